Context: an optimization exercise on an open-source flow, tuned for small area. The choices shown serve that exercise and are no tape-out recipe.
At most, simulation tests tie the RTL to the original design; equivalence was not proved.
The runs stand in the order in which they began. Some may have run side by side, so a run need not build on the results above it, and the first need not be the original design.
Some runs may be left out. An edit can pass the tests and still lose a function that they never use.
No functional check of the RTL was part of runs 2, 4, 9 to 13, 16, 23, 30, 31, 40 and 41.
No driver is modelled on the clock port, so clocking that relies on it looks cheaper here than on a real chip.
Power is estimated from default activity; no workload was simulated.

[constraint.sdc]
create_clock -name core_clock -period 36.0 [get_ports {clk}]
set_input_delay 7.2000 -clock core_clock [delete_from_list [all_inputs] [get_ports {clk}]]
set_output_delay 7.2000 -clock core_clock [all_outputs]
set_load 0.01 [all_outputs]
[config.mk]
export PLATFORM = sky130hd
export DESIGN_NAME = TOP_VIEW
export DESIGN_NICKNAME = TOP_VIEW
export VERILOG_FILES = /design/flow/design.v
export SDC_FILE = /design/flow/constraint.sdc
export NUM_CORES = 4
export LEC_CHECK = 0
export CAP_MARGIN = 20
export CORE_MARGIN = 2
export CORE_UTILIZATION = 40
export SLEW_MARGIN = 20
[design.v]
module DECODER_UNIT
(input wire [1:0]            alu_fun,
output reg arith_enable,logic_enable,comp_enable,shift_enable);
  always@(*)
  begin
    arith_enable = 1'b0;
    logic_enable = 1'b0;
    comp_enable = 1'b0;
    shift_enable = 1'b0;
    case(alu_fun)
      4'b00:arith_enable = 1'b1;
      4'b01:logic_enable = 1'b1;
      4'b10:comp_enable = 1'b1;
      4'b11:shift_enable = 1'b1;
      default: begin
            arith_enable = 1'b0;
            logic_enable = 1'b0;
            comp_enable =1'b 0;
            shift_enable = 1'b0;
        end
      endcase
  end
endmodule
module ARITHMATIC_UNIT#(parameter alu_width =16)
(
  input wire [alu_width-1:0]  A,B,
  input wire                  clk,rst,
  input wire arith_enable,
  input wire [1:0]            alu_fun,
  output reg                  arith_flag,carry_out,
  output reg [alu_width-1:0]  arith_out);
reg [alu_width:0] arith_out_reg;
wire carry_out_reg;
reg arith_flag_reg;  
always@(posedge clk or negedge rst)
begin
  if(!rst)
    begin
    arith_out <= 16'b0;
    carry_out <= 16'b0;
    arith_flag <= 16'b0;
    end
  else
   begin
    arith_out <= arith_out_reg[alu_width-1:0];
    carry_out <= carry_out_reg;
    arith_flag <= arith_flag_reg;
   end 
end
always@(*)
  begin
    arith_out_reg   = 1'b0  ;
    arith_flag_reg  = 1'b0 ;
      if(arith_enable)
        begin
    case(alu_fun)  
    4'b00:begin
    arith_out_reg   = A+B  ;
    arith_flag_reg  = 1'b1 ;
            end
    4'b01:begin
    arith_out_reg   = A-B  ;
    arith_flag_reg  = 1'b1 ;
           end
    4'b10:begin
    arith_out_reg   = A*B  ;
    arith_flag_reg  = 1'b1 ;
            end
    4'b11:begin
    arith_out_reg   = (B == 0) ? {1'b0, {alu_width{1'b1}}} : A/B  ;
    arith_flag_reg  = 1'b1 ;
           end
          endcase
          end    
end
assign carry_out_reg = arith_out_reg[alu_width] ;
endmodule
module LOGIC_UNIT#(parameter alu_width =16)
(
  input wire [alu_width-1:0]  A,B,
  input wire                  clk,rst,
  input wire logic_enable,
  input wire [1:0]            alu_fun,
  output reg                  logic_flag,
  output reg [alu_width-1:0]  logic_out);
reg [alu_width-1:0] logic_out_reg;
reg logic_flag_reg;
always @ (posedge clk or negedge rst)
 begin 
   if (!rst)
     begin
      logic_out  <= 'b0 ;
      logic_flag <= 'b0 ;	
	 end
   else
     begin   
      logic_out  <= logic_out_reg ;
      logic_flag <= logic_flag_reg ;
	 end
 end	
always@(*)
begin
    logic_out_reg  = 1'b0  ;
    logic_flag_reg = 1'b0 ;
    if(logic_enable)
        begin
    case(alu_fun)  
    4'b00:begin
    logic_out_reg   = A&B  ;
    logic_flag_reg  = 1'b1 ;
            end
    4'b01:begin
    logic_out_reg   = A|B  ;
    logic_flag_reg  = 1'b1 ;
           end
    4'b10:begin
    logic_out_reg   = ~(A&B) ;
    logic_flag_reg  = 1'b1 ;
            end
    4'b11:begin
    logic_out_reg   = ~(A|B) ;
    logic_flag_reg  = 1'b1 ;
           end
          endcase
          end            
end 
endmodule
module comparsion_unit#(parameter alu_width =16)
(
  input wire [alu_width-1:0]  A,B,
  input wire                  clk,rst,
  input wire comp_enable,
  input wire [1:0]            alu_fun,
  output reg                  comp_flag,
  output reg [alu_width-1:0]  comp_out);
reg comp_out_reg ;
reg  comp_flag_reg ;
always @ (posedge clk or negedge rst)
 begin 
   if (!rst)
     begin
      comp_out  <= 'b0 ;
      comp_flag <= 'b0 ;	
	 end
   else
     begin   
      comp_out  <= comp_out_reg ;
      comp_flag <= comp_flag_reg ;
	 end
 end
always@(*)
    begin
      comp_out_reg = 1'b0;
      comp_flag_reg = 1'b0;
      if(comp_enable)
        begin
  case(alu_fun)
      4'b00:begin
      comp_out_reg = 1'b0;
      comp_flag_reg = 1'b1;
      end 
      4'b01:begin
        comp_flag_reg  = 1'b1;
        if(A==B)
           begin
    comp_out_reg = 1'b1;
          end
       else
          begin
    comp_out_reg   = 1'b0;
          end
        end
    4'b10:begin
      comp_flag_reg  = 1'b1 ;
      if(A > B)
        begin
    comp_out_reg   = 1'b1;
        end
    else
        begin
    comp_out_reg   = 1'b0;
        end
        end
    4'b11:begin
      comp_flag_reg  = 1'b1;
      if(A < B)
          begin
    comp_out_reg   = 16'b1;
          end
    else
          begin
    comp_out_reg   = 1'b0;
          end
      end
   endcase
          end
   end
  endmodule
module shift_unit#(parameter alu_width =16)
(
  input wire [alu_width-1:0]  A,B,
  input wire                  clk,rst,
  input wire                shift_enable,
  input wire [1:0]            alu_fun,
  output reg                  shift_flag,
  output reg [alu_width-1:0]  shift_out);
reg [alu_width-1:0]  shift_out_reg ;
reg shift_flag_reg ;
always @ (posedge clk or negedge rst)
 begin 
   if (!rst)
     begin
      shift_out  <= 'b0 ;
      shift_flag <= 'b0 ;	
	 end
   else
     begin   
      shift_out  <= shift_out_reg ;
      shift_flag <= shift_flag_reg ;
	 end
 end
   always@(*)
begin
        shift_out_reg = 1'b0;
        shift_flag_reg = 1'b0;
      if(shift_enable)
        begin
      case(alu_fun)  
        4'b00:begin
        shift_flag_reg = 1'b1;
        shift_out_reg = A >> 1;
        end
        4'b01:begin
        shift_out_reg = A << 1;
        shift_flag_reg = 1'b1;
        end
        4'b10:begin
        shift_flag_reg = 1'b1;
        shift_out_reg = B >> 1;
         end
        4'b11:begin
        shift_flag_reg = 1'b1;
        shift_out_reg = B << 1;
        end
      endcase
end
end 
endmodule
module TOP_VIEW#(parameter alu_width =16)
(
  input wire [alu_width-1:0]    A,B,
  input wire                    clk,rst,
  input wire [3:0]              alu_fun,
  output wire                   arith_flag,carry_out,logic_flag,comp_flag,shift_flag,
  output wire [alu_width-1:0]   arith_out,logic_out,comp_out,shift_out
  );
wire                  comp_enable ;
wire                  shift_enable ;
wire                  logic_enable ;
wire                  arith_enable ;
  DECODER_UNIT U_decoder(
  .alu_fun(alu_fun[3:2]),
  .arith_enable(arith_enable),
  .logic_enable(logic_enable),
  .shift_enable(shift_enable),
  .comp_enable(comp_enable)
  );
  ARITHMATIC_UNIT U_arithmatic(
  .A(A),
  .arith_enable(arith_enable),
  .B(B),
  .clk(clk),
  .rst(rst),
  .alu_fun(alu_fun[1:0]),
  .arith_out(arith_out),
  .arith_flag(arith_flag),
  .carry_out(carry_out)
  );
   LOGIC_UNIT U_logic(
  .A(A),
  .logic_enable(logic_enable),
  .B(B),
  .clk(clk),
  .rst(rst),
  .alu_fun(alu_fun[1:0]),
  .logic_out(logic_out),
  .logic_flag(logic_flag)
   );
   comparsion_unit U_comp (
  .A(A),
  .comp_enable(comp_enable),
  .B(B),
  .clk(clk),
  .rst(rst),
  .alu_fun(alu_fun[1:0]),
  .comp_out(comp_out),
  .comp_flag(comp_flag)
  );
  shift_unit U_shift(
  .A(A),
  .shift_enable(shift_enable),
  .B(B),
  .clk(clk),
  .rst(rst),
  .alu_fun(alu_fun[1:0]),
  .shift_out(shift_out),
  .shift_flag(shift_flag)
  );
endmodule
[run.sh]
#!/bin/bash
# synth_recipe.tcl (not shown) runs the flow's synth.tcl, then flattens the netlist and writes it again
# the make line also repeats each setting of config.mk as NAME=value (left out here)
make -C /OpenROAD-flow-scripts/flow DESIGN_CONFIG=/design/flow/config.mk WORK_HOME=/design/flow/orfs CLKGATE_MAP_FILE= SYNTH_SCRIPT=/design/flow/synth_recipe.tcl finish
==> metrics.md, run 1 <==
| Metric | Value |
|---|---|
| Post-Route WL | 57670 µm |
| Setup-violating endpoint count in the final report | 0 |
| Layout cell share with drive strength beyond 1 | 13.77% |
| Max-slew violations | 0 |
| Critical Path Max Stage Delay | 570 ps |
| Startpoint types | input port |
| Mapped Cells | 2054 |
| Overall die height | 205.3 µm |
| Hold Violations, Final | 0 |
| Die width | 205.3 µm |
| Core ar. | 0.03991 mm² |
| Post-synth EDFFs | 0 |
| Post-synthesis sequential element count | 54 |
| Placed Area | 0.01814 mm² |
| P_leak | 8.869 nW |
| Ys Warns | 5 |
| CTS clk-pin slew, worst paths | 90 ps |
| Setup CP Type | in2reg |
| Synthesized area per cell | 7.895 µm² |
| Top_reg_cell synth | dfrtp_1 |
| Final cell count without fillers | 2718 |
| Max rail drop VDD | 0.06217 mV |
| Post-CTS Hold Buffers | 0 |
| WL/cell | 21.22 µm |
| Crit-path slowest cell | clkdlybuf4s50_1 |
| Max cap viols | 0 |
| Max Freq | 28.95 MHz |
| Async S/R FF share, synth | 100.0% |
| Area of the multi-input gates | 0.01405 mm² |
| I/O pin cnt | 107 |
| Crit-path max FO | 16 |
| Mapped cell area | 0.01622 mm² |
| Filler instances | 3952 |
| Clock Path Buffers | 2 |
| Final instance area | 0.01884 mm² |
| Commonest cells after routing, fill and taps aside | ha_1 (245), nor2_1 (235), inv_1 (199), nand2_1 (180), buf_4 (122) |
| Clock Sink Count | 54 |
| Slew headroom | 34.63% |
| CP arrival | 34760 ps |
| Period Utilization, post-route | 95.96% |
| Vias per cell | 5.799 |
| N_diodes | 0 |
| Die area | 0.04216 mm² |
| Hold Crit Class | in2async |
| Routability Congestion | 0.9549 |
| Worst path most repeated cell | ha_1 |
| Distinct cells, synth | 103 |
| Synthesis-to-finish area growth | 16.19% |
| Gr usage total | 27.28% |
| DRT Pass-1 Iters | 6 |
| CP endpoint kind | register |
| Hpwl dp | 44290 µm |
| Gr ovfl total | 0 |
| Largest net degree at the start of global routing | 77 |
| Most common cell after layout, fill and taps aside | ha_1 |
| Post-route ant nets | 0 |
| CTS root buf | clkbuf_16 |
| Total number of vias | 15.76k |
| Actual transition at the worst max-transition pin | 955.8 ps |
| # H-tree levels | 2 |
| Num CTS Buffers | 5 |
| Register area | 0.001351 mm² |
| Status | no timing/DRC/antenna violations |
| Num rows | 73 |
| CTS tree | built |
| Initial DRC count | 1228 |
| Vias in the first global route | 15.31k |
| Initial Util | 40.63% |
| Initial antenna violation count | 0 |
| Post-route DRC violation count | 0 |
| Sequential fraction of the synthesis area | 8.333% |
| Worst endpoint required time | 36210 ps |
| Power density cells | 38.80 mW/mm² |
| Placed Instances | 2686 |
| First-pass GRT wire length | 88620 µm |
| Tmin final | 34550 ps |
| Port Buffer Count | 91 |
| Fin nets | 2577 |
kinds of logic after synthesis:
family | synth area share, %
mux | 5.872
buf+inv | 7.562
xor+xnor | 7.940
compound gates | 19.29
fa+ha+maj | 31.22
simple gates | 19.76
flops | 8.333
other cells | 0.02313
critical path: cells and delay by family:
| family | cells | cell delay, ps |
|---|---|---|
| fa+ha+maj | 15 | 4670 |
| mux | 4 | 1270 |
| buf+inv | 17 | 3030 |
| simple gates | 36 | 6070 |
| compound gates | 57 | 12460 |
area by class of cell:
cell class / instances / share of cell area [%]
clock buffer: 5 / 0.6641
timing repair buffer: 217 / 9.915
clock inverter: 3 / 0.1328
sequential: 54 / 7.172
inverter: 204 / 4.064
multi-input combinational: 1710 / 74.57
tap: 525 / 3.487
routing by layer:
layer	global-route usage, %	share of wire, %	vias to the layer above
li1	-	-	7394
met1	36.97	44	7629
met2	45.62	46	628
met3	3.453	7.1	111
met4	7.477	2.8	0
met5	0	0	-
metrics by stage:
| step | hold WS (ps) | power [mW] | TNS, ps | util, % | worst slack [ps] |
|---|---|---|---|---|---|
| floorplan | 6904 | 0.5184 | 0 | - | 234.2 |
| global placement | 7374 | 0.6584 | -356.6 | 45.44 | -356.6 |
| detailed placement | 7376 | 0.6629 | -1052 | 45.44 | -1052 |
| CTS | 7054 | 0.7184 | 0 | 45.98 | 27.44 |
| global route | 7093 | 0.8035 | -211.2 | 47.20 | -211.2 |
| finish | 7032 | 0.7309 | 0 | 47.20 | 1453 |
power by group:
part           internal (mW)  switching [mW]  total, mW
combinational          0.273           0.340      0.613
sequential            0.0656         0.00173     0.0674
clock                 0.0263          0.0245     0.0508
cell usage after synthesis, types with 5 or more instances:
cell type,instances,area [µm²]
xor2_1,42,367.9
nand4_1,14,87.58
a31oi_1,17,106.4
nor3b_1,7,52.55
a21o_1,36,270.3
o21bai_1,12,90.09
buf_2,8,40.04
or2_2,17,106.4
xnor2_1,105,919.6
mux4_2,15,337.8
o21ai_1,9,45.04
buf_4,15,112.6
and3_1,9,56.30
a21boi_0,6,45.04
and2_1,10,62.56
a21oi_1,113,565.5
fa_1,96,1922
buf_1,7,26.28
o211ai_1,16,120.1
dfrtp_1,54,1351
o31ai_1,11,82.58
o31a_1,5,43.79
nor2_1,242,908.4
a211o_1,8,70.07
nand2b_1,17,106.4
o21a_1,37,277.8
clkbuf_1,69,259.0
inv_1,199,747.0
a2111oi_0,5,43.79
nand2_1,180,675.7
nor2b_1,35,219.0
o22ai_1,13,81.33
nand3_1,28,140.1
mux2_2,27,304.0
nor4_1,11,68.82
o21ai_0,68,340.3
mux2i_1,28,280.3
a211oi_1,16,120.1
or3_1,14,87.58
a31o_2,6,52.55
and4_1,5,43.79
nor3_1,64,320.3
ha_1,251,3141
worst max path at each step:
stage,end,depth (start not counted),start,slack [ps]
after floorplan,U_arithmatic.arith_out[0]$_DFF_PN0_,136,B[0],230
after global placement,U_arithmatic.arith_out[0]$_DFF_PN0_,133,B[0],-360
after detailed placement,U_arithmatic.arith_out[0]$_DFF_PN0_,132,B[0],-1050
after CTS,U_arithmatic.arith_out[0]$_DFF_PN0_,134,B[0],30
after global routing,U_arithmatic.arith_out[0]$_DFF_PN0_,137,B[10],-210
final,U_arithmatic.arith_out[0]$_DFF_PN0_,129,B[15],1450
repair_timing:
item | in CTS | in global routing
buffers inserted | 1 | 23
endpoints found under the setup margin | 1 | 2
hold endpoints to repair | 0 | 0
pin swaps | 1 | 25
gates resized for setup | 12 | 80
gates cloned | 0 | 0
==> run 2: changes to the inputs <==
==> design.v (replaced) <==
module DECODER_UNIT
(input wire [1:0]            alu_fun,
output wire arith_enable,logic_enable,comp_enable,shift_enable);
assign arith_enable = alu_fun == 2'b00;
assign logic_enable = alu_fun == 2'b01;
assign comp_enable  = alu_fun == 2'b10;
assign shift_enable = alu_fun == 2'b11;
endmodule
module ARITHMATIC_UNIT
(
  input wire [15:0]  A,B,
  input wire         mul, div, add,
  output wire [16:0] sum,
  output wire [15:0] quo);
wire [16:0] a = {1'b0, A};
wire [16:0] bx = {1'b0, B} ^ {17{~add}};   
wire cin = ~mul & ~add;
wire [16:0] hz;
assign hz[16] = 1'b1;
genvar k, i;
generate
  for (i = 15; i >= 0; i = i - 1) begin : g_hz
    assign hz[i] = hz[i+1] & ~B[i];
  end
endgenerate
wire [16:0] R [0:16];
assign R[16] = 17'b0;
generate
  for (k = 15; k >= 0; k = k - 1) begin : g_stage
    localparam W = 17 - k;
    wire [W-1:0] x, y, s;
    wire [W:0] c;
    assign x = {R[k+1][W-2:0], A[k] & ~mul};
    assign y = mul ? (a[W-1:0] & {W{B[k]}}) : bx[W-1:0];
    assign c[0] = cin;
    for (i = 0; i < W; i = i + 1) begin : g_bit
      assign s[i] = x[i] ^ y[i] ^ c[i];
      assign c[i+1] = (x[i] & y[i]) | (c[i] & (x[i] ^ y[i]));
    end
    assign quo[k] = hz[16-k] & c[W-1];
    if (k > 0) begin : g_sel
      wire sel = mul | (div & quo[k]);
      assign R[k] = {{k{1'b0}}, sel ? s : x};
    end else begin : g_last
      assign R[k] = s;
    end
  end
endgenerate
assign sum = R[0];
endmodule
module LOGIC_UNIT
(
  input wire [15:0]  A,B,
  input wire         logic_enable,
  input wire [1:0]   alu_fun,
  output wire [15:0] logic_out);
wire [15:0] r = alu_fun[0] ? (A | B) : (A & B);
assign logic_out = logic_enable ? (r ^ {16{alu_fun[1]}}) : 16'b0;
endmodule
module comparsion_unit
(
  input wire [16:0]  diff,
  input wire         comp_enable,
  input wire [1:0]   alu_fun,
  output wire [15:0] comp_out);
wire lt = diff[16];
wire eq = ~|diff[15:0];
wire gt = ~lt & ~eq;
assign comp_out = {15'b0, comp_enable & (alu_fun == 2'b01 ? eq :
                                         alu_fun == 2'b10 ? gt :
                                         alu_fun == 2'b11 ? lt : 1'b0)};
endmodule
module shift_unit
(
  input wire [15:0]  A,B,
  input wire         shift_enable,
  input wire [1:0]   alu_fun,
  output wire [15:0] shift_out);
wire [15:0] s = alu_fun[1] ? B : A;
assign shift_out = shift_enable ? (alu_fun[0] ? {s[14:0], 1'b0} : {1'b0, s[15:1]}) : 16'b0;
endmodule
module TOP_VIEW#(parameter alu_width =16)
(
  input wire [alu_width-1:0]    A,B,
  input wire                    clk,rst,
  input wire [3:0]              alu_fun,
  output wire                   arith_flag,carry_out,logic_flag,comp_flag,shift_flag,
  output wire [alu_width-1:0]   arith_out,logic_out,comp_out,shift_out
  );
reg [15:0] a_r, b_r;
reg [1:0]  fun_r;
reg        arith_en, logic_en, comp_en, shift_en;
wire arith_enable, logic_enable, comp_enable, shift_enable;
DECODER_UNIT U_decoder(
  .alu_fun(alu_fun[3:2]),
  .arith_enable(arith_enable),
  .logic_enable(logic_enable),
  .shift_enable(shift_enable),
  .comp_enable(comp_enable)
  );
always @(posedge clk) begin
  a_r   <= A;
  b_r   <= B;
  fun_r <= alu_fun[1:0];
end
always @(posedge clk or negedge rst) begin
  if (!rst) begin
    arith_en <= 1'b0;
    logic_en <= 1'b0;
    comp_en  <= 1'b0;
    shift_en <= 1'b0;
  end else begin
    arith_en <= arith_enable;
    logic_en <= logic_enable;
    comp_en  <= comp_enable;
    shift_en <= shift_enable;
  end
end
assign arith_flag = arith_en;
assign logic_flag = logic_en;
assign comp_flag  = comp_en;
assign shift_flag = shift_en;
wire [16:0] sum;
wire [15:0] quo;
ARITHMATIC_UNIT U_arithmatic(
  .A(a_r),
  .B(b_r),
  .mul(arith_en & fun_r == 2'b10),
  .div(arith_en & fun_r == 2'b11),
  .add(arith_en & fun_r == 2'b00),
  .sum(sum),
  .quo(quo)
  );
wire div_sel = fun_r == 2'b11;
assign arith_out = arith_en ? (div_sel ? quo : sum[15:0]) : 16'b0;
assign carry_out = arith_en & ~div_sel & sum[16];
LOGIC_UNIT U_logic(
  .A(a_r),
  .B(b_r),
  .logic_enable(logic_en),
  .alu_fun(fun_r),
  .logic_out(logic_out)
  );
comparsion_unit U_comp(
  .diff(sum),
  .comp_enable(comp_en),
  .alu_fun(fun_r),
  .comp_out(comp_out)
  );
shift_unit U_shift(
  .A(a_r),
  .B(b_r),
  .shift_enable(shift_en),
  .alu_fun(fun_r),
  .shift_out(shift_out)
  );
endmodule
==> metrics.md, run 2 <==
| Metric | Value |
|---|---|
| Status | finished with violations |
| Layout check failures | negative setup slack |
| Slew headroom | 48.03% (+13 points) |
| Core ar. | 0.02418 mm² (-39%) |
| Largest net degree at the start of global routing | 62 (-19%) |
| Initial antenna violation count | 1 (+1) |
| Num CTS Buffers | 5 (unchanged) |
| Mapped cell area | 0.009813 mm² (-39%) |
| Top_reg_cell synth | dfxtp_1 |
| Max Freq | 17.79 MHz (-39%) |
| Initial Util | 40.59% (about the same) |
| Layout cell share with drive strength beyond 1 | 37.30% (+24 points) |
| Total number of vias | 10.89k (-31%) |
| WL/cell | 22.05 µm (+3.9%) |
| Actual transition at the worst max-transition pin | 779.5 ps (-176.3 ps) |
| Overall die height | 160.6 µm (-22%) |
| Sequential fraction of the synthesis area | 7.956% (-0.38 points) |
| N_diodes | 0 (unchanged) |
| Post-synthesis sequential element count | 38 (-30%) |
| Vias in the first global route | 10.95k (-28%) |
| Post-synth EDFFs | 0 (unchanged) |
| First-pass GRT wire length | 63960 µm (-28%) |
| Final core occ | 56.77% (+9.6 points) |
| Setup-violating endpoint count in the final report | 18 (+18) |
| P_leak | 6.105 nW (-31%) |
| Max cap viols | 0 (unchanged) |
| Crit-path slowest cell | or4_4 |
| Gr ovfl total | 0 (unchanged) |
| Post-route DRC violation count | 0 (unchanged) |
| Hold Violations, Final | 0 (unchanged) |
| Ys Warns | 2 (-3) |
| Num rows | 57 (-22%) |
| Synthesis-to-finish area growth | 39.87% |
| Worst path top cell family by delay | adder cells |
| Post-route ant nets | 0 (unchanged) |
| Tmin final | 56200 ps (+21650 ps) |
| Startpoint types | register |
| Worst endpoint required time | 28800 ps (-7410 ps) |
| Crit-path max FO | 5 (-11) |
| Port Buffer Count | 91 (unchanged) |
| Max-slew violations | 0 (unchanged) |
| Hpwl dp | 31770 µm (-28%) |
| Most common cell in the netlist | nand2_1 |
| Worst path most repeated cell | fa_2 |
| Gr usage total | 32.82% (+5.5 points) |
| Most common cell after layout, fill and taps aside | buf_4 |
| Initial DRC count | 1097 (-11%) |
| Mapped Cells | 1306 (-36%) |
| Clock Sink Count | 38 (-30%) |
| CTS tree | built |
| Die area | 0.02580 mm² (-39%) |
| Period Utilization, post-route | 156.1% (+60 points) |
| Final cell count without fillers | 1919 (-29%) |
| I/O pin cnt | 107 (unchanged) |
| Commonest cells after routing, fill and taps aside | buf_4 (292), nand2_1 (291), fa_2 (120), nor2_1 (119), a21oi_1 (108) |
| # H-tree levels | 2 (unchanged) |
| Routability Congestion | 0.9757 (+2.2%) |
| Power density cells | 29.82 mW/mm² (-23%) |
| Commonest cells post-synth | nand2_1 (305), fa_1 (135), nor2_1 (123) |
| Post-Route WL | 42310 µm (-27%) |
| Setup CP Type | reg2out |
| Fin nets | 1768 (-31%) |
| Critical Path Max Stage Delay | 490 ps (-80 ps) |
| Final worst slack | -20200 ps (-21650 ps) |
| Clock Path Buffers | 2 (unchanged) |
| Placed Instances | 1891 (-30%) |
| Async S/R FF share, synth | 10.53% (-89 points) |
| Synth area leader | fa_1 |
| CTS root buf | clkbuf_16 |
| Vias per cell | 5.673 (-2.2%) |
| CP arrival | 49000 ps (+14240 ps) |
| Critical Path Sink | carry_out |
| Max rail drop VDD | 0.02189 mV (-65%) |
| Biggest regs | a_r: 16 flops, b_r: 16 flops, fun_r: 2 flops |
| DRT Pass-1 Iters | 5 (-1) |
| Synthesized area per cell | 7.514 µm² (-4.8%) |
| CP endpoint kind | output pin |
| Die width | 160.6 µm (-22%) |
| CTS clk-pin slew, worst paths | 60 ps (-30 ps) |
| Synth top area share | 27.54% (+8.2 points) |
| Critical Path Start | arith_en$_DFF_PN0_ |
| Crit path depth | 199 (+54%) |
| Hold Crit Class | in2async |
| Top post-synthesis cells by area | fa_1 (28%), nand2_1 (12%), dfxtp_1 (6.9%), a21oi_1 (5.8%), nor2_1 (4.7%) |
| Unrepaired setup endpoints after global routing | yes |
| WP buf/inv | 19 (+2) |
| Distinct cells, synth | 84 (-18%) |
==> run 2: worst min-delay path by stage <==
stage | start | to
finish | rst | logic_en$_DFF_PN0_
global route | rst | logic_en$_DFF_PN0_
CTS | rst | logic_en$_DFF_PN0_
detailed placement | rst | arith_en$_DFF_PN0_
global placement | rst | arith_en$_DFF_PN0_
floorplan | rst | arith_en$_DFF_PN0_
==> run 2: kinds of logic (layout without fill, tap and decap cells) <==
logic type,count (synthesis),in the layout,synth area share [%]
AO/OA/AOI/OAI,279,279,17.81
other,1,15,0.03821
XOR/XNOR,38,38,3.532
AND/OR/NAND/NOR,573,573,26.30
flip-flops,38,38,7.956
adder cells (fa/ha/maj),150,150,29.10
multiplexers,60,60,7.867
buffers and inverters,167,442,7.395
==> run 2: per-layer routing <==
metal  track usage (%)  wire (µm)
met4             16.95       2521
met2             52.49      18910
met1             42.06      16610
met3             6.818       4262
met5                 0          0
==> run 2: per-stage QoR <==
step	area (µm²)	hold WS [ps]	power [mW]	worst slack, ps	setup TNS (ps)
after global placement	13260	7422	0.3272	-19840	-315750
final	13730	7107	0.4093	-20200	-322780
after floorplan	10550	6904	0.2187	-20010	-320770
after detailed placement	13260	7415	0.3327	-20430	-325650
after CTS	13590	7109	0.4009	-20150	-322020
after global routing	13730	7117	0.4402	-21670	-347410
==> run 2: report_power, final <==
part	internal, mW	total, mW	switching, mW
clock	0.0371	0.0575	0.0204
combinational	0.151	0.305	0.153
sequential	0.0444	0.0472	0.00276
total	0.233	0.409	0.177
==> run 2: final cells by class <==
cell class	count	area (µm²)
fill	2225	10450
multi-input combinational	1115	9016
timing repair buffer	394	3181
sequential	38	784.5
tap	324	405.4
clock buffer	6	150.1
inverter	40	150.1
clock inverter	2	38.79
==> run 2: what timing repair did <==
item	4_1_cts	5_1_grt
setup endpoints to repair	18	18
hold buffers	0	0
cloned	0	0
pin swaps	20	21
setup buffers	12	8
resized for setup	96	27
==> run 3: changes to the inputs <==
--- a/design.v
+++ b/design.v
@@ -8,3 +8,3 @@
 endmodule
-module ARITHMATIC_UNIT
+module ARITHMATIC_UNIT #(parameter KH = 15, parameter KL = 0, parameter P_TOP = 0)
 (
@@ -12,4 +12,5 @@
   input wire         mul, div, add,
-  output wire [16:0] sum,
-  output wire [15:0] quo);
+  input wire [16:0]  r_in,     
+  output wire [16:0] r_out,    
+  output wire [15:0] quo);     
 wire [16:0] a = {1'b0, A};
@@ -17,2 +18,3 @@
 wire cin = ~mul & ~add;
+wire [15:0] mb = B & {16{mul}};
 wire [16:0] hz;
@@ -25,12 +27,18 @@
 endgenerate
-wire [16:0] R [0:16];
-assign R[16] = 17'b0;
+wire [16:0] R [KL:KH+1];
+assign R[KH+1] = r_in;
 generate
-  for (k = 15; k >= 0; k = k - 1) begin : g_stage
+  for (k = KH; k >= KL; k = k - 1) begin : g_stage
     localparam W = 17 - k;
+    localparam P = (P_TOP + KH - k) % 2;
     wire [W-1:0] x, y, s;
     wire [W:0] c;
-    assign x = {R[k+1][W-2:0], A[k] & ~mul};
-    assign y = mul ? (a[W-1:0] & {W{B[k]}}) : bx[W-1:0];
-    assign c[0] = cin;
+    wire lsb = (A[k] & ~mul) ^ P;
+    if (W > 1) begin : g_x
+      assign x = {R[k+1][W-2:0], lsb};
+    end else begin : g_x1
+      assign x = lsb;
+    end
+    assign y = ((a[W-1:0] & {W{mb[k]}}) | (bx[W-1:0] & {W{~mul}})) ^ {W{P[0]}};
+    assign c[0] = cin ^ P;
     for (i = 0; i < W; i = i + 1) begin : g_bit
@@ -39,6 +47,6 @@
     end
-    assign quo[k] = hz[16-k] & c[W-1];
+    assign quo[k] = hz[16-k] & (c[W-1] ^ P);
     if (k > 0) begin : g_sel
       wire sel = mul | (div & quo[k]);
-      assign R[k] = {{k{1'b0}}, sel ? s : x};
+      assign R[k] = {{k{1'b0}}, ~(sel ? s : x)};
     end else begin : g_last
@@ -48,3 +56,9 @@
 endgenerate
-assign sum = R[0];
+assign r_out = R[KL];
+if (KL > 0) begin : g_qlo
+  assign quo[KL-1:0] = {KL{1'b0}};
+end
+if (KH < 15) begin : g_qhi
+  assign quo[15:KH+1] = {(15-KH){1'b0}};
+end
 endmodule
@@ -89,5 +103,3 @@
   );
-reg [15:0] a_r, b_r;
-reg [1:0]  fun_r;
-reg        arith_en, logic_en, comp_en, shift_en;
+localparam KS = 5;
 wire arith_enable, logic_enable, comp_enable, shift_enable;
@@ -100,5 +112,26 @@
   );
+wire mul_i = arith_enable & alu_fun[1:0] == 2'b10;
+wire div_i = arith_enable & alu_fun[1:0] == 2'b11;
+wire add_i = arith_enable & alu_fun[1:0] == 2'b00;
+wire [16:0] r_mid;
+wire [15:0] quo_hi;
+localparam P0 = KS % 2;
+ARITHMATIC_UNIT #(.KH(15), .KL(KS), .P_TOP((15-KS)%2)) U_arith_hi(
+  .A(A), .B(B),
+  .mul(mul_i), .div(div_i), .add(add_i),
+  .r_in({17{(15-KS)%2 == 1}}),
+  .r_out(r_mid),
+  .quo(quo_hi)
+  );
+reg [KS-1:0]   a_lo;
+reg [15-KS:0]  h_r;        
+reg [15:0]     b_r;
+reg [16-KS:0]  r_r;
+reg [1:0]      fun_r;
+reg            arith_en, logic_en, comp_en, shift_en;
 always @(posedge clk) begin
-  a_r   <= A;
+  a_lo  <= A[KS-1:0];
+  h_r   <= div_i ? quo_hi[15:KS] : A[15:KS];
   b_r   <= B;
+  r_r   <= r_mid[16-KS:0];    
   fun_r <= alu_fun[1:0];
@@ -122,15 +155,17 @@
 assign shift_flag = shift_en;
-wire [16:0] sum;
-wire [15:0] quo;
-ARITHMATIC_UNIT U_arithmatic(
-  .A(a_r),
-  .B(b_r),
+wire [15:0] a_r = {h_r, a_lo};
+wire div_sel = fun_r == 2'b11;
+wire [16:0] sum_p;
+wire [16:0] sum = sum_p ^ {17{P0 == 1}};
+wire [15:0] quo_lo;
+ARITHMATIC_UNIT #(.KH(KS-1), .KL(0), .P_TOP(1)) U_arith_lo(
+  .A(a_r), .B(b_r),
   .mul(arith_en & fun_r == 2'b10),
-  .div(arith_en & fun_r == 2'b11),
+  .div(arith_en & div_sel),
   .add(arith_en & fun_r == 2'b00),
-  .sum(sum),
-  .quo(quo)
+  .r_in({{KS{1'b0}}, r_r}),
+  .r_out(sum_p),
+  .quo(quo_lo)
   );
-wire div_sel = fun_r == 2'b11;
-assign arith_out = arith_en ? (div_sel ? quo : sum[15:0]) : 16'b0;
+assign arith_out = arith_en ? (div_sel ? {h_r, quo_lo[KS-1:0]} : sum[15:0]) : 16'b0;
 assign carry_out = arith_en & ~div_sel & sum[16];
--- a/config.mk
+++ b/config.mk
@@ -7,2 +7,3 @@
 export LEC_CHECK = 0
+export ABC_AREA = 1
 export CAP_MARGIN = 20
==> metrics.md, run 3 <==
| Metric | Value |
|---|---|
| Status | no timing/DRC/antenna violations |
| Post-Route WL | 33500 µm (-21%) |
| Tmin final | 34990 ps (-21220 ps) |
| Port Buffer Count | 91 (unchanged) |
| Routability Congestion | 0.9746 (-0.11%) |
| I/O pin cnt | 107 (unchanged) |
| Placed Instances | 1636 (-13%) |
| CP arrival | 27790 ps (-21210 ps) |
| Worst endpoint required time | 28800 ps (about the same) |
| Power density cells | 30.53 mW/mm² (+2.4%) |
| Worst slack at placement | -52.36 ps (+20380 ps) |
| First-pass GRT wire length | 51850 µm (-19%) |
| Final core occ | 48.74% (-8.0 points) |
| Num CTS Buffers | 5 (unchanged) |
| Core ar. | 0.02182 mm² (-9.7%) |
| Num rows | 54 (-5.3%) |
| Startpoint types | register |
| Filler instances | 2257 (+1.4%) |
| Critical Path Max Stage Delay | 430 ps (-60 ps) |
| Mapped cell area | 0.008880 mm² (-9.5%) |
| Die area | 0.02341 mm² (-9.3%) |
| CTS tree | built |
| Setup-violating endpoint count in the final report | 0 (-18) |
| Setup CP Type | reg2out |
| Most common cell after layout, fill and taps aside | nand2_1 |
| Biggest regs | b_r: 16 flops, r_r: 12 flops, h_r: 11 flops |
| Final instance area | 0.01064 mm² (-23%) |
| Distinct cells, synth | 47 (-44%) |
| Top_reg_cell synth | dfxtp_1 |
| Synthesized area per cell | 7.053 µm² (-6.1%) |
| Die width | 153.0 µm (-4.8%) |
| Vias per cell | 5.488 (-3.3%) |
| Gr ovfl total | 0 (unchanged) |
| Worst path most repeated cell | fa_1 |
| Clock Sink Count | 50 (+32%) |
| N_diodes | 0 (unchanged) |
| CP endpoint kind | output pin |
| Hpwl dp | 27340 µm (-14%) |
| WL/cell | 20.29 µm (-8.0%) |
| Mapped Cells | 1259 (-3.6%) |
| Actual transition at the worst max-transition pin | 1112 ps (+332.1 ps) |
| Post-route ant nets | 0 (unchanged) |
| Clock Path Buffers | 2 (unchanged) |
| Commonest cells post-synth | nand2_1 (244), o21ai_0 (195), inv_1 (190) |
| DRT Pass-1 Iters | 5 (unchanged) |
| Layout cell share with drive strength beyond 1 | 11.74% (-26 points) |
| Hold Violations, Final | 0 (unchanged) |
| Largest net degree at the start of global routing | 43 (-31%) |
| Initial Util | 40.69% (+0.10 points) |
| Initial antenna violation count | 0 (-1) |
| Synth top area share | 30.66% (+3.1 points) |
| Synthesis-to-finish area growth | 19.78% |
| Max reg flops | 16 |
| Async S/R FF share, synth | 8.000% (-2.5 points) |
| Commonest cells after routing, fill and taps aside | nand2_1 (243), inv_1 (188), o21ai_0 (186), fa_1 (108), clkdlybuf4s50_1 (86) |
| CTS root buf | clkbuf_16 |
| Post-synthesis sequential element count | 50 (+32%) |
| Fin nets | 1544 (-13%) |
| Vias in the first global route | 9027 (-18%) |
| Post-synth EDFFs | 0 (unchanged) |
| Ys Warns | 3 (+1) |
| Max Freq | 28.58 MHz (+61%) |
| Synth area leader | fa_1 |
| Post-route DRC violation count | 0 (unchanged) |
| Final worst slack | 1014 ps (+21220 ps) |
| Overall die height | 153.0 µm (-4.8%) |
| Total number of vias | 9060 (-17%) |
| Hold Crit Class | in2async |
| Crit-path max FO | 4 (-1) |
| Most common cell in the netlist | nand2_1 |
| Crit-path slowest cell | fa_1 |
| Placed Area | 0.01028 mm² (-22%) |
| Gr usage total | 28.61% (-4.2 points) |
| CTS clk-pin slew, worst paths | 70 ps (about the same) |
| Max-slew violations | 0 (unchanged) |
| Sequential fraction of the synthesis area | 11.50% (+3.5 points) |
| # H-tree levels | 2 (unchanged) |
| Biggest register | b_r |
| Period Utilization, post-route | 97.18% (-59 points) |
| Post-CTS Hold Buffers | 0 (unchanged) |
| Initial DRC count | 777 (-29%) |
| Top post-synthesis cells by area | fa_1 (31%), o21ai_0 (11%), dfxtp_1 (10%), nand2_1 (10%), inv_1 (8.0%) |
| Max rail drop VDD | 0.01798 mV (-18%) |
| Max cap viols | 0 (unchanged) |
| P_leak | 4.921 nW (-19%) |
| Slew headroom | 25.11% (-23 points) |
| Final cell count without fillers | 1651 (-14%) |
==> run 3: worst max-delay path, delay by kind of cell, from the launching register on <==
kind                       cells  cell delay, ps
DFF                            1             420
xor gates and xnor gates       4             780
AOI/OAI and AO/OA              5             530
and+or+nand+nor               16            1480
adders and majority gates     66           22830
buffers and inverters         18            1460
==> run 3: final timing paths <==
kind / startpoint / to / slack [ps]
max: arith_en$_DFF_PN0_ / comp_out[0] / 1010
min: rst / comp_en$_DFF_PN0_ / 7130
max in group asynchronous: rst / arith_en$_DFF_PN0_ / 28670
min in group core_clock: alu_fun[0] / fun_r[0]$_DFF_P_ / 7150
==> run 3: final cells by class <==
type                    count  area (µm²)  area share (%)
inverters                 203       762.0           7.164
clock buffers               6       128.9           1.212
multi-input cells         959        6958           65.42
flip-flops and latches     50        1026           9.646
well taps                 280       350.3           3.294
repair buffers            151        1374           12.92
clock inverters             2       37.54          0.3529
==> run 3: power breakdown <==
part | switching (mW) | internal (mW)
Sequential | 0.00580 | 0.0605
Clock | 0.0205 | 0.0328
Combinational | 0.121 | 0.0841
==> run 3: per-layer routing <==
layer | up-vias | global-route usage, % | part of all wire, %
met3 | 94 | 1.730 | 6.4
li1 | 4242 | - | -
met5 | - | 0 | 0
met1 | 4298 | 37.10 | 40
met4 | 0 | 14.51 | 5.7
met2 | 426 | 48.58 | 48
==> run 3: timing repair <==
action	in CTS	in global routing
buffers inserted	3	4
pin swaps	2	9
endpoints found under the setup margin	2	18
gates resized for setup	7	50
hold endpoints to repair	0	0
==> run 3: logic make-up (layout without fill, tap and decap cells) <==
family / count (synthesis) / count (layout) / share of synthesized area (%)
and+or+nand+nor: 423 / 423 / 21.07
DFF: 50 / 50 / 11.50
xor gates and xnor gates: 24 / 24 / 2.367
muxes: 16 / 16 / 1.804
adders and majority gates: 136 / 136 / 30.66
other: 1 / 15 / 0.04223
buffers and inverters: 264 / 362 / 12.10
AOI/OAI and AO/OA: 345 / 345 / 20.46
==> run 3: metrics by stage <==
| stage | power, mW | hold slack [ps] | TNS [ps] |
|---|---|---|---|
| after floorplan | 0.1977 | 6904 | 0 |
| after global placement | 0.2578 | 7449 | 0 |
| after detailed placement | 0.2605 | 7451 | -52.36 |
| after CTS | 0.3176 | 7137 | 0 |
| after global routing | 0.3579 | 7136 | -67.66 |
| final | 0.3248 | 7132 | 0 |
==> run 4: changes to the inputs <==
--- a/design.v
+++ b/design.v
@@ -12,9 +12,8 @@
   input wire         mul, div, add,
-  input wire [16:0]  r_in,     
-  output wire [16:0] r_out,    
-  output wire [15:0] quo);     
-wire [16:0] a = {1'b0, A};
-wire [16:0] bx = {1'b0, B} ^ {17{~add}};   
-wire cin = ~mul & ~add;
-wire [15:0] mb = B & {16{mul}};
+  input wire [15-KH:0] r_in,    
+  output wire [16-KL:0] r_out,  
+  output wire [KH:KL] sel);     
+wire sub = ~mul & ~add;                  
+wire [15:0] mb = B & {16{mul}};          
+wire [15:0] nbx = (B ^ {16{sub}}) & {16{~mul}};   
 wire [16:0] hz;
@@ -27,4 +26,2 @@
 endgenerate
-wire [16:0] R [KL:KH+1];
-assign R[KH+1] = r_in;
 generate
@@ -33,22 +30,39 @@
     localparam P = (P_TOP + KH - k) % 2;
-    wire [W-1:0] x, y, s;
-    wire [W:0] c;
+    wire [W-1:0] x;        
+    wire [W-1:0] r;        
+    wire [W-1:0] c;        
     wire lsb = (A[k] & ~mul) ^ P;
-    if (W > 1) begin : g_x
-      assign x = {R[k+1][W-2:0], lsb};
-    end else begin : g_x1
-      assign x = lsb;
+    if (k == KH) begin : g_x0
+      if (W > 1) begin : g_w
+        assign x = {r_in[W-2:0], lsb};
+      end else begin : g_w1
+        assign x = lsb;
+      end
+    end else begin : g_x
+      assign x = {g_stage[k+1].r[W-2:0], lsb};
     end
-    assign y = ((a[W-1:0] & {W{mb[k]}}) | (bx[W-1:0] & {W{~mul}})) ^ {W{P[0]}};
-    assign c[0] = cin ^ P;
-    for (i = 0; i < W; i = i + 1) begin : g_bit
-      assign s[i] = x[i] ^ y[i] ^ c[i];
-      assign c[i+1] = (x[i] & y[i]) | (c[i] & (x[i] ^ y[i]));
+    for (i = 0; i < W-1; i = i + 1) begin : g_bit
+      if (k > 0) begin : g_c
+        ALU_CELL #(.P(P)) U_cell(
+          .x(x[i]), .c(i == 0 ? sub ^ P[0] : c[i-1]),
+          .a(A[i]), .mb(mb[k]), .nbx(nbx[i]), .sel(sel[k]),
+          .co(c[i]), .r(r[i]));
+      end else begin : g_c0
+        ALU_CELL0 #(.P(P)) U_cell(
+          .x(x[i]), .c(i == 0 ? sub ^ P[0] : c[i-1]),
+          .a(A[i]), .mb(mb[k]), .nbx(nbx[i]),
+          .co(c[i]), .s(r[i]));
+      end
     end
-    assign quo[k] = hz[16-k] & (c[W-1] ^ P);
-    if (k > 0) begin : g_sel
-      wire sel = mul | (div & quo[k]);
-      assign R[k] = {{k{1'b0}}, ~(sel ? s : x)};
-    end else begin : g_last
-      assign R[k] = s;
+    if (k > 0) begin : g_top
+      wire st = x[W-1] ^ ((A[W-1] & mb[k]) ^ P[0]) ^ c[W-2];
+      if (P == 0) begin : g_p0
+        assign r[W-1] = ~(sel[k] & st);
+      end else begin : g_p1
+        assign r[W-1] = sel[k] & ~st;
+      end
+      assign sel[k] = mul | (div & hz[16-k] & (c[W-2] ^ P[0]));
+    end else begin : g_top0
+      assign r[W-1] = x[W-1] ^ (sub ^ P[0]) ^ c[W-2];
+      assign sel[0] = c[W-2] ^ P[0];    
     end
@@ -56,9 +70,20 @@
 endgenerate
-assign r_out = R[KL];
-if (KL > 0) begin : g_qlo
-  assign quo[KL-1:0] = {KL{1'b0}};
-end
-if (KH < 15) begin : g_qhi
-  assign quo[15:KH+1] = {(15-KH){1'b0}};
-end
+assign r_out = g_stage[KL].r;
+endmodule
+module ALU_CELL #(parameter P = 0)
+(
+  input wire x, c, a, mb, nbx, sel,
+  output wire co, r);
+wire y = ((a & mb) | nbx) ^ P[0];
+wire s = x ^ y ^ c;
+assign co = (x & y) | (c & (x ^ y));
+assign r = ~(sel ? s : x);
+endmodule
+module ALU_CELL0 #(parameter P = 0)
+(
+  input wire x, c, a, mb, nbx,
+  output wire co, s);
+wire y = ((a & mb) | nbx) ^ P[0];
+assign s = x ^ y ^ c;
+assign co = (x & y) | (c & (x ^ y));
 endmodule
@@ -104,2 +129,3 @@
 localparam KS = 5;
+localparam P0 = KS % 2;
 wire arith_enable, logic_enable, comp_enable, shift_enable;
@@ -115,5 +141,4 @@
 wire add_i = arith_enable & alu_fun[1:0] == 2'b00;
-wire [16:0] r_mid;
-wire [15:0] quo_hi;
-localparam P0 = KS % 2;
+wire [16-KS:0] r_mid;
+wire [15:KS]   sel_hi;
 ARITHMATIC_UNIT #(.KH(15), .KL(KS), .P_TOP((15-KS)%2)) U_arith_hi(
@@ -121,5 +146,5 @@
   .mul(mul_i), .div(div_i), .add(add_i),
-  .r_in({17{(15-KS)%2 == 1}}),
+  .r_in((15-KS)%2 == 1),
   .r_out(r_mid),
-  .quo(quo_hi)
+  .sel(sel_hi)
   );
@@ -128,3 +153,3 @@
 reg [15:0]     b_r;
-reg [16-KS:0]  r_r;
+reg [16-KS:0]  r_r;        
 reg [1:0]      fun_r;
@@ -133,5 +158,5 @@
   a_lo  <= A[KS-1:0];
-  h_r   <= div_i ? quo_hi[15:KS] : A[15:KS];
+  h_r   <= div_i ? sel_hi : A[15:KS];
   b_r   <= B;
-  r_r   <= r_mid[16-KS:0];    
+  r_r   <= r_mid;
   fun_r <= alu_fun[1:0];
@@ -159,3 +184,3 @@
 wire [16:0] sum = sum_p ^ {17{P0 == 1}};
-wire [15:0] quo_lo;
+wire [KS-1:0] sel_lo;
 ARITHMATIC_UNIT #(.KH(KS-1), .KL(0), .P_TOP(1)) U_arith_lo(
@@ -165,7 +190,7 @@
   .add(arith_en & fun_r == 2'b00),
-  .r_in({{KS{1'b0}}, r_r}),
+  .r_in(r_r),
   .r_out(sum_p),
-  .quo(quo_lo)
-  );
-assign arith_out = arith_en ? (div_sel ? {h_r, quo_lo[KS-1:0]} : sum[15:0]) : 16'b0;
+  .sel(sel_lo)
+  );
+assign arith_out = arith_en ? (div_sel ? {h_r, sel_lo} : sum[15:0]) : 16'b0;
 assign carry_out = arith_en & ~div_sel & sum[16];
==> flow/run.sh (new file) <==
#!/bin/bash
# Layout flow: the standard flow (standard.sh), with two changes.
#  - Synthesis is the standard flow's synthesis script, except that ABC maps the logic
#    with the area-oriented script in flow/abc_area.script instead of
#    ORFS's default.  Registers are untouched by ABC, so they are the same
#    as in the standard synthesis.
#  - Port buffers are sky130_fd_sc_hd__buf_1; the resizer still sizes them
#    up where timing or slew needs it.
# Each tool's output goes to a log file in this folder.
set -euo pipefail
HERE=$(pwd)
FLOWDIR=$HERE/flow

# ORFS's synth.tcl with the abc call replaced
sed 's#^\(\s*\)log_cmd abc {\*}$abc_args$#\1log_cmd abc -script '"$FLOWDIR"'/abc_area.script {*}$lib_args {*}$lib_dont_use_args#' \
  "$FLOW_HOME/scripts/synth.tcl" > "$HERE/synth_area.tcl"
grep -q "abc_area.script {\*}\$lib_args" "$HERE/synth_area.tcl"

# The standard flow's synthesis script, sourcing that copy
sed 's#^source \$::env(SCRIPTS_DIR)/synth.tcl$#source '"$HERE"'/synth_area.tcl#' \
  "$HERE/synth_recipe.tcl" > "$HERE/synth_recipe_area.tcl"
grep -q "synth_area.tcl" "$HERE/synth_recipe_area.tcl"

# standard.sh, using that synthesis script
sed 's#SYNTH_SCRIPT=[^ ]*synth_recipe.tcl#SYNTH_SCRIPT='"$HERE"'/synth_recipe_area.tcl#' \
  "$HERE/standard.sh" > "$HERE/standard_area.sh"
grep -q "synth_recipe_area.tcl" "$HERE/standard_area.sh"

export BUFFER_PORTS_ARGS="-buffer_cell sky130_fd_sc_hd__buf_1"
bash "$HERE/standard_area.sh" > "$HERE/flow.log" 2>&1
==> flow/abc_area.script (new file) <==
strash
dch
map -a
topo
==> standard.sh (new file) <==
#!/bin/bash
# synth_recipe.tcl (not shown) runs the flow's synth.tcl, then flattens the netlist and writes it again
# the make line also repeats each setting of config.mk as NAME=value (left out here)
make -C /OpenROAD-flow-scripts/flow DESIGN_CONFIG=/design/flow/config.mk WORK_HOME=/design/flow/orfs CLKGATE_MAP_FILE= SYNTH_SCRIPT=/design/flow/synth_recipe.tcl "${@:-finish}"
--- a/config.mk
+++ b/config.mk
@@ -7,3 +7,2 @@
 export LEC_CHECK = 0
-export ABC_AREA = 1
 export CAP_MARGIN = 20
removed: run.sh
==> metrics.md, run 4 <==
| Metric | Value |
|---|---|
| Status | no timing/DRC/antenna violations |
| Top post-synthesis cells by area | fa_1 (33%), o21ai_0 (11%), dfxtp_1 (11%), nand2_1 (8.9%), clkinv_1 (7.2%) |
| Gr ovfl total | 0 (unchanged) |
| Most common cell in the netlist | nand2_1 |
| Die area | 0.02171 mm² (-7.2%) |
| Max rail drop VDD | 0.01983 mV (+10%) |
| Startpoint types | register |
| Synthesis-to-finish area growth | 18.11% |
| WL/cell | 18.57 µm (-8.5%) |
| Total number of vias | 8308 (-8.3%) |
| Switching pwr | 0.1417 mW (-3.8%) |
| P_leak | 3.595 nW (-27%) |
| Most common cell after layout, fill and taps aside | nand2_1 |
| Max-slew violations | 0 (unchanged) |
| Largest net degree at the start of global routing | 36 (-16%) |
| Ys Warns | 1 (-2) |
| Synth top area share | 33.12% (+2.5 points) |
| Worst endpoint required time | 28800 ps (about the same) |
| Clock power frac | 17.2% (+0.8 points) |
| Crit-path max FO | 11 (+7) |
| DRT Pass-1 Iters | 5 (unchanged) |
| CP arrival | 27750 ps (-40 ps) |
| Minimum hold slack | 6720 ps (-412.0 ps) |
| Final core occ | 48.14% (-0.60 points) |
| Worst path most repeated cell | fa_1 |
| Hpwl dp | 23380 µm (-14%) |
| Biggest regs | b_r: 16 flops, r_r: 12 flops, h_r: 11 flops |
| Largest family of logic cells by synthesized area | adder cells |
| Vias per cell | 5.427 (-1.1%) |
| CTS root buf | clkbuf_16 |
| Post-Synth Adder-Cell Area | 33.12% (+2.5 points) |
| Post-route DRC violation count | 0 (unchanged) |
| Async S/R FF share, synth | 8.000% (unchanged) |
| Reg power frac | 21.1% (+0.7 points) |
| Mux contribution to synthesized area | 4.444% (+2.6 points) |
| Post-Synth Simple-Gate Area | 16.21% (-4.9 points) |
| Logic pwr share | 61.7% (-1.5 points) |
| Biggest register | b_r |
| N_diodes | 0 (unchanged) |
| Fin nets | 1434 (-7.1%) |
| Max reg flops | 16 (unchanged) |
| Post-CTS Hold Buffers | 0 (unchanged) |
| Sw frac | 45.72% (+0.33 points) |
| # H-tree levels | 2 (unchanged) |
| Synthesized area per cell | 7.419 µm² (+5.2%) |
| Critical Path Max Stage Delay | 450 ps (+20 ps) |
| Routability Congestion | 0.9233 (-5.3%) |
| Post-synthesis sequential element count | 50 (unchanged) |
| CTS tree | built |
| CTS clk-pin slew, worst paths | 70 ps (about the same) |
| Tmin final | 34950 ps (-35.20 ps) |
| Clock Sink Count | 50 (unchanged) |
| Initial DRC count | 571 (-27%) |
| Core ar. | 0.02017 mm² (-7.6%) |
| Setup-violating endpoint count in the final report | 0 (unchanged) |
| Initial Util | 40.76% (+0.068 points) |
| Mapped cell area | 0.008220 mm² (-7.4%) |
| Period Utilization, post-route | 97.09% (-0.098 points) |
| Slew headroom | 39.53% (+14 points) |
| Xor/xnor share of the synthesized area | 2.983% (+0.62 points) |
| Post-route ant nets | 0 (unchanged) |
| Synth Area in Compound Gates | 22.19% (+1.7 points) |
| Commonest cells after routing, fill and taps aside | nand2_1 (192), o21ai_0 (176), clkinv_1 (149), fa_1 (112), a21oi_1 (110) |
| CP endpoint kind | output pin |
| Port Buffer Count | 91 (unchanged) |
| Post-Route WL | 28430 µm (-15%) |
| Setup CP Type | reg2out |
| Post-synth EDFFs | 0 (unchanged) |
| Die width | 147.4 µm (-3.7%) |
| Synth area leader | fa_1 |
| Max Freq | 28.61 MHz (+0.10%) |
| Num CTS Buffers | 5 (unchanged) |
| Sequential fraction of the synthesis area | 12.42% (+0.92 points) |
| First-pass GRT wire length | 44870 µm (-13%) |
| Layout cell share with drive strength beyond 1 | 10.71% (-1.0 points) |
| Actual transition at the worst max-transition pin | 897.6 ps (-214.0 ps) |
| Hold Crit Class | in2async |
| Vias in the first global route | 8047 (-11%) |
| Crit-path slowest cell | fa_1 |
| Power, Total | 0.3100 mW (-4.5%) |
| Commonest cells post-synth | nand2_1 (196), o21ai_0 (188), clkinv_1 (158) |
| Gr usage total | 26.32% (-2.3 points) |
| Int Power | 0.1682 mW (-5.1%) |
| Power density cells | 31.93 mW/mm² (+4.6%) |
| Filler instances | 2139 (-5.2%) |
| Distinct cells, synth | 28 (-40%) |
| Overall die height | 147.4 µm (-3.7%) |
| Num rows | 52 (-3.7%) |
| I/O pin cnt | 107 (unchanged) |
| Hold Violations, Final | 0 (unchanged) |
| Max cap viols | 0 (unchanged) |
| Top_reg_cell synth | dfxtp_1 |
| Mapped Cells | 1108 (-12%) |
| Initial antenna violation count | 0 (unchanged) |
| Clock Path Buffers | 2 (unchanged) |
run 4: cell types whose count changed in the layout (fill, tap and decap cells not counted), moves of 12 or more:
| cell | change |
|---|---|
| mux2i_1 | +12 |
| inv_2 | -12 |
| o21ai_1 | -19 |
| clkinv_1 | +147 |
| clkdlybuf4s50_1 | -86 |
| or2_2 | -17 |
| nor2_1 | +29 |
| buf_1 | +90 |
| a21oi_1 | +30 |
| nand3_1 | -27 |
| inv_1 | -188 |
| nand2_1 | -51 |
run 4: area by class of cell:
| class | instances | area, µm² | area share, % |
|---|---|---|---|
| flip-flops and latches | 50 | 1027 | 10.58 |
| multi-input cells | 899 | 6764 | 69.66 |
| well taps | 270 | 337.8 | 3.479 |
| inverters | 158 | 619.3 | 6.379 |
| clock inverters | 3 | 47.55 | 0.4897 |
| repair buffers | 146 | 788.3 | 8.119 |
| clock buffers | 5 | 125.1 | 1.289 |
run 4: cells by family (layout without fill, tap and decap cells):
logic type | count (synthesis) | after routing
AOI/OAI and AO/OA | 348 | 348
xor gates and xnor gates | 28 | 28
adders and majority gates | 136 | 136
buffers and inverters | 173 | 312
DFF | 50 | 50
muxes | 36 | 36
other | 1 | 15
and+or+nand+nor | 336 | 336
run 4: power by group through the flow:
stage	clock network (mW)	logic, mW	registers, mW
finish	0.0533	0.191	0.0654
global route	0.0565	0.221	0.0659
CTS	0.0545	0.185	0.0653
detailed placement	0	0.183	0.0665
global placement	0	0.181	0.0664
floorplan	0	0.133	0.0651
run 4: path summary, 6_finish.rpt:
path                                  start                  to  slack [ps]  cells after the start
setup / recovery           fun_r[0]$_DFF_P_         comp_out[0]        1050                    109
hold / removal                          rst   comp_en$_DFF_PN0_        6720                      1
max in group asynchronous               rst  arith_en$_DFF_PN0_       29090                      1
min in group core_clock               B[11]     b_r[11]$_DFF_P_        7030                      1
run 4: repair_timing:
item                       4_1_cts  5_1_grt
pin swaps                        2        9
hold endpoints to repair         0        0
setup endpoints to repair        4       18
gates resized for setup         25       65
setup buffers                    3       11
run 4: worst max-delay path, delay by kind of cell (launching register included):
kind,cells,cell delay (ps)
adders and majority gates,66,22840
and+or+nand+nor,19,1930
buffers and inverters,18,1570
AOI/OAI and AO/OA,6,730
DFF,1,410
run 4: per-layer routing:
layer  global-route usage [%]  part of all wire (%)  up-vias
li1                         -                     -     3963
met1                    36.80                    43     4013
met2                    44.30                    49      291
met3                    2.329                   5.9       41
met4                    6.635                   2.1        0
met5                        0                     0        -
run 4: per-stage QoR:
step                setup TNS [ps]  setup WS (ps)  cells  instance area, µm²
floorplan                        0          52.64   1122                8280
global placement            -530.0         -479.3   1509                9155
detailed placement          -673.7         -565.8   1509                9155
CTS                              0          33.73   1520                9422
global route                -13.59         -10.90   1531                9709
finish                           0           1049   1531                9709
==> run 5: changes to the inputs <==
--- a/design.v
+++ b/design.v
@@ -11,3 +11,3 @@
   input wire [15:0]  A,B,
-  input wire         mul, div, add,
+  input wire         mul, div, add,    
   input wire [15-KH:0] r_in,    
@@ -15,5 +15,4 @@
   output wire [KH:KL] sel);     
-wire sub = ~mul & ~add;                  
 wire [15:0] mb = B & {16{mul}};          
-wire [15:0] nbx = (B ^ {16{sub}}) & {16{~mul}};   
+wire [15:0] nbd = ~B & {16{~mul}};       
 wire [16:0] hz;
@@ -43,16 +42,9 @@
     end
-    for (i = 0; i < W-1; i = i + 1) begin : g_bit
-      if (k > 0) begin : g_c
+    if (k > 0) begin : g_mid
+      for (i = 0; i < W-1; i = i + 1) begin : g_bit
         ALU_CELL #(.P(P)) U_cell(
-          .x(x[i]), .c(i == 0 ? sub ^ P[0] : c[i-1]),
-          .a(A[i]), .mb(mb[k]), .nbx(nbx[i]), .sel(sel[k]),
+          .x(x[i]), .c(i == 0 ? ~mul ^ P[0] : c[i-1]),
+          .a(A[i]), .mb(mb[k]), .nb(nbd[i]), .sel(sel[k]),
           .co(c[i]), .r(r[i]));
-      end else begin : g_c0
-        ALU_CELL0 #(.P(P)) U_cell(
-          .x(x[i]), .c(i == 0 ? sub ^ P[0] : c[i-1]),
-          .a(A[i]), .mb(mb[k]), .nbx(nbx[i]),
-          .co(c[i]), .s(r[i]));
-      end
-    end
-    if (k > 0) begin : g_top
+      end
       wire st = x[W-1] ^ ((A[W-1] & mb[k]) ^ P[0]) ^ c[W-2];
@@ -64,3 +56,11 @@
       assign sel[k] = mul | (div & hz[16-k] & (c[W-2] ^ P[0]));
-    end else begin : g_top0
+    end else begin : g_last
+      wire sub = ~mul & ~add;
+      wire [15:0] nb0 = (B ^ {16{sub}}) & {16{~mul}};
+      for (i = 0; i < W-1; i = i + 1) begin : g_bit
+        ALU_CELL0 #(.P(P)) U_cell(
+          .x(x[i]), .c(i == 0 ? sub ^ P[0] : c[i-1]),
+          .a(A[i]), .mb(mb[k]), .nb(nb0[i]),
+          .co(c[i]), .s(r[i]));
+      end
       assign r[W-1] = x[W-1] ^ (sub ^ P[0]) ^ c[W-2];
@@ -74,5 +74,5 @@
 (
-  input wire x, c, a, mb, nbx, sel,
+  input wire x, c, a, mb, nb, sel,
   output wire co, r);
-wire y = ((a & mb) | nbx) ^ P[0];
+wire y = ((a & mb) | nb) ^ P[0];
 wire s = x ^ y ^ c;
@@ -83,5 +83,5 @@
 (
-  input wire x, c, a, mb, nbx,
+  input wire x, c, a, mb, nb,
   output wire co, s);
-wire y = ((a & mb) | nbx) ^ P[0];
+wire y = ((a & mb) | nb) ^ P[0];
 assign s = x ^ y ^ c;
@@ -98,3 +98,3 @@
 endmodule
-module comparsion_unit
+module comparsion_unit #(parameter P = 0)
 (
@@ -104,4 +104,4 @@
   output wire [15:0] comp_out);
-wire lt = diff[16];
-wire eq = ~|diff[15:0];
+wire lt = diff[16] ^ P[0];
+wire eq = P ? &diff[15:0] : ~|diff[15:0];
 wire gt = ~lt & ~eq;
@@ -203,4 +203,4 @@
   );
-comparsion_unit U_comp(
-  .diff(sum),
+comparsion_unit #(.P(P0)) U_comp(
+  .diff(sum_p),
   .comp_enable(comp_en),
--- a/config.mk
+++ b/config.mk
@@ -7,5 +7,7 @@
 export LEC_CHECK = 0
-export CAP_MARGIN = 20
+export CAP_MARGIN = 5
 export CORE_MARGIN = 2
 export CORE_UTILIZATION = 40
-export SLEW_MARGIN = 20
+export CTS_BUF_LIST = sky130_fd_sc_hd__clkbuf_8
+export SLEW_MARGIN = 5
+export SYNTH_HIERARCHICAL = 1
==> metrics.md, run 5 <==
| Metric | Value |
|---|---|
| Worst endpoint required time | 28800 ps (about the same) |
| Most common cell after layout, fill and taps aside | mux2i_1 |
| Die width | 145.9 µm (-0.97%) |
| Clock Path Buffers | 2 (unchanged) |
| Clock power frac | 11.5% (-5.7 points) |
| Fin nets | 1190 (-17%) |
| DRT Pass-1 Iters | 4 (-1) |
| Critical Path Sink | comp_out[0] |
| Placed Area | 0.009539 mm² (+4.2%) |
| Routability Congestion | 0.8726 (-5.5%) |
| Mapped cell area | 0.008058 mm² (-2.0%) |
| I/O pin cnt | 107 (unchanged) |
| Crit-path slowest cell | fa_1 |
| Initial Util | 41.13% (+0.37 points) |
| Hpwl dp | 20070 µm (-14%) |
| Post-Route WL | 25790 µm (-9.3%) |
| Minimum hold slack | 6680 ps (-39.81 ps) |
| P_leak | 3.533 nW (-1.7%) |
| Sw frac | 46.54% (+0.82 points) |
| CTS root buf | clkbuf_8 |
| Num rows | 51 (-1.9%) |
| Period Utilization, post-route | 98.43% (+1.3 points) |
| Startpoint types | register |
| Clock Sink Count | 50 (unchanged) |
| Post-route ant nets | 0 (unchanged) |
| Commonest cells after routing, fill and taps aside | mux2i_1 (121), fa_2 (119), a21oi_1 (104), nand2_1 (93), buf_1 (90) |
| Vias in the first global route | 7081 (-12%) |
| Num CTS Buffers | 5 (unchanged) |
| Max cap viols | 0 (unchanged) |
| Setup CP Type | reg2out |
| Biggest regs | b_r: 16 flops, r_r: 12 flops, h_r: 11 flops |
| Synthesis-to-finish area growth | 23.34% |
| Max Freq | 28.22 MHz (-1.4%) |
| Filler instances | 1885 (-12%) |
| CTS tree | built |
| Die area | 0.02130 mm² (-1.9%) |
| Max rail drop VDD | 0.01435 mV (-28%) |
| Critical Path Max Stage Delay | 530 ps (+80 ps) |
| Worst path most repeated cell | fa_2 |
| Hold Crit Class | in2async |
| Largest net degree at the start of global routing | 54 (+50%) |
| CTS clk-pin slew, worst paths | 100 ps (+30 ps) |
| Total number of vias | 7068 (-15%) |
| Max reg flops | 16 (unchanged) |
| Biggest register | b_r |
| WL/cell | 20.11 µm (+8.3%) |
| Overall die height | 145.9 µm (-0.97%) |
| Tmin final | 35430 ps (+482.6 ps) |
| # H-tree levels | 2 (unchanged) |
| Gr ovfl total | 0 (unchanged) |
| Gr usage total | 23.78% (-2.5 points) |
| Initial antenna violation count | 0 (unchanged) |
| Int Power | 0.1652 mW (-1.8%) |
| N_diodes | 0 (unchanged) |
| Post-route DRC violation count | 0 (unchanged) |
| Slew headroom | 30.09% (-9.4 points) |
| Core ar. | 0.01959 mm² (-2.9%) |
| Ys Warns | 7 (+6) |
| First-pass GRT wire length | 40080 µm (-11%) |
| Vias per cell | 5.513 (+1.6%) |
| Logic pwr share | 66.1% (+4.4 points) |
| Switching pwr | 0.1438 mW (+1.5%) |
| Initial DRC count | 402 (-30%) |
| Actual transition at the worst max-transition pin | 1045 ps (+147.2 ps) |
| Crit-path max FO | 5 (-6) |
| CP endpoint kind | output pin |
| Mapped Cells | 862 (-22%) |
| Max-slew violations | 0 (unchanged) |
| Reg power frac | 22.4% (+1.3 points) |
| Final instance area | 0.009938 mm² (+2.4%) |
| Power density cells | 31.09 mW/mm² (-2.6%) |
| CP arrival | 28230 ps (+480 ps) |
| Critical Path Start | arith_en$_DFF_PN0_ |
| Layout cell share with drive strength beyond 1 | 29.89% (+19 points) |
| Setup-violating endpoint count in the final report | 0 (unchanged) |
| Hold Violations, Final | 0 (unchanged) |
| Port Buffer Count | 91 (unchanged) |
| Synthesized area per cell | 9.348 µm² (+26%) |
| Status | no timing/DRC/antenna violations |
## run 5: timing repair
| item | CTS | global route |
|---|---|---|
| hold buffers | 0 | 0 |
| endpoints found under the setup margin | 0 | 15 |
| buffers inserted | 0 | 26 |
| resized for setup | 0 | 20 |
## run 5: routing by layer
metal  vias to the layer above  wire length [µm]  track usage [%]
li1                       3309                 -                -
met1                      3511             11530            33.82
met2                       212             12490            38.70
met3                        36              1257            2.696
met4                         0               513            6.176
met5                         -                 0                0
## run 5: cell type report
cell class	count	area [µm²]	share of cell area [%]
sequential	50	1025	10.31
clock inverter	3	28.78	0.2896
timing repair buffer	147	812.0	8.171
clock buffer	5	68.82	0.6924
inverter	44	186.4	1.876
multi-input combinational	768	7486	75.32
tap	265	331.6	3.336
## run 5: worst max-delay path: cells and delay by family, from the launching register on
kind / cells / cell delay [ps]
AOI/OAI and AO/OA: 4 / 930
DFF: 1 / 390
adders and majority gates: 66 / 24190
buffers and inverters: 4 / 510
muxes: 4 / 640
and+or+nand+nor: 8 / 1230
## run 5: metrics by stage
stage | power (mW) | TNS, ps | setup slack [ps] | util [%] | std cells
6_report | 0.3090 | 0 | 566.3 | 50.73 | 1282
5_1_grt | 0.3417 | -14.13 | -14.13 | 50.73 | 1282
4_1_cts | 0.3075 | 0 | 68.87 | 49.19 | 1254
3_5_place_dp | 0.2724 | -1429 | -128.3 | 48.69 | 1246
3_3_place_gp | 0.2682 | 0 | 225.7 | 48.69 | 1246
2_1_floorplan | 0.2208 | -9.754 | -9.754 | - | 876
## run 5: power groups by stage
stage	logic, mW	registers [mW]	clock network, mW
after floorplan	0.153	0.0682	0
after global placement	0.198	0.0705	0
after detailed placement	0.202	0.0705	0
after CTS	0.202	0.0692	0.0363
after global routing	0.233	0.0702	0.0382
final	0.204	0.0692	0.0356
## run 5: worst min-delay path by stage
stage,from,endpoint,slack [ps]
detailed placement,rst,comp_en$_DFF_PN0_,7040
floorplan,rst,arith_en$_DFF_PN0_,6900
finish,rst,comp_en$_DFF_PN0_,6680
global route,rst,comp_en$_DFF_PN0_,6690
global placement,rst,arith_en$_DFF_PN0_,7030
CTS,rst,comp_en$_DFF_PN0_,6680
==> run 6: changes to the inputs <==
--- a/config.mk
+++ b/config.mk
@@ -12,2 +12,2 @@
 export SLEW_MARGIN = 5
-export SYNTH_HIERARCHICAL = 1
+export SYNTH_HIERARCHICAL = 0
==> metrics.md, run 6 <==
| Metric | Value |
|---|---|
| Most common cell in the netlist | nand2_1 |
| Reg power frac | 23.5% (+1.1 points) |
| Power density cells | 29.98 mW/mm² (-3.6%) |
| Most common cell after layout, fill and taps aside | nand2_1 |
| Top_reg_cell synth | dfxtp_1 |
| N_diodes | 0 (unchanged) |
| Placed Instances | 1477 (+19%) |
| DRT Pass-1 Iters | 5 (+1) |
| CP endpoint kind | output pin |
| Slew headroom | 51.66% (+22 points) |
| Initial antenna violation count | 0 (unchanged) |
| CP arrival | 27780 ps (-450 ps) |
| Final worst slack | 1016 ps (+449.3 ps) |
| Switching pwr | 0.1304 mW (-9.3%) |
| Core ar. | 0.02010 mm² (+2.6%) |
| Period Utilization, post-route | 97.18% (-1.2 points) |
| Mapped Cells | 1088 (+26%) |
| Synth top area share | 33.53% |
| Clock Sink Count | 50 (unchanged) |
| Synthesized area per cell | 7.464 µm² (-20%) |
| Layout cell share with drive strength beyond 1 | 9.150% (-21 points) |
| Initial Util | 40.39% (-0.74 points) |
| Setup-violating endpoint count in the final report | 0 (unchanged) |
| I/O pin cnt | 107 (unchanged) |
| Initial DRC count | 685 (+70%) |
| Commonest cells after routing, fill and taps aside | nand2_1 (196), o21ai_0 (148), clkinv_1 (132), nor2_1 (117), fa_1 (107) |
| Die area | 0.02146 mm² (+0.76%) |
| Hold Violations, Final | 0 (unchanged) |
| Commonest cells post-synth | nand2_1 (199), o21ai_0 (157), clkinv_1 (140) |
| Max-slew violations | 0 (unchanged) |
| Worst slack at placement | -319.5 ps (-191.2 ps) |
| Top post-synthesis cells by area | fa_1 (34%), dfxtp_1 (11%), o21ai_0 (9.7%), nand2_1 (9.2%), clkinv_1 (6.5%) |
| Num CTS Buffers | 5 (unchanged) |
| Post-synthesis sequential element count | 50 |
| Post-CTS Hold Buffers | 0 (unchanged) |
| First-pass GRT wire length | 43220 µm (+7.9%) |
| Minimum hold slack | 6706 ps (+25.42 ps) |
| Placed Area | 0.008977 mm² (-5.9%) |
| Die width | 146.5 µm (+0.38%) |
| Max rail drop VDD | 0.01337 mV (-6.8%) |
| Total Neg Setup Slack | 0 ps (unchanged) |
| Final instance area | 0.009356 mm² (-5.9%) |
| Crit-path max FO | 20 (+15) |
| Crit-path slowest cell | fa_1 |
| Status | no timing/DRC/antenna violations |
| Final cell count without fillers | 1494 (+17%) |
| Actual transition at the worst max-transition pin | 722.5 ps (-322.3 ps) |
| Distinct cells, synth | 27 |
| Routability Congestion | 0.9469 (+8.5%) |
| Hold Crit Class | in2async |
| Gr usage total | 25.31% (+1.5 points) |
| Hpwl dp | 22680 µm (+13%) |
| Biggest register | b_r |
| CTS clk-pin slew, worst paths | 100 ps (about the same) |
| Num rows | 52 (+2.0%) |
| Tmin final | 34980 ps (-449.3 ps) |
| Post-Route WL | 27140 µm (+5.3%) |
| CTS root buf | clkbuf_8 |
| Gr ovfl total | 0 (unchanged) |
| Post-synth EDFFs | 0 |
| Sw frac | 46.50% (about the same) |
| Post-route ant nets | 0 (unchanged) |
| Vias in the first global route | 7934 (+12%) |
| Logic pwr share | 62.6% (-3.5 points) |
| Synth area leader | fa_1 |
| WL/cell | 18.17 µm (-9.7%) |
| Final core occ | 46.54% (-4.2 points) |
| Fin nets | 1397 (+17%) |
| Vias per cell | 5.439 (-1.3%) |
| Max cap viols | 0 (unchanged) |
| Clock power frac | 13.9% (+2.4 points) |
| Biggest regs | b_r: 16 flops, r_r: 12 flops, h_r: 11 flops |
| CTS tree | built |
| Power, Total | 0.2805 mW (-9.2%) |
| Critical Path Max Stage Delay | 480 ps (-50 ps) |
| Total number of vias | 8126 (+15%) |
| Overall die height | 146.5 µm (+0.38%) |
| Int Power | 0.1500 mW (-9.2%) |
| Filler instances | 2102 (+12%) |
| Worst path most repeated cell | fa_1 |
| Ys Warns | 1 (-6) |
| P_leak | 3.477 nW (-1.6%) |
| Clock Path Buffers | 2 (unchanged) |
| Max reg flops | 16 (unchanged) |
| Synthesis-to-finish area growth | 15.22% |
| Post-route DRC violation count | 0 (unchanged) |
| Largest net degree at the start of global routing | 37 (-31%) |
| Port Buffer Count | 91 (unchanged) |
| Setup CP Type | reg2out |
| Startpoint types | register |
| Worst endpoint required time | 28800 ps (about the same) |
| Sequential fraction of the synthesis area | 12.57% |
| # H-tree levels | 2 (unchanged) |
| Mapped cell area | 0.008120 mm² (+0.78%) |
| Max Freq | 28.58 MHz (+1.3%) |
| Async S/R FF share, synth | 8.000% |
run 6: kinds of logic (layout without fill, tap and decap cells):
group                    count (synthesis)  in the layout  synth area share, %
buffers and inverters                  155            277                7.858
flip-flops                              50             50                12.57
AO/OA/AOI/OAI                          317            317                21.02
XOR/XNOR                                29             29                3.128
AND/OR/NAND/NOR                        366            366                17.64
other                                    1             15              0.04618
multiplexers                            34             34                4.207
adder cells (fa/ha/maj)                136            136                33.53
run 6: metal layers:
metal  routed length, µm  global-route usage [%]
met3                1896                   2.125
met1               11920                   36.55
met4                 695                   6.796
met5                   0                       0
met2               12630                   41.13
run 6: layout make-up:
type	count	area, µm²	area share, %
Clock buffer	5	68.82	0.7355
Inverter	140	541.8	5.790
Timing Repair Buffer	129	658.1	7.034
Multi-Input combinational cell	897	6684	71.44
Clock inverter	3	43.79	0.4680
Sequential cell	50	1022	10.93
Tap cell	270	337.8	3.611
run 6: repair_timing:
action	CTS	global route
pin swaps	0	8
setup endpoints to repair	3	19
gates resized for setup	16	61
buffers inserted	0	9
run 6: worst paths after layout:
path	startpoint	slack (ps)	cells after the start	to
max in group asynchronous	rst	29100	1	shift_en$_DFF_PN0_
min in group core_clock	B[7]	7030	1	b_r[7]$_DFF_P_
min	rst	6710	1	logic_en$_DFF_PN0_
max	fun_r[1]$_DFF_P_	1020	107	comp_out[0]
run 6: worst max-delay path, delay by kind of cell, from the launching register on:
kind | cells | cell delay, ps
flip-flops | 1 | 350
AND/OR/NAND/NOR | 19 | 1930
AO/OA/AOI/OAI | 5 | 680
buffers and inverters | 17 | 1630
adder cells (fa/ha/maj) | 66 | 22840
run 6: power by group through the flow:
stage,combinational (mW),sequential [mW],clock [mW]
6_report,0.176,0.0659,0.0390
3_3_place_gp,0.167,0.0670,0
5_1_grt,0.203,0.0664,0.0414
4_1_cts,0.171,0.0657,0.0401
2_1_floorplan,0.124,0.0653,0
3_5_place_dp,0.169,0.0670,0
==> run 7: changes to the inputs <==
==> flow/abc_area.script (replaced) <==
strash
dch
amap
topo
--- a/config.mk
+++ b/config.mk
@@ -12,2 +12 @@
 export SLEW_MARGIN = 5
-export SYNTH_HIERARCHICAL = 0
==> metrics.md, run 7 <==
| Metric | Value |
|---|---|
| N_diodes | 0 (unchanged) |
| Critical Path Start | fun_r[0]$_DFF_P_ |
| Core ar. | 0.01940 mm² (-3.5%) |
| Actual transition at the worst max-transition pin | 800.0 ps (+77.51 ps) |
| Max rail drop VDD | 0.01529 mV (+14%) |
| Gr usage total | 25.62% (+0.31 points) |
| CTS clk-pin slew, worst paths | 100 ps (about the same) |
| Num rows | 51 (-1.9%) |
| Crit-path max FO | 16 (-20%) |
| Mapped cell area | 0.007886 mm² (-2.9%) |
| Clock Sink Count | 50 (unchanged) |
| Vias per cell | 5.727 (+5.3%) |
| Filler instances | 1984 (-5.6%) |
| Most common cell in the netlist | fa_1 |
| Die area | 0.02085 mm² (-2.8%) |
| CP arrival | 27690 ps (-90 ps) |
| Ys Warns | 1 (unchanged) |
| Clock power frac | 14.0% (about the same) |
| Critical Path Sink | comp_out[0] |
| Critical Path Max Stage Delay | 460 ps (-20 ps) |
| Synthesized area per cell | 8.080 µm² (+8.3%) |
| Sequential fraction of the synthesis area | 12.95% (+0.37 points) |
| P_leak | 3.202 nW (-7.9%) |
| Largest net degree at the start of global routing | 44 (+19%) |
| Slew headroom | 46.67% (-5.0 points) |
| Startpoint types | register |
| Commonest cells after routing, fill and taps aside | o22ai_1 (128), clkinv_1 (123), nor2_1 (121), o21ai_0 (119), fa_1 (110) |
| Top post-synthesis cells by area | fa_1 (35%), dfxtp_1 (12%), o22ai_1 (11%), o21ai_0 (7.9%), clkinv_1 (6.4%) |
| CP endpoint kind | output pin |
| Vias in the first global route | 7513 (-5.3%) |
| Tmin final | 34890 ps (-90.30 ps) |
| Top_reg_cell synth | dfxtp_1 |
| CTS root buf | clkbuf_8 |
| Die width | 144.4 µm (-1.4%) |
| CTS tree | built |
| Port Buffer Count | 91 (unchanged) |
| Routability Congestion | 0.9485 (+0.17%) |
| Crit path depth | 100 (-6.5%) |
| Crit-path slowest cell | fa_1 |
| Mapped Cells | 976 (-10%) |
| Initial Util | 40.65% (+0.26 points) |
| Power density cells | 30.15 mW/mm² (+0.56%) |
| Worst path top cell family by delay | adder cells |
| Synthesis-to-finish area growth | 17.61% |
| Hpwl dp | 21700 µm (-4.3%) |
| Commonest cells post-synth | fa_1 (136), clkinv_1 (134), o22ai_1 (133) |
| Logic pwr share | 62.9% (+0.3 points) |
| Synth area leader | fa_1 |
| Layout cell share with drive strength beyond 1 | 10.98% (+1.8 points) |
| Worst path most repeated cell | fa_1 |
| Max-slew violations | 0 (unchanged) |
| Post-CTS Hold Buffers | 0 (unchanged) |
| Initial antenna violation count | 0 (unchanged) |
| Gr ovfl total | 0 (unchanged) |
| Biggest regs | b_r: 16 flops, r_r: 12 flops, h_r: 11 flops |
| I/O pin cnt | 107 (unchanged) |
| Biggest register | b_r |
| Setup CP Type | reg2out |
| Worst endpoint required time | 28800 ps (about the same) |
| First-pass GRT wire length | 41540 µm (-3.9%) |
| Switching pwr | 0.1279 mW (-2.0%) |
| Total number of vias | 7932 (-2.4%) |
| Distinct cells, synth | 35 (+30%) |
| Status | no timing/DRC/antenna violations |
| # H-tree levels | 2 (unchanged) |
| Hold Violations, Final | 0 (unchanged) |
| Post-route DRC violation count | 0 (unchanged) |
| Post-Route WL | 26630 µm (-1.9%) |
| Hold Crit Class | in2async |
| Post-synthesis sequential element count | 50 (unchanged) |
| WP buf/inv | 12 (-5) |
| Final core occ | 47.81% (+1.3 points) |
| Num CTS Buffers | 5 (unchanged) |
| Synth top area share | 34.52% (+0.99 points) |
| Overall die height | 144.4 µm (-1.4%) |
| Power, Total | 0.2796 mW (-0.31%) |
| Most common cell after layout, fill and taps aside | o22ai_1 |
| Sw frac | 45.73% (-0.77 points) |
| WL/cell | 19.23 µm (+5.8%) |
| Int Power | 0.1517 mW (+1.1%) |
| Clock Path Buffers | 2 (unchanged) |
| Reg power frac | 23.1% (-0.4 points) |
| Setup-violating endpoint count in the final report | 0 (unchanged) |
| Initial DRC count | 685 (unchanged) |
| Max cap viols | 0 (unchanged) |
| DRT Pass-1 Iters | 5 (unchanged) |
| Max Freq | 28.66 MHz (+0.26%) |
| Post-route ant nets | 0 (unchanged) |
| Async S/R FF share, synth | 8.000% (unchanged) |
| Max reg flops | 16 (unchanged) |
| Post-synth EDFFs | 0 (unchanged) |
| Period Utilization, post-route | 96.93% (-0.25 points) |
| Fin nets | 1293 (-7.4%) |
run 7: power by group through the flow:
stage	Combinational (mW)	Clock (mW)	Sequential, mW
floorplan	0.126	0	0.0647
global placement	0.167	0	0.0655
detailed placement	0.168	0	0.0656
CTS	0.169	0.0398	0.0643
global route	0.202	0.0420	0.0650
finish	0.176	0.0393	0.0645
run 7: kinds of logic after synthesis:
kind of cell	share of synthesized area, %
and+or+nand+nor	13.20
DFF	12.95
xor gates and xnor gates	0.4443
AOI/OAI and AO/OA	31.03
adders and majority gates	34.52
other	0.04755
buffers and inverters	7.806
run 7: layer usage:
layer | GRT usage, % | up-vias | part of all wire (%) | routed length, µm
li1 | - | 3736 | - | -
met4 | 8.585 | 0 | 2.9 | 761
met1 | 35.89 | 3838 | 44 | 11730
met2 | 41.68 | 300 | 48 | 12650
met5 | 0 | - | 0 | 0
met3 | 2.583 | 58 | 5.6 | 1484
run 7: timing repair:
| action | in CTS | in global routing |
|---|---|---|
| endpoints found under the setup margin | 1 | 18 |
| setup buffers | 0 | 3 |
| pin swaps | 0 | 9 |
| resized for setup | 1 | 61 |
run 7: stage by stage:
stage	cells	setup slack (ps)	hold WS (ps)	area (µm²)	TNS (ps)
finish	1385	1106	6697	9275	0
global route	1385	-120.1	6707	9275	-615.0
CTS	1382	65.72	6694	9061	0
detailed placement	1374	-308.0	7037	8942	-3023
global placement	1374	325.7	7035	8942	0
floorplan	990	19.93	6904	8059	0
run 7: area by class of cell:
type	count	area, µm²	area share [%]
inverter	134	518.0	5.585
multi-input combinational	791	6594	71.09
timing repair buffer	137	695.7	7.500
clock inverter	3	45.04	0.4856
tap	265	331.6	3.575
sequential	50	1022	11.02
clock buffer	5	68.82	0.7419
run 7: worst min-delay path by stage:
stage | slack, ps | depth (start not counted) | endpoint
2_1_floorplan | 6900 | 0 | arith_en$_DFF_PN0_
3_3_place_gp | 7030 | 1 | shift_en$_DFF_PN0_
3_5_place_dp | 7040 | 1 | shift_en$_DFF_PN0_
4_1_cts | 6690 | 1 | logic_en$_DFF_PN0_
5_1_grt | 6710 | 1 | comp_en$_DFF_PN0_
6_report | 6700 | 1 | logic_en$_DFF_PN0_
==> run 8: changes to the inputs <==
==> flow/abc_area.script (replaced) <==
strash
dch -f
amap
topo
==> metrics.md, run 8 <==
| Metric | Value |
|---|---|
| Final cell count without fillers | 1396 (+0.79%) |
| Max-slew violations | 0 (unchanged) |
| I/O pin cnt | 107 (unchanged) |
| Area of the multi-input gates | 0.006583 mm² (-0.17%) |
| Critical Path Sink | comp_out[0] |
| Mapped Cells | 996 (+2.0%) |
| Hold Crit Class | in2async |
| Num CTS Buffers | 5 (unchanged) |
| Biggest regs | b_r: 16 flops, r_r: 12 flops, h_r: 11 flops |
| Initial DRC count | 669 (-2.3%) |
| Hold Violations, Final | 0 (unchanged) |
| Tmin final | 34990 ps (+94.80 ps) |
| First-pass GRT wire length | 42080 µm (+1.3%) |
| CTS root buf | clkbuf_8 |
| WL/cell | 19.49 µm (+1.4%) |
| Metal-1 WL | 11720 µm (about the same) |
| N_diodes | 0 (unchanged) |
| Layout cell share with drive strength beyond 1 | 10.70% (-0.28 points) |
| Synthesized area per cell | 7.928 µm² (-1.9%) |
| Hpwl dp | 21610 µm (-0.45%) |
| Port Buffer Count | 91 (unchanged) |
| Period Utilization, post-route | 97.19% (+0.26 points) |
| Top post-synthesis cells by area | fa_1 (34%), dfxtp_1 (12%), o22ai_1 (11%), o21ai_0 (9.6%), clkinv_1 (7.0%) |
| P_leak | 3.161 nW (-1.3%) |
| Largest net degree at the start of global routing | 48 (+9.1%) |
| Biggest register | b_r |
| Sequential fraction of the synthesis area | 12.93% (-0.016 points) |
| Fin nets | 1304 (+0.85%) |
| Crit-path slowest cell | fa_1 |
| Top sig layer | met4 |
| Worst endpoint required time | 28800 ps (about the same) |
| Vias per cell | 5.748 (+0.36%) |
| Clock Path Buffers | 2 (unchanged) |
| Post-Route WL | 27210 µm (+2.2%) |
| Synth top area share | 34.48% (-0.044 points) |
| Power density cells | 29.82 mW/mm² (-1.1%) |
| CP arrival | 27790 ps (+100 ps) |
| Commonest cells after routing, fill and taps aside | o21ai_0 (150), clkinv_1 (137), o22ai_1 (125), nor2_1 (117), fa_1 (108) |
| Synthesis-to-finish area growth | 16.89% |
| Core ar. | 0.01940 mm² (unchanged) |
| Power, Total | 0.2752 mW (-1.6%) |
| Post-CTS Hold Buffers | 0 (unchanged) |
| Register area | 0.001022 mm² (unchanged) |
| Distinct cells, synth | 34 (-2.9%) |
| Total number of vias | 8024 (+1.2%) |
| CP endpoint kind | output pin |
| Initial antenna violation count | 0 (unchanged) |
| Post-synthesis sequential element count | 50 (unchanged) |
| Post-route DRC violation count | 0 (unchanged) |
| Num rows | 51 (unchanged) |
| Status | no timing/DRC/antenna violations |
| CTS clk-pin slew, worst paths | 100 ps (about the same) |
| Actual transition at the worst max-transition pin | 710.5 ps (-89.50 ps) |
| Die area | 0.02088 mm² (+0.12%) |
| Placed Instances | 1381 (+0.51%) |
| Critical Path Max Stage Delay | 470 ps (about the same) |
| Gr ovfl total | 0 (unchanged) |
| Max rail drop VDD | 0.01690 mV (+11%) |
| Metal3 WL | 1730 µm (+17%) |
| Ys Warns | 1 (unchanged) |
| Max cap viols | 0 (unchanged) |
| Most common cell in the netlist | o21ai_0 |
| Total Neg Setup Slack | 0 ps (unchanged) |
| Wire length on met2 | 13150 µm (+3.9%) |
| Mapped cell area | 0.007896 mm² (+0.13%) |
| Post-synth EDFFs | 0 (unchanged) |
| Max Freq | 28.58 MHz (-0.27%) |
| Filler instances | 1966 (-0.91%) |
| Final core occ | 47.58% (-0.23 points) |
| Worst path most repeated cell | fa_1 |
| Setup-violating endpoint count in the final report | 0 (unchanged) |
| Die width | 144.5 µm (about the same) |
| CTS tree | built |
| Startpoint types | register |
| Vias in the first global route | 7625 (+1.5%) |
| Most common cell after layout, fill and taps aside | o21ai_0 |
| # H-tree levels | 2 (unchanged) |
| Gr usage total | 26.05% (+0.44 points) |
| Synth area leader | fa_1 |
| Overall die height | 144.5 µm (about the same) |
| Max reg flops | 16 (unchanged) |
| Clock Sink Count | 50 (unchanged) |
| Initial Util | 40.71% (+0.052 points) |
| Crit-path max FO | 6 (-10) |
| Slew headroom | 52.64% (+6.0 points) |
| Routability Congestion | 0.9230 (-2.7%) |
| Commonest cells post-synth | o21ai_0 (152), clkinv_1 (147), o22ai_1 (137) |
| Post-route ant nets | 0 (unchanged) |
| Top_reg_cell synth | dfxtp_1 |
| Async S/R FF share, synth | 8.000% (unchanged) |
| DRT Pass-1 Iters | 5 (unchanged) |
| Critical Path Start | fun_r[1]$_DFF_P_ |
| Minimum hold slack | 6692 ps (-5.240 ps) |
| Setup CP Type | reg2out |
## run 8: changes by cell type in the layout (fill, tap and decap cells not counted), moves of 7 or more
cell	previous run	this run
o22a_1	29	5
o22ai_2	4	11
o21ai_0	119	150
clkinv_1	123	137
buf_4	44	35
## run 8: area by class of cell
type                    instances  share of cell area, %
inverters                     147                  6.154
repair buffers                128                  6.805
clock inverters                 3                 0.3118
well taps                     265                  3.592
multi-input cells             798                  71.32
flip-flops and latches         50                  11.07
clock buffers                   5                 0.7456
## run 8: routing by layer
metal  global-route usage [%]  vias to the layer above
met5                        0                        -
met4                    7.205                        0
met3                    1.457                       45
met2                    43.70                      325
met1                    36.71                     3883
li1                         -                     3771
## run 8: where the power goes
part           internal [mW]  switching [mW]  total [mW]
logic                 0.0695           0.107       0.176
clock network         0.0145          0.0200      0.0345
registers             0.0601         0.00430      0.0644
total                  0.144           0.131       0.275
## run 8: per-stage QoR
stage	area (µm²)	setup WS (ps)
2_1_floorplan	8013	118.2
3_3_place_gp	8798	110.9
3_5_place_dp	8798	-604.3
4_1_cts	8922	0.6022
5_1_grt	9230	-27.44
6_report	9230	1011
## run 8: worst min-delay path by stage
stage | from | to | slack, ps | cells past startpoint
after floorplan | rst | arith_en$_DFF_PN0_ | 6900 | 0
after global placement | rst | logic_en$_DFF_PN0_ | 7030 | 1
after detailed placement | rst | logic_en$_DFF_PN0_ | 7040 | 1
after CTS | rst | logic_en$_DFF_PN0_ | 6690 | 1
after global routing | rst | comp_en$_DFF_PN0_ | 6700 | 1
final | rst | shift_en$_DFF_PN0_ | 6690 | 1
## run 8: repair_timing
action	in CTS	in global routing
endpoints found under the setup margin	12	18
gates resized for setup	7	69
buffers inserted	0	7
pin swaps	1	12
## run 8: cells by family (layout without fill, tap and decap cells)
logic type               after synthesis  after routing  synth area share, %
AO/OA/AOI/OAI                        398            398                30.77
flip-flops                            50             50                12.93
adder cells (fa/ha/maj)              136            136                34.48
AND/OR/NAND/NOR                      246            246                13.02
XOR/XNOR                               3              3               0.3328
other                                  1             15              0.04749
buffers and inverters                162            283                8.414
## run 8: critical path: cells and delay by family, from the launching register on
family	cells	cell delay [ps]
compound gates	7	950
fa+ha+maj	66	23190
buf+inv	15	1300
flops	1	370
simple gates	12	1610
==> run 9: changes to the inputs <==
--- a/design.v
+++ b/design.v
@@ -43,7 +43,15 @@
     if (k > 0) begin : g_mid
+      wire nsel;
       for (i = 0; i < W-1; i = i + 1) begin : g_bit
-        ALU_CELL #(.P(P)) U_cell(
-          .x(x[i]), .c(i == 0 ? ~mul ^ P[0] : c[i-1]),
-          .a(A[i]), .mb(mb[k]), .nb(nbd[i]), .sel(sel[k]),
-          .co(c[i]), .r(r[i]));
+        if (P == 0) begin : g_p
+          ALU_CELL_P U_cell(
+            .x(x[i]), .c(i == 0 ? ~mul : c[i-1]),
+            .a(A[i]), .mb(mb[k]), .nb(nbd[i]), .sel(sel[k]), .nsel(nsel),
+            .co(c[i]), .r(r[i]));
+        end else begin : g_n
+          ALU_CELL_N U_cell(
+            .x(x[i]), .c(i == 0 ? mul : c[i-1]),
+            .a(A[i]), .mb(mb[k]), .nb(nbd[i]), .sel(sel[k]), .nsel(nsel),
+            .co(c[i]), .r(r[i]));
+        end
       end
@@ -56,2 +64,3 @@
       assign sel[k] = mul | (div & hz[16-k] & (c[W-2] ^ P[0]));
+      assign nsel = ~sel[k];
     end else begin : g_last
@@ -60,6 +69,13 @@
       for (i = 0; i < W-1; i = i + 1) begin : g_bit
-        ALU_CELL0 #(.P(P)) U_cell(
-          .x(x[i]), .c(i == 0 ? sub ^ P[0] : c[i-1]),
-          .a(A[i]), .mb(mb[k]), .nb(nb0[i]),
-          .co(c[i]), .s(r[i]));
+        if (P == 0) begin : g_p
+          ALU_CELL0_P U_cell(
+            .x(x[i]), .c(i == 0 ? sub : c[i-1]),
+            .a(A[i]), .mb(mb[k]), .nb(nb0[i]),
+            .co(c[i]), .s(r[i]));
+        end else begin : g_n
+          ALU_CELL0_N U_cell(
+            .x(x[i]), .c(i == 0 ? ~sub : c[i-1]),
+            .a(A[i]), .mb(mb[k]), .nb(nb0[i]),
+            .co(c[i]), .s(r[i]));
+        end
       end
@@ -72,12 +88,21 @@
 endmodule
-module ALU_CELL #(parameter P = 0)
-(
-  input wire x, c, a, mb, nb, sel,
+module ALU_CELL_P
+(
+  input wire x, c, a, mb, nb, sel, nsel,
   output wire co, r);
-wire y = ((a & mb) | nb) ^ P[0];
+wire y = (a & mb) | nb;
 wire s = x ^ y ^ c;
 assign co = (x & y) | (c & (x ^ y));
-assign r = ~(sel ? s : x);
-endmodule
-module ALU_CELL0 #(parameter P = 0)
+assign r = ~((sel | x) & (nsel | s));
+endmodule
+module ALU_CELL_N
+(
+  input wire x, c, a, mb, nb, sel, nsel,
+  output wire co, r);
+wire y = ~((a & mb) | nb);
+wire s = x ^ y ^ c;
+assign co = (x & y) | (c & (x ^ y));
+assign r = ~((sel | x) & (nsel | s));
+endmodule
+module ALU_CELL0_P
 (
@@ -85,3 +110,11 @@
   output wire co, s);
-wire y = ((a & mb) | nb) ^ P[0];
+wire y = (a & mb) | nb;
+assign s = x ^ y ^ c;
+assign co = (x & y) | (c & (x ^ y));
+endmodule
+module ALU_CELL0_N
+(
+  input wire x, c, a, mb, nb,
+  output wire co, s);
+wire y = ~((a & mb) | nb);
 assign s = x ^ y ^ c;
--- a/flow/run.sh
+++ b/flow/run.sh
@@ -6,2 +6,5 @@
 #    as in the standard synthesis.
+#  - The adder cells of the array (modules ALU_CELL_*) keep their hierarchy
+#    through ABC, so each is mapped on its own; the netlist is flattened
+#    before the layout as usual.
 #  - Port buffers are sky130_fd_sc_hd__buf_1; the resizer still sizes them
@@ -29,2 +32,3 @@
 export BUFFER_PORTS_ARGS="-buffer_cell sky130_fd_sc_hd__buf_1"
+export SYNTH_KEEP_MODULES="ALU_CELL_P ALU_CELL_N ALU_CELL0_N"
 bash "$HERE/standard_area.sh" > "$HERE/flow.log" 2>&1
==> flow/abc_area.script (replaced) <==
strash; dch; map -a; topo
==> metrics.md, run 9 <==
| Metric | Value |
|---|---|
| Post-route DRC violation count | 0 (unchanged) |
| Setup-violating endpoint count in the final report | 0 (unchanged) |
| Gr ovfl total | 0 (unchanged) |
| Most common cell after layout, fill and taps aside | a21oi_1 |
| CTS tree | built |
| Die area | 0.02027 mm² (-2.9%) |
| Top_reg_cell synth | dfxtp_1 |
| Fin nets | 1261 (-3.3%) |
| Async S/R FF share, synth | 8.000% (unchanged) |
| Max reg flops | 16 (unchanged) |
| Synth area leader | fa_1 |
| Hold Crit Class | in2async |
| Initial Util | 40.81% (+0.11 points) |
| Startpoint types | register |
| CP arrival | 28200 ps (+410 ps) |
| Num CTS Buffers | 5 (unchanged) |
| Final instance area | 0.009751 mm² (+5.6%) |
| Initial DRC count | 739 (+10%) |
| First-pass GRT wire length | 43590 µm (+3.6%) |
| Post-Route WL | 28370 µm (+4.3%) |
| I/O pin cnt | 107 (unchanged) |
| Placed Area | 0.009216 mm² (+4.7%) |
| Crit-path max FO | 4 (-2) |
| Final core occ | 51.95% (+4.4 points) |
| N_diodes | 0 (unchanged) |
| Num rows | 50 (-2.0%) |
| Most common cell in the netlist | o22ai_1 |
| Die width | 142.4 µm (-1.5%) |
| Clock Path Buffers | 2 (unchanged) |
| Power density cells | 30.88 mW/mm² (+3.6%) |
| Overall die height | 142.4 µm (-1.5%) |
| Worst path most repeated cell | fa_2 |
| Slew headroom | 31.07% (-22 points) |
| Max rail drop VDD | 0.01549 mV (-8.4%) |
| Clock Sink Count | 50 (unchanged) |
| Max cap viols | 0 (unchanged) |
| Mapped Cells | 908 (-8.8%) |
| Sequential fraction of the synthesis area | 13.33% (+0.40 points) |
| Post-CTS Hold Buffers | 0 (unchanged) |
| P_leak | 3.532 nW (+12%) |
| Top post-synthesis cells by area | fa_1 (36%), dfxtp_1 (12%), o22ai_1 (12%), a21oi_1 (9.0%), a21o_2 (7.5%) |
| Synthesized area per cell | 8.436 µm² (+6.4%) |
| Actual transition at the worst max-transition pin | 1030 ps (+319.6 ps) |
| Setup CP Type | reg2out |
| Synth top area share | 35.54% (+1.1 points) |
| Critical Path Max Stage Delay | 590 ps (+120 ps) |
| Distinct cells, synth | 20 (-41%) |
| Port Buffer Count | 91 (unchanged) |
| Layout cell share with drive strength beyond 1 | 33.27% (+23 points) |
| Total number of vias | 7859 (-2.1%) |
| CTS root buf | clkbuf_8 |
| Unrepaired setup endpoints after global routing | yes |
| Period Utilization, post-route | 98.32% (+1.1 points) |
| Post-synthesis sequential element count | 50 (unchanged) |
| Biggest regs | b_r: 16 flops, r_r: 12 flops, h_r: 11 flops |
| Power, Total | 0.3011 mW (+9.4%) |
| Tmin final | 35400 ps (+408.0 ps) |
| Commonest cells after routing, fill and taps aside | a21oi_1 (136), fa_2 (122), o22ai_1 (120), buf_1 (90), buf_4 (80) |
| Worst endpoint required time | 28800 ps (about the same) |
| DRT Pass-1 Iters | 5 (unchanged) |
| Mapped cell area | 0.007660 mm² (-3.0%) |
| Vias per cell | 5.945 (+3.4%) |
| Max Freq | 28.25 MHz (-1.2%) |
| Minimum hold slack | 6694 ps (+1.710 ps) |
| Post-synth EDFFs | 0 (unchanged) |
| Filler instances | 1829 (-7.0%) |
| Max-slew violations | 0 (unchanged) |
| Crit-path slowest cell | fa_2 |
| Hold Violations, Final | 0 (unchanged) |
| Ys Warns | 1 (unchanged) |
| Status | no timing/DRC/antenna violations |
| Initial antenna violation count | 1 (+1) |
| CP endpoint kind | output pin |
| Synthesis-to-finish area growth | 27.29% |
| Vias in the first global route | 7815 (+2.5%) |
| Routability Congestion | 0.9558 (+3.6%) |
| # H-tree levels | 2 (unchanged) |
| Core ar. | 0.01877 mm² (-3.3%) |
| Gr usage total | 28.10% (+2.0 points) |
| CTS clk-pin slew, worst paths | 100 ps (about the same) |
| Hpwl dp | 22000 µm (+1.8%) |
| Largest net degree at the start of global routing | 63 (+31%) |
| WL/cell | 21.46 µm (+10%) |
| Post-route ant nets | 0 (unchanged) |
| Commonest cells post-synth | o22ai_1 (141), a21oi_1 (137), fa_1 (136) |
| Biggest register | b_r |
run 9: changes by cell type after synthesis, sizes merged, moves of 7 or more:
cell,before,now
a21oi,12,137
a21o,0,66
clkinv,147,79
o21a,33,0
xor2,3,24
a211oi,23,0
o31ai,9,0
o21ai,152,64
a22o,9,0
xnor2,0,7
or2,13,0
nor2,122,88
run 9: report_power, final:
group	switching (mW)	internal (mW)	leakage, nW
Sequential	0.00843	0.0601	0.438
Clock	0.0204	0.0145	0.0495
Combinational	0.109	0.0887	3.04
Total	0.138	0.163	3.53
run 9: final cells by class:
type / instances / area (µm²) / area share [%]
multi-input combinational: 778 / 7023 / 72.03
clock inverter: 3 / 26.28 / 0.2695
timing repair inverter: 1 / 6.256 / 0.06416
sequential: 50 / 1028 / 10.55
tap: 234 / 292.8 / 3.003
timing repair buffer: 172 / 954.7 / 9.791
inverter: 79 / 350.3 / 3.593
clock buffer: 5 / 68.82 / 0.7058
run 9: how the worst max path moves through the flow:
stage	from	to	slack, ps	depth (start not counted)
detailed placement	arith_en$_DFF_PN0_	comp_out[0]	-50	92
floorplan	alu_fun[3]	r_r[0]$_DFF_P_	4	108
global placement	B[11]	r_r[5]$_DFF_P_	50	109
CTS	fun_r[1]$_DFF_P_	comp_out[0]	40	93
finish	fun_r[1]$_DFF_P_	comp_out[0]	600	93
global route	fun_r[1]$_DFF_P_	comp_out[0]	-100	93
run 9: cell families after synthesis:
kind of cell             count (synthesis)  share of synthesized area [%]
XOR/XNOR                                31                          3.545
other                                    1                        0.04896
AO/OA/AOI/OAI                          413                          32.69
flip-flops                              50                          13.33
AND/OR/NAND/NOR                        183                          9.507
adder cells (fa/ha/maj)                136                          35.54
buffers and inverters                   94                          5.341
run 9: per-stage QoR:
stage,std cells,setup WS [ps],TNS (ps)
floorplan,922,4.366,0
detailed placement,1283,-46.42,-61.46
global placement,1283,46.91,0
global route,1322,-103.7,-900.1
finish,1322,603.2,0
CTS,1299,36.77,0
run 9: per-module statistics from Yosys, one instance, submodules excluded:
module	area, µm²	cells	flip-flops and latches
ALU_CELL0_N	25.02	2	0
ALU_CELL_N	31.28	3	0
ALU_CELL_P	35.03	3	0
TOP_VIEW	3266	516	50
run 9: critical path, delay by kind of cell (launching register included):
| kind | cells | cell delay (ps) |
|---|---|---|
| fa+ha+maj | 66 | 24630 |
| flops | 1 | 370 |
| simple gates | 15 | 1850 |
| compound gates | 6 | 570 |
| buf+inv | 6 | 440 |
run 9: timing repair:
action | CTS | global route
cloned | 0 | 1
pin swaps | 24 | 59
setup endpoints to repair | 2 | 16
resized for setup | 6 | 39
buffers inserted | 8 | 22
run 9: routing by layer:
| layer | share of wire, % | GRT usage [%] |
|---|---|---|
| met5 | 0.046 | 0 |
| met4 | 3.0 | 7.869 |
| met3 | 6.9 | 3.634 |
| met2 | 48 | 46.33 |
| met1 | 42 | 39.04 |
==> run 10: changes to the inputs <==
--- a/flow/run.sh
+++ b/flow/run.sh
@@ -1,3 +1,3 @@
 #!/bin/bash
-# Layout flow: the standard flow (standard.sh), with two changes.
+# Layout flow: the standard flow (standard.sh), with these changes.
 #  - Synthesis is the standard flow's synthesis script, except that ABC maps the logic
@@ -9,2 +9,5 @@
 #    before the layout as usual.
+#  - After synthesis, flow/fa_pins.py reconnects full adders whose ripple
+#    carry came in at A or B so that it comes in at CIN, the fastest input
+#    (the full adder's function is symmetric in its inputs).
 #  - Port buffers are sky130_fd_sc_hd__buf_1; the resizer still sizes them
@@ -33,2 +36,5 @@
 export SYNTH_KEEP_MODULES="ALU_CELL_P ALU_CELL_N ALU_CELL0_N"
+RESULTS=$HERE/orfs/results/$FLOW_PLATFORM/TOP_VIEW/base
+bash "$HERE/standard_area.sh" "$RESULTS/1_2_yosys.v" > "$HERE/flow_synth.log" 2>&1
+python3 "$FLOWDIR/fa_pins.py" "$RESULTS/1_2_yosys.v" > "$HERE/fa_pins.log" 2>&1
 bash "$HERE/standard_area.sh" > "$HERE/flow.log" 2>&1
==> flow/fa_pins.py (new file) <==
#!/usr/bin/env python3
"""Reconnect full adders so that the ripple carry enters at CIN.

A sky130 full adder (fa_N) computes the same function of its inputs A, B and
CIN in any order, but CIN is its fastest input.  Yosys's full adder
extraction sometimes puts the carry from the previous adder on A or B.  For
every fa cell whose A or B net is driven by the COUT of another fa cell (and
whose CIN net is not), this swaps that net with the CIN net.  The netlist's
function is unchanged.

usage: fa_pins.py NETLIST.v   (rewritten in place)
"""
import re
import sys

path = sys.argv[1]
text = open(path).read()
inst_re = re.compile(r'(sky130_fd_sc_hd__fa_\d+\s+\S+\s*\()(.*?)(\);)', re.S)
pin_re = re.compile(r'\.(\w+)\(([^()]*)\)')

couts = set()
for m in inst_re.finditer(text):
    for pin, net in pin_re.findall(m.group(2)):
        if pin == 'COUT':
            couts.add(net.strip())

swapped = 0

def fix(m):
    global swapped
    body = m.group(2)
    pins = {p: n.strip() for p, n in pin_re.findall(body)}
    if pins.get('CIN') in couts:
        return m.group(0)
    for p in ('A', 'B'):
        if pins.get(p) in couts:
            a, c = pins[p], pins['CIN']
            body = re.sub(r'\.%s\([^()]*\)' % p, lambda _: '.%s(%s)' % (p, c), body)
            body = re.sub(r'\.CIN\([^()]*\)', lambda _: '.CIN(%s)' % a, body)
            swapped += 1
            break
    return m.group(1) + body + m.group(3)

text = inst_re.sub(fix, text)
open(path, 'w').write(text)
print('fa_pins: moved the carry to CIN on %d full adders' % swapped)
==> metrics.md, run 10 <==
| Metric | Value |
|---|---|
| Status | stopped before the end |
| Last stage | netlist read-in after synthesis |
| Ys Warns | 1 (unchanged) |
| Error | [ERROR STA-0171] /design/flow/orfs/results/sky130hd/TOP_VIEW/base/1_2_yosys.v line 3490, syntax error |
==> run 11: changes to the inputs <==
==> flow/abc_area.script (replaced) <==
strash
dch -f
amap
topo
==> metrics.md, run 11 <==
| Metric | Value |
|---|---|
| Status | stopped before the end |
| Last stage | netlist read-in after synthesis |
| Error | [ERROR STA-0171] /design/flow/orfs/results/sky130hd/TOP_VIEW/base/1_2_yosys.v line 3395, syntax error |
| Ys Warns | 1 (unchanged) |
==> run 12: changes to the inputs <==
==> flow/abc_area.script (replaced) <==
strash; dch; map -a; topo
--- a/flow/fa_pins.py
+++ b/flow/fa_pins.py
@@ -31,3 +31,5 @@
     body = m.group(2)
-    pins = {p: n.strip() for p, n in pin_re.findall(body)}
+    # nets as written (an escaped name keeps its closing space)
+    raw = {p: n for p, n in pin_re.findall(body)}
+    pins = {p: n.strip() for p, n in raw.items()}
     if pins.get('CIN') in couts:
@@ -36,3 +38,3 @@
         if pins.get(p) in couts:
-            a, c = pins[p], pins['CIN']
+            a, c = raw[p], raw['CIN']
             body = re.sub(r'\.%s\([^()]*\)' % p, lambda _: '.%s(%s)' % (p, c), body)
==> metrics.md, run 12 <==
| Metric | Value |
|---|---|
| Status | no timing/DRC/antenna violations |
| Max-slew violations | 0 |
| Vias per cell | 5.995 |
| N_diodes | 0 |
| Switching pwr | 0.1352 mW |
| Largest net degree at the start of global routing | 63 |
| Clock Path Buffers | 2 |
| Distinct cells, synth | 20 |
| Setup-violating endpoint count in the final report | 0 |
| Power, Total | 0.2920 mW |
| Synth top area share | 35.54% |
| Top_reg_cell synth | dfxtp_1 |
| Num rows | 50 |
| Hold Violations, Final | 0 |
| Synth area leader | fa_1 |
| Top post-synthesis cells by area | fa_1 (36%), dfxtp_1 (12%), o22ai_1 (12%), a21oi_1 (9.0%), a21o_2 (7.5%) |
| Die width | 142.4 µm |
| Post-route DRC violation count | 0 |
| Post-synth EDFFs | 0 |
| Crit-path max FO | 15 |
| # H-tree levels | 2 |
| Max reg flops | 16 |
| Max cap viols | 0 |
| Tmin final | 35260 ps |
| Placed Instances | 1286 |
| CTS tree | built |
| Post-route ant nets | 0 |
| Hpwl dp | 22300 µm |
| Biggest regs | b_r: 16 flops, r_r: 12 flops, h_r: 11 flops |
| First-pass GRT wire length | 43730 µm |
| Power density cells | 31.07 mW/mm² |
| Post-synthesis sequential element count | 50 |
| Worst slack at placement | -317.1 ps |
| Sw frac | 46.29% |
| Worst endpoint required time | 28800 ps |
| Routability Congestion | 0.9196 |
| Startpoint types | register |
| Filler instances | 1836 |
| Initial DRC count | 654 |
| Initial antenna violation count | 0 |
| Sequential fraction of the synthesis area | 13.33% |
| Commonest cells after routing, fill and taps aside | a21oi_1 (136), o22ai_1 (133), buf_1 (90), nand2_1 (69) |
| Slew headroom | 33.44% |
| Worst path most repeated cell | fa_2 |
| Critical Path Start | fun_r[1]$_DFF_P_ |
| Layout cell share with drive strength beyond 1 | 25.46% |
| Vias in the first global route | 7601 |
| CP endpoint kind | output pin |
| Core ar. | 0.01877 mm² |
| Overall die height | 142.4 µm |
| Num CTS Buffers | 5 |
| Reg power frac | 23.3% |
| Commonest cells post-synth | o22ai_1 (141), a21oi_1 (137), fa_1 (136) |
| Final core occ | 50.07% |
| Die area | 0.02027 mm² |
| Max rail drop VDD | 0.01754 mV |
| Clock Sink Count | 50 |
| Post-CTS Hold Buffers | 0 |
| Most common cell in the netlist | o22ai_1 |
| Period Utilization, post-route | 97.94% |
| Setup CP Type | reg2out |
| Int Power | 0.1569 mW |
| Mapped Cells | 908 |
| Initial Util | 40.81% |
| P_leak | 3.472 nW |
| Ys Warns | 1 (unchanged) |
| Critical Path Max Stage Delay | 540 ps |
| Final worst slack | 741.4 ps |
| CTS clk-pin slew, worst paths | 100 ps |
| DRT Pass-1 Iters | 5 |
| Gr ovfl total | 0 |
| Fin nets | 1249 |
| Synthesis-to-finish area growth | 22.69% |
| Crit-path slowest cell | fa_2 |
| Hold Crit Class | in2async |
| Max Freq | 28.36 MHz |
| Biggest register | b_r |
| Synthesized area per cell | 8.436 µm² |
| Mapped cell area | 0.007660 mm² |
| Post-Route WL | 28640 µm |
| WL/cell | 21.86 µm |
| I/O pin cnt | 107 |
| Most common cell after layout, fill and taps aside | a21oi_1 |
| Logic pwr share | 64.8% |
| Final cell count without fillers | 1310 |
| Actual transition at the worst max-transition pin | 994.7 ps |
| Clock power frac | 11.9% |
| CTS root buf | clkbuf_8 |
| Total number of vias | 7854 |
| Port Buffer Count | 91 |
| Gr usage total | 28.23% |
| CP arrival | 28060 ps |
| Async S/R FF share, synth | 8.000% |
run 12: logic make-up (layout without fill, tap and decap cells):
kind of cell / Yosys count / in the layout / share of synthesized area, %
other: 1 / 15 / 0.04896
buffers and inverters: 94 / 248 / 5.341
adders and majority gates: 136 / 136 / 35.54
xor gates and xnor gates: 31 / 31 / 3.545
AOI/OAI and AO/OA: 413 / 413 / 32.69
and+or+nand+nor: 183 / 183 / 9.507
DFF: 50 / 50 / 13.33
run 12: worst paths after layout:
kind | slack (ps) | depth (start not counted) | endpoint
max | 740 | 93 | comp_out[0]
max in group asynchronous | 29070 | 1 | arith_en$_DFF_PN0_
min | 6710 | 1 | arith_en$_DFF_PN0_
min in group core_clock | 7020 | 1 | b_r[0]$_DFF_P_
run 12: power groups by stage:
stage | combinational [mW] | sequential (mW) | clock (mW)
floorplan | 0.127 | 0.0669 | 0
global placement | 0.171 | 0.0692 | 0
detailed placement | 0.175 | 0.0692 | 0
CTS | 0.179 | 0.0680 | 0.0356
global route | 0.210 | 0.0688 | 0.0376
finish | 0.189 | 0.0681 | 0.0346
run 12: layer usage:
layer / track usage, % / routed length [µm] / share of wire, % / up-vias
li1: - / - / - / 3596
met1: 39.22 / 12020 / 42 / 3867
met2: 47.11 / 13940 / 49 / 333
met3: 2.288 / 1826 / 6.4 / 58
met4: 8.859 / 850 / 3.0 / 0
met5: 0 / 0 / 0 / -
run 12: cell type report:
cell class / count / area (µm²) / share of cell area [%]
Multi-Input combinational cell: 778 / 6765 / 71.99
Sequential cell: 50 / 1027 / 10.93
Timing Repair Buffer: 160 / 864.6 / 9.200
Inverter: 79 / 344.1 / 3.661
Tap cell: 234 / 292.8 / 3.115
Clock buffer: 5 / 68.82 / 0.7323
Clock inverter: 3 / 28.78 / 0.3062
Timing Repair inverter: 1 / 6.256 / 0.06657
run 12: timing repair:
item                       in CTS  in global routing
buffers inserted                6                  9
setup endpoints to repair       4                 17
resized for setup              19                 50
pin swaps                       8                 18
cloned                          0                  1
run 12: worst max-delay path, delay by kind of cell (launching register included):
family,cells,cell delay (ps)
AOI/OAI and AO/OA,6,650
buffers and inverters,6,460
DFF,1,370
adders and majority gates,66,24390
and+or+nand+nor,15,1860
run 12: Yosys stat by module (local to each module, per instance):
module	cells	area, µm²	copies in the design	flip-flops and latches
ALU_CELL_P	3	35.03	64	0
TOP_VIEW	516	3266	1	50
ALU_CELL0_N	2	25.02	16	0
ALU_CELL_N	3	31.28	56	0
run 12: per-stage QoR:
step / hold slack [ps] / TNS, ps / cell area [µm²]
after floorplan: 6904 / 0 / 8030
after detailed placement: 7048 / -2438 / 8957
after global placement: 7056 / -469.9 / 8957
after global routing: 6705 / -945.5 / 9398
final: 6711 / 0 / 9398
after CTS: 6700 / 0 / 9161
==> run 13: changes to the inputs <==
==> flow/abc_area.script (replaced) <==
strash
dch -f
amap
topo
==> metrics.md, run 13 <==
| Metric | Value |
|---|---|
| Overall die height | 141.7 µm (-0.51%) |
| Layout cell share with drive strength beyond 1 | 21.31% (-4.2 points) |
| Largest net degree at the start of global routing | 49 (-22%) |
| Clock Sink Count | 50 (unchanged) |
| Mapped cell area | 0.007580 mm² (-1.0%) |
| Crit-path max FO | 4 (-11) |
| WL/cell | 20.61 µm (-5.7%) |
| Final cell count without fillers | 1299 (-0.84%) |
| Total number of vias | 7914 (+0.76%) |
| Initial Util | 40.66% (-0.16 points) |
| Max Freq | 28.30 MHz (-0.23%) |
| Distinct cells, synth | 27 (+35%) |
| Setup-violating endpoint count in the final report | 0 (unchanged) |
| Gr ovfl total | 0 (unchanged) |
| Hpwl dp | 21320 µm (-4.4%) |
| Power, Total | 0.2861 mW (-2.0%) |
| Max rail drop VDD | 0.01634 mV (-6.8%) |
| Sequential fraction of the synthesis area | 13.47% (+0.14 points) |
| Synth top area share | 35.92% (+0.38 points) |
| Power density cells | 30.18 mW/mm² (-2.9%) |
| Worst path top cell family by delay | adder cells |
| Hold Violations, Final | 0 (unchanged) |
| Top post-synthesis cells by area | fa_1 (36%), o22ai_1 (13%), dfxtp_1 (12%), a21o_1 (6.3%), a21oi_1 (5.5%) |
| Top_reg_cell synth | dfxtp_1 |
| Status | no timing/DRC/antenna violations |
| CP arrival | 28140 ps (+80 ps) |
| Register area | 0.001026 mm² (-0.12%) |
| Crit-path slowest cell | fa_1 |
| Vias in the first global route | 7893 (+3.8%) |
| Synth area leader | fa_1 |
| Hold Crit Class | in2async |
| I/O pin cnt | 107 (unchanged) |
| Die area | 0.02007 mm² (-1.0%) |
| CTS clk-pin slew, worst paths | 100 ps (about the same) |
| Slew headroom | 22.87% (-11 points) |
| Period Utilization, post-route | 98.17% (+0.22 points) |
| Setup CP Type | reg2out |
| Post-synthesis sequential element count | 50 (unchanged) |
| Max-slew violations | 0 (unchanged) |
| Ys Warns | 1 (unchanged) |
| Num CTS Buffers | 5 (unchanged) |
| Port Buffer Count | 91 (unchanged) |
| Actual transition at the worst max-transition pin | 1153 ps (+158.0 ps) |
| Worst slack at placement | -387.1 ps (-69.99 ps) |
| Num rows | 50 (unchanged) |
| Commonest cells after routing, fill and taps aside | o22ai_1 (152), nor2_1 (92), buf_1 (90), buf_4 (87), a21oi_1 (82) |
| P_leak | 3.592 nW (+3.5%) |
| Final worst slack | 660.5 ps (-80.91 ps) |
| Clock Path Buffers | 2 (unchanged) |
| Post-route DRC violation count | 0 (unchanged) |
| Startpoint types | register |
| Worst endpoint required time | 28800 ps (about the same) |
| CTS tree | built |
| Filler instances | 1851 (+0.82%) |
| Area of the multi-input gates | 0.006703 mm² (-0.92%) |
| Tmin final | 35340 ps (+80.91 ps) |
| Mapped Cells | 878 (-3.3%) |
| Async S/R FF share, synth | 8.000% (unchanged) |
| DRT Pass-1 Iters | 5 (unchanged) |
| Initial antenna violation count | 0 (unchanged) |
| Post-Route WL | 26780 µm (-6.5%) |
| Worst path most repeated cell | fa_2 |
| Fin nets | 1238 (-0.88%) |
| N_diodes | 0 (unchanged) |
| Final instance area | 0.009479 mm² (+0.87%) |
| Most common cell after layout, fill and taps aside | o22ai_1 |
| CP endpoint kind | output pin |
| Placed Instances | 1279 (-0.54%) |
| Placed Area | 0.009089 mm² (+1.5%) |
| Synthesis-to-finish area growth | 25.06% |
| Max reg flops | 16 (unchanged) |
| Gr usage total | 27.47% (-0.77 points) |
| Critical Path Max Stage Delay | 510 ps (-30 ps) |
| Core ar. | 0.01864 mm² (-0.67%) |
| CTS root buf | clkbuf_8 |
| Post-route ant nets | 0 (unchanged) |
| Most common cell in the netlist | o22ai_1 |
| # H-tree levels | 2 (unchanged) |
| Routability Congestion | 0.9291 (+1.0%) |
| Biggest register | b_r |
| Vias per cell | 6.092 (+1.6%) |
| First-pass GRT wire length | 43180 µm (-1.2%) |
| Post-synth EDFFs | 0 (unchanged) |
| Synthesized area per cell | 8.633 µm² (+2.3%) |
| Max cap viols | 0 (unchanged) |
| WP buf/inv | 5 (-1) |
| Initial DRC count | 607 (-7.2%) |
| Biggest regs | b_r: 16 flops, r_r: 12 flops, h_r: 11 flops |
| Die width | 141.7 µm (-0.51%) |
| Commonest cells post-synth | o22ai_1 (163), fa_1 (136), nor2_1 (101) |
[run 13: cell count changes after synthesis, sizes merged, moves of 6 or more]
cell | previous run | this run
a21oi | 137 | 83
nor2 | 88 | 101
nand2 | 71 | 34
xnor2 | 7 | 0
o22ai | 141 | 163
or3 | 0 | 11
nor2b | 0 | 16
o21ai | 64 | 42
xor2 | 24 | 7
a211oi | 0 | 23
a221oi | 0 | 19
clkinv | 79 | 73
[run 13: layout make-up]
type / instances / area share, %
clock buffers: 5 / 0.7260
clock inverters: 3 / 0.5016
inverters: 73 / 3.471
multi-input cells: 754 / 70.71
flip-flops and latches: 50 / 10.82
well taps: 234 / 3.089
repair buffers: 179 / 10.63
repair inverters: 1 / 0.05280
[run 13: modules after synthesis (local to each module, per instance)]
module | cells | cell area, µm² | times used
TOP_VIEW | 486 | 3266 | 1
ALU_CELL0_N | 2 | 25.02 | 16
ALU_CELL_P | 3 | 33.78 | 64
ALU_CELL_N | 3 | 31.28 | 56
[run 13: what timing repair did]
action,in CTS,in global routing
gates resized for setup,20,44
hold buffers,0,0
setup endpoints to repair,13,15
pin swaps,8,18
buffers inserted,2,9
gates cloned,1,0
hold endpoints to repair,0,0
[run 13: worst max-delay path by stage]
stage                     start        endpoint  cells after the start
5_1_grt              alu_fun[2]  r_r[7]$_DFF_P_                    108
4_1_cts              alu_fun[3]  r_r[1]$_DFF_P_                    104
3_3_place_gp   fun_r[1]$_DFF_P_     comp_out[0]                     88
6_report       fun_r[1]$_DFF_P_     comp_out[0]                     88
2_1_floorplan  fun_r[1]$_DFF_P_     comp_out[0]                     87
3_5_place_dp              B[15]  r_r[3]$_DFF_P_                    106
[run 13: kinds of logic (layout without fill, tap and decap cells)]
group	after synthesis	in the layout	share of synthesized area, %
buffers and inverters	88	261	5.101
flip-flops	50	50	13.47
other	1	15	0.04947
XOR/XNOR	7	7	0.8089
AO/OA/AOI/OAI	400	400	33.10
adder cells (fa/ha/maj)	136	136	35.92
AND/OR/NAND/NOR	196	196	11.55
[run 13: power breakdown]
group | leakage [nW] | internal (mW) | switching, mW
clock | 0.0591 | 0.0212 | 0.0205
sequential | 0.440 | 0.0601 | 0.00672
combinational | 3.09 | 0.0748 | 0.103
total | 3.59 | 0.156 | 0.130
[run 13: routing by layer]
layer / track usage, % / part of all wire, %
met3: 2.902 / 6.4
met4: 10.21 / 3.7
met2: 44.38 / 47
met1: 38.38 / 43
met5: 0 / 0
[run 13: stage by stage]
| stage | util [%] | hold slack [ps] | TNS [ps] |
|---|---|---|---|
| detailed placement | 48.75 | 7041 | -4510 |
| finish | 50.85 | 6684 | 0 |
| floorplan | - | 6904 | -6.875 |
| CTS | 49.85 | 6688 | 0 |
| global placement | 48.75 | 7034 | -18.86 |
| global route | 50.85 | 6688 | -44.42 |
==> run 14: changes to the inputs <==
--- a/design.v
+++ b/design.v
@@ -63,4 +63,10 @@
       end
-      assign sel[k] = mul | (div & hz[16-k] & (c[W-2] ^ P[0]));
-      assign nsel = ~sel[k];
+      wire dv = div & hz[16-k];
+      if (P == 0) begin : g_sp
+        ALU_SEL_P U_sel(.c(c[W-2]), .dv(dv), .dv2(dv), .mul(mul), .mul2(mul),
+          .sel(sel[k]), .nsel(nsel));
+      end else begin : g_sn
+        ALU_SEL_N U_sel(.cn(c[W-2]), .dv(dv), .dv2(dv), .mul(mul), .mul2(mul),
+          .sel(sel[k]), .nsel(nsel));
+      end
     end else begin : g_last
@@ -69,13 +75,6 @@
       for (i = 0; i < W-1; i = i + 1) begin : g_bit
-        if (P == 0) begin : g_p
-          ALU_CELL0_P U_cell(
-            .x(x[i]), .c(i == 0 ? sub : c[i-1]),
-            .a(A[i]), .mb(mb[k]), .nb(nb0[i]),
-            .co(c[i]), .s(r[i]));
-        end else begin : g_n
-          ALU_CELL0_N U_cell(
-            .x(x[i]), .c(i == 0 ? ~sub : c[i-1]),
-            .a(A[i]), .mb(mb[k]), .nb(nb0[i]),
-            .co(c[i]), .s(r[i]));
-        end
+        ALU_CELL0_N U_cell(
+          .x(x[i]), .c(i == 0 ? ~sub : c[i-1]),
+          .a(A[i]), .mb(mb[k]), .nb(nb0[i]),
+          .co(c[i]), .s(r[i]));
       end
@@ -106,10 +105,2 @@
 endmodule
-module ALU_CELL0_P
-(
-  input wire x, c, a, mb, nb,
-  output wire co, s);
-wire y = (a & mb) | nb;
-assign s = x ^ y ^ c;
-assign co = (x & y) | (c & (x ^ y));
-endmodule
 module ALU_CELL0_N
@@ -121,2 +112,16 @@
 assign co = (x & y) | (c & (x ^ y));
+endmodule
+module ALU_SEL_P
+(
+  input wire c, dv, dv2, mul, mul2,
+  output wire sel, nsel);
+assign sel = mul | (dv & c);
+assign nsel = ~(mul2 | (dv2 & c));
+endmodule
+module ALU_SEL_N
+(
+  input wire cn, dv, dv2, mul, mul2,
+  output wire sel, nsel);
+assign sel = mul | (dv & ~cn);
+assign nsel = ~(mul2 | (dv2 & ~cn));
 endmodule
--- a/flow/run.sh
+++ b/flow/run.sh
@@ -6,3 +6,3 @@
 #    as in the standard synthesis.
-#  - The adder cells of the array (modules ALU_CELL_*) keep their hierarchy
+#  - The array's cells (modules ALU_CELL*, ALU_SEL*) keep their hierarchy
 #    through ABC, so each is mapped on its own; the netlist is flattened
@@ -35,3 +35,5 @@
 export BUFFER_PORTS_ARGS="-buffer_cell sky130_fd_sc_hd__buf_1"
-export SYNTH_KEEP_MODULES="ALU_CELL_P ALU_CELL_N ALU_CELL0_N"
+# the modules named ALU_CELL* and ALU_SEL* in the design
+export SYNTH_KEEP_MODULES="$(sed -n 's/^\s*module\s\+\(ALU_\(CELL\|SEL\)\w*\).*/\1/p' "$FLOW_DESIGN" | sort -u | tr '\n' ' ')"
+echo "SYNTH_KEEP_MODULES=$SYNTH_KEEP_MODULES" > "$HERE/keep_modules.log"
 RESULTS=$HERE/orfs/results/$FLOW_PLATFORM/TOP_VIEW/base
==> flow/abc_area.script (replaced) <==
strash; dch; map -a; topo
==> metrics.md, run 14 <==
| Metric | Value |
|---|---|
| Post-route ant nets | 0 (unchanged) |
| Post-synthesis sequential element count | 50 (unchanged) |
| Hold Crit Class | in2async |
| Synthesized area per cell | 8.448 µm² (-2.1%) |
| Period Utilization, post-route | 97.71% (-0.46 points) |
| N_diodes | 0 (unchanged) |
| Reg power frac | 23.5% (+0.2 points) |
| CP arrival | 27970 ps (-170 ps) |
| # H-tree levels | 2 (unchanged) |
| Sequential fraction of the synthesis area | 13.17% (-0.30 points) |
| Biggest register | b_r |
| WL/cell | 20.68 µm (+0.34%) |
| Max reg flops | 16 (unchanged) |
| Gr ovfl total | 0 (unchanged) |
| DRT Pass-1 Iters | 5 (unchanged) |
| Post-route DRC violation count | 0 (unchanged) |
| Port Buffer Count | 91 (unchanged) |
| Initial antenna violation count | 0 (unchanged) |
| Clock Sink Count | 50 (unchanged) |
| Max cap viols | 0 (unchanged) |
| Top post-synthesis cells by area | fa_1 (35%), dfxtp_1 (12%), o22ai_1 (11%), a21oi_1 (10%), a21o_2 (8.9%) |
| Switching pwr | 0.1321 mW (+1.6%) |
| Vias per cell | 5.912 (-3.0%) |
| Vias in the first global route | 7744 (-1.9%) |
| Worst path top cell family by delay | adder cells |
| Overall die height | 143.2 µm (+1.1%) |
| Crit-path slowest cell | fa_1 |
| Async S/R FF share, synth | 8.000% (unchanged) |
| Core ar. | 0.01889 mm² (+1.3%) |
| Top_reg_cell synth | dfxtp_1 |
| Worst slack at placement | -228.7 ps (+158.4 ps) |
| Max Freq | 28.43 MHz (+0.47%) |
| Crit-path max FO | 5 (+1) |
| Biggest regs | b_r: 16 flops, r_r: 12 flops, h_r: 11 flops |
| Power, Total | 0.2918 mW (+2.0%) |
| Int Power | 0.1597 mW (+2.3%) |
| Num rows | 50 (unchanged) |
| Gr usage total | 27.30% (-0.17 points) |
| Die width | 143.2 µm (+1.1%) |
| CP endpoint kind | output pin |
| Largest net degree at the start of global routing | 63 (+29%) |
| Max rail drop VDD | 0.01594 mV (-2.5%) |
| Setup CP Type | reg2out |
| CTS tree | built |
| Register area | 0.001027 mm² (+0.12%) |
| Hpwl dp | 21570 µm (+1.2%) |
| Synth top area share | 35.11% (-0.81 points) |
| Layout cell share with drive strength beyond 1 | 19.57% (-1.7 points) |
| Commonest cells after routing, fill and taps aside | a21oi_1 (156), o22ai_1 (135), fa_1 (94), buf_1 (91), nor2_1 (81) |
| Mapped cell area | 0.007755 mm² (+2.3%) |
| First-pass GRT wire length | 43130 µm (-0.13%) |
| Power density cells | 31.75 mW/mm² (+5.2%) |
| Unrepaired setup endpoints after global routing | no |
| Routability Congestion | 0.8935 (-3.8%) |
| Worst path most repeated cell | fa_2 |
| P_leak | 3.446 nW (-4.1%) |
| Initial Util | 41.05% (+0.39 points) |
| Synth area leader | fa_1 |
| Filler instances | 1925 (+4.0%) |
| Sw frac | 45.28% (-0.17 points) |
| Critical Path Max Stage Delay | 520 ps (about the same) |
| Most common cell in the netlist | a21oi_1 |
| Most common cell after layout, fill and taps aside | a21oi_1 |
| Post-Route WL | 27470 µm (+2.6%) |
| Worst endpoint required time | 28800 ps (about the same) |
| Synthesis-to-finish area growth | 18.51% |
| Logic pwr share | 62.6% (+0.5 points) |
| Post-CTS Hold Buffers | 0 (unchanged) |
| Hold Violations, Final | 0 (unchanged) |
| I/O pin cnt | 107 (unchanged) |
| Total number of vias | 7851 (-0.80%) |
| Startpoint types | register |
| Area of the multi-input gates | 0.006723 mm² (+0.30%) |
| Num CTS Buffers | 5 (unchanged) |
| Tmin final | 35170 ps (-165.1 ps) |
| Setup-violating endpoint count in the final report | 0 (unchanged) |
| CTS clk-pin slew, worst paths | 110 ps (about the same) |
| Commonest cells post-synth | a21oi_1 (162), o22ai_1 (140), fa_1 (136) |
| Mapped Cells | 918 (+4.6%) |
| Clock power frac | 13.8% (-0.8 points) |
| Clock Path Buffers | 2 (unchanged) |
| Status | no timing/DRC/antenna violations |
| Final worst slack | 825.6 ps (+165.1 ps) |
| Initial DRC count | 667 (+9.9%) |
| Die area | 0.02052 mm² (+2.3%) |
| Slew headroom | 33.09% (+10 points) |
| Fin nets | 1241 (+0.24%) |
| Distinct cells, synth | 21 (-22%) |
| Max-slew violations | 0 (unchanged) |
| Ys Warns | 1 (unchanged) |
| Actual transition at the worst max-transition pin | 1000 ps (-152.8 ps) |
| WP buf/inv | 4 (-1) |
| Post-synth EDFFs | 0 (unchanged) |
| CTS root buf | clkbuf_8 |
==> run 14: path summary, 6_finish.rpt <==
kind / from / to / slack, ps / cells after the start
min: rst / comp_en$_DFF_PN0_ / 6690 / 1
max: fun_r[1]$_DFF_P_ / comp_out[0] / 830 / 87
max in group asynchronous: rst / arith_en$_DFF_PN0_ / 29100 / 1
min in group core_clock: B[14] / b_r[14]$_DFF_P_ / 7020 / 1
==> run 14: per-layer routing <==
metal  wire length, µm  GRT usage, %  vias to the layer above  share of wire [%]
li1                  -             -                     3621                  -
met1             11920         38.96                     3808                 43
met2             12770         43.09                      380                 47
met3              2024         3.521                       42                7.4
met4               752         8.669                        0                2.7
met5                 0         1.253                        -                  0
==> run 14: repair_timing <==
| action | in CTS | in global routing |
|---|---|---|
| pin swaps | 4 | 8 |
| endpoints found under the setup margin | 4 | 17 |
| endpoints found under the hold margin | 0 | 0 |
| resized for setup | 15 | 45 |
| setup buffers | 0 | 2 |
==> run 14: modules after synthesis, one instance, submodules excluded <==
module | flops+latches | area, µm²
ALU_CELL0_N | 0 | 25.02
ALU_SEL_P | 0 | 13.76
ALU_SEL_N | 0 | 17.52
ALU_CELL_P | 0 | 35.03
ALU_CELL_N | 0 | 31.28
TOP_VIEW | 50 | 3128
==> run 14: final cells by class <==
type / count / share of cell area (%)
multi-input combinational: 800 / 73.15
sequential: 50 / 11.18
timing repair buffer: 143 / 7.965
tap: 260 / 3.540
inverter: 67 / 2.900
clock buffer: 5 / 0.7488
clock inverter: 3 / 0.5174
==> run 14: per-stage QoR <==
| stage | cells | area [µm²] | hold WS, ps | TNS (ps) | utilization [%] |
|---|---|---|---|---|---|
| finish | 1328 | 9190 | 6692 | 0 | 48.64 |
| global route | 1328 | 9190 | 6699 | 0 | 48.64 |
| floorplan | 932 | 7923 | 6904 | -165.5 | - |
| global placement | 1318 | 8852 | 7038 | 0 | 46.85 |
| CTS | 1326 | 9005 | 6694 | 0 | 47.66 |
| detailed placement | 1318 | 8852 | 7045 | -1445 | 46.85 |
==> run 14: kinds of logic after synthesis <==
logic type      synth area share (%)
buf+inv                        4.695
compound gates                 35.04
flops                          13.17
other cells                  0.04836
fa+ha+maj                      35.11
xor+xnor                       2.823
simple gates                   9.116
==> run 14: power by group through the flow <==
stage	Clock (mW)	Combinational, mW	Sequential, mW
floorplan	0	0.124	0.0670
global placement	0	0.169	0.0696
detailed placement	0	0.173	0.0697
CTS	0.0411	0.175	0.0685
global route	0.0436	0.207	0.0694
finish	0.0404	0.183	0.0687
==> run 15: changes to the inputs <==
==> flow/abc_area.script (replaced) <==
strash
dch -f
amap
topo
==> metrics.md, run 15 <==
| Metric | Value |
|---|---|
| Hold Crit Class | in2async |
| Crit-path max FO | 5 (unchanged) |
| Commonest cells after routing, fill and taps aside | o22ai_1 (165), nor2_1 (102), a21oi_1 (102), buf_1 (90), fa_1 (89) |
| Startpoint types | register |
| Fin nets | 1219 (-1.8%) |
| Post-Route WL | 28580 µm (+4.1%) |
| Biggest register | b_r |
| Post-route ant nets | 0 (unchanged) |
| Initial antenna violation count | 0 (unchanged) |
| Clock Sink Count | 50 (unchanged) |
| Power density cells | 31.52 mW/mm² (-0.72%) |
| CTS tree | built |
| Die width | 142.2 µm (-0.76%) |
| Ys Warns | 1 (unchanged) |
| CTS clk-pin slew, worst paths | 100 ps (about the same) |
| Minimum hold slack | 6709 ps (+16.23 ps) |
| Post-CTS Hold Buffers | 0 (unchanged) |
| I/O pin cnt | 107 (unchanged) |
| Num CTS Buffers | 5 (unchanged) |
| Top_reg_cell synth | dfxtp_1 |
| Setup CP Type | reg2out |
| CP endpoint kind | output pin |
| Largest net degree at the start of global routing | 51 (-19%) |
| Layout cell share with drive strength beyond 1 | 13.86% (-5.7 points) |
| Die area | 0.02021 mm² (-1.5%) |
| Initial DRC count | 614 (-7.9%) |
| Critical Path Start | fun_r[1]$_DFF_P_ |
| Critical Path Max Stage Delay | 550 ps (+30 ps) |
| Sw frac | 48.00% (+2.7 points) |
| N_diodes | 0 (unchanged) |
| Reg power frac | 23.6% (about the same) |
| Vias per cell | 6.248 (+5.7%) |
| Area of the multi-input gates | 0.006571 mm² (-2.3%) |
| Biggest regs | b_r: 16 flops, r_r: 12 flops, h_r: 11 flops |
| Logic pwr share | 64.1% (+1.5 points) |
| # H-tree levels | 2 (unchanged) |
| Worst path most repeated cell | fa_2 |
| Gr ovfl total | 0 (unchanged) |
| Post-synth EDFFs | 0 (unchanged) |
| Register area | 0.001026 mm² (-0.12%) |
| Async S/R FF share, synth | 8.000% (unchanged) |
| Port Buffer Count | 91 (unchanged) |
| Crit-path slowest cell | fa_2 |
| Max-slew violations | 0 (unchanged) |
| Slew headroom | 28.53% (-4.6 points) |
| WL/cell | 22.33 µm (+8.0%) |
| Max Freq | 28.32 MHz (-0.39%) |
| DRT Pass-1 Iters | 5 (unchanged) |
| P_leak | 3.493 nW (+1.4%) |
| Clock power frac | 12.2% (-1.6 points) |
| Mapped cell area | 0.007635 mm² (-1.5%) |
| Synth area leader | fa_1 |
| Switching pwr | 0.1369 mW (+3.6%) |
| Setup-violating endpoint count in the final report | 0 (unchanged) |
| Synthesis-to-finish area growth | 18.50% (about the same) |
| CP arrival | 28110 ps (+140 ps) |
| Tmin final | 35310 ps (+138.1 ps) |
| Int Power | 0.1483 mW (-7.1%) |
| Distinct cells, synth | 29 (+38%) |
| Final core occ | 48.37% (-0.27 points) |
| Clock Path Buffers | 2 (unchanged) |
| Top post-synthesis cells by area | fa_1 (36%), o22ai_1 (14%), dfxtp_1 (12%), a21o_1 (7.8%), a21oi_1 (7.3%) |
| Most common cell in the netlist | o22ai_1 |
| Gr usage total | 28.48% (+1.2 points) |
| Hold Violations, Final | 0 (unchanged) |
| Most common cell after layout, fill and taps aside | o22ai_1 |
| Num rows | 50 (unchanged) |
| Period Utilization, post-route | 98.09% (+0.38 points) |
| Commonest cells post-synth | o22ai_1 (169), fa_1 (136), a21oi_1 (112) |
| Synth top area share | 35.66% (+0.55 points) |
| Core ar. | 0.01871 mm² (-0.99%) |
| Synthesized area per cell | 8.550 µm² (+1.2%) |
| Filler instances | 1893 (-1.7%) |
| Max cap viols | 0 (unchanged) |
| Hpwl dp | 22280 µm (+3.3%) |
| Worst slack at placement | -186.5 ps (+42.24 ps) |
| Max reg flops | 16 (unchanged) |
| Total number of vias | 7997 (+1.9%) |
| Overall die height | 142.2 µm (-0.76%) |
| CTS root buf | clkbuf_8 |
| Actual transition at the worst max-transition pin | 1072 ps (+72.02 ps) |
| Final worst slack | 687.5 ps (-138.1 ps) |
| Routability Congestion | 0.9427 (+5.5%) |
| Sequential fraction of the synthesis area | 13.37% (+0.21 points) |
| Unrepaired setup endpoints after global routing | no |
| Post-route DRC violation count | 0 (unchanged) |
| Status | no timing/DRC/antenna violations |
| Post-synthesis sequential element count | 50 (unchanged) |
| Max rail drop VDD | 0.01458 mV (-8.5%) |
| Mapped Cells | 893 (-2.7%) |
| First-pass GRT wire length | 43730 µm (+1.4%) |
| Worst endpoint required time | 28800 ps (about the same) |
| Initial Util | 40.82% (-0.23 points) |
| Vias in the first global route | 7920 (+2.3%) |
run 15: critical path: cells and delay by family, from the launching register on:
kind	cells	cell delay [ps]
fa+ha+maj	66	24900
buf+inv	4	360
flops	1	400
simple gates	7	860
compound gates	10	1230
run 15: what timing repair did:
item	in CTS	in global routing
gates resized for setup	17	45
setup endpoints to repair	4	17
buffers inserted	1	3
pin swaps	6	17
run 15: kinds of logic (layout without fill, tap and decap cells):
kind of cell / Yosys count / count (layout) / share of synthesized area (%)
flops: 50 / 50 / 13.37
other cells: 1 / 15 / 0.04912
simple gates: 178 / 178 / 9.882
buf+inv: 89 / 228 / 5.113
compound gates: 434 / 434 / 35.35
fa+ha+maj: 136 / 136 / 35.66
xor+xnor: 5 / 5 / 0.5736
run 15: Yosys stat by module, one instance, submodules excluded:
| module | flip-flops and latches | copies in the design | area [µm²] |
|---|---|---|---|
| ALU_SEL_N | 0 | 7 | 16.27 |
| ALU_CELL_N | 0 | 56 | 31.28 |
| ALU_SEL_P | 0 | 8 | 12.51 |
| TOP_VIEW | 50 | 1 | 3107 |
| ALU_CELL_P | 0 | 64 | 33.78 |
| ALU_CELL0_N | 0 | 16 | 25.02 |
run 15: layout make-up:
type	count	share of cell area (%)
Tap cell	234	3.236
Inverter	74	3.402
Clock inverter	3	0.2766
Multi-Input combinational cell	768	72.63
Timing Repair Buffer	146	8.353
Sequential cell	50	11.34
Clock buffer	5	0.7606
run 15: routing by layer:
layer  part of all wire (%)  GRT usage [%]  up-vias
li1                       -              -     3608
met1                     42          38.22     3942
met2                     47          46.50      378
met3                    7.5          4.711       69
met4                    3.6          10.53        0
met5                      0              0        -
run 15: metrics by stage:
step / instances / power (mW) / setup TNS, ps / cell area, µm²
after floorplan: 907 / 0.1874 / 0 / 7828
after global placement: 1268 / 0.2348 / 0 / 8732
after detailed placement: 1268 / 0.2394 / -1348 / 8732
after CTS: 1277 / 0.2780 / 0 / 8884
after global routing: 1280 / 0.3107 / 0 / 9047
final: 1280 / 0.2852 / 0 / 9047
run 15: power groups by stage:
stage | Combinational [mW] | Clock, mW | Sequential (mW)
6_report | 0.183 | 0.0348 | 0.0674
5_1_grt | 0.205 | 0.0377 | 0.0679
4_1_cts | 0.175 | 0.0358 | 0.0674
3_5_place_dp | 0.171 | 0 | 0.0687
3_3_place_gp | 0.166 | 0 | 0.0687
2_1_floorplan | 0.121 | 0 | 0.0662
run 15: path summary, 6_finish.rpt:
path / end / slack (ps) / cells past startpoint
worst max-delay path: comp_out[0] / 690 / 87
worst min-delay path: comp_en$_DFF_PN0_ / 6710 / 1
max in group asynchronous: shift_en$_DFF_PN0_ / 29070 / 1
min in group core_clock: b_r[13]$_DFF_P_ / 7020 / 1
==> run 16: changes to the inputs <==
--- a/design.v
+++ b/design.v
@@ -16,3 +16,3 @@
 wire [15:0] mb = B & {16{mul}};          
-wire [15:0] nbd = ~B & {16{~mul}};       
+wire [15:0] nbd = ~B & {16{div}};        
 wire [16:0] hz;
@@ -47,3 +47,3 @@
           ALU_CELL_P U_cell(
-            .x(x[i]), .c(i == 0 ? ~mul : c[i-1]),
+            .x(x[i]), .c(i == 0 ? div : c[i-1]),
             .a(A[i]), .mb(mb[k]), .nb(nbd[i]), .sel(sel[k]), .nsel(nsel),
@@ -52,3 +52,3 @@
           ALU_CELL_N U_cell(
-            .x(x[i]), .c(i == 0 ? mul : c[i-1]),
+            .x(x[i]), .c(i == 0 ? ~div : c[i-1]),
             .a(A[i]), .mb(mb[k]), .nb(nbd[i]), .sel(sel[k]), .nsel(nsel),
@@ -57,8 +57,3 @@
       end
-      wire st = x[W-1] ^ ((A[W-1] & mb[k]) ^ P[0]) ^ c[W-2];
-      if (P == 0) begin : g_p0
-        assign r[W-1] = ~(sel[k] & st);
-      end else begin : g_p1
-        assign r[W-1] = sel[k] & ~st;
-      end
+      assign r[W-1] = ~(x[W-1] ^ ((A[W-1] & mb[k]) ^ P[0]) ^ c[W-2]);
       wire dv = div & hz[16-k];
==> metrics.md, run 16 <==
| Metric | Value |
|---|---|
| Status | no timing/DRC/antenna violations |
| N_diodes | 0 (unchanged) |
| Actual transition at the worst max-transition pin | 892.2 ps (-179.7 ps) |
| Setup CP Type | reg2out |
| Distinct cells, synth | 26 (-10%) |
| CP arrival | 28040 ps (-70 ps) |
| Register area | 0.001028 mm² (+0.24%) |
| Most common cell after layout, fill and taps aside | o22ai_1 |
| Crit-path slowest cell | or4_4 |
| Max-slew violations | 0 (unchanged) |
| Startpoint types | register |
| Max reg flops | 16 (unchanged) |
| Setup-violating endpoint count in the final report | 0 (unchanged) |
| Layout cell share with drive strength beyond 1 | 15.21% (+1.3 points) |
| Fin nets | 1225 (+0.49%) |
| Synthesized area per cell | 8.600 µm² (+0.59%) |
| Post-route DRC violation count | 0 (unchanged) |
| Synth area leader | fa_1 |
| Hpwl dp | 21630 µm (-2.9%) |
| Commonest cells after routing, fill and taps aside | o22ai_1 (158), nor2_1 (113), a21oi_1 (99), fa_1 (90), buf_1 (90) |
| Post-CTS Hold Buffers | 0 (unchanged) |
| Vias per cell | 6.100 (-2.4%) |
| Core ar. | 0.01864 mm² (-0.33%) |
| Minimum hold slack | 6698 ps (-10.39 ps) |
| WL/cell | 21.57 µm (-3.4%) |
| Mapped Cells | 883 (-1.1%) |
| CP endpoint kind | output pin |
| Initial Util | 40.73% (-0.085 points) |
| Hold Violations, Final | 0 (unchanged) |
| Mapped cell area | 0.007594 mm² (-0.54%) |
| Initial DRC count | 569 (-7.3%) |
| Initial antenna violation count | 0 (unchanged) |
| Unrepaired setup endpoints after global routing | no |
| Max cap viols | 0 (unchanged) |
| CTS root buf | clkbuf_8 |
| Port Buffer Count | 91 (unchanged) |
| Worst endpoint required time | 28800 ps (about the same) |
| P_leak | 3.782 nW (+8.3%) |
| Final worst slack | 757.8 ps (+70.29 ps) |
| Top_reg_cell synth | dfxtp_1 |
| Gr ovfl total | 0 (unchanged) |
| Overall die height | 141.8 µm (-0.26%) |
| Num CTS Buffers | 5 (unchanged) |
| Die width | 141.8 µm (-0.26%) |
| Max rail drop VDD | 0.01603 mV (+9.9%) |
| First-pass GRT wire length | 43100 µm (-1.4%) |
| I/O pin cnt | 107 (unchanged) |
| Synth top area share | 35.85% (+0.19 points) |
| Synthesis-to-finish area growth | 20.58% |
| Total number of vias | 7845 (-1.9%) |
| Power density cells | 25.39 mW/mm² (-19%) |
| Post-route ant nets | 0 (unchanged) |
| Commonest cells post-synth | o22ai_1 (161), fa_1 (136), nor2_1 (120) |
| Final core occ | 49.11% (+0.75 points) |
| Ys Warns | 1 (unchanged) |
| Worst path most repeated cell | fa_2 |
| Max Freq | 28.38 MHz (+0.20%) |
| Post-synth EDFFs | 0 (unchanged) |
| Hold Crit Class | in2async |
| Num rows | 50 (unchanged) |
| # H-tree levels | 2 (unchanged) |
| Clock Sink Count | 50 (unchanged) |
| Biggest regs | b_r: 16 flops, r_r: 12 flops, h_r: 11 flops |
| Gr usage total | 27.73% (-0.75 points) |
| Top post-synthesis cells by area | fa_1 (36%), o22ai_1 (13%), dfxtp_1 (12%), a21o_1 (7.8%), a21oi_1 (7.1%) |
| Most common cell in the netlist | o22ai_1 |
| Async S/R FF share, synth | 8.000% (unchanged) |
| Critical Path Max Stage Delay | 570 ps (+20 ps) |
| Vias in the first global route | 7675 (-3.1%) |
| Crit-path max FO | 4 (-1) |
| Tmin final | 35240 ps (-70.29 ps) |
| Post-Route WL | 27740 µm (-2.9%) |
| Die area | 0.02010 mm² (-0.53%) |
| Largest net degree at the start of global routing | 47 (-7.8%) |
| DRT Pass-1 Iters | 5 (unchanged) |
| Biggest register | b_r |
| Worst slack at placement | -168.9 ps (+17.59 ps) |
| Slew headroom | 40.30% (+12 points) |
| CTS clk-pin slew, worst paths | 90 ps (about the same) |
| Area of the multi-input gates | 0.006584 mm² (+0.19%) |
| Clock Path Buffers | 2 (unchanged) |
| Post-synthesis sequential element count | 50 (unchanged) |
| Routability Congestion | 0.9506 (+0.84%) |
| CTS tree | built |
| Filler instances | 1869 (-1.3%) |
| Sequential fraction of the synthesis area | 13.45% (+0.073 points) |
| Total Neg Setup Slack | 0 ps (unchanged) |
| Power, Total | 0.2325 mW (-18%) |
| Period Utilization, post-route | 97.90% (-0.20 points) |
==> run 16: cell types whose count changed in the layout (fill, tap and decap cells not counted), sizes merged, moves of 4 or more <==
cell    before  now
o22ai      169  161
nor2       107  120
xnor2        4    0
o22a         2    6
clkinv      75   64
buf        146  162
xor2         1    6
a21oi      112  107
and2         2    9
o21ai       36   31
==> run 16: timing repair <==
item,in CTS,in global routing
setup endpoints to repair,1,17
gates resized for setup,14,43
setup buffers,0,2
pin swaps,2,11
==> run 16: cells by family after synthesis <==
group / after synthesis / share of synthesized area, %
AO/OA/AOI/OAI: 421 / 34.78
XOR/XNOR: 6 / 0.6920
adder cells (fa/ha/maj): 136 / 35.85
buffers and inverters: 79 / 4.647
flip-flops: 50 / 13.45
other: 1 / 0.04938
AND/OR/NAND/NOR: 190 / 10.53
==> run 16: per-module statistics from Yosys, one instance, submodules excluded <==
module | area (µm²) | cells inside | flip-flops and latches | copies in the design
ALU_CELL0_N | 25.02 | 2 | 0 | 16
ALU_SEL_N | 16.27 | 3 | 0 | 7
TOP_VIEW | 3065 | 454 | 50 | 1
ALU_SEL_P | 12.51 | 2 | 0 | 8
ALU_CELL_N | 31.28 | 3 | 0 | 56
ALU_CELL_P | 33.78 | 3 | 0 | 64
==> run 16: per-stage QoR <==
step | area [µm²] | std cells
after floorplan | 7809 | 897
after global placement | 8848 | 1276
after detailed placement | 8848 | 1276
after CTS | 9012 | 1284
after global routing | 9156 | 1286
final | 9156 | 1286
==> run 16: routing by layer <==
metal	GRT usage (%)	routed length (µm)
met1	37.11	11380
met2	45.04	13290
met3	4.320	2091
met4	11.53	979
met5	0	0
==> run 16: final cells by class <==
cell class | count | share of cell area (%)
clock buffers | 5 | 0.7516
repair buffers | 162 | 9.606
flip-flops and latches | 50 | 11.23
clock inverters | 3 | 0.4919
inverters | 64 | 2.815
multi-input cells | 768 | 71.90
well taps | 234 | 3.198
==> run 16: where the power goes <==
part	internal [mW]	switching (mW)
combinational	0.0480	0.0766
clock	0.0207	0.0187
sequential	0.0602	0.00833
total	0.129	0.104
==> run 16: worst max path at each step <==
stage | from | cells past startpoint | endpoint | slack [ps]
after global routing | alu_fun[2] | 97 | h_r[0]$_DFF_P_ | 20
after CTS | fun_r[1]$_DFF_P_ | 86 | comp_out[0] | 4
after floorplan | fun_r[1]$_DFF_P_ | 84 | comp_out[0] | -4
after global placement | alu_fun[3] | 97 | h_r[0]$_DFF_P_ | 60
final | fun_r[1]$_DFF_P_ | 85 | comp_out[0] | 760
after detailed placement | fun_r[0]$_DFF_P_ | 86 | comp_out[0] | -170
==> run 16: worst max-delay path, delay by kind of cell, from the launching register on <==
family / cells / cell delay, ps
compound gates: 10 / 1240
fa+ha+maj: 66 / 24720
buf+inv: 4 / 380
flops: 1 / 390
simple gates: 5 / 1000
==> run 17: changes to the inputs <==
--- a/design.v
+++ b/design.v
@@ -188,2 +188,3 @@
 reg [1:0]      fun_r;
+reg            mul_r, div_r;     
 reg            arith_en, logic_en, comp_en, shift_en;
@@ -195,2 +196,4 @@
   fun_r <= alu_fun[1:0];
+  mul_r <= mul_i;
+  div_r <= div_i;
 end
@@ -220,4 +223,4 @@
   .A(a_r), .B(b_r),
-  .mul(arith_en & fun_r == 2'b10),
-  .div(arith_en & div_sel),
+  .mul(mul_r),
+  .div(div_r),
   .add(arith_en & fun_r == 2'b00),
==> metrics.md, run 17 <==
| Metric | Value |
|---|---|
| Post-synth EDFFs | 0 (unchanged) |
| Startpoint types | register |
| Metal3 WL | 2048 µm (-2.1%) |
| Crit-path max FO | 9 (+5) |
| Placed Area | 0.008705 mm² (-1.6%) |
| Critical Path Max Stage Delay | 530 ps (-40 ps) |
| Synthesis-to-finish area growth | 17.91% |
| Vias per cell | 6.253 (+2.5%) |
| Hpwl dp | 21460 µm (-0.80%) |
| Num CTS Buffers | 5 (unchanged) |
| Overall die height | 142.5 µm (+0.50%) |
| Synth area leader | fa_1 |
| Max Freq | 28.33 MHz (-0.17%) |
| Initial DRC count | 822 (+44%) |
| Initial Util | 40.87% (+0.14 points) |
| Gr ovfl total | 0 (unchanged) |
| Commonest cells after routing, fill and taps aside | o22ai_1 (151), nor2_1 (126), a21oi_1 (112), buf_1 (90), fa_1 (87) |
| CTS tree | built |
| Hold Crit Class | in2async |
| Actual transition at the worst max-transition pin | 1043 ps (+151.2 ps) |
| Mapped Cells | 891 (+0.91%) |
| Ys Warns | 1 (unchanged) |
| Power density cells | 25.97 mW/mm² (+2.3%) |
| Critical Path Start | mul_r$_DFF_P_ |
| Die area | 0.02030 mm² (+1.0%) |
| First-pass GRT wire length | 43550 µm (+1.1%) |
| Largest net degree at the start of global routing | 48 (+2.1%) |
| Synthesized area per cell | 8.610 µm² (+0.11%) |
| Biggest regs | b_r: 16 flops, r_r: 12 flops, h_r: 11 flops |
| Top_reg_cell synth | dfxtp_1 |
| CP endpoint kind | output pin |
| Port Buffer Count | 91 (unchanged) |
| Post-synthesis sequential element count | 52 (+4.0%) |
| Final instance area | 0.009045 mm² (-1.2%) |
| I/O pin cnt | 107 (unchanged) |
| DRT Pass-1 Iters | 5 (unchanged) |
| Core ar. | 0.01877 mm² (+0.67%) |
| Die width | 142.5 µm (+0.50%) |
| Max-slew violations | 0 (unchanged) |
| Max reg flops | 16 (unchanged) |
| Layout cell share with drive strength beyond 1 | 13.16% (-2.0 points) |
| Sequential fraction of the synthesis area | 13.83% (+0.39 points) |
| Clock Path Buffers | 2 (unchanged) |
| Commonest cells post-synth | o22ai_1 (155), fa_1 (136), nor2_1 (131) |
| Setup CP Type | reg2out |
| Power, Total | 0.2349 mW (+1.0%) |
| Vias in the first global route | 7789 (+1.5%) |
| Post-CTS Hold Buffers | 0 (unchanged) |
| Synth top area share | 35.49% (-0.36 points) |
| Wire length on met2 | 12970 µm (-2.4%) |
| CP arrival | 28100 ps (+60 ps) |
| Max cap viols | 0 (unchanged) |
| Top sig layer | met4 |
| Worst endpoint required time | 28800 ps (about the same) |
| Post-route ant nets | 0 (unchanged) |
| Slew headroom | 30.18% (-10 points) |
| Filler instances | 1872 (+0.16%) |
| WL/cell | 21.81 µm (+1.1%) |
| Post-route DRC violation count | 0 (unchanged) |
| Gr usage total | 27.55% (-0.18 points) |
| Status | no timing/DRC/antenna violations |
| # H-tree levels | 2 (unchanged) |
| CTS root buf | clkbuf_8 |
| Initial antenna violation count | 0 (unchanged) |
| Crit-path slowest cell | fa_1 |
| Mapped cell area | 0.007671 mm² (+1.0%) |
| Final core occ | 48.19% (-0.92 points) |
| Routability Congestion | 0.9022 (-5.1%) |
| Total number of vias | 7972 (+1.6%) |
| Metal-1 WL | 11920 µm (+4.8%) |
| CTS clk-pin slew, worst paths | 100 ps (about the same) |
| Distinct cells, synth | 28 (+7.7%) |
| Biggest register | b_r |
| Most common cell after layout, fill and taps aside | o22ai_1 |
| Tmin final | 35300 ps (+59.85 ps) |
| P_leak | 3.714 nW (-1.8%) |
| Worst path most repeated cell | fa_2 |
| Num rows | 50 (unchanged) |
| Post-Route WL | 27810 µm (+0.25%) |
| Setup-violating endpoint count in the final report | 0 (unchanged) |
| Hold Violations, Final | 0 (unchanged) |
| Period Utilization, post-route | 98.06% (+0.17 points) |
| N_diodes | 0 (unchanged) |
| Most common cell in the netlist | o22ai_1 |
| Max rail drop VDD | 0.01567 mV (-2.2%) |
| Fin nets | 1214 (-0.90%) |
| Clock Sink Count | 52 (+4.0%) |
| Total Neg Setup Slack | 0 ps (unchanged) |
| Async S/R FF share, synth | 7.692% (-0.31 points) |
| Top post-synthesis cells by area | fa_1 (35%), o22ai_1 (13%), dfxtp_1 (13%), a21o_1 (7.7%), a21oi_1 (7.7%) |
[run 17: worst max-delay path by stage]
stage                              to  slack, ps  cells past startpoint
after floorplan           comp_out[0]          9                     83
after global placement    comp_out[0]       -660                     84
after detailed placement  comp_out[0]       -740                     84
after CTS                 comp_out[0]          4                     84
after global routing      comp_out[0]         -7                     84
final                     comp_out[0]        700                     84
[run 17: kinds of logic (layout without fill, tap and decap cells)]
| family | Yosys count | in the layout | synth area share (%) |
|---|---|---|---|
| adder cells (fa/ha/maj) | 136 | 136 | 35.49 |
| other | 1 | 15 | 0.04888 |
| buffers and inverters | 74 | 210 | 4.355 |
| AND/OR/NAND/NOR | 202 | 202 | 11.09 |
| flip-flops | 52 | 52 | 13.83 |
| XOR/XNOR | 6 | 6 | 0.6850 |
| AO/OA/AOI/OAI | 420 | 420 | 34.50 |
[run 17: per-layer routing]
metal  global-route usage (%)  up-vias
met3                    4.038       70
met5                        0        -
met1                    38.85     3914
met2                    43.83      381
li1                         -     3607
met4                    8.755        0
[run 17: critical path, delay by kind of cell, from the launching register on]
family          cells  cell delay [ps]
flops               1              370
fa+ha+maj          66            24870
compound gates     10             1380
buf+inv             4              420
simple gates        4              680
[run 17: per-stage QoR]
stage	cells	hold WS [ps]	setup slack [ps]
final	1275	6693	697.9
after global routing	1275	6699	-7.244
after CTS	1275	6690	4.041
after detailed placement	1266	7034	-743.6
after global placement	1266	7032	-663.8
after floorplan	905	6904	8.974
[run 17: power breakdown]
part | internal (mW) | leakage (nW) | switching, mW
Clock | 0.0227 | 0.0614 | 0.0190
Sequential | 0.0625 | 0.457 | 0.00873
Combinational | 0.0463 | 3.20 | 0.0756
Total | 0.132 | 3.71 | 0.103
[run 17: modules after synthesis, one instance, submodules excluded]
module	times used	area [µm²]
ALU_SEL_N	7	16.27
TOP_VIEW	1	3143
ALU_CELL_N	56	31.28
ALU_SEL_P	8	12.51
ALU_CELL_P	64	33.78
ALU_CELL0_N	16	25.02
[run 17: area by class of cell]
type                    count  area, µm²  area share, %
multi-input cells         779       6600          72.97
well taps                 234      292.8          3.237
flip-flops and latches     52       1065          11.77
repair buffers            143      737.0          8.148
clock buffers               6      82.58         0.9130
clock inverters             2      38.79         0.4288
inverters                  59      229.0          2.531
[run 17: repair_timing]
item,in CTS,in global routing
endpoints found under the setup margin,5,17
pin swaps,7,10
hold endpoints to repair,0,0
buffers inserted,1,0
gates resized for setup,24,46
==> run 18: changes to the inputs <==
--- a/config.mk
+++ b/config.mk
@@ -11,2 +11,3 @@
 export CTS_BUF_LIST = sky130_fd_sc_hd__clkbuf_8
+export GPL_TIMING_DRIVEN = 0
 export SLEW_MARGIN = 5
==> metrics.md, run 18 <==
| Metric | Value |
|---|---|
| Status | no timing/DRC/antenna violations |
| Post-Route WL | 27460 µm (-1.3%) |
| Commonest cells after routing, fill and taps aside | o22ai_1 (147), nor2_1 (126), a21oi_1 (110), buf_1 (90), fa_1 (79) |
| Num CTS Buffers | 5 (unchanged) |
| CTS root buf | clkbuf_8 |
| Filler instances | 1894 (+1.2%) |
| Final cell count without fillers | 1273 (-0.16%) |
| Tmin final | 35450 ps (+144.7 ps) |
| Synthesis-to-finish area growth | 20.23% |
| I/O pin cnt | 107 (unchanged) |
| CTS tree | built |
| DRT Pass-1 Iters | 5 (unchanged) |
| Most common cell in the netlist | o22ai_1 |
| Max reg flops | 16 (unchanged) |
| Post-route ant nets | 0 (unchanged) |
| Total number of vias | 7881 (-1.1%) |
| Gr ovfl total | 0 (unchanged) |
| Distinct cells, synth | 28 (unchanged) |
| Gr usage total | 26.94% (-0.61 points) |
| Power density cells | 24.46 mW/mm² (-5.8%) |
| Most common cell after layout, fill and taps aside | o22ai_1 |
| Port Buffer Count | 91 (unchanged) |
| N_diodes | 0 (unchanged) |
| Clock Sink Count | 52 (unchanged) |
| Hold Crit Class | in2async |
| CTS clk-pin slew, worst paths | 100 ps (about the same) |
| Critical Path Max Stage Delay | 530 ps (about the same) |
| Final worst slack | 553.2 ps (-144.7 ps) |
| Layout cell share with drive strength beyond 1 | 15.40% (+2.2 points) |
| Largest net degree at the start of global routing | 49 (+2.1%) |
| Slew headroom | 13.21% (-17 points) |
| Post-CTS Hold Buffers | 0 (unchanged) |
| Max Freq | 28.21 MHz (-0.41%) |
| Max rail drop VDD | 0.01836 mV (+17%) |
| Mapped cell area | 0.007671 mm² (unchanged) |
| Routability Congestion | 0.8914 (-1.2%) |
| Top_reg_cell synth | dfxtp_1 |
| Synth area leader | fa_1 |
| Vias in the first global route | 7763 (-0.33%) |
| Setup-violating endpoint count in the final report | 0 (unchanged) |
| CP arrival | 28250 ps (+150 ps) |
| Commonest cells post-synth | o22ai_1 (155), fa_1 (136), nor2_1 (131) |
| Async S/R FF share, synth | 7.692% (unchanged) |
| Startpoint types | register |
| Post-synthesis sequential element count | 52 (unchanged) |
| Actual transition at the worst max-transition pin | 1302 ps (+258.4 ps) |
| Ys Warns | 1 (unchanged) |
| Critical Path Sink | comp_out[0] |
| CP endpoint kind | output pin |
| # H-tree levels | 2 (unchanged) |
| Num rows | 50 (unchanged) |
| Worst endpoint required time | 28800 ps (about the same) |
| Die width | 142.5 µm (unchanged) |
| Worst slack at placement | -3305 ps (-2561 ps) |
| Sequential fraction of the synthesis area | 13.83% (unchanged) |
| Max-slew violations | 0 (unchanged) |
| Hold Violations, Final | 0 (unchanged) |
| Hpwl dp | 20080 µm (-6.4%) |
| Post-route DRC violation count | 0 (unchanged) |
| Max cap viols | 0 (unchanged) |
| Biggest register | b_r |
| Initial antenna violation count | 0 (unchanged) |
| Post-synth EDFFs | 0 (unchanged) |
| Die area | 0.02030 mm² (unchanged) |
| Core ar. | 0.01877 mm² (unchanged) |
| Period Utilization, post-route | 98.46% (+0.40 points) |
| Initial Util | 40.87% (unchanged) |
| Critical Path Start | mul_r$_DFF_P_ |
| WL/cell | 21.57 µm (-1.1%) |
| Overall die height | 142.5 µm (unchanged) |
| Setup CP Type | reg2out |
| Initial DRC count | 643 (-22%) |
| Crit-path slowest cell | fa_1 |
| Synth top area share | 35.49% (unchanged) |
| Crit-path max FO | 9 (unchanged) |
| Biggest regs | b_r: 16 flops, r_r: 12 flops, h_r: 11 flops |
| Fin nets | 1212 (-0.16%) |
| First-pass GRT wire length | 42860 µm (-1.6%) |
| Vias per cell | 6.191 (-0.99%) |
| Placed Instances | 1230 (-2.8%) |
| Clock Path Buffers | 2 (unchanged) |
| P_leak | 3.712 nW (about the same) |
| Worst path most repeated cell | fa_2 |
| Synthesized area per cell | 8.610 µm² (unchanged) |
| Mapped Cells | 891 (unchanged) |
| Top post-synthesis cells by area | fa_1 (35%), o22ai_1 (13%), dfxtp_1 (13%), a21o_1 (7.7%), a21oi_1 (7.7%) |
-- run 18: per-module statistics from Yosys, one instance, submodules excluded --
module       flip-flops and latches  area, µm²  cells  copies in the design
ALU_CELL0_N                       0      25.02      2                    16
ALU_CELL_N                        0      31.28      3                    56
ALU_CELL_P                        0      33.78      3                    64
ALU_SEL_N                         0      16.27      3                     7
ALU_SEL_P                         0      12.51      2                     8
TOP_VIEW                         52       3143    462                     1
-- run 18: layout make-up --
class | instances | area [µm²] | share of cell area, %
Tap cell | 234 | 292.8 | 3.175
Inverter | 59 | 249.0 | 2.700
Clock buffer | 5 | 68.82 | 0.7462
Buffer | 15 | 112.6 | 1.221
Sequential cell | 52 | 1075 | 11.65
Timing Repair Buffer | 123 | 619.3 | 6.716
Multi-Input combinational cell | 782 | 6779 | 73.50
Clock inverter | 3 | 26.28 | 0.2849
-- run 18: worst max-delay path, delay by kind of cell (launching register included) --
| kind | cells | cell delay (ps) |
|---|---|---|
| AND/OR/NAND/NOR | 4 | 590 |
| flip-flops | 1 | 400 |
| adder cells (fa/ha/maj) | 66 | 24850 |
| AO/OA/AOI/OAI | 10 | 1410 |
| buffers and inverters | 5 | 610 |
-- run 18: power by group --
| part | total [mW] | internal [mW] | switching [mW] |
|---|---|---|---|
| Combinational | 0.120 | 0.0464 | 0.0731 |
| Clock | 0.0344 | 0.0142 | 0.0202 |
| Sequential | 0.0716 | 0.0624 | 0.00920 |
| Total | 0.226 | 0.123 | 0.103 |
-- run 18: worst min path at each step --
| stage | from | endpoint | slack, ps | cells past startpoint |
|---|---|---|---|---|
| 2_1_floorplan | rst | arith_en$_DFF_PN0_ | 6900 | 0 |
| 3_3_place_gp | rst | comp_en$_DFF_PN0_ | 7030 | 1 |
| 3_5_place_dp | rst | comp_en$_DFF_PN0_ | 7030 | 1 |
| 4_1_cts | rst | comp_en$_DFF_PN0_ | 6690 | 1 |
| 5_1_grt | rst | comp_en$_DFF_PN0_ | 6700 | 1 |
| 6_report | rst | comp_en$_DFF_PN0_ | 6680 | 1 |
-- run 18: metal layers --
layer  vias up  wire length, µm  part of all wire (%)  global-route usage [%]
met4         0              765                   2.8                   8.442
met1      3868            11400                    42                   36.89
met2       359            13410                    49                   45.32
met3        56             1884                   6.9                   2.389
li1       3598                -                     -                       -
met5         -                0                     0                       0
-- run 18: stage by stage --
stage	instance area (µm²)	util, %	hold slack (ps)	TNS, ps	total power, mW
finish	9223	49.14	6685	0	0.2256
global placement	8434	44.94	7030	-48990	0.1804
CTS	8949	47.68	6688	-77.20	0.2214
floorplan	7800	-	6904	0	0.1502
detailed placement	8434	44.94	7034	-55000	0.1830
global route	9223	49.14	6699	-987.4	0.2447
-- run 18: cell families after synthesis --
logic type      count (synthesis)  synth area share [%]
flops                          52                 13.83
compound gates                420                 34.50
other cells                     1               0.04888
fa+ha+maj                     136                 35.49
xor+xnor                        6                0.6850
buf+inv                        74                 4.355
simple gates                  202                 11.09
-- run 18: timing repair --
item                                    in CTS  in global routing
pin swaps                                   19                 26
gates cloned                                 1                  2
gates resized for setup                     66                 45
endpoints found under the setup margin      22                 17
buffers inserted                            23                  8
==> run 19: changes to the inputs <==
--- a/flow/run.sh
+++ b/flow/run.sh
@@ -34,2 +34,3 @@
 
+export RECOVER_POWER=100
 export BUFFER_PORTS_ARGS="-buffer_cell sky130_fd_sc_hd__buf_1"
--- a/config.mk
+++ b/config.mk
@@ -11,3 +11,2 @@
 export CTS_BUF_LIST = sky130_fd_sc_hd__clkbuf_8
-export GPL_TIMING_DRIVEN = 0
 export SLEW_MARGIN = 5
==> metrics.md, run 19 <==
| Metric | Value |
|---|---|
| Final cell count without fillers | 1275 (+0.16%) |
| Max cap viols | 0 (unchanged) |
| Core ar. | 0.01877 mm² (unchanged) |
| Max reg flops | 16 (unchanged) |
| Slew headroom | 29.64% (+16 points) |
| Post-Route WL | 27820 µm (+1.3%) |
| # H-tree levels | 2 (unchanged) |
| Xor/xnor share of the synthesized area | 0.6850% (unchanged) |
| Post-synthesis sequential element count | 52 (unchanged) |
| Final core occ | 48.05% (-1.1 points) |
| Die area | 0.02030 mm² (unchanged) |
| Largest net degree at the start of global routing | 48 (-2.0%) |
| Critical Path Max Stage Delay | 530 ps (about the same) |
| Most common cell after layout, fill and taps aside | o22ai_1 |
| Initial DRC count | 823 (+28%) |
| Clock Sink Count | 52 (unchanged) |
| CP endpoint kind | output pin |
| Layout cell share with drive strength beyond 1 | 12.78% (-2.6 points) |
| Hold Crit Class | in2async |
| Hold Violations, Final | 0 (unchanged) |
| Biggest regs | b_r: 16 flops, r_r: 12 flops, h_r: 11 flops |
| Post-Synth Adder-Cell Area | 35.49% (unchanged) |
| Synth area leader | fa_1 |
| Setup-violating endpoint count in the final report | 0 (unchanged) |
| Fin nets | 1214 (+0.17%) |
| Crit-path slowest cell | fa_1 |
| Total Neg Setup Slack | 0 ps (unchanged) |
| CTS tree | built |
| Max rail drop VDD | 0.01568 mV (-15%) |
| Num CTS Buffers | 5 (unchanged) |
| Hpwl dp | 21460 µm (+6.9%) |
| P_leak | 3.697 nW (-0.41%) |
| Post-Synth Simple-Gate Area | 11.09% (unchanged) |
| Post-synth EDFFs | 0 (unchanged) |
| Post-CTS Hold Buffers | 0 (unchanged) |
| Top post-synthesis cells by area | fa_1 (35%), o22ai_1 (13%), dfxtp_1 (13%), a21o_1 (7.7%), a21oi_1 (7.7%) |
| Placed Instances | 1266 (+2.9%) |
| Sequential fraction of the synthesis area | 13.83% (unchanged) |
| CP arrival | 28120 ps (-130 ps) |
| Commonest cells after routing, fill and taps aside | o22ai_1 (151), nor2_1 (126), a21oi_1 (112), fa_1 (87), buf_1 (85) |
| Commonest cells post-synth | o22ai_1 (155), fa_1 (136), nor2_1 (131) |
| Minimum hold slack | 6693 ps (+8.320 ps) |
| Worst path most repeated cell | fa_2 |
| Vias in the first global route | 7789 (+0.33%) |
| Worst slack at placement | -743.6 ps (+2561 ps) |
| Clock Path Buffers | 2 (unchanged) |
| Final instance area | 0.009019 mm² (-2.2%) |
| Largest family of logic cells by synthesized area | adder cells |
| Total number of vias | 7946 (+0.82%) |
| Gr ovfl total | 0 (unchanged) |
| Power, Total | 0.2345 mW (+3.9%) |
| N_diodes | 0 (unchanged) |
| I/O pin cnt | 107 (unchanged) |
| Max-slew violations | 0 (unchanged) |
| Final worst slack | 684.5 ps (+131.4 ps) |
| Synth Area in Compound Gates | 34.50% (unchanged) |
| Initial antenna violation count | 0 (unchanged) |
| Max Freq | 28.32 MHz (+0.37%) |
| Port Buffer Count | 91 (unchanged) |
| WL/cell | 21.82 µm (+1.1%) |
| Startpoint types | register |
| Most common cell in the netlist | o22ai_1 |
| Post-route ant nets | 0 (unchanged) |
| Status | no timing/DRC/antenna violations |
| Synthesized area per cell | 8.610 µm² (unchanged) |
| Crit-path max FO | 9 (unchanged) |
| Mux contribution to synthesized area | 0% (unchanged) |
| First-pass GRT wire length | 43550 µm (+1.6%) |
| Period Utilization, post-route | 98.10% (-0.36 points) |
| Synth top area share | 35.49% (unchanged) |
| Power density cells | 26.00 mW/mm² (+6.3%) |
| Num rows | 50 (unchanged) |
| CTS clk-pin slew, worst paths | 100 ps (about the same) |
| Distinct cells, synth | 28 (unchanged) |
| Tmin final | 35320 ps (-131.4 ps) |
| Mapped cell area | 0.007671 mm² (unchanged) |
| Initial Util | 40.87% (unchanged) |
| Setup CP Type | reg2out |
| Biggest register | b_r |
| Vias per cell | 6.232 (+0.67%) |
| Top_reg_cell synth | dfxtp_1 |
| Gr usage total | 27.55% (+0.61 points) |
| Async S/R FF share, synth | 7.692% (unchanged) |
| Post-route DRC violation count | 0 (unchanged) |
| Ys Warns | 1 (unchanged) |
| Die width | 142.5 µm (unchanged) |
| Synthesis-to-finish area growth | 17.57% |
| Overall die height | 142.5 µm (unchanged) |
| Actual transition at the worst max-transition pin | 1051 ps (-250.3 ps) |
| Placed Area | 0.008705 mm² (+3.2%) |
| Routability Congestion | 0.9022 (+1.2%) |
| DRT Pass-1 Iters | 5 (unchanged) |
| CTS root buf | clkbuf_8 |
| Mapped Cells | 891 (unchanged) |
| Worst endpoint required time | 28800 ps (about the same) |
## run 19: what timing repair did
item                                    CTS  global route
setup buffers                             1             0
pin swaps                                 7            10
endpoints found under the setup margin    5            17
gates resized for setup                  24            46
## run 19: cells by family (layout without fill, tap and decap cells)
group | Yosys count | after routing
fa+ha+maj | 136 | 136
xor+xnor | 6 | 6
flops | 52 | 52
buf+inv | 74 | 210
simple gates | 202 | 202
compound gates | 420 | 420
other cells | 1 | 15
## run 19: area by class of cell
class                           instances  area [µm²]
Sequential cell                        52        1065
Fill cell                            1878        9749
Inverter                               59       229.0
Timing Repair Buffer                  143       718.2
Clock inverter                          2       38.79
Clock buffer                            6       82.58
Tap cell                              234       292.8
Multi-Input combinational cell        779        6593
## run 19: per-layer routing
| layer | track usage, % | up-vias | share of wire (%) | routed length (µm) |
|---|---|---|---|---|
| met4 | 8.755 | 0 | 3.1 | 874 |
| met1 | 38.85 | 3877 | 43 | 11970 |
| met5 | 0 | - | 0 | 0 |
| met2 | 43.83 | 390 | 47 | 12980 |
| li1 | - | 3608 | - | - |
| met3 | 4.038 | 71 | 7.2 | 1990 |
## run 19: path summary, 6_finish.rpt
path	start	end	slack, ps	depth (start not counted)
max in group asynchronous	rst	shift_en$_DFF_PN0_	29130	1
setup / recovery	mul_r$_DFF_P_	comp_out[0]	680	84
hold / removal	rst	arith_en$_DFF_PN0_	6690	1
min in group core_clock	B[0]	b_r[0]$_DFF_P_	7040	1
## run 19: critical path, delay by kind of cell (launching register included)
kind	cells	cell delay [ps]
and+or+nand+nor	4	700
buffers and inverters	4	420
adders and majority gates	66	24890
AOI/OAI and AO/OA	10	1380
DFF	1	370
## run 19: Yosys stat by module, one instance, submodules excluded
module,cells,flip-flops and latches
ALU_CELL_P,3,0
ALU_CELL0_N,2,0
ALU_CELL_N,3,0
TOP_VIEW,462,52
ALU_SEL_P,2,0
ALU_SEL_N,3,0
## run 19: report_power, final
part	total [mW]	internal, mW	leakage, nW	switching (mW)
logic	0.121	0.0461	3.18	0.0754
clock network	0.0417	0.0227	0.0614	0.0190
registers	0.0712	0.0625	0.457	0.00875
total	0.234	0.131	3.70	0.103
==> run 20: changes to the inputs <==
--- a/flow/run.sh
+++ b/flow/run.sh
@@ -1,15 +1,17 @@
 #!/bin/bash
-# Layout flow: the standard flow (standard.sh), with these changes.
+# Layout flow: the standard flow (standard.sh) with these changes.
 #  - Synthesis is the standard flow's synthesis script, except that ABC maps the logic
-#    with the area-oriented script in flow/abc_area.script instead of
-#    ORFS's default.  Registers are untouched by ABC, so they are the same
-#    as in the standard synthesis.
+#    with the area-oriented script flow/abc_area.script instead of ORFS's
+#    default.  ABC does not touch registers, so they are the same as in the
+#    standard synthesis.
 #  - The array's cells (modules ALU_CELL*, ALU_SEL*) keep their hierarchy
-#    through ABC, so each is mapped on its own; the netlist is flattened
-#    before the layout as usual.
+#    through ABC, so each is mapped on its own; the standard flow's synthesis script
+#    flattens the netlist before the layout as usual.
 #  - After synthesis, flow/fa_pins.py reconnects full adders whose ripple
 #    carry came in at A or B so that it comes in at CIN, the fastest input
-#    (the full adder's function is symmetric in its inputs).
+#    (a full adder's function is symmetric in its inputs).
 #  - Port buffers are sky130_fd_sc_hd__buf_1; the resizer still sizes them
 #    up where timing or slew needs it.
+#  - After global routing, ORFS's power recovery (RECOVER_POWER) downsizes
+#    gates off the critical paths.
 # Each tool's output goes to a log file in this folder.
@@ -34,4 +36,2 @@
 
-export RECOVER_POWER=100
-export BUFFER_PORTS_ARGS="-buffer_cell sky130_fd_sc_hd__buf_1"
 # the modules named ALU_CELL* and ALU_SEL* in the design
@@ -39,2 +39,5 @@
 echo "SYNTH_KEEP_MODULES=$SYNTH_KEEP_MODULES" > "$HERE/keep_modules.log"
+export BUFFER_PORTS_ARGS="-buffer_cell sky130_fd_sc_hd__buf_1"
+export RECOVER_POWER=100
+
 RESULTS=$HERE/orfs/results/$FLOW_PLATFORM/TOP_VIEW/base
==> metrics.md, run 20 <==
| Metric | Value |
|---|---|
| Status | no timing/DRC/antenna violations |
| Minimum hold slack | 6693 ps (unchanged) |
| Final instance area | 0.009019 mm² (unchanged) |
| Placed Area | 0.008705 mm² (unchanged) |
| Gr ovfl total | 0 (unchanged) |
| Worst endpoint required time | 28800 ps (about the same) |
| Fin nets | 1214 (unchanged) |
| Total number of vias | 7946 (unchanged) |
| Placed Instances | 1266 (unchanged) |
| Post-synthesis sequential element count | 52 (unchanged) |
| Critical Path Max Stage Delay | 530 ps (about the same) |
| WP buf/inv | 4 (unchanged) |
| Area of the multi-input gates | 0.006593 mm² (unchanged) |
| Worst path most repeated cell | fa_2 |
| Overall die height | 142.5 µm (unchanged) |
| Max-slew violations | 0 (unchanged) |
| WL/cell | 21.82 µm (unchanged) |
| Worst path top cell family by delay | adder cells |
| Top_reg_cell synth | dfxtp_1 |
| Tmin final | 35320 ps (unchanged) |
| Synthesized area per cell | 8.610 µm² (unchanged) |
| Max cap viols | 0 (unchanged) |
| Setup CP Type | reg2out |
| Distinct cells, synth | 28 (unchanged) |
| Core ar. | 0.01877 mm² (unchanged) |
| Num rows | 50 (unchanged) |
| Sequential fraction of the synthesis area | 13.83% (unchanged) |
| Most common cell after layout, fill and taps aside | o22ai_1 |
| Mapped Cells | 891 (unchanged) |
| Post-Route WL | 27820 µm (unchanged) |
| Largest net degree at the start of global routing | 48 (unchanged) |
| Max Freq | 28.32 MHz (unchanged) |
| Top post-synthesis cells by area | fa_1 (35%), o22ai_1 (13%), dfxtp_1 (13%), a21o_1 (7.7%), a21oi_1 (7.7%) |
| I/O pin cnt | 107 (unchanged) |
| Synth top area share | 35.49% (unchanged) |
| Die area | 0.02030 mm² (unchanged) |
| Max reg flops | 16 (unchanged) |
| Mapped cell area | 0.007671 mm² (unchanged) |
| Async S/R FF share, synth | 7.692% (unchanged) |
| CTS root buf | clkbuf_8 |
| Most common cell in the netlist | o22ai_1 |
| Ys Warns | 1 (unchanged) |
| Die width | 142.5 µm (unchanged) |
| CTS tree | built |
| Vias in the first global route | 7789 (unchanged) |
| Num CTS Buffers | 5 (unchanged) |
| Commonest cells after routing, fill and taps aside | o22ai_1 (151), nor2_1 (126), a21oi_1 (112), fa_1 (87), buf_1 (85) |
| Setup-violating endpoint count in the final report | 0 (unchanged) |
| N_diodes | 0 (unchanged) |
| Register area | 0.001065 mm² (unchanged) |
| Layout cell share with drive strength beyond 1 | 12.78% (unchanged) |
| Post-synth EDFFs | 0 (unchanged) |
| Final cell count without fillers | 1275 (unchanged) |
| Biggest regs | b_r: 16 flops, r_r: 12 flops, h_r: 11 flops |
| Synthesis-to-finish area growth | 17.57% (unchanged) |
| Actual transition at the worst max-transition pin | 1051 ps (unchanged) |
| Synth area leader | fa_1 |
| # H-tree levels | 2 (unchanged) |
| Crit path depth | 84 (unchanged) |
| Initial DRC count | 823 (unchanged) |
| DRT Pass-1 Iters | 5 (unchanged) |
| CTS clk-pin slew, worst paths | 100 ps (about the same) |
| P_leak | 3.697 nW (unchanged) |
| Post-route DRC violation count | 0 (unchanged) |
| Max rail drop VDD | 0.01568 mV (unchanged) |
| Post-route ant nets | 0 (unchanged) |
| First-pass GRT wire length | 43550 µm (unchanged) |
| Period Utilization, post-route | 98.10% (unchanged) |
| CP arrival | 28120 ps (about the same) |
| Crit-path slowest cell | fa_1 |
| Initial Util | 40.87% (unchanged) |
| Commonest cells post-synth | o22ai_1 (155), fa_1 (136), nor2_1 (131) |
| Clock Path Buffers | 2 (unchanged) |
| Initial antenna violation count | 0 (unchanged) |
| Gr usage total | 27.55% (unchanged) |
| Biggest register | b_r |
| Crit-path max FO | 9 (unchanged) |
| Power density cells | 26.00 mW/mm² (unchanged) |
| Filler instances | 1878 (unchanged) |
| Port Buffer Count | 91 (unchanged) |
| Hold Crit Class | in2async |
| Vias per cell | 6.232 (unchanged) |
| CP endpoint kind | output pin |
| Hold Violations, Final | 0 (unchanged) |
| Hpwl dp | 21460 µm (unchanged) |
| Routability Congestion | 0.9022 (unchanged) |
| Startpoint types | register |
| Slew headroom | 29.64% (unchanged) |
| Clock Sink Count | 52 (unchanged) |
run 20: stage by stage:
step           power [mW]  setup WS [ps]  utilization (%)  TNS, ps
6_report           0.2345          684.5            48.05        0
2_1_floorplan      0.1502          8.974                -        0
3_5_place_dp       0.1891         -743.6            46.38    -1117
3_3_place_gp       0.1872         -663.8            46.38   -759.1
4_1_cts            0.2320          4.041            47.37        0
5_1_grt            0.2533         -7.244            48.05   -7.837
run 20: report_power, final:
part           leakage (nW)  total, mW  internal [mW]  switching (mW)
Sequential            0.457     0.0712         0.0625         0.00875
Combinational          3.18      0.121         0.0461          0.0754
Clock                0.0614     0.0417         0.0227          0.0190
run 20: metal layers:
metal | vias to the layer above | share of wire, % | GRT usage [%]
li1 | 3608 | - | -
met1 | 3877 | 43 | 38.85
met2 | 390 | 47 | 43.83
met3 | 71 | 7.2 | 4.038
met4 | 0 | 3.1 | 8.755
met5 | - | 0 | 0
run 20: logic make-up (layout without fill, tap and decap cells):
group           Yosys count  in the layout  synth area share [%]
flops                    52             52                 13.83
buf+inv                  74            210                 4.355
other cells               1             15               0.04888
simple gates            202            202                 11.09
fa+ha+maj               136            136                 35.49
xor+xnor                  6              6                0.6850
compound gates          420            420                 34.50
run 20: area by class of cell:
type	count	share of cell area, %
multi-input combinational	779	73.10
clock inverter	2	0.4301
sequential	52	11.81
timing repair buffer	143	7.963
tap	234	3.246
inverter	59	2.539
clock buffer	6	0.9156
run 20: what timing repair did:
item                       in CTS  in global routing
pin swaps                       7                 10
cloned                          0                  0
gates resized for setup        24                 46
setup buffers                   1                  0
hold buffers                    0                  0
setup endpoints to repair       5                 17
run 20: Yosys stat by module (local to each module, per instance):
| module | cell area, µm² | copies in the design |
|---|---|---|
| ALU_CELL0_N | 25.02 | 16 |
| ALU_CELL_N | 31.28 | 56 |
| ALU_CELL_P | 33.78 | 64 |
| ALU_SEL_N | 16.27 | 7 |
| ALU_SEL_P | 12.51 | 8 |
| TOP_VIEW | 3143 | 1 |
run 20: worst max-delay path by stage:
stage,startpoint,endpoint,slack (ps)
floorplan,mul_r$_DFF_P_,comp_out[0],9
global placement,b_r[4]$_DFF_P_,comp_out[0],-660
detailed placement,b_r[4]$_DFF_P_,comp_out[0],-740
CTS,mul_r$_DFF_P_,comp_out[0],4
global route,mul_r$_DFF_P_,comp_out[0],-7
finish,mul_r$_DFF_P_,comp_out[0],680
==> run 21: changes to the inputs <==
--- a/config.mk
+++ b/config.mk
@@ -9,3 +9,3 @@
 export CORE_MARGIN = 2
-export CORE_UTILIZATION = 40
+export CORE_UTILIZATION = 60
 export CTS_BUF_LIST = sky130_fd_sc_hd__clkbuf_8
==> metrics.md, run 21 <==
| Metric | Value |
|---|---|
| Placed Area | 0.008552 mm² (-1.8%) |
| DRT Pass-1 Iters | 6 (+1) |
| Hold Violations, Final | 0 (unchanged) |
| Startpoint types | register |
| Num rows | 41 (-18%) |
| P_leak | 3.686 nW (-0.30%) |
| Metal3 WL | 3534 µm (+78%) |
| Synth top area share | 35.49% (unchanged) |
| Synthesis-to-finish area growth | 17.09% |
| Wire length on met2 | 13630 µm (+5.0%) |
| Overall die height | 117.1 µm (-18%) |
| Most common cell in the netlist | o22ai_1 |
| Power density cells | 26.26 mW/mm² (+1.0%) |
| Ys Warns | 1 (unchanged) |
| Post-CTS Hold Buffers | 0 (unchanged) |
| Hpwl dp | 21960 µm (+2.3%) |
| CP arrival | 28140 ps (+20 ps) |
| Total Neg Setup Slack | 0 ps (unchanged) |
| Critical Path Max Stage Delay | 530 ps (about the same) |
| CTS root buf | clkbuf_8 |
| Period Utilization, post-route | 98.18% (about the same) |
| Register area | 0.001066 mm² (+0.12%) |
| Routability Congestion | 1.057 (+17%) |
| Mapped Cells | 891 (unchanged) |
| Die width | 117.1 µm (-18%) |
| Vias in the first global route | 8426 (+8.2%) |
| Num CTS Buffers | 5 (unchanged) |
| Filler instances | 999 (-47%) |
| Commonest cells post-synth | o22ai_1 (155), fa_1 (136), nor2_1 (131) |
| Post-route DRC violation count | 0 (unchanged) |
| Layout cell share with drive strength beyond 1 | 13.49% (+0.71 points) |
| Fin nets | 1211 (-0.25%) |
| Initial DRC count | 922 (+12%) |
| Clock Sink Count | 52 (unchanged) |
| Core ar. | 0.01257 mm² (-33%) |
| Hold Crit Class | in2async |
| Initial Util | 61.04% (+20 points) |
| Most common cell after layout, fill and taps aside | o22ai_1 |
| Worst path most repeated cell | fa_2 |
| Gr usage total | 43.84% (+16 points) |
| Area of the multi-input gates | 0.006673 mm² (+1.2%) |
| N_diodes | 0 (unchanged) |
| Distinct cells, synth | 28 (unchanged) |
| Worst endpoint required time | 28800 ps (about the same) |
| CP endpoint kind | output pin |
| Worst slack at placement | -849.1 ps (-105.5 ps) |
| First-pass GRT wire length | 45260 µm (+3.9%) |
| Crit-path max FO | 9 (unchanged) |
| Post-Route WL | 29340 µm (+5.5%) |
| Async S/R FF share, synth | 7.692% (unchanged) |
| Top sig layer | met4 |
| Initial antenna violation count | 0 (unchanged) |
| Vias per cell | 7.034 (+13%) |
| Final core occ | 71.47% (+23 points) |
| Sequential fraction of the synthesis area | 13.83% (unchanged) |
| Actual transition at the worst max-transition pin | 984.8 ps (-66.68 ps) |
| CTS clk-pin slew, worst paths | 90 ps (about the same) |
| Max cap viols | 0 (unchanged) |
| Metal-1 WL | 10070 µm (-16%) |
| Tmin final | 35340 ps (+29.24 ps) |
| Largest net degree at the start of global routing | 48 (unchanged) |
| I/O pin cnt | 107 (unchanged) |
| Critical Path Start | mul_r$_DFF_P_ |
| Gr ovfl total | 0 (unchanged) |
| Max reg flops | 16 (unchanged) |
| Max Freq | 28.29 MHz (about the same) |
| Port Buffer Count | 91 (unchanged) |
| Top_reg_cell synth | dfxtp_1 |
| Max rail drop VDD | 0.01939 mV (+24%) |
| Final worst slack | 655.3 ps (-29.24 ps) |
| # H-tree levels | 2 (unchanged) |
| Mapped cell area | 0.007671 mm² (unchanged) |
| Post-route ant nets | 0 (unchanged) |
| Slew headroom | 34.35% (+4.7 points) |
| Top post-synthesis cells by area | fa_1 (35%), o22ai_1 (13%), dfxtp_1 (13%), a21o_1 (7.7%), a21oi_1 (7.7%) |
| Biggest regs | b_r: 16 flops, r_r: 12 flops, h_r: 11 flops |
| Crit-path slowest cell | fa_1 |
| WL/cell | 24.25 µm (+11%) |
| Commonest cells after routing, fill and taps aside | o22ai_1 (148), nor2_1 (126), a21oi_1 (110), fa_1 (85), buf_1 (83) |
| Total number of vias | 8511 (+7.1%) |
| Post-synthesis sequential element count | 52 (unchanged) |
| Status | no timing/DRC/antenna violations |
| Critical Path Sink | comp_out[0] |
| Synthesized area per cell | 8.610 µm² (unchanged) |
| Post-synth EDFFs | 0 (unchanged) |
| Final instance area | 0.008982 mm² (-0.40%) |
| Setup CP Type | reg2out |
| Max-slew violations | 0 (unchanged) |
| CTS tree | built |
| Die area | 0.01371 mm² (-32%) |
| Synth area leader | fa_1 |
| Clock Path Buffers | 2 (unchanged) |
| Biggest register | b_r |
| Setup-violating endpoint count in the final report | 0 (unchanged) |
## run 21: changes by cell type in the layout (fill, tap and decap cells not counted), sizes merged
| cell | previous run | this run |
|---|---|---|
| clkinvlp | 0 | 1 |
| clkbuf | 15 | 16 |
| a21oi | 118 | 119 |
| buf | 134 | 128 |
## run 21: Yosys stat by module (local to each module, per instance)
module,area [µm²],flops+latches,cells
TOP_VIEW,3143,52,462
ALU_CELL0_N,25.02,0,2
ALU_SEL_P,12.51,0,2
ALU_CELL_P,33.78,0,3
ALU_CELL_N,31.28,0,3
ALU_SEL_N,16.27,0,3
## run 21: per-layer routing
metal | vias up | track usage [%]
met5 | - | 0
met1 | 3986 | 54.50
met3 | 190 | 9.938
met2 | 734 | 69.52
met4 | 0 | 27.76
li1 | 3601 | -
## run 21: timing repair
item | CTS | global route
buffers inserted | 2 | 5
resized for setup | 31 | 51
setup endpoints to repair | 18 | 18
hold endpoints to repair | 0 | 0
cloned | 0 | 1
pin swaps | 8 | 16
## run 21: area by class of cell
class / instances / share of cell area (%)
Sequential cell: 52 / 11.87
Timing Repair Buffer: 139 / 7.661
Clock inverter: 3 / 0.4736
Tap cell: 172 / 2.396
Clock buffer: 5 / 0.7661
Multi-Input combinational cell: 780 / 74.29
Inverter: 59 / 2.549
## run 21: how the worst min path moves through the flow
stage,startpoint,to,slack [ps],cells past startpoint
3_5_place_dp,rst,logic_en$_DFF_PN0_,7040,1
2_1_floorplan,rst,arith_en$_DFF_PN0_,6900,0
4_1_cts,rst,logic_en$_DFF_PN0_,6700,1
6_report,rst,logic_en$_DFF_PN0_,6710,1
3_3_place_gp,rst,logic_en$_DFF_PN0_,7020,1
5_1_grt,rst,shift_en$_DFF_PN0_,6720,1
## run 21: worst max-delay path, delay by kind of cell (launching register included)
family          cells  cell delay, ps
flops               1             370
simple gates        4             620
buf+inv             4             400
fa+ha+maj          66           25020
compound gates     10            1370
## run 21: kinds of logic (layout without fill, tap and decap cells)
group / Yosys count / count (layout) / share of synthesized area [%]
compound gates: 420 / 421 / 34.50
xor+xnor: 6 / 6 / 0.6850
fa+ha+maj: 136 / 136 / 35.49
buf+inv: 74 / 206 / 4.355
flops: 52 / 52 / 13.83
other cells: 1 / 15 / 0.04888
simple gates: 202 / 202 / 11.09
## run 21: where the power goes
group | internal, mW | total, mW | switching (mW) | leakage, nW
registers | 0.0625 | 0.0719 | 0.00940 | 0.457
clock network | 0.0205 | 0.0388 | 0.0182 | 0.0541
logic | 0.0465 | 0.125 | 0.0787 | 3.17
## run 21: through the flow
stage / hold slack, ps / power (mW) / instances
after floorplan: 6904 / 0.1502 / 905
after global placement: 7021 / 0.1840 / 1194
after detailed placement: 7042 / 0.1887 / 1194
after CTS: 6699 / 0.2288 / 1204
after global routing: 6718 / 0.2521 / 1210
final: 6709 / 0.2359 / 1210
==> run 22: changes to the inputs <==
--- a/config.mk
+++ b/config.mk
@@ -7,6 +7,6 @@
 export LEC_CHECK = 0
-export CAP_MARGIN = 5
+export CAP_MARGIN = 0
 export CORE_MARGIN = 2
-export CORE_UTILIZATION = 60
+export CORE_UTILIZATION = 40
 export CTS_BUF_LIST = sky130_fd_sc_hd__clkbuf_8
-export SLEW_MARGIN = 5
+export SLEW_MARGIN = 0
==> metrics.md, run 22 <==
| Metric | Value |
|---|---|
| Status | no timing/DRC/antenna violations |
| Synth area leader | fa_1 |
| Post-Route WL | 27820 µm (-5.2%) |
| Distinct cells, synth | 28 (unchanged) |
| Max reg flops | 16 (unchanged) |
| Die area | 0.02030 mm² (+48%) |
| CP endpoint kind | output pin |
| Clock Sink Count | 52 (unchanged) |
| Core ar. | 0.01877 mm² (+49%) |
| Worst endpoint required time | 28800 ps (about the same) |
| Mapped cell area | 0.007671 mm² (unchanged) |
| Setup CP Type | reg2out |
| Setup-violating endpoint count in the final report | 0 (unchanged) |
| Max Freq | 28.32 MHz (about the same) |
| Sequential fraction of the synthesis area | 13.83% (unchanged) |
| First-pass GRT wire length | 43550 µm (-3.8%) |
| Commonest cells post-synth | o22ai_1 (155), fa_1 (136), nor2_1 (131) |
| Final core occ | 48.05% (-23 points) |
| Crit-path slowest cell | fa_1 |
| Int Power | 0.1313 mW (+1.4%) |
| Gr ovfl total | 0 (unchanged) |
| Port Buffer Count | 91 (unchanged) |
| Sw frac | 43.99% (-1.1 points) |
| CTS root buf | clkbuf_8 |
| Largest net degree at the start of global routing | 48 (unchanged) |
| Vias per cell | 6.232 (-11%) |
| Worst path most repeated cell | fa_2 |
| Ys Warns | 1 (unchanged) |
| Power, Total | 0.2345 mW (-0.62%) |
| Filler instances | 1878 (+88%) |
| Gr usage total | 27.55% (-16 points) |
| Initial DRC count | 823 (-11%) |
| Reg power frac | 30.4% (about the same) |
| Switching pwr | 0.1031 mW (-3.0%) |
| Post-CTS Hold Buffers | 0 (unchanged) |
| Vias in the first global route | 7789 (-7.6%) |
| Top_reg_cell synth | dfxtp_1 |
| Period Utilization, post-route | 98.10% (about the same) |
| Overall die height | 142.5 µm (+22%) |
| # H-tree levels | 2 (unchanged) |
| Top post-synthesis cells by area | fa_1 (35%), o22ai_1 (13%), dfxtp_1 (13%), a21o_1 (7.7%), a21oi_1 (7.7%) |
| Synth top area share | 35.49% (unchanged) |
| Num rows | 50 (+22%) |
| Num CTS Buffers | 5 (unchanged) |
| Post-route DRC violation count | 0 (unchanged) |
| Fin nets | 1214 (+0.25%) |
| Actual transition at the worst max-transition pin | 1051 ps (+66.68 ps) |
| Max cap viols | 0 (unchanged) |
| Power density cells | 26.00 mW/mm² (-1.0%) |
| Critical Path Start | mul_r$_DFF_P_ |
| WL/cell | 21.82 µm (-10%) |
| Post-synthesis sequential element count | 52 (unchanged) |
| Total number of vias | 7946 (-6.6%) |
| I/O pin cnt | 107 (unchanged) |
| Clock power frac | 17.8% (+1.4 points) |
| Crit-path max FO | 9 (unchanged) |
| DRT Pass-1 Iters | 5 (-1) |
| CP arrival | 28120 ps (-20 ps) |
| Critical Path Max Stage Delay | 530 ps (about the same) |
| Startpoint types | register |
| CTS tree | built |
| N_diodes | 0 (unchanged) |
| Synthesis-to-finish area growth | 17.57% |
| Routability Congestion | 0.9022 (-15%) |
| Max rail drop VDD | 0.01568 mV (-19%) |
| Layout cell share with drive strength beyond 1 | 12.78% (-0.71 points) |
| Hold Crit Class | in2async |
| Most common cell after layout, fill and taps aside | o22ai_1 |
| CTS clk-pin slew, worst paths | 100 ps (about the same) |
| Hpwl dp | 21460 µm (-2.3%) |
| Logic pwr share | 51.8% (-1.3 points) |
| Initial antenna violation count | 0 (unchanged) |
| Clock Path Buffers | 2 (unchanged) |
| Async S/R FF share, synth | 7.692% (unchanged) |
| Biggest regs | b_r: 16 flops, r_r: 12 flops, h_r: 11 flops |
| Mapped Cells | 891 (unchanged) |
| P_leak | 3.697 nW (+0.30%) |
| Biggest register | b_r |
| Post-route ant nets | 0 (unchanged) |
| Final cell count without fillers | 1275 (+5.4%) |
| Synthesized area per cell | 8.610 µm² (unchanged) |
| Max-slew violations | 0 (unchanged) |
| Commonest cells after routing, fill and taps aside | o22ai_1 (151), nor2_1 (126), a21oi_1 (112), fa_1 (87), buf_1 (85) |
| Most common cell in the netlist | o22ai_1 |
| Placed Instances | 1266 (+6.0%) |
| Slew headroom | 29.64% (-4.7 points) |
| Post-synth EDFFs | 0 (unchanged) |
| Die width | 142.5 µm (+22%) |
| Hold Violations, Final | 0 (unchanged) |
| Tmin final | 35320 ps (-29.24 ps) |
| Initial Util | 40.87% (-20 points) |
[run 22: worst max-delay path: cells and delay by family (launching register included)]
family / cells / cell delay [ps]
adder cells (fa/ha/maj): 66 / 24890
AO/OA/AOI/OAI: 10 / 1380
AND/OR/NAND/NOR: 4 / 700
buffers and inverters: 4 / 420
flip-flops: 1 / 370
[run 22: worst max path at each step]
stage                   to  cells after the start
2_1_floorplan  comp_out[0]                     83
3_3_place_gp   comp_out[0]                     84
3_5_place_dp   comp_out[0]                     84
4_1_cts        comp_out[0]                     84
5_1_grt        comp_out[0]                     84
6_report       comp_out[0]                     84
[run 22: logic make-up (layout without fill, tap and decap cells)]
group           Yosys count  in the layout  share of synthesized area [%]
flops                    52             52                          13.83
buf+inv                  74            210                          4.355
other cells               1             15                        0.04888
simple gates            202            202                          11.09
fa+ha+maj               136            136                          35.49
xor+xnor                  6              6                         0.6850
compound gates          420            420                          34.50
[run 22: cell type report]
type,instances,area [µm²],share of cell area [%]
Inverter,59,229.0,2.539
Sequential cell,52,1065,11.81
Clock inverter,2,38.79,0.4301
Clock buffer,6,82.58,0.9156
Multi-Input combinational cell,779,6593,73.10
Timing Repair Buffer,143,718.2,7.963
Tap cell,234,292.8,3.246
[run 22: power by group through the flow]
| stage | Clock (mW) | Sequential (mW) | Combinational, mW |
|---|---|---|---|
| after global routing | 0.0448 | 0.0719 | 0.136 |
| after floorplan | 0 | 0.0690 | 0.0813 |
| after detailed placement | 0 | 0.0723 | 0.117 |
| after global placement | 0 | 0.0722 | 0.115 |
| after CTS | 0.0428 | 0.0709 | 0.118 |
| final | 0.0417 | 0.0712 | 0.121 |
[run 22: Yosys stat by module, one instance, submodules excluded]
module       area (µm²)  cells  flip-flops and latches
TOP_VIEW           3143    462                      52
ALU_CELL_N        31.28      3                       0
ALU_CELL0_N       25.02      2                       0
ALU_CELL_P        33.78      3                       0
ALU_SEL_P         12.51      2                       0
ALU_SEL_N         16.27      3                       0
[run 22: repair_timing]
item	in CTS	in global routing
gates resized for setup	24	46
pin swaps	7	10
endpoints found under the setup margin	5	17
buffers inserted	1	0
[run 22: through the flow]
stage / worst slack [ps] / cell area [µm²] / hold slack, ps / setup TNS (ps)
final: 684.5 / 9019 / 6693 / 0
after CTS: 4.041 / 8891 / 6690 / 0
after global routing: -7.244 / 9019 / 6699 / -7.837
after detailed placement: -743.6 / 8705 / 7034 / -1117
after floorplan: 8.974 / 7800 / 6904 / 0
after global placement: -663.8 / 8705 / 7032 / -759.1
[run 22: layer usage]
layer  global-route usage [%]  vias to the layer above  wire length (µm)
li1                         -                     3608                 -
met1                    38.85                     3877             11970
met2                    43.83                      390             12980
met3                    4.038                       71              1990
met4                    8.755                        0               874
met5                        0                        -                 0
==> run 23: changes to the inputs <==
--- a/design.v
+++ b/design.v
@@ -188,3 +188,2 @@
 reg [1:0]      fun_r;
-reg            mul_r, div_r;     
 reg            arith_en, logic_en, comp_en, shift_en;
@@ -196,4 +195,2 @@
   fun_r <= alu_fun[1:0];
-  mul_r <= mul_i;
-  div_r <= div_i;
 end
@@ -223,4 +220,4 @@
   .A(a_r), .B(b_r),
-  .mul(mul_r),
-  .div(div_r),
+  .mul(arith_en & fun_r == 2'b10),
+  .div(arith_en & div_sel),
   .add(arith_en & fun_r == 2'b00),
--- a/config.mk
+++ b/config.mk
@@ -7,3 +7,3 @@
 export LEC_CHECK = 0
-export CAP_MARGIN = 0
+export CAP_MARGIN = 5
 export CORE_MARGIN = 2
@@ -11,2 +11,2 @@
 export CTS_BUF_LIST = sky130_fd_sc_hd__clkbuf_8
-export SLEW_MARGIN = 0
+export SLEW_MARGIN = 5
==> metrics.md, run 23 <==
| Metric | Value |
|---|---|
| Max reg flops | 16 (unchanged) |
| N_diodes | 0 (unchanged) |
| Max cap viols | 1 (+1) |
| Area of the multi-input gates | 0.006578 mm² (-0.23%) |
| Worst path most repeated cell | fa_2 |
| Core ar. | 0.01864 mm² (-0.67%) |
| Clock Sink Count | 50 (-3.8%) |
| Gr ovfl total | 0 (unchanged) |
| Critical Path Max Stage Delay | 570 ps (+40 ps) |
| Post-Route WL | 27650 µm (-0.61%) |
| Top post-synthesis cells by area | fa_1 (36%), o22ai_1 (13%), dfxtp_1 (12%), a21o_1 (7.8%), a21oi_1 (7.1%) |
| Switching pwr | 0.1036 mW (+0.46%) |
| Num CTS Buffers | 5 (unchanged) |
| Hold Crit Class | in2async |
| Largest net degree at the start of global routing | 47 (-2.1%) |
| Commonest cells post-synth | o22ai_1 (161), fa_1 (136), nor2_1 (120) |
| Overall die height | 141.8 µm (-0.49%) |
| Int Power | 0.1288 mW (-1.9%) |
| Distinct cells, synth | 26 (-7.1%) |
| Port Buffer Count | 91 (unchanged) |
| Synth area leader | fa_1 |
| Mapped cell area | 0.007594 mm² (-1.0%) |
| Crit-path max FO | 4 (-5) |
| CTS clk-pin slew, worst paths | 90 ps (about the same) |
| Layout check failures | max-capacitance violations, max-slew violations |
| Filler instances | 1873 (-0.27%) |
| Mapped Cells | 883 (-0.90%) |
| Async S/R FF share, synth | 8.000% (+0.31 points) |
| Post-route DRC violation count | 0 (unchanged) |
| Most common cell after layout, fill and taps aside | o22ai_1 |
| Status | finished with violations |
| Most common cell in the netlist | o22ai_1 |
| Layout cell share with drive strength beyond 1 | 14.83% (+2.1 points) |
| Biggest register | b_r |
| Top_reg_cell synth | dfxtp_1 |
| Reg power frac | 29.5% (-0.9 points) |
| CP endpoint kind | output pin |
| Vias in the first global route | 7675 (-1.5%) |
| P_leak | 3.768 nW (+1.9%) |
| Sequential fraction of the synthesis area | 13.45% (-0.39 points) |
| Max Freq | 28.36 MHz (+0.16%) |
| Post-synth EDFFs | 0 (unchanged) |
| Total number of vias | 7834 (-1.4%) |
| Synth top area share | 35.85% (+0.36 points) |
| Fin nets | 1225 (+0.91%) |
| CTS tree | built |
| Placed Area | 0.008848 mm² (+1.7%) |
| Commonest cells after routing, fill and taps aside | o22ai_1 (159), nor2_1 (113), a21oi_1 (99), fa_1 (90), buf_1 (82) |
| Die width | 141.8 µm (-0.49%) |
| Initial DRC count | 536 (-35%) |
| Final instance area | 0.009139 mm² (+1.3%) |
| # H-tree levels | 2 (unchanged) |
| Clock power frac | 17.0% (-0.8 points) |
| Total Neg Setup Slack | 0 ps (unchanged) |
| Unrepaired setup endpoints after global routing | no |
| Post-synthesis sequential element count | 50 (-3.8%) |
| Ys Warns | 1 (unchanged) |
| Initial Util | 40.73% (-0.14 points) |
| Register area | 0.001028 mm² (-3.4%) |
| Num rows | 50 (unchanged) |
| Synthesis-to-finish area growth | 20.35% |
| Worst slack at placement | -168.9 ps (+574.7 ps) |
| Sw frac | 44.59% (+0.60 points) |
| DRT Pass-1 Iters | 5 (unchanged) |
| Post-CTS Hold Buffers | 0 (unchanged) |
| Initial antenna violation count | 0 (unchanged) |
| I/O pin cnt | 107 (unchanged) |
| Setup CP Type | reg2out |
| Clock Path Buffers | 2 (unchanged) |
| Max-slew violations | 47 (+47) |
| Tmin final | 35260 ps (-54.64 ps) |
| Gr usage total | 27.73% (+0.18 points) |
| Logic pwr share | 53.5% (+1.7 points) |
| WL/cell | 21.50 µm (-1.5%) |
| Slew headroom | -27.39% (-57 points) |
| Worst endpoint required time | 28800 ps (about the same) |
| Period Utilization, post-route | 97.95% (-0.15 points) |
| CP arrival | 28060 ps (-60 ps) |
| Die area | 0.02010 mm² (-0.99%) |
| Startpoint types | register |
| CTS root buf | clkbuf_8 |
| Actual transition at the worst max-transition pin | 1911 ps (+859.4 ps) |
| Hold Violations, Final | 0 (unchanged) |
| Post-route ant nets | 0 (unchanged) |
| Routability Congestion | 0.9506 (+5.4%) |
| First-pass GRT wire length | 43100 µm (-1.0%) |
| Max rail drop VDD | 0.01611 mV (+2.8%) |
| Power density cells | 25.43 mW/mm² (-2.2%) |
| Final worst slack | 739.2 ps (+54.64 ps) |
| Biggest regs | b_r: 16 flops, r_r: 12 flops, h_r: 11 flops |
| Hpwl dp | 21630 µm (+0.80%) |
| Setup-violating endpoint count in the final report | 0 (unchanged) |
| Synthesized area per cell | 8.600 µm² (-0.11%) |
| Crit-path slowest cell | or4_4 |
| Power, Total | 0.2324 mW (-0.89%) |
| Vias per cell | 6.092 (-2.3%) |
-- run 23: final timing paths --
path / to / from / cells after the start
min in group core_clock: b_r[15]$_DFF_P_ / B[15] / 1
min: comp_en$_DFF_PN0_ / rst / 1
max: comp_out[0] / fun_r[1]$_DFF_P_ / 85
max in group asynchronous: arith_en$_DFF_PN0_ / rst / 1
-- run 23: stage by stage --
stage	utilization (%)	hold WS, ps	cells
finish	49.02	6699	1286
global placement	47.46	7033	1276
floorplan	-	6904	897
detailed placement	47.46	7037	1276
global route	49.02	6708	1286
CTS	48.34	6692	1284
-- run 23: metal layers --
layer	vias up	track usage, %	wire length [µm]
li1	3605	-	-
met1	3794	37.11	11310
met2	363	45.04	13270
met3	72	4.320	2058
met4	0	11.53	1013
met5	-	0	0
-- run 23: kinds of logic after synthesis --
logic type | count (synthesis) | synth area share, %
compound gates | 421 | 34.78
xor+xnor | 6 | 0.6920
flops | 50 | 13.45
simple gates | 190 | 10.53
other cells | 1 | 0.04938
fa+ha+maj | 136 | 35.85
buf+inv | 79 | 4.647
-- run 23: modules after synthesis, one instance, submodules excluded --
module / times used / cells / flip-flops and latches / area (µm²)
ALU_CELL0_N: 16 / 2 / 0 / 25.02
ALU_CELL_N: 56 / 3 / 0 / 31.28
ALU_CELL_P: 64 / 3 / 0 / 33.78
ALU_SEL_N: 7 / 3 / 0 / 16.27
ALU_SEL_P: 8 / 2 / 0 / 12.51
TOP_VIEW: 1 / 454 / 50 / 3065
-- run 23: final cells by class --
class                   instances  share of cell area, %
clock buffers                   5                 0.7530
clock inverters                 3                 0.4929
inverters                      64                  2.820
multi-input cells             768                  71.97
flip-flops and latches         50                  11.25
well taps                     234                  3.204
repair buffers                162                  9.502
-- run 23: critical path, delay by kind of cell (launching register included) --
family / cells / cell delay [ps]
and+or+nand+nor: 5 / 1010
DFF: 1 / 390
buffers and inverters: 4 / 380
AOI/OAI and AO/OA: 10 / 1250
adders and majority gates: 66 / 24750
-- run 23: what timing repair did --
item / CTS / global route
pin swaps: 2 / 11
gates resized for setup: 14 / 43
setup buffers: 0 / 2
setup endpoints to repair: 1 / 17
-- run 23: power by group through the flow --
stage,Sequential [mW],Combinational [mW],Clock [mW]
floorplan,0.0664,0.0831,0
global placement,0.0694,0.118,0
detailed placement,0.0696,0.120,0
CTS,0.0683,0.122,0.0402
global route,0.0690,0.141,0.0414
finish,0.0686,0.124,0.0394
==> run 24: changes to the inputs <==
--- a/design.v
+++ b/design.v
@@ -188,2 +188,3 @@
 reg [1:0]      fun_r;
+reg            mul_r, div_r;     
 reg            arith_en, logic_en, comp_en, shift_en;
@@ -195,2 +196,4 @@
   fun_r <= alu_fun[1:0];
+  mul_r <= mul_i;
+  div_r <= div_i;
 end
@@ -220,4 +223,4 @@
   .A(a_r), .B(b_r),
-  .mul(arith_en & fun_r == 2'b10),
-  .div(arith_en & div_sel),
+  .mul(mul_r),
+  .div(div_r),
   .add(arith_en & fun_r == 2'b00),
--- a/flow/run.sh
+++ b/flow/run.sh
@@ -3,8 +3,9 @@
 #  - Synthesis is the standard flow's synthesis script, except that ABC maps the logic
-#    with the area-oriented script flow/abc_area.script instead of ORFS's
-#    default.  ABC does not touch registers, so they are the same as in the
-#    standard synthesis.
-#  - The array's cells (modules ALU_CELL*, ALU_SEL*) keep their hierarchy
-#    through ABC, so each is mapped on its own; the standard flow's synthesis script
-#    flattens the netlist before the layout as usual.
+#    with area-oriented scripts instead of ORFS's default: the logic unit
+#    (module LOGIC_UNIT) with flow/abc_logic.script, the rest with
+#    flow/abc_area.script.  ABC does not touch registers, so they are the
+#    same as in the standard synthesis.
+#  - The array's cells (modules ALU_CELL*, ALU_SEL*) and LOGIC_UNIT keep
+#    their hierarchy through ABC, so each is mapped on its own; the standard flow's
+#    synthesis script flattens the netlist before the layout as usual.
 #  - After synthesis, flow/fa_pins.py reconnects full adders whose ripple
@@ -21,5 +22,8 @@
 
-# ORFS's synth.tcl with the abc call replaced
-sed 's#^\(\s*\)log_cmd abc {\*}$abc_args$#\1log_cmd abc -script '"$FLOWDIR"'/abc_area.script {*}$lib_args {*}$lib_dont_use_args#' \
+# ORFS's synth.tcl with the abc call replaced by two
+ABC1="log_cmd abc -script $FLOWDIR/abc_logic.script {*}\$lib_args {*}\$lib_dont_use_args LOGIC_UNIT"
+ABC2="log_cmd abc -script $FLOWDIR/abc_area.script {*}\$lib_args {*}\$lib_dont_use_args * LOGIC_UNIT %d"
+sed 's#^\(\s*\)log_cmd abc {\*}$abc_args$#\1'"$ABC1"'\n\1'"$ABC2"'#' \
   "$FLOW_HOME/scripts/synth.tcl" > "$HERE/synth_area.tcl"
+grep -q "abc_logic.script {\*}\$lib_args" "$HERE/synth_area.tcl"
 grep -q "abc_area.script {\*}\$lib_args" "$HERE/synth_area.tcl"
@@ -36,4 +40,4 @@
 
-# the modules named ALU_CELL* and ALU_SEL* in the design
-export SYNTH_KEEP_MODULES="$(sed -n 's/^\s*module\s\+\(ALU_\(CELL\|SEL\)\w*\).*/\1/p' "$FLOW_DESIGN" | sort -u | tr '\n' ' ')"
+# the modules named ALU_CELL* and ALU_SEL* in the design, and LOGIC_UNIT
+export SYNTH_KEEP_MODULES="$(sed -n 's/^\s*module\s\+\(ALU_\(CELL\|SEL\)\w*\).*/\1/p' "$FLOW_DESIGN" | sort -u | tr '\n' ' ')LOGIC_UNIT"
 echo "SYNTH_KEEP_MODULES=$SYNTH_KEEP_MODULES" > "$HERE/keep_modules.log"
==> flow/abc_logic.script (new file) <==
strash; dch; map -a; topo
==> metrics.md, run 24 <==
| Metric | Value |
|---|---|
| Initial DRC count | 612 (+14%) |
| CP arrival | 28100 ps (+40 ps) |
| Vias in the first global route | 7668 (-0.091%) |
| Setup CP Type | reg2out |
| Mapped Cells | 870 (-1.5%) |
| Clock power frac | 18.7% (+1.7 points) |
| Unrepaired setup endpoints after global routing | no |
| Layout cell share with drive strength beyond 1 | 12.77% (-2.1 points) |
| WL/cell | 21.43 µm (-0.30%) |
| I/O pin cnt | 107 (unchanged) |
| Initial Util | 40.84% (+0.11 points) |
| Initial antenna violation count | 0 (unchanged) |
| Status | finished with violations |
| P_leak | 3.703 nW (-1.7%) |
| CP endpoint kind | output pin |
| # H-tree levels | 2 (unchanged) |
| Switching pwr | 0.09904 mW (-4.4%) |
| Fin nets | 1199 (-2.1%) |
| Power, Total | 0.2319 mW (-0.20%) |
| DRT Pass-1 Iters | 5 (unchanged) |
| Reg power frac | 30.3% (+0.8 points) |
| Final cell count without fillers | 1260 (-2.0%) |
| Max Freq | 28.33 MHz (about the same) |
| Final instance area | 0.009022 mm² (-1.3%) |
| Biggest regs | b_r: 16 flops, r_r: 12 flops, h_r: 11 flops |
| Tmin final | 35300 ps (+34.50 ps) |
| Final core occ | 48.23% (-0.79 points) |
| Worst slack at placement | -759.5 ps (-590.6 ps) |
| Largest family of logic cells by synthesized area | adder cells |
| Sw frac | 42.71% (-1.9 points) |
| Max-slew violations | 51 (+8.5%) |
| Gr usage total | 27.29% (-0.45 points) |
| Filler instances | 1841 (-1.7%) |
| Largest net degree at the start of global routing | 51 (+8.5%) |
| Placed Area | 0.008703 mm² (-1.6%) |
| Final worst slack | 704.7 ps (-34.50 ps) |
| Post-Synth Adder-Cell Area | 37.73% (+1.9 points) |
| Worst path most repeated cell | fa_2 |
| Async S/R FF share, synth | 7.692% (-0.31 points) |
| Register area | 0.001065 mm² (+3.5%) |
| Port Buffer Count | 91 (unchanged) |
| Commonest cells after routing, fill and taps aside | o22ai_1 (144), a21oi_1 (129), nor2_1 (94), fa_1 (92), buf_1 (82) |
| Top post-synthesis cells by area | fa_1 (36%), dfxtp_1 (13%), o22ai_1 (12%), a21oi_1 (8.9%), a21o_1 (7.8%) |
| Slew headroom | -32.09% (-4.7 points) |
| Logic pwr share | 51.0% (-2.5 points) |
| Post-synthesis sequential element count | 52 (+4.0%) |
| CTS root buf | clkbuf_8 |
| Power density cells | 25.70 mW/mm² (+1.1%) |
| Mapped cell area | 0.007640 mm² (+0.61%) |
| First-pass GRT wire length | 42950 µm (-0.34%) |
| Top_reg_cell synth | dfxtp_1 |
| Num CTS Buffers | 5 (unchanged) |
| Most common cell after layout, fill and taps aside | o22ai_1 |
| Post-CTS Hold Buffers | 0 (unchanged) |
| Hold Crit Class | in2async |
| Post-route DRC violation count | 0 (unchanged) |
| Worst endpoint required time | 28800 ps (about the same) |
| Max cap viols | 1 (unchanged) |
| Post-synth EDFFs | 0 (unchanged) |
| Distinct cells, synth | 27 (+3.8%) |
| Crit-path slowest cell | fa_1 |
| Gr ovfl total | 0 (unchanged) |
| Synth area leader | fa_1 |
| Vias per cell | 6.102 (+0.16%) |
| Ys Warns | 1 (unchanged) |
| Synth Area in Compound Gates | 33.49% (-1.3 points) |
| Max rail drop VDD | 0.01438 mV (-11%) |
| Clock Path Buffers | 2 (unchanged) |
| Post-Synth Simple-Gate Area | 10.66% (+0.13 points) |
| N_diodes | 0 (unchanged) |
| Area of the multi-input gates | 0.006618 mm² (+0.61%) |
| Xor/xnor share of the synthesized area | 0.6878% (-0.0042 points) |
| CTS clk-pin slew, worst paths | 90 ps (about the same) |
| Max reg flops | 16 (unchanged) |
| Synthesized area per cell | 8.781 µm² (+2.1%) |
| Period Utilization, post-route | 98.04% (about the same) |
| Mux contribution to synthesized area | 0% (unchanged) |
| Synthesis-to-finish area growth | 18.10% |
| Startpoint types | register |
| Biggest register | b_r |
| Num rows | 50 (unchanged) |
| Int Power | 0.1329 mW (+3.2%) |
| Clock Sink Count | 52 (+4.0%) |
| Total number of vias | 7688 (-1.9%) |
| CTS tree | built |
| Sequential fraction of the synthesis area | 13.89% (+0.44 points) |
| Overall die height | 142.2 µm (+0.30%) |
| Critical Path Max Stage Delay | 520 ps (-50 ps) |
| Crit-path max FO | 9 (+5) |
| Setup-violating endpoint count in the final report | 0 (unchanged) |
| Die area | 0.02022 mm² (+0.59%) |
| Placed Instances | 1249 (-2.1%) |
| Die width | 142.2 µm (+0.30%) |
| Post-route ant nets | 0 (unchanged) |
| Core ar. | 0.01871 mm² (+0.34%) |
| Hpwl dp | 20800 µm (-3.9%) |
| Hold Violations, Final | 0 (unchanged) |
| Synth top area share | 35.64% (-0.22 points) |
| Layout check failures | max-capacitance violations, max-slew violations |
| Routability Congestion | 0.9248 (-2.7%) |
| Commonest cells post-synth | o22ai_1 (146), a21oi_1 (136), fa_1 (136) |
| Most common cell in the netlist | o22ai_1 |
| Actual transition at the worst max-transition pin | 1981 ps (+70.48 ps) |
| Post-Route WL | 27010 µm (-2.3%) |
-- run 24: cell count changes after synthesis, moves of 12 or more --
cell,delta
nor2b_1,+12
nor2_1,-21
o22ai_1,-15
clkinv_1,-23
maj3_1,+16
a21oi_1,+29
-- run 24: what timing repair did --
action,4_1_cts,5_1_grt
endpoints found under the hold margin,0,0
pin swaps,6,8
gates resized for setup,27,36
buffers inserted,1,2
setup endpoints to repair,5,17
-- run 24: worst max-delay path, delay by kind of cell (launching register included) --
kind                     cells  cell delay [ps]
AO/OA/AOI/OAI               10             1350
flip-flops                   1              370
buffers and inverters        4              420
adder cells (fa/ha/maj)     66            24950
AND/OR/NAND/NOR              4              690
-- run 24: cell type report --
| type | instances | share of cell area, % |
|---|---|---|
| Timing Repair Buffer | 149 | 8.418 |
| Clock buffer | 7 | 1.068 |
| Tap cell | 234 | 3.245 |
| Multi-Input combinational cell | 776 | 73.35 |
| Sequential cell | 52 | 11.80 |
| Inverter | 41 | 1.789 |
| Clock inverter | 1 | 0.3328 |
-- run 24: cell families after synthesis --
family | after synthesis
flops | 52
fa+ha+maj | 152
simple gates | 185
xor+xnor | 6
compound gates | 418
buf+inv | 56
other cells | 1
-- run 24: how the worst max path moves through the flow --
| stage | startpoint | endpoint | slack [ps] | cells past startpoint |
|---|---|---|---|---|
| 2_1_floorplan | mul_r$_DFF_P_ | comp_out[0] | 6 | 83 |
| 3_3_place_gp | b_r[4]$_DFF_P_ | comp_out[0] | -740 | 84 |
| 3_5_place_dp | b_r[4]$_DFF_P_ | comp_out[0] | -760 | 84 |
| 4_1_cts | mul_r$_DFF_P_ | comp_out[0] | 10 | 84 |
| 5_1_grt | alu_fun[3] | h_r[0]$_DFF_P_ | 20 | 95 |
| 6_report | mul_r$_DFF_P_ | comp_out[0] | 700 | 84 |
-- run 24: power groups by stage --
| stage | logic, mW | clock network [mW] | registers (mW) |
|---|---|---|---|
| after CTS | 0.116 | 0.0438 | 0.0702 |
| after global placement | 0.113 | 0 | 0.0713 |
| after detailed placement | 0.114 | 0 | 0.0715 |
| after floorplan | 0.0802 | 0 | 0.0695 |
| final | 0.118 | 0.0434 | 0.0703 |
| after global routing | 0.134 | 0.0462 | 0.0711 |
-- run 24: stage by stage --
step                hold WS, ps  TNS, ps
floorplan                  6904        0
global placement           7037   -937.7
detailed placement         7042    -1420
CTS                        6700        0
global route               6701        0
finish                     6698        0
-- run 24: per-layer routing --
layer	global-route usage, %	share of wire (%)	vias up
li1	-	-	3531
met1	38.41	43	3764
met2	44.50	48	354
met3	3.567	7.6	39
met4	7.316	1.8	0
met5	0	0	-
-- run 24: per-module statistics from Yosys, one instance, submodules excluded, excerpt --
module | cells | flops+latches | area (µm²) | times used
ALU_SEL_P | 2 | 0 | 12.51 | 8
ALU_CELL_P | 3 | 0 | 33.78 | 64
LOGIC_UNIT | 48 | 0 | 320.3 | 1
ALU_CELL0_N | 2 | 0 | 25.02 | 16
TOP_VIEW | 393 | 52 | 2791 | 1
ALU_SEL_N | 3 | 0 | 16.27 | 7
==> run 25: changes to the inputs <==
--- a/flow/run.sh
+++ b/flow/run.sh
@@ -15,4 +15,2 @@
 #    up where timing or slew needs it.
-#  - After global routing, ORFS's power recovery (RECOVER_POWER) downsizes
-#    gates off the critical paths.
 # Each tool's output goes to a log file in this folder.
@@ -44,3 +42,2 @@
 export BUFFER_PORTS_ARGS="-buffer_cell sky130_fd_sc_hd__buf_1"
-export RECOVER_POWER=100
 
==> metrics.md, run 25 <==
| Metric | Value |
|---|---|
| DRT Pass-1 Iters | 5 (unchanged) |
| Post-synthesis sequential element count | 52 (unchanged) |
| N_diodes | 0 (unchanged) |
| Clock Path Buffers | 2 (unchanged) |
| Hold Crit Class | in2async |
| Setup-violating endpoint count in the final report | 0 (unchanged) |
| Switching pwr | 0.09885 mW (-0.19%) |
| Post-synth EDFFs | 0 (unchanged) |
| # H-tree levels | 2 (unchanged) |
| Max-slew violations | 0 (-100%) |
| CTS root buf | clkbuf_8 |
| Die area | 0.02022 mm² (unchanged) |
| Xor/xnor share of the synthesized area | 0.6878% (unchanged) |
| First-pass GRT wire length | 42950 µm (unchanged) |
| Final core occ | 48.35% (+0.11 points) |
| Top post-synthesis cells by area | fa_1 (36%), dfxtp_1 (13%), o22ai_1 (12%), a21oi_1 (8.9%), a21o_1 (7.8%) |
| Mux contribution to synthesized area | 0% (unchanged) |
| Power density cells | 25.64 mW/mm² (-0.24%) |
| Max cap viols | 0 (-1) |
| Post-Route WL | 26950 µm (-0.20%) |
| Most common cell in the netlist | o22ai_1 |
| P_leak | 3.721 nW (+0.49%) |
| Tmin final | 35280 ps (-18.15 ps) |
| Synth top area share | 35.64% (unchanged) |
| Clock Sink Count | 52 (unchanged) |
| Gr ovfl total | 0 (unchanged) |
| WL/cell | 21.39 µm (-0.20%) |
| Biggest register | b_r |
| Distinct cells, synth | 27 (unchanged) |
| Num rows | 50 (unchanged) |
| Initial Util | 40.84% (unchanged) |
| Sequential fraction of the synthesis area | 13.89% (unchanged) |
| Vias per cell | 6.110 (+0.14%) |
| Int Power | 0.1330 mW (+0.13%) |
| Synthesis-to-finish area growth | 18.38% |
| Post-Synth Adder-Cell Area | 37.73% (unchanged) |
| Mapped Cells | 870 (unchanged) |
| Worst slack at placement | -759.5 ps (unchanged) |
| Vias in the first global route | 7668 (unchanged) |
| CTS clk-pin slew, worst paths | 90 ps (about the same) |
| Biggest regs | b_r: 16 flops, r_r: 12 flops, h_r: 11 flops |
| Slew headroom | 38.30% (+70 points) |
| Final worst slack | 722.8 ps (+18.15 ps) |
| Most common cell after layout, fill and taps aside | o22ai_1 |
| Power, Total | 0.2319 mW (about the same) |
| Setup CP Type | reg2out |
| Gr usage total | 27.29% (unchanged) |
| Clock power frac | 18.7% (about the same) |
| Fin nets | 1199 (unchanged) |
| Commonest cells after routing, fill and taps aside | o22ai_1 (144), a21oi_1 (129), nor2_1 (94), fa_1 (92), buf_1 (90) |
| Initial DRC count | 652 (+6.5%) |
| Post-route ant nets | 0 (unchanged) |
| Logic pwr share | 51.0% (about the same) |
| Status | no timing/DRC/antenna violations |
| Crit-path slowest cell | fa_1 |
| Hpwl dp | 20800 µm (unchanged) |
| Async S/R FF share, synth | 7.692% (unchanged) |
| Post-route DRC violation count | 0 (unchanged) |
| Max Freq | 28.35 MHz (about the same) |
| Die width | 142.2 µm (unchanged) |
| Largest net degree at the start of global routing | 51 (unchanged) |
| Total number of vias | 7699 (+0.14%) |
| Startpoint types | register |
| Synth Area in Compound Gates | 33.49% (unchanged) |
| Post-CTS Hold Buffers | 0 (unchanged) |
| Top_reg_cell synth | dfxtp_1 |
| CP endpoint kind | output pin |
| Unrepaired setup endpoints after global routing | no |
| Period Utilization, post-route | 97.99% (about the same) |
| Max reg flops | 16 (unchanged) |
| Mapped cell area | 0.007640 mm² (unchanged) |
| Routability Congestion | 0.9248 (unchanged) |
| Commonest cells post-synth | o22ai_1 (146), a21oi_1 (136), fa_1 (136) |
| Synthesized area per cell | 8.781 µm² (unchanged) |
| Worst path most repeated cell | fa_2 |
| Actual transition at the worst max-transition pin | 925.4 ps (-1056 ps) |
| Sw frac | 42.63% (-0.080 points) |
| Initial antenna violation count | 0 (unchanged) |
| Worst endpoint required time | 28800 ps (about the same) |
| Ys Warns | 1 (unchanged) |
| CTS tree | built |
| Port Buffer Count | 91 (unchanged) |
| Synth area leader | fa_1 |
| Crit-path max FO | 9 (unchanged) |
| Reg power frac | 30.3% (about the same) |
| CP arrival | 28080 ps (-20 ps) |
| Layout cell share with drive strength beyond 1 | 13.35% (+0.58 points) |
| I/O pin cnt | 107 (unchanged) |
| Post-Synth Simple-Gate Area | 10.66% (unchanged) |
| Hold Violations, Final | 0 (unchanged) |
| Core ar. | 0.01871 mm² (unchanged) |
| Max rail drop VDD | 0.01445 mV (+0.49%) |
| Largest family of logic cells by synthesized area | adder cells |
| Critical Path Max Stage Delay | 520 ps (about the same) |
| Filler instances | 1835 (-0.33%) |
| Num CTS Buffers | 5 (unchanged) |
| Overall die height | 142.2 µm (unchanged) |
[run 25: metal layers]
layer	global-route usage, %	up-vias	wire length [µm]	share of wire (%)
met5	0	-	0	0
met3	3.567	45	2146	8.0
met4	7.316	0	566	2.1
met1	38.41	3730	11420	42
met2	44.50	387	12820	48
li1	-	3537	-	-
[run 25: repair_timing]
action	CTS	global route
setup endpoints to repair	5	17
pin swaps	6	8
setup buffers	1	2
resized for setup	27	36
[run 25: how the worst max path moves through the flow]
| stage | startpoint | endpoint | slack (ps) |
|---|---|---|---|
| after floorplan | mul_r$_DFF_P_ | comp_out[0] | 6 |
| after global placement | b_r[4]$_DFF_P_ | comp_out[0] | -740 |
| after detailed placement | b_r[4]$_DFF_P_ | comp_out[0] | -760 |
| after CTS | mul_r$_DFF_P_ | comp_out[0] | 10 |
| after global routing | mul_r$_DFF_P_ | comp_out[0] | 20 |
| final | mul_r$_DFF_P_ | comp_out[0] | 720 |
[run 25: final cells by class]
type	instances	area [µm²]	share of cell area (%)
Multi-Input combinational cell	776	6620	73.20
Clock buffer	7	96.34	1.065
Inverter	41	161.4	1.785
Timing Repair Buffer	149	778.2	8.605
Clock inverter	1	30.03	0.3320
Sequential cell	52	1065	11.77
Tap cell	234	292.8	3.237
[run 25: logic make-up (layout without fill, tap and decap cells)]
| group | Yosys count | count (layout) |
|---|---|---|
| other cells | 1 | 15 |
| buf+inv | 56 | 198 |
| compound gates | 418 | 418 |
| flops | 52 | 52 |
| fa+ha+maj | 152 | 152 |
| xor+xnor | 6 | 6 |
| simple gates | 185 | 185 |
[run 25: worst max-delay path, delay by kind of cell (launching register included)]
family | cells | cell delay (ps)
flip-flops | 1 | 370
AO/OA/AOI/OAI | 10 | 1340
AND/OR/NAND/NOR | 4 | 690
adder cells (fa/ha/maj) | 66 | 24920
buffers and inverters | 4 | 420
[run 25: Yosys stat by module, one instance, submodules excluded, a selection]
module,cells,copies in the design,flip-flops and latches,cell area (µm²)
ALU_CELL0_N,2,16,0,25.02
ALU_CELL_N,3,56,0,31.28
ALU_CELL_P,3,64,0,33.78
ALU_SEL_N,3,7,0,16.27
LOGIC_UNIT,48,1,0,320.3
TOP_VIEW,393,1,52,2791
[run 25: power groups by stage]
stage / Combinational, mW / Sequential, mW / Clock (mW)
after global placement: 0.113 / 0.0713 / 0
after floorplan: 0.0802 / 0.0695 / 0
after detailed placement: 0.114 / 0.0715 / 0
after CTS: 0.116 / 0.0702 / 0.0438
final: 0.118 / 0.0704 / 0.0433
after global routing: 0.134 / 0.0711 / 0.0462
[run 25: stage by stage]
| stage | std cells | TNS (ps) | area (µm²) | hold slack [ps] |
|---|---|---|---|---|
| after global routing | 1260 | 0 | 9044 | 6701 |
| final | 1260 | 0 | 9044 | 6699 |
| after CTS | 1258 | 0 | 8906 | 6700 |
| after detailed placement | 1249 | -1420 | 8703 | 7042 |
| after floorplan | 884 | 0 | 7769 | 6904 |
| after global placement | 1249 | -937.7 | 8703 | 7037 |
==> run 26: changes to the inputs <==
==> flow/run.sh: back to that of run 20 <==
--- a/config.mk
+++ b/config.mk
@@ -11,2 +11,4 @@
 export CTS_BUF_LIST = sky130_fd_sc_hd__clkbuf_8
+export CTS_CLUSTER_DIAMETER = 200
+export CTS_CLUSTER_SIZE = 30
 export SLEW_MARGIN = 5
removed: flow/abc_logic.script
==> metrics.md, run 26 <==
| Metric | Value |
|---|---|
| Largest family of logic cells by synthesized area | adder cells |
| Power, Total | 0.2345 mW (+1.1%) |
| Overall die height | 142.5 µm (+0.20%) |
| Post-Synth Simple-Gate Area | 11.09% (+0.43 points) |
| First-pass GRT wire length | 43550 µm (+1.4%) |
| Vias in the first global route | 7789 (+1.6%) |
| Post-Route WL | 27820 µm (+3.2%) |
| Commonest cells post-synth | o22ai_1 (155), fa_1 (136), nor2_1 (131) |
| Period Utilization, post-route | 98.10% (+0.11 points) |
| Hold Crit Class | in2async |
| Final worst slack | 684.5 ps (-38.29 ps) |
| Routability Congestion | 0.9022 (-2.4%) |
| Synth area leader | fa_1 |
| Clock Path Buffers | 2 (unchanged) |
| Worst endpoint required time | 28800 ps (about the same) |
| Initial DRC count | 823 (+26%) |
| Top post-synthesis cells by area | fa_1 (35%), o22ai_1 (13%), dfxtp_1 (13%), a21o_1 (7.7%), a21oi_1 (7.7%) |
| Max cap viols | 0 (unchanged) |
| Die area | 0.02030 mm² (+0.40%) |
| Synth Area in Compound Gates | 34.50% (+1.0 points) |
| CP arrival | 28120 ps (+40 ps) |
| Commonest cells after routing, fill and taps aside | o22ai_1 (151), nor2_1 (126), a21oi_1 (112), fa_1 (87), buf_1 (85) |
| Initial antenna violation count | 0 (unchanged) |
| Top_reg_cell synth | dfxtp_1 |
| Synthesis-to-finish area growth | 17.57% |
| Synth top area share | 35.49% (-0.15 points) |
| Initial Util | 40.87% (about the same) |
| Actual transition at the worst max-transition pin | 1051 ps (+126.1 ps) |
| Die width | 142.5 µm (+0.20%) |
| Port Buffer Count | 91 (unchanged) |
| Total Neg Setup Slack | 0 ps (unchanged) |
| Async S/R FF share, synth | 7.692% (unchanged) |
| Critical Path Max Stage Delay | 530 ps (about the same) |
| Core ar. | 0.01877 mm² (+0.33%) |
| Distinct cells, synth | 28 (+3.7%) |
| Most common cell after layout, fill and taps aside | o22ai_1 |
| Largest net degree at the start of global routing | 48 (-5.9%) |
| Vias per cell | 6.232 (+2.0%) |
| Biggest regs | b_r: 16 flops, r_r: 12 flops, h_r: 11 flops |
| WL/cell | 21.82 µm (+2.0%) |
| Gr ovfl total | 0 (unchanged) |
| Clock Sink Count | 52 (unchanged) |
| N_diodes | 0 (unchanged) |
| Most common cell in the netlist | o22ai_1 |
| CTS tree | built |
| Max Freq | 28.32 MHz (-0.11%) |
| Post-synthesis sequential element count | 52 (unchanged) |
| Fin nets | 1214 (+1.3%) |
| Crit-path max FO | 9 (unchanged) |
| Final core occ | 48.05% (-0.29 points) |
| Worst slack at placement | -743.6 ps (+15.91 ps) |
| Worst path most repeated cell | fa_2 |
| Startpoint types | register |
| Status | no timing/DRC/antenna violations |
| Hpwl dp | 21460 µm (+3.2%) |
| Power density cells | 26.00 mW/mm² (+1.4%) |
| Xor/xnor share of the synthesized area | 0.6850% (-0.0028 points) |
| Sequential fraction of the synthesis area | 13.83% (-0.057 points) |
| Slew headroom | 29.64% (-8.7 points) |
| Setup CP Type | reg2out |
| Post-route DRC violation count | 0 (unchanged) |
| Tmin final | 35320 ps (+38.29 ps) |
| Post-Synth Adder-Cell Area | 35.49% (-2.2 points) |
| Synthesized area per cell | 8.610 µm² (-2.0%) |
| Total number of vias | 7946 (+3.2%) |
| DRT Pass-1 Iters | 5 (unchanged) |
| Num CTS Buffers | 5 (unchanged) |
| Max-slew violations | 0 (unchanged) |
| CTS root buf | clkbuf_8 |
| P_leak | 3.697 nW (-0.65%) |
| Mapped cell area | 0.007671 mm² (+0.41%) |
| Worst path top cell family by delay | adder cells |
| Mux contribution to synthesized area | 0% (unchanged) |
| Mapped Cells | 891 (+2.4%) |
| CTS clk-pin slew, worst paths | 100 ps (about the same) |
| Post-route ant nets | 0 (unchanged) |
| # H-tree levels | 2 (unchanged) |
| Num rows | 50 (unchanged) |
| Post-synth EDFFs | 0 (unchanged) |
| Gr usage total | 27.55% (+0.27 points) |
| Minimum hold slack | 6693 ps (-5.680 ps) |
| Setup-violating endpoint count in the final report | 0 (unchanged) |
| WP buf/inv | 4 (unchanged) |
| CP endpoint kind | output pin |
| I/O pin cnt | 107 (unchanged) |
| Max reg flops | 16 (unchanged) |
| Biggest register | b_r |
| Layout cell share with drive strength beyond 1 | 12.78% (-0.58 points) |
| Crit-path slowest cell | fa_1 |
| Ys Warns | 1 (unchanged) |
| Hold Violations, Final | 0 (unchanged) |
| Max rail drop VDD | 0.01568 mV (+8.5%) |
[run 26: cell count changes in the layout (fill, tap and decap cells not counted), sizes merged, moves of 8 or more]
cell,delta
a221oi,+14
a21oi,-18
o22ai,+9
nor2b,-13
clkbuf,+8
o21ai,-9
buf,-15
and2,+10
clkinv,+19
nor2,+32
maj3,-16
[run 26: final timing paths]
path                          startpoint                  to  slack (ps)  depth (start not counted)
worst min-delay path                 rst  arith_en$_DFF_PN0_        6690                          1
max in group asynchronous            rst  shift_en$_DFF_PN0_       29130                          1
min in group core_clock             B[0]      b_r[0]$_DFF_P_        7040                          1
worst max-delay path       mul_r$_DFF_P_         comp_out[0]         680                         84
[run 26: timing repair]
item / CTS / global route
setup endpoints to repair: 5 / 17
pin swaps: 7 / 10
hold buffers: 0 / 0
resized for setup: 24 / 46
buffers inserted: 1 / 0
[run 26: metal layers]
layer / global-route usage (%) / routed length (µm) / vias to the layer above / share of wire (%)
met2: 43.83 / 12980 / 390 / 47
met5: 0 / 0 / - / 0
met4: 8.755 / 874 / 0 / 3.1
li1: - / - / 3608 / -
met3: 4.038 / 1990 / 71 / 7.2
met1: 38.85 / 11970 / 3877 / 43
[run 26: power breakdown]
part	switching, mW	internal (mW)	leakage (nW)
Combinational	0.0754	0.0461	3.18
Clock	0.0190	0.0227	0.0614
Sequential	0.00875	0.0625	0.457
Total	0.103	0.131	3.70
[run 26: kinds of logic after synthesis]
| logic type | Yosys count |
|---|---|
| AO/OA/AOI/OAI | 420 |
| AND/OR/NAND/NOR | 202 |
| adder cells (fa/ha/maj) | 136 |
| buffers and inverters | 74 |
| flip-flops | 52 |
| XOR/XNOR | 6 |
| other | 1 |
[run 26: modules after synthesis, one instance, submodules excluded]
| module | cells inside | flip-flops and latches |
|---|---|---|
| ALU_SEL_P | 2 | 0 |
| ALU_CELL0_N | 2 | 0 |
| TOP_VIEW | 462 | 52 |
| ALU_SEL_N | 3 | 0 |
| ALU_CELL_P | 3 | 0 |
| ALU_CELL_N | 3 | 0 |
[run 26: area by class of cell]
class / count / area, µm²
clock buffers: 6 / 82.58
well taps: 234 / 292.8
repair buffers: 143 / 718.2
clock inverters: 2 / 38.79
flip-flops and latches: 52 / 1065
fillers: 1878 / 9749
inverters: 59 / 229.0
multi-input cells: 779 / 6593
[run 26: through the flow]
step / instance area (µm²) / std cells
final: 9019 / 1275
after global routing: 9019 / 1275
after CTS: 8891 / 1275
after detailed placement: 8705 / 1266
after global placement: 8705 / 1266
after floorplan: 7800 / 905
==> run 27: changes to the inputs <==
--- a/config.mk
+++ b/config.mk
@@ -10,5 +10,4 @@
 export CORE_UTILIZATION = 40
-export CTS_BUF_LIST = sky130_fd_sc_hd__clkbuf_8
-export CTS_CLUSTER_DIAMETER = 200
-export CTS_CLUSTER_SIZE = 30
+export CTS_BUF_LIST = sky130_fd_sc_hd__clkbuf_4 sky130_fd_sc_hd__clkbuf_8
+export CTS_CLUSTER_SIZE = 12
 export SLEW_MARGIN = 5
==> metrics.md, run 27 <==
| Metric | Value |
|---|---|
| CP arrival | 28120 ps (about the same) |
| Mapped Cells | 891 (unchanged) |
| Num CTS Buffers | 5 (unchanged) |
| DRT Pass-1 Iters | 5 (unchanged) |
| Most common cell after layout, fill and taps aside | o22ai_1 |
| Mux contribution to synthesized area | 0% (unchanged) |
| Initial antenna violation count | 0 (unchanged) |
| Placed Instances | 1266 (unchanged) |
| Initial DRC count | 823 (unchanged) |
| Final cell count without fillers | 1275 (unchanged) |
| N_diodes | 0 (unchanged) |
| Max Freq | 28.32 MHz (unchanged) |
| I/O pin cnt | 107 (unchanged) |
| Largest net degree at the start of global routing | 48 (unchanged) |
| Max-slew violations | 0 (unchanged) |
| Commonest cells post-synth | o22ai_1 (155), fa_1 (136), nor2_1 (131) |
| Logic pwr share | 51.8% (about the same) |
| Total Neg Setup Slack | 0 ps (unchanged) |
| Core ar. | 0.01877 mm² (unchanged) |
| Slew headroom | 29.64% (unchanged) |
| First-pass GRT wire length | 43550 µm (unchanged) |
| Clock Sink Count | 52 (unchanged) |
| Xor/xnor share of the synthesized area | 0.6850% (unchanged) |
| Ys Warns | 1 (unchanged) |
| Die area | 0.02030 mm² (unchanged) |
| CP endpoint kind | output pin |
| Routability Congestion | 0.9022 (unchanged) |
| Vias per cell | 6.232 (unchanged) |
| Period Utilization, post-route | 98.10% (unchanged) |
| Clock Path Buffers | 2 (unchanged) |
| Top_reg_cell synth | dfxtp_1 |
| Synth area leader | fa_1 |
| Int Power | 0.1313 mW (unchanged) |
| Startpoint types | register |
| Synthesized area per cell | 8.610 µm² (unchanged) |
| CTS clk-pin slew, worst paths | 100 ps (about the same) |
| Filler instances | 1878 (unchanged) |
| Port Buffer Count | 91 (unchanged) |
| Clock power frac | 17.8% (about the same) |
| Status | no timing/DRC/antenna violations |
| Biggest regs | b_r: 16 flops, r_r: 12 flops, h_r: 11 flops |
| Synth top area share | 35.49% (unchanged) |
| Critical Path Max Stage Delay | 530 ps (about the same) |
| Post-route ant nets | 0 (unchanged) |
| Hold Crit Class | in2async |
| Setup CP Type | reg2out |
| Worst path most repeated cell | fa_2 |
| Sw frac | 43.99% (unchanged) |
| WP buf/inv | 4 (unchanged) |
| Hold Violations, Final | 0 (unchanged) |
| Gr ovfl total | 0 (unchanged) |
| Num rows | 50 (unchanged) |
| Distinct cells, synth | 28 (unchanged) |
| Post-CTS Hold Buffers | 0 (unchanged) |
| Most common cell in the netlist | o22ai_1 |
| Placed Area | 0.008705 mm² (unchanged) |
| Commonest cells after routing, fill and taps aside | o22ai_1 (151), nor2_1 (126), a21oi_1 (112), fa_1 (87), buf_1 (85) |
| Mapped cell area | 0.007671 mm² (unchanged) |
| Hpwl dp | 21460 µm (unchanged) |
| Synth Area in Compound Gates | 34.50% (unchanged) |
| Fin nets | 1214 (unchanged) |
| Post-synth EDFFs | 0 (unchanged) |
| Max rail drop VDD | 0.01568 mV (unchanged) |
| Post-Synth Simple-Gate Area | 11.09% (unchanged) |
| Crit-path slowest cell | fa_1 |
| Switching pwr | 0.1031 mW (unchanged) |
| Sequential fraction of the synthesis area | 13.83% (unchanged) |
| Die width | 142.5 µm (unchanged) |
| Power density cells | 26.00 mW/mm² (unchanged) |
| Synthesis-to-finish area growth | 17.57% (unchanged) |
| Max reg flops | 16 (unchanged) |
| Reg power frac | 30.4% (about the same) |
| Biggest register | b_r |
| Worst path top cell family by delay | adder cells |
| Max cap viols | 0 (unchanged) |
| Post-synthesis sequential element count | 52 (unchanged) |
| Worst endpoint required time | 28800 ps (about the same) |
| Final instance area | 0.009019 mm² (unchanged) |
| CTS root buf | clkbuf_8 |
| Initial Util | 40.87% (unchanged) |
| Overall die height | 142.5 µm (unchanged) |
| Setup-violating endpoint count in the final report | 0 (unchanged) |
| Top post-synthesis cells by area | fa_1 (35%), o22ai_1 (13%), dfxtp_1 (13%), a21o_1 (7.7%), a21oi_1 (7.7%) |
| Post-Synth Adder-Cell Area | 35.49% (unchanged) |
| Layout cell share with drive strength beyond 1 | 12.78% (unchanged) |
| P_leak | 3.697 nW (unchanged) |
| Vias in the first global route | 7789 (unchanged) |
| Actual transition at the worst max-transition pin | 1051 ps (unchanged) |
| Total number of vias | 7946 (unchanged) |
| Tmin final | 35320 ps (unchanged) |
| Post-Route WL | 27820 µm (unchanged) |
| Post-route DRC violation count | 0 (unchanged) |
| CTS tree | built |
| Async S/R FF share, synth | 7.692% (unchanged) |
| WL/cell | 21.82 µm (unchanged) |
| Crit-path max FO | 9 (unchanged) |
| Largest family of logic cells by synthesized area | adder cells |
| # H-tree levels | 2 (unchanged) |
| Gr usage total | 27.55% (unchanged) |
-- run 27: cell counts in the layout (fill, tap and decap cells not counted) --
No cell type changed its count.
-- run 27: what timing repair did --
action	in CTS	in global routing
cloned	0	0
setup endpoints to repair	5	17
gates resized for setup	24	46
setup buffers	1	0
pin swaps	7	10
-- run 27: logic make-up after synthesis --
family	after synthesis
other	1
AOI/OAI and AO/OA	420
xor gates and xnor gates	6
buffers and inverters	74
DFF	52
and+or+nand+nor	202
adders and majority gates	136
-- run 27: cell type report --
class	count	area [µm²]	share of cell area, %
Inverter	59	229.0	2.539
Timing Repair Buffer	143	718.2	7.963
Clock buffer	6	82.58	0.9156
Multi-Input combinational cell	779	6593	73.10
Clock inverter	2	38.79	0.4301
Sequential cell	52	1065	11.81
Tap cell	234	292.8	3.246
-- run 27: worst max-delay path by stage --
stage	startpoint	end	slack, ps	depth (start not counted)
6_report	mul_r$_DFF_P_	comp_out[0]	680	84
5_1_grt	mul_r$_DFF_P_	comp_out[0]	-7	84
4_1_cts	mul_r$_DFF_P_	comp_out[0]	4	84
3_5_place_dp	b_r[4]$_DFF_P_	comp_out[0]	-740	84
3_3_place_gp	b_r[4]$_DFF_P_	comp_out[0]	-660	84
2_1_floorplan	mul_r$_DFF_P_	comp_out[0]	9	83
-- run 27: per-stage QoR --
step	hold slack [ps]	util (%)	setup slack, ps	power (mW)
6_report	6693	48.05	684.5	0.2345
5_1_grt	6699	48.05	-7.244	0.2533
4_1_cts	6690	47.37	4.041	0.2320
3_5_place_dp	7034	46.38	-743.6	0.1891
3_3_place_gp	7032	46.38	-663.8	0.1872
2_1_floorplan	6904	-	8.974	0.1502
-- run 27: per-module statistics from Yosys (local to each module, per instance) --
module	cells	flip-flops and latches	area, µm²
ALU_CELL_P	3	0	33.78
TOP_VIEW	462	52	3143
ALU_SEL_P	2	0	12.51
ALU_SEL_N	3	0	16.27
ALU_CELL_N	3	0	31.28
ALU_CELL0_N	2	0	25.02
-- run 27: routing by layer --
metal,share of wire (%),global-route usage [%]
met1,43,38.85
met2,47,43.83
met3,7.2,4.038
met4,3.1,8.755
met5,0,0
-- run 27: power by group through the flow --
stage | registers [mW] | logic, mW | clock network, mW
2_1_floorplan | 0.0690 | 0.0813 | 0
3_3_place_gp | 0.0722 | 0.115 | 0
3_5_place_dp | 0.0723 | 0.117 | 0
4_1_cts | 0.0709 | 0.118 | 0.0428
5_1_grt | 0.0719 | 0.136 | 0.0448
6_report | 0.0712 | 0.121 | 0.0417
==> run 28: changes to the inputs <==
--- a/config.mk
+++ b/config.mk
@@ -10,4 +10,4 @@
 export CORE_UTILIZATION = 40
-export CTS_BUF_LIST = sky130_fd_sc_hd__clkbuf_4 sky130_fd_sc_hd__clkbuf_8
-export CTS_CLUSTER_SIZE = 12
+export CTS_BUF_LIST = sky130_fd_sc_hd__clkbuf_8
+export PLACE_DENSITY = 0.8
 export SLEW_MARGIN = 5
==> metrics.md, run 28 <==
| Metric | Value |
|---|---|
| Slew headroom | -24.22% (-54 points) |
| Commonest cells after routing, fill and taps aside | o22ai_1 (150), nor2_1 (126), a21oi_1 (112), fa_1 (87), buf_1 (83) |
| Hold Crit Class | in2async |
| CP arrival | 28210 ps (+90 ps) |
| N_diodes | 0 (unchanged) |
| Initial DRC count | 898 (+9.1%) |
| Period Utilization, post-route | 98.35% (+0.25 points) |
| Xor/xnor share of the synthesized area | 0.6850% (unchanged) |
| Synthesized area per cell | 8.610 µm² (unchanged) |
| Total Neg Setup Slack | 0 ps (unchanged) |
| Clock Path Buffers | 2 (unchanged) |
| # H-tree levels | 2 (unchanged) |
| Gr ovfl total | 0 (unchanged) |
| Die width | 142.5 µm (unchanged) |
| Most common cell after layout, fill and taps aside | o22ai_1 |
| Vias in the first global route | 7928 (+1.8%) |
| Setup-violating endpoint count in the final report | 0 (unchanged) |
| Post-Synth Simple-Gate Area | 11.09% (unchanged) |
| Commonest cells post-synth | o22ai_1 (155), fa_1 (136), nor2_1 (131) |
| Mapped cell area | 0.007671 mm² (unchanged) |
| Mapped Cells | 891 (unchanged) |
| Final core occ | 47.95% (-0.11 points) |
| Num rows | 50 (unchanged) |
| Layout check failures | max-capacitance violations, max-slew violations |
| Post-route ant nets | 0 (unchanged) |
| Worst path most repeated cell | fa_2 |
| Largest family of logic cells by synthesized area | adder cells |
| Crit-path max FO | 9 (unchanged) |
| CP endpoint kind | output pin |
| Biggest register | b_r |
| Setup CP Type | reg2out |
| Top post-synthesis cells by area | fa_1 (35%), o22ai_1 (13%), dfxtp_1 (13%), a21o_1 (7.7%), a21oi_1 (7.7%) |
| Clock Sink Count | 52 (unchanged) |
| Max reg flops | 16 (unchanged) |
| Die area | 0.02030 mm² (unchanged) |
| CTS root buf | clkbuf_8 |
| Fin nets | 1212 (-0.16%) |
| P_leak | 3.664 nW (-0.88%) |
| Max rail drop VDD | 0.01925 mV (+23%) |
| CTS clk-pin slew, worst paths | 100 ps (about the same) |
| Synth Area in Compound Gates | 34.50% (unchanged) |
| DRT Pass-1 Iters | 9 (+4) |
| Synth top area share | 35.49% (unchanged) |
| Post-Synth Adder-Cell Area | 35.49% (unchanged) |
| Ys Warns | 1 (unchanged) |
| Distinct cells, synth | 28 (unchanged) |
| Hold Violations, Final | 0 (unchanged) |
| Most common cell in the netlist | o22ai_1 |
| Max Freq | 28.24 MHz (-0.26%) |
| Max-slew violations | 48 (+48) |
| Startpoint types | register |
| Synth area leader | fa_1 |
| Overall die height | 142.5 µm (unchanged) |
| Synthesis-to-finish area growth | 17.31% |
| Post-synthesis sequential element count | 52 (unchanged) |
| First-pass GRT wire length | 41590 µm (-4.5%) |
| Gr usage total | 26.01% (-1.5 points) |
| Mux contribution to synthesized area | 0% (unchanged) |
| Largest net degree at the start of global routing | 48 (unchanged) |
| Core ar. | 0.01877 mm² (unchanged) |
| Routability Congestion | 0.9560 (+6.0%) |
| Top_reg_cell synth | dfxtp_1 |
| Crit-path slowest cell | fa_1 |
| Worst endpoint required time | 28800 ps (about the same) |
| Total number of vias | 8066 (+1.5%) |
| Tmin final | 35410 ps (+91.53 ps) |
| Num CTS Buffers | 5 (unchanged) |
| Status | finished with violations |
| Hpwl dp | 20340 µm (-5.2%) |
| Vias per cell | 6.336 (+1.7%) |
| CTS tree | built |
| Power density cells | 25.22 mW/mm² (-3.0%) |
| Sequential fraction of the synthesis area | 13.83% (unchanged) |
| Initial Util | 40.87% (unchanged) |
| Initial antenna violation count | 0 (unchanged) |
| WL/cell | 20.98 µm (-3.8%) |
| Layout cell share with drive strength beyond 1 | 12.90% (+0.12 points) |
| Worst path top cell family by delay | adder cells |
| Post-route DRC violation count | 0 (unchanged) |
| Biggest regs | b_r: 16 flops, r_r: 12 flops, h_r: 11 flops |
| I/O pin cnt | 107 (unchanged) |
| Post-CTS Hold Buffers | 0 (unchanged) |
| Actual transition at the worst max-transition pin | 1863 ps (+811.9 ps) |
| Critical Path Max Stage Delay | 530 ps (about the same) |
| WP buf/inv | 5 (+1) |
| Post-synth EDFFs | 0 (unchanged) |
| Port Buffer Count | 91 (unchanged) |
| Async S/R FF share, synth | 7.692% (unchanged) |
| Max cap viols | 1 (+1) |
| Post-Route WL | 26710 µm (-4.0%) |
-- run 28: changes by cell type in the layout (fill, tap and decap cells not counted), sizes merged --
cell / delta
clkbuf: +1
bufinv: -1
inv: +1
clkinvlp: +1
buf: -5
a21oi: +1
-- run 28: routing by layer --
layer  vias up  share of wire (%)  GRT usage [%]
met1      3826                 39          35.35
met5         -                  0              0
met4         0                3.9          10.32
met3        95                 10          3.970
li1       3599                  -              -
met2       546                 46          41.83
-- run 28: logic make-up after synthesis --
logic type      count (synthesis)
buf+inv                        74
compound gates                420
fa+ha+maj                     136
simple gates                  202
other cells                     1
xor+xnor                        6
flops                          52
-- run 28: metrics by stage --
| step | power, mW | hold slack (ps) | setup slack [ps] | area [µm²] | std cells |
|---|---|---|---|---|---|
| after floorplan | 0.1502 | 6904 | 8.974 | 7800 | 905 |
| final | 0.2270 | 6700 | 593.0 | 8999 | 1273 |
| after CTS | 0.2215 | 6697 | 25.18 | 8833 | 1270 |
| after detailed placement | 0.1860 | 7041 | -801.9 | 8652 | 1259 |
| after global routing | 0.2439 | 6699 | -98.19 | 8999 | 1273 |
| after global placement | 0.1825 | 7030 | -594.0 | 8652 | 1259 |
-- run 28: layout make-up --
class                      instances  area, µm²
multi-input combinational        780       6626
sequential                        52       1065
tap                              234      292.8
clock inverter                     3      21.27
timing repair buffer             140      695.7
inverter                          59      229.0
clock buffer                       5      68.82
fill                            1799       9769
-- run 28: final timing paths --
check	slack, ps	cells past startpoint	startpoint	endpoint
min in group core_clock	7020	1	B[15]	b_r[15]$_DFF_P_
max in group asynchronous	29110	1	rst	arith_en$_DFF_PN0_
worst min-delay path	6700	1	rst	comp_en$_DFF_PN0_
worst max-delay path	590	85	mul_r$_DFF_P_	comp_out[0]
-- run 28: where the power goes --
| part | leakage (nW) | internal, mW | switching, mW |
|---|---|---|---|
| logic | 3.16 | 0.0469 | 0.0759 |
| clock network | 0.0445 | 0.0138 | 0.0197 |
| registers | 0.457 | 0.0625 | 0.00821 |
| total | 3.66 | 0.123 | 0.104 |
-- run 28: modules after synthesis, one instance, submodules excluded --
module,cell area (µm²),times used
TOP_VIEW,3143,1
ALU_CELL_P,33.78,64
ALU_CELL_N,31.28,56
ALU_CELL0_N,25.02,16
ALU_SEL_N,16.27,7
ALU_SEL_P,12.51,8
-- run 28: repair_timing --
| item | CTS | global route |
|---|---|---|
| setup buffers | 3 | 2 |
| pin swaps | 7 | 14 |
| hold endpoints to repair | 0 | 0 |
| resized for setup | 27 | 45 |
| gates cloned | 0 | 1 |
| setup endpoints to repair | 5 | 17 |
==> run 29: changes to the inputs <==
--- a/config.mk
+++ b/config.mk
@@ -11,3 +11,3 @@
 export CTS_BUF_LIST = sky130_fd_sc_hd__clkbuf_8
-export PLACE_DENSITY = 0.8
+export PLACE_DENSITY = 0.45
 export SLEW_MARGIN = 5
==> metrics.md, run 29 <==
| Metric | Value |
|---|---|
| Initial DRC count | 557 (-38%) |
| Async S/R FF share, synth | 7.692% (unchanged) |
| Num CTS Buffers | 5 (unchanged) |
| Overall die height | 142.5 µm (unchanged) |
| Crit-path max FO | 9 (unchanged) |
| Placed Instances | 1274 (+1.2%) |
| Slew headroom | -26.15% (-1.9 points) |
| Tmin final | 35380 ps (-31.45 ps) |
| Most common cell after layout, fill and taps aside | o22ai_1 |
| Mapped cell area | 0.007671 mm² (unchanged) |
| Hpwl dp | 23710 µm (+17%) |
| Gr ovfl total | 0 (unchanged) |
| Biggest regs | b_r: 16 flops, r_r: 12 flops, h_r: 11 flops |
| Max Freq | 28.27 MHz (about the same) |
| Crit path depth | 84 (-1.2%) |
| Ys Warns | 1 (unchanged) |
| WP buf/inv | 4 (-1) |
| CTS tree | built |
| Initial Util | 40.87% (unchanged) |
| Unrepaired setup endpoints after global routing | no |
| Critical Path Start | mul_r$_DFF_P_ |
| Fin nets | 1223 (+0.91%) |
| Commonest cells after routing, fill and taps aside | o22ai_1 (151), nor2_1 (127), a21oi_1 (111), fa_1 (96), buf_1 (83) |
| Most common cell in the netlist | o22ai_1 |
| Synthesis-to-finish area growth | 18.61% |
| CTS root buf | clkbuf_8 |
| Hold Violations, Final | 0 (unchanged) |
| Setup-violating endpoint count in the final report | 0 (unchanged) |
| Power, Total | 0.2359 mW (+4.0%) |
| Die width | 142.5 µm (unchanged) |
| Actual transition at the worst max-transition pin | 1892 ps (+28.82 ps) |
| Post-synthesis sequential element count | 52 (unchanged) |
| I/O pin cnt | 107 (unchanged) |
| Final instance area | 0.009099 mm² (+1.1%) |
| CP endpoint kind | output pin |
| DRT Pass-1 Iters | 5 (-4) |
| Core ar. | 0.01877 mm² (unchanged) |
| Setup CP Type | reg2out |
| Port Buffer Count | 91 (unchanged) |
| Initial antenna violation count | 0 (unchanged) |
| Clock Path Buffers | 2 (unchanged) |
| Post-synth EDFFs | 0 (unchanged) |
| Top_reg_cell synth | dfxtp_1 |
| Final cell count without fillers | 1284 (+0.86%) |
| Synth top area share | 35.49% (unchanged) |
| Synthesized area per cell | 8.610 µm² (unchanged) |
| Post-route ant nets | 0 (unchanged) |
| Status | finished with violations |
| Sequential fraction of the synthesis area | 13.83% (unchanged) |
| Worst endpoint required time | 28800 ps (about the same) |
| Routability Congestion | 0.9245 (-3.3%) |
| Max reg flops | 16 (unchanged) |
| WL/cell | 23.43 µm (+12%) |
| Post-CTS Hold Buffers | 0 (unchanged) |
| Layout cell share with drive strength beyond 1 | 12.86% (-0.040 points) |
| Clock Sink Count | 52 (unchanged) |
| Distinct cells, synth | 28 (unchanged) |
| Placed Area | 0.008765 mm² (+1.3%) |
| Post-Route WL | 30080 µm (+13%) |
| Synth area leader | fa_1 |
| Minimum hold slack | 6706 ps (+5.180 ps) |
| Top post-synthesis cells by area | fa_1 (35%), o22ai_1 (13%), dfxtp_1 (13%), a21o_1 (7.7%), a21oi_1 (7.7%) |
| Total Neg Setup Slack | 0 ps (unchanged) |
| Power density cells | 25.93 mW/mm² (+2.8%) |
| P_leak | 3.756 nW (+2.5%) |
| N_diodes | 0 (unchanged) |
| Crit-path slowest cell | fa_1 |
| # H-tree levels | 2 (unchanged) |
| Max cap viols | 1 (unchanged) |
| Num rows | 50 (unchanged) |
| Die area | 0.02030 mm² (unchanged) |
| Largest net degree at the start of global routing | 48 (unchanged) |
| Period Utilization, post-route | 98.27% (about the same) |
| Critical Path Max Stage Delay | 510 ps (-20 ps) |
| Biggest register | b_r |
| Gr usage total | 29.88% (+3.9 points) |
| Vias per cell | 6.238 (-1.5%) |
| Layout check failures | max-capacitance violations, max-slew violations |
| Startpoint types | register |
| Commonest cells post-synth | o22ai_1 (155), fa_1 (136), nor2_1 (131) |
| Worst path top cell family by delay | adder cells |
| Max-slew violations | 48 (unchanged) |
| Hold Crit Class | in2async |
| First-pass GRT wire length | 46140 µm (+11%) |
| CP arrival | 28180 ps (-30 ps) |
| Post-route DRC violation count | 0 (unchanged) |
| Mapped Cells | 891 (unchanged) |
| Vias in the first global route | 8111 (+2.3%) |
| Total number of vias | 8010 (-0.69%) |
| Max rail drop VDD | 0.01637 mV (-15%) |
| CTS clk-pin slew, worst paths | 90 ps (about the same) |
run 29: through the flow:
| stage | setup WS [ps] | utilization (%) |
|---|---|---|
| final | 624.4 | 48.48 |
| after global routing | 1.378 | 48.48 |
| after CTS | 33.95 | 47.70 |
| after detailed placement | -383.7 | 46.70 |
| after global placement | -66.22 | 46.70 |
| after floorplan | 8.974 | - |
run 29: per-layer routing:
metal / share of wire (%) / global-route usage (%)
met1: 41 / 39.14
met2: 48 / 50.00
met3: 6.3 / 3.903
met4: 4.2 / 12.45
met5: 0 / 0
run 29: kinds of logic after synthesis:
group | share of synthesized area [%]
and+or+nand+nor | 11.09
xor gates and xnor gates | 0.6850
AOI/OAI and AO/OA | 34.50
other | 0.04888
DFF | 13.83
adders and majority gates | 35.49
buffers and inverters | 4.355
run 29: where the power goes:
group / internal, mW / switching [mW]
Sequential: 0.0625 / 0.00841
Clock: 0.0245 / 0.0184
Combinational: 0.0457 / 0.0765
Total: 0.133 / 0.103
run 29: path summary, 6_finish.rpt:
check                                     end  slack [ps]
min in group core_clock        b_r[0]$_DFF_P_        7020
max                               comp_out[0]         620
max in group asynchronous  logic_en$_DFF_PN0_       29110
min                         comp_en$_DFF_PN0_        6710
run 29: repair_timing:
item,in CTS,in global routing
pin swaps,6,16
setup endpoints to repair,16,18
setup buffers,1,1
gates resized for setup,20,43
run 29: modules after synthesis, one instance, submodules excluded:
module       cells inside  times used  area, µm²  flops+latches
TOP_VIEW              462           1       3143             52
ALU_CELL_P              3          64      33.78              0
ALU_CELL_N              3          56      31.28              0
ALU_CELL0_N             2          16      25.02              0
ALU_SEL_N               3           7      16.27              0
ALU_SEL_P               2           8      12.51              0
run 29: cell type report:
type,instances,area (µm²)
Fill cell,1904,9669
Multi-Input combinational cell,779,6590
Sequential cell,52,1066
Timing Repair Buffer,152,794.5
Tap cell,234,292.8
Inverter,59,229.0
Clock buffer,7,96.34
Clock inverter,1,30.03
==> run 30: changes to the inputs <==
--- a/design.v
+++ b/design.v
@@ -11,3 +11,3 @@
   input wire [15:0]  A,B,
-  input wire         mul, div, add,    
+  input wire         mul, div, add,
   input wire [15-KH:0] r_in,    
@@ -17,2 +17,3 @@
 wire [15:0] nbd = ~B & {16{div}};        
+wire ma = mul | add;                     
 wire [16:0] hz;
@@ -47,3 +48,3 @@
           ALU_CELL_P U_cell(
-            .x(x[i]), .c(i == 0 ? div : c[i-1]),
+            .x(x[i]), .c(i == 0 ? div | (add & B[k]) : c[i-1]),
             .a(A[i]), .mb(mb[k]), .nb(nbd[i]), .sel(sel[k]), .nsel(nsel),
@@ -52,3 +53,3 @@
           ALU_CELL_N U_cell(
-            .x(x[i]), .c(i == 0 ? ~div : c[i-1]),
+            .x(x[i]), .c(i == 0 ? ~(div | (add & B[k])) : c[i-1]),
             .a(A[i]), .mb(mb[k]), .nb(nbd[i]), .sel(sel[k]), .nsel(nsel),
@@ -60,6 +61,6 @@
       if (P == 0) begin : g_sp
-        ALU_SEL_P U_sel(.c(c[W-2]), .dv(dv), .dv2(dv), .mul(mul), .mul2(mul),
+        ALU_SEL_P U_sel(.c(c[W-2]), .dv(dv), .dv2(dv), .mul(ma), .mul2(ma),
           .sel(sel[k]), .nsel(nsel));
       end else begin : g_sn
-        ALU_SEL_N U_sel(.cn(c[W-2]), .dv(dv), .dv2(dv), .mul(mul), .mul2(mul),
+        ALU_SEL_N U_sel(.cn(c[W-2]), .dv(dv), .dv2(dv), .mul(ma), .mul2(ma),
           .sel(sel[k]), .nsel(nsel));
@@ -68,6 +69,6 @@
       wire sub = ~mul & ~add;
-      wire [15:0] nb0 = (B ^ {16{sub}}) & {16{~mul}};
+      wire [15:0] nb0 = ~B & {16{sub}};
       for (i = 0; i < W-1; i = i + 1) begin : g_bit
         ALU_CELL0_N U_cell(
-          .x(x[i]), .c(i == 0 ? ~sub : c[i-1]),
+          .x(x[i]), .c(i == 0 ? ~(sub | (add & B[0])) : c[i-1]),
           .a(A[i]), .mb(mb[k]), .nb(nb0[i]),
--- a/config.mk
+++ b/config.mk
@@ -11,3 +11,2 @@
 export CTS_BUF_LIST = sky130_fd_sc_hd__clkbuf_8
-export PLACE_DENSITY = 0.45
 export SLEW_MARGIN = 5
==> metrics.md, run 30 <==
| Metric | Value |
|---|---|
| Post-route ant nets | 0 (unchanged) |
| Placed Area | 0.008788 mm² (+0.27%) |
| Crit-path slowest cell | or4_4 |
| CP endpoint kind | output pin |
| CTS clk-pin slew, worst paths | 100 ps (about the same) |
| First-pass GRT wire length | 44530 µm (-3.5%) |
| Initial antenna violation count | 0 (unchanged) |
| Post-CTS Hold Buffers | 0 (unchanged) |
| Sequential fraction of the synthesis area | 13.86% (+0.027 points) |
| Overall die height | 142.4 µm (about the same) |
| P_leak | 3.774 nW (+0.47%) |
| Hpwl dp | 22080 µm (-6.8%) |
| # H-tree levels | 2 (unchanged) |
| Most common cell after layout, fill and taps aside | o22ai_1 |
| Final instance area | 0.009198 mm² (+1.1%) |
| Critical Path Max Stage Delay | 560 ps (+50 ps) |
| Initial DRC count | 567 (+1.8%) |
| Largest net degree at the start of global routing | 49 (+2.1%) |
| Post-Route WL | 28660 µm (-4.7%) |
| CTS root buf | clkbuf_8 |
| Crit-path max FO | 2 (-7) |
| Placed Instances | 1288 (+1.1%) |
| Max cap viols | 0 (-1) |
| Mapped cell area | 0.007656 mm² (-0.20%) |
| Power density cells | 27.61 mW/mm² (+6.5%) |
| Hold Violations, Final | 0 (unchanged) |
| Num rows | 50 (unchanged) |
| DRT Pass-1 Iters | 5 (unchanged) |
| Filler instances | 1853 (-2.7%) |
| Status | no timing/DRC/antenna violations |
| Post-synthesis sequential element count | 52 (unchanged) |
| N_diodes | 0 (unchanged) |
| Hold Crit Class | in2async |
| Max rail drop VDD | 0.02010 mV (+23%) |
| Clock Path Buffers | 2 (unchanged) |
| Synth top area share | 35.56% (+0.070 points) |
| Post-route DRC violation count | 0 (unchanged) |
| Setup CP Type | reg2out |
| Synth area leader | fa_1 |
| Fin nets | 1241 (+1.5%) |
| Final cell count without fillers | 1302 (+1.4%) |
| CP arrival | 28120 ps (-60 ps) |
| Commonest cells after routing, fill and taps aside | o22ai_1 (151), nor2_1 (142), a21oi_1 (110), buf_1 (87), fa_1 (86) |
| Die area | 0.02026 mm² (-0.19%) |
| Slew headroom | 27.54% (+54 points) |
| I/O pin cnt | 107 (unchanged) |
| Gr ovfl total | 0 (unchanged) |
| Vias per cell | 6.104 (-2.2%) |
| Tmin final | 35320 ps (-58.98 ps) |
| Initial Util | 40.79% (-0.080 points) |
| Vias in the first global route | 7975 (-1.7%) |
| Period Utilization, post-route | 98.10% (-0.16 points) |
| Total Neg Setup Slack | 0 ps (unchanged) |
| Num CTS Buffers | 5 (unchanged) |
| Ys Warns | 1 (unchanged) |
| Max-slew violations | 0 (-100%) |
| Clock Sink Count | 52 (unchanged) |
| Distinct cells, synth | 27 (-3.6%) |
| WL/cell | 22.01 µm (-6.1%) |
| Synthesized area per cell | 8.526 µm² (-0.97%) |
| Die width | 142.4 µm (about the same) |
| Worst path most repeated cell | fa_2 |
| Biggest register | b_r |
| Worst endpoint required time | 28800 ps (about the same) |
| Routability Congestion | 0.9346 (+1.1%) |
| Port Buffer Count | 91 (unchanged) |
| Startpoint types | register |
| Max Freq | 28.32 MHz (+0.17%) |
| Biggest regs | b_r: 16 flops, r_r: 12 flops, h_r: 11 flops |
| Top post-synthesis cells by area | fa_1 (36%), o22ai_1 (13%), dfxtp_1 (13%), a21o_1 (7.7%), a21oi_1 (7.6%) |
| Commonest cells post-synth | o22ai_1 (155), nor2_1 (147), fa_1 (136) |
| Total number of vias | 7947 (-0.79%) |
| Gr usage total | 28.72% (-1.2 points) |
| Core ar. | 0.01877 mm² (unchanged) |
| Max reg flops | 16 (unchanged) |
| Top_reg_cell synth | dfxtp_1 |
| Most common cell in the netlist | o22ai_1 |
| Post-synth EDFFs | 0 (unchanged) |
| Actual transition at the worst max-transition pin | 1083 ps (-809.2 ps) |
| Synthesis-to-finish area growth | 20.13% |
| Setup-violating endpoint count in the final report | 0 (unchanged) |
| Mapped Cells | 898 (+0.79%) |
| CTS tree | built |
| Layout cell share with drive strength beyond 1 | 14.98% (+2.1 points) |
| Async S/R FF share, synth | 7.692% (unchanged) |
==> run 30: changes by cell type in the layout (fill, tap and decap cells not counted), sizes merged, moves of 3 or more <==
cell / before / now
a21boi: 0 / 5
o21ai: 21 / 25
nor2: 131 / 147
clkbuf: 19 / 12
a221oi: 23 / 9
clkinv: 59 / 56
buf: 140 / 156
a31oi: 1 / 7
nor2b: 10 / 7
==> run 30: logic make-up after synthesis <==
group	share of synthesized area [%]
flops	13.86
compound gates	34.24
buf+inv	4.167
fa+ha+maj	35.56
simple gates	11.44
other cells	0.04898
xor+xnor	0.6864
==> run 30: what timing repair did <==
action	CTS	global route
cloned	0	1
setup endpoints to repair	17	17
gates resized for setup	25	55
setup buffers	0	5
hold endpoints to repair	0	0
pin swaps	6	13
==> run 30: layout make-up <==
| cell class | count | area [µm²] | area share, % |
|---|---|---|---|
| sequential | 52 | 1062 | 11.55 |
| clock buffer | 5 | 68.82 | 0.7482 |
| inverter | 55 | 207.7 | 2.258 |
| tap | 234 | 292.8 | 3.183 |
| timing repair buffer | 163 | 874.6 | 9.509 |
| multi-input combinational | 790 | 6649 | 72.29 |
| clock inverter | 3 | 42.54 | 0.4625 |
==> run 30: where the power goes <==
| part | internal (mW) | switching, mW |
|---|---|---|
| registers | 0.0630 | 0.00834 |
| logic | 0.0545 | 0.0874 |
| clock network | 0.0206 | 0.0201 |
==> run 30: per-stage QoR <==
step / total power, mW / util, % / hold slack (ps) / setup WS, ps
after floorplan: 0.1622 / - / 6904 / -226.3
after global placement: 0.2044 / 46.83 / 7068 / -252.7
after detailed placement: 0.2062 / 46.83 / 7070 / -653.6
after CTS: 0.2487 / 47.83 / 6729 / 0.1954
after global routing: 0.2741 / 49.01 / 6729 / -102.2
final: 0.2539 / 49.01 / 6722 / 683.4
==> run 30: Yosys stat by module, one instance, submodules excluded <==
module	flip-flops and latches	cell area [µm²]	cells
ALU_SEL_N	0	16.27	3
ALU_CELL_N	0	31.28	3
ALU_CELL_P	0	33.78	3
ALU_CELL0_N	0	25.02	2
ALU_SEL_P	0	12.51	2
TOP_VIEW	52	3128	469
==> run 30: worst max-delay path by stage <==
stage	startpoint	to	cells after the start
final	fun_r[0]$_DFF_P_	comp_out[0]	85
after global routing	B[12]	r_r[9]$_DFF_P_	98
after floorplan	fun_r[1]$_DFF_P_	comp_out[0]	84
after CTS	alu_fun[3]	r_r[8]$_DFF_P_	98
after global placement	fun_r[0]$_DFF_P_	comp_out[0]	85
after detailed placement	fun_r[0]$_DFF_P_	comp_out[0]	85
==> run 30: metal layers <==
metal | global-route usage (%) | vias up | part of all wire, %
met5 | 0 | - | 0
met4 | 10.53 | 0 | 3.9
met3 | 5.720 | 69 | 7.6
met2 | 46.50 | 360 | 46
met1 | 38.35 | 3876 | 42
li1 | - | 3642 | -
==> run 30: critical path, delay by kind of cell (launching register included) <==
kind,cells,cell delay [ps]
compound gates,11,1390
flops,1,340
simple gates,4,870
buf+inv,4,370
fa+ha+maj,66,24780
==> run 31: changes to the inputs <==
--- a/flow/run.sh
+++ b/flow/run.sh
@@ -14,4 +14,2 @@
 #    up where timing or slew needs it.
-#  - After global routing, ORFS's power recovery (RECOVER_POWER) downsizes
-#    gates off the critical paths.
 # Each tool's output goes to a log file in this folder.
@@ -40,3 +38,2 @@
 export BUFFER_PORTS_ARGS="-buffer_cell sky130_fd_sc_hd__buf_1"
-export RECOVER_POWER=100
 
==> metrics.md, run 31 <==
| Metric | Value |
|---|---|
| CP arrival | 28120 ps (about the same) |
| Reg power frac | 28.1% (about the same) |
| Post-CTS Hold Buffers | 0 (unchanged) |
| Worst path most repeated cell | fa_2 |
| Filler instances | 1851 (-0.11%) |
| Synth top area share | 35.56% (unchanged) |
| Ys Warns | 1 (unchanged) |
| Top post-synthesis cells by area | fa_1 (36%), o22ai_1 (13%), dfxtp_1 (13%), a21o_1 (7.7%), a21oi_1 (7.6%) |
| Clock Sink Count | 52 (unchanged) |
| Critical Path Start | fun_r[0]$_DFF_P_ |
| Hpwl dp | 22080 µm (unchanged) |
| Gr usage total | 28.72% (unchanged) |
| Distinct cells, synth | 27 (unchanged) |
| Period Utilization, post-route | 98.10% (about the same) |
| Num CTS Buffers | 5 (unchanged) |
| Die width | 142.4 µm (unchanged) |
| Post-route DRC violation count | 0 (unchanged) |
| P_leak | 3.781 nW (+0.19%) |
| Total Neg Setup Slack | 0 ps (unchanged) |
| DRT Pass-1 Iters | 5 (unchanged) |
| First-pass GRT wire length | 44530 µm (unchanged) |
| Clock Path Buffers | 2 (unchanged) |
| Final core occ | 49.05% (about the same) |
| Post-route ant nets | 0 (unchanged) |
| Placed Instances | 1288 (unchanged) |
| Die area | 0.02026 mm² (unchanged) |
| Mapped cell area | 0.007656 mm² (unchanged) |
| Int Power | 0.1381 mW (about the same) |
| Synthesized area per cell | 8.526 µm² (unchanged) |
| Layout cell share with drive strength beyond 1 | 15.17% (+0.19 points) |
| Tmin final | 35320 ps (+0.7530 ps) |
| Max cap viols | 0 (unchanged) |
| Startpoint types | register |
| Post-synth EDFFs | 0 (unchanged) |
| Most common cell after layout, fill and taps aside | o22ai_1 |
| Port Buffer Count | 91 (unchanged) |
| Switching pwr | 0.1158 mW (about the same) |
| Initial Util | 40.79% (unchanged) |
| Worst slack at placement | -653.6 ps (unchanged) |
| Largest net degree at the start of global routing | 49 (unchanged) |
| Final worst slack | 682.7 ps (-0.7530 ps) |
| Minimum hold slack | 6723 ps (+0.9800 ps) |
| CP endpoint kind | output pin |
| Fin nets | 1241 (unchanged) |
| Mapped Cells | 898 (unchanged) |
| Synthesis-to-finish area growth | 20.23% (about the same) |
| Final cell count without fillers | 1302 (unchanged) |
| Post-Route WL | 28610 µm (-0.17%) |
| Max-slew violations | 0 (unchanged) |
| N_diodes | 0 (unchanged) |
| Commonest cells after routing, fill and taps aside | o22ai_1 (151), nor2_1 (142), a21oi_1 (110), buf_1 (91), fa_1 (86) |
| Biggest register | b_r |
| Routability Congestion | 0.9346 (unchanged) |
| Worst endpoint required time | 28800 ps (about the same) |
| Total number of vias | 7947 (unchanged) |
| Sequential fraction of the synthesis area | 13.86% (unchanged) |
| WL/cell | 21.97 µm (-0.17%) |
| Actual transition at the worst max-transition pin | 1084 ps (+1.413 ps) |
| Synth area leader | fa_1 |
| CTS tree | built |
| # H-tree levels | 2 (unchanged) |
| Power density cells | 27.58 mW/mm² (about the same) |
| CTS clk-pin slew, worst paths | 100 ps (about the same) |
| Placed Area | 0.008788 mm² (unchanged) |
| Final instance area | 0.009205 mm² (about the same) |
| Max Freq | 28.31 MHz (about the same) |
| Gr ovfl total | 0 (unchanged) |
| Top_reg_cell synth | dfxtp_1 |
| Critical Path Max Stage Delay | 560 ps (about the same) |
| Crit-path max FO | 2 (unchanged) |
| Hold Violations, Final | 0 (unchanged) |
| Vias in the first global route | 7975 (unchanged) |
| CTS root buf | clkbuf_8 |
| Core ar. | 0.01877 mm² (unchanged) |
| Initial DRC count | 576 (+1.6%) |
| Crit-path slowest cell | or4_4 |
| Post-synthesis sequential element count | 52 (unchanged) |
| Power, Total | 0.2539 mW (about the same) |
| Setup CP Type | reg2out |
| Setup-violating endpoint count in the final report | 0 (unchanged) |
| Clock power frac | 16.0% (about the same) |
| Async S/R FF share, synth | 7.692% (unchanged) |
| Most common cell in the netlist | o22ai_1 |
| Initial antenna violation count | 0 (unchanged) |
| Num rows | 50 (unchanged) |
| Slew headroom | 27.44% (-0.095 points) |
| Logic pwr share | 55.9% (about the same) |
| Vias per cell | 6.104 (unchanged) |
| Hold Crit Class | in2async |
| Max rail drop VDD | 0.02009 mV (about the same) |
| Commonest cells post-synth | o22ai_1 (155), nor2_1 (147), fa_1 (136) |
| I/O pin cnt | 107 (unchanged) |
| Sw frac | 45.59% (about the same) |
| Overall die height | 142.4 µm (unchanged) |
| Status | no timing/DRC/antenna violations |
| Max reg flops | 16 (unchanged) |
| Biggest regs | b_r: 16 flops, r_r: 12 flops, h_r: 11 flops |
run 31: cell counts after synthesis:
Identical to the previous run, type by type.
run 31: worst paths after layout:
kind,endpoint,slack [ps],depth (start not counted)
worst max-delay path,comp_out[0],680,85
worst min-delay path,comp_en$_DFF_PN0_,6720,1
max in group asynchronous,shift_en$_DFF_PN0_,29050,1
min in group core_clock,b_r[13]$_DFF_P_,7040,1
run 31: power by group through the flow:
stage          logic [mW]  clock network (mW)  registers, mW
6_report            0.142              0.0407         0.0713
3_5_place_dp        0.134                   0         0.0724
5_1_grt             0.159              0.0436         0.0718
3_3_place_gp        0.132                   0         0.0724
2_1_floorplan      0.0928                   0         0.0694
4_1_cts             0.137              0.0409         0.0710
run 31: critical path: cells and delay by family, from the launching register on:
kind / cells / cell delay, ps
and+or+nand+nor: 4 / 870
DFF: 1 / 340
buffers and inverters: 4 / 370
AOI/OAI and AO/OA: 11 / 1390
adders and majority gates: 66 / 24780
run 31: routing by layer:
| metal | wire (µm) | global-route usage [%] |
|---|---|---|
| met4 | 1092 | 10.53 |
| met5 | 0 | 0 |
| met3 | 2152 | 5.720 |
| met1 | 12140 | 38.35 |
| met2 | 13220 | 46.50 |
run 31: cell families after synthesis:
| logic type | Yosys count | synth area share [%] |
|---|---|---|
| buffers and inverters | 70 | 4.167 |
| AOI/OAI and AO/OA | 421 | 34.24 |
| xor gates and xnor gates | 6 | 0.6864 |
| adders and majority gates | 136 | 35.56 |
| DFF | 52 | 13.86 |
| and+or+nand+nor | 212 | 11.44 |
| other | 1 | 0.04898 |
run 31: modules after synthesis, one instance, submodules excluded:
module       copies in the design  area [µm²]
ALU_CELL0_N                    16       25.02
ALU_CELL_N                     56       31.28
ALU_CELL_P                     64       33.78
ALU_SEL_N                       7       16.27
ALU_SEL_P                       8       12.51
TOP_VIEW                        1        3128
run 31: area by class of cell:
type                       instances  area, µm²  share of cell area (%)
clock inverter                     3      42.54                  0.4621
clock buffer                       5      68.82                  0.7476
inverter                          55      207.7                   2.256
timing repair buffer             163      882.1                   9.583
multi-input combinational        790       6649                   72.23
tap                              234      292.8                   3.181
sequential                        52       1062                   11.54
run 31: what timing repair did:
| item | CTS | global route |
|---|---|---|
| setup endpoints to repair | 17 | 17 |
| hold endpoints to repair | 0 | 0 |
| resized for setup | 25 | 55 |
| cloned | 0 | 1 |
| buffers inserted | 0 | 5 |
| pin swaps | 6 | 13 |
==> run 32: changes to the inputs <==
--- a/design.v
+++ b/design.v
@@ -11,3 +11,3 @@
   input wire [15:0]  A,B,
-  input wire         mul, div, add,
+  input wire         mul, div, add,    
   input wire [15-KH:0] r_in,    
@@ -17,3 +17,2 @@
 wire [15:0] nbd = ~B & {16{div}};        
-wire ma = mul | add;                     
 wire [16:0] hz;
@@ -48,3 +47,3 @@
           ALU_CELL_P U_cell(
-            .x(x[i]), .c(i == 0 ? div | (add & B[k]) : c[i-1]),
+            .x(x[i]), .c(i == 0 ? div : c[i-1]),
             .a(A[i]), .mb(mb[k]), .nb(nbd[i]), .sel(sel[k]), .nsel(nsel),
@@ -53,3 +52,3 @@
           ALU_CELL_N U_cell(
-            .x(x[i]), .c(i == 0 ? ~(div | (add & B[k])) : c[i-1]),
+            .x(x[i]), .c(i == 0 ? ~div : c[i-1]),
             .a(A[i]), .mb(mb[k]), .nb(nbd[i]), .sel(sel[k]), .nsel(nsel),
@@ -61,6 +60,6 @@
       if (P == 0) begin : g_sp
-        ALU_SEL_P U_sel(.c(c[W-2]), .dv(dv), .dv2(dv), .mul(ma), .mul2(ma),
+        ALU_SEL_P U_sel(.c(c[W-2]), .dv(dv), .dv2(dv), .mul(mul), .mul2(mul),
           .sel(sel[k]), .nsel(nsel));
       end else begin : g_sn
-        ALU_SEL_N U_sel(.cn(c[W-2]), .dv(dv), .dv2(dv), .mul(ma), .mul2(ma),
+        ALU_SEL_N U_sel(.cn(c[W-2]), .dv(dv), .dv2(dv), .mul(mul), .mul2(mul),
           .sel(sel[k]), .nsel(nsel));
@@ -69,6 +68,6 @@
       wire sub = ~mul & ~add;
-      wire [15:0] nb0 = ~B & {16{sub}};
+      wire [15:0] nb0 = (B ^ {16{sub}}) & {16{~mul}};
       for (i = 0; i < W-1; i = i + 1) begin : g_bit
         ALU_CELL0_N U_cell(
-          .x(x[i]), .c(i == 0 ? ~(sub | (add & B[0])) : c[i-1]),
+          .x(x[i]), .c(i == 0 ? ~sub : c[i-1]),
           .a(A[i]), .mb(mb[k]), .nb(nb0[i]),
--- a/flow/run.sh
+++ b/flow/run.sh
@@ -14,2 +14,5 @@
 #    up where timing or slew needs it.
+#  - Timing-driven global placement does not keep the buffers and sizes of
+#    its trial repairs (GPL_KEEP_OVERFLOW=0); the later repair steps make
+#    the layout's own.
 # Each tool's output goes to a log file in this folder.
@@ -38,2 +41,3 @@
 export BUFFER_PORTS_ARGS="-buffer_cell sky130_fd_sc_hd__buf_1"
+export GPL_KEEP_OVERFLOW=0
 
==> metrics.md, run 32 <==
| Metric | Value |
|---|---|
| Status | no timing/DRC/antenna violations |
| Num rows | 50 (unchanged) |
| Hold Crit Class | in2async |
| Setup CP Type | reg2out |
| Tmin final | 35280 ps (-38.93 ps) |
| Max reg flops | 16 (unchanged) |
| CTS tree | built |
| Post-CTS Hold Buffers | 0 (unchanged) |
| Crit-path max FO | 5 (+3) |
| Biggest register | b_r |
| P_leak | 3.639 nW (-3.8%) |
| Max rail drop VDD | 0.01688 mV (-16%) |
| Initial antenna violation count | 0 (unchanged) |
| Final worst slack | 721.6 ps (+38.93 ps) |
| Synth top area share | 35.49% (-0.070 points) |
| Die width | 142.5 µm (about the same) |
| Filler instances | 1867 (+0.86%) |
| Setup-violating endpoint count in the final report | 0 (unchanged) |
| Core ar. | 0.01877 mm² (unchanged) |
| Worst path most repeated cell | fa_2 |
| Initial DRC count | 738 (+28%) |
| Post-Route WL | 28950 µm (+1.2%) |
| Most common cell in the netlist | o22ai_1 |
| Num CTS Buffers | 5 (unchanged) |
| Post-synthesis sequential element count | 52 (unchanged) |
| Biggest regs | b_r: 16 flops, r_r: 12 flops, h_r: 11 flops |
| Hpwl dp | 21230 µm (-3.9%) |
| Gr ovfl total | 0 (unchanged) |
| Post-route ant nets | 0 (unchanged) |
| Routability Congestion | 0.9315 (-0.33%) |
| Mapped cell area | 0.007671 mm² (+0.20%) |
| Async S/R FF share, synth | 7.692% (unchanged) |
| Period Utilization, post-route | 98.00% (-0.11 points) |
| Worst path top cell family by delay | adder cells |
| Top_reg_cell synth | dfxtp_1 |
| # H-tree levels | 2 (unchanged) |
| Power density cells | 25.43 mW/mm² (-7.8%) |
| Clock Sink Count | 52 (unchanged) |
| WL/cell | 22.97 µm (+4.6%) |
| Crit path depth | 84 (-1.2%) |
| Sequential fraction of the synthesis area | 13.83% (-0.027 points) |
| Total Neg Setup Slack | 0 ps (unchanged) |
| Post-route DRC violation count | 0 (unchanged) |
| Final core occ | 48.35% (-0.69 points) |
| Clock Path Buffers | 2 (unchanged) |
| I/O pin cnt | 107 (unchanged) |
| Worst endpoint required time | 28800 ps (about the same) |
| Crit-path slowest cell | fa_1 |
| Die area | 0.02030 mm² (+0.19%) |
| Slew headroom | 24.33% (-3.1 points) |
| N_diodes | 0 (unchanged) |
| Initial Util | 40.87% (+0.080 points) |
| Post-synth EDFFs | 0 (unchanged) |
| Max Freq | 28.35 MHz (+0.11%) |
| Power, Total | 0.2308 mW (-9.1%) |
| Vias in the first global route | 7606 (-4.6%) |
| Vias per cell | 6.326 (+3.6%) |
| CTS clk-pin slew, worst paths | 100 ps (about the same) |
| WP buf/inv | 4 (unchanged) |
| CP arrival | 28080 ps (-40 ps) |
| Max-slew violations | 0 (unchanged) |
| Overall die height | 142.5 µm (about the same) |
| Largest net degree at the start of global routing | 49 (unchanged) |
| Distinct cells, synth | 28 (+3.7%) |
| Commonest cells after routing, fill and taps aside | o22ai_1 (150), nor2_1 (125), a21oi_1 (111), buf_1 (90), fa_1 (87) |
| CP endpoint kind | output pin |
| Actual transition at the worst max-transition pin | 1131 ps (+46.44 ps) |
| Gr usage total | 28.29% (-0.43 points) |
| Ys Warns | 1 (unchanged) |
| Hold Violations, Final | 0 (unchanged) |
| Synth area leader | fa_1 |
| Synthesis-to-finish area growth | 18.30% |
| Max cap viols | 0 (unchanged) |
| Register area | 0.001074 mm² (+1.1%) |
| Critical Path Max Stage Delay | 520 ps (-40 ps) |
| Commonest cells post-synth | o22ai_1 (155), fa_1 (136), nor2_1 (131) |
| Layout cell share with drive strength beyond 1 | 13.16% (-2.0 points) |
| Area of the multi-input gates | 0.006723 mm² (+1.1%) |
| Total number of vias | 7971 (+0.30%) |
| CTS root buf | clkbuf_8 |
| Worst slack at placement | -3337 ps (-2683 ps) |
| Fin nets | 1199 (-3.4%) |
| Top post-synthesis cells by area | fa_1 (35%), o22ai_1 (13%), dfxtp_1 (13%), a21o_1 (7.7%), a21oi_1 (7.7%) |
| DRT Pass-1 Iters | 5 (unchanged) |
| Mapped Cells | 891 (-0.78%) |
| Startpoint types | register |
| Synthesized area per cell | 8.610 µm² (+0.98%) |
| First-pass GRT wire length | 43750 µm (-1.8%) |
| Port Buffer Count | 91 (unchanged) |
| Most common cell after layout, fill and taps aside | o22ai_1 |
run 32: cell families after synthesis:
logic type	after synthesis	share of synthesized area [%]
and+or+nand+nor	202	11.09
adders and majority gates	136	35.49
AOI/OAI and AO/OA	420	34.50
other	1	0.04888
buffers and inverters	74	4.355
xor gates and xnor gates	6	0.6850
DFF	52	13.83
run 32: per-stage QoR:
stage,instances,hold slack (ps),cell area [µm²]
after global routing,1260,6704,9075
after global placement,1215,7030,8322
after CTS,1242,6696,8783
final,1260,6696,9075
after detailed placement,1215,7043,8322
after floorplan,905,6904,7800
run 32: timing repair:
item,CTS,global route
pin swaps,15,22
cloned,1,1
endpoints found under the setup margin,20,18
buffers inserted,18,16
resized for setup,55,42
run 32: per-module statistics from Yosys, one instance, submodules excluded:
module / cell area (µm²) / flops+latches / cells inside
ALU_CELL0_N: 25.02 / 0 / 2
ALU_CELL_N: 31.28 / 0 / 3
ALU_CELL_P: 33.78 / 0 / 3
ALU_SEL_N: 16.27 / 0 / 3
ALU_SEL_P: 12.51 / 0 / 2
TOP_VIEW: 3143 / 52 / 462
run 32: worst paths after layout:
kind / from / endpoint / slack (ps)
worst max-delay path: b_r[4]$_DFF_P_ / comp_out[0] / 720
max in group asynchronous: rst / comp_en$_DFF_PN0_ / 29110
min in group core_clock: B[12] / b_r[12]$_DFF_P_ / 7010
worst min-delay path: rst / logic_en$_DFF_PN0_ / 6700
run 32: metal layers:
layer / wire [µm] / vias up / GRT usage (%) / part of all wire [%]
li1: - / 3579 / - / -
met3: 2209 / 94 / 2.423 / 7.6
met1: 11850 / 3855 / 39.11 / 41
met5: 0 / - / 0 / 0
met4: 1381 / 0 / 13.50 / 4.8
met2: 13510 / 443 / 44.99 / 47
run 32: area by class of cell:
class,count,area share [%]
Clock buffer,5,0.7583
Tap cell,234,3.226
Clock inverter,3,0.2757
Sequential cell,52,11.83
Inverter,59,2.661
Multi-Input combinational cell,781,74.08
Timing Repair Buffer,126,7.169
run 32: power by group:
group	leakage, nW	switching [mW]	total, mW	internal (mW)
clock	0.0466	0.0214	0.0357	0.0142
sequential	0.458	0.00998	0.0724	0.0624
combinational	3.13	0.0769	0.123	0.0458
==> run 33: changes to the inputs <==
--- a/flow/run.sh
+++ b/flow/run.sh
@@ -14,5 +14,4 @@
 #    up where timing or slew needs it.
-#  - Timing-driven global placement does not keep the buffers and sizes of
-#    its trial repairs (GPL_KEEP_OVERFLOW=0); the later repair steps make
-#    the layout's own.
+#  - After global routing, ORFS's power recovery (RECOVER_POWER) downsizes
+#    gates off the critical paths.
 # Each tool's output goes to a log file in this folder.
@@ -41,3 +40,3 @@
 export BUFFER_PORTS_ARGS="-buffer_cell sky130_fd_sc_hd__buf_1"
-export GPL_KEEP_OVERFLOW=0
+export RECOVER_POWER=100
 
--- a/config.mk
+++ b/config.mk
@@ -11,2 +11,3 @@
 export CTS_BUF_LIST = sky130_fd_sc_hd__clkbuf_8
+export GPL_ROUTABILITY_DRIVEN = 0
 export SLEW_MARGIN = 5
==> metrics.md, run 33 <==
| Metric | Value |
|---|---|
| Status | finished with violations |
| Layout check failures | max-capacitance violations, max-slew violations |
| Final cell count without fillers | 1285 (+2.0%) |
| Total Neg Setup Slack | 0 ps (unchanged) |
| Sequential fraction of the synthesis area | 13.83% (unchanged) |
| Period Utilization, post-route | 97.96% (about the same) |
| I/O pin cnt | 107 (unchanged) |
| Post-CTS Hold Buffers | 0 (unchanged) |
| Hold Crit Class | in2async |
| Initial antenna violation count | 0 (unchanged) |
| Synthesis-to-finish area growth | 18.12% |
| CP arrival | 28070 ps (about the same) |
| Vias per cell | 6.191 (-2.1%) |
| Max Freq | 28.36 MHz (about the same) |
| DRT Pass-1 Iters | 5 (unchanged) |
| Mapped Cells | 891 (unchanged) |
| Clock Path Buffers | 2 (unchanged) |
| Setup CP Type | reg2out |
| Top post-synthesis cells by area | fa_1 (35%), o22ai_1 (13%), dfxtp_1 (13%), a21o_1 (7.7%), a21oi_1 (7.7%) |
| Most common cell after layout, fill and taps aside | o22ai_1 |
| Hold Violations, Final | 0 (unchanged) |
| Gr usage total | 28.01% (-0.27 points) |
| Layout cell share with drive strength beyond 1 | 13.32% (+0.16 points) |
| Post-route ant nets | 0 (unchanged) |
| Initial Util | 40.87% (unchanged) |
| Setup-violating endpoint count in the final report | 0 (unchanged) |
| CP endpoint kind | output pin |
| P_leak | 3.732 nW (+2.6%) |
| Largest net degree at the start of global routing | 48 (-2.0%) |
| Die area | 0.02030 mm² (unchanged) |
| Async S/R FF share, synth | 7.692% (unchanged) |
| First-pass GRT wire length | 44190 µm (+1.0%) |
| Commonest cells after routing, fill and taps aside | o22ai_1 (152), nor2_1 (126), a21oi_1 (111), fa_1 (92), buf_1 (84) |
| Fin nets | 1224 (+2.1%) |
| Startpoint types | register |
| Minimum hold slack | 6701 ps (+4.910 ps) |
| Post-synth EDFFs | 0 (unchanged) |
| Distinct cells, synth | 28 (unchanged) |
| Placed Instances | 1273 (+4.8%) |
| Gr ovfl total | 0 (unchanged) |
| Port Buffer Count | 91 (unchanged) |
| Max rail drop VDD | 0.01712 mV (+1.4%) |
| Num CTS Buffers | 5 (unchanged) |
| Synth top area share | 35.49% (unchanged) |
| Power, Total | 0.2285 mW (-0.97%) |
| Post-synthesis sequential element count | 52 (unchanged) |
| Biggest regs | b_r: 16 flops, r_r: 12 flops, h_r: 11 flops |
| Tmin final | 35270 ps (-12.57 ps) |
| Ys Warns | 1 (unchanged) |
| Biggest register | b_r |
| Crit-path slowest cell | fa_1 |
| Initial DRC count | 630 (-15%) |
| Synthesized area per cell | 8.610 µm² (unchanged) |
| Worst endpoint required time | 28800 ps (about the same) |
| Post-Route WL | 28190 µm (-2.6%) |
| Overall die height | 142.5 µm (unchanged) |
| Post-route DRC violation count | 0 (unchanged) |
| Mapped cell area | 0.007671 mm² (unchanged) |
| Slew headroom | -25.58% (-50 points) |
| Power density cells | 25.22 mW/mm² (-0.82%) |
| Synth area leader | fa_1 |
| Clock Sink Count | 52 (unchanged) |
| Max cap viols | 1 (+1) |
| Core ar. | 0.01877 mm² (unchanged) |
| Critical Path Max Stage Delay | 510 ps (about the same) |
| WL/cell | 21.93 µm (-4.5%) |
| # H-tree levels | 2 (unchanged) |
| N_diodes | 0 (unchanged) |
| Hpwl dp | 21620 µm (+1.9%) |
| Vias in the first global route | 7684 (+1.0%) |
| CTS tree | built |
| Actual transition at the worst max-transition pin | 1884 ps (+752.8 ps) |
| Most common cell in the netlist | o22ai_1 |
| Top_reg_cell synth | dfxtp_1 |
| Crit-path max FO | 9 (+4) |
| CTS clk-pin slew, worst paths | 100 ps (about the same) |
| Total number of vias | 7956 (-0.19%) |
| Max-slew violations | 48 (+48) |
| Commonest cells post-synth | o22ai_1 (155), fa_1 (136), nor2_1 (131) |
| CTS root buf | clkbuf_8 |
| Max reg flops | 16 (unchanged) |
| Worst path most repeated cell | fa_2 |
| Num rows | 50 (unchanged) |
| Die width | 142.5 µm (unchanged) |
run 33: cell counts after synthesis:
Identical to the previous run, type by type.
run 33: power by group:
| group | internal, mW | switching (mW) |
|---|---|---|
| combinational | 0.0462 | 0.0764 |
| sequential | 0.0625 | 0.00874 |
| clock | 0.0156 | 0.0192 |
| total | 0.124 | 0.104 |
run 33: cells by family after synthesis:
family,after synthesis,share of synthesized area [%]
AOI/OAI and AO/OA,420,34.50
xor gates and xnor gates,6,0.6850
adders and majority gates,136,35.49
buffers and inverters,74,4.355
DFF,52,13.83
other,1,0.04888
and+or+nand+nor,202,11.09
run 33: per-stage QoR:
step                util [%]  worst slack [ps]  cell area, µm²
floorplan                  -             8.974            7800
global placement       46.66             58.54            8757
detailed placement     46.66            -290.4            8757
CTS                    47.41             10.00            8899
global route           48.28            -20.31            9061
finish                 48.28             734.2            9061
run 33: final cells by class:
class                           count  area (µm²)
Fill cell                        1900        9707
Sequential cell                    52        1066
Clock buffer                        6       82.58
Clock inverter                      2       15.01
Timing Repair Buffer              153       789.5
Multi-Input combinational cell    779        6589
Inverter                           59       226.5
Tap cell                          234       292.8
run 33: path summary, 6_finish.rpt:
path	cells after the start	slack [ps]	end	startpoint
min in group core_clock	1	7040	b_r[15]$_DFF_P_	B[15]
setup / recovery	83	730	comp_out[0]	mul_r$_DFF_P_
max in group asynchronous	1	29120	shift_en$_DFF_PN0_	rst
hold / removal	1	6700	logic_en$_DFF_PN0_	rst
run 33: routing by layer:
layer	GRT usage [%]	wire length, µm
met3	3.668	2229
met4	9.328	858
met1	40.06	11850
met5	0	0
met2	43.98	13250
run 33: critical path: cells and delay by family (launching register included):
family | cells | cell delay (ps)
flops | 1 | 360
buf+inv | 4 | 410
simple gates | 4 | 660
fa+ha+maj | 66 | 25090
compound gates | 9 | 1230
run 33: what timing repair did:
item,4_1_cts,5_1_grt
pin swaps,4,11
resized for setup,16,50
setup endpoints to repair,4,18
setup buffers,1,3
run 33: modules after synthesis (local to each module, per instance):
module | cells | copies in the design
TOP_VIEW | 462 | 1
ALU_SEL_N | 3 | 7
ALU_CELL_N | 3 | 56
ALU_CELL0_N | 2 | 16
ALU_CELL_P | 3 | 64
ALU_SEL_P | 2 | 8
==> run 34: changes to the inputs <==
--- a/config.mk
+++ b/config.mk
@@ -9,5 +9,5 @@
 export CORE_MARGIN = 2
-export CORE_UTILIZATION = 40
+export CORE_UTILIZATION = 50
 export CTS_BUF_LIST = sky130_fd_sc_hd__clkbuf_8
-export GPL_ROUTABILITY_DRIVEN = 0
+export PLACE_DENSITY = 0.7
 export SLEW_MARGIN = 5
==> metrics.md, run 34 <==
| Metric | Value |
|---|---|
| Status | finished with violations |
| Layout check failures | max-capacitance violations, max-slew violations |
| Die width | 127.9 µm (-10%) |
| Hpwl dp | 20180 µm (-6.6%) |
| Initial DRC count | 812 (+29%) |
| Top_reg_cell synth | dfxtp_1 |
| Most common cell in the netlist | o22ai_1 |
| WL/cell | 21.40 µm (-2.4%) |
| Fin nets | 1214 (-0.82%) |
| Clock Path Buffers | 2 (unchanged) |
| DRT Pass-1 Iters | 7 (+2) |
| I/O pin cnt | 107 (unchanged) |
| Worst path most repeated cell | fa_2 |
| CTS clk-pin slew, worst paths | 90 ps (about the same) |
| Slew headroom | -24.39% (+1.2 points) |
| Num rows | 45 (-10%) |
| Synthesis-to-finish area growth | 16.20% |
| Power density cells | 25.12 mW/mm² (-0.39%) |
| Actual transition at the worst max-transition pin | 1866 ps (-17.83 ps) |
| Biggest regs | b_r: 16 flops, r_r: 12 flops, h_r: 11 flops |
| Worst slack at placement | -506.3 ps (-215.8 ps) |
| Distinct cells, synth | 28 (unchanged) |
| Synth top area share | 35.49% (unchanged) |
| Vias in the first global route | 7681 (-0.039%) |
| Worst path top cell family by delay | adder cells |
| Worst endpoint required time | 28800 ps (about the same) |
| Startpoint types | register |
| Setup CP Type | reg2out |
| Initial antenna violation count | 0 (unchanged) |
| Crit path depth | 84 (+1.2%) |
| Biggest register | b_r |
| Placed Instances | 1216 (-4.5%) |
| Port Buffer Count | 91 (unchanged) |
| P_leak | 3.674 nW (-1.6%) |
| Layout cell share with drive strength beyond 1 | 12.30% (-1.0 points) |
| Die area | 0.01635 mm² (-19%) |
| Commonest cells post-synth | o22ai_1 (155), fa_1 (136), nor2_1 (131) |
| Power, Total | 0.2239 mW (-2.0%) |
| CP endpoint kind | output pin |
| Tmin final | 35230 ps (-38.80 ps) |
| Post-Route WL | 26300 µm (-6.7%) |
| Final worst slack | 773.0 ps (+38.80 ps) |
| Post-route DRC violation count | 0 (unchanged) |
| Max reg flops | 16 (unchanged) |
| Mapped Cells | 891 (unchanged) |
| Filler instances | 1413 (-26%) |
| Setup-violating endpoint count in the final report | 0 (unchanged) |
| Largest net degree at the start of global routing | 48 (unchanged) |
| Async S/R FF share, synth | 7.692% (unchanged) |
| CP arrival | 28030 ps (-40 ps) |
| Commonest cells after routing, fill and taps aside | o22ai_1 (154), nor2_1 (127), a21oi_1 (113), fa_1 (88), buf_1 (87) |
| Post-synth EDFFs | 0 (unchanged) |
| Period Utilization, post-route | 97.85% (-0.11 points) |
| Total number of vias | 7969 (+0.16%) |
| Synthesized area per cell | 8.610 µm² (unchanged) |
| WP buf/inv | 4 (unchanged) |
| Top post-synthesis cells by area | fa_1 (35%), o22ai_1 (13%), dfxtp_1 (13%), a21o_1 (7.7%), a21oi_1 (7.7%) |
| Clock Sink Count | 52 (unchanged) |
| Post-route ant nets | 0 (unchanged) |
| Total Neg Setup Slack | 0 ps (unchanged) |
| Final core occ | 59.07% (+11 points) |
| Gr usage total | 32.51% (+4.5 points) |
| Crit-path max FO | 9 (unchanged) |
| Overall die height | 127.9 µm (-10%) |
| Final cell count without fillers | 1229 (-4.4%) |
| Crit-path slowest cell | fa_1 |
| Critical Path Max Stage Delay | 580 ps (+70 ps) |
| Initial Util | 50.84% (+10 points) |
| Hold Crit Class | in2async |
| Vias per cell | 6.484 (+4.7%) |
| Hold Violations, Final | 0 (unchanged) |
| Max-slew violations | 48 (unchanged) |
| Mapped cell area | 0.007671 mm² (unchanged) |
| Gr ovfl total | 0 (unchanged) |
| Ys Warns | 1 (unchanged) |
| Max rail drop VDD | 0.01465 mV (-14%) |
| Max cap viols | 1 (unchanged) |
| Synth area leader | fa_1 |
| Max Freq | 28.39 MHz (+0.11%) |
| Most common cell after layout, fill and taps aside | o22ai_1 |
| CTS root buf | clkbuf_8 |
| Routability Congestion | 0.9837 |
| First-pass GRT wire length | 41490 µm (-6.1%) |
| Core ar. | 0.01509 mm² (-20%) |
| # H-tree levels | 2 (unchanged) |
| N_diodes | 0 (unchanged) |
| Post-synthesis sequential element count | 52 (unchanged) |
| CTS tree | built |
| Num CTS Buffers | 5 (unchanged) |
| Sequential fraction of the synthesis area | 13.83% (unchanged) |
-- run 34: cell counts after synthesis --
No cell type changed its count.
-- run 34: Yosys stat by module (local to each module, per instance) --
| module | cells inside | flip-flops and latches | copies in the design | cell area, µm² |
|---|---|---|---|---|
| ALU_SEL_P | 2 | 0 | 8 | 12.51 |
| ALU_CELL_P | 3 | 0 | 64 | 33.78 |
| ALU_CELL_N | 3 | 0 | 56 | 31.28 |
| ALU_CELL0_N | 2 | 0 | 16 | 25.02 |
| ALU_SEL_N | 3 | 0 | 7 | 16.27 |
| TOP_VIEW | 462 | 52 | 1 | 3143 |
-- run 34: path summary, 6_finish.rpt --
check                              start                  to  slack, ps
max in group asynchronous            rst  shift_en$_DFF_PN0_      29130
hold / removal                       rst   comp_en$_DFF_PN0_       6690
setup / recovery           mul_r$_DFF_P_         comp_out[0]        770
min in group core_clock            B[14]     b_r[14]$_DFF_P_       7020
-- run 34: power breakdown --
group	leakage, nW	internal, mW	total [mW]	switching, mW
registers	0.457	0.0625	0.0708	0.00829
clock network	0.0485	0.0139	0.0334	0.0195
logic	3.17	0.0458	0.120	0.0740
-- run 34: layout make-up --
cell class / count / area, µm² / share of cell area (%)
Clock buffer: 5 / 68.82 / 0.7720
Sequential cell: 52 / 1066 / 11.96
Multi-Input combinational cell: 780 / 6578 / 73.79
Tap cell: 188 / 235.2 / 2.639
Timing Repair Buffer: 142 / 714.4 / 8.015
Inverter: 59 / 229.0 / 2.569
Clock inverter: 3 / 22.52 / 0.2527
-- run 34: what timing repair did --
item | CTS | global route
gates cloned | 0 | 1
resized for setup | 21 | 42
pin swaps | 6 | 12
hold buffers | 0 | 0
endpoints found under the setup margin | 5 | 17
buffers inserted | 2 | 2
-- run 34: cells by family (layout without fill, tap and decap cells) --
family                   count (synthesis)  after routing  share of synthesized area, %
buffers and inverters                   74            209                         4.355
flip-flops                              52             52                         13.83
other                                    1             15                       0.04888
adder cells (fa/ha/maj)                136            136                         35.49
AO/OA/AOI/OAI                          420            421                         34.50
XOR/XNOR                                 6              6                        0.6850
AND/OR/NAND/NOR                        202            202                         11.09
-- run 34: routing by layer --
layer	track usage [%]	vias to the layer above	share of wire (%)	wire length [µm]
li1	-	3606	-	-
met1	45.18	3836	40	10450
met2	52.56	445	48	12560
met3	3.589	82	8.6	2252
met4	12.80	0	3.9	1029
met5	0	-	0	0
-- run 34: per-stage QoR --
stage | area, µm² | hold WS [ps]
final | 8914 | 6694
after global placement | 8617 | 7027
after global routing | 8914 | 6691
after CTS | 8773 | 6690
after floorplan | 7800 | 6904
after detailed placement | 8617 | 7031
==> run 35: changes to the inputs <==
--- a/flow/run.sh
+++ b/flow/run.sh
@@ -14,4 +14,4 @@
 #    up where timing or slew needs it.
-#  - After global routing, ORFS's power recovery (RECOVER_POWER) downsizes
-#    gates off the critical paths.
+#  - After clock tree synthesis, flow/post_cts.tcl downsizes gates with
+#    timing slack to spare (power recovery) and repairs slew again.
 # Each tool's output goes to a log file in this folder.
@@ -40,3 +40,3 @@
 export BUFFER_PORTS_ARGS="-buffer_cell sky130_fd_sc_hd__buf_1"
-export RECOVER_POWER=100
+export POST_CTS_TCL="$FLOWDIR/post_cts.tcl"
 
==> flow/post_cts.tcl (new file) <==
# Sourced by ORFS's cts.tcl at its end (POST_CTS_TCL): recover area from
# gates that the repair made larger than their timing needs, then repair
# slew and capacitance again and legalize.  The global-route step repairs
# timing again with routing parasitics.
log_cmd estimate_parasitics -placement
log_cmd repair_timing -recover_power 100 -match_cell_footprint -verbose
log_cmd repair_design -slew_margin $::env(SLEW_MARGIN) -cap_margin $::env(CAP_MARGIN) -match_cell_footprint -verbose
log_cmd detailed_placement
check_placement -verbose
--- a/config.mk
+++ b/config.mk
@@ -9,5 +9,4 @@
 export CORE_MARGIN = 2
-export CORE_UTILIZATION = 50
+export CORE_UTILIZATION = 40
 export CTS_BUF_LIST = sky130_fd_sc_hd__clkbuf_8
-export PLACE_DENSITY = 0.7
 export SLEW_MARGIN = 5
==> metrics.md, run 35 <==
| Metric | Value |
|---|---|
| Status | no timing/DRC/antenna violations |
| Routability Congestion | 0.9022 (-8.3%) |
| Post-Route WL | 27730 µm (+5.4%) |
| Die width | 142.5 µm (+11%) |
| Slew headroom | 28.51% (+53 points) |
| Largest net degree at the start of global routing | 48 (unchanged) |
| Biggest register | b_r |
| Core ar. | 0.01877 mm² (+24%) |
| Unrepaired setup endpoints after global routing | yes |
| Max cap viols | 0 (-1) |
| Distinct cells, synth | 28 (unchanged) |
| Vias per cell | 6.195 (-4.5%) |
| Overall die height | 142.5 µm (+11%) |
| Post-synth EDFFs | 0 (unchanged) |
| Commonest cells after routing, fill and taps aside | o22ai_1 (151), nor2_1 (126), a21oi_1 (112), buf_1 (97), fa_1 (88) |
| P_leak | 3.683 nW (+0.25%) |
| Worst endpoint required time | 28800 ps (about the same) |
| First-pass GRT wire length | 43550 µm (+5.0%) |
| Ys Warns | 1 (unchanged) |
| CP arrival | 28140 ps (+110 ps) |
| Post-route DRC violation count | 0 (unchanged) |
| N_diodes | 0 (unchanged) |
| Synth area leader | fa_1 |
| Setup-violating endpoint count in the final report | 0 (unchanged) |
| Max rail drop VDD | 0.01569 mV (+7.2%) |
| Max Freq | 28.30 MHz (-0.32%) |
| CP endpoint kind | output pin |
| Synth top area share | 35.49% (unchanged) |
| Synthesized area per cell | 8.610 µm² (unchanged) |
| Layout cell share with drive strength beyond 1 | 12.39% (+0.096 points) |
| Synthesis-to-finish area growth | 17.37% |
| Async S/R FF share, synth | 7.692% (unchanged) |
| Mapped cell area | 0.007671 mm² (unchanged) |
| Power, Total | 0.2342 mW (+4.6%) |
| Hold Violations, Final | 0 (unchanged) |
| Gr ovfl total | 0 (unchanged) |
| Sequential fraction of the synthesis area | 13.83% (unchanged) |
| Most common cell after layout, fill and taps aside | o22ai_1 |
| Period Utilization, post-route | 98.17% (+0.31 points) |
| Top_reg_cell synth | dfxtp_1 |
| Placed Area | 0.008705 mm² (+1.0%) |
| Hpwl dp | 21460 µm (+6.3%) |
| Top post-synthesis cells by area | fa_1 (35%), o22ai_1 (13%), dfxtp_1 (13%), a21o_1 (7.7%), a21oi_1 (7.7%) |
| DRT Pass-1 Iters | 5 (-2) |
| Num rows | 50 (+11%) |
| I/O pin cnt | 107 (unchanged) |
| Most common cell in the netlist | o22ai_1 |
| Vias in the first global route | 7789 (+1.4%) |
| Critical Path Max Stage Delay | 530 ps (-50 ps) |
| WL/cell | 21.75 µm (+1.6%) |
| Total number of vias | 7898 (-0.89%) |
| CTS clk-pin slew, worst paths | 100 ps (about the same) |
| Crit-path slowest cell | fa_1 |
| Fin nets | 1214 (unchanged) |
| Crit-path max FO | 9 (unchanged) |
| Gr usage total | 27.55% (-5.0 points) |
| Post-synthesis sequential element count | 52 (unchanged) |
| CTS tree | built |
| Initial antenna violation count | 0 (unchanged) |
| Mapped Cells | 891 (unchanged) |
| Tmin final | 35340 ps (+112.5 ps) |
| Initial Util | 40.87% (-10 points) |
| Die area | 0.02030 mm² (+24%) |
| Startpoint types | register |
| Setup CP Type | reg2out |
| Actual transition at the worst max-transition pin | 1068 ps (-797.5 ps) |
| Clock Sink Count | 52 (unchanged) |
| Post-route ant nets | 0 (unchanged) |
| Max reg flops | 16 (unchanged) |
| Power density cells | 26.01 mW/mm² (+3.5%) |
| Hold Crit Class | in2async |
| Port Buffer Count | 91 (unchanged) |
| Initial DRC count | 765 (-5.8%) |
| Worst path most repeated cell | fa_2 |
| Max-slew violations | 0 (-100%) |
| Final instance area | 0.009004 mm² (+1.0%) |
| Commonest cells post-synth | o22ai_1 (155), fa_1 (136), nor2_1 (131) |
| Biggest regs | b_r: 16 flops, r_r: 12 flops, h_r: 11 flops |
[run 35: logic make-up after synthesis]
logic type      synth area share [%]
buf+inv                        4.355
flops                          13.83
compound gates                 34.50
simple gates                   11.09
fa+ha+maj                      35.49
other cells                  0.04888
xor+xnor                      0.6850
[run 35: cell type report]
cell class | count | area, µm²
Multi-Input combinational cell | 779 | 6590
Fill cell | 1888 | 9764
Clock buffer | 6 | 82.58
Tap cell | 234 | 292.8
Clock inverter | 2 | 38.79
Timing Repair Buffer | 143 | 705.7
Inverter | 59 | 229.0
Sequential cell | 52 | 1065
[run 35: through the flow]
| stage | hold WS (ps) | util (%) | instances | setup TNS, ps | setup WS [ps] |
|---|---|---|---|---|---|
| after floorplan | 6904 | - | 905 | 0 | 8.974 |
| after global placement | 7032 | 46.38 | 1266 | -759.1 | -663.8 |
| after detailed placement | 7034 | 46.38 | 1266 | -1117 | -743.6 |
| after global routing | 6699 | 47.97 | 1275 | -10.92 | -7.244 |
| final | 6694 | 47.97 | 1275 | 0 | 660.5 |
[run 35: critical path, delay by kind of cell, from the launching register on]
kind | cells | cell delay (ps)
compound gates | 10 | 1370
buf+inv | 4 | 420
flops | 1 | 370
simple gates | 4 | 700
fa+ha+maj | 66 | 24880
[run 35: path summary, 6_finish.rpt]
path	from	to	slack, ps
max in group asynchronous	rst	shift_en$_DFF_PN0_	29130
min in group core_clock	B[12]	b_r[12]$_DFF_P_	7040
hold / removal	rst	arith_en$_DFF_PN0_	6690
setup / recovery	mul_r$_DFF_P_	comp_out[0]	660
[run 35: where the power goes]
| part | leakage [nW] | total (mW) | switching (mW) | internal, mW |
|---|---|---|---|---|
| sequential | 0.457 | 0.0713 | 0.00879 | 0.0625 |
| combinational | 3.17 | 0.121 | 0.0753 | 0.0459 |
| clock | 0.0614 | 0.0417 | 0.0190 | 0.0227 |
[run 35: per-layer routing]
metal	track usage [%]	share of wire, %	vias to the layer above	wire (µm)
met1	38.85	43	3879	11940
met3	4.038	7.0	65	1949
met4	8.755	3.2	0	878
met2	43.83	47	349	12960
met5	0	0	-	0
li1	-	-	3605	-
[run 35: Yosys stat by module, one instance, submodules excluded]
module | times used | flip-flops and latches
ALU_CELL_N | 56 | 0
ALU_SEL_N | 7 | 0
ALU_CELL_P | 64 | 0
ALU_CELL0_N | 16 | 0
TOP_VIEW | 1 | 52
ALU_SEL_P | 8 | 0
==> run 36: changes to the inputs <==
--- a/config.mk
+++ b/config.mk
@@ -9,4 +9,5 @@
 export CORE_MARGIN = 2
-export CORE_UTILIZATION = 40
+export CORE_UTILIZATION = 50
 export CTS_BUF_LIST = sky130_fd_sc_hd__clkbuf_8
+export PLACE_DENSITY = 0.7
 export SLEW_MARGIN = 5
==> metrics.md, run 36 <==
| Metric | Value |
|---|---|
| GR met1 Demand/Resource | 45.21% (+6.4 points) |
| Commonest cells after routing, fill and taps aside | o22ai_1 (153), nor2_1 (128), a21oi_1 (113), buf_1 (93), fa_1 (88) |
| Startpoint types | register |
| Setup-violating endpoint count in the final report | 0 (unchanged) |
| Distinct cells, synth | 28 (unchanged) |
| Worst slack at placement | -506.3 ps (+237.3 ps) |
| Routability Congestion | 0.9837 (+9.0%) |
| Crit-path slowest cell | fa_1 |
| Initial Util | 50.84% (+10 points) |
| Fin nets | 1213 (-0.082%) |
| Switching pwr | 0.1015 mW (-1.5%) |
| Final core occ | 58.99% (+11 points) |
| Hold Violations, Final | 0 (unchanged) |
| Tmin final | 35230 ps (-110.0 ps) |
| Status | no timing/DRC/antenna violations |
| Power density cells | 25.13 mW/mm² (-3.4%) |
| Post-Synth Simple-Gate Area | 11.09% (unchanged) |
| Port Buffer Count | 91 (unchanged) |
| Die width | 127.9 µm (-10%) |
| Final worst slack | 770.5 ps (+110.0 ps) |
| CTS clk-pin slew, worst paths | 90 ps (about the same) |
| Hold Crit Class | in2async |
| GR peak layer | met2 |
| Period Utilization, post-route | 97.86% (-0.31 points) |
| Synthesized area per cell | 8.610 µm² (unchanged) |
| Most common cell after layout, fill and taps aside | o22ai_1 |
| Synth top area share | 35.49% (unchanged) |
| Vias per cell | 6.412 (+3.5%) |
| I/O pin cnt | 107 (unchanged) |
| Ys Warns | 1 (unchanged) |
| Biggest regs | b_r: 16 flops, r_r: 12 flops, h_r: 11 flops |
| Async S/R FF share, synth | 7.692% (unchanged) |
| Mux contribution to synthesized area | 0% (unchanged) |
| Post-synth EDFFs | 0 (unchanged) |
| Met2 track demand over resource | 52.60% (+8.8 points) |
| DRT Pass-1 Iters | 5 (unchanged) |
| Hpwl dp | 20180 µm (-6.0%) |
| Mapped cell area | 0.007671 mm² (unchanged) |
| Initial DRC count | 738 (-3.5%) |
| Logic pwr share | 53.5% (+1.8 points) |
| Post-synthesis sequential element count | 52 (unchanged) |
| Post-route ant nets | 0 (unchanged) |
| Core ar. | 0.01509 mm² (-20%) |
| Total Neg Setup Slack | 0 ps (unchanged) |
| Die area | 0.01635 mm² (-19%) |
| Max rail drop VDD | 0.01447 mV (-7.8%) |
| Overall die height | 127.9 µm (-10%) |
| CP arrival | 28030 ps (-110 ps) |
| Num rows | 45 (-10%) |
| Sw frac | 45.38% (+1.4 points) |
| WL/cell | 21.29 µm (-2.1%) |
| Largest net degree at the start of global routing | 48 (unchanged) |
| Initial antenna violation count | 0 (unchanged) |
| Post-route DRC violation count | 0 (unchanged) |
| Largest family of logic cells by synthesized area | adder cells |
| Worst endpoint required time | 28800 ps (about the same) |
| Xor/xnor share of the synthesized area | 0.6850% (unchanged) |
| Critical Path Max Stage Delay | 580 ps (+50 ps) |
| Slew headroom | 34.87% (+6.4 points) |
| Gr usage total | 32.53% (+5.0 points) |
| Worst path top cell family by delay | adder cells |
| Top post-synthesis cells by area | fa_1 (35%), o22ai_1 (13%), dfxtp_1 (13%), a21o_1 (7.7%), a21oi_1 (7.7%) |
| P_leak | 3.671 nW (-0.33%) |
| Worst path most repeated cell | fa_2 |
| Clock power frac | 14.8% (-3.0 points) |
| Crit-path max FO | 9 (unchanged) |
| Commonest cells post-synth | o22ai_1 (155), fa_1 (136), nor2_1 (131) |
| Total number of vias | 7874 (-0.30%) |
| Post-Synth Adder-Cell Area | 35.49% (unchanged) |
| GR Layer Usage met3 | 3.589% (-0.45 points) |
| Most common cell in the netlist | o22ai_1 |
| WP buf/inv | 4 (unchanged) |
| Max-slew violations | 0 (unchanged) |
| Post-Route WL | 26140 µm (-5.7%) |
| Biggest register | b_r |
| Reg power frac | 31.6% (+1.2 points) |
| Layout cell share with drive strength beyond 1 | 12.21% (-0.18 points) |
| CP endpoint kind | output pin |
| Filler instances | 1416 (-25%) |
| Synth area leader | fa_1 |
| Max cap viols | 0 (unchanged) |
| First-pass GRT wire length | 41510 µm (-4.7%) |
| Max reg flops | 16 (unchanged) |
| Setup CP Type | reg2out |
| Top_reg_cell synth | dfxtp_1 |
| Mapped Cells | 891 (unchanged) |
| Clock Sink Count | 52 (unchanged) |
| Minimum hold slack | 6694 ps (+0.3200 ps) |
| Actual transition at the worst max-transition pin | 973.4 ps (-94.99 ps) |
| Synth Area in Compound Gates | 34.50% (unchanged) |
| Int Power | 0.1222 mW (-6.9%) |
| Synthesis-to-finish area growth | 16.03% |
| Gr ovfl total | 0 (unchanged) |
| Sequential fraction of the synthesis area | 13.83% (unchanged) |
| Max Freq | 28.39 MHz (+0.31%) |
| N_diodes | 0 (unchanged) |
| Vias in the first global route | 7684 (-1.3%) |
| CTS tree | built |
==> run 36: cell counts after synthesis <==
No cell type changed its count.
==> run 36: how the worst max path moves through the flow <==
stage,depth (start not counted),slack (ps),from,endpoint
floorplan,83,9,mul_r$_DFF_P_,comp_out[0]
global placement,84,-450,b_r[4]$_DFF_P_,comp_out[0]
global route,98,-2,alu_fun[3],h_r[0]$_DFF_P_
finish,84,770,mul_r$_DFF_P_,comp_out[0]
detailed placement,84,-510,b_r[4]$_DFF_P_,comp_out[0]
==> run 36: final cells by class <==
| type | instances | area [µm²] | share of cell area, % |
|---|---|---|---|
| Clock inverter | 3 | 22.52 | 0.2530 |
| Multi-Input combinational cell | 779 | 6573 | 73.84 |
| Tap cell | 188 | 235.2 | 2.643 |
| Clock buffer | 5 | 68.82 | 0.7731 |
| Sequential cell | 52 | 1066 | 11.98 |
| Timing Repair Buffer | 142 | 706.9 | 7.942 |
| Inverter | 59 | 229.0 | 2.572 |
==> run 36: kinds of logic (layout without fill, tap and decap cells) <==
logic type                 Yosys count  after routing
DFF                                 52             52
adders and majority gates          136            136
and+or+nand+nor                    202            202
AOI/OAI and AO/OA                  420            420
buffers and inverters               74            209
xor gates and xnor gates             6              6
other                                1             15
==> run 36: metrics by stage <==
| step | cell area [µm²] | power [mW] | cells |
|---|---|---|---|
| floorplan | 7800 | 0.1502 | 905 |
| global placement | 8617 | 0.1843 | 1216 |
| detailed placement | 8617 | 0.1857 | 1216 |
| global route | 8901 | 0.2410 | 1228 |
| finish | 8901 | 0.2237 | 1228 |
==> run 36: power by group through the flow <==
stage	combinational [mW]	clock, mW	sequential (mW)
floorplan	0.0813	0	0.0690
global placement	0.113	0	0.0718
detailed placement	0.114	0	0.0718
global route	0.133	0.0362	0.0714
finish	0.120	0.0332	0.0708
==> run 36: per-module statistics from Yosys, one instance, submodules excluded <==
| module | flip-flops and latches | times used | area, µm² | cells inside |
|---|---|---|---|---|
| TOP_VIEW | 52 | 1 | 3143 | 462 |
| ALU_CELL_P | 0 | 64 | 33.78 | 3 |
| ALU_CELL_N | 0 | 56 | 31.28 | 3 |
| ALU_CELL0_N | 0 | 16 | 25.02 | 2 |
| ALU_SEL_N | 0 | 7 | 16.27 | 3 |
| ALU_SEL_P | 0 | 8 | 12.51 | 2 |
==> run 36: routing by layer <==
metal	part of all wire, %	vias to the layer above
met4	3.7	0
li1	-	3596
met1	40	3776
met5	0	-
met2	48	428
met3	8.4	74
==> run 37: changes to the inputs <==
--- a/config.mk
+++ b/config.mk
@@ -9,5 +9,5 @@
 export CORE_MARGIN = 2
-export CORE_UTILIZATION = 50
+export CORE_UTILIZATION = 55
 export CTS_BUF_LIST = sky130_fd_sc_hd__clkbuf_8
-export PLACE_DENSITY = 0.7
+export PLACE_DENSITY = 0.8
 export SLEW_MARGIN = 5
==> metrics.md, run 37 <==
| Metric | Value |
|---|---|
| Status | no timing/DRC/antenna violations |
| Max-slew violations | 0 (unchanged) |
| Initial DRC count | 755 (+2.3%) |
| Critical Path Max Stage Delay | 510 ps (-70 ps) |
| Commonest cells post-synth | o22ai_1 (155), fa_1 (136), nor2_1 (131) |
| Power density cells | 26.03 mW/mm² (+3.6%) |
| Routability Congestion | 1.019 (+3.6%) |
| CP arrival | 28170 ps (+140 ps) |
| I/O pin cnt | 107 (unchanged) |
| Synth top area share | 35.49% (unchanged) |
| Max Freq | 28.28 MHz (-0.39%) |
| Vias per cell | 6.609 (+3.1%) |
| Top_reg_cell synth | dfxtp_1 |
| Filler instances | 1208 (-15%) |
| Commonest cells after routing, fill and taps aside | o22ai_1 (153), nor2_1 (126), a21oi_1 (111), fa_1 (93), buf_1 (92) |
| Max rail drop VDD | 0.02017 mV (+39%) |
| Minimum hold slack | 6686 ps (-7.810 ps) |
| Worst endpoint required time | 28800 ps (about the same) |
| Max reg flops | 16 (unchanged) |
| First-pass GRT wire length | 40130 µm (-3.3%) |
| Crit-path slowest cell | fa_1 |
| Ys Warns | 1 (unchanged) |
| Crit-path max FO | 9 (unchanged) |
| Synthesized area per cell | 8.610 µm² (unchanged) |
| Initial Util | 55.70% (+4.9 points) |
| Biggest regs | b_r: 16 flops, r_r: 12 flops, h_r: 11 flops |
| Async S/R FF share, synth | 7.692% (unchanged) |
| Final cell count without fillers | 1221 (-0.57%) |
| Post-route ant nets | 0 (unchanged) |
| Actual transition at the worst max-transition pin | 949.9 ps (-23.46 ps) |
| Post-route DRC violation count | 0 (unchanged) |
| Final instance area | 0.008930 mm² (+0.32%) |
| Synthesis-to-finish area growth | 16.41% |
| Die width | 122.1 µm (-4.5%) |
| Synth area leader | fa_1 |
| Area of the multi-input gates | 0.006595 mm² (+0.34%) |
| Hold Violations, Final | 0 (unchanged) |
| Worst path most repeated cell | fa_1 |
| Fin nets | 1214 (+0.082%) |
| Most common cell after layout, fill and taps aside | o22ai_1 |
| Mapped Cells | 891 (unchanged) |
| Hold Crit Class | in2async |
| WL/cell | 21.32 µm (+0.16%) |
| Sequential fraction of the synthesis area | 13.83% (unchanged) |
| P_leak | 3.698 nW (+0.73%) |
| Overall die height | 122.1 µm (-4.5%) |
| Distinct cells, synth | 28 (unchanged) |
| Placed Area | 0.008569 mm² (-0.55%) |
| Worst slack at placement | -292.7 ps (+213.6 ps) |
| Post-Route WL | 26030 µm (-0.41%) |
| Vias in the first global route | 7600 (-1.1%) |
| Placed Instances | 1203 (-1.1%) |
| Setup-violating endpoint count in the final report | 0 (unchanged) |
| N_diodes | 0 (unchanged) |
| Mapped cell area | 0.007671 mm² (unchanged) |
| Post-synth EDFFs | 0 (unchanged) |
| Port Buffer Count | 91 (unchanged) |
| Setup CP Type | reg2out |
| Gr usage total | 35.31% (+2.8 points) |
| Register area | 0.001065 mm² (-0.12%) |
| Period Utilization, post-route | 98.24% (+0.38 points) |
| Slew headroom | 36.44% (+1.6 points) |
| Gr ovfl total | 0 (unchanged) |
| Final worst slack | 634.0 ps (-136.4 ps) |
| Total number of vias | 8070 (+2.5%) |
| Most common cell in the netlist | o22ai_1 |
| Layout cell share with drive strength beyond 1 | 12.30% (+0.084 points) |
| Hpwl dp | 19770 µm (-2.1%) |
| Critical Path Start | mul_r$_DFF_P_ |
| Power, Total | 0.2325 mW (+3.9%) |
| Top post-synthesis cells by area | fa_1 (35%), o22ai_1 (13%), dfxtp_1 (13%), a21o_1 (7.7%), a21oi_1 (7.7%) |
| Clock Sink Count | 52 (unchanged) |
| Core ar. | 0.01377 mm² (-8.7%) |
| Post-synthesis sequential element count | 52 (unchanged) |
| Max cap viols | 0 (unchanged) |
| CTS tree | built |
| Startpoint types | register |
| DRT Pass-1 Iters | 5 (unchanged) |
| Num rows | 43 (-4.4%) |
| Initial antenna violation count | 0 (unchanged) |
| Largest net degree at the start of global routing | 48 (unchanged) |
| CP endpoint kind | output pin |
| CTS clk-pin slew, worst paths | 100 ps (about the same) |
| Tmin final | 35370 ps (+136.4 ps) |
| Die area | 0.01491 mm² (-8.8%) |
| Biggest register | b_r |
## run 37: cell counts after synthesis
No cell type changed its count.
## run 37: layer usage
layer / GRT usage (%) / up-vias / routed length (µm) / share of wire (%)
li1: - / 3609 / - / -
met1: 46.92 / 3823 / 9775 / 38
met2: 55.52 / 534 / 12300 / 47
met3: 7.678 / 104 / 2780 / 11
met4: 16.16 / 0 / 1175 / 4.5
met5: 0 / - / 0 / 0
## run 37: how the worst max path moves through the flow
| stage | cells after the start | slack, ps | end |
|---|---|---|---|
| floorplan | 83 | 9 | comp_out[0] |
| global placement | 97 | 60 | r_r[4]$_DFF_P_ |
| detailed placement | 97 | -290 | r_r[7]$_DFF_P_ |
| global route | 84 | -80 | comp_out[0] |
| finish | 84 | 630 | comp_out[0] |
## run 37: critical path, delay by kind of cell, from the launching register on
family / cells / cell delay, ps
AOI/OAI and AO/OA: 10 / 1370
DFF: 1 / 370
buffers and inverters: 4 / 410
and+or+nand+nor: 4 / 670
adders and majority gates: 66 / 25030
## run 37: final cells by class
type,count,area share (%)
clock buffer,5,0.7706
clock inverter,3,0.4764
inverter,59,2.550
multi-input combinational,781,73.85
sequential,52,11.92
tap,180,2.522
timing repair buffer,141,7.902
## run 37: power breakdown
part	switching, mW	leakage, nW	internal [mW]
Sequential	0.00847	0.457	0.0625
Combinational	0.0756	3.18	0.0462
Clock	0.0190	0.0599	0.0207
Total	0.103	3.70	0.129
## run 37: logic make-up after synthesis
family	share of synthesized area [%]
buf+inv	4.355
fa+ha+maj	35.49
xor+xnor	0.6850
simple gates	11.09
compound gates	34.50
flops	13.83
other cells	0.04888
## run 37: per-module statistics from Yosys, one instance, submodules excluded
module / flip-flops and latches / area (µm²)
ALU_CELL0_N: 0 / 25.02
ALU_CELL_N: 0 / 31.28
TOP_VIEW: 52 / 3143
ALU_CELL_P: 0 / 33.78
ALU_SEL_P: 0 / 12.51
ALU_SEL_N: 0 / 16.27
## run 37: per-stage QoR
step / util, % / TNS (ps)
6_report: 64.83 / 0
3_5_place_dp: 62.22 / -3351
2_1_floorplan: - / 0
5_1_grt: 64.83 / -245.8
3_3_place_gp: 62.22 / 0
==> run 38: changes to the inputs <==
--- a/config.mk
+++ b/config.mk
@@ -9,5 +9,5 @@
 export CORE_MARGIN = 2
-export CORE_UTILIZATION = 55
+export CORE_UTILIZATION = 45
 export CTS_BUF_LIST = sky130_fd_sc_hd__clkbuf_8
-export PLACE_DENSITY = 0.8
+export PLACE_DENSITY = 0.65
 export SLEW_MARGIN = 5
==> metrics.md, run 38 <==
| Metric | Value |
|---|---|
| Most common cell after layout, fill and taps aside | o22ai_1 |
| DRT Pass-1 Iters | 5 (unchanged) |
| Hpwl dp | 20670 µm (+4.6%) |
| GR peak layer | met2 |
| Power, Total | 0.2256 mW (-3.0%) |
| Largest net degree at the start of global routing | 48 (unchanged) |
| Clock Sink Count | 52 (unchanged) |
| Area of the multi-input gates | 0.006594 mm² (about the same) |
| Initial antenna violation count | 0 (unchanged) |
| Synthesized area per cell | 8.610 µm² (unchanged) |
| Actual transition at the worst max-transition pin | 994.2 ps (+44.34 ps) |
| Synth top area share | 35.49% (unchanged) |
| Vias per cell | 6.261 (-5.3%) |
| Post-route ant nets | 0 (unchanged) |
| Post-route DRC violation count | 0 (unchanged) |
| Worst path most repeated cell | fa_2 |
| Tmin final | 35270 ps (-99.27 ps) |
| Critical Path Max Stage Delay | 510 ps (about the same) |
| Post-synth EDFFs | 0 (unchanged) |
| Routability Congestion | 0.9350 (-8.3%) |
| Post-Route WL | 26550 µm (+2.0%) |
| Startpoint types | register |
| Ys Warns | 1 (unchanged) |
| N_diodes | 0 (unchanged) |
| WL/cell | 21.09 µm (-1.1%) |
| Max rail drop VDD | 0.01444 mV (-28%) |
| Max-slew violations | 0 (unchanged) |
| Commonest cells after routing, fill and taps aside | o22ai_1 (151), nor2_1 (126), a21oi_1 (112), fa_1 (94), buf_1 (93) |
| Crit-path max FO | 9 (unchanged) |
| Mapped cell area | 0.007671 mm² (unchanged) |
| Setup CP Type | reg2out |
| Synth area leader | fa_1 |
| Overall die height | 134.6 µm (+10%) |
| Max reg flops | 16 (unchanged) |
| I/O pin cnt | 107 (unchanged) |
| Fin nets | 1212 (-0.16%) |
| Synthesis-to-finish area growth | 16.95% |
| Biggest regs | b_r: 16 flops, r_r: 12 flops, h_r: 11 flops |
| Max cap viols | 0 (unchanged) |
| CP arrival | 28070 ps (-100 ps) |
| P_leak | 3.689 nW (-0.24%) |
| Status | no timing/DRC/antenna violations |
| Top post-synthesis cells by area | fa_1 (35%), o22ai_1 (13%), dfxtp_1 (13%), a21o_1 (7.7%), a21oi_1 (7.7%) |
| Setup-violating endpoint count in the final report | 0 (unchanged) |
| CP endpoint kind | output pin |
| Worst endpoint required time | 28800 ps (about the same) |
| Post-synthesis sequential element count | 52 (unchanged) |
| Unrepaired setup endpoints after global routing | no |
| Hold Violations, Final | 0 (unchanged) |
| GR met1 Demand/Resource | 40.76% (-6.2 points) |
| CTS tree | built |
| Vias in the first global route | 7670 (+0.92%) |
| Power density cells | 25.15 mW/mm² (-3.4%) |
| Slew headroom | 33.47% (-3.0 points) |
| Most common cell in the netlist | o22ai_1 |
| Initial DRC count | 684 (-9.4%) |
| Async S/R FF share, synth | 7.692% (unchanged) |
| Period Utilization, post-route | 97.96% (-0.28 points) |
| Die area | 0.01811 mm² (+21%) |
| Distinct cells, synth | 28 (unchanged) |
| Hold Crit Class | in2async |
| Register area | 0.001065 mm² (unchanged) |
| Gr usage total | 29.72% (-5.6 points) |
| Gr ovfl total | 0 (unchanged) |
| Die width | 134.6 µm (+10%) |
| Num rows | 47 (+9.3%) |
| Commonest cells post-synth | o22ai_1 (155), fa_1 (136), nor2_1 (131) |
| Layout cell share with drive strength beyond 1 | 12.22% (-0.073 points) |
| CTS clk-pin slew, worst paths | 100 ps (about the same) |
| Core ar. | 0.01664 mm² (+21%) |
| Filler instances | 1618 (+34%) |
| Met2 track demand over resource | 48.44% (-7.1 points) |
| Initial Util | 46.09% (-9.6 points) |
| Biggest register | b_r |
| First-pass GRT wire length | 41810 µm (+4.2%) |
| Max Freq | 28.36 MHz (+0.28%) |
| Crit-path slowest cell | fa_1 |
| GR Layer Usage met3 | 3.679% (-4.0 points) |
| Mapped Cells | 891 (unchanged) |
| Top_reg_cell synth | dfxtp_1 |
| Sequential fraction of the synthesis area | 13.83% (unchanged) |
| Total number of vias | 7883 (-2.3%) |
| Total Neg Setup Slack | 0 ps (unchanged) |
| Port Buffer Count | 91 (unchanged) |
-- run 38: changes by cell type in the layout (fill, tap and decap cells not counted), moves of 2 or more --
cell | previous run | this run
buf_4 | 46 | 44
a21oi_2 | 5 | 2
o22ai_1 | 153 | 151
o22ai_2 | 2 | 4
-- run 38: cell type report --
class	instances	area share, %
clock buffers	5	0.7671
clock inverters	3	0.2789
inverters	59	2.552
multi-input cells	779	73.50
flip-flops and latches	52	11.87
well taps	220	3.068
repair buffers	141	7.964
-- run 38: worst paths after layout --
kind / start / to / slack, ps / depth (start not counted)
min in group core_clock: B[15] / b_r[15]$_DFF_P_ / 7020 / 1
max in group asynchronous: rst / shift_en$_DFF_PN0_ / 29140 / 1
min: rst / logic_en$_DFF_PN0_ / 6690 / 1
max: mul_r$_DFF_P_ / comp_out[0] / 730 / 84
-- run 38: per-stage QoR --
step | std cells | cell area [µm²] | setup WS [ps] | util [%] | hold slack (ps)
finish | 1259 | 8971 | 733.3 | 53.91 | 6687
global route | 1259 | 8971 | 2.490 | 53.91 | 6690
detailed placement | 1246 | 8642 | -398.3 | 51.93 | 7033
global placement | 1246 | 8642 | -156.0 | 51.93 | 7033
floorplan | 905 | 7800 | 8.974 | - | 6904
-- run 38: modules after synthesis, one instance, submodules excluded --
module	copies in the design	cells inside
ALU_CELL_N	56	3
TOP_VIEW	1	462
ALU_CELL_P	64	3
ALU_SEL_P	8	2
ALU_CELL0_N	16	2
ALU_SEL_N	7	3
-- run 38: worst max-delay path: cells and delay by family, from the launching register on --
family	cells	cell delay, ps
AOI/OAI and AO/OA	10	1330
and+or+nand+nor	4	610
DFF	1	370
buffers and inverters	4	400
adders and majority gates	66	25060
-- run 38: power breakdown --
part           internal (mW)  leakage (nW)  switching [mW]
Clock                 0.0142        0.0452          0.0195
Combinational         0.0457          3.19          0.0755
Sequential            0.0625         0.457         0.00819
Total                  0.122          3.69           0.103
-- run 38: metal layers --
layer / up-vias / share of wire [%] / wire length [µm]
li1: 3603 / - / -
met1: 3841 / 41 / 11000
met2: 370 / 47 / 12570
met3: 69 / 7.5 / 1986
met4: 0 / 3.8 / 996
met5: - / 0 / 0
-- run 38: cells by family (layout without fill, tap and decap cells) --
| group | count (synthesis) | in the layout | synth area share (%) |
|---|---|---|---|
| compound gates | 420 | 420 | 34.50 |
| xor+xnor | 6 | 6 | 0.6850 |
| fa+ha+maj | 136 | 136 | 35.49 |
| buf+inv | 74 | 208 | 4.355 |
| flops | 52 | 52 | 13.83 |
| other cells | 1 | 15 | 0.04888 |
| simple gates | 202 | 202 | 11.09 |
==> run 39: changes to the inputs <==
--- a/flow/run.sh
+++ b/flow/run.sh
@@ -3,8 +3,9 @@
 #  - Synthesis is the standard flow's synthesis script, except that ABC maps the logic
-#    with the area-oriented script flow/abc_area.script instead of ORFS's
-#    default.  ABC does not touch registers, so they are the same as in the
-#    standard synthesis.
-#  - The array's cells (modules ALU_CELL*, ALU_SEL*) keep their hierarchy
-#    through ABC, so each is mapped on its own; the standard flow's synthesis script
-#    flattens the netlist before the layout as usual.
+#    with area-oriented scripts instead of ORFS's default: the logic unit
+#    (module LOGIC_UNIT) with flow/abc_logic.script, the rest with
+#    flow/abc_area.script.  ABC does not touch registers, so they are the
+#    same as in the standard synthesis.
+#  - The array's cells (modules ALU_CELL*, ALU_SEL*) and LOGIC_UNIT keep
+#    their hierarchy through ABC, so each is mapped on its own; the standard flow's
+#    synthesis script flattens the netlist before the layout as usual.
 #  - After synthesis, flow/fa_pins.py reconnects full adders whose ripple
@@ -21,5 +22,8 @@
 
-# ORFS's synth.tcl with the abc call replaced
-sed 's#^\(\s*\)log_cmd abc {\*}$abc_args$#\1log_cmd abc -script '"$FLOWDIR"'/abc_area.script {*}$lib_args {*}$lib_dont_use_args#' \
+# ORFS's synth.tcl with the abc call replaced by two
+ABC1="log_cmd abc -script $FLOWDIR/abc_logic.script {*}\$lib_args {*}\$lib_dont_use_args LOGIC_UNIT"
+ABC2="log_cmd abc -script $FLOWDIR/abc_area.script {*}\$lib_args {*}\$lib_dont_use_args * LOGIC_UNIT %d"
+sed 's#^\(\s*\)log_cmd abc {\*}$abc_args$#\1'"$ABC1"'\n\1'"$ABC2"'#' \
   "$FLOW_HOME/scripts/synth.tcl" > "$HERE/synth_area.tcl"
+grep -q "abc_logic.script {\*}\$lib_args" "$HERE/synth_area.tcl"
 grep -q "abc_area.script {\*}\$lib_args" "$HERE/synth_area.tcl"
@@ -36,4 +40,4 @@
 
-# the modules named ALU_CELL* and ALU_SEL* in the design
-export SYNTH_KEEP_MODULES="$(sed -n 's/^\s*module\s\+\(ALU_\(CELL\|SEL\)\w*\).*/\1/p' "$FLOW_DESIGN" | sort -u | tr '\n' ' ')"
+# the modules named ALU_CELL* and ALU_SEL* in the design, and LOGIC_UNIT
+export SYNTH_KEEP_MODULES="$(sed -n 's/^\s*module\s\+\(ALU_\(CELL\|SEL\)\w*\).*/\1/p' "$FLOW_DESIGN" | sort -u | tr '\n' ' ')LOGIC_UNIT"
 echo "SYNTH_KEEP_MODULES=$SYNTH_KEEP_MODULES" > "$HERE/keep_modules.log"
==> flow/abc_logic.script (new file) <==
strash; dch; map -a; topo
--- a/config.mk
+++ b/config.mk
@@ -9,5 +9,5 @@
 export CORE_MARGIN = 2
-export CORE_UTILIZATION = 45
+export CORE_UTILIZATION = 50
 export CTS_BUF_LIST = sky130_fd_sc_hd__clkbuf_8
-export PLACE_DENSITY = 0.65
+export PLACE_DENSITY = 0.7
 export SLEW_MARGIN = 5
==> metrics.md, run 39 <==
| Metric | Value |
|---|---|
| Status | no timing/DRC/antenna violations |
| Biggest regs | b_r: 16 flops, r_r: 12 flops, h_r: 11 flops |
| Clock power frac | 20.0% (+5.1 points) |
| Synthesis-to-finish area growth | 17.52% |
| Post-route DRC violation count | 0 (unchanged) |
| Max Freq | 28.45 MHz (+0.32%) |
| Distinct cells, synth | 27 (-3.6%) |
| Hpwl dp | 20180 µm (-2.4%) |
| P_leak | 3.688 nW (about the same) |
| Gr usage total | 32.86% (+3.1 points) |
| CP arrival | 27950 ps (-120 ps) |
| Crit-path slowest cell | fa_1 |
| GR peak layer | met2 |
| Synth top area share | 35.64% (+0.15 points) |
| Routability Congestion | 0.9640 (+3.1%) |
| Synth area leader | fa_1 |
| Logic pwr share | 50.0% (-3.7 points) |
| CTS clk-pin slew, worst paths | 90 ps (about the same) |
| Die width | 127.6 µm (-5.2%) |
| Commonest cells after routing, fill and taps aside | o22ai_1 (141), a21oi_1 (129), buf_1 (95), nor2_1 (94), fa_1 (90) |
| Tmin final | 35150 ps (-112.8 ps) |
| Num rows | 45 (-4.3%) |
| Fin nets | 1194 (-1.5%) |
| Worst path most repeated cell | fa_2 |
| Sequential fraction of the synthesis area | 13.89% (+0.057 points) |
| N_diodes | 0 (unchanged) |
| DRT Pass-1 Iters | 6 (+1) |
| Setup-violating endpoint count in the final report | 0 (unchanged) |
| Mapped Cells | 870 (-2.4%) |
| Crit-path max FO | 9 (unchanged) |
| Critical Path Max Stage Delay | 530 ps (+20 ps) |
| Post-synthesis sequential element count | 52 (unchanged) |
| CP endpoint kind | output pin |
| Clock Sink Count | 52 (unchanged) |
| Most common cell in the netlist | o22ai_1 |
| Crit path depth | 84 (unchanged) |
| Reg power frac | 30.0% (-1.3 points) |
| Initial DRC count | 795 (+16%) |
| Met2 track demand over resource | 53.63% (+5.2 points) |
| Top post-synthesis cells by area | fa_1 (36%), dfxtp_1 (13%), o22ai_1 (12%), a21oi_1 (8.9%), a21o_1 (7.8%) |
| Gr ovfl total | 0 (unchanged) |
| Actual transition at the worst max-transition pin | 1015 ps (+20.93 ps) |
| Die area | 0.01628 mm² (-10%) |
| Ys Warns | 1 (unchanged) |
| Commonest cells post-synth | o22ai_1 (146), a21oi_1 (136), fa_1 (136) |
| I/O pin cnt | 107 (unchanged) |
| Core ar. | 0.01509 mm² (-9.3%) |
| GR met1 Demand/Resource | 43.26% (+2.5 points) |
| Most common cell after layout, fill and taps aside | o22ai_1 |
| Initial antenna violation count | 0 (unchanged) |
| GR Layer Usage met3 | 5.779% (+2.1 points) |
| Synthesized area per cell | 8.781 µm² (+2.0%) |
| Hold Violations, Final | 0 (unchanged) |
| Max rail drop VDD | 0.01375 mV (-4.7%) |
| Placed Instances | 1196 (-4.0%) |
| Sw frac | 42.66% (-3.1 points) |
| Layout cell share with drive strength beyond 1 | 13.32% (+1.1 points) |
| Startpoint types | register |
| Total number of vias | 7846 (-0.47%) |
| Mapped cell area | 0.007640 mm² (-0.41%) |
| WL/cell | 21.94 µm (+4.0%) |
| WP buf/inv | 4 (unchanged) |
| Port Buffer Count | 91 (unchanged) |
| Power density cells | 26.59 mW/mm² (+5.7%) |
| Vias in the first global route | 7735 (+0.85%) |
| Max-slew violations | 0 (unchanged) |
| CTS tree | built |
| Period Utilization, post-route | 97.65% (-0.31 points) |
| Post-Route WL | 26520 µm (-0.11%) |
| Vias per cell | 6.490 (+3.6%) |
| Largest net degree at the start of global routing | 51 (+6.3%) |
| Total Neg Setup Slack | 0 ps (unchanged) |
| Setup CP Type | reg2out |
| Post-route ant nets | 0 (unchanged) |
| Max reg flops | 16 (unchanged) |
| Worst path top cell family by delay | adder cells |
| Async S/R FF share, synth | 7.692% (unchanged) |
| Filler instances | 1397 (-14%) |
| Slew headroom | 32.07% (-1.4 points) |
| Post-synth EDFFs | 0 (unchanged) |
| Worst endpoint required time | 28800 ps (about the same) |
| Initial Util | 50.63% (+4.5 points) |
| Int Power | 0.1369 mW (+12%) |
| Max cap viols | 0 (unchanged) |
| Top_reg_cell synth | dfxtp_1 |
| First-pass GRT wire length | 41380 µm (-1.0%) |
| Final cell count without fillers | 1209 (-4.0%) |
| Biggest register | b_r |
| Overall die height | 127.6 µm (-5.2%) |
| Hold Crit Class | in2async |
| Switching pwr | 0.1018 mW (-1.3%) |
[run 39: layer usage]
metal / share of wire (%) / up-vias
li1: - / 3534
met1: 40 / 3781
met4: 4.1 / 0
met2: 48 / 430
met5: 0 / -
met3: 8.4 / 101
[run 39: final timing paths]
path / from / end / slack [ps]
worst max-delay path: mul_r$_DFF_P_ / comp_out[0] / 850
worst min-delay path: rst / comp_en$_DFF_PN0_ / 6690
max in group asynchronous: rst / arith_en$_DFF_PN0_ / 29140
min in group core_clock: B[0] / b_r[0]$_DFF_P_ / 7010
[run 39: cell type report]
type	instances	area [µm²]	share of cell area [%]
timing repair buffer	144	729.5	8.124
clock buffer	5	68.82	0.7664
inverter	41	161.4	1.798
tap	188	235.2	2.620
multi-input combinational	776	6648	74.04
clock inverter	3	68.82	0.7664
sequential	52	1067	11.89
[run 39: per-stage QoR]
step / instance area (µm²) / hold WS (ps) / setup WS, ps / utilization (%) / power, mW
finish: 8979 / 6693 / 846.1 / 59.50 / 0.2387
global route: 8979 / 6703 / -59.29 / 59.50 / 0.2563
detailed placement: 8593 / 7027 / -540.4 / 56.95 / 0.1863
global placement: 8593 / 7025 / -197.0 / 56.95 / 0.1833
floorplan: 7769 / 6904 / 5.846 / - / 0.1496
[run 39: Yosys stat by module, one instance, submodules excluded]
module	area [µm²]	flip-flops and latches
TOP_VIEW	2791	52
LOGIC_UNIT	320.3	0
ALU_CELL_P	33.78	0
ALU_CELL_N	31.28	0
ALU_CELL0_N	25.02	0
ALU_SEL_N	16.27	0
ALU_SEL_P	12.51	0
[run 39: cell families after synthesis]
family / share of synthesized area (%)
adder cells (fa/ha/maj): 37.73
XOR/XNOR: 0.6878
other: 0.04908
AND/OR/NAND/NOR: 10.66
buffers and inverters: 3.488
AO/OA/AOI/OAI: 33.49
flip-flops: 13.89
[run 39: power groups by stage]
stage               Clock [mW]  Sequential [mW]  Combinational (mW)
floorplan                    0           0.0695              0.0802
global placement             0           0.0725               0.111
detailed placement           0           0.0725               0.114
global route            0.0510           0.0723               0.133
finish                  0.0477           0.0717               0.119
==> run 40: changes to the inputs <==
--- a/design.v
+++ b/design.v
@@ -188,3 +188,2 @@
 reg [1:0]      fun_r;
-reg            mul_r, div_r;     
 reg            arith_en, logic_en, comp_en, shift_en;
@@ -196,4 +195,2 @@
   fun_r <= alu_fun[1:0];
-  mul_r <= mul_i;
-  div_r <= div_i;
 end
@@ -223,4 +220,4 @@
   .A(a_r), .B(b_r),
-  .mul(mul_r),
-  .div(div_r),
+  .mul(arith_en & fun_r == 2'b10),
+  .div(arith_en & div_sel),
   .add(arith_en & fun_r == 2'b00),
--- a/flow/run.sh
+++ b/flow/run.sh
@@ -3,9 +3,8 @@
 #  - Synthesis is the standard flow's synthesis script, except that ABC maps the logic
-#    with area-oriented scripts instead of ORFS's default: the logic unit
-#    (module LOGIC_UNIT) with flow/abc_logic.script, the rest with
-#    flow/abc_area.script.  ABC does not touch registers, so they are the
-#    same as in the standard synthesis.
-#  - The array's cells (modules ALU_CELL*, ALU_SEL*) and LOGIC_UNIT keep
-#    their hierarchy through ABC, so each is mapped on its own; the standard flow's
-#    synthesis script flattens the netlist before the layout as usual.
+#    with the area-oriented script flow/abc_area.script instead of ORFS's
+#    default.  ABC does not touch registers, so they are the same as in the
+#    standard synthesis.
+#  - The array's cells (modules ALU_CELL*, ALU_SEL*) keep their hierarchy
+#    through ABC, so each is mapped on its own; the standard flow's synthesis script
+#    flattens the netlist before the layout as usual.
 #  - After synthesis, flow/fa_pins.py reconnects full adders whose ripple
@@ -22,8 +21,5 @@
 
-# ORFS's synth.tcl with the abc call replaced by two
-ABC1="log_cmd abc -script $FLOWDIR/abc_logic.script {*}\$lib_args {*}\$lib_dont_use_args LOGIC_UNIT"
-ABC2="log_cmd abc -script $FLOWDIR/abc_area.script {*}\$lib_args {*}\$lib_dont_use_args * LOGIC_UNIT %d"
-sed 's#^\(\s*\)log_cmd abc {\*}$abc_args$#\1'"$ABC1"'\n\1'"$ABC2"'#' \
+# ORFS's synth.tcl with the abc call replaced
+sed 's#^\(\s*\)log_cmd abc {\*}$abc_args$#\1log_cmd abc -script '"$FLOWDIR"'/abc_area.script {*}$lib_args {*}$lib_dont_use_args#' \
   "$FLOW_HOME/scripts/synth.tcl" > "$HERE/synth_area.tcl"
-grep -q "abc_logic.script {\*}\$lib_args" "$HERE/synth_area.tcl"
 grep -q "abc_area.script {\*}\$lib_args" "$HERE/synth_area.tcl"
@@ -40,4 +36,4 @@
 
-# the modules named ALU_CELL* and ALU_SEL* in the design, and LOGIC_UNIT
-export SYNTH_KEEP_MODULES="$(sed -n 's/^\s*module\s\+\(ALU_\(CELL\|SEL\)\w*\).*/\1/p' "$FLOW_DESIGN" | sort -u | tr '\n' ' ')LOGIC_UNIT"
+# the modules named ALU_CELL* and ALU_SEL* in the design
+export SYNTH_KEEP_MODULES="$(sed -n 's/^\s*module\s\+\(ALU_\(CELL\|SEL\)\w*\).*/\1/p' "$FLOW_DESIGN" | sort -u | tr '\n' ' ')"
 echo "SYNTH_KEEP_MODULES=$SYNTH_KEEP_MODULES" > "$HERE/keep_modules.log"
removed: flow/abc_logic.script
==> metrics.md, run 40 <==
| Metric | Value |
|---|---|
| Final instance area | 0.009007 mm² (+0.32%) |
| Die width | 127.2 µm (-0.29%) |
| First-pass GRT wire length | 41770 µm (+0.95%) |
| Power density cells | 25.59 mW/mm² (-3.8%) |
| Actual transition at the worst max-transition pin | 1016 ps (+0.5759 ps) |
| Biggest regs | b_r: 16 flops, r_r: 12 flops, h_r: 11 flops |
| Metal3 WL | 2270 µm (+2.1%) |
| Sw frac | 44.19% (+1.5 points) |
| Max cap viols | 0 (unchanged) |
| Post-route DRC violation count | 0 (unchanged) |
| Gr ovfl total | 0 (unchanged) |
| I/O pin cnt | 107 (unchanged) |
| Final cell count without fillers | 1232 (+1.9%) |
| Filler instances | 1380 (-1.2%) |
| Sequential fraction of the synthesis area | 13.45% (-0.44 points) |
| Commonest cells post-synth | o22ai_1 (161), fa_1 (136), nor2_1 (120) |
| Vias per cell | 6.406 (-1.3%) |
| Worst slack at placement | -555.4 ps (-15.00 ps) |
| Clock power frac | 16.9% (-3.1 points) |
| Top sig layer | met4 |
| DRT Pass-1 Iters | 5 (-1) |
| Synthesis-to-finish area growth | 18.62% |
| Max rail drop VDD | 0.01530 mV (+11%) |
| Post-route ant nets | 0 (unchanged) |
| Period Utilization, post-route | 98.07% (+0.42 points) |
| P_leak | 3.724 nW (+0.95%) |
| Commonest cells after routing, fill and taps aside | o22ai_1 (158), nor2_1 (113), a21oi_1 (100), buf_1 (96), fa_1 (90) |
| Overall die height | 127.2 µm (-0.29%) |
| Initial Util | 50.51% (-0.12 points) |
| CP endpoint kind | output pin |
| Synth top area share | 35.85% (+0.22 points) |
| Core ar. | 0.01503 mm² (-0.37%) |
| Critical Path Sink | comp_out[0] |
| Wire length on met2 | 12580 µm (-1.1%) |
| Mapped Cells | 883 (+1.5%) |
| Reg power frac | 29.5% (-0.5 points) |
| Post-synthesis sequential element count | 50 (-3.8%) |
| Crit-path max FO | 5 (-4) |
| Distinct cells, synth | 26 (-3.7%) |
| Critical Path Start | fun_r[0]$_DFF_P_ |
| Hold Violations, Final | 0 (unchanged) |
| Mapped cell area | 0.007594 mm² (-0.61%) |
| Fin nets | 1217 (+1.9%) |
| Critical Path Max Stage Delay | 580 ps (+50 ps) |
| Hold Crit Class | in2async |
| Initial DRC count | 721 (-9.3%) |
| Ys Warns | 1 (unchanged) |
| Logic pwr share | 53.6% (+3.6 points) |
| Synth area leader | fa_1 |
| Placed Instances | 1222 (+2.2%) |
| Post-Route WL | 26350 µm (-0.66%) |
| Minimum hold slack | 6698 ps (+4.900 ps) |
| Slew headroom | 32.28% (+0.21 points) |
| Gr usage total | 32.80% (-0.059 points) |
| Setup-violating endpoint count in the final report | 0 (unchanged) |
| Initial antenna violation count | 0 (unchanged) |
| Unrepaired setup endpoints after global routing | no |
| Clock Sink Count | 50 (-3.8%) |
| Crit-path slowest cell | fa_1 |
| Synthesized area per cell | 8.600 µm² (-2.1%) |
| Setup CP Type | reg2out |
| WL/cell | 21.38 µm (-2.5%) |
| Total Neg Setup Slack | 0 ps (unchanged) |
| CTS tree | built |
| Layout cell share with drive strength beyond 1 | 13.98% (+0.66 points) |
| Status | no timing/DRC/antenna violations |
| Routability Congestion | 0.9785 (+1.5%) |
| Placed Area | 0.008731 mm² (+1.6%) |
| Most common cell in the netlist | o22ai_1 |
| Num rows | 45 (unchanged) |
| Top post-synthesis cells by area | fa_1 (36%), o22ai_1 (13%), dfxtp_1 (12%), a21o_1 (7.8%), a21oi_1 (7.1%) |
| Total number of vias | 7892 (+0.59%) |
| N_diodes | 0 (unchanged) |
| Worst endpoint required time | 28800 ps (about the same) |
| Async S/R FF share, synth | 8.000% (+0.31 points) |
| Largest net degree at the start of global routing | 47 (-7.8%) |
| Final worst slack | 694.3 ps (-151.8 ps) |
| Switching pwr | 0.1019 mW (about the same) |
| Metal-1 WL | 10560 µm (+0.72%) |
| Startpoint types | register |
| CTS clk-pin slew, worst paths | 100 ps (about the same) |
| CP arrival | 28110 ps (+160 ps) |
| Worst path most repeated cell | fa_2 |
| Tmin final | 35310 ps (+151.8 ps) |
| Port Buffer Count | 91 (unchanged) |
| Die area | 0.01619 mm² (-0.59%) |
| Biggest register | b_r |
| Top_reg_cell synth | dfxtp_1 |
| Int Power | 0.1286 mW (-6.0%) |
| Hpwl dp | 20760 µm (+2.9%) |
| Max Freq | 28.32 MHz (-0.43%) |
| Max reg flops | 16 (unchanged) |
| Most common cell after layout, fill and taps aside | o22ai_1 |
| Vias in the first global route | 7737 (+0.026%) |
| Post-synth EDFFs | 0 (unchanged) |
| Max-slew violations | 0 (unchanged) |
## run 40: worst min path at each step
stage	end	slack, ps
after floorplan	arith_en$_DFF_PN0_	6900
after global placement	logic_en$_DFF_PN0_	7040
after detailed placement	comp_en$_DFF_PN0_	7040
after global routing	comp_en$_DFF_PN0_	6700
final	comp_en$_DFF_PN0_	6700
## run 40: logic make-up after synthesis
family	count (synthesis)	synth area share, %
AO/OA/AOI/OAI	421	34.78
AND/OR/NAND/NOR	190	10.53
adder cells (fa/ha/maj)	136	35.85
buffers and inverters	79	4.647
flip-flops	50	13.45
XOR/XNOR	6	0.6920
other	1	0.04938
## run 40: layer usage
layer / track usage (%) / up-vias
li1: - / 3591
met1: 43.99 / 3823
met2: 53.92 / 411
met3: 5.235 / 67
met4: 12.67 / 0
met5: 0 / -
## run 40: through the flow
stage / power (mW) / utilization (%)
global placement: 0.1837 / 58.08
detailed placement: 0.1857 / 58.08
global route: 0.2490 / 59.92
finish: 0.2305 / 59.92
floorplan: 0.1495 / -
## run 40: worst max-delay path, delay by kind of cell (launching register included)
family	cells	cell delay, ps
fa+ha+maj	66	24800
compound gates	10	1280
simple gates	5	920
flops	1	400
buf+inv	4	380
## run 40: power by group through the flow
stage               Sequential [mW]  Clock [mW]  Combinational [mW]
finish                       0.0680      0.0390               0.123
global route                 0.0686      0.0420               0.138
detailed placement           0.0690           0               0.117
global placement             0.0689           0               0.115
floorplan                    0.0664           0              0.0831
## run 40: per-module statistics from Yosys, one instance, submodules excluded
module,flops+latches,cell area [µm²]
ALU_CELL0_N,0,25.02
ALU_CELL_N,0,31.28
ALU_CELL_P,0,33.78
ALU_SEL_N,0,16.27
ALU_SEL_P,0,12.51
TOP_VIEW,50,3065
## run 40: area by class of cell
cell class                 count  area (µm²)  share of cell area [%]
multi-input combinational    768        6590                   73.16
inverter                      64       257.7                   2.862
sequential                    50        1028                   11.42
timing repair buffer         154       783.3                   8.696
tap                          188       235.2                   2.611
clock inverter                 3       43.79                  0.4862
clock buffer                   5       68.82                  0.7640
==> run 41: changes to the inputs <==
--- a/design.v
+++ b/design.v
@@ -138,3 +138,5 @@
 wire lt = diff[16] ^ P[0];
-wire eq = P ? &diff[15:0] : ~|diff[15:0];
+wire [15:0] z = P ? ~diff[15:0] : diff[15:0];    
+wire eq;
+ALU_SEL_EQ U_eq(.lo_zero(~|z[11:0]), .z(z[15:12]), .eq(eq));
 wire gt = ~lt & ~eq;
@@ -143,2 +145,9 @@
                                          alu_fun == 2'b11 ? lt : 1'b0)};
+endmodule
+module ALU_SEL_EQ
+(
+  input wire       lo_zero,
+  input wire [3:0] z,
+  output wire      eq);
+assign eq = lo_zero & ~|z;
 endmodule
@@ -188,2 +197,3 @@
 reg [1:0]      fun_r;
+reg            mul_r, div_r;     
 reg            arith_en, logic_en, comp_en, shift_en;
@@ -195,2 +205,4 @@
   fun_r <= alu_fun[1:0];
+  mul_r <= mul_i;
+  div_r <= div_i;
 end
@@ -220,4 +232,4 @@
   .A(a_r), .B(b_r),
-  .mul(arith_en & fun_r == 2'b10),
-  .div(arith_en & div_sel),
+  .mul(mul_r),
+  .div(div_r),
   .add(arith_en & fun_r == 2'b00),
==> metrics.md, run 41 <==
| Metric | Value |
|---|---|
| Status | no timing/DRC/antenna violations |
| CTS clk-pin slew, worst paths | 100 ps (about the same) |
| N_diodes | 0 (unchanged) |
| Critical Path Max Stage Delay | 520 ps (-60 ps) |
| Routability Congestion | 0.9572 (-2.2%) |
| Worst path most repeated cell | fa_2 |
| Sequential fraction of the synthesis area | 13.82% (+0.37 points) |
| Biggest register | b_r |
| P_leak | 3.734 nW (+0.28%) |
| Max Freq | 28.31 MHz (about the same) |
| Crit-path slowest cell | fa_1 |
| Layout cell share with drive strength beyond 1 | 13.84% (-0.15 points) |
| Largest net degree at the start of global routing | 48 (+2.1%) |
| Minimum hold slack | 6678 ps (-19.91 ps) |
| Worst endpoint required time | 28800 ps (about the same) |
| Commonest cells post-synth | o22ai_1 (147), fa_1 (136), a21oi_1 (123) |
| Biggest regs | b_r: 16 flops, r_r: 12 flops, h_r: 11 flops |
| Max cap viols | 0 (unchanged) |
| Commonest cells after routing, fill and taps aside | o22ai_1 (140), a21oi_1 (120), nor2_1 (116), buf_1 (95), fa_1 (84) |
| CP arrival | 28120 ps (about the same) |
| Slew headroom | 35.07% (+2.8 points) |
| Num rows | 45 (unchanged) |
| DRT Pass-1 Iters | 6 (+1) |
| WL/cell | 21.21 µm (-0.82%) |
| Setup-violating endpoint count in the final report | 0 (unchanged) |
| Post-Synth Adder-Cell Area | 35.45% (-0.40 points) |
| Top post-synthesis cells by area | fa_1 (35%), dfxtp_1 (13%), o22ai_1 (12%), a21oi_1 (8.0%), a21o_1 (7.7%) |
| Most common cell after layout, fill and taps aside | o22ai_1 |
| Fin nets | 1221 (+0.33%) |
| Async S/R FF share, synth | 7.692% (-0.31 points) |
| Die width | 127.9 µm (+0.55%) |
| Post-Route WL | 26220 µm (-0.49%) |
| Startpoint types | register |
| Distinct cells, synth | 28 (+7.7%) |
| Synth area leader | fa_1 |
| Vias in the first global route | 7837 (+1.3%) |
| Max reg flops | 16 (unchanged) |
| Core ar. | 0.01509 mm² (+0.37%) |
| Total number of vias | 8106 (+2.7%) |
| Power density cells | 25.18 mW/mm² (-1.6%) |
| Ys Warns | 1 (unchanged) |
| CTS tree | built |
| Synthesized area per cell | 8.629 µm² (+0.34%) |
| Crit-path max FO | 8 (+3) |
| Tmin final | 35320 ps (+12.42 ps) |
| Clock Sink Count | 52 (+4.0%) |
| Hold Violations, Final | 0 (unchanged) |
| Hold Crit Class | in2async |
| Worst path top cell family by delay | adder cells |
| Synth top area share | 35.45% (-0.40 points) |
| Xor/xnor share of the synthesized area | 1.369% (+0.68 points) |
| Port Buffer Count | 91 (unchanged) |
| Setup CP Type | reg2out |
| Synth Area in Compound Gates | 34.65% (-0.13 points) |
| Initial antenna violation count | 0 (unchanged) |
| Post-synth EDFFs | 0 (unchanged) |
| Top_reg_cell synth | dfxtp_1 |
| Post-Synth Simple-Gate Area | 10.07% (-0.46 points) |
| Initial DRC count | 840 (+17%) |
| Most common cell in the netlist | o22ai_1 |
| First-pass GRT wire length | 41340 µm (-1.0%) |
| Vias per cell | 6.558 (+2.4%) |
| Gr usage total | 32.20% (-0.60 points) |
| Period Utilization, post-route | 98.11% (about the same) |
| Mapped Cells | 890 (+0.79%) |
| Max rail drop VDD | 0.01460 mV (-4.6%) |
| Post-route DRC violation count | 0 (unchanged) |
| Actual transition at the worst max-transition pin | 970.4 ps (-45.38 ps) |
| Mux contribution to synthesized area | 0% (unchanged) |
| WP buf/inv | 6 (+2) |
| Largest family of logic cells by synthesized area | adder cells |
| Final core occ | 59.78% (-0.14 points) |
| Max-slew violations | 0 (unchanged) |
| Gr ovfl total | 0 (unchanged) |
| CP endpoint kind | output pin |
| Mapped cell area | 0.007680 mm² (+1.1%) |
| I/O pin cnt | 107 (unchanged) |
| Synthesis-to-finish area growth | 17.45% |
| Initial Util | 50.90% (+0.38 points) |
| Die area | 0.01637 mm² (+1.1%) |
| Post-route ant nets | 0 (unchanged) |
| Overall die height | 127.9 µm (+0.55%) |
| Hpwl dp | 20280 µm (-2.3%) |
| Post-synthesis sequential element count | 52 (+4.0%) |
[run 41: cell count changes after synthesis, moves of 5 or more]
cell	delta
and2_0	-5
a21oi_1	+16
xor2_1	+6
o21ai_0	-6
o22ai_1	-14
[run 41: power by group]
part	internal (mW)	total (mW)	switching, mW
clock	0.0136	0.0327	0.0191
sequential	0.0626	0.0702	0.00759
combinational	0.0473	0.124	0.0769
total	0.124	0.227	0.104
[run 41: cell type report]
type,count,area [µm²]
Multi-Input combinational cell,775,6633
Fill cell,1382,6070
Sequential cell,52,1065
Timing Repair Buffer,149,754.5
Inverter,64,246.5
Tap cell,188,235.2
Clock buffer,5,68.82
Clock inverter,3,17.52
[run 41: through the flow]
stage,cells,setup slack (ps),cell area [µm²],TNS [ps],total power [mW]
detailed placement,1220,-735.5,8662,-2091,0.1879
global route,1236,-7.557,9020,-7.557,0.2442
global placement,1220,-557.0,8662,-557.0,0.1851
floorplan,904,-7.379,7807,-7.379,0.1525
finish,1236,681.9,9020,0,0.2272
[run 41: logic make-up after synthesis]
| logic type | after synthesis |
|---|---|
| fa+ha+maj | 136 |
| buf+inv | 79 |
| other cells | 1 |
| xor+xnor | 12 |
| simple gates | 186 |
| compound gates | 424 |
| flops | 52 |
[run 41: how the worst max path moves through the flow]
stage / startpoint / to / slack [ps] / depth (start not counted)
finish: mul_r$_DFF_P_ / comp_out[0] / 680 / 86
global route: alu_fun[2] / h_r[0]$_DFF_P_ / -8 / 96
detailed placement: div_r$_DFF_P_ / comp_out[0] / -740 / 86
global placement: div_r$_DFF_P_ / comp_out[0] / -560 / 86
floorplan: mul_r$_DFF_P_ / comp_out[0] / -7 / 85
[run 41: Yosys stat by module, one instance, submodules excluded]
module,copies in the design,flops+latches,cells inside
ALU_CELL_P,64,0,3
ALU_CELL0_N,16,0,2
ALU_SEL_N,7,0,3
ALU_SEL_EQ,1,0,2
ALU_SEL_P,8,0,2
TOP_VIEW,1,52,459
ALU_CELL_N,56,0,3
[run 41: routing by layer]
layer / vias up / track usage (%) / wire (µm)
met5: - / 0 / 0
met4: 0 / 13.77 / 1084
met3: 100 / 4.007 / 2488
met2: 507 / 51.40 / 12240
met1: 3897 / 44.55 / 10410
li1: 3602 / - / -

## port drivers added, routing unchanged
The flow's constraints put no driver on any port. The routed layouts listed below were extracted and timed again, unchanged, in two steps. Step 1 (the two cells are an assumption about what drives the block):
set clk [get_ports {clk}]
set_driving_cell -lib_cell sky130_fd_sc_hd__clkbuf_16 $clk
set_driving_cell -lib_cell sky130_fd_sc_hd__buf_2 [delete_from_list [all_inputs] $clk]
Step 2 times the ports against the registers' clock, not the clock port: input delays grow and output delays shrink by t, the midpoint of the rising clock arrivals with the driver on. a / b / c = no drivers / after step 1 / after step 2; a / b = the first two.
run	t (ns)	setup WS [ns]	worst slew at a driven data input, ns
run 1	0.343	1.453 / 1.472 / 1.129	0.08
run 2	0.331	-20.201 / -20.241 / -19.910	0.06
run 3	0.322	1.014 / 0.979 / 1.300	0.04
run 4	0.321	1.049 / 1.014 / 1.114	0.04
run 5	0.347	0.566 / 0.535 / 0.612	0.03
run 6	0.325	1.016 / 0.990 / 1.230	0.04
run 7	0.335	1.106 / 1.075 / 0.835	0.05
run 8	0.335	1.011 / 0.983 / 0.868	0.05
run 9	0.337	0.603 / 0.574 / 0.623	0.04
run 12	0.339	0.741 / 0.706 / 0.751	0.05
run 13	0.348	0.661 / 0.624 / 0.664	0.04
run 14	0.334	0.826 / 0.797 / 1.023	0.04
run 15	0.359	0.687 / 0.645 / 0.850	0.03
run 16	0.336	0.758 / 0.728 / 0.907	0.04
run 17	0.331	0.698 / 0.671 / 0.851	0.04
run 18	0.342	0.553 / 0.524 / 0.588	0.04
run 19	0.331	0.685 / 0.657 / 0.848	0.05
run 20	0.331	0.685 / 0.657 / 0.848	0.05
run 21	0.340	0.655 / 0.620 / 0.615	0.04
run 22	0.331	0.685 / 0.657 / 0.848	0.05
run 23	0.337	0.739 / 0.710 / 0.903	0.04
run 24	0.338	0.705 / 0.674 / 0.901	0.04
run 25	0.338	0.723 / 0.692 / 0.901	0.04
run 26	0.331	0.685 / 0.657 / 0.848	0.05
run 27	0.331	0.685 / 0.657 / 0.848	0.05
run 28	0.335	0.593 / 0.567 / 0.644	0.04
run 29	0.329	0.624 / 0.594 / 0.907	0.04
run 30	0.347	0.683 / 0.645 / 0.788	0.04
run 31	0.347	0.683 / 0.644 / 0.792	0.04
run 32	0.340	0.722 / 0.692 / 0.582	0.05
run 33	0.325	0.734 / 0.706 / 0.860	0.03
run 34	0.338	0.773 / 0.742 / 0.774	0.04
run 35	0.331	0.660 / 0.633 / 0.884	0.05
run 36	0.337	0.770 / 0.738 / 0.758	0.03
run 37	0.338	0.634 / 0.603 / 0.826	0.03
run 38	0.335	0.733 / 0.705 / 0.952	0.04
run 39	0.339	0.846 / 0.814 / 0.684	0.04
run 40	0.335	0.694 / 0.663 / 0.729	0.04
run 41	0.342	0.682 / 0.650 / 0.732	0.04
For run 1, which loses most, drivers alone change the setup slack by +0.019 ns; drivers and shift together by -0.324 ns.
